What follows belongs to an exercise in optimizing a design on an open flow for small area; a production flow would make more cautious choices. Where RTL was checked, it was by simulation tests only, not by an equivalence proof against the original. Runs are listed by start time; runs that overlapped did not see each other's results, and the first one shown may already differ from the original design. The series may have gaps, and a smaller design here may also do less where the tests do not look. Only the layout flow was run in runs 1 to 3; the RTL was not checked for function there.

--- flow/run.sh ---
#!/bin/bash
# synth_recipe.tcl (not shown) runs the flow's synth.tcl, then flattens the netlist and writes it again
# the make line also repeats each setting of config.mk as NAME=value (left out here)
make -C /OpenROAD-flow-scripts/flow DESIGN_CONFIG=/design/flow/config.mk WORK_HOME=/design/flow/orfs CLKGATE_MAP_FILE= SYNTH_SCRIPT=/design/flow/synth_recipe.tcl finish
--- flow/config.mk ---
export PLATFORM = sky130hd
export DESIGN_NAME = screen
export DESIGN_NICKNAME = screen
export VERILOG_FILES = /design/flow/design.v
export SDC_FILE = /design/flow/constraint.sdc
export NUM_CORES = 8
export LEC_CHECK = 0
export CAP_MARGIN = 20
export CORE_MARGIN = 2
export CORE_UTILIZATION = 20
export PLACE_DENSITY = 0.3
export SLEW_MARGIN = 20
--- flow/constraint.sdc ---
create_clock -name core_clock -period 16.0 [get_ports {clk}]
set_input_delay 3.2000 -clock core_clock [delete_from_list [all_inputs] [get_ports {clk}]]
set_output_delay 3.2000 -clock core_clock [all_outputs]
set_load 0.01 [all_outputs]
--- flow/design.v ---
module screen(input wire clk,input wire rst,output[3:0]vgaRed,output[3:0]vgaGreen,output [3:0]vgaBlue,output hsync,output vsync,
input [2:0]color,input [3:0]blockcommand,input isenter,input choosing,input[4:0]keyboardcommand,input ischanged,input auto,output[15:0] led,output isdone);
    wire valid;
    wire [9:0] h_cnt;  
    wire [9:0] v_cnt;   
   pixel_gen pixel_gen_inst(
       .h_cnt(h_cnt),
       .v_cnt(v_cnt),
       .clk(clk),
       .rst(rst),
       .valid(valid),
       .vgaRed(vgaRed),
       .vgaGreen(vgaGreen),
       .vgaBlue(vgaBlue),
       .color(color),
       .blockcommand(blockcommand),
       .isenter(isenter),
       .choosing(choosing),
       .keyboardcommand(keyboardcommand),
       .keyboardischanged(ischanged),
       .auto(auto),
       .led(led),
       .isdone(isdone)
    );
    vga_controller   vga_inst(
      .pclk(clk),
      .reset(rst),
      .hsync(hsync),
      .vsync(vsync),
      .valid(valid),
      .h_cnt(h_cnt),
      .v_cnt(v_cnt)
    );
endmodule
module pixel_gen(
   input [9:0] h_cnt,
   input [9:0] v_cnt,
   input clk,
   input rst,
   input valid,
   input [2:0]color,
   input [3:0]blockcommand,
   input isenter,
   input choosing,
   input [4:0]keyboardcommand,
   output reg [3:0] vgaRed,
   output reg [3:0] vgaGreen,
   output reg [3:0] vgaBlue,
   input wire keyboardischanged,
   input wire auto,
   output wire[15:0]led,
   output wire isdone
   );
   wire v_1;
   wire v_2;
   wire v_3;
   wire v_4;
   wire h_1;
   wire h_2;
   wire h_3;
   wire h_4;
   wire h_5;
   wire h_6;
   wire h_7;
   wire h_8;
   wire h_9;
   wire h_10;
   wire h_11;
   wire blackpart1;
   wire blackpart2;
   wire blackpart3;
   wire blackpart4;
   wire blackpart5;
   wire blackpart6;
   wire blackpart7;
   wire blackpart8;
   wire blackpart9;
   wire blackpart10;
   wire block1;
   wire block2;
   wire block3;
   wire block4;
   wire block5;
   wire block6;
   wire block7;
   wire block8;
   wire block9;
   wire block10;
   wire block11;
   wire block12;
   wire bound1;
   wire bound2;
   wire bound3;
   wire bound4;
   wire bound5;
   wire bound6;
   wire frame1;
   wire frame2;
   wire frame3;
   wire frame4;
   wire frame5;
   wire frame6;
   wire frame7;
   wire frame8;
   wire frame9;
   wire frame;
   wire frame10;
   wire frame11;
   wire frame12;
   wire blank;
   reg [2:0]color1,nextcolor1;
   reg [2:0]color2,nextcolor2;
   reg [2:0]color3,nextcolor3;
   reg [2:0]color4,nextcolor4;
   reg [2:0]color5,nextcolor5;
   reg [2:0]color6,nextcolor6;
   reg [2:0]color7,nextcolor7;
   reg [2:0]color8,nextcolor8;
   reg [2:0]color9,nextcolor9;
   reg [2:0]color10,nextcolor10;
   reg [2:0]color11,nextcolor11;
   reg [2:0]color12,nextcolor12; 
   reg [11:0] colors1,colors2,colors3,colors4,colors5,colors6,colors7,colors8,colors9,colors10,colors11,colors12;
   reg [11:0] nextcolors1,nextcolors2,nextcolors3,nextcolors4,nextcolors5,nextcolors6,nextcolors7,nextcolors8,nextcolors9,nextcolors10,nextcolors11,nextcolors12;
   reg [1:0]state;
   reg [1:0]nextstate;
   wire isenter_de;
   wire isenter_pul;
   wire clk13;
   reg [2:0]entercnt;
   reg [2:0]nextentercnt;
   reg entering;
   reg flag;
   reg nextflag;
   wire colorfull;
   wire b_1,b_2,b_3,b_4,b_5,b_6,b_7,b_8;
   wire [11:0] b1;
   wire [11:0] b2;
   wire [11:0] b3;
   wire [11:0] b4;
   wire [11:0] b5;
   wire [11:0] b6;
   wire [11:0] b7;
   wire [11:0] b8;
   wire [11:0] b9;
   wire [11:0] b10;
   wire [11:0] b11;
   wire [11:0] b12;
   wire [11:0] b13, b14, b15, b16, b17, b18, b19, b20, b21, b22, b23, b24;
    wire ischanged;
    wire [4:0]downfacecommand,command,topfacecommand,sidefacecommand;
    wire downfaceischanged,topfaceischanged,sidefaceischanged;
   wire [11:0]f_colors1,f_colors2,f_colors3,f_colors4,f_colors5,f_colors6,f_colors7,f_colors8,f_colors9,f_colors10,f_colors11,f_colors12;
   wire [11:0]b_colors1,b_colors2,b_colors3,b_colors4,b_colors5,b_colors6,b_colors7,b_colors8,b_colors9,b_colors10,b_colors11,b_colors12;
   reg prechoosing;
   cube_cntrl cub1(.clk(clk),.rst(rst),.command(command),.colors1(f_colors1),.colors2(f_colors2),.colors3(f_colors3),.colors4(f_colors4),.colors5(f_colors5),.colors6(f_colors6),
   .colors7(f_colors7),.colors8(f_colors8),.colors9(f_colors9),.colors10(f_colors10),.colors11(f_colors11),.colors12(f_colors12),
   .colors13(b_colors1),.colors14(b_colors2),.colors15(b_colors3),.colors16(b_colors4),.colors17(b_colors5),.colors18(b_colors6),.colors19(b_colors7),
   .colors20(b_colors8),.colors21(b_colors9),.colors22(b_colors10),.colors23(b_colors11),.colors24(b_colors12),
   .b1(b1),.b2(b2),.b3(b3),.b4(b4),.b5(b5),.b6(b6),.b7(b7),.b8(b8),.b9(b9),.b10(b10),.b11(b11),.b12(b12),
   .b13(b13),.b14(b14),.b15(b15),.b16(b16),.b17(b17),.b18(b18),.b19(b19),.b20(b20),.b21(b21),.b22(b22),.b23(b23),.b24(b24),
   .choosing(choosing),.entercnt(entercnt),.ischanged(ischanged));
    wire downfaceready,downfacedone,topfaceready,topfacedone,sidefaceready;
    wire [3:0]testing;
    AIsolving sol0(.clk(clk),.rst(rst),.ischanged(downfaceischanged),.f1(b1),.f2(b2),.f3(b3),.f4(b4),.f5(b5),.f6(b6),.f7(b7),.f8(b8),.f9(b9),.f10(b10),.f11(b11),.f12(b12),
    .b1(b13),.b2(b14),.b3(b15),.b4(b16),.b5(b17),.b6(b18),.b7(b19),.b8(b20),.b9(b21),.b10(b22),.b11(b23),.b12(b24), .AIcmd(downfacecommand),.ready(downfaceready)
    ,.downfacedone(downfacedone));
    solvetop sol1(.clk(clk),.rst(rst),.ischanged(topfaceischanged),.f2(b2),.f4(b4),.f6(b6),.f8(b8),.f9(b9),.f10(b10),.f11(b11),.f12(b12),
    .b1(b13),.b3(b15),.b5(b17),.b7(b19),  .AIcmd(topfacecommand),.ready(topfaceready)
    ,.topfacedone(topfacedone)
    );
    solveside sol2(.clk(clk),.rst(rst),.ischanged(sidefaceischanged),.f1(b1),.f2(b2),.f3(b3),.f4(b4),.f5(b5),.f6(b6),.f7(b7),.f8(b8),
    .b1(b13),.b2(b14),.b3(b15),.b4(b16),.b5(b17),.b6(b18),.b7(b19),.b8(b20),
    .AIcmd(sidefacecommand),.ready(sidefaceready)
    ,.isdone(isdone),.testing(testing)
    );
    assign led=(isdone)?16'b1111_1111_1111_1111:(topfacedone)?16'b0000_0011_1111_1111:(downfacedone)?16'b0000_0000_0001_1111:16'b0000_0000_0000_0000;
    assign downfaceready=(auto==1&&choosing==0&&entercnt>=2)? 1:0;
    assign topfaceready=(downfacedone==1)? 1:0;
    assign sidefaceready=(topfacedone==1)? 1:0;
   assign command=(auto==0)? keyboardcommand:(downfacedone==0)? downfacecommand:(topfacedone==0)? topfacecommand:sidefacecommand;
   assign ischanged=(auto==0)? keyboardischanged:(downfacedone==0)? downfaceischanged:(topfacedone==0)? topfaceischanged:sidefaceischanged;
   assign v_1=(h_cnt>222&&h_cnt<268)?1'b1:1'b0;
   assign v_2=(h_cnt>272&&h_cnt<318)?1'b1:1'b0;
   assign v_3=(h_cnt>322&&h_cnt<368)?1'b1:1'b0;
   assign v_4=(h_cnt>372&&h_cnt<418)?1'b1:1'b0;
   assign h_1=(427*(v_cnt)<105042+h_cnt*234)?1'b1:1'b0;
   assign h_2=(427*(v_cnt+100)<105042+h_cnt*234)?1'b1:1'b0;
   assign h_3=(427*(v_cnt+200)<105042+h_cnt*234)?1'b1:1'b0;
   assign h_4=(1732*v_cnt<1000*h_cnt-37197)?1'b1:1'b0;
   assign h_5=(1732*v_cnt<1000*h_cnt-137209)?1'b1:1'b0;
   assign h_6=(1000*h_cnt+1732*v_cnt<508490)?1'b1:1'b0;
   assign h_7=(1000*h_cnt+1732*v_cnt<606017)?1'b1:1'b0;
   assign h_8=(1000*h_cnt+1732*v_cnt<702783)?1'b1:1'b0;
   assign h_9=(1000*h_cnt+1732*(v_cnt-100)<702783)?1'b1:1'b0;
   assign h_10=(1000*h_cnt+1732*(v_cnt-200)<702783)?1'b1:1'b0;
   assign b_1=(427*(v_cnt-2)<105042+h_cnt*234 && 427*(v_cnt+100+2)>105042+h_cnt*234)? 1:0;
   assign b_2=(427*(v_cnt+100-2)<105042+h_cnt*234 && 427*(v_cnt+200+2)>105042+h_cnt*234)? 1:0;
   assign b_3=(427*(v_cnt+200-2)<105042+h_cnt*234 && 1732*(v_cnt+2)>1000*h_cnt-37197)? 1:0;
   assign b_4=(1732*(v_cnt-2)<1000*h_cnt-37197 && 1732*(v_cnt+2)>1000*h_cnt-137209)? 1:0;
   assign b_5=(1000*h_cnt+1732*(v_cnt-200-2)<702783 && 1000*h_cnt+1732*(v_cnt-100+2)>702783)? 1:0;
   assign b_6=(1000*h_cnt+1732*(v_cnt-100-2)<702783 && 1000*h_cnt+1732*(v_cnt+2)>702783)? 1:0;
   assign b_7=(1000*h_cnt+1732*(v_cnt-2)<702783 && 1000*h_cnt+1732*(v_cnt+2)>606017)? 1:0;
   assign b_8=(1000*h_cnt+1732*(v_cnt-2)<606017 && 1000*h_cnt+1732*(v_cnt+2)>508490)? 1:0;
   assign blackpart1=((427*(v_cnt-2)<105042+h_cnt*234)&&(427*(v_cnt+2)>105042+h_cnt*234))?1'b1:1'b0;
   assign blackpart2=((427*(v_cnt+100-2)<105042+h_cnt*234)&&(427*(v_cnt+100+2)>105042+h_cnt*234))?1'b1:1'b0;
   assign blackpart3=((427*(v_cnt+200-2)<105042+h_cnt*234)&&(427*(v_cnt+200+2)>105042+h_cnt*234))?1'b1:1'b0;
   assign blackpart4=((1000*h_cnt+1732*(v_cnt-200-2)<702783)&&(1000*h_cnt+1732*(v_cnt-200+2)>702783))?1'b1:1'b0;
   assign blackpart5=((1000*h_cnt+1732*(v_cnt-100-2)<702783)&&(1000*h_cnt+1732*(v_cnt-100+2)>702783))?1'b1:1'b0;
   assign blackpart6=((1000*h_cnt+1732*(v_cnt-2)<702783)&&(1000*h_cnt+1732*(v_cnt+2)>702783))?1'b1:1'b0;
   assign blackpart7=((1732*(v_cnt-2)<1000*h_cnt-37197)&&(1732*(v_cnt+2)>1000*h_cnt-37197))?1'b1:1'b0;
   assign blackpart8=((1732*(v_cnt-2)<1000*h_cnt-137209)&&(1732*(v_cnt+2)>1000*h_cnt-137209))?1'b1:1'b0;
   assign blackpart9=((1000*h_cnt+1732*(v_cnt-2)<606017)&&(1000*h_cnt+1732*(v_cnt+2)>606017))?1'b1:1'b0;
   assign blackpart10=((1000*h_cnt+1732*(v_cnt-2)<508490)&&(1000*h_cnt+1732*(v_cnt+2)>508490))?1'b1:1'b0;
    assign block1=(v_1&&b_1&&!blackpart1&&!blackpart2)?1'b1:1'b0;
    assign block2=(v_1&&b_2&&!blackpart2&&!blackpart3)?1'b1:1'b0;
    assign block3=(v_2&&b_1&&!blackpart1&&!blackpart2)?1'b1:1'b0;
    assign block4=(v_2&&b_2&&!blackpart2&&!blackpart3)?1'b1:1'b0;
    assign block5=(v_3&&b_5&&!blackpart4&&!blackpart5)?1'b1:1'b0;
    assign block6=(v_3&&b_6&&!blackpart5&&!blackpart6)?1'b1:1'b0;
    assign block7=(v_4&&b_5&&!blackpart4&&!blackpart5)?1'b1:1'b0;
    assign block8=(v_4&&b_6&&!blackpart5&&!blackpart6)?1'b1:1'b0;
    assign block9=(b_3&&b_8&&!blackpart3&&!blackpart7&&!blackpart9&&!blackpart10)?1'b1:1'b0;
    assign block10=(b_3&&b_7&&!blackpart6&&!blackpart3&&!blackpart7&&!blackpart9)?1'b1:1'b0;
    assign block11=(b_4&&b_7&&!blackpart6&&!blackpart7&&!blackpart8&&!blackpart9)?1'b1:1'b0;
    assign block12=(b_4&&b_8&&!blackpart7&&!blackpart8&&!blackpart9&&!blackpart10)?1'b1:1'b0;
    assign bound1=(h_cnt<220-2)?1'b1:1'b0;
    assign bound2=(h_cnt>420+2)?1'b1:1'b0;
    assign bound3=(1000*h_cnt+1732*(v_cnt+2)<508490)?1'b1:1'b0;
    assign bound4=(427*(v_cnt-2)>105042+h_cnt*234)?1'b1:1'b0;
    assign bound5=(1732*(v_cnt+2)<1000*h_cnt-137209)?1'b1:1'b0;
    assign bound6=(1000*h_cnt+1732*(v_cnt-200-2)>702783)?1'b1:1'b0;
    assign blank=(bound1|bound2|bound3|bound4|bound5|bound6);
    assign frame1=((blackpart2&&h_cnt>218&&h_cnt<272)||(h_cnt>270-2&&h_cnt<270+2&&h_1&&!h_2)||(blackpart1&&h_cnt>218&&h_cnt<272)||(h_cnt<222&&!blank&&!h_2));
    assign frame2=((blackpart3&&h_cnt>218&&h_cnt<272)||(h_cnt>270-2&&h_cnt<270+2&&h_2&&!h_3)||(blackpart2&&h_cnt>218&&h_cnt<272)||(h_cnt<222&&!blank&&!h_3&&h_2));
    assign frame3=((h_cnt>270-2&&h_cnt<270+2&&h_1&&!h_2)||(h_cnt>270-2&&h_cnt<320+2&&blackpart1)||(h_cnt>320-2&&h_cnt<320+2&&h_1&&!h_2)||(h_cnt>270-2&&h_cnt<320+2&&blackpart2));
    assign frame4=((h_cnt>270-2&&h_cnt<270+2&&h_2&&!h_3)||(h_cnt>270-2&&h_cnt<320+2&&blackpart2)||(h_cnt>320-2&&h_cnt<320+2&&h_2&&!h_3)||(h_cnt>270-2&&h_cnt<320+2&&blackpart3));
    assign frame5=((h_cnt>320-2&&h_cnt<320+2&&h_1&&!h_2)||(h_cnt>320-2&&h_cnt<370+2&&blackpart4)||(h_cnt>370-2&&h_cnt<370+2&&h_10&&!h_9)||(h_cnt>320-2&&h_cnt<370+2&&blackpart5));
    assign frame6=((h_cnt>320-2&&h_cnt<320+2&&h_2&&!h_3)||(h_cnt>320-2&&h_cnt<370+2&&blackpart5)||(h_cnt>370-2&&h_cnt<370+2&&h_9&&!h_8)||(h_cnt>320-2&&h_cnt<370+2&&blackpart6));
    assign frame7=((h_cnt>370-2&&h_cnt<370+2&&h_10&&!h_9)||(h_cnt>370-2&&h_cnt<420+2&&blackpart4)||(h_cnt>420-2&&h_cnt<420+2&&h_10&&!h_9)||(h_cnt>370-2&&h_cnt<420+2&&blackpart5));
    assign frame8=((h_cnt>370-2&&h_cnt<370+2&&h_9&&!h_8)||(h_cnt>370-2&&h_cnt<420+2&&blackpart5)||(h_cnt>420-2&&h_cnt<420+2&&h_9&&!h_8)||(h_cnt>370-2&&h_cnt<420+2&&blackpart6));
    assign frame9=((h_cnt>220-2&&h_cnt<270+2&&blackpart3)||(h_3&&!h_4&&blackpart9)||(h_7&&!h_6&&blackpart7)||(h_3&&!h_4&&blackpart10));
    assign frame10=((h_cnt>270-2&&h_cnt<320+2&&blackpart3)||(h_3&&!h_4&&blackpart6)||(h_8&&!h_7&&blackpart7)||(h_3&&!h_4&&blackpart9));
    assign frame11=((h_8&&!h_7&&blackpart7)||(h_4&&!h_5&&blackpart6)||(h_8&&!h_7&&blackpart8)||(h_4&&!h_5&&blackpart9));
    assign frame12=((h_7&&!h_6&&blackpart7)||(h_4&&!h_5&&blackpart9)||(h_7&&!h_6&&blackpart8)||(h_4&&!h_5&&blackpart10));
    assign frame=blockcommand==1?frame1:
                 blockcommand==2?frame2:
                 blockcommand==3?frame3:
                 blockcommand==4?frame4:
                 blockcommand==5?frame5:
                 blockcommand==6?frame6:
                 blockcommand==7?frame7:
                 blockcommand==8?frame8:
                 blockcommand==9?frame9:
                 blockcommand==10?frame10:
                 blockcommand==11?frame11:
                 blockcommand==12?frame12:
                 frame1;
        always@(posedge clk or posedge rst)begin
            if(rst)begin
                color1<=3'b111;
                color2<=3'b111;
                color3<=3'b111;
                color4<=3'b111;
                color5<=3'b111;
                color6<=3'b111;
                color7<=3'b111;
                color8<=3'b111;
                color9<=3'b111;
                color10<=3'b111;
                color11<=3'b111;
                color12<=3'b111;
                colors1<=12'h0;
                colors2<=12'h0;
                colors3<=12'h0;
                colors4<=12'h0;
                colors5<=12'h0;
                colors6<=12'h0;
                colors7<=12'h0;
                colors8<=12'h0;
                colors9<=12'h0;
                colors10<=12'h0;
                colors11<=12'h0;
                colors12<=12'h0;
                state<=2'b00;
                flag<=1'b0;
                prechoosing<=0;
            end
            else begin
                color1<=nextcolor1;
                color2<=nextcolor2;
                color3<=nextcolor3;
                color4<=nextcolor4;
                color5<=nextcolor5;
                color6<=nextcolor6;
                color7<=nextcolor7;
                color8<=nextcolor8;
                color9<=nextcolor9;
                color10<=nextcolor10;
                color11<=nextcolor11;
                color12<=nextcolor12;
                colors1<=nextcolors1;
                colors2<=nextcolors2;
                colors3<=nextcolors3;
                colors4<=nextcolors4;
                colors5<=nextcolors5;
                colors6<=nextcolors6;
                colors7<=nextcolors7;
                colors8<=nextcolors8;
                colors9<=nextcolors9;
                colors10<=nextcolors10;
                colors11<=nextcolors11;
                colors12<=nextcolors12;
                state<=nextstate;
                flag<=nextflag;
                prechoosing<=choosing;
            end
        end
        always@(*)begin
            nextcolor1=(blockcommand==1&&choosing)? color:color1;
            nextcolor2=(blockcommand==2&&choosing)? color:color2;
            nextcolor3=(blockcommand==3&&choosing)? color:color3;
            nextcolor4=(blockcommand==4&&choosing)? color:color4;
            nextcolor5=(blockcommand==5&&choosing)? color:color5;
            nextcolor6=(blockcommand==6&&choosing)? color:color6;
            nextcolor7=(blockcommand==7&&choosing)? color:color7;
            nextcolor8=(blockcommand==8&&choosing)? color:color8;
            nextcolor9=(blockcommand==9&&choosing)? color:color9;
            nextcolor10=(blockcommand==10&&choosing)? color:color10;
            nextcolor11=(blockcommand==11&&choosing)? color:color11;
            nextcolor12=(blockcommand==12&&choosing)? color:color12;
            nextcolors1=colors1;
            nextcolors2=colors2;
            nextcolors3=colors3;
            nextcolors4=colors4;
            nextcolors5=colors5;
            nextcolors6=colors6;
            nextcolors7=colors7;
            nextcolors8=colors8;
            nextcolors9=colors9;
            nextcolors10=colors10;
            nextcolors11=colors11;
            nextcolors12=colors12;
            nextflag=flag;
            nextstate=state;
            if(choosing)
                begin
                    case(state)
                        2'b00:
                            begin
                                nextcolors1=(prechoosing==0&&choosing==1)? 12'h0:(color1==3'b000)?12'hf00:(color1==3'b001)?12'h0f0:(color1==3'b010)?12'h00f:(color1==3'b011)?12'hfff:(color1==3'b100)?12'hf90:(color1==3'b101)?12'hff0:colors1;
                                nextcolors2=(prechoosing==0&&choosing==1)? 12'h0:(color2==3'b000)?12'hf00:(color2==3'b001)?12'h0f0:(color2==3'b010)?12'h00f:(color2==3'b011)?12'hfff:(color2==3'b100)?12'hf90:(color2==3'b101)?12'hff0:colors2;
                                nextcolors3=(prechoosing==0&&choosing==1)? 12'h0:(color3==3'b000)?12'hf00:(color3==3'b001)?12'h0f0:(color3==3'b010)?12'h00f:(color3==3'b011)?12'hfff:(color3==3'b100)?12'hf90:(color3==3'b101)?12'hff0:colors3;
                                nextcolors4=(prechoosing==0&&choosing==1)? 12'h0:(color4==3'b000)?12'hf00:(color4==3'b001)?12'h0f0:(color4==3'b010)?12'h00f:(color4==3'b011)?12'hfff:(color4==3'b100)?12'hf90:(color4==3'b101)?12'hff0:colors4;
                                nextcolors5=(prechoosing==0&&choosing==1)? 12'h0:(color5==3'b000)?12'hf00:(color5==3'b001)?12'h0f0:(color5==3'b010)?12'h00f:(color5==3'b011)?12'hfff:(color5==3'b100)?12'hf90:(color5==3'b101)?12'hff0:colors5;
                                nextcolors6=(prechoosing==0&&choosing==1)? 12'h0:(color6==3'b000)?12'hf00:(color6==3'b001)?12'h0f0:(color6==3'b010)?12'h00f:(color6==3'b011)?12'hfff:(color6==3'b100)?12'hf90:(color6==3'b101)?12'hff0:colors6;
                                nextcolors7=(prechoosing==0&&choosing==1)? 12'h0:(color7==3'b000)?12'hf00:(color7==3'b001)?12'h0f0:(color7==3'b010)?12'h00f:(color7==3'b011)?12'hfff:(color7==3'b100)?12'hf90:(color7==3'b101)?12'hff0:colors7;
                                nextcolors8=(prechoosing==0&&choosing==1)? 12'h0:(color8==3'b000)?12'hf00:(color8==3'b001)?12'h0f0:(color8==3'b010)?12'h00f:(color8==3'b011)?12'hfff:(color8==3'b100)?12'hf90:(color8==3'b101)?12'hff0:colors8;
                                nextcolors9=(prechoosing==0&&choosing==1)? 12'h0:(color9==3'b000)?12'hf00:(color9==3'b001)?12'h0f0:(color9==3'b010)?12'h00f:(color9==3'b011)?12'hfff:(color9==3'b100)?12'hf90:(color9==3'b101)?12'hff0:colors9;
                                nextcolors10=(prechoosing==0&&choosing==1)? 12'h0:(color10==3'b000)?12'hf00:(color10==3'b001)?12'h0f0:(color10==3'b010)?12'h00f:(color10==3'b011)?12'hfff:(color10==3'b100)?12'hf90:(color10==3'b101)?12'hff0:colors10;
                                nextcolors11=(prechoosing==0&&choosing==1)? 12'h0:(color11==3'b000)?12'hf00:(color11==3'b001)?12'h0f0:(color11==3'b010)?12'h00f:(color11==3'b011)?12'hfff:(color11==3'b100)?12'hf90:(color11==3'b101)?12'hff0:colors11;
                                nextcolors12=(prechoosing==0&&choosing==1)? 12'h0:(color12==3'b000)?12'hf00:(color12==3'b001)?12'h0f0:(color12==3'b010)?12'h00f:(color12==3'b011)?12'hfff:(color12==3'b100)?12'hf90:(color12==3'b101)?12'hff0:colors12;
                                nextstate=(entercnt==3'b001&&flag==1'b0)?2'b01:2'b00;
                            end
                        2'b01:
                             begin
                                nextcolor1=3'b111;
                                nextcolor2=3'b111;
                                nextcolor3=3'b111;
                                nextcolor4=3'b111;
                                nextcolor5=3'b111;
                                nextcolor6=3'b111;
                                nextcolor7=3'b111;
                                nextcolor8=3'b111;
                                nextcolor9=3'b111;
                                nextcolor10=3'b111;
                                nextcolor11=3'b111;
                                nextcolor12=3'b111;
                                nextcolors1=0;
                                nextcolors2=0;
                                nextcolors3=0;
                                nextcolors4=0;
                                nextcolors5=0;
                                nextcolors6=0;
                                nextcolors7=0;
                                nextcolors8=0;
                                nextcolors9=0;
                                nextcolors10=0;
                                nextcolors11=0;
                                nextcolors12=0;
                                nextflag=1'b1;
                                nextstate=2'b00;
                            end
                    endcase
                end    
            else 
                begin
                    nextcolors1=b1;
                    nextcolors2=b2;
                    nextcolors3=b3;
                    nextcolors4=b4;
                    nextcolors5=b5;
                    nextcolors6=b6;
                    nextcolors7=b7;
                    nextcolors8=b8;
                    nextcolors9=b9;
                    nextcolors10=b10;
                    nextcolors11=b11;
                    nextcolors12=b12;
                end
        end
        assign colorfull=(colors1!=0&&colors2!=0&&colors3!=0&&colors4!=0&&colors5!=0&&colors6!=0&&colors7!=0
                        &&colors8!=0&&colors9!=0&&colors10!=0&&colors11!=0&&colors12!=0)?1'b1:1'b0;
        always@(*)
            begin
                if(rst)begin nextentercnt=0; end
                else
                    begin
                        if(isenter && entercnt==3'b000 && colorfull) begin nextentercnt=entercnt+3'b001; end
                        else if(isenter && entercnt==3'b001) begin nextentercnt=entercnt+3'b001; end
                        else if(isenter && entercnt==3'b010 && colorfull) begin nextentercnt=entercnt+3'b001; end
                        else begin nextentercnt=entercnt; end
                    end
            end
        always@(posedge clk or posedge rst)
            begin 
                if(rst) begin entercnt<=0; end
                else begin entercnt<=nextentercnt; end
            end
        wire tmpenter;
        wire tmpenter2;
        assign tmpenter=(entercnt==3'b001&&flag==1'b0&&choosing)?1'b1:1'b0;
        assign tmpenter2=(entercnt==3'b010&&choosing)?1'b1:1'b0;
        storecolor str1(.colors1(colors1),.colors2(colors2),.colors3(colors3),.colors4(colors4),.colors5(colors5),
                        .colors6(colors6),.colors7(colors7),.colors8(colors8),.colors9(colors9),.colors10(colors10),.colors11(colors11),.colors12(colors12),
                .f_colors1(f_colors1),.f_colors2(f_colors2),.f_colors3(f_colors3),.f_colors4(f_colors4),.f_colors5(f_colors5),.
                f_colors6(f_colors6),.f_colors7(f_colors7),.f_colors8(f_colors8),.f_colors9(f_colors9),.f_colors10(f_colors10),.f_colors11(f_colors11),.f_colors12(f_colors12),
                .b_colors1(b_colors1),.b_colors2(b_colors2),.b_colors3(b_colors3),.b_colors4(b_colors4),.b_colors5(b_colors5),.b_colors6(b_colors6),
                .b_colors7(b_colors7),.b_colors8(b_colors8),.b_colors9(b_colors9),.b_colors10(b_colors10),.b_colors11(b_colors11),.b_colors12(b_colors12),
                .isenteronce(tmpenter),.isentertwice(tmpenter2),.rst(rst),.clk(clk));
       always @(*) begin
       if(!valid)
             {vgaRed, vgaGreen, vgaBlue} = 12'h0;
        else if(frame)
        begin
            if(choosing&&entercnt==3'b000) begin {vgaRed, vgaGreen, vgaBlue} = 12'h60c; end
            else if(choosing&&entercnt==3'b001) begin {vgaRed, vgaGreen, vgaBlue} = 12'h0; end
            else if(choosing&&entercnt==3'b010) begin {vgaRed, vgaGreen, vgaBlue} = 12'h60c; end
            else if(choosing&&entercnt==3'b011) begin {vgaRed, vgaGreen, vgaBlue} = 12'h0; end
            else if(!choosing) begin {vgaRed, vgaGreen, vgaBlue} = 12'h0; end
            else begin {vgaRed, vgaGreen, vgaBlue} = 12'h0; end
        end
        else if(block1)begin
            if(choosing&&entercnt==3'b000)begin {vgaRed, vgaGreen, vgaBlue} =colors1; end
            else if(choosing&&entercnt==3'b001) begin {vgaRed, vgaGreen, vgaBlue} = f_colors1; end
            else if(choosing&&entercnt==3'b010) begin {vgaRed, vgaGreen, vgaBlue} = colors1; end
            else if(choosing&&entercnt==3'b011) begin {vgaRed, vgaGreen, vgaBlue} = b_colors1; end
            else if(!choosing) begin {vgaRed, vgaGreen, vgaBlue} = b1; end
            else begin {vgaRed, vgaGreen, vgaBlue} = 12'h0; end
        end
        else if(block2)begin
             if(choosing&&entercnt==3'b000)begin {vgaRed, vgaGreen, vgaBlue} = colors2; end
             else if(choosing&&entercnt==3'b001) begin {vgaRed, vgaGreen, vgaBlue} = f_colors2; end
             else if(choosing&&entercnt==3'b010) begin {vgaRed, vgaGreen, vgaBlue} = colors2; end
             else if(choosing&&entercnt==3'b011) begin {vgaRed, vgaGreen, vgaBlue} = b_colors2; end
             else if(!choosing) begin {vgaRed, vgaGreen, vgaBlue} = b2; end
             else begin {vgaRed, vgaGreen, vgaBlue} = 12'h0; end
        end
        else if(block3)begin
            if(choosing&&entercnt==3'b000)begin {vgaRed, vgaGreen, vgaBlue} = colors3; end
            else if(choosing&&entercnt==3'b001) begin {vgaRed, vgaGreen, vgaBlue} = f_colors3; end
            else if(choosing&&entercnt==3'b010) begin {vgaRed, vgaGreen, vgaBlue} = colors3; end
            else if(choosing&&entercnt==3'b011) begin {vgaRed, vgaGreen, vgaBlue} = b_colors3; end
            else if(!choosing) begin {vgaRed, vgaGreen, vgaBlue} = b3; end
            else begin {vgaRed, vgaGreen, vgaBlue} = 12'h0; end
        end
        else if(block4)begin
            if(choosing&&entercnt==3'b000)begin {vgaRed, vgaGreen, vgaBlue} = colors4; end
            else if(choosing&&entercnt==3'b001) begin {vgaRed, vgaGreen, vgaBlue} = f_colors4; end
            else if(choosing&&entercnt==3'b010) begin {vgaRed, vgaGreen, vgaBlue} = colors4; end
            else if(choosing&&entercnt==3'b011) begin {vgaRed, vgaGreen, vgaBlue} = b_colors4; end
            else if(!choosing) begin {vgaRed, vgaGreen, vgaBlue} = b4; end
            else begin {vgaRed, vgaGreen, vgaBlue} = 12'h0; end
        end
        else if(block5)begin
            if(choosing&&entercnt==3'b000)begin {vgaRed, vgaGreen, vgaBlue} = colors5; end
            else if(choosing&&entercnt==3'b001) begin {vgaRed, vgaGreen, vgaBlue} = f_colors5; end
            else if(choosing&&entercnt==3'b010) begin {vgaRed, vgaGreen, vgaBlue} = colors5; end
            else if(choosing&&entercnt==3'b011) begin {vgaRed, vgaGreen, vgaBlue} = b_colors5; end
            else if(!choosing) begin {vgaRed, vgaGreen, vgaBlue} = b5; end
            else begin {vgaRed, vgaGreen, vgaBlue} = 12'h0; end
        end
        else if(block6)begin
            if(choosing&&entercnt==3'b000)begin {vgaRed, vgaGreen, vgaBlue} = colors6; end
            else if(choosing&&entercnt==3'b001) begin {vgaRed, vgaGreen, vgaBlue} = f_colors6; end
            else if(choosing&&entercnt==3'b010) begin {vgaRed, vgaGreen, vgaBlue} = colors6; end
            else if(choosing&&entercnt==3'b011) begin {vgaRed, vgaGreen, vgaBlue} = b_colors6; end
            else if(!choosing) begin {vgaRed, vgaGreen, vgaBlue} = b6; end
            else begin {vgaRed, vgaGreen, vgaBlue} = 12'h0; end
        end
        else if(block7)begin
            if(choosing&&entercnt==3'b000)begin {vgaRed, vgaGreen, vgaBlue} = colors7; end
            else if(choosing&&entercnt==3'b001) begin {vgaRed, vgaGreen, vgaBlue} = f_colors7; end
            else if(choosing&&entercnt==3'b010) begin {vgaRed, vgaGreen, vgaBlue} = colors7; end
            else if(choosing&&entercnt==3'b011) begin {vgaRed, vgaGreen, vgaBlue} = b_colors7; end
            else if(!choosing) begin {vgaRed, vgaGreen, vgaBlue} = b7; end
            else begin {vgaRed, vgaGreen, vgaBlue} = 12'h0; end
        end
        else if(block8)begin
            if(choosing&&entercnt==3'b000)begin {vgaRed, vgaGreen, vgaBlue} = colors8; end
            else if(choosing&&entercnt==3'b001) begin {vgaRed, vgaGreen, vgaBlue} = f_colors8; end
            else if(choosing&&entercnt==3'b010) begin {vgaRed, vgaGreen, vgaBlue} = colors8; end
            else if(choosing&&entercnt==3'b011) begin {vgaRed, vgaGreen, vgaBlue} = b_colors8; end
            else if(!choosing) begin {vgaRed, vgaGreen, vgaBlue} = b8; end
            else begin {vgaRed, vgaGreen, vgaBlue} = 12'h0; end
        end
        else if(block9)begin
            if(choosing&&entercnt==3'b000)begin {vgaRed, vgaGreen, vgaBlue} = colors9; end
            else if(choosing&&entercnt==3'b001) begin {vgaRed, vgaGreen, vgaBlue} = f_colors9; end
            else if(choosing&&entercnt==3'b010) begin {vgaRed, vgaGreen, vgaBlue} = colors9; end
            else if(choosing&&entercnt==3'b011) begin {vgaRed, vgaGreen, vgaBlue} = b_colors9; end
            else if(!choosing) begin {vgaRed, vgaGreen, vgaBlue} = b9; end
            else begin {vgaRed, vgaGreen, vgaBlue} = 12'h0; end
        end
        else if(block10)begin
            if(choosing&&entercnt==3'b000)begin{vgaRed, vgaGreen, vgaBlue} = colors10; end
            else if(choosing&&entercnt==3'b001) begin {vgaRed, vgaGreen, vgaBlue} = f_colors10; end
            else if(choosing&&entercnt==3'b010) begin {vgaRed, vgaGreen, vgaBlue} = colors10; end
            else if(choosing&&entercnt==3'b011) begin {vgaRed, vgaGreen, vgaBlue} = b_colors10; end
            else if(!choosing) begin {vgaRed, vgaGreen, vgaBlue} = b10; end
            else begin {vgaRed, vgaGreen, vgaBlue} = 12'h0; end
        end
        else if(block11)begin
            if(choosing&&entercnt==3'b000)begin {vgaRed, vgaGreen, vgaBlue} = colors11; end
            else if(choosing&&entercnt==3'b001) begin {vgaRed, vgaGreen, vgaBlue} = f_colors11;end
            else if(choosing&&entercnt==3'b010) begin {vgaRed, vgaGreen, vgaBlue} = colors11; end
            else if(choosing&&entercnt==3'b011) begin {vgaRed, vgaGreen, vgaBlue} = b_colors11; end
            else if(!choosing) begin {vgaRed, vgaGreen, vgaBlue} = b11; end
            else begin {vgaRed, vgaGreen, vgaBlue} = 12'h0; end
        end
        else if(block12)begin
            if(choosing&&entercnt==3'b000)begin {vgaRed, vgaGreen, vgaBlue} = colors12; end
            else if(choosing&&entercnt==3'b001) begin {vgaRed, vgaGreen, vgaBlue} = f_colors12; end
            else if(choosing&&entercnt==3'b010) begin {vgaRed, vgaGreen, vgaBlue} = colors12; end
            else if(choosing&&entercnt==3'b011) begin {vgaRed, vgaGreen, vgaBlue} = b_colors12; end
            else if(!choosing) begin {vgaRed, vgaGreen, vgaBlue} = b12; end
            else begin {vgaRed, vgaGreen, vgaBlue} = 12'h0; end
        end
        else if(blank)
            {vgaRed, vgaGreen, vgaBlue} = 12'hffc;
        else
             {vgaRed, vgaGreen, vgaBlue} = 12'h0;
   end
endmodule
module vga_controller (
    input wire pclk, reset,
    output wire hsync, vsync, valid,
    output wire [9:0]h_cnt,
    output wire [9:0]v_cnt
    );
    reg [9:0]pixel_cnt;
    reg [9:0]line_cnt;
    reg hsync_i,vsync_i;
    parameter HD = 640;
    parameter HF = 16;
    parameter HS = 96;
    parameter HB = 48;
    parameter HT = 800; 
    parameter VD = 480;
    parameter VF = 10;
    parameter VS = 2;
    parameter VB = 33;
    parameter VT = 525;
    parameter hsync_default = 1'b1;
    parameter vsync_default = 1'b1;
    always @(posedge pclk)
        if (reset)
            pixel_cnt <= 0;
        else
            if (pixel_cnt < (HT - 1))
                pixel_cnt <= pixel_cnt + 1;
            else
                pixel_cnt <= 0;
    always @(posedge pclk)
        if (reset)
            hsync_i <= hsync_default;
        else
            if ((pixel_cnt >= (HD + HF - 1)) && (pixel_cnt < (HD + HF + HS - 1)))
                hsync_i <= ~hsync_default;
            else
                hsync_i <= hsync_default; 
    always @(posedge pclk)
        if (reset)
            line_cnt <= 0;
        else
            if (pixel_cnt == (HT -1))
                if (line_cnt < (VT - 1))
                    line_cnt <= line_cnt + 1;
                else
                    line_cnt <= 0;
    always @(posedge pclk)
        if (reset)
            vsync_i <= vsync_default; 
        else if ((line_cnt >= (VD + VF - 1)) && (line_cnt < (VD + VF + VS - 1)))
            vsync_i <= ~vsync_default; 
        else
            vsync_i <= vsync_default; 
    assign hsync = hsync_i;
    assign vsync = vsync_i;
    assign valid = ((pixel_cnt < HD) && (line_cnt < VD));
    assign h_cnt = (pixel_cnt < HD) ? pixel_cnt : 10'd0;
    assign v_cnt = (line_cnt < VD) ? line_cnt : 10'd0;
endmodule
module storecolor(colors1,colors2,colors3,colors4,colors5,colors6,colors7,colors8,colors9,colors10,colors11,colors12,
                f_colors1,f_colors2,f_colors3,f_colors4,f_colors5,f_colors6,f_colors7,f_colors8,f_colors9,f_colors10,f_colors11,f_colors12,
                b_colors1,b_colors2,b_colors3,b_colors4,b_colors5,b_colors6,b_colors7,b_colors8,b_colors9,b_colors10,b_colors11,b_colors12,
                isenteronce,isentertwice,rst,clk);
        input wire [11:0]colors1;
        input wire [11:0]colors2;
        input wire [11:0]colors3;
        input wire [11:0]colors4;
        input wire [11:0]colors5;
        input wire [11:0]colors6;
        input wire [11:0]colors7;
        input wire [11:0]colors8;
        input wire [11:0]colors9;
        input wire [11:0]colors10;
        input wire [11:0]colors11;
        input wire [11:0]colors12;
        input wire isenteronce;
        input wire isentertwice;
        input wire rst;
        input wire clk;
        output reg [11:0]f_colors1;
        output reg [11:0]f_colors2;
        output reg [11:0]f_colors3;
        output reg [11:0]f_colors4;
        output reg [11:0]f_colors5;
        output reg [11:0]f_colors6;
        output reg [11:0]f_colors7;
        output reg [11:0]f_colors8;
        output reg [11:0]f_colors9;
        output reg [11:0]f_colors10;
        output reg [11:0]f_colors11;
        output reg [11:0]f_colors12;
        output reg [11:0]b_colors1;
        output reg [11:0]b_colors2;
        output reg [11:0]b_colors3;
        output reg [11:0]b_colors4;
        output reg [11:0]b_colors5;
        output reg [11:0]b_colors6;
        output reg [11:0]b_colors7;
        output reg [11:0]b_colors8;
        output reg [11:0]b_colors9;
        output reg [11:0]b_colors10;
        output reg [11:0]b_colors11;
        output reg [11:0]b_colors12;
        reg [11:0]nextf_colors1;
        reg [11:0]nextf_colors2;
        reg [11:0]nextf_colors3;
        reg [11:0]nextf_colors4;
        reg [11:0]nextf_colors5;
        reg [11:0]nextf_colors6;
        reg [11:0]nextf_colors7;
        reg [11:0]nextf_colors8;
        reg [11:0]nextf_colors9;
        reg [11:0]nextf_colors10;
        reg [11:0]nextf_colors11;
        reg [11:0]nextf_colors12;
        reg [11:0]nextb_colors1;
        reg [11:0]nextb_colors2;
        reg [11:0]nextb_colors3;
        reg [11:0]nextb_colors4;
        reg [11:0]nextb_colors5;
        reg [11:0]nextb_colors6;
        reg [11:0]nextb_colors7;
        reg [11:0]nextb_colors8;
        reg [11:0]nextb_colors9;
        reg [11:0]nextb_colors10;
        reg [11:0]nextb_colors11;
        reg [11:0]nextb_colors12;
       always@(posedge clk or posedge rst)begin
                if(rst)begin
                        f_colors1<=0;
                        f_colors2<=0;
                        f_colors3<=0;
                        f_colors4<=0;
                        f_colors5<=0;
                        f_colors6<=0;
                        f_colors7<=0;
                        f_colors8<=0;
                        f_colors9<=0;
                        f_colors10<=0;
                        f_colors11<=0;
                        f_colors12<=0;
                        b_colors1<=0;
                        b_colors2<=0;
                        b_colors3<=0;
                        b_colors4<=0;
                        b_colors5<=0;
                        b_colors6<=0;
                        b_colors7<=0;
                        b_colors8<=0;
                        b_colors9<=0;
                        b_colors10<=0;
                        b_colors11<=0;
                        b_colors12<=0;
                end
                else begin
                        f_colors1<=nextf_colors1;
                        f_colors2<=nextf_colors2;
                        f_colors3<=nextf_colors3;
                        f_colors4<=nextf_colors4;
                        f_colors5<=nextf_colors5;
                        f_colors6<=nextf_colors6;
                        f_colors7<=nextf_colors7;
                        f_colors8<=nextf_colors8;
                        f_colors9<=nextf_colors9;
                        f_colors10<=nextf_colors10;
                        f_colors11<=nextf_colors11;
                        f_colors12<=nextf_colors12;
                        b_colors1<=nextb_colors1;
                        b_colors2<=nextb_colors2;
                        b_colors3<=nextb_colors3;
                        b_colors4<=nextb_colors4;
                        b_colors5<=nextb_colors5;
                        b_colors6<=nextb_colors6;
                        b_colors7<=nextb_colors7;
                        b_colors8<=nextb_colors8;
                        b_colors9<=nextb_colors9;
                        b_colors10<=nextb_colors10;
                        b_colors11<=nextb_colors11;
                        b_colors12<=nextb_colors12;
                end
       end
       always@(*)
        begin
                nextf_colors1=(isenteronce)?colors1:f_colors1;
                nextf_colors2=(isenteronce)?colors2:f_colors2;
                nextf_colors3=(isenteronce)?colors3:f_colors3;
                nextf_colors4=(isenteronce)?colors4:f_colors4;
                nextf_colors5=(isenteronce)?colors5:f_colors5;
                nextf_colors6=(isenteronce)?colors6:f_colors6;
                nextf_colors7=(isenteronce)?colors7:f_colors7;
                nextf_colors8=(isenteronce)?colors8:f_colors8;
                nextf_colors9=(isenteronce)?colors9:f_colors9;
                nextf_colors10=(isenteronce)?colors10:f_colors10;
                nextf_colors11=(isenteronce)?colors11:f_colors11;
                nextf_colors12=(isenteronce)?colors12:f_colors12;
                nextb_colors1=(isentertwice)?colors1:b_colors1;
                nextb_colors2=(isentertwice)?colors2:b_colors2;
                nextb_colors3=(isentertwice)?colors3:b_colors3;
                nextb_colors4=(isentertwice)?colors4:b_colors4;
                nextb_colors5=(isentertwice)?colors5:b_colors5;
                nextb_colors6=(isentertwice)?colors6:b_colors6;
                nextb_colors7=(isentertwice)?colors7:b_colors7;
                nextb_colors8=(isentertwice)?colors8:b_colors8;
                nextb_colors9=(isentertwice)?colors9:b_colors9;
                nextb_colors10=(isentertwice)?colors10:b_colors10;
                nextb_colors11=(isentertwice)?colors11:b_colors11;
                nextb_colors12=(isentertwice)?colors12:b_colors12;
        end
endmodule
module cube_cntrl(
input wire clk,
input wire rst,
input wire [4:0]command,
input wire [11:0] colors1,
input wire [11:0] colors2,
input wire [11:0] colors3,
input wire [11:0] colors4,
input wire [11:0] colors5,
input wire [11:0] colors6,
input wire [11:0] colors7,
input wire [11:0] colors8,
input wire [11:0] colors9,
input wire [11:0] colors10,
input wire [11:0] colors11,
input wire [11:0] colors12,
input wire [11:0] colors13,
input wire [11:0] colors14,
input wire [11:0] colors15,
input wire [11:0] colors16,
input wire [11:0] colors17,
input wire [11:0] colors18,
input wire [11:0] colors19,
input wire [11:0] colors20,
input wire [11:0] colors21,
input wire [11:0] colors22,
input wire [11:0] colors23,
input wire [11:0] colors24,
output reg [11:0] b1,
output reg [11:0] b2,
output reg [11:0] b3,
output reg [11:0] b4,
output reg [11:0] b5,
output reg [11:0] b6,
output reg [11:0] b7,
output reg [11:0] b8,
output reg [11:0] b9,
output reg [11:0] b10,
output reg [11:0] b11,
output reg [11:0] b12,
output reg [11:0] b13,
output reg [11:0] b14,
output reg [11:0] b15,
output reg [11:0] b16,
output reg [11:0] b17,
output reg [11:0] b18,
output reg [11:0] b19,
output reg [11:0] b20,
output reg [11:0] b21,
output reg [11:0] b22,
output reg [11:0] b23,
output reg [11:0] b24,
input wire choosing,
input wire [2:0]entercnt,
input wire ischanged  
);
reg state,nextstate;
reg [11:0] nextb1,nextb2,nextb3,nextb4,nextb5,nextb6,nextb7,nextb8,nextb9,nextb10,nextb11,nextb12,
            nextb13,nextb14,nextb15,nextb16,nextb17,nextb18,nextb19,nextb20,nextb21,nextb22,nextb23,nextb24;
always@(posedge clk or posedge rst)begin
    if(rst)begin
        state<=0;
        b1<=0;
        b2<=0;
        b3<=0;
        b4<=0;
        b5<=0;
        b6<=0;
        b7<=0;
        b8<=0;
        b9<=0;
        b10<=0;
        b11<=0;
        b12<=0;
        b13<=0;
        b14<=0;
        b15<=0;
        b16<=0;
        b17<=0;
        b18<=0;
        b19<=0;
        b20<=0;
        b21<=0;
        b22<=0;
        b23<=0;
        b24<=0;
    end
    else begin
        state<=nextstate;
        b1<=nextb1;
        b2<=nextb2;
        b3<=nextb3;
        b4<=nextb4;
        b5<=nextb5;
        b6<=nextb6;
        b7<=nextb7;
        b8<=nextb8;
        b9<=nextb9;
        b10<=nextb10;
        b11<=nextb11;
        b12<=nextb12;
        b13<=nextb13;
        b14<=nextb14;
        b15<=nextb15;
        b16<=nextb16;
        b17<=nextb17;
        b18<=nextb18;
        b19<=nextb19;
        b20<=nextb20;
        b21<=nextb21;
        b22<=nextb22;
        b23<=nextb23;
        b24<=nextb24;
    end
end
always@(*)begin
    nextstate=state;
    nextb1=b1; nextb2=b2; nextb3=b3; nextb4=b4; nextb5=b5; nextb6=b6; nextb7=b7; nextb8=b8; nextb9=b9; nextb10=b10; nextb11=b11; nextb12=b12;
    nextb13=b13; nextb14=b14; nextb15=b15; nextb16=b16; nextb17=b17; nextb18=b18; nextb19=b19; nextb20=b20; nextb21=b21; nextb22=b22; nextb23=b23; nextb24=b24;
    case(state)
        1'b0:begin
            nextb1=colors1;
            nextb2=colors2;
            nextb3=colors3;
            nextb4=colors4;
            nextb5=colors5;
            nextb6=colors6;
            nextb7=colors7;
            nextb8=colors8;
            nextb9=colors9;
            nextb10=colors10;
            nextb11=colors11;
            nextb12=colors12;
            nextb13=colors13;
            nextb14=colors14;
            nextb15=colors15;
            nextb16=colors16;
            nextb17=colors17;
            nextb18=colors18;
            nextb19=colors19;
            nextb20=colors20;
            nextb21=colors21;
            nextb22=colors22;
            nextb23=colors23;
            nextb24=colors24;
            nextstate=(choosing==0 && entercnt>=2)? 1:0;
        end
        1'b1:begin
            if(command==5'b00000&&ischanged)begin
                nextb11=b4;
                nextb10=b3;
                nextb4=b24;
                nextb3=b23;
                nextb24=b20;
                nextb23=b19;
                nextb20=b11;
                nextb19=b10;
                nextb6=b5;
                nextb5=b7;
                nextb7=b8;
                nextb8=b6;
            end
            else if(command==5'b00001&&ischanged)begin
                nextb3=b10;
                nextb4=b11;
                nextb10=b19;
                nextb11=b20;
                nextb19=b23;
                nextb20=b24;
                nextb23=b3;
                nextb24=b4;
                nextb7=b5;
                nextb8=b7;
                nextb6=b8;
                nextb5=b6;
            end
            else if(command==5'b00100&&ischanged)begin
                nextb2=b6;
                nextb4=b8;
                nextb6=b19;
                nextb8=b17;
                nextb19=b15;
                nextb17=b13;
                nextb15=b2;
                nextb13=b4;
                nextb10=b11;
                nextb11=b12;
                nextb12=b9;
                nextb9=b10;
            end
            else if(command==5'b00101&&ischanged)begin
                nextb6=b2;
                nextb8=b4;
                nextb2=b15;
                nextb4=b13;
                nextb15=b19;
                nextb13=b17;
                nextb19=b6;
                nextb17=b8;
                nextb10=b9;
                nextb9=b12;
                nextb12=b11;
                nextb11=b10;
            end
            else if(command==5'b00010&&ischanged)begin
                nextb10=b13;
                nextb9=b14;
                nextb13=b21;
                nextb14=b24;
                nextb21=b5;
                nextb24=b6;
                nextb5=b10;
                nextb6=b9;
                nextb3=b4;
                nextb4=b2;
                nextb2=b1;
                nextb1=b3;
            end
            else if(command==5'b00011&&ischanged)begin
                nextb24=b14;
                nextb21=b13;
                nextb14=b9;
                nextb13=b10;
                nextb9=b6;
                nextb10=b5;
                nextb6=b24;
                nextb5=b21;
                nextb1=b2;
                nextb2=b4;
                nextb4=b3;
                nextb3=b1;
            end
            else if(command==5'b00110&&ischanged)begin
                nextb1=b9;
                nextb2=b12;
                nextb9=b17;
                nextb12=b18;
                nextb17=b22;
                nextb18=b21;
                nextb22=b1;
                nextb21=b2;
                nextb15=b16;
                nextb16=b14;
                nextb14=b13;
                nextb13=b15;
            end
            else if(command==5'b00111&&ischanged)begin
                nextb1=b22;
                nextb2=b21;
                nextb22=b17;
                nextb21=b18;
                nextb17=b9;
                nextb18=b12;
                nextb9=b1;
                nextb12=b2;
                nextb13=b14;
                nextb14=b16;
                nextb16=b15;
                nextb15=b13;
            end
            else if(command==5'b01000&&ischanged)begin
                nextb12=b2;
                nextb11=b4;
                nextb9=b1;
                nextb10=b3;
                nextb2=b21;
                nextb4=b24;
                nextb1=b22;
                nextb3=b23;
                nextb21=b18;
                nextb24=b20;
                nextb22=b17;
                nextb23=b19;
                nextb18=b12;
                nextb20=b11;
                nextb17=b9;
                nextb19=b10;
                nextb5=b7;
                nextb7=b8;
                nextb8=b6;
                nextb6=b5;
                nextb13=b14;
                nextb14=b16;
                nextb16=b15;
                nextb15=b13;
            end
            else if(command==5'b01001&&ischanged)begin
                nextb1=b9;
                nextb2=b12;
                nextb3=b10;                
                nextb4=b11;
                nextb9=b17;
                nextb12=b18;
                nextb10=b19;
                nextb11=b20;
                nextb17=b22;
                nextb18=b21;
                nextb19=b23;
                nextb20=b24;
                nextb22=b1;
                nextb21=b2;
                nextb23=b3;
                nextb24=b4;
                nextb5=b6;
                nextb6=b8;
                nextb7=b5;
                nextb8=b7;
                nextb13=b15;
                nextb14=b13;
                nextb15=b16;
                nextb16=b14;
            end
            else if(command==5'b01010&&ischanged)begin
                nextb1=b5;
                nextb2=b6;
                nextb3=b7;
                nextb4=b8;
                nextb5=b20;
                nextb6=b19;
                nextb7=b18;
                nextb8=b17;
                nextb20=b16;
                nextb19=b15;
                nextb18=b14;
                nextb17=b13;
                nextb16=b1;
                nextb15=b2;
                nextb14=b3;
                nextb13=b4;
                nextb9=b10;
                nextb10=b11;
                nextb11=b12;
                nextb12=b9;
                nextb21=b24;
                nextb22=b21;
                nextb23=b22;
                nextb24=b23;
            end
            else if(command==5'b01011&&ischanged)begin
                nextb1=b16;
                nextb2=b15;
                nextb3=b14;
                nextb4=b13;
                nextb5=b1;
                nextb6=b2;
                nextb7=b3;
                nextb8=b4;
                nextb9=b12;
                nextb10=b9;
                nextb11=b10;
                nextb12=b11;
                nextb13=b17;
                nextb14=b18;
                nextb15=b19;
                nextb16=b20;
                nextb17=b8;
                nextb18=b7;
                nextb19=b6;
                nextb20=b5;
                nextb21=b22;
                nextb22=b23;
                nextb23=b24;
                nextb24=b21;
            end
            else if(command==5'b01100&&ischanged)begin
                nextb1=b3;
                nextb2=b1;
                nextb3=b4;
                nextb4=b2;
                nextb5=b10;
                nextb6=b9;
                nextb7=b11;
                nextb8=b12;
                nextb9=b14;
                nextb10=b13;
                nextb11=b15;
                nextb12=b16;
                nextb13=b21;
                nextb14=b24;
                nextb15=b22;
                nextb16=b23;
                nextb17=b18;
                nextb18=b20;
                nextb19=b17;
                nextb20=b19;
                nextb21=b5;
                nextb22=b7;
                nextb23=b8;
                nextb24=b6;
            end
            else if(command==5'b01101&&ischanged)begin
                nextb1=b2;
                nextb2=b4;
                nextb3=b1;
                nextb4=b3;
                nextb5=b21;
                nextb6=b24;
                nextb7=b22;
                nextb8=b23;
                nextb9=b6;
                nextb10=b5;
                nextb11=b7;
                nextb12=b8;
                nextb13=b10;
                nextb14=b9;
                nextb15=b11;
                nextb16=b12;
                nextb17=b19;
                nextb18=b17;
                nextb19=b20;
                nextb20=b18;
                nextb21=b13;
                nextb22=b15;
                nextb23=b16;
                nextb24=b14;
            end
            else if(command==5'b01110&&ischanged)begin
                nextb12=b8;
                nextb11=b7;
                nextb8=b23;
                nextb7=b22;
                nextb23=b16;
                nextb22=b15;
                nextb16=b12;
                nextb15=b11;
                nextb19=b20;
                nextb20=b18;
                nextb18=b17;
                nextb17=b19;
            end
            else if(command==5'b01111&&ischanged)begin
                nextb12=b16;
                nextb11=b15;
                nextb16=b23;
                nextb15=b22;
                nextb23=b8;
                nextb22=b7;
                nextb8=b12;
                nextb7=b11;
                nextb19=b17;
                nextb17=b18;
                nextb18=b20;
                nextb20=b19;
            end
            else if(command==5'b10000&& ischanged)begin
                nextb1=b16;
                nextb3=b14;
                nextb16=b20;
                nextb14=b18;
                nextb20=b5;
                nextb18=b7;
                nextb5=b1;
                nextb7=b3;
                nextb21=b22;
                nextb22=b23;
                nextb23=b24;
                nextb24=b21;
            end
            else if(command==5'b10001&& ischanged)begin
                nextb1=b5;
                nextb3=b7;
                nextb5=b20;
                nextb7=b18;
                nextb20=b16;
                nextb18=b14;
                nextb16=b1;
                nextb14=b3;
                nextb21=b24;
                nextb24=b23;
                nextb23=b22;
                nextb22=b21;
            end
        end
    endcase
end
endmodule
module AIsolving(clk,rst,ischanged,f1,f2,f3,f4,f5,f6,f7,f8,f9,f10,f11,f12, b1,b2,b3,b4,b5,b6,b7,b8,b9,b10,b11,b12, AIcmd,ready,downfacedone);
    input wire clk;
    input wire rst;
    output reg ischanged;
    input wire ready;
    output reg downfacedone;
    input wire [11:0]f1;
    input wire [11:0]f2;
    input wire [11:0]f3;
    input wire [11:0]f4;
    input wire [11:0]f5;
    input wire [11:0]f6;
    input wire [11:0]f7;
    input wire [11:0]f8;
    input wire [11:0]f9;
    input wire [11:0]f10;
    input wire [11:0]f11;
    input wire [11:0]f12;
    input wire [11:0]b1;
    input wire [11:0]b2;
    input wire [11:0]b3;
    input wire [11:0]b4;
    input wire [11:0]b5;
    input wire [11:0]b6;
    input wire [11:0]b7;
    input wire [11:0]b8;
    input wire [11:0]b9;
    input wire [11:0]b10;
    input wire [11:0]b11;
    input wire [11:0]b12;
    output wire[4:0]AIcmd;
    reg [4:0]aicmd;
    reg [6:0]state;
    reg [6:0]nextstate;
    reg [4:0]nowblock;
    reg [4:0]nextnowblock;
    reg [3:0]f_face1_cnt;
    reg [3:0]f_face2_cnt;
    reg [3:0]f_face3_cnt;    
    reg [3:0]b_face1_cnt;
    reg [3:0]b_face2_cnt;
    reg [3:0]b_face3_cnt;
    reg [3:0]next_f_face1_cnt;
    reg [3:0]next_f_face2_cnt;
    reg [3:0]next_f_face3_cnt;    
    reg [3:0]next_b_face1_cnt;
    reg [3:0]next_b_face2_cnt;
    reg [3:0]next_b_face3_cnt;
    reg [2:0]facecnter;
    reg [2:0]nextfacecnter;
    reg [2:0]Dface;
    reg [2:0]nextDface;
    reg [3:0]maxwhite;
    reg [3:0]nextmaxwhite;
    reg [27:0]turncnt;
    reg [27:0]nextturncnt;
    reg [2:0]spaceblock;
    reg [2:0]nextspaceblock;
    reg [4:0]nowwhiteblock;
    reg [4:0]nextnowwhiteblock;
    assign AIcmd=aicmd;
    always@(*)
        begin
            next_f_face1_cnt=f_face1_cnt;
            next_f_face2_cnt=f_face2_cnt;
            next_f_face3_cnt=f_face3_cnt;
            next_b_face1_cnt=b_face1_cnt;
            next_b_face2_cnt=b_face2_cnt;
            next_b_face3_cnt=b_face3_cnt;
            nextstate=state;
            aicmd=5'b11111;
            nextnowblock=nowblock;
            nextfacecnter=facecnter;
            nextDface=Dface;
            nextmaxwhite=maxwhite;
            nextturncnt=turncnt;
            nextspaceblock=spaceblock;
            nextnowwhiteblock=nowwhiteblock;
            ischanged=0;
            downfacedone=0;
            if(rst)
                begin
                    aicmd=5'b11111;
                    nextnowblock=5'b00000;                    
                    next_f_face1_cnt=4'b0000;
                    next_f_face2_cnt=4'b0000;
                    next_f_face3_cnt=4'b0000;
                    next_b_face1_cnt=4'b0000;
                    next_b_face2_cnt=4'b0000;
                    next_b_face3_cnt=4'b0000;    
                    nextfacecnter=3'b000;    
                    nextDface=3'b000;   
                    nextmaxwhite=4'b0000;   
                    nextturncnt=0;      
                    nextspaceblock=3'b100;
                    nextnowwhiteblock=5'd21;
                    nextstate=7'd0;
                end
            else
                begin
                    if(ready)begin
                        case(state)
                            7'd0:
                                begin                                
                                    aicmd=5'b11111;
                                    ischanged=0;
                                    nextnowblock=5'b00000;
                                    nextstate=7'd1;
                                end
                            7'd1:
                                begin
                                    aicmd=5'b11111;
                                    nextnowblock=nowblock+1;
                                    if(nowblock==5'd1)
                                        begin                                        
                                            if(f1==12'hfff)begin next_f_face1_cnt=f_face1_cnt+1; end
                                            else begin next_f_face1_cnt=f_face1_cnt; end
                                        end
                                    else if(nowblock==5'd2)
                                        begin
                                            if(f2==12'hfff)begin next_f_face1_cnt=f_face1_cnt+1; end
                                            else begin next_f_face1_cnt=f_face1_cnt; end
                                        end
                                    else if(nowblock==5'd3)
                                        begin
                                            if(f3==12'hfff)begin next_f_face1_cnt=f_face1_cnt+1; end
                                            else begin next_f_face1_cnt=f_face1_cnt; end
                                        end
                                    else if(nowblock==5'd4)
                                        begin
                                            if(f4==12'hfff)begin next_f_face1_cnt=f_face1_cnt+1; end
                                            else begin next_f_face1_cnt=f_face1_cnt; end
                                        end
                                    else if(nowblock==5'd5)
                                        begin
                                            if(f5==12'hfff)begin next_f_face2_cnt=f_face2_cnt+1; end
                                            else begin next_f_face2_cnt=f_face2_cnt; end
                                        end
                                    else if(nowblock==5'd6)
                                        begin
                                            if(f6==12'hfff)begin next_f_face2_cnt=f_face2_cnt+1; end
                                            else begin next_f_face2_cnt=f_face2_cnt; end
                                        end
                                    else if(nowblock==5'd7)
                                        begin
                                            if(f7==12'hfff)begin next_f_face2_cnt=f_face2_cnt+1; end
                                            else begin next_f_face2_cnt=f_face2_cnt; end
                                        end
                                    else if(nowblock==5'd8)
                                        begin
                                            if(f8==12'hfff)begin next_f_face2_cnt=f_face2_cnt+1; end
                                            else begin next_f_face2_cnt=f_face2_cnt; end
                                        end
                                    else if(nowblock==5'd9)
                                        begin
                                            if(f9==12'hfff)begin next_f_face3_cnt=f_face3_cnt+1; end
                                            else begin next_f_face3_cnt=f_face3_cnt; end
                                        end
                                    else if(nowblock==5'd10)
                                        begin
                                            if(f10==12'hfff)begin next_f_face3_cnt=f_face3_cnt+1; end
                                            else begin next_f_face3_cnt=f_face3_cnt; end
                                        end
                                    else if(nowblock==5'd11)
                                        begin
                                            if(f11==12'hfff)begin next_f_face3_cnt=f_face3_cnt+1; end
                                            else begin next_f_face3_cnt=f_face3_cnt; end
                                        end
                                    else if(nowblock==5'd12)
                                        begin
                                            if(f12==12'hfff)begin next_f_face3_cnt=f_face3_cnt+1; end
                                            else begin next_f_face3_cnt=f_face3_cnt; end
                                        end
                                    else if(nowblock==5'd13)
                                        begin
                                            if(b1==12'hfff)begin next_b_face1_cnt=b_face1_cnt+1; end
                                            else begin next_b_face1_cnt=b_face1_cnt; end
                                        end
                                    else if(nowblock==5'd14)
                                        begin
                                            if(b2==12'hfff)begin next_b_face1_cnt=b_face1_cnt+1; end
                                            else begin next_b_face1_cnt=b_face1_cnt; end
                                        end
                                    else if(nowblock==5'd15)
                                        begin
                                            if(b3==12'hfff)begin next_b_face1_cnt=b_face1_cnt+1; end
                                            else begin next_b_face1_cnt=b_face1_cnt; end
                                        end
                                    else if(nowblock==5'd16)
                                        begin
                                            if(b4==12'hfff)begin next_b_face1_cnt=b_face1_cnt+1; end
                                            else begin next_b_face1_cnt=b_face1_cnt; end
                                        end
                                    else if(nowblock==5'd17)
                                        begin
                                            if(b5==12'hfff)begin next_b_face2_cnt=b_face2_cnt+1; end
                                            else begin next_b_face2_cnt=b_face2_cnt; end
                                        end
                                    else if(nowblock==5'd18)
                                        begin
                                            if(b6==12'hfff)begin next_b_face2_cnt=b_face2_cnt+1; end
                                            else begin next_b_face2_cnt=b_face2_cnt; end
                                        end
                                    else if(nowblock==5'd19)
                                        begin
                                            if(b7==12'hfff)begin next_b_face2_cnt=b_face2_cnt+1; end
                                            else begin next_b_face2_cnt=b_face2_cnt; end
                                        end
                                    else if(nowblock==5'd20)
                                        begin
                                            if(b8==12'hfff)begin next_b_face2_cnt=b_face2_cnt+1; end
                                            else begin next_b_face2_cnt=b_face2_cnt; end
                                        end
                                    else if(nowblock==5'd21)
                                        begin
                                            if(b9==12'hfff)begin next_b_face3_cnt=b_face3_cnt+1; end
                                            else begin next_b_face3_cnt=b_face3_cnt; end
                                        end
                                    else if(nowblock==5'd22)
                                        begin
                                            if(b10==12'hfff)begin next_b_face3_cnt=b_face3_cnt+1; end
                                            else begin next_b_face3_cnt=b_face3_cnt; end
                                        end
                                    else if(nowblock==5'd23)
                                        begin
                                            if(b11==12'hfff)begin next_b_face3_cnt=b_face3_cnt+1; end
                                            else begin next_b_face3_cnt=b_face3_cnt; end
                                        end
                                    else if(nowblock==5'd24)
                                        begin
                                            if(b12==12'hfff)begin next_b_face3_cnt=b_face3_cnt+1; end
                                            else begin next_b_face3_cnt=b_face3_cnt; end
                                        end
                                    if(nowblock==5'd24)begin nextstate=7'd2; nextnowblock=0;end
                                    else begin nextstate=7'd1; end
                                end
                            7'd2:
                                begin
                                    nextfacecnter=facecnter+1;
                                    if(facecnter==3'd1)
                                        begin 
                                            if(f_face1_cnt>maxwhite) begin nextmaxwhite=f_face1_cnt; nextDface=3'b000; end
                                            else begin nextmaxwhite=maxwhite; nextDface=Dface; end
                                        end
                                    else if(facecnter==3'd2)
                                        begin 
                                            if(f_face2_cnt>maxwhite) begin nextmaxwhite=f_face2_cnt; nextDface=3'b001; end
                                            else begin nextmaxwhite=maxwhite; nextDface=Dface; end
                                        end
                                    else if(facecnter==3'd3)
                                        begin 
                                            if(f_face3_cnt>maxwhite) begin nextmaxwhite=f_face3_cnt; nextDface=3'b010; end
                                            else begin nextmaxwhite=maxwhite; nextDface=Dface; end
                                        end
                                    else if(facecnter==3'd4)
                                        begin 
                                            if(b_face1_cnt>maxwhite) begin nextmaxwhite=b_face1_cnt; nextDface=3'b011; end
                                            else begin nextmaxwhite=maxwhite; nextDface=Dface; end
                                        end
                                    else if(facecnter==3'd5)
                                        begin 
                                            if(b_face2_cnt>maxwhite) begin nextmaxwhite=b_face2_cnt; nextDface=3'b100; end
                                            else begin nextmaxwhite=maxwhite; nextDface=Dface; end
                                        end
                                    else if(facecnter==3'd6)
                                        begin 
                                            if(b_face3_cnt>maxwhite) begin nextmaxwhite=b_face3_cnt; nextDface=3'b101; end
                                            else begin nextmaxwhite=maxwhite; nextDface=Dface; end
                                            nextstate=7'd3;
                                            nextfacecnter=0;
                                        end
                                end
                            7'd3:
                                begin
                                    if(turncnt<27'd7)
                                        begin
                                            nextturncnt=turncnt+1;
                                        end
                                    else
                                        begin
                                            nextstate=7'd5;
                                            ischanged=1;
                                            nextturncnt=0;
                                            if(Dface==3'b000) begin aicmd=5'b01001; end
                                            else if(Dface==3'b001) begin aicmd=5'b01100; end
                                            else if(Dface==3'b010) begin aicmd=5'b01100; nextstate=7'd4;end
                                            else if(Dface==3'b011) begin aicmd=5'b01101; end
                                            else if(Dface==3'b100) begin aicmd=5'b01000; end
                                            else if(Dface==3'b101) begin aicmd=5'b11111;end
                                            else begin aicmd=5'b11111; end
                                        end
                                end
                            7'd4:
                                begin
                                    if(turncnt<27'd7)
                                        begin
                                            nextturncnt=turncnt+1;
                                        end
                                    else
                                        begin
                                            nextstate=7'd5;
                                            ischanged=1;
                                            nextturncnt=0;
                                            aicmd=5'b01100;
                                        end
                                end
                            7'd5:
                                begin
                                    nextnowblock=nowblock+1;
                                    if(nowblock==5'd1)
                                        begin
                                            if(b12!=12'hfff) begin nextspaceblock=3'b000; end
                                            else begin nextspaceblock=spaceblock; end
                                        end
                                    else if(nowblock==5'd2)
                                        begin
                                            if(b11!=12'hfff) begin nextspaceblock=3'b001; end
                                            else begin nextspaceblock=spaceblock; end
                                        end
                                    else if(nowblock==5'd3)
                                        begin
                                            if(b10!=12'hfff) begin nextspaceblock=3'b010; end
                                            else begin nextspaceblock=spaceblock; end
                                        end
                                    else if(nowblock==5'd4)
                                        begin
                                            if(b9!=12'hfff) begin nextspaceblock=3'b011; end
                                            else begin nextspaceblock=spaceblock; end
                                            nextnowblock=0;
                                            nextstate=7'd6;
                                        end
                                end
                            7'd6:
                                begin
                                    if(turncnt<27'd7)
                                        begin
                                            nextturncnt=turncnt+1;
                                        end
                                    else
                                        begin
                                            nextstate=7'd28;
                                            ischanged=1;
                                            nextturncnt=0;
                                            if(spaceblock==3'b000) begin aicmd=5'b11111; end
                                            else if(spaceblock==3'b001) begin aicmd=5'b10001; end
                                            else if(spaceblock==3'b010) begin aicmd=5'b10001; nextstate=7'd7;end
                                            else if(spaceblock==3'b011) begin aicmd=5'b10000; end
                                            else if(spaceblock==3'b100) begin aicmd=5'b11111; nextstate=7'd30; end
                                            else begin aicmd=5'b11111; end
                                        end
                                end
                            7'd7:
                                begin
                                     if(turncnt<27'd7)
                                        begin
                                            nextturncnt=turncnt+1;
                                        end
                                    else
                                        begin
                                            nextstate=7'd28;
                                            nextnowblock=0;
                                            ischanged=1;
                                            nextturncnt=0;
                                            aicmd=5'b10001;
                                        end
                                end
                            7'd28:
                                begin
                                    nextnowblock=nowblock+1;
                                    if(nowblock==5'd1)
                                        begin
                                            if(f4==12'hfff) begin nextnowwhiteblock=5'd1; end
                                            else begin nextnowwhiteblock=nowwhiteblock; end
                                        end
                                    else if(nowblock==5'd2)
                                        begin
                                            if(f6==12'hfff) begin nextnowwhiteblock=5'd2; end
                                            else begin nextnowwhiteblock=nowwhiteblock; end
                                        end
                                    else if(nowblock==5'd3)
                                        begin
                                            if(f10==12'hfff) begin nextnowwhiteblock=5'd3; end
                                            else begin nextnowwhiteblock=nowwhiteblock; end
                                        end
                                    else if(nowblock==5'd4)
                                        begin
                                            if(f8==12'hfff) begin nextnowwhiteblock=5'd4; end
                                            else begin nextnowwhiteblock=nowwhiteblock; end
                                        end
                                    else if(nowblock==5'd5)
                                        begin
                                            if(b7==12'hfff) begin nextnowwhiteblock=5'd5; end
                                            else begin nextnowwhiteblock=nowwhiteblock; end 
                                        end
                                    else if(nowblock==5'd6)
                                        begin
                                            if(f11==12'hfff) begin nextnowwhiteblock=5'd6; end
                                            else begin nextnowwhiteblock=nowwhiteblock; end 
                                        end
                                    else if(nowblock==5'd7)
                                        begin
                                            if(b5==12'hfff) begin nextnowwhiteblock=5'd7; end
                                            else begin nextnowwhiteblock=nowwhiteblock; end 
                                        end
                                    else if(nowblock==5'd8)
                                        begin
                                            if(b3==12'hfff) begin nextnowwhiteblock=5'd8; end
                                            else begin nextnowwhiteblock=nowwhiteblock; end 
                                        end
                                    else if(nowblock==5'd9)
                                        begin
                                            if(f12==12'hfff) begin nextnowwhiteblock=5'd9; end
                                            else begin nextnowwhiteblock=nowwhiteblock; end
                                        end
                                    else if(nowblock==5'd10)
                                        begin
                                            if(b1==12'hfff) begin nextnowwhiteblock=5'd10; end
                                            else begin nextnowwhiteblock=nowwhiteblock; end 
                                        end
                                    else if(nowblock==5'd11)
                                        begin
                                            if(f2==12'hfff) begin nextnowwhiteblock=5'd11; end
                                            else begin nextnowwhiteblock=nowwhiteblock; end 
                                        end
                                    else if(nowblock==5'd12)
                                        begin
                                            if(f9==12'hfff) begin nextnowwhiteblock=5'd12; end
                                            else begin nextnowwhiteblock=nowwhiteblock; end 
                                        end
                                    else if(nowblock==5'd13)
                                        begin
                                            if(f3==12'hfff) begin nextnowwhiteblock=5'd13; end
                                            else begin nextnowwhiteblock=nowwhiteblock; end
                                        end
                                    else if(nowblock==5'd14)
                                        begin
                                            if(f5==12'hfff) begin nextnowwhiteblock=5'd14; end
                                            else begin nextnowwhiteblock=nowwhiteblock; end 
                                        end
                                    else if(nowblock==5'd15)
                                        begin
                                            if(f7==12'hfff) begin nextnowwhiteblock=5'd15; end
                                            else begin nextnowwhiteblock=nowwhiteblock; end
                                        end
                                    else if(nowblock==5'd16)
                                        begin
                                            if(b8==12'hfff) begin nextnowwhiteblock=5'd16; end
                                            else begin nextnowwhiteblock=nowwhiteblock; end
                                        end
                                    else if(nowblock==5'd17)
                                        begin
                                            if(b6==12'hfff) begin nextnowwhiteblock=5'd17; end
                                            else begin nextnowwhiteblock=nowwhiteblock; end 
                                        end
                                    else if(nowblock==5'd18)
                                        begin
                                            if(b4==12'hfff) begin nextnowwhiteblock=5'd18; end
                                            else begin nextnowwhiteblock=nowwhiteblock; end 
                                        end
                                    else if(nowblock==5'd19)
                                        begin
                                            if(b2==12'hfff) begin nextnowwhiteblock=5'd19; end
                                            else begin nextnowwhiteblock=nowwhiteblock; end 
                                        end
                                    else if(nowblock==5'd20)
                                        begin
                                            if(f1==12'hfff) begin nextnowwhiteblock=5'd20; end
                                            else begin nextnowwhiteblock=nowwhiteblock; end 
                                            nextnowblock=0;
                                            nextstate=7'd29;
                                        end
                                end
                            7'd29:
                                begin
                                     if(nowwhiteblock==5'd1) begin nextstate=7'd8; end
                                     else if(nowwhiteblock==5'd2) begin nextstate=7'd9; end
                                     else if(nowwhiteblock==5'd3) begin nextstate=7'd10; end
                                     else if(nowwhiteblock==5'd4) begin nextstate=7'd11; end
                                     else if(nowwhiteblock==5'd5) begin nextstate=7'd12; end
                                     else if(nowwhiteblock==5'd6) begin nextstate=7'd13; end
                                     else if(nowwhiteblock==5'd7) begin nextstate=7'd14; end
                                     else if(nowwhiteblock==5'd8) begin nextstate=7'd15; end
                                     else if(nowwhiteblock==5'd9) begin nextstate=7'd16; end
                                     else if(nowwhiteblock==5'd10) begin nextstate=7'd17; end
                                     else if(nowwhiteblock==5'd11) begin nextstate=7'd18; end
                                     else if(nowwhiteblock==5'd12) begin nextstate=7'd19; end
                                     else if(nowwhiteblock==5'd13) begin nextstate=7'd20; end
                                     else if(nowwhiteblock==5'd14) begin nextstate=7'd21; end
                                     else if(nowwhiteblock==5'd15) begin nextstate=7'd22; end
                                     else if(nowwhiteblock==5'd16) begin nextstate=7'd23; end
                                     else if(nowwhiteblock==5'd17) begin nextstate=7'd24; end
                                     else if(nowwhiteblock==5'd18) begin nextstate=7'd25; end
                                     else if(nowwhiteblock==5'd19) begin nextstate=7'd26; end
                                     else if(nowwhiteblock==5'd20) begin nextstate=7'd27; end
                                     else if(nowwhiteblock==5'd21) begin nextstate=7'd30; end
                                end
                            7'd8:
                                begin
                                    if(turncnt<27'd7)
                                        begin
                                            nextturncnt=turncnt+1;
                                        end
                                    else
                                        begin
                                            nextstate=7'd31;
                                            ischanged=1;
                                            nextturncnt=0;
                                            aicmd=5'b00100;
                                        end
                                end
                            7'd31:
                                begin
                                    if(turncnt<27'd7)
                                        begin
                                            nextturncnt=turncnt+1;
                                        end
                                    else
                                        begin
                                            nextstate=7'd32;
                                            ischanged=1;
                                            nextturncnt=0;
                                            aicmd=5'b00000;
                                        end
                                end
                            7'd32:
                                begin
                                    if(turncnt<27'd7)
                                        begin
                                            nextturncnt=turncnt+1;
                                        end
                                    else
                                        begin
                                            nextstate=7'd33;
                                            ischanged=1;
                                            nextturncnt=0;
                                            aicmd=5'b00101;
                                        end
                                end
                            7'd33:
                                begin
                                    if(turncnt<27'd7)
                                        begin
                                            nextturncnt=turncnt+1;
                                        end
                                    else
                                        begin
                                            nextstate=7'd34;
                                            ischanged=1;
                                            nextturncnt=0;
                                            aicmd=5'b00001;
                                        end
                                end
                            7'd9:
                                begin
                                    if(turncnt<27'd7)
                                        begin
                                            nextturncnt=turncnt+1;
                                        end
                                    else
                                        begin
                                            nextstate=7'd35;
                                            ischanged=1;
                                            nextturncnt=0;
                                            aicmd=5'b00101;
                                        end
                                end
                            7'd35:
                                begin
                                    if(turncnt<27'd7)
                                        begin
                                            nextturncnt=turncnt+1;
                                        end
                                    else
                                        begin
                                            nextstate=7'd36;
                                            ischanged=1;
                                            nextturncnt=0;
                                            aicmd=5'b00011;
                                        end
                                end
                            7'd36:
                                begin
                                    if(turncnt<27'd7)
                                        begin
                                            nextturncnt=turncnt+1;
                                        end
                                    else
                                        begin
                                            nextstate=7'd37;
                                            ischanged=1;
                                            nextturncnt=0;
                                            aicmd=5'b00100;
                                        end
                                end
                            7'd37:
                                begin
                                    if(turncnt<27'd7)
                                        begin
                                            nextturncnt=turncnt+1;
                                        end
                                    else
                                        begin
                                            nextstate=7'd34;
                                            ischanged=1;
                                            nextturncnt=0;
                                            aicmd=5'b00010;
                                        end
                                end
                            7'd10:
                                begin
                                    if(turncnt<27'd7)
                                        begin
                                            nextturncnt=turncnt+1;
                                        end
                                    else
                                        begin
                                            nextstate=7'd38;
                                            ischanged=1;
                                            nextturncnt=0;
                                            aicmd=5'b00011;
                                        end
                                end
                            7'd38:
                                begin
                                    if(turncnt<27'd7)
                                        begin
                                            nextturncnt=turncnt+1;
                                        end
                                    else
                                        begin
                                            nextstate=7'd39;
                                            ischanged=1;
                                            nextturncnt=0;
                                            aicmd=5'b00100;
                                        end
                                end
                            7'd39:
                                begin
                                    if(turncnt<27'd7)
                                        begin
                                            nextturncnt=turncnt+1;
                                        end
                                    else
                                        begin
                                            nextstate=7'd40;
                                            ischanged=1;
                                            nextturncnt=0;
                                            aicmd=5'b00100;
                                        end
                                end
                            7'd40:
                                begin
                                    if(turncnt<27'd7)
                                        begin
                                            nextturncnt=turncnt+1;
                                        end
                                    else
                                        begin
                                            nextstate=7'd41;
                                            ischanged=1;
                                            nextturncnt=0;
                                            aicmd=5'b00010;
                                        end
                                end
                            7'd41:
                                begin
                                    if(turncnt<27'd7)
                                        begin
                                            nextturncnt=turncnt+1;
                                        end
                                    else
                                        begin
                                            nextstate=7'd42;
                                            ischanged=1;
                                            nextturncnt=0;
                                            aicmd=5'b00100;
                                        end
                                end
                            7'd42:
                                begin
                                    if(turncnt<27'd7)
                                        begin
                                            nextturncnt=turncnt+1;
                                        end
                                    else
                                        begin
                                            nextstate=7'd8;
                                            ischanged=1;
                                            nextturncnt=0;
                                            aicmd=5'b11111;
                                        end
                                end
                            7'd11:
                                begin
                                    if(turncnt<27'd7)
                                        begin
                                            nextturncnt=turncnt+1;
                                        end
                                    else
                                        begin
                                            nextstate=7'd43;
                                            ischanged=1;
                                            nextturncnt=0;
                                            aicmd=5'b00100;
                                        end
                                end
                            7'd43:
                                begin
                                    if(turncnt<27'd7)
                                        begin
                                            nextturncnt=turncnt+1;
                                        end
                                    else
                                        begin
                                            nextstate=7'd8;
                                            ischanged=1;
                                            nextturncnt=0;
                                            aicmd=5'b11111;
                                        end
                                end
                            7'd12:
                                begin
                                    if(turncnt<27'd7)
                                        begin
                                            nextturncnt=turncnt+1;
                                        end
                                    else
                                        begin
                                            nextstate=7'd44;
                                            ischanged=1;
                                            nextturncnt=0;
                                            aicmd=5'b00100;
                                        end
                                end
                            7'd44:
                                begin
                                    if(turncnt<27'd7)
                                        begin
                                            nextturncnt=turncnt+1;
                                        end
                                    else
                                        begin
                                            nextstate=7'd9;
                                            ischanged=1;
                                            nextturncnt=0;
                                            aicmd=5'b11111;
                                        end
                                end
                            7'd13:
                                begin
                                    if(turncnt<27'd7)
                                        begin
                                            nextturncnt=turncnt+1;
                                        end
                                    else
                                        begin
                                            nextstate=7'd45;
                                            ischanged=1;
                                            nextturncnt=0;
                                            aicmd=5'b00100;
                                        end
                                end
                            7'd45:
                                begin
                                    if(turncnt<27'd7)
                                        begin
                                            nextturncnt=turncnt+1;
                                        end
                                    else
                                        begin
                                            nextstate=7'd10;
                                            ischanged=1;
                                            nextturncnt=0;
                                            aicmd=5'b11111;
                                        end
                                end
                            7'd14:
                                begin
                                    if(turncnt<27'd7)
                                        begin
                                            nextturncnt=turncnt+1;
                                        end
                                    else
                                        begin
                                            nextstate=7'd46;
                                            ischanged=1;
                                            nextturncnt=0;
                                            aicmd=5'b00100;
                                        end
                                end
                            7'd46:
                                begin
                                    if(turncnt<27'd7)
                                        begin
                                            nextturncnt=turncnt+1;
                                        end
                                    else
                                        begin
                                            nextstate=7'd47;
                                            ischanged=1;
                                            nextturncnt=0;
                                            aicmd=5'b00100;
                                        end
                                end
                            7'd47:
                                begin
                                    if(turncnt<27'd7)
                                        begin
                                            nextturncnt=turncnt+1;
                                        end
                                    else
                                        begin
                                            nextstate=7'd8;
                                            ischanged=1;
                                            nextturncnt=0;
                                            aicmd=5'b11111;
                                        end
                                end
                            7'd15:
                                begin
                                    if(turncnt<27'd7)
                                        begin
                                            nextturncnt=turncnt+1;
                                        end
                                    else
                                        begin
                                            nextstate=7'd48;
                                            ischanged=1;
                                            nextturncnt=0;
                                            aicmd=5'b00100;
                                        end
                                end
                            7'd48:
                                begin
                                    if(turncnt<27'd7)
                                        begin
                                            nextturncnt=turncnt+1;
                                        end
                                    else
                                        begin
                                            nextstate=7'd49;
                                            ischanged=1;
                                            nextturncnt=0;
                                            aicmd=5'b00100;
                                        end
                                end
                            7'd49:
                                begin
                                    if(turncnt<27'd7)
                                        begin
                                            nextturncnt=turncnt+1;
                                        end
                                    else
                                        begin
                                            nextstate=7'd9;
                                            ischanged=1;
                                            nextturncnt=0;
                                            aicmd=5'b11111;
                                        end
                                end
                            7'd16:
                                begin
                                    if(turncnt<27'd7)
                                        begin
                                            nextturncnt=turncnt+1;
                                        end
                                    else
                                        begin
                                            nextstate=7'd50;
                                            ischanged=1;
                                            nextturncnt=0;
                                            aicmd=5'b00100;
                                        end
                                end
                            7'd50:
                                begin
                                    if(turncnt<27'd7)
                                        begin
                                            nextturncnt=turncnt+1;
                                        end
                                    else
                                        begin
                                            nextstate=7'd51;
                                            ischanged=1;
                                            nextturncnt=0;
                                            aicmd=5'b00100;
                                        end
                                end
                            7'd51:
                                begin
                                    if(turncnt<27'd7)
                                        begin
                                            nextturncnt=turncnt+1;
                                        end
                                    else
                                        begin
                                            nextstate=7'd10;
                                            ischanged=1;
                                            nextturncnt=0;
                                            aicmd=5'b11111;
                                        end
                                end
                            7'd17:
                                begin
                                     if(turncnt<27'd7)
                                        begin
                                            nextturncnt=turncnt+1;
                                        end
                                    else
                                        begin
                                            nextstate=7'd52;
                                            ischanged=1;
                                            nextturncnt=0;
                                            aicmd=5'b00101;
                                        end
                                end
                            7'd52:
                                begin
                                     if(turncnt<27'd7)
                                        begin
                                            nextturncnt=turncnt+1;
                                        end
                                    else
                                        begin
                                            nextstate=7'd8;
                                            ischanged=1;
                                            nextturncnt=0;
                                            aicmd=5'b11111;
                                        end
                                end
                            7'd18:
                                begin
                                    if(turncnt<27'd7)
                                        begin
                                            nextturncnt=turncnt+1;
                                        end
                                    else
                                        begin
                                            nextstate=7'd53;
                                            ischanged=1;
                                            nextturncnt=0;
                                            aicmd=5'b00101;
                                        end
                                end
                            7'd53:
                                begin
                                    if(turncnt<27'd7)
                                        begin
                                            nextturncnt=turncnt+1;
                                        end
                                    else
                                        begin
                                            nextstate=7'd9;
                                            ischanged=1;
                                            nextturncnt=0;
                                            aicmd=5'b11111;
                                        end
                                end
                            7'd19:
                                begin
                                    if(turncnt<27'd7)
                                        begin
                                            nextturncnt=turncnt+1;
                                        end
                                    else
                                        begin
                                            nextstate=7'd54;
                                            ischanged=1;
                                            nextturncnt=0;
                                            aicmd=5'b00101;
                                        end
                                end
                            7'd54:
                                begin
                                    if(turncnt<27'd7)
                                        begin
                                            nextturncnt=turncnt+1;
                                        end
                                    else
                                        begin
                                            nextstate=7'd10;
                                            ischanged=1;
                                            nextturncnt=0;
                                            aicmd=5'b11111;
                                        end
                                end
                            7'd20:
                                begin
                                     if(turncnt<27'd7)
                                        begin
                                            nextturncnt=turncnt+1;
                                        end
                                    else
                                        begin
                                            nextstate=7'd55;
                                            ischanged=1;
                                            nextturncnt=0;
                                            aicmd=5'b00000;
                                        end
                                end
                            7'd55:
                                begin
                                    if(turncnt<27'd7)
                                        begin
                                            nextturncnt=turncnt+1;
                                        end
                                    else
                                        begin
                                            nextstate=7'd56;
                                            ischanged=1;
                                            nextturncnt=0;
                                            aicmd=5'b00101;
                                        end
                                end
                            7'd56:
                                begin
                                     if(turncnt<27'd7)
                                        begin
                                            nextturncnt=turncnt+1;
                                        end
                                    else
                                        begin
                                            nextstate=7'd57;
                                            ischanged=1;
                                            nextturncnt=0;
                                            aicmd=5'b00001;
                                        end
                                end
                            7'd57:
                                begin
                                    if(turncnt<27'd7)
                                        begin
                                            nextturncnt=turncnt+1;
                                        end
                                    else
                                        begin
                                            nextstate=7'd8;
                                            ischanged=1;
                                            nextturncnt=0;
                                            aicmd=5'b11111;
                                        end
                                end
                            7'd21:
                                begin
                                    if(turncnt<27'd7)
                                        begin
                                            nextturncnt=turncnt+1;
                                        end
                                    else
                                        begin
                                            nextstate=7'd58;
                                            ischanged=1;
                                            nextturncnt=0;
                                            aicmd=5'b00011;
                                        end
                                end
                            7'd58:
                                begin
                                    if(turncnt<27'd7)
                                        begin
                                            nextturncnt=turncnt+1;
                                        end
                                    else
                                        begin
                                            nextstate=7'd59;
                                            ischanged=1;
                                            nextturncnt=0;
                                            aicmd=5'b00100;
                                        end
                                end
                            7'd59:
                                begin
                                    if(turncnt<27'd7)
                                        begin
                                            nextturncnt=turncnt+1;
                                        end
                                    else
                                        begin
                                            nextstate=7'd60;
                                            ischanged=1;
                                            nextturncnt=0;
                                            aicmd=5'b00010;
                                        end
                                end
                            7'd60:
                                begin
                                     if(turncnt<27'd7)
                                        begin
                                            nextturncnt=turncnt+1;
                                        end
                                    else
                                        begin
                                            nextstate=7'd9;
                                            ischanged=1;
                                            nextturncnt=0;
                                            aicmd=5'b11111;
                                        end
                                end
                            7'd22:
                                begin
                                    if(turncnt<27'd7)
                                        begin
                                            nextturncnt=turncnt+1;
                                        end
                                    else
                                        begin
                                            nextstate=7'd61;
                                            ischanged=1;
                                            nextturncnt=0;
                                            aicmd=5'b10001;
                                        end
                                end
                            7'd61:
                                begin
                                    if(turncnt<27'd7)
                                        begin
                                            nextturncnt=turncnt+1;
                                        end
                                    else
                                        begin
                                            nextstate=7'd20;
                                            ischanged=1;
                                            nextturncnt=0;
                                            aicmd=5'b11111;
                                        end
                                end
                            7'd23:
                                begin
                                    if(turncnt<27'd7)
                                        begin
                                            nextturncnt=turncnt+1;
                                        end
                                    else
                                        begin
                                            nextstate=7'd62;
                                            ischanged=1;
                                            nextturncnt=0;
                                            aicmd=5'b10001;
                                        end
                                end
                            7'd62:
                                begin
                                    if(turncnt<27'd7)
                                        begin
                                            nextturncnt=turncnt+1;
                                        end
                                    else
                                        begin
                                            nextstate=7'd21;
                                            ischanged=1;
                                            nextturncnt=0;
                                            aicmd=5'b11111;
                                        end
                                end
                            7'd24:
                                begin
                                    if(turncnt<27'd7)
                                        begin
                                            nextturncnt=turncnt+1;
                                        end
                                    else
                                        begin
                                            nextstate=7'd63;
                                            ischanged=1;
                                            nextturncnt=0;
                                            aicmd=5'b10001;
                                        end
                                end
                            7'd63:
                                begin
                                    if(turncnt<27'd7)
                                        begin
                                            nextturncnt=turncnt+1;
                                        end
                                    else
                                        begin
                                            nextstate=7'd64;
                                            ischanged=1;
                                            nextturncnt=0;
                                            aicmd=5'b10001;
                                        end
                                end
                            7'd64:
                                begin
                                    if(turncnt<27'd7)
                                        begin
                                            nextturncnt=turncnt+1;
                                        end
                                    else
                                        begin
                                            nextstate=7'd20;
                                            ischanged=1;
                                            nextturncnt=0;
                                            aicmd=5'b11111;
                                        end
                                end
                            7'd25:
                                begin
                                    if(turncnt<27'd7)
                                        begin
                                            nextturncnt=turncnt+1;
                                        end
                                    else
                                        begin
                                            nextstate=7'd56;
                                            ischanged=1;
                                            nextturncnt=0;
                                            aicmd=5'b10001;
                                        end
                                end
                            7'd56:
                                begin
                                    if(turncnt<27'd7)
                                        begin
                                            nextturncnt=turncnt+1;
                                        end
                                    else
                                        begin
                                            nextstate=7'd57;
                                            ischanged=1;
                                            nextturncnt=0;
                                            aicmd=5'b10001;
                                        end
                                end
                            7'd57:
                                begin
                                    if(turncnt<27'd7)
                                        begin
                                            nextturncnt=turncnt+1;
                                        end
                                    else
                                        begin
                                            nextstate=7'd21;
                                            ischanged=1;
                                            nextturncnt=0;
                                            aicmd=5'b11111;
                                        end
                                end
                            7'd26:
                                begin
                                     if(turncnt<27'd7)
                                        begin
                                            nextturncnt=turncnt+1;
                                        end
                                    else
                                        begin
                                            nextstate=7'd58;
                                            ischanged=1;
                                            nextturncnt=0;
                                            aicmd=5'b10000;
                                        end
                                end
                            7'd58:
                                begin
                                    if(turncnt<27'd7)
                                        begin
                                            nextturncnt=turncnt+1;
                                        end
                                    else
                                        begin
                                            nextstate=7'd20;
                                            ischanged=1;
                                            nextturncnt=0;
                                            aicmd=5'b11111;
                                        end
                                end
                            7'd27:
                                begin
                                    if(turncnt<27'd7)
                                        begin
                                            nextturncnt=turncnt+1;
                                        end
                                    else
                                        begin
                                            nextstate=7'd59;
                                            ischanged=1;
                                            nextturncnt=0;
                                            aicmd=5'b10000;
                                        end
                                end
                            7'd59:
                                begin
                                    if(turncnt<27'd7)
                                        begin
                                            nextturncnt=turncnt+1;
                                        end
                                    else
                                        begin
                                            nextstate=7'd21;
                                            ischanged=1;
                                            nextturncnt=0;
                                            aicmd=5'b11111;
                                        end
                                end
                            7'd34:
                                begin
                                    if(turncnt<27'd7)
                                        begin
                                            nextturncnt=turncnt+1;
                                        end
                                    else
                                        begin
                                            nextstate=7'd5;
                                            nextspaceblock=3'b100;
                                            nextnowwhiteblock=5'd21;
                                            ischanged=1;
                                            nextturncnt=0;
                                            aicmd=5'b11111;
                                        end
                                end
                            7'd30:
                                begin
                                    nextstate=7'd30;
                                    aicmd=5'b11111;
                                    downfacedone=1;
                                end
                        endcase
                    end
                end
        end
    always@(posedge clk or posedge rst)
        begin 
            if(rst)
                begin 
                    nowblock<=5'b00000;
                    f_face1_cnt<=4'b0000;
                    f_face2_cnt<=4'b0000;
                    f_face3_cnt<=4'b0000;
                    b_face1_cnt<=4'b0000;
                    b_face2_cnt<=4'b0000;
                    b_face3_cnt<=4'b0000; 
                    facecnter<=3'b000;
                    Dface<=3'b000;
                    maxwhite<=4'b0000;
                    turncnt<=0;
                    state<=7'd0;
                    spaceblock<=3'b100;
                    nowwhiteblock<=5'd21;
                end
            else
                begin
                    state<=nextstate;
                    nowblock<=nextnowblock;
                    f_face1_cnt<=next_f_face1_cnt;
                    f_face2_cnt<=next_f_face2_cnt;
                    f_face3_cnt<=next_f_face3_cnt;
                    b_face1_cnt<=next_b_face1_cnt;
                    b_face2_cnt<=next_b_face2_cnt;
                    b_face3_cnt<=next_b_face3_cnt; 
                    facecnter<=nextfacecnter;
                    Dface<=nextDface;
                    maxwhite<=nextmaxwhite;
                    turncnt<=nextturncnt;
                    spaceblock<=nextspaceblock;
                    nowwhiteblock<=nextnowwhiteblock;
                end
        end
endmodule
module solvetop(
    input clk,
    input rst,
    input wire [11:0]f2,
    input wire [11:0]f4,
    input wire [11:0]f6,
    input wire [11:0]f8,
    input wire [11:0]f9,
    input wire [11:0]f10,
    input wire [11:0]f11,
    input wire [11:0]f12,
    input wire [11:0]b1,
    input wire [11:0]b3,
    input wire [11:0]b5,
    input wire [11:0]b7,
    input wire ready,
    output reg topfacedone,
    output reg [4:0]AIcmd,
    output reg ischanged
);
reg [2:0]topfacestate,nexttopfacestate;
reg [24:0]count,nextcount;
reg [3:0]outputstate,nextoutputstate;
reg [2:0]pattern,nextpattern;
always@(posedge clk or posedge rst)begin
    if(rst)begin
        topfacestate<=1;
        pattern<=0;
        count<=0;
        outputstate<=0;
    end
    else begin
        topfacestate<=nexttopfacestate;
        pattern<=nextpattern;
        count<=nextcount;
        outputstate<=nextoutputstate;
    end
end
always@(*)begin
    nexttopfacestate=topfacestate;
    ischanged=0;
    nextpattern=pattern;
    AIcmd=5'b11111;
    nextcount=count;
    nextoutputstate=outputstate;
    topfacedone=0;
    if(ready)begin
        case(topfacestate)
            1:begin  
                if(f12==12'hff0&&f2==12'hff0&&f6==12'hff0&&b7==12'hff0)begin
                    nexttopfacestate=2;
                    nextpattern=1;
                end
                else if(f9==12'hff0&&f4==12'hff0&&f8==12'hff0&&b5==12'hff0)begin
                    nexttopfacestate=2;
                    nextpattern=2;
                end
                else if(f12==12'hff0&&f10==12'hff0&&f2==12'hff0&&f8==12'hff0)begin
                    nexttopfacestate=2;
                    nextpattern=3;
                end
                else if(f2==12'hff0&&f10==12'hff0&&f11==12'hff0&&b5==12'hff0)begin
                    nexttopfacestate=2;
                    nextpattern=4;
                end
                else if(f10==12'hff0&&f11==12'hff0&&b1==12'hff0&&b3==12'hff0)begin
                    nexttopfacestate=2;
                    nextpattern=5;
                end
                else if(f2==12'hff0&&f4==12'hff0&&b5==12'hff0&&b7==12'hff0)begin
                    nexttopfacestate=2;
                    nextpattern=6;
                end
                else if(f4==12'hff0&&b1==12'hff0&&b3==12'hff0&&b7==12'hff0)begin
                    nexttopfacestate=2;
                    nextpattern=7;
                end
                else if(f9==12'hff0&&f10==12'hff0&&f11==12'hff0&&f12==12'hff0)begin
                    nexttopfacestate=3;
                end
                else begin
                    if(count<25'd7)begin
                        nextcount=count+1;
                    end
                    else begin
                        nextcount=0;
                        AIcmd=5'b01010;
                        ischanged=1;
                    end
                end
            end
            2:begin  
                case(pattern)
                    1:begin
                        case(outputstate)
                            0:begin
                                if(count<25'd7)begin
                                    nextcount=count+1;
                                end
                                else begin
                                    nextcount=0;
                                    nextoutputstate=1;
                                    AIcmd=5'b00001;
                                    ischanged=1;
                                end
                            end
                            1:begin
                                if(count<25'd7)begin
                                    nextcount=count+1;
                                end
                                else begin
                                    nextcount=0;
                                    nextoutputstate=2;
                                    AIcmd=5'b00101;
                                    ischanged=1;
                                end
                            end
                            2:begin
                                if(count<25'd7)begin
                                    nextcount=count+1;
                                end
                                else begin
                                    nextcount=0;
                                    nextoutputstate=3;
                                    AIcmd=5'b00000;
                                    ischanged=1;
                                end
                            end
                            3:begin
                                if(count<25'd7)begin
                                    nextcount=count+1;
                                end
                                else begin
                                    nextcount=0;
                                    nextoutputstate=4;
                                    AIcmd=5'b00101;
                                    ischanged=1;
                                end
                            end
                            4:begin
                                if(count<25'd7)begin
                                    nextcount=count+1;
                                end
                                else begin
                                    nextcount=0;
                                    nextoutputstate=5;
                                    AIcmd=5'b00001;
                                    ischanged=1;
                                end
                            end
                            5:begin
                                if(count<25'd7)begin
                                    nextcount=count+1;
                                end
                                else begin
                                    nextcount=0;
                                    nextoutputstate=6;
                                    AIcmd=5'b00100;
                                    ischanged=1;
                                end
                            end
                            6:begin
                                if(count<25'd7)begin
                                    nextcount=count+1;
                                end
                                else begin
                                    nextcount=0;
                                    nextoutputstate=7;
                                    AIcmd=5'b00100;
                                    ischanged=1;
                                end
                            end
                            7:begin
                                if(count<25'd7)begin
                                    nextcount=count+1;
                                end
                                else begin
                                    nexttopfacestate=3;
                                    AIcmd=5'b00000;
                                    ischanged=1;
                                end
                            end
                        endcase
                    end
                    2:begin
                        case(outputstate)
                            0:begin
                                if(count<25'd7)begin
                                    nextcount=count+1;
                                end
                                else begin
                                    nextcount=0;
                                    nextoutputstate=1;
                                    AIcmd=5'b00000;
                                    ischanged=1;
                                end
                            end
                            1:begin
                                if(count<25'd7)begin
                                    nextcount=count+1;
                                end
                                else begin
                                    nextcount=0;
                                    nextoutputstate=2;
                                    AIcmd=5'b00100;
                                    ischanged=1;
                                end
                            end
                            2:begin
                                if(count<25'd7)begin
                                    nextcount=count+1;
                                end
                                else begin
                                    nextcount=0;
                                    nextoutputstate=3;
                                    AIcmd=5'b00001;
                                    ischanged=1;
                                end
                            end
                            3:begin
                                if(count<25'd7)begin
                                    nextcount=count+1;
                                end
                                else begin
                                    nextcount=0;
                                    nextoutputstate=4;
                                    AIcmd=5'b00100;
                                    ischanged=1;
                                end
                            end
                            4:begin
                                if(count<25'd7)begin
                                    nextcount=count+1;
                                end
                                else begin
                                    nextcount=0;
                                    nextoutputstate=5;
                                    AIcmd=5'b00000;
                                    ischanged=1;
                                end
                            end
                            5:begin
                                if(count<25'd7)begin
                                    nextcount=count+1;
                                end
                                else begin
                                    nextcount=0;
                                    nextoutputstate=6;
                                    AIcmd=5'b00101;
                                    ischanged=1;
                                end
                            end
                            6:begin
                                if(count<25'd7)begin
                                    nextcount=count+1;
                                end
                                else begin
                                    nextcount=0;
                                    nextoutputstate=7;
                                    AIcmd=5'b00101;
                                    ischanged=1;
                                end
                            end
                            7:begin
                                if(count<25'd7)begin
                                    nextcount=count+1;
                                end
                                else begin
                                    nexttopfacestate=3;
                                    AIcmd=5'b00001;
                                    ischanged=1;
                                end
                            end
                        endcase
                    end
                    3:begin
                        case(outputstate)
                            0:begin
                                if(count<25'd7)begin
                                    nextcount=count+1;
                                end
                                else begin
                                    nextcount=0;
                                    nextoutputstate=1;
                                    AIcmd=5'b00010;
                                    ischanged=1;
                                end
                            end
                            1:begin
                                if(count<25'd7)begin
                                    nextcount=count+1;
                                end
                                else begin
                                    nextcount=0;
                                    nextoutputstate=2;
                                    AIcmd=5'b00001;
                                    ischanged=1;
                                end
                            end
                            2:begin
                                if(count<25'd7)begin
                                    nextcount=count+1;
                                end
                                else begin
                                    nextcount=0;
                                    nextoutputstate=3;
                                    AIcmd=5'b00011;
                                    ischanged=1;
                                end
                            end
                            3:begin
                                if(count<25'd7)begin
                                    nextcount=count+1;
                                end
                                else begin
                                    nextcount=0;
                                    nextoutputstate=4;
                                    AIcmd=5'b00000;
                                    ischanged=1;
                                end
                            end
                            4:begin
                                if(count<25'd7)begin
                                    nextcount=count+1;
                                end
                                else begin
                                    nextcount=0;
                                    nextoutputstate=5;
                                    AIcmd=5'b00100;
                                    ischanged=1;
                                end
                            end
                            5:begin
                                if(count<25'd7)begin
                                    nextcount=count+1;
                                end
                                else begin
                                    nextcount=0;
                                    nextoutputstate=6;
                                    AIcmd=5'b00000;
                                    ischanged=1;
                                end
                            end
                            6:begin
                                if(count<25'd7)begin
                                    nextcount=count+1;
                                end
                                else begin
                                    nextcount=0;
                                    nextoutputstate=7;
                                    AIcmd=5'b00101;
                                    ischanged=1;
                                end
                            end
                            7:begin
                                if(count<25'd7)begin
                                    nextcount=count+1;
                                end
                                else begin
                                    nexttopfacestate=3;
                                    AIcmd=5'b00001;
                                    ischanged=1;
                                end
                            end
                        endcase
                    end
                    4:begin
                        case(outputstate)
                            0:begin
                                if(count<25'd7)begin
                                    nextcount=count+1;
                                end
                                else begin
                                    nextcount=0;
                                    nextoutputstate=1;
                                    AIcmd=5'b00000;
                                    ischanged=1;
                                end
                            end
                            1:begin
                                if(count<25'd7)begin
                                    nextcount=count+1;
                                end
                                else begin
                                    nextcount=0;
                                    nextoutputstate=2;
                                    AIcmd=5'b00100;
                                    ischanged=1;
                                end
                            end
                            2:begin
                                if(count<25'd7)begin
                                    nextcount=count+1;
                                end
                                else begin
                                    nextcount=0;
                                    nextoutputstate=3;
                                    AIcmd=5'b00001;
                                    ischanged=1;
                                end
                            end
                            3:begin
                                if(count<25'd7)begin
                                    nextcount=count+1;
                                end
                                else begin
                                    nextcount=0;
                                    nextoutputstate=4;
                                    AIcmd=5'b00101;
                                    ischanged=1;
                                end
                            end
                            4:begin
                                if(count<25'd7)begin
                                    nextcount=count+1;
                                end
                                else begin
                                    nextcount=0;
                                    nextoutputstate=5;
                                    AIcmd=5'b00001;
                                    ischanged=1;
                                end
                            end
                            5:begin
                                if(count<25'd7)begin
                                    nextcount=count+1;
                                end
                                else begin
                                    nextcount=0;
                                    nextoutputstate=6;
                                    AIcmd=5'b00010;
                                    ischanged=1;
                                end
                            end
                            6:begin
                                if(count<25'd7)begin
                                    nextcount=count+1;
                                end
                                else begin
                                    nextcount=0;
                                    nextoutputstate=7;
                                    AIcmd=5'b00000;
                                    ischanged=1;
                                end
                            end
                            7:begin
                                if(count<25'd7)begin
                                    nextcount=count+1;
                                end
                                else begin
                                    nexttopfacestate=3;
                                    AIcmd=5'b00011;
                                    ischanged=1;
                                end
                            end
                        endcase
                    end
                    5:begin
                        case(outputstate)
                            0:begin
                                if(count<25'd7)begin
                                    nextcount=count+1;
                                end
                                else begin
                                    nextcount=0;
                                    nextoutputstate=1;
                                    AIcmd=5'b00010;
                                    ischanged=1;
                                end
                            end
                            1:begin
                                if(count<25'd7)begin
                                    nextcount=count+1;
                                end
                                else begin
                                    nextcount=0;
                                    nextoutputstate=2;
                                    AIcmd=5'b00000;
                                    ischanged=1;
                                end
                            end
                            2:begin
                                if(count<25'd7)begin
                                    nextcount=count+1;
                                end
                                else begin
                                    nextcount=0;
                                    nextoutputstate=3;
                                    AIcmd=5'b00100;
                                    ischanged=1;
                                end
                            end
                            3:begin
                                if(count<25'd7)begin
                                    nextcount=count+1;
                                end
                                else begin
                                    nextcount=0;
                                    nextoutputstate=4;
                                    AIcmd=5'b00001;
                                    ischanged=1;
                                end
                            end
                            4:begin
                                if(count<25'd7)begin
                                    nextcount=count+1;
                                end
                                else begin
                                    nextcount=0;
                                    nextoutputstate=5;
                                    AIcmd=5'b00101;
                                    ischanged=1;
                                end
                            end
                            5:begin
                                if(count<25'd7)begin
                                    nextcount=count+1;
                                end
                                else begin
                                    nexttopfacestate=3;
                                    AIcmd=5'b00011;
                                    ischanged=1;
                                end
                            end                            
                        endcase
                    end
                    6:begin
                        case(outputstate)
                            0:begin
                                if(count<25'd7)begin
                                    nextcount=count+1;
                                end
                                else begin
                                    nextcount=0;
                                    nextoutputstate=1;
                                    AIcmd=5'b00000;
                                    ischanged=1;
                                end
                            end
                            1:begin
                                if(count<25'd7)begin
                                    nextcount=count+1;
                                end
                                else begin
                                    nextcount=0;
                                    nextoutputstate=2;
                                    AIcmd=5'b00000;
                                    ischanged=1;
                                end
                            end
                            2:begin
                                if(count<25'd7)begin
                                    nextcount=count+1;
                                end
                                else begin
                                    nextcount=0;
                                    nextoutputstate=3;
                                    AIcmd=5'b00100;
                                    ischanged=1;
                                end
                            end
                            3:begin
                                if(count<25'd7)begin
                                    nextcount=count+1;
                                end
                                else begin
                                    nextcount=0;
                                    nextoutputstate=4;
                                    AIcmd=5'b00100;
                                    ischanged=1;
                                end
                            end
                            4:begin
                                if(count<25'd7)begin
                                    nextcount=count+1;
                                end
                                else begin
                                    nextcount=0;
                                    nextoutputstate=5;
                                    AIcmd=5'b00001;
                                    ischanged=1;
                                end
                            end
                            5:begin
                                if(count<25'd7)begin
                                    nextcount=count+1;
                                end
                                else begin
                                    nextcount=0;
                                    nextoutputstate=6;
                                    AIcmd=5'b00100;
                                    ischanged=1;
                                end
                            end
                            6:begin
                                if(count<25'd7)begin
                                    nextcount=count+1;
                                end
                                else begin
                                    nextcount=0;
                                    nextoutputstate=7;
                                    AIcmd=5'b00100;
                                    ischanged=1;
                                end
                            end
                            7:begin
                                if(count<25'd7)begin
                                    nextcount=count+1;
                                end
                                else begin
                                    nextoutputstate=8;
                                    nextcount=0;
                                    AIcmd=5'b00001;
                                    ischanged=1;
                                end
                            end
                            8:begin
                                if(count<25'd7)begin
                                    nextcount=count+1;
                                end
                                else begin
                                    nexttopfacestate=3;
                                    AIcmd=5'b00001;
                                    ischanged=1;
                                end
                            end
                        endcase
                    end
                    7:begin
                        case(outputstate)
                            0:begin
                                if(count<25'd7)begin
                                    nextcount=count+1;
                                end
                                else begin
                                    nextcount=0;
                                    nextoutputstate=1;
                                    AIcmd=5'b00010;
                                    ischanged=1;
                                end
                            end
                            1:begin
                                if(count<25'd7)begin
                                    nextcount=count+1;
                                end
                                else begin
                                    nextcount=0;
                                    nextoutputstate=2;
                                    AIcmd=5'b00000;
                                    ischanged=1;
                                end
                            end
                            2:begin
                                if(count<25'd7)begin
                                    nextcount=count+1;
                                end
                                else begin
                                    nextcount=0;
                                    nextoutputstate=3;
                                    AIcmd=5'b00100;
                                    ischanged=1;
                                end
                            end
                            3:begin
                                if(count<25'd7)begin
                                    nextcount=count+1;
                                end
                                else begin
                                    nextcount=0;
                                    nextoutputstate=4;
                                    AIcmd=5'b00001;
                                    ischanged=1;
                                end
                            end
                            4:begin
                                if(count<25'd7)begin
                                    nextcount=count+1;
                                end
                                else begin
                                    nextcount=0;
                                    nextoutputstate=5;
                                    AIcmd=5'b00101;
                                    ischanged=1;
                                end
                            end
                            5:begin
                                if(count<25'd7)begin
                                    nextcount=count+1;
                                end
                                else begin
                                    nextcount=0;
                                    nextoutputstate=6;
                                    AIcmd=5'b00000;
                                    ischanged=1;
                                end
                            end
                            6:begin
                                if(count<25'd7)begin
                                    nextcount=count+1;
                                end
                                else begin
                                    nextcount=0;
                                    nextoutputstate=7;
                                    AIcmd=5'b00100;
                                    ischanged=1;
                                end
                            end
                            7:begin
                                if(count<25'd7)begin
                                    nextcount=count+1;
                                end
                                else begin
                                    nextcount=0;
                                    nextoutputstate=8;
                                    AIcmd=5'b00001;
                                    ischanged=1;
                                end
                            end
                            8:begin
                                if(count<25'd7)begin
                                    nextcount=count+1;
                                end
                                else begin
                                    nextcount=0;
                                    nextoutputstate=9;
                                    AIcmd=5'b00101;
                                    ischanged=1;
                                end
                            end
                            9:begin
                                if(count<25'd7)begin
                                    nextcount=count+1;
                                end
                                else begin
                                    nexttopfacestate=3;
                                    AIcmd=5'b00011;
                                    ischanged=1;
                                end
                            end
                        endcase
                    end
                    default:begin
                        nexttopfacestate=3;
                    end
                endcase
            end
            3:begin
                AIcmd=5'b11111;
                ischanged=1;
                topfacedone=1;
            end
        endcase
    end 
end
endmodule
module solveside(
    input clk,
    input rst,
    input wire [11:0]f1,
    input wire [11:0]f2,
    input wire [11:0]f3,
    input wire [11:0]f4,
    input wire [11:0]f5,
    input wire [11:0]f6,
    input wire [11:0]f7,
    input wire [11:0]f8,
    input wire [11:0]b1,
    input wire [11:0]b2,
    input wire [11:0]b3,
    input wire [11:0]b4,
    input wire [11:0]b5,
    input wire [11:0]b6,
    input wire [11:0]b7,
    input wire [11:0]b8,
    input wire ready,
    output reg isdone,
    output reg [4:0]AIcmd,
    output reg ischanged,
    output wire [3:0]testing
);
reg [4:0] sidestate,nextsidestate; 
reg [24:0]count,nextcount;
reg [3:0]countpair,nextcountpair;
reg [4:0]outputstate,nextoutputstate;
wire countface_1,countface_2,countface_3,countface_4,countface_5,countface_6,countface_7,countface_8;
wire [1:0]inface_1,inface_2,inface_3,inface_4;  
assign countface_1=(f1==f3)? 1:0;   
assign countface_2=(f2==f4)? 1:0;
assign countface_3=(f5==f7)? 1:0;
assign countface_4=(f6==f8)? 1:0;
assign countface_5=(b1==b3)? 1:0;
assign countface_6=(b2==b4)? 1:0;
assign countface_7=(b5==b7)? 1:0;
assign countface_8=(b6==b8)? 1:0;
assign testing=countpair;
always@(posedge clk or posedge rst)begin
    if(rst)begin
        sidestate<=6;
        outputstate<=0;
        countpair<=0;
        count<=0;
    end
    else begin
        sidestate<=nextsidestate;
        outputstate<=nextoutputstate;
        countpair<=nextcountpair;
        count<=nextcount;
    end
end
always@(*)begin
    AIcmd=5'b11111;
    ischanged=0;
    isdone=0;
    nextcountpair=countpair;
    nextcount=count;
    nextsidestate=sidestate;
    nextoutputstate=outputstate;
    if(ready)begin
        case(sidestate)
            0:begin  
                nextcountpair=countface_1+countface_2+countface_3+countface_4+countface_5+countface_6+countface_7+countface_8;
                nextsidestate=1;
            end
            1:begin
                case(countpair) 
                    0:begin
                        case(outputstate)
                            0:begin
                                 if(count<25'd7)begin
                                    nextcount=count+1;
                                end
                                else begin
                                    nextcount=0;
                                    nextoutputstate=1;
                                    AIcmd=5'b00001;
                                    ischanged=1;
                                end
                            end
                            1:begin
                                 if(count<25'd7)begin
                                    nextcount=count+1;
                                end
                                else begin
                                    nextcount=0;
                                    nextoutputstate=2;
                                    AIcmd=5'b00001;
                                    ischanged=1;
                                end
                            end
                            2:begin
                                 if(count<25'd7)begin
                                    nextcount=count+1;
                                end
                                else begin
                                    nextcount=0;
                                    nextoutputstate=3;
                                    AIcmd=5'b00010;
                                    ischanged=1;
                                end
                            end
                            3:begin
                                if(count<25'd7)begin
                                    nextcount=count+1;
                                end
                                else begin
                                    nextcount=0;
                                    nextoutputstate=4;
                                    AIcmd=5'b00010;
                                    ischanged=1;
                                end
                            end
                            4:begin
                                if(count<25'd7)begin
                                    nextcount=count+1;
                                end
                                else begin
                                    nextcount=0;
                                    nextoutputstate=5;
                                    AIcmd=5'b00000;
                                    ischanged=1;
                                end
                            end
                            5:begin
                                if(count<25'd7)begin
                                    nextcount=count+1;
                                end
                                else begin
                                    nextsidestate=3;
                                    AIcmd=5'b00000;
                                    ischanged=1;
                                end
                            end
                        endcase
                    end
                    1:begin
                        if(f2==f4)begin
                            nextsidestate=2;
                        end
                        else if(f1==f3)begin                                                            
                            nextsidestate=5;
                        end
                        else begin
                            if(count<25'd7)begin
                                nextcount=count+1;
                            end
                            else begin
                                nextcount=0;
                                AIcmd=5'b01010;                                
                                ischanged=1;
                            end
                        end
                    end
                    2:begin
                        if(f1==f3&&f2==f4)begin
                            nextsidestate=2;
                        end
                        else begin
                            if(f1!=f3&&f2!=f4)begin
                               if(count<25'd7)begin
                                    nextcount=count+1;
                                end
                                else begin
                                    nextcount=0;
                                    AIcmd=5'b01010;                                    
                                    ischanged=1;
                                end 
                            end
                            else begin
                                if(count<25'd7)begin
                                    nextcount=count+1;
                                end
                                else begin
                                    nextcount=0;
                                    AIcmd=5'b10000;                                    
                                    ischanged=1;
                                end
                            end
                        end
                    end
                    4:begin
                        if(f2==f4)begin
                            nextsidestate=5;
                        end
                        else begin
                            nextsidestate=2;
                        end
                    end
                    5:begin
                        if(f2==f4&&f6==f8)begin
                            nextsidestate=5;
                        end
                        else begin
                            nextsidestate=2;
                        end
                    end                    
                    default:begin
                        nextsidestate=3;
                    end
                endcase
            end
            2:begin
                case(countpair)
                    1:begin
                        case(outputstate)
                            0:begin
                                if(f1==f2)begin                                
                                    nextoutputstate=1;
                                end
                                else begin
                                    if(count<25'd7)begin
                                        nextcount=count+1;
                                    end
                                    else begin
                                        nextcount=0;
                                        AIcmd=5'b10000;
                                        ischanged=1;
                                    end
                                end
                            end
                            1:begin                              
                                if(count<25'd7)begin
                                    nextcount=count+1;
                                end
                                else begin
                                    nextcount=0;
                                    nextoutputstate=2;
                                    AIcmd=5'b00001;
                                    ischanged=1;
                                end                                                                 
                            end
                            2:begin
                                if(count<25'd7)begin
                                    nextcount=count+1;
                                end
                                else begin
                                    nextcount=0;
                                    nextoutputstate=3;
                                    AIcmd=5'b00010;
                                    ischanged=1;
                                end                                        
                            end
                            3:begin
                                if(count<25'd7)begin
                                    nextcount=count+1;
                                end
                                else begin
                                    nextcount=0;
                                    nextoutputstate=4;
                                    AIcmd=5'b00001;
                                    ischanged=1;
                                end    
                            end
                            4:begin
                                if(count<25'd7)begin
                                    nextcount=count+1;
                                end
                                else begin
                                    nextcount=0;
                                    nextoutputstate=5;
                                    AIcmd=5'b00010;
                                    ischanged=1;
                                end    
                            end
                            5:begin
                                if(count<25'd7)begin
                                    nextcount=count+1;
                                end
                                else begin
                                    nextcount=0;
                                    nextoutputstate=6;
                                    AIcmd=5'b00010;
                                    ischanged=1;
                                end    
                            end
                            6:begin
                                if(count<25'd7)begin
                                    nextcount=count+1;
                                end
                                else begin
                                    nextcount=0;
                                    nextoutputstate=7;
                                    AIcmd=5'b00110;
                                    ischanged=1;
                                end    
                            end
                            7:begin
                                if(count<25'd7)begin
                                    nextcount=count+1;
                                end
                                else begin
                                    nextcount=0;
                                    nextoutputstate=8;
                                    AIcmd=5'b00011;
                                    ischanged=1;
                                end    
                            end
                            8:begin
                                if(count<25'd7)begin
                                    nextcount=count+1;
                                end
                                else begin
                                    nextsidestate=3;
                                    AIcmd=5'b00110;
                                    ischanged=1;
                                end    
                            end
                        endcase
                    end
                    2:begin
                        case(outputstate)
                            0:begin
                                if(count<25'd7)begin
                                    nextcount=count+1;
                                end
                                else begin
                                    nextcount=0;
                                    nextoutputstate=1;
                                    AIcmd=5'b00001;
                                    ischanged=1;
                                end    
                            end
                            1:begin
                                if(count<25'd7)begin
                                    nextcount=count+1;
                                end
                                else begin
                                    nextcount=0;
                                    nextoutputstate=2;
                                    AIcmd=5'b00001;
                                    ischanged=1;
                                end    
                            end
                            2:begin
                                if(count<25'd7)begin
                                    nextcount=count+1;
                                end
                                else begin
                                    nextcount=0;
                                    nextoutputstate=3;
                                    AIcmd=5'b00100;
                                    ischanged=1;
                                end    
                            end
                            3:begin
                                if(count<25'd7)begin
                                    nextcount=count+1;
                                end
                                else begin
                                    nextcount=0;
                                    nextoutputstate=4;
                                    AIcmd=5'b00001;
                                    ischanged=1;
                                end    
                            end
                            4:begin
                                if(count<25'd7)begin
                                    nextcount=count+1;
                                end
                                else begin
                                    nextcount=0;
                                    nextoutputstate=5;
                                    AIcmd=5'b00001;
                                    ischanged=1;
                                end    
                            end
                            5:begin
                                if(count<25'd7)begin
                                    nextcount=count+1;
                                end
                                else begin
                                    nextcount=0;
                                    nextoutputstate=6;
                                    AIcmd=5'b00100;
                                    ischanged=1;
                                end    
                            end
                            6:begin
                                if(count<25'd7)begin
                                    nextcount=count+1;
                                end
                                else begin
                                    nextcount=0;
                                    nextoutputstate=7;
                                    AIcmd=5'b10000;
                                    ischanged=1;
                                end    
                            end
                            7:begin
                                if(count<25'd7)begin
                                    nextcount=count+1;
                                end
                                else begin
                                    nextcount=0;
                                    nextoutputstate=8;
                                    AIcmd=5'b00001;
                                    ischanged=1;
                                end    
                            end
                            8:begin
                                if(count<25'd7)begin
                                    nextcount=count+1;
                                end
                                else begin
                                    nextcount=0;
                                    nextoutputstate=9;
                                    AIcmd=5'b00001;
                                    ischanged=1;
                                end    
                            end
                            9:begin
                                if(count<25'd7)begin
                                    nextcount=count+1;
                                end
                                else begin
                                    nextcount=0;
                                    nextoutputstate=10;
                                    AIcmd=5'b00100;
                                    ischanged=1;
                                end    
                            end
                            10:begin
                                if(count<25'd7)begin
                                    nextcount=count+1;
                                end
                                else begin
                                    nextcount=0;
                                    nextoutputstate=11;
                                    AIcmd=5'b00001;
                                    ischanged=1;
                                end    
                            end
                            11:begin
                                if(count<25'd7)begin
                                    nextcount=count+1;
                                end
                                else begin
                                    nextsidestate=3;
                                    AIcmd=5'b00001;
                                    ischanged=1;
                                end    
                            end
                        endcase
                    end
                    4:begin
                     case(outputstate)
                            0:begin
                                if(count<25'd7)begin
                                    nextcount=count+1;
                                end
                                else begin
                                    nextcount=0;
                                    nextoutputstate=1;
                                    AIcmd=5'b00010;
                                    ischanged=1;
                                end    
                            end
                            1:begin
                                if(count<25'd7)begin
                                    nextcount=count+1;
                                end
                                else begin
                                    nextcount=0;
                                    nextoutputstate=2;
                                    AIcmd=5'b00000;
                                    ischanged=1;
                                end    
                            end
                            2:begin
                                if(count<25'd7)begin
                                    nextcount=count+1;
                                end
                                else begin
                                    nextcount=0;
                                    nextoutputstate=3;
                                    AIcmd=5'b00101;
                                    ischanged=1;
                                end    
                            end
                            3:begin
                                if(count<25'd7)begin
                                    nextcount=count+1;
                                end
                                else begin
                                    nextcount=0;
                                    nextoutputstate=4;
                                    AIcmd=5'b00001;
                                    ischanged=1;
                                end    
                            end
                            4:begin
                                if(count<25'd7)begin
                                    nextcount=count+1;
                                end
                                else begin
                                    nextcount=0;
                                    nextoutputstate=5;
                                    AIcmd=5'b00101;
                                    ischanged=1;
                                end    
                            end
                            5:begin
                                if(count<25'd7)begin
                                    nextcount=count+1;
                                end
                                else begin
                                    nextcount=0;
                                    nextoutputstate=6;
                                    AIcmd=5'b00000;
                                    ischanged=1;
                                end    
                            end
                            6:begin
                                if(count<25'd7)begin
                                    nextcount=count+1;
                                end
                                else begin
                                    nextcount=0;
                                    nextoutputstate=7;
                                    AIcmd=5'b00100;
                                    ischanged=1;
                                end    
                            end
                            7:begin
                                if(count<25'd7)begin
                                    nextcount=count+1;
                                end
                                else begin
                                    nextcount=0;
                                    nextoutputstate=8;
                                    AIcmd=5'b00001;
                                    ischanged=1;
                                end    
                            end
                            8:begin
                                if(count<25'd7)begin
                                    nextcount=count+1;
                                end
                                else begin
                                    nextcount=0;
                                    nextoutputstate=9;
                                    AIcmd=5'b00011;
                                    ischanged=1;
                                end    
                            end
                            9:begin
                                if(count<25'd7)begin
                                    nextcount=count+1;
                                end
                                else begin
                                    nextcount=0;
                                    nextoutputstate=10;
                                    AIcmd=5'b00000;
                                    ischanged=1;
                                end    
                            end
                            10:begin
                                if(count<25'd7)begin
                                    nextcount=count+1;
                                end
                                else begin
                                    nextcount=0;
                                    nextoutputstate=11;
                                    AIcmd=5'b00100;
                                    ischanged=1;
                                end    
                            end
                            11:begin
                                if(count<25'd7)begin
                                    nextcount=count+1;
                                end
                                else begin
                                    nextcount=0;
                                    nextoutputstate=12;
                                    AIcmd=5'b00001;
                                    ischanged=1;
                                end    
                            end
                            12:begin
                                if(count<25'd7)begin
                                    nextcount=count+1;
                                end
                                else begin
                                    nextcount=0;
                                    nextoutputstate=13;
                                    AIcmd=5'b00101;
                                    ischanged=1;
                                end 
                            end
                            13:begin
                                if(count<25'd7)begin
                                    nextcount=count+1;
                                end
                                else begin
                                    nextcount=0;
                                    nextoutputstate=14;
                                    AIcmd=5'b00001;
                                    ischanged=1;
                                end 
                            end
                            14:begin
                                if(count<25'd7)begin
                                    nextcount=count+1;
                                end
                                else begin
                                    nextcount=0;
                                    nextoutputstate=15;
                                    AIcmd=5'b00010;
                                    ischanged=1;
                                end 
                            end
                            15:begin
                                if(count<25'd7)begin
                                    nextcount=count+1;
                                end
                                else begin
                                    nextcount=0;
                                    nextoutputstate=16;
                                    AIcmd=5'b00000;
                                    ischanged=1;
                                end 
                            end
                            16:begin
                                if(count<25'd7)begin
                                    nextcount=count+1;
                                end
                                else begin
                                    nextcount=0;
                                    nextoutputstate=17;
                                    AIcmd=5'b00011;
                                    ischanged=1;
                                end 
                            end
                            17:begin
                                if(f1==f2)begin
                                    nextsidestate=3;
                                end
                                else begin
                                    if(count<25'd7)begin
                                        nextcount=count+1;
                                    end
                                    else begin
                                        nextcount=0;
                                        AIcmd=5'b00100;
                                        ischanged=1;
                                    end 
                                end
                            end
                        endcase   
                    end
                    5:begin
                        case(outputstate)
                            0:begin
                                if(b1==b3)begin
                                    nextoutputstate=1;
                                end
                                else begin
                                    if(count<25'd7)begin
                                        nextcount=count+1;
                                    end
                                    else begin
                                        nextcount=0;
                                        AIcmd=5'b00100;
                                        ischanged=1;
                                    end
                                end                                
                            end
                            1:begin  
                                if(count<25'd7)begin
                                    nextcount=count+1;
                                end
                                else begin
                                    nextcount=0;
                                    nextoutputstate=2;
                                    AIcmd=5'b00000;
                                    ischanged=1;
                                end
                            end
                            2:begin
                                if(count<25'd7)begin
                                    nextcount=count+1;
                                end
                                else begin
                                    nextcount=0;
                                    nextoutputstate=3;
                                    AIcmd=5'b00100;
                                    ischanged=1;
                                end    
                            end
                            3:begin
                                if(count<25'd7)begin
                                    nextcount=count+1;
                                end
                                else begin
                                    nextcount=0;
                                    nextoutputstate=4;
                                    AIcmd=5'b00001;
                                    ischanged=1;
                                end    
                            end
                            4:begin
                                if(count<25'd7)begin
                                    nextcount=count+1;
                                end
                                else begin
                                    nextcount=0;
                                    nextoutputstate=5;
                                    AIcmd=5'b00101;
                                    ischanged=1;
                                end    
                            end
                            5:begin
                                if(count<25'd7)begin
                                    nextcount=count+1;
                                end
                                else begin
                                    nextcount=0;
                                    nextoutputstate=6;
                                    AIcmd=5'b00001;
                                    ischanged=1;
                                end    
                            end
                            6:begin
                                if(count<25'd7)begin
                                    nextcount=count+1;
                                end
                                else begin
                                    nextcount=0;
                                    nextoutputstate=7;
                                    AIcmd=5'b00010;
                                    ischanged=1;
                                end    
                            end
                            7:begin
                                if(count<25'd7)begin
                                    nextcount=count+1;
                                end
                                else begin
                                    nextcount=0;
                                    nextoutputstate=8;
                                    AIcmd=5'b00000;
                                    ischanged=1;
                                end    
                            end
                            8:begin
                                if(count<25'd7)begin
                                    nextcount=count+1;
                                end
                                else begin
                                    nextcount=0;
                                    nextoutputstate=9;
                                    AIcmd=5'b00000;
                                    ischanged=1;
                                end    
                            end
                            9:begin
                                if(count<25'd7)begin
                                    nextcount=count+1;
                                end
                                else begin
                                    nextcount=0;
                                    nextoutputstate=10;
                                    AIcmd=5'b00101;
                                    ischanged=1;
                                end    
                            end
                            10:begin
                                if(count<25'd7)begin
                                    nextcount=count+1;
                                end
                                else begin
                                    nextcount=0;
                                    nextoutputstate=11;
                                    AIcmd=5'b00001;
                                    ischanged=1;
                                end    
                            end
                            11:begin
                                if(count<25'd7)begin
                                    nextcount=count+1;
                                end
                                else begin
                                    nextcount=0;
                                    nextoutputstate=12;
                                    AIcmd=5'b00101;
                                    ischanged=1;
                                end    
                            end
                            12:begin
                                if(count<25'd7)begin
                                    nextcount=count+1;
                                end
                                else begin
                                    nextcount=0;
                                    nextoutputstate=13;
                                    AIcmd=5'b00000;
                                    ischanged=1;
                                end 
                            end
                            13:begin
                                if(count<25'd7)begin
                                    nextcount=count+1;
                                end
                                else begin
                                    nextcount=0;
                                    nextoutputstate=14;
                                    AIcmd=5'b00100;
                                    ischanged=1;
                                end 
                            end
                            14:begin
                                if(count<25'd7)begin
                                    nextcount=count+1;
                                end
                                else begin
                                    nextcount=0;
                                    nextoutputstate=15;
                                    AIcmd=5'b00001;
                                    ischanged=1;
                                end 
                            end
                            15:begin
                                if(count<25'd7)begin
                                    nextcount=count+1;
                                end
                                else begin
                                    nextsidestate=3;
                                    AIcmd=5'b00011;
                                    ischanged=1;
                                end 
                            end
                        endcase
                    end
                    default:begin
                        nextsidestate=3;
                    end
                endcase
            end
            3:begin   
                if(f1!=f2&&b1!=b2)begin
                    nextsidestate=7;
                end
                else begin
                    AIcmd=5'b11111;
                    ischanged=0;
                    isdone=1;
                end
            end
            5:begin  
                case(outputstate)
                    0:begin
                        if(count<25'd7)begin
                            nextcount=count+1;
                        end
                        else begin
                            nextcount=0;
                            nextoutputstate=1;
                            AIcmd=5'b01100;
                            ischanged=1;
                        end
                    end
                    1:begin
                        if(count<25'd7)begin
                            nextcount=count+1;
                        end
                        else begin
                            nextcount=0;
                            nextoutputstate=0;
                            nextsidestate=1;
                            AIcmd=5'b01100;
                            ischanged=1;
                        end
                    end
                endcase
            end
            6:begin  
                if(count<25'd7)begin
                    nextcount=count+1;
                end
                else begin
                    nextcount=0;
                    nextsidestate=0;
                end
            end
            7:begin  
                if(count<25'd7)begin
                    nextcount=count+1;
                end
                else begin
                    nextcount=0;
                    nextsidestate=3;
                    AIcmd=5'b00100;
                    ischanged=1;
                end
            end
            default:begin
                nextsidestate=3;
            end
        endcase
    end
end
endmodule
==> impl_metrics.json, run 1 <==
{
  "status": "finished clean",
  "ant_nets": 0,
  "maxSlewViolCount": 0,
  "highest_layer": "met5",
  "antenna_found_initial": 118,
  "synth-edff-count": 0,
  "drc_errors": 0,
  "reg.largest.list": "pixel_gen_inst.sol0.turncnt: 28 flops, pixel_gen_inst.sol1.count: 25 flops, pixel_gen_inst.sol2.count: 25 flops",
  "core_region_area_um2": 723000,
  "final.fill_count": 79900,
  "syn_area_um2": 145000,
  "place_inst": 27700,
  "finalWeightedCongestion": 0.974,
  "arrival_ps": 12480,
  "fin_nets": 20900,
  "numCtsBuffers": 145,
  "max_cap_violations": 0,
  "fmax_ghz": 0.0638,
  "dieArea_um2": 733000,
  "syn_to_final_growth_pct": 14.9,
  "dr_wl_met2_mm": 413,
  "ios": 49,
  "met3RoutedLength_mm": 84.1,
  "cts_root_buffer": "clkbuf_16",
  "clk_latency_ps": 950,
  "cts_tree": "yes",
  "fin_skew_ps": 109,
  "yosysUniqueCellTypes": 128,
  "tightest_slew_ps": 1430,
  "hold_violations": 0,
  "setup_viol": 0,
  "grt_pass1_vias": 148000,
  "synthDominantCellAreaShare_pct": 15.1,
  "grt_pass1_wl_mm": 1310,
  "synth_common_cells": "2,006 x nand2_1, 1,681 x ha_1, 1,681 x inv_1",
  "dp.final_hpwl_mm": 724,
  "syn_inst": 18600,
  "vias": 153000,
  "start_kind": "register",
  "wl_met1_mm": 410,
  "die_x_um": 856,
  "cp-end-kind": "output pin",
  "wl_mm": 963,
  "synth-seq-area-share_pct": 16.2,
  "timing.final.crit_share_pct": 98.0,
  "synthMostInstantiatedCell": "nand2_1",
  "stdcell_count": 28100,
  "avgSynthCellArea_um2": 7.82,
  "crit_fanout": 7,
  "grt_overflow": 0,
  "postPlaceCellArea_um2": 160000,
  "drt_pre_antenna_iters": 10,
  "htreeDepth": 4,
  "regMostFlops": "pixel_gen_inst.sol0.turncnt",
  "rsz0062_at_grt": "true",
  "r2r_setup_slack_ps": 6140,
  "synth_flop_cell": "dfrtp_1",
  "relSlewSlack_pct": 4.86,
  "fin_crit_ps": 15680,
  "std_cell_rows": 312,
  "die-height_um": 856,
  "clk_path_buf_depth": 4,
  "initial_utilization_pct": 20.1,
  "wl_per_cell_um": 34.3,
  "synth_async_sr_flop_share_pct": 97.7,
  "clk_pin_slew_ps": 60,
  "ys_ff_latch": 940,
  "viasPerCell": 5.44,
  "crit_type": "register to output pin",
  "worst_path_most_repeated_cell": "ha_1",
  "min-delay-path-class": "register to register",
  "crit_path_max_incr_delay_ps": 760,
  "crit_slowest_cell": "or4b_1",
  "design_area_um2": 167000,
  "synth_area_leaders": "dfrtp_1 15%, ha_1 14%, fa_1 11%",
  "grt_usage_pct": 25.2,
  "yosys_warnings": 7,
  "synth_largest_area_cell": "dfrtp_1",
  "drt_iter0_markers": 17900,
  "cts_sinks": 940,
  "largest_reg_flops": 28,
  "required_ps": 12800,
  "cts_hold_buffers": 0,
  "drive_gt1_share_pct": 10.0,
  "portBuffers": 48,
  "grt_max_degree": 117
}
## critical path, delay by kind of cell (launching register included)
family	cells	cell delay (ps)
flip-flops	1	340
buffers and inverters	10	2080
adder cells (fa/ha/maj)	7	2860
XOR/XNOR	2	560
AO/OA/AOI/OAI	15	4120
AND/OR/NAND/NOR	5	1570
## kinds of logic (layout without fill, tap and decap cells)
kind of cell    count (synthesis)  after routing  synth area share, %
compound gates               5444           5444                 25.1
xor+xnor                      704            704                 4.28
fa+ha+maj                    2508           2508                 25.9
buf+inv                      3014           2883                 7.99
flops                         940            940                 16.2
mux                           406            406                 2.93
other cells                     2             60              0.00517
simple gates                 5545           5545                 17.7
## metal layers
layer / GRT usage, % / vias up
li1: - / 66200
met1: 33.0 / 77100
met2: 38.6 / 7380
met3: 6.66 / 1879
met4: 11.6 / 54
met5: 0.0452 / -
## path summary, 6_finish.rpt
path / start / to / depth (start not counted)
max in group asynchronous: rst / pixel_gen_inst.colors7[1] / 5
worst max register to register: pixel_gen_inst.cub1.b11[8] / pixel_gen_inst.cub1.b23[10] / 19
min in group asynchronous: rst / pixel_gen_inst.sol0.state[1] / 2
worst min register to register: pixel_gen_inst.cub1.b15[4] / pixel_gen_inst.cub1.b15[4] / 2
worst max-delay path: vga_inst.line_cnt[5] / vgaGreen[2] / 39
worst min-delay path: pixel_gen_inst.cub1.b15[4] / pixel_gen_inst.cub1.b15[4] / 2
## final cells by class
| cell class | count | area (um^2) | area share (%) |
|---|---|---|---|
| antenna | 52 | 130 | 0.0780 |
| timing repair buffer | 934 | 7620 | 4.57 |
| tap | 9577 | 12000 | 7.18 |
| clock buffer | 201 | 4200 | 2.52 |
| sequential | 940 | 23500 | 14.1 |
| multi-input combinational | 14600 | 112000 | 67.4 |
| clock inverter | 55 | 592 | 0.355 |
| inverter | 1693 | 6400 | 3.83 |
## through the flow
step / hold WS, ps / utilization [%] / setup TNS (ps) / worst slack (ps)
2_1_floorplan: 435 / - / 0 / 1610
3_3_place_gp: 468 / 22.1 / -5480 / -582
3_5_place_dp: 471 / 22.1 / -5640 / -586
4_1_cts: 484 / 22.9 / 0 / 0.505
5_1_grt: 512 / 23.1 / -80.1 / -40.5
6_report: 481 / 23.1 / 0 / 321
## placed cells by master (no fill, tap or decap), types with 225 or more instances in the layout
| master | n |
|---|---|
| o211ai_1 | 239 |
| nor2_1 | 1374 |
| a21oi_1 | 1310 |
| o22ai_1 | 272 |
| a221oi_1 | 258 |
| inv_1 | 1662 |
| xor2_1 | 239 |
| a211oi_1 | 225 |
| o21ai_0 | 1039 |
| fa_1 | 824 |
| nor3_1 | 314 |
| nand2_1 | 1969 |
| nand4_1 | 226 |
| mux2i_1 | 251 |
| dfrtp_1 | 872 |
| a31oi_1 | 250 |
| ha_1 | 1649 |
| buf_4 | 836 |
| nor2b_1 | 255 |
| nand3_1 | 397 |
| xnor2_1 | 410 |
## timing repair
item,CTS,global route
setup buffers,13,36
endpoints found under the hold margin,0,0
pin swaps,15,32
resized for setup,132,189
endpoints found under the setup margin,12,12
Power of run 1 is not shown: the default activity estimate is doubtful for this run.
==> inputs of run 2 (changes only) <==
==> flow/design.v (replaced) <==
module screen(input wire clk, input wire rst, output [3:0] vgaRed, output [3:0] vgaGreen,
    output [3:0] vgaBlue, output hsync, output vsync,
    input [2:0] color, input [3:0] blockcommand, input isenter, input choosing,
    input [4:0] keyboardcommand, input ischanged, input auto, output [15:0] led, output isdone);
    reg [9:0] pixel_cnt, line_cnt;
    reg hsync_i, vsync_i;
    always @(posedge clk) begin
        if (rst) pixel_cnt <= 10'd0;
        else if (pixel_cnt < 10'd799) pixel_cnt <= pixel_cnt + 10'd1;
        else pixel_cnt <= 10'd0;
    end
    always @(posedge clk) begin
        if (rst) hsync_i <= 1'b1;
        else hsync_i <= !((pixel_cnt >= 10'd655) && (pixel_cnt < 10'd751));
    end
    always @(posedge clk) begin
        if (rst) line_cnt <= 10'd0;
        else if (pixel_cnt == 10'd799) begin
            if (line_cnt < 10'd524) line_cnt <= line_cnt + 10'd1;
            else line_cnt <= 10'd0;
        end
    end
    always @(posedge clk) begin
        if (rst) vsync_i <= 1'b1;
        else vsync_i <= !((line_cnt >= 10'd489) && (line_cnt < 10'd491));
    end
    assign hsync = hsync_i;
    assign vsync = vsync_i;
    wire vis_line = (line_cnt < 10'd480);
    wire valid = (pixel_cnt < 10'd640) && vis_line;
    reg [9:0] ga, gr, ga2;
    reg [7:0] gr2;
    always @(posedge clk) begin
        if (rst || !vis_line) begin ga <= 10'd0; gr <= 10'd0; ga2 <= 10'd0; gr2 <= 8'd0; end
        else if (pixel_cnt == 10'd799) begin
            if (gr >= 10'd268) begin gr <= gr - 10'd268; ga <= ga + 10'd2; end
            else begin gr <= gr + 10'd732; ga <= ga + 10'd1; end
            if (gr2 >= 8'd41) begin gr2 <= gr2 - 8'd41; ga2 <= ga2 + 10'd2; end
            else begin gr2 <= gr2 + 8'd193; ga2 <= ga2 + 10'd1; end
        end
    end
    wire [12:1] blk, fr;
    wire blank;
    geom geom_inst(.h(pixel_cnt), .a(ga), .r(gr), .a2(ga2), .r2(gr2), .blk(blk), .fr(fr), .blank(blank));
    reg [2:0] ccode;
    always @(*) begin
        case (color)
            3'd0: ccode = 3'b100;  3'd1: ccode = 3'b010;  3'd2: ccode = 3'b001;
            3'd3: ccode = 3'b101;  3'd4: ccode = 3'b110;  3'd5: ccode = 3'b111;
            default: ccode = 3'b000;
        endcase
    end
    reg [35:0] cN;       
    reg [35:0] csN;      
    reg st, fl, prech;
    reg [1:0] ec;
    wire [71:0] cube;
    wire [35:0] f_colors, b_colors;
    wire [12:1] csnz;
    genvar gi;
    generate for (gi = 1; gi <= 12; gi = gi + 1) begin : g_entry
        always @(posedge clk or posedge rst) begin
            if (rst) cN[3*gi-1:3*gi-3] <= 3'd0;
            else if (choosing) begin
                if (st) cN[3*gi-1:3*gi-3] <= 3'd0;
                else if (blockcommand == gi) cN[3*gi-1:3*gi-3] <= ccode;
            end
        end
        always @(posedge clk or posedge rst) begin
            if (rst) csN[3*gi-1:3*gi-3] <= 3'd0;
            else if (choosing) begin
                if (st || !prech) csN[3*gi-1:3*gi-3] <= 3'd0;
                else if (cN[3*gi-1:3*gi-3] != 3'd0) csN[3*gi-1:3*gi-3] <= cN[3*gi-1:3*gi-3];
            end
            else csN[3*gi-1:3*gi-3] <= cube[3*gi-1:3*gi-3];
        end
        assign csnz[gi] = (csN[3*gi-1:3*gi-3] != 3'd0);
    end endgenerate
    wire colorfull = &csnz;
    always @(posedge clk or posedge rst) begin
        if (rst) begin st <= 1'b0; fl <= 1'b0; prech <= 1'b0; ec <= 2'd0; end
        else begin
            prech <= choosing;
            if (choosing) begin
                if (st) begin st <= 1'b0; fl <= 1'b1; end
                else if (ec == 2'd1 && !fl) st <= 1'b1;
            end
            if (isenter) begin
                case (ec)
                    2'd0: if (colorfull) ec <= 2'd1;
                    2'd1: ec <= 2'd2;
                    2'd2: if (colorfull) ec <= 2'd3;
                    default: ;
                endcase
            end
        end
    end
    wire tmpenter = (ec == 2'd1) && !fl && choosing;
    wire tmpenter2 = (ec == 2'd2) && choosing;
    storecolor str1(.clk(clk), .rst(rst), .isenteronce(tmpenter), .isentertwice(tmpenter2),
                    .colors(csN), .f_colors(f_colors), .b_colors(b_colors));
    wire [4:0] command;
    wire chg;
    cube_cntrl cub1(.clk(clk), .rst(rst), .command(command), .ischanged(chg),
                    .fcol(f_colors), .bcol(b_colors), .load_done(!choosing && ec[1]), .b(cube));
    wire ready0 = auto && !choosing && ec[1];
    wire dfd, tfd;
    reg [4:0] cnt;
    wire [4:0] cnt0, cnt1, cnt2, cmd0, cmd1, cmd2;
    wire chg0, chg1, chg2;
    AIsolving sol0(.clk(clk), .rst(rst), .ready(ready0), .cube(cube), .cnt(cnt), .cnt_nxt(cnt0),
                   .AIcmd(cmd0), .ischanged(chg0), .downfacedone(dfd));
    solvetop sol1(.clk(clk), .rst(rst), .ready(dfd), .cube(cube), .cnt(cnt), .cnt_nxt(cnt1),
                  .AIcmd(cmd1), .ischanged(chg1), .topfacedone(tfd));
    solveside sol2(.clk(clk), .rst(rst), .ready(tfd), .cube(cube), .cnt(cnt), .cnt_nxt(cnt2),
                   .AIcmd(cmd2), .ischanged(chg2), .isdone(isdone));
    always @(posedge clk or posedge rst) begin
        if (rst) cnt <= 5'd0;
        else if (ready0) cnt <= !dfd ? cnt0 : !tfd ? cnt1 : cnt2;
    end
    assign command = !auto ? keyboardcommand : !dfd ? cmd0 : !tfd ? cmd1 : cmd2;
    assign chg = !auto ? ischanged : !dfd ? chg0 : !tfd ? chg1 : chg2;
    assign led = isdone ? 16'hffff : tfd ? 16'h03ff : dfd ? 16'h001f : 16'h0000;
    reg frame;
    always @(*) begin
        case (blockcommand)
            4'd2: frame = fr[2];   4'd3: frame = fr[3];   4'd4: frame = fr[4];
            4'd5: frame = fr[5];   4'd6: frame = fr[6];   4'd7: frame = fr[7];
            4'd8: frame = fr[8];   4'd9: frame = fr[9];   4'd10: frame = fr[10];
            4'd11: frame = fr[11]; 4'd12: frame = fr[12]; default: frame = fr[1];
        endcase
    end
    wire m_col = choosing && !ec[0];
    reg [2:0] bcode;
    integer k;
    always @(*) begin
        bcode = 3'd0;
        for (k = 1; k <= 12; k = k + 1)
            if (blk[k])
                bcode = bcode | (!choosing ? cube[3*k-1 -: 3] :
                                 !ec[0] ? csN[3*k-1 -: 3] :
                                 ec[1] ? b_colors[3*k-1 -: 3] : f_colors[3*k-1 -: 3]);
    end
    reg [11:0] rgb;
    always @(*) begin
        if (!valid) rgb = 12'h000;
        else if (frame) rgb = m_col ? 12'h60c : 12'h000;
        else if (|blk) rgb = {{4{bcode[2]}}, {bcode[1] | (bcode[2] & bcode[0]), {2{(bcode[1] & !bcode[2]) | (bcode[2] & bcode[0])}},
                              bcode[1] | (bcode[2] & bcode[0])}, {4{bcode[0] & !bcode[1]}}};
        else if (blank) rgb = 12'hffc;
        else rgb = 12'h000;
    end
    assign {vgaRed, vgaGreen, vgaBlue} = rgb;
endmodule
module geom(input [9:0] h, input [9:0] a, input [9:0] r, input [9:0] a2, input [7:0] r2,
  output [12:1] blk, output [12:1] fr, output blank);
  wire [10:0] S = {1'b0,h} + {1'b0,a};
  wire [11:0] Du = {2'b0,h} + 12'd1024 - {2'b0,a};
  wire [11:0] D2u = {2'b0,h} + 12'd1024 - {2'b0,a2};
  wire tA0 = (D2u>=12'd577) | ((D2u==12'd576) & (r2<=8'd209));
  wire h_1 = tA0;
  wire tA1 = (D2u>=12'd759) | ((D2u==12'd758) & (r2<=8'd97));
  wire h_2 = tA1;
  wire tA2 = (D2u>=12'd942) | ((D2u==12'd941) & (r2<=8'd219));
  wire h_3 = tA2;
  wire tB3 = (Du>=12'd1063) | ((Du==12'd1062) & (r<=10'd802));
  wire h_4 = tB3;
  wire tB4 = (Du>=12'd1163) | ((Du==12'd1162) & (r<=10'd790));
  wire h_5 = tB4;
  wire tC5 = (S>11'd508) | ((S==11'd508) & (r>=10'd490));
  wire h_6 = ~tC5;
  wire tC6 = (S>11'd606) | ((S==11'd606) & (r>=10'd17));
  wire h_7 = ~tC6;
  wire tC7 = (S>11'd702) | ((S==11'd702) & (r>=10'd783));
  wire h_8 = ~tC7;
  wire tC8 = (S>11'd875) | ((S==11'd875) & (r>=10'd983));
  wire h_9 = ~tC8;
  wire tC9 = (S>11'd1049) | ((S==11'd1049) & (r>=10'd183));
  wire h_10 = ~tC9;
  wire tA10 = (D2u>=12'd573) | ((D2u==12'd572) & (r2<=8'd127));
  wire tA11 = (D2u>=12'd763) | ((D2u==12'd762) & (r2<=8'd180));
  wire b_1 = tA10 & ~tA11;
  wire tA12 = (D2u>=12'd755) | ((D2u==12'd754) & (r2<=8'd15));
  wire tA13 = (D2u>=12'd945) | ((D2u==12'd944) & (r2<=8'd68));
  wire b_2 = tA12 & ~tA13;
  wire tA14 = (D2u>=12'd938) | ((D2u==12'd937) & (r2<=8'd137));
  wire tB15 = (Du>=12'd1066) | ((Du==12'd1065) & (r<=10'd339));
  wire b_3 = tA14 & ~tB15;
  wire tB16 = (Du>=12'd1059) | ((Du==12'd1058) & (r<=10'd266));
  wire tB17 = (Du>=12'd1166) | ((Du==12'd1165) & (r<=10'd327));
  wire b_4 = tB16 & ~tB17;
  wire tC18 = (S>11'd1052) | ((S==11'd1052) & (r>=10'd647));
  wire tC19 = (S>11'd872) | ((S==11'd872) & (r>=10'd520));
  wire b_5 = ~tC18 & tC19;
  wire tC20 = (S>11'd879) | ((S==11'd879) & (r>=10'd447));
  wire tC21 = (S>11'd699) | ((S==11'd699) & (r>=10'd320));
  wire b_6 = ~tC20 & tC21;
  wire tC22 = (S>11'd706) | ((S==11'd706) & (r>=10'd247));
  wire tC23 = (S>11'd602) | ((S==11'd602) & (r>=10'd554));
  wire b_7 = ~tC22 & tC23;
  wire tC24 = (S>11'd609) | ((S==11'd609) & (r>=10'd481));
  wire tC25 = (S>11'd505) | ((S==11'd505) & (r>=10'd27));
  wire b_8 = ~tC24 & tC25;
  wire tA26 = (D2u>=12'd580) | ((D2u==12'd579) & (r2<=8'd58));
  wire bp1 = tA10 & ~tA26;
  wire bp2 = tA12 & ~tA11;
  wire bp3 = tA14 & ~tA13;
  wire tC27 = (S>11'd1045) | ((S==11'd1045) & (r>=10'd720));
  wire bp4 = ~tC18 & tC27;
  wire bp5 = ~tC20 & tC19;
  wire bp6 = ~tC22 & tC21;
  wire bp7 = tB16 & ~tB15;
  wire tB28 = (Du>=12'd1159) | ((Du==12'd1158) & (r<=10'd254));
  wire bp8 = tB28 & ~tB17;
  wire bp9 = ~tC24 & tC23;
  wire tC29 = (S>11'd511) | ((S==11'd511) & (r>=10'd954));
  wire bp10 = ~tC29 & tC25;
  wire v_1 = (h>10'd222)&(h<10'd268);
  wire v_2 = (h>10'd272)&(h<10'd318);
  wire v_3 = (h>10'd322)&(h<10'd368);
  wire v_4 = (h>10'd372)&(h<10'd418);
  assign blk[1] = v_1&b_1&~bp1&~bp2;
  assign blk[2] = v_1&b_2&~bp2&~bp3;
  assign blk[3] = v_2&b_1&~bp1&~bp2;
  assign blk[4] = v_2&b_2&~bp2&~bp3;
  assign blk[5] = v_3&b_5&~bp4&~bp5;
  assign blk[6] = v_3&b_6&~bp5&~bp6;
  assign blk[7] = v_4&b_5&~bp4&~bp5;
  assign blk[8] = v_4&b_6&~bp5&~bp6;
  assign blk[9] = b_3&b_8&~bp3&~bp7&~bp9&~bp10;
  assign blk[10] = b_3&b_7&~bp6&~bp3&~bp7&~bp9;
  assign blk[11] = b_4&b_7&~bp6&~bp7&~bp8&~bp9;
  assign blk[12] = b_4&b_8&~bp7&~bp8&~bp9&~bp10;
  wire tC30 = (S>11'd505) | ((S==11'd505) & (r>=10'd26));
  wire tA31 = (D2u>=12'd573) | ((D2u==12'd572) & (r2<=8'd128));
  wire tB32 = (Du>=12'd1166) | ((Du==12'd1165) & (r<=10'd326));
  wire tC33 = (S>11'd1052) | ((S==11'd1052) & (r>=10'd648));
  assign blank = (h<10'd218) | (h>10'd422) | ~tC30 | ~tA31 | tB32 | tC33;
  assign fr[1] = (bp2&(h>10'd218)&(h<10'd272))|((h>10'd268)&(h<10'd272)&h_1&~h_2)|(bp1&(h>10'd218)&(h<10'd272))|((h<10'd222)&~blank&~h_2);
  assign fr[2] = (bp3&(h>10'd218)&(h<10'd272))|((h>10'd268)&(h<10'd272)&h_2&~h_3)|(bp2&(h>10'd218)&(h<10'd272))|((h<10'd222)&~blank&~h_3&h_2);
  assign fr[3] = ((h>10'd268)&(h<10'd272)&h_1&~h_2)|((h>10'd268)&(h<10'd322)&bp1)|((h>10'd318)&(h<10'd322)&h_1&~h_2)|((h>10'd268)&(h<10'd322)&bp2);
  assign fr[4] = ((h>10'd268)&(h<10'd272)&h_2&~h_3)|((h>10'd268)&(h<10'd322)&bp2)|((h>10'd318)&(h<10'd322)&h_2&~h_3)|((h>10'd268)&(h<10'd322)&bp3);
  assign fr[5] = ((h>10'd318)&(h<10'd322)&h_1&~h_2)|((h>10'd318)&(h<10'd372)&bp4)|((h>10'd368)&(h<10'd372)&h_10&~h_9)|((h>10'd318)&(h<10'd372)&bp5);
  assign fr[6] = ((h>10'd318)&(h<10'd322)&h_2&~h_3)|((h>10'd318)&(h<10'd372)&bp5)|((h>10'd368)&(h<10'd372)&h_9&~h_8)|((h>10'd318)&(h<10'd372)&bp6);
  assign fr[7] = ((h>10'd368)&(h<10'd372)&h_10&~h_9)|((h>10'd368)&(h<10'd422)&bp4)|((h>10'd418)&(h<10'd422)&h_10&~h_9)|((h>10'd368)&(h<10'd422)&bp5);
  assign fr[8] = ((h>10'd368)&(h<10'd372)&h_9&~h_8)|((h>10'd368)&(h<10'd422)&bp5)|((h>10'd418)&(h<10'd422)&h_9&~h_8)|((h>10'd368)&(h<10'd422)&bp6);
  assign fr[9] = ((h>10'd218)&(h<10'd272)&bp3)|(h_3&~h_4&bp9)|(h_7&~h_6&bp7)|(h_3&~h_4&bp10);
  assign fr[10] = ((h>10'd268)&(h<10'd322)&bp3)|(h_3&~h_4&bp6)|(h_8&~h_7&bp7)|(h_3&~h_4&bp9);
  assign fr[11] = (h_8&~h_7&bp7)|(h_4&~h_5&bp6)|(h_8&~h_7&bp8)|(h_4&~h_5&bp9);
  assign fr[12] = (h_7&~h_6&bp7)|(h_4&~h_5&bp9)|(h_7&~h_6&bp8)|(h_4&~h_5&bp10);
endmodule
module storecolor(input wire clk, input wire rst, input wire isenteronce, input wire isentertwice,
    input wire [35:0] colors, output reg [35:0] f_colors, output reg [35:0] b_colors);
    always @(posedge clk or posedge rst) begin
        if (rst) begin f_colors <= 36'd0; b_colors <= 36'd0; end
        else begin
            if (isenteronce) f_colors <= colors;
            if (isentertwice) b_colors <= colors;
        end
    end
endmodule
module cube_cntrl(input wire clk, input wire rst, input wire [4:0] command, input wire ischanged,
  input wire [35:0] fcol, input wire [35:0] bcol, input wire load_done, output reg [71:0] b);
  reg state;
  always @(posedge clk or posedge rst) begin
    if (rst) begin state <= 1'b0; b <= 72'd0; end
    else if (!state) begin b <= {bcol, fcol}; state <= load_done; end
    else if (ischanged) begin
      case (command)
        5'd0: begin  
          b[8:6] <= b[68:66]; b[11:9] <= b[71:69]; b[14:12] <= b[20:18]; b[17:15] <= b[14:12];
          b[20:18] <= b[23:21]; b[23:21] <= b[17:15]; b[29:27] <= b[8:6]; b[32:30] <= b[11:9];
          b[56:54] <= b[29:27]; b[59:57] <= b[32:30]; b[68:66] <= b[56:54]; b[71:69] <= b[59:57];
        end
        5'd1: begin  
          b[8:6] <= b[29:27]; b[11:9] <= b[32:30]; b[14:12] <= b[17:15]; b[17:15] <= b[23:21];
          b[20:18] <= b[14:12]; b[23:21] <= b[20:18]; b[29:27] <= b[56:54]; b[32:30] <= b[59:57];
          b[56:54] <= b[68:66]; b[59:57] <= b[71:69]; b[68:66] <= b[8:6]; b[71:69] <= b[11:9];
        end
        5'd2: begin  
          b[2:0] <= b[8:6]; b[5:3] <= b[2:0]; b[8:6] <= b[11:9]; b[11:9] <= b[5:3];
          b[14:12] <= b[29:27]; b[17:15] <= b[26:24]; b[26:24] <= b[41:39]; b[29:27] <= b[38:36];
          b[38:36] <= b[62:60]; b[41:39] <= b[71:69]; b[62:60] <= b[14:12]; b[71:69] <= b[17:15];
        end
        5'd3: begin  
          b[2:0] <= b[5:3]; b[5:3] <= b[11:9]; b[8:6] <= b[2:0]; b[11:9] <= b[8:6];
          b[14:12] <= b[62:60]; b[17:15] <= b[71:69]; b[26:24] <= b[17:15]; b[29:27] <= b[14:12];
          b[38:36] <= b[29:27]; b[41:39] <= b[26:24]; b[62:60] <= b[38:36]; b[71:69] <= b[41:39];
        end
        5'd4: begin  
          b[5:3] <= b[17:15]; b[11:9] <= b[23:21]; b[17:15] <= b[56:54]; b[23:21] <= b[50:48];
          b[26:24] <= b[29:27]; b[29:27] <= b[32:30]; b[32:30] <= b[35:33]; b[35:33] <= b[26:24];
          b[38:36] <= b[11:9]; b[44:42] <= b[5:3]; b[50:48] <= b[38:36]; b[56:54] <= b[44:42];
        end
        5'd5: begin  
          b[5:3] <= b[44:42]; b[11:9] <= b[38:36]; b[17:15] <= b[5:3]; b[23:21] <= b[11:9];
          b[26:24] <= b[35:33]; b[29:27] <= b[26:24]; b[32:30] <= b[29:27]; b[35:33] <= b[32:30];
          b[38:36] <= b[50:48]; b[44:42] <= b[56:54]; b[50:48] <= b[23:21]; b[56:54] <= b[17:15];
        end
        5'd6: begin  
          b[2:0] <= b[26:24]; b[5:3] <= b[35:33]; b[26:24] <= b[50:48]; b[35:33] <= b[53:51];
          b[38:36] <= b[44:42]; b[41:39] <= b[38:36]; b[44:42] <= b[47:45]; b[47:45] <= b[41:39];
          b[50:48] <= b[65:63]; b[53:51] <= b[62:60]; b[62:60] <= b[5:3]; b[65:63] <= b[2:0];
        end
        5'd7: begin  
          b[2:0] <= b[65:63]; b[5:3] <= b[62:60]; b[26:24] <= b[2:0]; b[35:33] <= b[5:3];
          b[38:36] <= b[41:39]; b[41:39] <= b[47:45]; b[44:42] <= b[38:36]; b[47:45] <= b[44:42];
          b[50:48] <= b[26:24]; b[53:51] <= b[35:33]; b[62:60] <= b[53:51]; b[65:63] <= b[50:48];
        end
        5'd8: begin  
          b[2:0] <= b[65:63]; b[5:3] <= b[62:60]; b[8:6] <= b[68:66]; b[11:9] <= b[71:69];
          b[14:12] <= b[20:18]; b[17:15] <= b[14:12]; b[20:18] <= b[23:21]; b[23:21] <= b[17:15];
          b[26:24] <= b[2:0]; b[29:27] <= b[8:6]; b[32:30] <= b[11:9]; b[35:33] <= b[5:3];
          b[38:36] <= b[41:39]; b[41:39] <= b[47:45]; b[44:42] <= b[38:36]; b[47:45] <= b[44:42];
          b[50:48] <= b[26:24]; b[53:51] <= b[35:33]; b[56:54] <= b[29:27]; b[59:57] <= b[32:30];
          b[62:60] <= b[53:51]; b[65:63] <= b[50:48]; b[68:66] <= b[56:54]; b[71:69] <= b[59:57];
        end
        5'd9: begin  
          b[2:0] <= b[26:24]; b[5:3] <= b[35:33]; b[8:6] <= b[29:27]; b[11:9] <= b[32:30];
          b[14:12] <= b[17:15]; b[17:15] <= b[23:21]; b[20:18] <= b[14:12]; b[23:21] <= b[20:18];
          b[26:24] <= b[50:48]; b[29:27] <= b[56:54]; b[32:30] <= b[59:57]; b[35:33] <= b[53:51];
          b[38:36] <= b[44:42]; b[41:39] <= b[38:36]; b[44:42] <= b[47:45]; b[47:45] <= b[41:39];
          b[50:48] <= b[65:63]; b[53:51] <= b[62:60]; b[56:54] <= b[68:66]; b[59:57] <= b[71:69];
          b[62:60] <= b[5:3]; b[65:63] <= b[2:0]; b[68:66] <= b[8:6]; b[71:69] <= b[11:9];
        end
        5'd10: begin  
          b[2:0] <= b[14:12]; b[5:3] <= b[17:15]; b[8:6] <= b[20:18]; b[11:9] <= b[23:21];
          b[14:12] <= b[59:57]; b[17:15] <= b[56:54]; b[20:18] <= b[53:51]; b[23:21] <= b[50:48];
          b[26:24] <= b[29:27]; b[29:27] <= b[32:30]; b[32:30] <= b[35:33]; b[35:33] <= b[26:24];
          b[38:36] <= b[11:9]; b[41:39] <= b[8:6]; b[44:42] <= b[5:3]; b[47:45] <= b[2:0];
          b[50:48] <= b[38:36]; b[53:51] <= b[41:39]; b[56:54] <= b[44:42]; b[59:57] <= b[47:45];
          b[62:60] <= b[71:69]; b[65:63] <= b[62:60]; b[68:66] <= b[65:63]; b[71:69] <= b[68:66];
        end
        5'd11: begin  
          b[2:0] <= b[47:45]; b[5:3] <= b[44:42]; b[8:6] <= b[41:39]; b[11:9] <= b[38:36];
          b[14:12] <= b[2:0]; b[17:15] <= b[5:3]; b[20:18] <= b[8:6]; b[23:21] <= b[11:9];
          b[26:24] <= b[35:33]; b[29:27] <= b[26:24]; b[32:30] <= b[29:27]; b[35:33] <= b[32:30];
          b[38:36] <= b[50:48]; b[41:39] <= b[53:51]; b[44:42] <= b[56:54]; b[47:45] <= b[59:57];
          b[50:48] <= b[23:21]; b[53:51] <= b[20:18]; b[56:54] <= b[17:15]; b[59:57] <= b[14:12];
          b[62:60] <= b[65:63]; b[65:63] <= b[68:66]; b[68:66] <= b[71:69]; b[71:69] <= b[62:60];
        end
        5'd12: begin  
          b[2:0] <= b[8:6]; b[5:3] <= b[2:0]; b[8:6] <= b[11:9]; b[11:9] <= b[5:3];
          b[14:12] <= b[29:27]; b[17:15] <= b[26:24]; b[20:18] <= b[32:30]; b[23:21] <= b[35:33];
          b[26:24] <= b[41:39]; b[29:27] <= b[38:36]; b[32:30] <= b[44:42]; b[35:33] <= b[47:45];
          b[38:36] <= b[62:60]; b[41:39] <= b[71:69]; b[44:42] <= b[65:63]; b[47:45] <= b[68:66];
          b[50:48] <= b[53:51]; b[53:51] <= b[59:57]; b[56:54] <= b[50:48]; b[59:57] <= b[56:54];
          b[62:60] <= b[14:12]; b[65:63] <= b[20:18]; b[68:66] <= b[23:21]; b[71:69] <= b[17:15];
        end
        5'd13: begin  
          b[2:0] <= b[5:3]; b[5:3] <= b[11:9]; b[8:6] <= b[2:0]; b[11:9] <= b[8:6];
          b[14:12] <= b[62:60]; b[17:15] <= b[71:69]; b[20:18] <= b[65:63]; b[23:21] <= b[68:66];
          b[26:24] <= b[17:15]; b[29:27] <= b[14:12]; b[32:30] <= b[20:18]; b[35:33] <= b[23:21];
          b[38:36] <= b[29:27]; b[41:39] <= b[26:24]; b[44:42] <= b[32:30]; b[47:45] <= b[35:33];
          b[50:48] <= b[56:54]; b[53:51] <= b[50:48]; b[56:54] <= b[59:57]; b[59:57] <= b[53:51];
          b[62:60] <= b[38:36]; b[65:63] <= b[44:42]; b[68:66] <= b[47:45]; b[71:69] <= b[41:39];
        end
        5'd14: begin  
          b[20:18] <= b[65:63]; b[23:21] <= b[68:66]; b[32:30] <= b[20:18]; b[35:33] <= b[23:21];
          b[44:42] <= b[32:30]; b[47:45] <= b[35:33]; b[50:48] <= b[56:54]; b[53:51] <= b[50:48];
          b[56:54] <= b[59:57]; b[59:57] <= b[53:51]; b[65:63] <= b[44:42]; b[68:66] <= b[47:45];
        end
        5'd15: begin  
          b[20:18] <= b[32:30]; b[23:21] <= b[35:33]; b[32:30] <= b[44:42]; b[35:33] <= b[47:45];
          b[44:42] <= b[65:63]; b[47:45] <= b[68:66]; b[50:48] <= b[53:51]; b[53:51] <= b[59:57];
          b[56:54] <= b[50:48]; b[59:57] <= b[56:54]; b[65:63] <= b[20:18]; b[68:66] <= b[23:21];
        end
        5'd16: begin  
          b[2:0] <= b[47:45]; b[8:6] <= b[41:39]; b[14:12] <= b[2:0]; b[20:18] <= b[8:6];
          b[41:39] <= b[53:51]; b[47:45] <= b[59:57]; b[53:51] <= b[20:18]; b[59:57] <= b[14:12];
          b[62:60] <= b[65:63]; b[65:63] <= b[68:66]; b[68:66] <= b[71:69]; b[71:69] <= b[62:60];
        end
        5'd17: begin  
          b[2:0] <= b[14:12]; b[8:6] <= b[20:18]; b[14:12] <= b[59:57]; b[20:18] <= b[53:51];
          b[41:39] <= b[8:6]; b[47:45] <= b[2:0]; b[53:51] <= b[41:39]; b[59:57] <= b[47:45];
          b[62:60] <= b[71:69]; b[65:63] <= b[62:60]; b[68:66] <= b[65:63]; b[71:69] <= b[68:66];
        end
        default: ;
      endcase
    end
  end
endmodule
module AIsolving(input wire clk, input wire rst, input wire ready, input wire [71:0] cube,
    input wire [4:0] cnt, output reg [4:0] cnt_nxt, output reg [4:0] AIcmd,
    output reg ischanged, output wire downfacedone);
    localparam WHITE = 3'b101;
    localparam C_R = 5'd0, C_RP = 5'd1, C_F = 5'd2, C_FP = 5'd3, C_U = 5'd4, C_UP = 5'd5,
               C_X = 5'd8, C_XP = 5'd9, C_Z = 5'd12, C_ZP = 5'd13, C_D = 5'd16, C_DP = 5'd17,
               C_NO = 5'd31;
    localparam Initial = 7'd0, Scan = 7'd1, FindD = 7'd2, Turning = 7'd3, Turnagain = 7'd4,
               Findspace = 7'd5, TurningDown = 7'd6, DownTurnagain = 7'd7, findWhite = 7'd28,
               readyturnwhite = 7'd29, End = 7'd30, rest = 7'd34;
    reg [6:0] state, nstate;
    reg [8:0] x, nx;
    wire [24:1] wh;
    genvar gi;
    generate for (gi = 1; gi <= 24; gi = gi + 1) begin : g_wh
        assign wh[gi] = (cube[3*gi-1:3*gi-3] == WHITE);
    end endgenerate
    reg scanw, findw, spacew;
    always @(*) begin
        case (cnt)
            5'd1: scanw = wh[1];   5'd2: scanw = wh[2];   5'd3: scanw = wh[3];   5'd4: scanw = wh[4];
            5'd5: scanw = wh[5];   5'd6: scanw = wh[6];   5'd7: scanw = wh[7];   5'd8: scanw = wh[8];
            5'd9: scanw = wh[9];   5'd10: scanw = wh[10]; 5'd11: scanw = wh[11]; 5'd12: scanw = wh[12];
            5'd13: scanw = wh[13]; 5'd14: scanw = wh[14]; 5'd15: scanw = wh[15]; 5'd16: scanw = wh[16];
            5'd17: scanw = wh[17]; 5'd18: scanw = wh[18]; 5'd19: scanw = wh[19]; 5'd20: scanw = wh[20];
            5'd21: scanw = wh[21]; 5'd22: scanw = wh[22]; 5'd23: scanw = wh[23]; 5'd24: scanw = wh[24];
            default: scanw = 1'b0;
        endcase
        case (cnt)
            5'd1: findw = wh[4];   5'd2: findw = wh[6];   5'd3: findw = wh[10];  5'd4: findw = wh[8];
            5'd5: findw = wh[19];  5'd6: findw = wh[11];  5'd7: findw = wh[17];  5'd8: findw = wh[15];
            5'd9: findw = wh[12];  5'd10: findw = wh[13]; 5'd11: findw = wh[2];  5'd12: findw = wh[9];
            5'd13: findw = wh[3];  5'd14: findw = wh[5];  5'd15: findw = wh[7];  5'd16: findw = wh[20];
            5'd17: findw = wh[18]; 5'd18: findw = wh[16]; 5'd19: findw = wh[14]; 5'd20: findw = wh[1];
            default: findw = 1'b0;
        endcase
        case (cnt)
            5'd1: spacew = wh[24]; 5'd2: spacew = wh[23]; 5'd3: spacew = wh[22]; 5'd4: spacew = wh[21];
            default: spacew = 1'b1;
        endcase
    end
    wire act = (cnt[2:0] == 3'd7);
    wire [2:0] cur1 = x[2:0] + {2'b00, scanw};
    wire faceend = (cnt == 5'd4) | (cnt == 5'd8) | (cnt == 5'd12) | (cnt == 5'd16) |
                   (cnt == 5'd20) | (cnt == 5'd24);
    reg [2:0] faceidx;
    always @(*) begin
        case (cnt)
            5'd4: faceidx = 3'd0;  5'd8: faceidx = 3'd1;  5'd12: faceidx = 3'd2;
            5'd16: faceidx = 3'd3; 5'd20: faceidx = 3'd4; default: faceidx = 3'd5;
        endcase
    end
    task step(input [4:0] c, input [6:0] n);
        begin
            if (!act) cnt_nxt = cnt + 5'd1;
            else begin cnt_nxt = 5'd0; ischanged = 1'b1; AIcmd = c; nstate = n; end
        end
    endtask
    always @(*) begin
        nstate = state;
        nx = x;
        cnt_nxt = cnt;
        AIcmd = C_NO;
        ischanged = 1'b0;
        if (ready) begin
            case (state)
                Initial: begin cnt_nxt = 5'd0; nstate = Scan; end
                Scan: begin
                    cnt_nxt = cnt + 5'd1;
                    nx[2:0] = cur1;
                    if (faceend) begin
                        nx[2:0] = 3'd0;
                        if (cur1 > x[5:3]) begin nx[5:3] = cur1; nx[8:6] = faceidx; end
                    end
                    if (cnt == 5'd24) begin nstate = FindD; cnt_nxt = 5'd0; end
                end
                FindD: begin
                    cnt_nxt = cnt + 5'd1;
                    if (cnt == 5'd6) begin nstate = Turning; cnt_nxt = 5'd0; end
                end
                Turning: begin
                    if (!act) cnt_nxt = cnt + 5'd1;
                    else begin
                        cnt_nxt = 5'd0; ischanged = 1'b1; nstate = Findspace; nx[2:0] = 3'd4;
                        case (x[8:6])
                            3'd0: AIcmd = C_XP;
                            3'd1: AIcmd = C_Z;
                            3'd2: begin AIcmd = C_Z; nstate = Turnagain; end
                            3'd3: AIcmd = C_ZP;
                            3'd4: AIcmd = C_X;
                            default: AIcmd = C_NO;
                        endcase
                    end
                end
                Turnagain: begin step(C_Z, Findspace); if (act) nx[2:0] = 3'd4; end
                Findspace: begin
                    cnt_nxt = cnt + 5'd1;
                    if (!spacew) nx[2:0] = cnt[2:0] - 3'd1;
                    if (cnt == 5'd4) begin cnt_nxt = 5'd0; nstate = TurningDown; end
                end
                TurningDown: begin
                    if (!act) cnt_nxt = cnt + 5'd1;
                    else begin
                        cnt_nxt = 5'd0; ischanged = 1'b1; nstate = findWhite; nx[8:4] = 5'd21;
                        case (x[2:0])
                            3'd0: AIcmd = C_NO;
                            3'd1: AIcmd = C_DP;
                            3'd2: begin AIcmd = C_DP; nstate = DownTurnagain; end
                            3'd3: AIcmd = C_D;
                            3'd4: begin AIcmd = C_NO; nstate = End; end
                            default: AIcmd = C_NO;
                        endcase
                    end
                end
                DownTurnagain: begin step(C_DP, findWhite); if (act) nx[8:4] = 5'd21; end
                findWhite: begin
                    cnt_nxt = cnt + 5'd1;
                    if (findw) nx[8:4] = cnt;
                    if (cnt == 5'd20) begin cnt_nxt = 5'd0; nstate = readyturnwhite; end
                end
                readyturnwhite: begin
                    if (x[8:4] == 5'd21) nstate = End;
                    else if (x[8:4] >= 5'd1 && x[8:4] <= 5'd20) nstate = {2'b00, x[8:4]} + 7'd7;
                end
                7'd8:  step(C_U, 7'd31);
                7'd31: step(C_R, 7'd32);
                7'd32: step(C_UP, 7'd33);
                7'd33: step(C_RP, rest);
                7'd9:  step(C_UP, 7'd35);
                7'd35: step(C_FP, 7'd36);
                7'd36: step(C_U, 7'd37);
                7'd37: step(C_F, rest);
                7'd10: step(C_FP, 7'd38);
                7'd38: step(C_U, 7'd39);
                7'd39: step(C_U, 7'd40);
                7'd40: step(C_F, 7'd41);
                7'd41: step(C_U, 7'd42);
                7'd42: step(C_NO, 7'd8);
                7'd11: step(C_U, 7'd43);
                7'd43: step(C_NO, 7'd8);
                7'd12: step(C_U, 7'd44);
                7'd44: step(C_NO, 7'd9);
                7'd13: step(C_U, 7'd45);
                7'd45: step(C_NO, 7'd10);
                7'd14: step(C_U, 7'd46);
                7'd46: step(C_U, 7'd47);
                7'd47: step(C_NO, 7'd8);
                7'd15: step(C_U, 7'd48);
                7'd48: step(C_U, 7'd49);
                7'd49: step(C_NO, 7'd9);
                7'd16: step(C_U, 7'd50);
                7'd50: step(C_U, 7'd51);
                7'd51: step(C_NO, 7'd10);
                7'd17: step(C_UP, 7'd52);
                7'd52: step(C_NO, 7'd8);
                7'd18: step(C_UP, 7'd53);
                7'd53: step(C_NO, 7'd9);
                7'd19: step(C_UP, 7'd54);
                7'd54: step(C_NO, 7'd10);
                7'd20: step(C_R, 7'd55);
                7'd55: step(C_UP, 7'd56);
                7'd56: step(C_RP, 7'd57);
                7'd57: step(C_NO, 7'd8);
                7'd21: step(C_FP, 7'd58);
                7'd58: step(C_U, 7'd59);
                7'd59: step(C_F, 7'd60);
                7'd60: step(C_NO, 7'd9);
                7'd22: step(C_DP, 7'd61);
                7'd61: step(C_NO, 7'd20);
                7'd23: step(C_DP, 7'd62);
                7'd62: step(C_NO, 7'd21);
                7'd24: step(C_DP, 7'd63);
                7'd63: step(C_DP, 7'd64);
                7'd64: step(C_NO, 7'd20);
                7'd25: step(C_DP, 7'd56);
                7'd26: step(C_D, 7'd58);
                7'd27: step(C_D, 7'd59);
                rest: begin step(C_NO, Findspace); if (act) nx[2:0] = 3'd4; end
                default: ;
            endcase
        end
    end
    assign downfacedone = ready & (state == End);
    always @(posedge clk or posedge rst) begin
        if (rst) begin state <= Initial; x <= 9'd0; end
        else begin state <= nstate; x <= nx; end
    end
endmodule
module solvetop(input wire clk, input wire rst, input wire ready, input wire [71:0] cube,
    input wire [4:0] cnt, output reg [4:0] cnt_nxt, output reg [4:0] AIcmd,
    output reg ischanged, output wire topfacedone);
    localparam YELLOW = 3'b111;
    localparam C_R = 5'd0, C_RP = 5'd1, C_F = 5'd2, C_FP = 5'd3, C_U = 5'd4, C_UP = 5'd5,
               C_Y = 5'd10, C_NO = 5'd31;
    reg [1:0] state;           
    reg [2:0] pattern;
    reg [3:0] ostate;
    reg [1:0] nstate;
    reg [2:0] npattern;
    reg [3:0] nostate;
    wire y2  = cube[5:3]   == YELLOW;
    wire y4  = cube[11:9]  == YELLOW;
    wire y6  = cube[17:15] == YELLOW;
    wire y8  = cube[23:21] == YELLOW;
    wire y9  = cube[26:24] == YELLOW;
    wire y10 = cube[29:27] == YELLOW;
    wire y11 = cube[32:30] == YELLOW;
    wire y12 = cube[35:33] == YELLOW;
    wire y13 = cube[38:36] == YELLOW;
    wire y15 = cube[44:42] == YELLOW;
    wire y17 = cube[50:48] == YELLOW;
    wire y19 = cube[56:54] == YELLOW;
    wire act = (cnt[2:0] == 3'd7);
    reg [4:0] pcmd;
    reg plast;
    always @(*) begin
        pcmd = C_NO;
        plast = 1'b0;
        case (pattern)
            3'd1: case (ostate)
                4'd0: pcmd = C_RP; 4'd1: pcmd = C_UP; 4'd2: pcmd = C_R;  4'd3: pcmd = C_UP;
                4'd4: pcmd = C_RP; 4'd5: pcmd = C_U;  4'd6: pcmd = C_U;
                4'd7: begin pcmd = C_R; plast = 1'b1; end
                default: ;
            endcase
            3'd2: case (ostate)
                4'd0: pcmd = C_R;  4'd1: pcmd = C_U;  4'd2: pcmd = C_RP; 4'd3: pcmd = C_U;
                4'd4: pcmd = C_R;  4'd5: pcmd = C_UP; 4'd6: pcmd = C_UP;
                4'd7: begin pcmd = C_RP; plast = 1'b1; end
                default: ;
            endcase
            3'd3: case (ostate)
                4'd0: pcmd = C_F;  4'd1: pcmd = C_RP; 4'd2: pcmd = C_FP; 4'd3: pcmd = C_R;
                4'd4: pcmd = C_U;  4'd5: pcmd = C_R;  4'd6: pcmd = C_UP;
                4'd7: begin pcmd = C_RP; plast = 1'b1; end
                default: ;
            endcase
            3'd4: case (ostate)
                4'd0: pcmd = C_R;  4'd1: pcmd = C_U;  4'd2: pcmd = C_RP; 4'd3: pcmd = C_UP;
                4'd4: pcmd = C_RP; 4'd5: pcmd = C_F;  4'd6: pcmd = C_R;
                4'd7: begin pcmd = C_FP; plast = 1'b1; end
                default: ;
            endcase
            3'd5: case (ostate)
                4'd0: pcmd = C_F;  4'd1: pcmd = C_R;  4'd2: pcmd = C_U;  4'd3: pcmd = C_RP;
                4'd4: pcmd = C_UP;
                4'd5: begin pcmd = C_FP; plast = 1'b1; end
                default: ;
            endcase
            3'd6: case (ostate)
                4'd0: pcmd = C_R;  4'd1: pcmd = C_R;  4'd2: pcmd = C_U;  4'd3: pcmd = C_U;
                4'd4: pcmd = C_RP; 4'd5: pcmd = C_U;  4'd6: pcmd = C_U;  4'd7: pcmd = C_RP;
                4'd8: begin pcmd = C_RP; plast = 1'b1; end
                default: ;
            endcase
            3'd7: case (ostate)
                4'd0: pcmd = C_F;  4'd1: pcmd = C_R;  4'd2: pcmd = C_U;  4'd3: pcmd = C_RP;
                4'd4: pcmd = C_UP; 4'd5: pcmd = C_R;  4'd6: pcmd = C_U;  4'd7: pcmd = C_RP;
                4'd8: pcmd = C_UP;
                4'd9: begin pcmd = C_FP; plast = 1'b1; end
                default: ;
            endcase
            default: ;
        endcase
    end
    wire pvalid = (pattern == 3'd5) ? (ostate <= 4'd5) :
                  (pattern == 3'd6) ? (ostate <= 4'd8) :
                  (pattern == 3'd7) ? (ostate <= 4'd9) : (ostate <= 4'd7);
    always @(*) begin
        nstate = state;
        npattern = pattern;
        nostate = ostate;
        cnt_nxt = cnt;
        AIcmd = C_NO;
        ischanged = 1'b0;
        if (ready) begin
            case (state)
                2'd1: begin
                    if (y12 & y2 & y6 & y19)        begin nstate = 2'd2; npattern = 3'd1; end
                    else if (y9 & y4 & y8 & y17)    begin nstate = 2'd2; npattern = 3'd2; end
                    else if (y12 & y10 & y2 & y8)   begin nstate = 2'd2; npattern = 3'd3; end
                    else if (y2 & y10 & y11 & y17)  begin nstate = 2'd2; npattern = 3'd4; end
                    else if (y10 & y11 & y13 & y15) begin nstate = 2'd2; npattern = 3'd5; end
                    else if (y2 & y4 & y17 & y19)   begin nstate = 2'd2; npattern = 3'd6; end
                    else if (y4 & y13 & y15 & y19)  begin nstate = 2'd2; npattern = 3'd7; end
                    else if (y9 & y10 & y11 & y12)  begin nstate = 2'd3; cnt_nxt = 5'd0; end
                    else if (!act) cnt_nxt = cnt + 5'd1;
                    else begin cnt_nxt = 5'd0; AIcmd = C_Y; ischanged = 1'b1; end
                end
                2'd2: begin
                    if (pattern == 3'd0) begin nstate = 2'd3; cnt_nxt = 5'd0; end
                    else if (pvalid) begin
                        if (!act) cnt_nxt = cnt + 5'd1;
                        else begin
                            cnt_nxt = 5'd0; AIcmd = pcmd; ischanged = 1'b1;
                            if (plast) nstate = 2'd3;
                            else nostate = ostate + 4'd1;
                        end
                    end
                end
                2'd3: begin AIcmd = C_NO; ischanged = 1'b1; end
                default: ;
            endcase
        end
    end
    assign topfacedone = ready & (state == 2'd3);
    always @(posedge clk or posedge rst) begin
        if (rst) begin state <= 2'd1; pattern <= 3'd0; ostate <= 4'd0; end
        else begin state <= nstate; pattern <= npattern; ostate <= nostate; end
    end
endmodule
module solveside(input wire clk, input wire rst, input wire ready, input wire [71:0] cube,
    input wire [4:0] cnt, output reg [4:0] cnt_nxt, output reg [4:0] AIcmd,
    output reg ischanged, output reg isdone);
    localparam C_R = 5'd0, C_RP = 5'd1, C_F = 5'd2, C_FP = 5'd3, C_U = 5'd4, C_UP = 5'd5,
               C_L = 5'd6, C_Y = 5'd10, C_Z = 5'd12, C_D = 5'd16, C_NO = 5'd31;
    wire [2:0] f1 = cube[2:0],   f2 = cube[5:3],   f3 = cube[8:6],   f4 = cube[11:9];
    wire [2:0] f5 = cube[14:12], f6 = cube[17:15], f7 = cube[20:18], f8 = cube[23:21];
    wire [2:0] b1 = cube[38:36], b2 = cube[41:39], b3 = cube[44:42], b4 = cube[47:45];
    wire [2:0] b5 = cube[50:48], b6 = cube[53:51], b7 = cube[56:54], b8 = cube[59:57];
    reg [2:0] state, nstate;
    reg [3:0] countpair, ncountpair;
    reg [4:0] ostate, nostate;
    wire act = (cnt[2:0] == 3'd7);
    wire e13 = (f1 == f3), e24 = (f2 == f4), e12 = (f1 == f2), e68 = (f6 == f8);
    wire [3:0] pairs = {3'd0, e13} + {3'd0, e24} + {3'd0, f5 == f7} + {3'd0, e68} +
                       {3'd0, b1 == b3} + {3'd0, b2 == b4} + {3'd0, b5 == b7} + {3'd0, b6 == b8};
    reg [4:0] scmd;
    reg slast, sknown;
    always @(*) begin
        scmd = C_NO; slast = 1'b0; sknown = 1'b1;
        if (state == 3'd1) begin    
            case (ostate)
                5'd0: scmd = C_RP; 5'd1: scmd = C_RP; 5'd2: scmd = C_F; 5'd3: scmd = C_F;
                5'd4: scmd = C_R;  5'd5: begin scmd = C_R; slast = 1'b1; end
                default: sknown = 1'b0;
            endcase
        end else case (countpair)
            4'd1: case (ostate)
                5'd1: scmd = C_RP; 5'd2: scmd = C_F; 5'd3: scmd = C_RP; 5'd4: scmd = C_F;
                5'd5: scmd = C_F;  5'd6: scmd = C_L; 5'd7: scmd = C_FP;
                5'd8: begin scmd = C_L; slast = 1'b1; end
                default: sknown = 1'b0;
            endcase
            4'd2: case (ostate)
                5'd0: scmd = C_RP; 5'd1: scmd = C_RP; 5'd2: scmd = C_U;  5'd3: scmd = C_RP;
                5'd4: scmd = C_RP; 5'd5: scmd = C_U;  5'd6: scmd = C_D;  5'd7: scmd = C_RP;
                5'd8: scmd = C_RP; 5'd9: scmd = C_U;  5'd10: scmd = C_RP;
                5'd11: begin scmd = C_RP; slast = 1'b1; end
                default: sknown = 1'b0;
            endcase
            4'd4: case (ostate)
                5'd0: scmd = C_F;   5'd1: scmd = C_R;   5'd2: scmd = C_UP;  5'd3: scmd = C_RP;
                5'd4: scmd = C_UP;  5'd5: scmd = C_R;   5'd6: scmd = C_U;   5'd7: scmd = C_RP;
                5'd8: scmd = C_FP;  5'd9: scmd = C_R;   5'd10: scmd = C_U;  5'd11: scmd = C_RP;
                5'd12: scmd = C_UP; 5'd13: scmd = C_RP; 5'd14: scmd = C_F;  5'd15: scmd = C_R;
                5'd16: scmd = C_FP;
                default: sknown = 1'b0;
            endcase
            4'd5: case (ostate)
                5'd1: scmd = C_R;   5'd2: scmd = C_U;   5'd3: scmd = C_RP;  5'd4: scmd = C_UP;
                5'd5: scmd = C_RP;  5'd6: scmd = C_F;   5'd7: scmd = C_R;   5'd8: scmd = C_R;
                5'd9: scmd = C_UP;  5'd10: scmd = C_RP; 5'd11: scmd = C_UP; 5'd12: scmd = C_R;
                5'd13: scmd = C_U;  5'd14: scmd = C_RP;
                5'd15: begin scmd = C_FP; slast = 1'b1; end
                default: sknown = 1'b0;
            endcase
            default: sknown = 1'b0;
        endcase
    end
    task seqstep;
        begin
            if (!act) cnt_nxt = cnt + 5'd1;
            else begin
                AIcmd = scmd; ischanged = 1'b1;
                if (slast) nstate = 3'd3;
                else begin cnt_nxt = 5'd0; nostate = ostate + 5'd1; end
            end
        end
    endtask
    task wait_move(input [4:0] c);
        begin
            if (!act) cnt_nxt = cnt + 5'd1;
            else begin cnt_nxt = 5'd0; AIcmd = c; ischanged = 1'b1; end
        end
    endtask
    always @(*) begin
        nstate = state;
        ncountpair = countpair;
        nostate = ostate;
        cnt_nxt = cnt;
        AIcmd = C_NO;
        ischanged = 1'b0;
        isdone = 1'b0;
        if (ready) begin
            case (state)
                3'd0: begin ncountpair = pairs; nstate = 3'd1; end
                3'd1: case (countpair)
                    4'd0: if (sknown) seqstep;
                    4'd1: if (e24) nstate = 3'd2;
                          else if (e13) nstate = 3'd5;
                          else wait_move(C_Y);
                    4'd2: if (e13 & e24) nstate = 3'd2;
                          else if (!e13 & !e24) wait_move(C_Y);
                          else wait_move(C_D);
                    4'd4: nstate = e24 ? 3'd5 : 3'd2;
                    4'd5: nstate = (e24 & e68) ? 3'd5 : 3'd2;
                    default: nstate = 3'd3;
                endcase
                3'd2: case (countpair)
                    4'd1: if (ostate == 5'd0) begin
                              if (e12) nostate = 5'd1;
                              else wait_move(C_D);
                          end else if (sknown) seqstep;
                    4'd2: if (sknown) seqstep;
                    4'd4: if (ostate == 5'd17) begin
                              if (e12) nstate = 3'd3;
                              else wait_move(C_U);
                          end else if (sknown) seqstep;
                    4'd5: if (ostate == 5'd0) begin
                              if (b1 == b3) nostate = 5'd1;
                              else wait_move(C_U);
                          end else if (sknown) seqstep;
                    default: nstate = 3'd3;
                endcase
                3'd3: if (f1 != f2 && b1 != b2) nstate = 3'd7;
                      else isdone = 1'b1;
                3'd5: case (ostate)
                    5'd0: begin wait_move(C_Z); if (act) nostate = 5'd1; end
                    5'd1: begin wait_move(C_Z); if (act) begin nostate = 5'd0; nstate = 3'd1; end end
                    default: ;
                endcase
                3'd6: if (!act) cnt_nxt = cnt + 5'd1;
                      else begin cnt_nxt = 5'd0; nstate = 3'd0; end
                3'd7: begin wait_move(C_U); if (act) nstate = 3'd3; end
                default: nstate = 3'd3;
            endcase
        end
    end
    always @(posedge clk or posedge rst) begin
        if (rst) begin state <= 3'd6; countpair <= 4'd0; ostate <= 5'd0; end
        else begin state <= nstate; countpair <= ncountpair; ostate <= nostate; end
    end
endmodule
==> impl_metrics.json, run 2 <==
{
  "status": "finished clean",
  "relSlewSlack_pct": 25.5,
  "initial_utilization_pct": 20.2,
  "fin_tns_setup_ps": 0,
  "cts_sinks": 322,
  "hold_path_depth": 1,
  "max_cap_violations": 0,
  "cp-end-kind": "output pin",
  "wl_mm": 158,
  "drt_iter0_markers": 2917,
  "synth_largest_area_cell": "dfrtp_1",
  "layout_commonest_cell": "nor2_1",
  "clk_latency_ps": 660,
  "crit_slowest_cell": "clkdlybuf4s50_1",
  "vias": 31800,
  "avgSynthCellArea_um2": 7.71,
  "ant_nets": 0,
  "die-height_um": 393,
  "timing.final.crit_share_pct": 63.1,
  "path_buf_inv": 3,
  "postPlaceCellArea_um2": 32800,
  "syn_to_final_growth_pct": 14.0,
  "fin_nets": 3925,
  "met1_usage_pct": 26.7,
  "crit_chain": "clkdlybuf4s50_1, nor2_1, inv_1, a31oi_1, o31ai_1, a211oi_1, nand4_1, nor3_1, nand4_1, a21boi_1, nor3b_1, clkdlybuf4s50_1",
  "yosysUniqueCellTypes": 115,
  "largest_reg_flops": 72,
  "hold_violations": 0,
  "synth-seq-area-share_pct": 25.6,
  "ios": 49,
  "synth_common_cells": "349 x nor2_1, 325 x nand2_1, 291 x a21oi_1",
  "synth-edff-count": 0,
  "postCtsSetupRepairBufs": 0,
  "numCtsBuffers": 50,
  "clk_pin_slew_ps": 50,
  "fin_crit_ps": 10090,
  "dp.final_hpwl_mm": 114,
  "drive_gt1_share_pct": 9.68,
  "viasPerCell": 5.41,
  "grt_pass1_vias": 31300,
  "cp_top_family": "buffers and inverters",
  "timing.rr.end": "cub1.b[20]",
  "grt.busiest_layer": "met2",
  "final.fill_count": 16700,
  "synth_async_sr_flop_share_pct": 82.0,
  "dieArea_um2": 155000,
  "grt_overflow": 0,
  "gr-usage-met2_pct": 33.0,
  "grt_max_degree": 91,
  "min-delay-path-class": "register to register",
  "finalWeightedCongestion": 0.863,
  "min_from": "fl",
  "stdcell_count": 5874,
  "synth_area_leaders": "dfrtp_1 22%, a21oi_1 4.8%, o21ai_0 4.5%",
  "holdPathEnd": "fl",
  "htreeDepth": 2,
  "fin_skew_ps": 29.3,
  "antenna_found_initial": 6,
  "rsz0062_at_grt": "false",
  "syn_area_um2": 30300,
  "place_inst": 5777,
  "tightest_slew_ps": 1110,
  "crit_path_max_incr_delay_ps": 700,
  "crit_type": "primary input to output pin",
  "post_cts_resized": 0,
  "fmax_ghz": 0.0991,
  "synthDominantCellAreaShare_pct": 21.6,
  "maxSlewViolCount": 0,
  "yosys_warnings": 6,
  "drc_errors": 0,
  "portBuffers": 48,
  "regMostFlops": "cub1.b",
  "synthMostInstantiatedCell": "nor2_1",
  "wl_per_cell_um": 26.8,
  "grt_usage_pct": 19.9,
  "synth_flop_cell": "dfrtp_1",
  "clk_path_buf_depth": 3,
  "holdWs_ps": 456,
  "drt_pre_antenna_iters": 9,
  "core_region_area_um2": 150000,
  "grt_pass1_wl_mm": 230,
  "crit_fanout": 14,
  "cts_hold_buffers": 0,
  "std_cell_rows": 142,
  "r2r_start": "sol2.ostate[0]",
  "met3_usage_pct": 2.07,
  "setup_viol": 0,
  "cts_root_buffer": "clkbuf_16",
  "start_kind": "primary input",
  "r2r_setup_slack_ps": 9790,
  "cts_tree": "yes",
  "arrival_ps": 6890,
  "required_ps": 12800,
  "final_cell_mix": "349 x nor2_1, 323 x nand2_1, 291 x a21oi_1, 269 x o21ai_0, 259 x dfrtp_1",
  "design_area_um2": 34500,
  "ys_ff_latch": 322,
  "die_x_um": 393,
  "syn_inst": 3932,
  "r2r_cells": 14
}
run 2: cell types whose count changed after synthesis, sizes merged, moves of 225 or more:
cell / change
xor2: -225
nor3: -248
inv: -1579
xnor2: -371
ha: -1594
nand3: -281
nor2: -1071
clkbuf: -779
nand2: -1683
a21oi: -1052
fa: -817
o21ai: -799
dfrtp: -614
run 2: worst max path at each step:
stage                     from          end  cells after the start
6_report       blockcommand[0]   vgaBlue[0]                     12
5_1_grt        blockcommand[0]   vgaBlue[1]                     12
4_1_cts        blockcommand[0]   vgaBlue[0]                     12
3_5_place_dp   blockcommand[0]   vgaBlue[0]                     12
3_3_place_gp   blockcommand[0]   vgaBlue[0]                     12
2_1_floorplan              rst  line_cnt[1]                      3
run 2: cell type report:
cell class	count	area, um^2	share of cell area [%]
diodes	4	10.0	0.0290
clock buffers	69	1410	4.07
clock inverters	24	300	0.869
inverters	116	443	1.28
multi-input cells	3150	20700	59.8
flip-flops and latches	322	7770	22.5
well taps	2016	2520	7.30
repair buffers	173	1420	4.10
run 2: per-stage QoR:
stage,setup WS (ps),util (%)
3_3_place_gp,5730,21.9
4_1_cts,5850,23.0
6_report,5910,23.0
5_1_grt,5630,23.0
2_1_floorplan,5420,-
3_5_place_dp,5860,21.9
run 2: layer usage:
layer  wire length, um  part of all wire (%)
met5                43                 0.027
met4              5600                   3.6
met3              6510                   4.1
met2             73900                    47
met1             71400                    45
run 2: kinds of logic after synthesis:
family / share of synthesized area (%)
AND/OR/NAND/NOR: 23.1
XOR/XNOR: 3.10
multiplexers: 6.99
AO/OA/AOI/OAI: 30.9
flip-flops: 25.6
adder cells (fa/ha/maj): 4.05
buffers and inverters: 6.28
Power of run 2 is not shown: the default activity estimate is doubtful for this run.
==> inputs of run 3 (changes only) <==
--- a/flow/design.v
+++ b/flow/design.v
@@ -29,11 +29,11 @@
     wire vis_line = (line_cnt < 10'd480);
     wire valid = (pixel_cnt < 10'd640) && vis_line;
-    reg [9:0] ga, gr, ga2;
-    reg [7:0] gr2;
+    reg [9:0] ga, ga2;
+    reg [7:0] gr, gr2;
     always @(posedge clk) begin
-        if (rst || !vis_line) begin ga <= 10'd0; gr <= 10'd0; ga2 <= 10'd0; gr2 <= 8'd0; end
+        if (rst || !vis_line) begin ga <= 10'd0; gr <= 8'd0; ga2 <= 10'd0; gr2 <= 8'd0; end
         else if (pixel_cnt == 10'd799) begin
-            if (gr >= 10'd268) begin gr <= gr - 10'd268; ga <= ga + 10'd2; end
-            else begin gr <= gr + 10'd732; ga <= ga + 10'd1; end
+            if (gr >= 8'd67) begin gr <= gr - 8'd67; ga <= ga + 10'd2; end
+            else begin gr <= gr + 8'd183; ga <= ga + 10'd1; end
             if (gr2 >= 8'd41) begin gr2 <= gr2 - 8'd41; ga2 <= ga2 + 10'd2; end
             else begin gr2 <= gr2 + 8'd193; ga2 <= ga2 + 10'd1; end
@@ -60,5 +60,5 @@
     genvar gi;
     generate for (gi = 1; gi <= 12; gi = gi + 1) begin : g_entry
-        always @(posedge clk or posedge rst) begin
+        always @(posedge clk) begin
             if (rst) cN[3*gi-1:3*gi-3] <= 3'd0;
             else if (choosing) begin
@@ -67,5 +67,5 @@
             end
         end
-        always @(posedge clk or posedge rst) begin
+        always @(posedge clk) begin
             if (rst) csN[3*gi-1:3*gi-3] <= 3'd0;
             else if (choosing) begin
@@ -100,25 +100,23 @@
     storecolor str1(.clk(clk), .rst(rst), .isenteronce(tmpenter), .isentertwice(tmpenter2),
                     .colors(csN), .f_colors(f_colors), .b_colors(b_colors));
-    wire [4:0] command;
-    wire chg;
-    cube_cntrl cub1(.clk(clk), .rst(rst), .command(command), .ischanged(chg),
+    wire [17:0] mv, mv0, mv1, mv2;
+    cube_cntrl cub1(.clk(clk), .rst(rst), .mv(mv),
                     .fcol(f_colors), .bcol(b_colors), .load_done(!choosing && ec[1]), .b(cube));
     wire ready0 = auto && !choosing && ec[1];
     wire dfd, tfd;
     reg [4:0] cnt;
-    wire [4:0] cnt0, cnt1, cnt2, cmd0, cmd1, cmd2;
-    wire chg0, chg1, chg2;
+    wire [4:0] cnt0, cnt1, cnt2;
     AIsolving sol0(.clk(clk), .rst(rst), .ready(ready0), .cube(cube), .cnt(cnt), .cnt_nxt(cnt0),
-                   .AIcmd(cmd0), .ischanged(chg0), .downfacedone(dfd));
+                   .mv(mv0), .downfacedone(dfd));
     solvetop sol1(.clk(clk), .rst(rst), .ready(dfd), .cube(cube), .cnt(cnt), .cnt_nxt(cnt1),
-                  .AIcmd(cmd1), .ischanged(chg1), .topfacedone(tfd));
+                  .mv(mv1), .topfacedone(tfd));
     solveside sol2(.clk(clk), .rst(rst), .ready(tfd), .cube(cube), .cnt(cnt), .cnt_nxt(cnt2),
-                   .AIcmd(cmd2), .ischanged(chg2), .isdone(isdone));
+                   .mv(mv2), .isdone(isdone));
     always @(posedge clk or posedge rst) begin
         if (rst) cnt <= 5'd0;
         else if (ready0) cnt <= !dfd ? cnt0 : !tfd ? cnt1 : cnt2;
     end
-    assign command = !auto ? keyboardcommand : !dfd ? cmd0 : !tfd ? cmd1 : cmd2;
-    assign chg = !auto ? ischanged : !dfd ? chg0 : !tfd ? chg1 : chg2;
+    wire [17:0] kmv = (!auto && ischanged && keyboardcommand < 5'd18) ? (18'd1 << keyboardcommand) : 18'd0;
+    assign mv = kmv | mv0 | mv1 | mv2;
     assign led = isdone ? 16'hffff : tfd ? 16'h03ff : dfd ? 16'h001f : 16'h0000;
     reg frame;
@@ -153,5 +151,5 @@
     assign {vgaRed, vgaGreen, vgaBlue} = rgb;
 endmodule
-module geom(input [9:0] h, input [9:0] a, input [9:0] r, input [9:0] a2, input [7:0] r2,
+module geom(input [9:0] h, input [9:0] a, input [7:0] r, input [9:0] a2, input [7:0] r2,
   output [12:1] blk, output [12:1] fr, output blank);
   wire [10:0] S = {1'b0,h} + {1'b0,a};
@@ -164,17 +162,17 @@
   wire tA2 = (D2u>=12'd942) | ((D2u==12'd941) & (r2<=8'd219));
   wire h_3 = tA2;
-  wire tB3 = (Du>=12'd1063) | ((Du==12'd1062) & (r<=10'd802));
+  wire tB3 = (Du>=12'd1063) | ((Du==12'd1062) & (r<=8'd200));
   wire h_4 = tB3;
-  wire tB4 = (Du>=12'd1163) | ((Du==12'd1162) & (r<=10'd790));
+  wire tB4 = (Du>=12'd1163) | ((Du==12'd1162) & (r<=8'd197));
   wire h_5 = tB4;
-  wire tC5 = (S>11'd508) | ((S==11'd508) & (r>=10'd490));
+  wire tC5 = (S>11'd508) | ((S==11'd508) & (r>=8'd123));
   wire h_6 = ~tC5;
-  wire tC6 = (S>11'd606) | ((S==11'd606) & (r>=10'd17));
+  wire tC6 = (S>11'd606) | ((S==11'd606) & (r>=8'd5));
   wire h_7 = ~tC6;
-  wire tC7 = (S>11'd702) | ((S==11'd702) & (r>=10'd783));
+  wire tC7 = (S>11'd702) | ((S==11'd702) & (r>=8'd196));
   wire h_8 = ~tC7;
-  wire tC8 = (S>11'd875) | ((S==11'd875) & (r>=10'd983));
+  wire tC8 = (S>11'd879) | ((S==11'd879) & (r>=8'd112));
   wire h_9 = ~tC8;
-  wire tC9 = (S>11'd1049) | ((S==11'd1049) & (r>=10'd183));
+  wire tC9 = (S>11'd1052) | ((S==11'd1052) & (r>=8'd162));
   wire h_10 = ~tC9;
   wire tA10 = (D2u>=12'd573) | ((D2u==12'd572) & (r2<=8'd127));
@@ -185,35 +183,33 @@
   wire b_2 = tA12 & ~tA13;
   wire tA14 = (D2u>=12'd938) | ((D2u==12'd937) & (r2<=8'd137));
-  wire tB15 = (Du>=12'd1066) | ((Du==12'd1065) & (r<=10'd339));
+  wire tB15 = (Du>=12'd1066) | ((Du==12'd1065) & (r<=8'd84));
   wire b_3 = tA14 & ~tB15;
-  wire tB16 = (Du>=12'd1059) | ((Du==12'd1058) & (r<=10'd266));
-  wire tB17 = (Du>=12'd1166) | ((Du==12'd1165) & (r<=10'd327));
+  wire tB16 = (Du>=12'd1059) | ((Du==12'd1058) & (r<=8'd66));
+  wire tB17 = (Du>=12'd1166) | ((Du==12'd1165) & (r<=8'd81));
   wire b_4 = tB16 & ~tB17;
-  wire tC18 = (S>11'd1052) | ((S==11'd1052) & (r>=10'd647));
-  wire tC19 = (S>11'd872) | ((S==11'd872) & (r>=10'd520));
-  wire b_5 = ~tC18 & tC19;
-  wire tC20 = (S>11'd879) | ((S==11'd879) & (r>=10'd447));
-  wire tC21 = (S>11'd699) | ((S==11'd699) & (r>=10'd320));
-  wire b_6 = ~tC20 & tC21;
-  wire tC22 = (S>11'd706) | ((S==11'd706) & (r>=10'd247));
-  wire tC23 = (S>11'd602) | ((S==11'd602) & (r>=10'd554));
-  wire b_7 = ~tC22 & tC23;
-  wire tC24 = (S>11'd609) | ((S==11'd609) & (r>=10'd481));
-  wire tC25 = (S>11'd505) | ((S==11'd505) & (r>=10'd27));
-  wire b_8 = ~tC24 & tC25;
-  wire tA26 = (D2u>=12'd580) | ((D2u==12'd579) & (r2<=8'd58));
-  wire bp1 = tA10 & ~tA26;
+  wire tC18 = (S>11'd872) | ((S==11'd872) & (r>=8'd130));
+  wire b_5 = ~tC9 & tC18;
+  wire tC19 = (S>11'd699) | ((S==11'd699) & (r>=8'd80));
+  wire b_6 = ~tC8 & tC19;
+  wire tC20 = (S>11'd706) | ((S==11'd706) & (r>=8'd62));
+  wire tC21 = (S>11'd602) | ((S==11'd602) & (r>=8'd139));
+  wire b_7 = ~tC20 & tC21;
+  wire tC22 = (S>11'd609) | ((S==11'd609) & (r>=8'd121));
+  wire tC23 = (S>11'd505) | ((S==11'd505) & (r>=8'd7));
+  wire b_8 = ~tC22 & tC23;
+  wire tA24 = (D2u>=12'd580) | ((D2u==12'd579) & (r2<=8'd58));
+  wire bp1 = tA10 & ~tA24;
   wire bp2 = tA12 & ~tA11;
   wire bp3 = tA14 & ~tA13;
-  wire tC27 = (S>11'd1045) | ((S==11'd1045) & (r>=10'd720));
-  wire bp4 = ~tC18 & tC27;
-  wire bp5 = ~tC20 & tC19;
-  wire bp6 = ~tC22 & tC21;
+  wire tC25 = (S>11'd1045) | ((S==11'd1045) & (r>=8'd180));
+  wire bp4 = ~tC9 & tC25;
+  wire bp5 = ~tC8 & tC18;
+  wire bp6 = ~tC20 & tC19;
   wire bp7 = tB16 & ~tB15;
-  wire tB28 = (Du>=12'd1159) | ((Du==12'd1158) & (r<=10'd254));
-  wire bp8 = tB28 & ~tB17;
-  wire bp9 = ~tC24 & tC23;
-  wire tC29 = (S>11'd511) | ((S==11'd511) & (r>=10'd954));
-  wire bp10 = ~tC29 & tC25;
+  wire tB26 = (Du>=12'd1159) | ((Du==12'd1158) & (r<=8'd63));
+  wire bp8 = tB26 & ~tB17;
+  wire bp9 = ~tC22 & tC21;
+  wire tC27 = (S>11'd511) | ((S==11'd511) & (r>=8'd239));
+  wire bp10 = ~tC27 & tC23;
   wire v_1 = (h>10'd222)&(h<10'd268);
   wire v_2 = (h>10'd272)&(h<10'd318);
@@ -232,9 +228,8 @@
   assign blk[11] = b_4&b_7&~bp6&~bp7&~bp8&~bp9;
   assign blk[12] = b_4&b_8&~bp7&~bp8&~bp9&~bp10;
-  wire tC30 = (S>11'd505) | ((S==11'd505) & (r>=10'd26));
-  wire tA31 = (D2u>=12'd573) | ((D2u==12'd572) & (r2<=8'd128));
-  wire tB32 = (Du>=12'd1166) | ((Du==12'd1165) & (r<=10'd326));
-  wire tC33 = (S>11'd1052) | ((S==11'd1052) & (r>=10'd648));
-  assign blank = (h<10'd218) | (h>10'd422) | ~tC30 | ~tA31 | tB32 | tC33;
+  wire tC28 = (S>11'd505) | ((S==11'd505) & (r>=8'd7));
+  wire tB29 = (Du>=12'd1166) | ((Du==12'd1165) & (r<=8'd81));
+  wire tC30 = (S>11'd1052) | ((S==11'd1052) & (r>=8'd162));
+  assign blank = (h<10'd218) | (h>10'd422) | ~tC28 | ~tA10 | tB29 | tC30;
   assign fr[1] = (bp2&(h>10'd218)&(h<10'd272))|((h>10'd268)&(h<10'd272)&h_1&~h_2)|(bp1&(h>10'd218)&(h<10'd272))|((h<10'd222)&~blank&~h_2);
   assign fr[2] = (bp3&(h>10'd218)&(h<10'd272))|((h>10'd268)&(h<10'd272)&h_2&~h_3)|(bp2&(h>10'd218)&(h<10'd272))|((h<10'd222)&~blank&~h_3&h_2);
@@ -252,5 +247,5 @@
 module storecolor(input wire clk, input wire rst, input wire isenteronce, input wire isentertwice,
     input wire [35:0] colors, output reg [35:0] f_colors, output reg [35:0] b_colors);
-    always @(posedge clk or posedge rst) begin
+    always @(posedge clk) begin
         if (rst) begin f_colors <= 36'd0; b_colors <= 36'd0; end
         else begin
@@ -260,128 +255,214 @@
     end
 endmodule
-module cube_cntrl(input wire clk, input wire rst, input wire [4:0] command, input wire ischanged,
+module cube_cntrl(input wire clk, input wire rst, input wire [17:0] mv,
   input wire [35:0] fcol, input wire [35:0] bcol, input wire load_done, output reg [71:0] b);
   reg state;
   always @(posedge clk or posedge rst) begin
-    if (rst) begin state <= 1'b0; b <= 72'd0; end
-    else if (!state) begin b <= {bcol, fcol}; state <= load_done; end
-    else if (ischanged) begin
-      case (command)
-        5'd0: begin  
-          b[8:6] <= b[68:66]; b[11:9] <= b[71:69]; b[14:12] <= b[20:18]; b[17:15] <= b[14:12];
-          b[20:18] <= b[23:21]; b[23:21] <= b[17:15]; b[29:27] <= b[8:6]; b[32:30] <= b[11:9];
-          b[56:54] <= b[29:27]; b[59:57] <= b[32:30]; b[68:66] <= b[56:54]; b[71:69] <= b[59:57];
-        end
-        5'd1: begin  
-          b[8:6] <= b[29:27]; b[11:9] <= b[32:30]; b[14:12] <= b[17:15]; b[17:15] <= b[23:21];
-          b[20:18] <= b[14:12]; b[23:21] <= b[20:18]; b[29:27] <= b[56:54]; b[32:30] <= b[59:57];
-          b[56:54] <= b[68:66]; b[59:57] <= b[71:69]; b[68:66] <= b[8:6]; b[71:69] <= b[11:9];
-        end
-        5'd2: begin  
-          b[2:0] <= b[8:6]; b[5:3] <= b[2:0]; b[8:6] <= b[11:9]; b[11:9] <= b[5:3];
-          b[14:12] <= b[29:27]; b[17:15] <= b[26:24]; b[26:24] <= b[41:39]; b[29:27] <= b[38:36];
-          b[38:36] <= b[62:60]; b[41:39] <= b[71:69]; b[62:60] <= b[14:12]; b[71:69] <= b[17:15];
-        end
-        5'd3: begin  
-          b[2:0] <= b[5:3]; b[5:3] <= b[11:9]; b[8:6] <= b[2:0]; b[11:9] <= b[8:6];
-          b[14:12] <= b[62:60]; b[17:15] <= b[71:69]; b[26:24] <= b[17:15]; b[29:27] <= b[14:12];
-          b[38:36] <= b[29:27]; b[41:39] <= b[26:24]; b[62:60] <= b[38:36]; b[71:69] <= b[41:39];
-        end
-        5'd4: begin  
-          b[5:3] <= b[17:15]; b[11:9] <= b[23:21]; b[17:15] <= b[56:54]; b[23:21] <= b[50:48];
-          b[26:24] <= b[29:27]; b[29:27] <= b[32:30]; b[32:30] <= b[35:33]; b[35:33] <= b[26:24];
-          b[38:36] <= b[11:9]; b[44:42] <= b[5:3]; b[50:48] <= b[38:36]; b[56:54] <= b[44:42];
-        end
-        5'd5: begin  
-          b[5:3] <= b[44:42]; b[11:9] <= b[38:36]; b[17:15] <= b[5:3]; b[23:21] <= b[11:9];
-          b[26:24] <= b[35:33]; b[29:27] <= b[26:24]; b[32:30] <= b[29:27]; b[35:33] <= b[32:30];
-          b[38:36] <= b[50:48]; b[44:42] <= b[56:54]; b[50:48] <= b[23:21]; b[56:54] <= b[17:15];
-        end
-        5'd6: begin  
-          b[2:0] <= b[26:24]; b[5:3] <= b[35:33]; b[26:24] <= b[50:48]; b[35:33] <= b[53:51];
-          b[38:36] <= b[44:42]; b[41:39] <= b[38:36]; b[44:42] <= b[47:45]; b[47:45] <= b[41:39];
-          b[50:48] <= b[65:63]; b[53:51] <= b[62:60]; b[62:60] <= b[5:3]; b[65:63] <= b[2:0];
-        end
-        5'd7: begin  
-          b[2:0] <= b[65:63]; b[5:3] <= b[62:60]; b[26:24] <= b[2:0]; b[35:33] <= b[5:3];
-          b[38:36] <= b[41:39]; b[41:39] <= b[47:45]; b[44:42] <= b[38:36]; b[47:45] <= b[44:42];
-          b[50:48] <= b[26:24]; b[53:51] <= b[35:33]; b[62:60] <= b[53:51]; b[65:63] <= b[50:48];
-        end
-        5'd8: begin  
-          b[2:0] <= b[65:63]; b[5:3] <= b[62:60]; b[8:6] <= b[68:66]; b[11:9] <= b[71:69];
-          b[14:12] <= b[20:18]; b[17:15] <= b[14:12]; b[20:18] <= b[23:21]; b[23:21] <= b[17:15];
-          b[26:24] <= b[2:0]; b[29:27] <= b[8:6]; b[32:30] <= b[11:9]; b[35:33] <= b[5:3];
-          b[38:36] <= b[41:39]; b[41:39] <= b[47:45]; b[44:42] <= b[38:36]; b[47:45] <= b[44:42];
-          b[50:48] <= b[26:24]; b[53:51] <= b[35:33]; b[56:54] <= b[29:27]; b[59:57] <= b[32:30];
-          b[62:60] <= b[53:51]; b[65:63] <= b[50:48]; b[68:66] <= b[56:54]; b[71:69] <= b[59:57];
-        end
-        5'd9: begin  
-          b[2:0] <= b[26:24]; b[5:3] <= b[35:33]; b[8:6] <= b[29:27]; b[11:9] <= b[32:30];
-          b[14:12] <= b[17:15]; b[17:15] <= b[23:21]; b[20:18] <= b[14:12]; b[23:21] <= b[20:18];
-          b[26:24] <= b[50:48]; b[29:27] <= b[56:54]; b[32:30] <= b[59:57]; b[35:33] <= b[53:51];
-          b[38:36] <= b[44:42]; b[41:39] <= b[38:36]; b[44:42] <= b[47:45]; b[47:45] <= b[41:39];
-          b[50:48] <= b[65:63]; b[53:51] <= b[62:60]; b[56:54] <= b[68:66]; b[59:57] <= b[71:69];
-          b[62:60] <= b[5:3]; b[65:63] <= b[2:0]; b[68:66] <= b[8:6]; b[71:69] <= b[11:9];
-        end
-        5'd10: begin  
-          b[2:0] <= b[14:12]; b[5:3] <= b[17:15]; b[8:6] <= b[20:18]; b[11:9] <= b[23:21];
-          b[14:12] <= b[59:57]; b[17:15] <= b[56:54]; b[20:18] <= b[53:51]; b[23:21] <= b[50:48];
-          b[26:24] <= b[29:27]; b[29:27] <= b[32:30]; b[32:30] <= b[35:33]; b[35:33] <= b[26:24];
-          b[38:36] <= b[11:9]; b[41:39] <= b[8:6]; b[44:42] <= b[5:3]; b[47:45] <= b[2:0];
-          b[50:48] <= b[38:36]; b[53:51] <= b[41:39]; b[56:54] <= b[44:42]; b[59:57] <= b[47:45];
-          b[62:60] <= b[71:69]; b[65:63] <= b[62:60]; b[68:66] <= b[65:63]; b[71:69] <= b[68:66];
-        end
-        5'd11: begin  
-          b[2:0] <= b[47:45]; b[5:3] <= b[44:42]; b[8:6] <= b[41:39]; b[11:9] <= b[38:36];
-          b[14:12] <= b[2:0]; b[17:15] <= b[5:3]; b[20:18] <= b[8:6]; b[23:21] <= b[11:9];
-          b[26:24] <= b[35:33]; b[29:27] <= b[26:24]; b[32:30] <= b[29:27]; b[35:33] <= b[32:30];
-          b[38:36] <= b[50:48]; b[41:39] <= b[53:51]; b[44:42] <= b[56:54]; b[47:45] <= b[59:57];
-          b[50:48] <= b[23:21]; b[53:51] <= b[20:18]; b[56:54] <= b[17:15]; b[59:57] <= b[14:12];
-          b[62:60] <= b[65:63]; b[65:63] <= b[68:66]; b[68:66] <= b[71:69]; b[71:69] <= b[62:60];
-        end
-        5'd12: begin  
-          b[2:0] <= b[8:6]; b[5:3] <= b[2:0]; b[8:6] <= b[11:9]; b[11:9] <= b[5:3];
-          b[14:12] <= b[29:27]; b[17:15] <= b[26:24]; b[20:18] <= b[32:30]; b[23:21] <= b[35:33];
-          b[26:24] <= b[41:39]; b[29:27] <= b[38:36]; b[32:30] <= b[44:42]; b[35:33] <= b[47:45];
-          b[38:36] <= b[62:60]; b[41:39] <= b[71:69]; b[44:42] <= b[65:63]; b[47:45] <= b[68:66];
-          b[50:48] <= b[53:51]; b[53:51] <= b[59:57]; b[56:54] <= b[50:48]; b[59:57] <= b[56:54];
-          b[62:60] <= b[14:12]; b[65:63] <= b[20:18]; b[68:66] <= b[23:21]; b[71:69] <= b[17:15];
-        end
-        5'd13: begin  
-          b[2:0] <= b[5:3]; b[5:3] <= b[11:9]; b[8:6] <= b[2:0]; b[11:9] <= b[8:6];
-          b[14:12] <= b[62:60]; b[17:15] <= b[71:69]; b[20:18] <= b[65:63]; b[23:21] <= b[68:66];
-          b[26:24] <= b[17:15]; b[29:27] <= b[14:12]; b[32:30] <= b[20:18]; b[35:33] <= b[23:21];
-          b[38:36] <= b[29:27]; b[41:39] <= b[26:24]; b[44:42] <= b[32:30]; b[47:45] <= b[35:33];
-          b[50:48] <= b[56:54]; b[53:51] <= b[50:48]; b[56:54] <= b[59:57]; b[59:57] <= b[53:51];
-          b[62:60] <= b[38:36]; b[65:63] <= b[44:42]; b[68:66] <= b[47:45]; b[71:69] <= b[41:39];
-        end
-        5'd14: begin  
-          b[20:18] <= b[65:63]; b[23:21] <= b[68:66]; b[32:30] <= b[20:18]; b[35:33] <= b[23:21];
-          b[44:42] <= b[32:30]; b[47:45] <= b[35:33]; b[50:48] <= b[56:54]; b[53:51] <= b[50:48];
-          b[56:54] <= b[59:57]; b[59:57] <= b[53:51]; b[65:63] <= b[44:42]; b[68:66] <= b[47:45];
-        end
-        5'd15: begin  
-          b[20:18] <= b[32:30]; b[23:21] <= b[35:33]; b[32:30] <= b[44:42]; b[35:33] <= b[47:45];
-          b[44:42] <= b[65:63]; b[47:45] <= b[68:66]; b[50:48] <= b[53:51]; b[53:51] <= b[59:57];
-          b[56:54] <= b[50:48]; b[59:57] <= b[56:54]; b[65:63] <= b[20:18]; b[68:66] <= b[23:21];
-        end
-        5'd16: begin  
-          b[2:0] <= b[47:45]; b[8:6] <= b[41:39]; b[14:12] <= b[2:0]; b[20:18] <= b[8:6];
-          b[41:39] <= b[53:51]; b[47:45] <= b[59:57]; b[53:51] <= b[20:18]; b[59:57] <= b[14:12];
-          b[62:60] <= b[65:63]; b[65:63] <= b[68:66]; b[68:66] <= b[71:69]; b[71:69] <= b[62:60];
-        end
-        5'd17: begin  
-          b[2:0] <= b[14:12]; b[8:6] <= b[20:18]; b[14:12] <= b[59:57]; b[20:18] <= b[53:51];
-          b[41:39] <= b[8:6]; b[47:45] <= b[2:0]; b[53:51] <= b[41:39]; b[59:57] <= b[47:45];
-          b[62:60] <= b[71:69]; b[65:63] <= b[62:60]; b[68:66] <= b[65:63]; b[71:69] <= b[68:66];
-        end
-        default: ;
-      endcase
-    end
+    if (rst) state <= 1'b0;
+    else if (!state) state <= load_done;
   end
+  wire ld = !state && !rst;
+  wire [17:0] m = mv & {18{state}};
+  wire [71:0] src = {bcol, fcol};
+  wire [71:0] nb;
+  assign nb[2:0] = ({3{ld}} & src[2:0])
+      | ({3{state & ~(m[2] | m[3] | m[6] | m[7] | m[8] | m[9] | m[10] | m[11] | m[12] | m[13] | m[16] | m[17])}} & b[2:0])
+      | ({3{m[3] | m[13]}} & b[5:3])
+      | ({3{m[2] | m[12]}} & b[8:6])
+      | ({3{m[10] | m[17]}} & b[14:12])
+      | ({3{m[6] | m[9]}} & b[26:24])
+      | ({3{m[11] | m[16]}} & b[47:45])
+      | ({3{m[7] | m[8]}} & b[65:63]);
+  assign nb[5:3] = ({3{ld}} & src[5:3])
+      | ({3{state & ~(m[2] | m[3] | m[4] | m[5] | m[6] | m[7] | m[8] | m[9] | m[10] | m[11] | m[12] | m[13])}} & b[5:3])
+      | ({3{m[2] | m[12]}} & b[2:0])
+      | ({3{m[3] | m[13]}} & b[11:9])
+      | ({3{m[4] | m[10]}} & b[17:15])
+      | ({3{m[6] | m[9]}} & b[35:33])
+      | ({3{m[5] | m[11]}} & b[44:42])
+      | ({3{m[7] | m[8]}} & b[62:60]);
+  assign nb[8:6] = ({3{ld}} & src[8:6])
+      | ({3{state & ~(m[0] | m[1] | m[2] | m[3] | m[8] | m[9] | m[10] | m[11] | m[12] | m[13] | m[16] | m[17])}} & b[8:6])
+      | ({3{m[3] | m[13]}} & b[2:0])
+      | ({3{m[2] | m[12]}} & b[11:9])
+      | ({3{m[10] | m[17]}} & b[20:18])
+      | ({3{m[1] | m[9]}} & b[29:27])
+      | ({3{m[11] | m[16]}} & b[41:39])
+      | ({3{m[0] | m[8]}} & b[68:66]);
+  assign nb[11:9] = ({3{ld}} & src[11:9])
+      | ({3{state & ~(m[0] | m[1] | m[2] | m[3] | m[4] | m[5] | m[8] | m[9] | m[10] | m[11] | m[12] | m[13])}} & b[11:9])
+      | ({3{m[2] | m[12]}} & b[5:3])
+      | ({3{m[3] | m[13]}} & b[8:6])
+      | ({3{m[4] | m[10]}} & b[23:21])
+      | ({3{m[1] | m[9]}} & b[32:30])
+      | ({3{m[5] | m[11]}} & b[38:36])
+      | ({3{m[0] | m[8]}} & b[71:69]);
+  assign nb[14:12] = ({3{ld}} & src[14:12])
+      | ({3{state & ~(m[0] | m[1] | m[2] | m[3] | m[8] | m[9] | m[10] | m[11] | m[12] | m[13] | m[16] | m[17])}} & b[14:12])
+      | ({3{m[11] | m[16]}} & b[2:0])
+      | ({3{m[1] | m[9]}} & b[17:15])
+      | ({3{m[0] | m[8]}} & b[20:18])
+      | ({3{m[2] | m[12]}} & b[29:27])
+      | ({3{m[10] | m[17]}} & b[59:57])
+      | ({3{m[3] | m[13]}} & b[62:60]);
+  assign nb[17:15] = ({3{ld}} & src[17:15])
+      | ({3{state & ~(m[0] | m[1] | m[2] | m[3] | m[4] | m[5] | m[8] | m[9] | m[10] | m[11] | m[12] | m[13])}} & b[17:15])
+      | ({3{m[5] | m[11]}} & b[5:3])
+      | ({3{m[0] | m[8]}} & b[14:12])
+      | ({3{m[1] | m[9]}} & b[23:21])
+      | ({3{m[2] | m[12]}} & b[26:24])
+      | ({3{m[4] | m[10]}} & b[56:54])
+      | ({3{m[3] | m[13]}} & b[71:69]);
+  assign nb[20:18] = ({3{ld}} & src[20:18])
+      | ({3{state & ~(m[0] | m[1] | m[8] | m[9] | m[10] | m[11] | m[12] | m[13] | m[14] | m[15] | m[16] | m[17])}} & b[20:18])
+      | ({3{m[11] | m[16]}} & b[8:6])
+      | ({3{m[1] | m[9]}} & b[14:12])
+      | ({3{m[0] | m[8]}} & b[23:21])
+      | ({3{m[12] | m[15]}} & b[32:30])
+      | ({3{m[10] | m[17]}} & b[53:51])
+      | ({3{m[13] | m[14]}} & b[65:63]);
+  assign nb[23:21] = ({3{ld}} & src[23:21])
+      | ({3{state & ~(m[0] | m[1] | m[4] | m[5] | m[8] | m[9] | m[10] | m[11] | m[12] | m[13] | m[14] | m[15])}} & b[23:21])
+      | ({3{m[5] | m[11]}} & b[11:9])
+      | ({3{m[0] | m[8]}} & b[17:15])
+      | ({3{m[1] | m[9]}} & b[20:18])
+      | ({3{m[12] | m[15]}} & b[35:33])
+      | ({3{m[4] | m[10]}} & b[50:48])
+      | ({3{m[13] | m[14]}} & b[68:66]);
+  assign nb[26:24] = ({3{ld}} & src[26:24])
+      | ({3{state & ~(m[2] | m[3] | m[4] | m[5] | m[6] | m[7] | m[8] | m[9] | m[10] | m[11] | m[12] | m[13])}} & b[26:24])
+      | ({3{m[7] | m[8]}} & b[2:0])
+      | ({3{m[3] | m[13]}} & b[17:15])
+      | ({3{m[4] | m[10]}} & b[29:27])
+      | ({3{m[5] | m[11]}} & b[35:33])
+      | ({3{m[2] | m[12]}} & b[41:39])
+      | ({3{m[6] | m[9]}} & b[50:48]);
+  assign nb[29:27] = ({3{ld}} & src[29:27])
+      | ({3{state & ~(m[0] | m[1] | m[2] | m[3] | m[4] | m[5] | m[8] | m[9] | m[10] | m[11] | m[12] | m[13])}} & b[29:27])
+      | ({3{m[0] | m[8]}} & b[8:6])
+      | ({3{m[3] | m[13]}} & b[14:12])
+      | ({3{m[5] | m[11]}} & b[26:24])
+      | ({3{m[4] | m[10]}} & b[32:30])
+      | ({3{m[2] | m[12]}} & b[38:36])
+      | ({3{m[1] | m[9]}} & b[56:54]);
+  assign nb[32:30] = ({3{ld}} & src[32:30])
+      | ({3{state & ~(m[0] | m[1] | m[4] | m[5] | m[8] | m[9] | m[10] | m[11] | m[12] | m[13] | m[14] | m[15])}} & b[32:30])
+      | ({3{m[0] | m[8]}} & b[11:9])
+      | ({3{m[13] | m[14]}} & b[20:18])
+      | ({3{m[5] | m[11]}} & b[29:27])
+      | ({3{m[4] | m[10]}} & b[35:33])
+      | ({3{m[12] | m[15]}} & b[44:42])
+      | ({3{m[1] | m[9]}} & b[59:57]);
+  assign nb[35:33] = ({3{ld}} & src[35:33])
+      | ({3{state & ~(m[4] | m[5] | m[6] | m[7] | m[8] | m[9] | m[10] | m[11] | m[12] | m[13] | m[14] | m[15])}} & b[35:33])
+      | ({3{m[7] | m[8]}} & b[5:3])
+      | ({3{m[13] | m[14]}} & b[23:21])
+      | ({3{m[4] | m[10]}} & b[26:24])
+      | ({3{m[5] | m[11]}} & b[32:30])
+      | ({3{m[12] | m[15]}} & b[47:45])
+      | ({3{m[6] | m[9]}} & b[53:51]);
+  assign nb[38:36] = ({3{ld}} & src[38:36])
+      | ({3{state & ~(m[2] | m[3] | m[4] | m[5] | m[6] | m[7] | m[8] | m[9] | m[10] | m[11] | m[12] | m[13])}} & b[38:36])
+      | ({3{m[4] | m[10]}} & b[11:9])
+      | ({3{m[3] | m[13]}} & b[29:27])
+      | ({3{m[7] | m[8]}} & b[41:39])
+      | ({3{m[6] | m[9]}} & b[44:42])
+      | ({3{m[5] | m[11]}} & b[50:48])
+      | ({3{m[2] | m[12]}} & b[62:60]);
+  assign nb[41:39] = ({3{ld}} & src[41:39])
+      | ({3{state & ~(m[2] | m[3] | m[6] | m[7] | m[8] | m[9] | m[10] | m[11] | m[12] | m[13] | m[16] | m[17])}} & b[41:39])
+      | ({3{m[10] | m[17]}} & b[8:6])
+      | ({3{m[3] | m[13]}} & b[26:24])
+      | ({3{m[6] | m[9]}} & b[38:36])
+      | ({3{m[7] | m[8]}} & b[47:45])
+      | ({3{m[11] | m[16]}} & b[53:51])
+      | ({3{m[2] | m[12]}} & b[71:69]);
+  assign nb[44:42] = ({3{ld}} & src[44:42])
+      | ({3{state & ~(m[4] | m[5] | m[6] | m[7] | m[8] | m[9] | m[10] | m[11] | m[12] | m[13] | m[14] | m[15])}} & b[44:42])
+      | ({3{m[4] | m[10]}} & b[5:3])
+      | ({3{m[13] | m[14]}} & b[32:30])
+      | ({3{m[7] | m[8]}} & b[38:36])
+      | ({3{m[6] | m[9]}} & b[47:45])
+      | ({3{m[5] | m[11]}} & b[56:54])
+      | ({3{m[12] | m[15]}} & b[65:63]);
+  assign nb[47:45] = ({3{ld}} & src[47:45])
+      | ({3{state & ~(m[6] | m[7] | m[8] | m[9] | m[10] | m[11] | m[12] | m[13] | m[14] | m[15] | m[16] | m[17])}} & b[47:45])
+      | ({3{m[10] | m[17]}} & b[2:0])
+      | ({3{m[13] | m[14]}} & b[35:33])
+      | ({3{m[6] | m[9]}} & b[41:39])
+      | ({3{m[7] | m[8]}} & b[44:42])
+      | ({3{m[11] | m[16]}} & b[59:57])
+      | ({3{m[12] | m[15]}} & b[68:66]);
+  assign nb[50:48] = ({3{ld}} & src[50:48])
+      | ({3{state & ~(m[4] | m[5] | m[6] | m[7] | m[8] | m[9] | m[10] | m[11] | m[12] | m[13] | m[14] | m[15])}} & b[50:48])
+      | ({3{m[5] | m[11]}} & b[23:21])
+      | ({3{m[7] | m[8]}} & b[26:24])
+      | ({3{m[4] | m[10]}} & b[38:36])
+      | ({3{m[12] | m[15]}} & b[53:51])
+      | ({3{m[13] | m[14]}} & b[56:54])
+      | ({3{m[6] | m[9]}} & b[65:63]);
+  assign nb[53:51] = ({3{ld}} & src[53:51])
+      | ({3{state & ~(m[6] | m[7] | m[8] | m[9] | m[10] | m[11] | m[12] | m[13] | m[14] | m[15] | m[16] | m[17])}} & b[53:51])
+      | ({3{m[11] | m[16]}} & b[20:18])
+      | ({3{m[7] | m[8]}} & b[35:33])
+      | ({3{m[10] | m[17]}} & b[41:39])
+      | ({3{m[13] | m[14]}} & b[50:48])
+      | ({3{m[12] | m[15]}} & b[59:57])
+      | ({3{m[6] | m[9]}} & b[62:60]);
+  assign nb[56:54] = ({3{ld}} & src[56:54])
+      | ({3{state & ~(m[0] | m[1] | m[4] | m[5] | m[8] | m[9] | m[10] | m[11] | m[12] | m[13] | m[14] | m[15])}} & b[56:54])
+      | ({3{m[5] | m[11]}} & b[17:15])
+      | ({3{m[0] | m[8]}} & b[29:27])
+      | ({3{m[4] | m[10]}} & b[44:42])
+      | ({3{m[12] | m[15]}} & b[50:48])
+      | ({3{m[13] | m[14]}} & b[59:57])
+      | ({3{m[1] | m[9]}} & b[68:66]);
+  assign nb[59:57] = ({3{ld}} & src[59:57])
+      | ({3{state & ~(m[0] | m[1] | m[8] | m[9] | m[10] | m[11] | m[12] | m[13] | m[14] | m[15] | m[16] | m[17])}} & b[59:57])
+      | ({3{m[11] | m[16]}} & b[14:12])
+      | ({3{m[0] | m[8]}} & b[32:30])
+      | ({3{m[10] | m[17]}} & b[47:45])
+      | ({3{m[13] | m[14]}} & b[53:51])
+      | ({3{m[12] | m[15]}} & b[56:54])
+      | ({3{m[1] | m[9]}} & b[71:69]);
+  assign nb[62:60] = ({3{ld}} & src[62:60])
+      | ({3{state & ~(m[2] | m[3] | m[6] | m[7] | m[8] | m[9] | m[10] | m[11] | m[12] | m[13] | m[16] | m[17])}} & b[62:60])
+      | ({3{m[6] | m[9]}} & b[5:3])
+      | ({3{m[2] | m[12]}} & b[14:12])
+      | ({3{m[3] | m[13]}} & b[38:36])
+      | ({3{m[7] | m[8]}} & b[53:51])
+      | ({3{m[11] | m[16]}} & b[65:63])
+      | ({3{m[10] | m[17]}} & b[71:69]);
+  assign nb[65:63] = ({3{ld}} & src[65:63])
+      | ({3{state & ~(m[6] | m[7] | m[8] | m[9] | m[10] | m[11] | m[12] | m[13] | m[14] | m[15] | m[16] | m[17])}} & b[65:63])
+      | ({3{m[6] | m[9]}} & b[2:0])
+      | ({3{m[12] | m[15]}} & b[20:18])
+      | ({3{m[13] | m[14]}} & b[44:42])
+      | ({3{m[7] | m[8]}} & b[50:48])
+      | ({3{m[10] | m[17]}} & b[62:60])
+      | ({3{m[11] | m[16]}} & b[68:66]);
+  assign nb[68:66] = ({3{ld}} & src[68:66])
+      | ({3{state & ~(m[0] | m[1] | m[8] | m[9] | m[10] | m[11] | m[12] | m[13] | m[14] | m[15] | m[16] | m[17])}} & b[68:66])
+      | ({3{m[1] | m[9]}} & b[8:6])
+      | ({3{m[12] | m[15]}} & b[23:21])
+      | ({3{m[13] | m[14]}} & b[47:45])
+      | ({3{m[0] | m[8]}} & b[56:54])
+      | ({3{m[10] | m[17]}} & b[65:63])
+      | ({3{m[11] | m[16]}} & b[71:69]);
+  assign nb[71:69] = ({3{ld}} & src[71:69])
+      | ({3{state & ~(m[0] | m[1] | m[2] | m[3] | m[8] | m[9] | m[10] | m[11] | m[12] | m[13] | m[16] | m[17])}} & b[71:69])
+      | ({3{m[1] | m[9]}} & b[11:9])
+      | ({3{m[2] | m[12]}} & b[17:15])
+      | ({3{m[3] | m[13]}} & b[41:39])
+      | ({3{m[0] | m[8]}} & b[59:57])
+      | ({3{m[11] | m[16]}} & b[62:60])
+      | ({3{m[10] | m[17]}} & b[68:66]);
+  always @(posedge clk) b <= nb;
 endmodule
 module AIsolving(input wire clk, input wire rst, input wire ready, input wire [71:0] cube,
-    input wire [4:0] cnt, output reg [4:0] cnt_nxt, output reg [4:0] AIcmd,
-    output reg ischanged, output wire downfacedone);
+    input wire [4:0] cnt, output reg [4:0] cnt_nxt, output wire [17:0] mv, output wire downfacedone);
+    reg [4:0] AIcmd;
+    reg ischanged;
+    assign mv = (ischanged && AIcmd < 5'd18) ? (18'd1 << AIcmd) : 18'd0;
     localparam WHITE = 3'b101;
     localparam C_R = 5'd0, C_RP = 5'd1, C_F = 5'd2, C_FP = 5'd3, C_U = 5'd4, C_UP = 5'd5,
@@ -570,6 +651,8 @@
 endmodule
 module solvetop(input wire clk, input wire rst, input wire ready, input wire [71:0] cube,
-    input wire [4:0] cnt, output reg [4:0] cnt_nxt, output reg [4:0] AIcmd,
-    output reg ischanged, output wire topfacedone);
+    input wire [4:0] cnt, output reg [4:0] cnt_nxt, output wire [17:0] mv, output wire topfacedone);
+    reg [4:0] AIcmd;
+    reg ischanged;
+    assign mv = (ischanged && AIcmd < 5'd18) ? (18'd1 << AIcmd) : 18'd0;
     localparam YELLOW = 3'b111;
     localparam C_R = 5'd0, C_RP = 5'd1, C_F = 5'd2, C_FP = 5'd3, C_U = 5'd4, C_UP = 5'd5,
@@ -693,6 +776,8 @@
 endmodule
 module solveside(input wire clk, input wire rst, input wire ready, input wire [71:0] cube,
-    input wire [4:0] cnt, output reg [4:0] cnt_nxt, output reg [4:0] AIcmd,
-    output reg ischanged, output reg isdone);
+    input wire [4:0] cnt, output reg [4:0] cnt_nxt, output wire [17:0] mv, output reg isdone);
+    reg [4:0] AIcmd;
+    reg ischanged;
+    assign mv = (ischanged && AIcmd < 5'd18) ? (18'd1 << AIcmd) : 18'd0;
     localparam C_R = 5'd0, C_RP = 5'd1, C_F = 5'd2, C_FP = 5'd3, C_U = 5'd4, C_UP = 5'd5,
                C_L = 5'd6, C_Y = 5'd10, C_Z = 5'd12, C_D = 5'd16, C_NO = 5'd31;
--- a/flow/config.mk
+++ b/flow/config.mk
@@ -6,7 +6,8 @@
 export NUM_CORES = 8
 export LEC_CHECK = 0
-export CAP_MARGIN = 20
+export CAP_MARGIN = 0
 export CORE_MARGIN = 2
-export CORE_UTILIZATION = 20
-export PLACE_DENSITY = 0.3
-export SLEW_MARGIN = 20
+export CORE_UTILIZATION = 45
+export CTS_BUF_LIST = sky130_fd_sc_hd__clkbuf_4
+export PLACE_DENSITY = 0.6
+export SLEW_MARGIN = 0
==> impl_metrics.json, run 3 <==
{
  "dieArea_um2": 67500,
  "synth-seq-area-share_pct": 22.7,
  "max_cap_violations": 0,
  "stdcell_count": 4930,
  "cp_top_family": "compound AO/OA/AOI/OAI gates",
  "synth_flop_cell": "dfxtp_1",
  "grt_overflow": 0,
  "grt_pass1_wl_mm": 184,
  "crit_path_max_incr_delay_ps": 840,
  "syn_to_final_growth_pct": 6.40,
  "layout_commonest_cell": "nand2_1",
  "grt_usage_pct": 34.7,
  "yosysUniqueCellTypes": 112,
  "fin_crit_ps": 10470,
  "min_from": "str1.f_colors[32]",
  "fin_ws_ps": 5530,
  "post_cts_resized": 0,
  "core_region_area_um2": 64600,
  "portBuffers": 48,
  "vias": 33300,
  "crit_fanout": 20,
  "rsz0062_at_grt": "false",
  "status": "finished clean",
  "cts_sinks": 322,
  "synth_area_leaders": "dfxtp_1 19%, nand2_1 7.2%, a21oi_1 6.0%",
  "start_kind": "register",
  "antenna_found_initial": 6,
  "hold_path_depth": 2,
  "r2r_cells": 16,
  "place_inst": 4744,
  "min-delay-path-class": "register to register",
  "crit_chain": "ha_1, nor2b_1, a2111oi_0, o211ai_1, a21oi_1, nand4bb_1, nor2_1, nor3_1, o2111ai_1, o21ai_0, a2111oi_0, a21oi_1, o31ai_1, clkdlybuf4s50_1",
  "fin_tns_setup_ps": 0,
  "die_x_um": 260,
  "ant_nets": 0,
  "crit_type": "register to output pin",
  "holdWs_ps": 470,
  "fmax_ghz": 0.0955,
  "synth_common_cells": "568 x nand2_1, 353 x a21oi_1, 312 x nor2_1",
  "holdPathEnd": "str1.f_colors[32]",
  "hold_violations": 0,
  "drt_pre_antenna_iters": 9,
  "synthMostInstantiatedCell": "nand2_1",
  "largest_reg_flops": 72,
  "regMostFlops": "cub1.b",
  "viasPerCell": 6.76,
  "r2r_setup_slack_ps": 9700,
  "syn_area_um2": 29500,
  "timing.final.crit_share_pct": 65.4,
  "drive_gt1_share_pct": 8.41,
  "arrival_ps": 7270,
  "grt_pass1_vias": 30500,
  "cts_root_buffer": "clkbuf_4",
  "required_ps": 12800,
  "postCtsSetupRepairBufs": 0,
  "clk_pin_slew_ps": 70,
  "wl_mm": 121,
  "avgSynthCellArea_um2": 7.10,
  "cts_tree": "yes",
  "die-height_um": 260,
  "fin_skew_ps": 93.4,
  "tightest_slew_ps": 1290,
  "ys_ff_latch": 322,
  "drc_errors": 0,
  "std_cell_rows": 93,
  "numCtsBuffers": 98,
  "wl_per_cell_um": 24.5,
  "synth-edff-count": 0,
  "cts_hold_buffers": 0,
  "relSlewSlack_pct": 13.6,
  "initial_utilization_pct": 45.6,
  "clk_path_buf_depth": 3,
  "cp-end-kind": "output pin",
  "r2r_start": "cub1.b[4]",
  "maxSlewViolCount": 0,
  "synth_async_sr_flop_share_pct": 14.9,
  "drt_iter0_markers": 4712,
  "path_buf_inv": 1,
  "dp.final_hpwl_mm": 84.4,
  "crit_slowest_cell": "dfxtp_1",
  "setup_viol": 0,
  "synthDominantCellAreaShare_pct": 18.6,
  "syn_inst": 4151,
  "finalWeightedCongestion": 0.980,
  "ios": 49,
  "timing.rr.end": "cub1.b[62]",
  "htreeDepth": 3,
  "synth_largest_area_cell": "dfxtp_1",
  "grt_max_degree": 84,
  "final_cell_mix": "567 x nand2_1, 352 x a21oi_1, 309 x nor2_1, 274 x dfxtp_1, 239 x o21ai_0",
  "fin_nets": 4103,
  "place_ws_ps": 5660,
  "clk_latency_ps": 960,
  "yosys_warnings": 6
}
run 3: cell types whose count changed after synthesis, moves of 45 or more:
cell	before	now
clkbuf_1	245	290
mux2i_1	115	52
dfxtp_1	58	274
dfrtp_1	261	45
nand3_1	131	226
a21oi_1	291	353
a32oi_1	16	77
nand2_1	325	568
mux2_2	86	13
run 3: worst max path at each step:
stage / start / to / slack, ps / depth (start not counted)
2_1_floorplan: blockcommand[2] / vgaBlue[3] / 7070 / 11
3_3_place_gp: blockcommand[1] / vgaRed[2] / 5620 / 12
3_5_place_dp: blockcommand[1] / vgaRed[2] / 5660 / 12
4_1_cts: pixel_cnt[4] / vgaRed[2] / 5610 / 14
5_1_grt: pixel_cnt[2] / vgaRed[2] / 5040 / 14
6_report: pixel_cnt[2] / vgaRed[2] / 5530 / 14
run 3: metal layers:
layer  up-vias  routed length (um)  GRT usage, %  part of all wire (%)
met5         -                  26             0                 0.022
met1     15700               49600          46.7                    41
met3       418               13400          7.92                    11
met4         4                6680          17.7                   5.5
li1      15200                   -             -                     -
met2      2043               51200          51.7                    42
run 3: cells by family after synthesis:
family	Yosys count	share of synthesized area [%]
xor gates and xnor gates	104	3.09
buffers and inverters	499	6.83
muxes	65	2.26
and+or+nand+nor	1690	28.5
DFF	322	22.7
adders and majority gates	97	4.29
AOI/OAI and AO/OA	1374	32.3
run 3: stage by stage:
stage	util, %	cell area [um^2]
after global routing	48.5	31300
after global placement	46.5	30100
final	48.5	31300
after detailed placement	46.5	30100
after floorplan	-	29500
after CTS	48.5	31300
run 3: worst reg2reg max path, cell delays in order (launching register included):
cell and delay (ps):
dfxtp_1 830, xnor2_1 230, nand3_1 260, inv_1 230, ha_1 350, nand2b_1 150
a2111oi_0 140, a41oi_1 370, inv_1 90, a31oi_1 500, o31a_1 210, nor4_1 70
nor3_1 770, nand2_1 1030, a32oi_1 600, nand3_1 120, a221o_1 270
run 3: final cells by class:
class	count	area, um^2
tap	855	1070
antenna	7	17.5
clock inverter	39	210
multi-input combinational	3330	20800
timing repair buffer	119	1010
fill	6668	33200
clock buffer	140	1050
sequential	322	6700
inverter	118	443
Power of run 3 is not shown: the default activity estimate is doubtful for this run.
==> inputs of run 4 (changes only) <==
--- a/flow/design.v
+++ b/flow/design.v
@@ -56,5 +56,6 @@
     reg [1:0] ec;
     wire [71:0] cube;
-    wire [35:0] f_colors, b_colors;
+    wire [35:0] store;        
+    wire cstate;              
     wire [12:1] csnz;
     genvar gi;
@@ -98,9 +99,10 @@
     wire tmpenter = (ec == 2'd1) && !fl && choosing;
     wire tmpenter2 = (ec == 2'd2) && choosing;
-    storecolor str1(.clk(clk), .rst(rst), .isenteronce(tmpenter), .isentertwice(tmpenter2),
-                    .colors(csN), .f_colors(f_colors), .b_colors(b_colors));
+    wire load_done = !choosing && ec[1];
+    storecolor str1(.clk(clk), .rst(rst), .cube_on(cstate), .isenteronce(tmpenter), .isentertwice(tmpenter2),
+                    .xfer(!cstate && load_done), .colors(csN), .half2(cube[71:36]), .store(store));
     wire [17:0] mv, mv0, mv1, mv2;
-    cube_cntrl cub1(.clk(clk), .rst(rst), .mv(mv),
-                    .fcol(f_colors), .bcol(b_colors), .load_done(!choosing && ec[1]), .b(cube));
+    cube_cntrl cub1(.clk(clk), .rst(rst), .mv(mv), .fcol(store), .csN(csN), .we2(tmpenter2),
+                    .load_done(load_done), .state(cstate), .b(cube));
     wire ready0 = auto && !choosing && ec[1];
     wire dfd, tfd;
@@ -138,5 +140,5 @@
                 bcode = bcode | (!choosing ? cube[3*k-1 -: 3] :
                                  !ec[0] ? csN[3*k-1 -: 3] :
-                                 ec[1] ? b_colors[3*k-1 -: 3] : f_colors[3*k-1 -: 3]);
+                                 (ec[1] && !cstate) ? cube[3*k+35 -: 3] : store[3*k-1 -: 3]);
     end
     reg [11:0] rgb;
@@ -245,17 +247,17 @@
   assign fr[12] = (h_7&~h_6&bp7)|(h_4&~h_5&bp9)|(h_7&~h_6&bp8)|(h_4&~h_5&bp10);
 endmodule
-module storecolor(input wire clk, input wire rst, input wire isenteronce, input wire isentertwice,
-    input wire [35:0] colors, output reg [35:0] f_colors, output reg [35:0] b_colors);
+module storecolor(input wire clk, input wire rst, input wire cube_on, input wire isenteronce,
+    input wire isentertwice, input wire xfer, input wire [35:0] colors, input wire [35:0] half2,
+    output reg [35:0] store);
+    wire wr = isenteronce || (cube_on && isentertwice);
     always @(posedge clk) begin
-        if (rst) begin f_colors <= 36'd0; b_colors <= 36'd0; end
-        else begin
-            if (isenteronce) f_colors <= colors;
-            if (isentertwice) b_colors <= colors;
-        end
+        if (rst) store <= 36'd0;
+        else if (wr) store <= colors;
+        else if (xfer) store <= half2;
     end
 endmodule
 module cube_cntrl(input wire clk, input wire rst, input wire [17:0] mv,
-  input wire [35:0] fcol, input wire [35:0] bcol, input wire load_done, output reg [71:0] b);
-  reg state;
+  input wire [35:0] fcol, input wire [35:0] csN, input wire we2, input wire load_done,
+  output reg state, output reg [71:0] b);
   always @(posedge clk or posedge rst) begin
     if (rst) state <= 1'b0;
@@ -264,7 +266,8 @@
   wire ld = !state && !rst;
   wire [17:0] m = mv & {18{state}};
-  wire [71:0] src = {bcol, fcol};
+  wire ld2 = ld && we2;
+  wire hold2 = ld && !we2;
   wire [71:0] nb;
-  assign nb[2:0] = ({3{ld}} & src[2:0])
+  assign nb[2:0] = ({3{ld}} & fcol[2:0])
       | ({3{state & ~(m[2] | m[3] | m[6] | m[7] | m[8] | m[9] | m[10] | m[11] | m[12] | m[13] | m[16] | m[17])}} & b[2:0])
       | ({3{m[3] | m[13]}} & b[5:3])
@@ -274,5 +277,5 @@
       | ({3{m[11] | m[16]}} & b[47:45])
       | ({3{m[7] | m[8]}} & b[65:63]);
-  assign nb[5:3] = ({3{ld}} & src[5:3])
+  assign nb[5:3] = ({3{ld}} & fcol[5:3])
       | ({3{state & ~(m[2] | m[3] | m[4] | m[5] | m[6] | m[7] | m[8] | m[9] | m[10] | m[11] | m[12] | m[13])}} & b[5:3])
       | ({3{m[2] | m[12]}} & b[2:0])
@@ -282,5 +285,5 @@
       | ({3{m[5] | m[11]}} & b[44:42])
       | ({3{m[7] | m[8]}} & b[62:60]);
-  assign nb[8:6] = ({3{ld}} & src[8:6])
+  assign nb[8:6] = ({3{ld}} & fcol[8:6])
       | ({3{state & ~(m[0] | m[1] | m[2] | m[3] | m[8] | m[9] | m[10] | m[11] | m[12] | m[13] | m[16] | m[17])}} & b[8:6])
       | ({3{m[3] | m[13]}} & b[2:0])
@@ -290,5 +293,5 @@
       | ({3{m[11] | m[16]}} & b[41:39])
       | ({3{m[0] | m[8]}} & b[68:66]);
-  assign nb[11:9] = ({3{ld}} & src[11:9])
+  assign nb[11:9] = ({3{ld}} & fcol[11:9])
       | ({3{state & ~(m[0] | m[1] | m[2] | m[3] | m[4] | m[5] | m[8] | m[9] | m[10] | m[11] | m[12] | m[13])}} & b[11:9])
       | ({3{m[2] | m[12]}} & b[5:3])
@@ -298,5 +301,5 @@
       | ({3{m[5] | m[11]}} & b[38:36])
       | ({3{m[0] | m[8]}} & b[71:69]);
-  assign nb[14:12] = ({3{ld}} & src[14:12])
+  assign nb[14:12] = ({3{ld}} & fcol[14:12])
       | ({3{state & ~(m[0] | m[1] | m[2] | m[3] | m[8] | m[9] | m[10] | m[11] | m[12] | m[13] | m[16] | m[17])}} & b[14:12])
       | ({3{m[11] | m[16]}} & b[2:0])
@@ -306,5 +309,5 @@
       | ({3{m[10] | m[17]}} & b[59:57])
       | ({3{m[3] | m[13]}} & b[62:60]);
-  assign nb[17:15] = ({3{ld}} & src[17:15])
+  assign nb[17:15] = ({3{ld}} & fcol[17:15])
       | ({3{state & ~(m[0] | m[1] | m[2] | m[3] | m[4] | m[5] | m[8] | m[9] | m[10] | m[11] | m[12] | m[13])}} & b[17:15])
       | ({3{m[5] | m[11]}} & b[5:3])
@@ -314,5 +317,5 @@
       | ({3{m[4] | m[10]}} & b[56:54])
       | ({3{m[3] | m[13]}} & b[71:69]);
-  assign nb[20:18] = ({3{ld}} & src[20:18])
+  assign nb[20:18] = ({3{ld}} & fcol[20:18])
       | ({3{state & ~(m[0] | m[1] | m[8] | m[9] | m[10] | m[11] | m[12] | m[13] | m[14] | m[15] | m[16] | m[17])}} & b[20:18])
       | ({3{m[11] | m[16]}} & b[8:6])
@@ -322,5 +325,5 @@
       | ({3{m[10] | m[17]}} & b[53:51])
       | ({3{m[13] | m[14]}} & b[65:63]);
-  assign nb[23:21] = ({3{ld}} & src[23:21])
+  assign nb[23:21] = ({3{ld}} & fcol[23:21])
       | ({3{state & ~(m[0] | m[1] | m[4] | m[5] | m[8] | m[9] | m[10] | m[11] | m[12] | m[13] | m[14] | m[15])}} & b[23:21])
       | ({3{m[5] | m[11]}} & b[11:9])
@@ -330,5 +333,5 @@
       | ({3{m[4] | m[10]}} & b[50:48])
       | ({3{m[13] | m[14]}} & b[68:66]);
-  assign nb[26:24] = ({3{ld}} & src[26:24])
+  assign nb[26:24] = ({3{ld}} & fcol[26:24])
       | ({3{state & ~(m[2] | m[3] | m[4] | m[5] | m[6] | m[7] | m[8] | m[9] | m[10] | m[11] | m[12] | m[13])}} & b[26:24])
       | ({3{m[7] | m[8]}} & b[2:0])
@@ -338,5 +341,5 @@
       | ({3{m[2] | m[12]}} & b[41:39])
       | ({3{m[6] | m[9]}} & b[50:48]);
-  assign nb[29:27] = ({3{ld}} & src[29:27])
+  assign nb[29:27] = ({3{ld}} & fcol[29:27])
       | ({3{state & ~(m[0] | m[1] | m[2] | m[3] | m[4] | m[5] | m[8] | m[9] | m[10] | m[11] | m[12] | m[13])}} & b[29:27])
       | ({3{m[0] | m[8]}} & b[8:6])
@@ -346,5 +349,5 @@
       | ({3{m[2] | m[12]}} & b[38:36])
       | ({3{m[1] | m[9]}} & b[56:54]);
-  assign nb[32:30] = ({3{ld}} & src[32:30])
+  assign nb[32:30] = ({3{ld}} & fcol[32:30])
       | ({3{state & ~(m[0] | m[1] | m[4] | m[5] | m[8] | m[9] | m[10] | m[11] | m[12] | m[13] | m[14] | m[15])}} & b[32:30])
       | ({3{m[0] | m[8]}} & b[11:9])
@@ -354,5 +357,5 @@
       | ({3{m[12] | m[15]}} & b[44:42])
       | ({3{m[1] | m[9]}} & b[59:57]);
-  assign nb[35:33] = ({3{ld}} & src[35:33])
+  assign nb[35:33] = ({3{ld}} & fcol[35:33])
       | ({3{state & ~(m[4] | m[5] | m[6] | m[7] | m[8] | m[9] | m[10] | m[11] | m[12] | m[13] | m[14] | m[15])}} & b[35:33])
       | ({3{m[7] | m[8]}} & b[5:3])
@@ -362,6 +365,6 @@
       | ({3{m[12] | m[15]}} & b[47:45])
       | ({3{m[6] | m[9]}} & b[53:51]);
-  assign nb[38:36] = ({3{ld}} & src[38:36])
-      | ({3{state & ~(m[2] | m[3] | m[4] | m[5] | m[6] | m[7] | m[8] | m[9] | m[10] | m[11] | m[12] | m[13])}} & b[38:36])
+  assign nb[38:36] = ({3{ld2}} & csN[2:0])
+      | ({3{hold2 | (state & ~(m[2] | m[3] | m[4] | m[5] | m[6] | m[7] | m[8] | m[9] | m[10] | m[11] | m[12] | m[13]))}} & b[38:36])
       | ({3{m[4] | m[10]}} & b[11:9])
       | ({3{m[3] | m[13]}} & b[29:27])
@@ -370,6 +373,6 @@
       | ({3{m[5] | m[11]}} & b[50:48])
       | ({3{m[2] | m[12]}} & b[62:60]);
-  assign nb[41:39] = ({3{ld}} & src[41:39])
-      | ({3{state & ~(m[2] | m[3] | m[6] | m[7] | m[8] | m[9] | m[10] | m[11] | m[12] | m[13] | m[16] | m[17])}} & b[41:39])
+  assign nb[41:39] = ({3{ld2}} & csN[5:3])
+      | ({3{hold2 | (state & ~(m[2] | m[3] | m[6] | m[7] | m[8] | m[9] | m[10] | m[11] | m[12] | m[13] | m[16] | m[17]))}} & b[41:39])
       | ({3{m[10] | m[17]}} & b[8:6])
       | ({3{m[3] | m[13]}} & b[26:24])
@@ -378,6 +381,6 @@
       | ({3{m[11] | m[16]}} & b[53:51])
       | ({3{m[2] | m[12]}} & b[71:69]);
-  assign nb[44:42] = ({3{ld}} & src[44:42])
-      | ({3{state & ~(m[4] | m[5] | m[6] | m[7] | m[8] | m[9] | m[10] | m[11] | m[12] | m[13] | m[14] | m[15])}} & b[44:42])
+  assign nb[44:42] = ({3{ld2}} & csN[8:6])
+      | ({3{hold2 | (state & ~(m[4] | m[5] | m[6] | m[7] | m[8] | m[9] | m[10] | m[11] | m[12] | m[13] | m[14] | m[15]))}} & b[44:42])
       | ({3{m[4] | m[10]}} & b[5:3])
       | ({3{m[13] | m[14]}} & b[32:30])
@@ -386,6 +389,6 @@
       | ({3{m[5] | m[11]}} & b[56:54])
       | ({3{m[12] | m[15]}} & b[65:63]);
-  assign nb[47:45] = ({3{ld}} & src[47:45])
-      | ({3{state & ~(m[6] | m[7] | m[8] | m[9] | m[10] | m[11] | m[12] | m[13] | m[14] | m[15] | m[16] | m[17])}} & b[47:45])
+  assign nb[47:45] = ({3{ld2}} & csN[11:9])
+      | ({3{hold2 | (state & ~(m[6] | m[7] | m[8] | m[9] | m[10] | m[11] | m[12] | m[13] | m[14] | m[15] | m[16] | m[17]))}} & b[47:45])
       | ({3{m[10] | m[17]}} & b[2:0])
       | ({3{m[13] | m[14]}} & b[35:33])
@@ -394,6 +397,6 @@
       | ({3{m[11] | m[16]}} & b[59:57])
       | ({3{m[12] | m[15]}} & b[68:66]);
-  assign nb[50:48] = ({3{ld}} & src[50:48])
-      | ({3{state & ~(m[4] | m[5] | m[6] | m[7] | m[8] | m[9] | m[10] | m[11] | m[12] | m[13] | m[14] | m[15])}} & b[50:48])
+  assign nb[50:48] = ({3{ld2}} & csN[14:12])
+      | ({3{hold2 | (state & ~(m[4] | m[5] | m[6] | m[7] | m[8] | m[9] | m[10] | m[11] | m[12] | m[13] | m[14] | m[15]))}} & b[50:48])
       | ({3{m[5] | m[11]}} & b[23:21])
       | ({3{m[7] | m[8]}} & b[26:24])
@@ -402,6 +405,6 @@
       | ({3{m[13] | m[14]}} & b[56:54])
       | ({3{m[6] | m[9]}} & b[65:63]);
-  assign nb[53:51] = ({3{ld}} & src[53:51])
-      | ({3{state & ~(m[6] | m[7] | m[8] | m[9] | m[10] | m[11] | m[12] | m[13] | m[14] | m[15] | m[16] | m[17])}} & b[53:51])
+  assign nb[53:51] = ({3{ld2}} & csN[17:15])
+      | ({3{hold2 | (state & ~(m[6] | m[7] | m[8] | m[9] | m[10] | m[11] | m[12] | m[13] | m[14] | m[15] | m[16] | m[17]))}} & b[53:51])
       | ({3{m[11] | m[16]}} & b[20:18])
       | ({3{m[7] | m[8]}} & b[35:33])
@@ -410,6 +413,6 @@
       | ({3{m[12] | m[15]}} & b[59:57])
       | ({3{m[6] | m[9]}} & b[62:60]);
-  assign nb[56:54] = ({3{ld}} & src[56:54])
-      | ({3{state & ~(m[0] | m[1] | m[4] | m[5] | m[8] | m[9] | m[10] | m[11] | m[12] | m[13] | m[14] | m[15])}} & b[56:54])
+  assign nb[56:54] = ({3{ld2}} & csN[20:18])
+      | ({3{hold2 | (state & ~(m[0] | m[1] | m[4] | m[5] | m[8] | m[9] | m[10] | m[11] | m[12] | m[13] | m[14] | m[15]))}} & b[56:54])
       | ({3{m[5] | m[11]}} & b[17:15])
       | ({3{m[0] | m[8]}} & b[29:27])
@@ -418,6 +421,6 @@
       | ({3{m[13] | m[14]}} & b[59:57])
       | ({3{m[1] | m[9]}} & b[68:66]);
-  assign nb[59:57] = ({3{ld}} & src[59:57])
-      | ({3{state & ~(m[0] | m[1] | m[8] | m[9] | m[10] | m[11] | m[12] | m[13] | m[14] | m[15] | m[16] | m[17])}} & b[59:57])
+  assign nb[59:57] = ({3{ld2}} & csN[23:21])
+      | ({3{hold2 | (state & ~(m[0] | m[1] | m[8] | m[9] | m[10] | m[11] | m[12] | m[13] | m[14] | m[15] | m[16] | m[17]))}} & b[59:57])
       | ({3{m[11] | m[16]}} & b[14:12])
       | ({3{m[0] | m[8]}} & b[32:30])
@@ -426,6 +429,6 @@
       | ({3{m[12] | m[15]}} & b[56:54])
       | ({3{m[1] | m[9]}} & b[71:69]);
-  assign nb[62:60] = ({3{ld}} & src[62:60])
-      | ({3{state & ~(m[2] | m[3] | m[6] | m[7] | m[8] | m[9] | m[10] | m[11] | m[12] | m[13] | m[16] | m[17])}} & b[62:60])
+  assign nb[62:60] = ({3{ld2}} & csN[26:24])
+      | ({3{hold2 | (state & ~(m[2] | m[3] | m[6] | m[7] | m[8] | m[9] | m[10] | m[11] | m[12] | m[13] | m[16] | m[17]))}} & b[62:60])
       | ({3{m[6] | m[9]}} & b[5:3])
       | ({3{m[2] | m[12]}} & b[14:12])
@@ -434,6 +437,6 @@
       | ({3{m[11] | m[16]}} & b[65:63])
       | ({3{m[10] | m[17]}} & b[71:69]);
-  assign nb[65:63] = ({3{ld}} & src[65:63])
-      | ({3{state & ~(m[6] | m[7] | m[8] | m[9] | m[10] | m[11] | m[12] | m[13] | m[14] | m[15] | m[16] | m[17])}} & b[65:63])
+  assign nb[65:63] = ({3{ld2}} & csN[29:27])
+      | ({3{hold2 | (state & ~(m[6] | m[7] | m[8] | m[9] | m[10] | m[11] | m[12] | m[13] | m[14] | m[15] | m[16] | m[17]))}} & b[65:63])
       | ({3{m[6] | m[9]}} & b[2:0])
       | ({3{m[12] | m[15]}} & b[20:18])
@@ -442,6 +445,6 @@
       | ({3{m[10] | m[17]}} & b[62:60])
       | ({3{m[11] | m[16]}} & b[68:66]);
-  assign nb[68:66] = ({3{ld}} & src[68:66])
-      | ({3{state & ~(m[0] | m[1] | m[8] | m[9] | m[10] | m[11] | m[12] | m[13] | m[14] | m[15] | m[16] | m[17])}} & b[68:66])
+  assign nb[68:66] = ({3{ld2}} & csN[32:30])
+      | ({3{hold2 | (state & ~(m[0] | m[1] | m[8] | m[9] | m[10] | m[11] | m[12] | m[13] | m[14] | m[15] | m[16] | m[17]))}} & b[68:66])
       | ({3{m[1] | m[9]}} & b[8:6])
       | ({3{m[12] | m[15]}} & b[23:21])
@@ -450,6 +453,6 @@
       | ({3{m[10] | m[17]}} & b[65:63])
       | ({3{m[11] | m[16]}} & b[71:69]);
-  assign nb[71:69] = ({3{ld}} & src[71:69])
-      | ({3{state & ~(m[0] | m[1] | m[2] | m[3] | m[8] | m[9] | m[10] | m[11] | m[12] | m[13] | m[16] | m[17])}} & b[71:69])
+  assign nb[71:69] = ({3{ld2}} & csN[35:33])
+      | ({3{hold2 | (state & ~(m[0] | m[1] | m[2] | m[3] | m[8] | m[9] | m[10] | m[11] | m[12] | m[13] | m[16] | m[17]))}} & b[71:69])
       | ({3{m[1] | m[9]}} & b[11:9])
       | ({3{m[2] | m[12]}} & b[17:15])
==> flow/flow/run.sh (new file) <==
#!/bin/bash
# Own layout flow: the standard synthesis, then an area re-mapping of the
# combinational logic (flip-flops untouched), then the standard flow from
# floorplan to finish with a lighter clock tree and port buffers.
set -euo pipefail
W=$(pwd)
F=$W/flow
YOSYS=${FLOW_HOME}/../tools/install/yosys/bin/yosys
[[ -x $YOSYS ]] || YOSYS=yosys
PLAT=${FLOW_PLATFORM:-sky130hd}
LIB=${FLOW_HOME}/platforms/$PLAT/lib/sky130_fd_sc_hd__tt_025C_1v80.lib
R=$W/orfs/results/$PLAT/screen/base

# 1. standard synthesis
bash standard.sh synth > $W/log_1_synth.txt 2>&1

# 2. area re-mapping of the logic between the flip-flops
cp $R/1_2_yosys.v $W/std_1_2_yosys.v
DU=$(sed -n '/DONT_USE_CELLS/,/^$/p' ${FLOW_HOME}/platforms/$PLAT/config.mk | grep -o 'sky130_fd_sc_hd__[A-Za-z0-9_]*' | sed 's/^/-dont_use /' | tr '\n' ' ')
sed -e "s|@LIB@|$LIB|g" -e "s|@IN@|$W/std_1_2_yosys.v|" -e "s|@TOP@|${FLOW_TOP:-screen}|" \
    -e "s|@ABC@|$F/area.abc|" -e "s|@OUT@|$W/reopt_1_2_yosys.v|g" -e "s|@DONTUSE@|$DU|" $F/reopt.ys > $W/reopt.ys
$YOSYS -s $W/reopt.ys > $W/log_2_reopt.txt 2>&1
cp $W/reopt_1_2_yosys.v $R/1_2_yosys.v
touch $R/1_2_yosys.v

# 3. the standard flow from the re-mapped netlist
bash standard.sh \
  "CTS_ARGS=-sink_clustering_enable -repair_clock_nets -buf_list sky130_fd_sc_hd__clkbuf_4 -dont_use_dummy_load" \
  "BUFFER_PORTS_ARGS=-buffer_cell sky130_fd_sc_hd__buf_1" \
  finish > $W/log_3_finish.txt 2>&1
==> flow/flow/area.abc (new file) <==
strash
dch
map -a
mfs2
strash
dch
map -a
mfs2
strash
dch
map -a
mfs2
strash
dch
map -a
mfs2
strash
dch
map -a
mfs2
strash
dch
map -a
mfs2
strash
dch
map -a
mfs2
strash
dch
map -a
mfs2
strash
dch
map -a
topo
==> flow/flow/reopt.ys (new file) <==
# Re-map the standard synthesis's logic for area. The flip-flop cells are kept as
# they are (blackboxes: same instances, names and cell types); only the
# combinational cells between them are rebuilt by ABC.
read_liberty -ignore_miss_func @LIB@
blackbox sky130_fd_sc_hd__df* sky130_fd_sc_hd__edf* sky130_fd_sc_hd__sdf* sky130_fd_sc_hd__sedf* sky130_fd_sc_hd__dl*
read_verilog @IN@
hierarchy -top @TOP@
flatten
opt -purge
abc -liberty @LIB@ @DONTUSE@ -script @ABC@
read_liberty -lib -overwrite -ignore_miss_func @LIB@
opt_clean -purge
setundef -zero
hilomap -singleton -hicell sky130_fd_sc_hd__conb_1 HI -locell sky130_fd_sc_hd__conb_1 LO
splitnets
opt_clean -purge
insbuf -buf sky130_fd_sc_hd__buf_4 A X
check -assert -mapped
tee -o @OUT@.stat stat -liberty @LIB@
write_verilog -noattr -nohex -nodec @OUT@
==> flow/standard.sh (new file) <==
#!/bin/bash
# synth_recipe.tcl (not shown) runs the flow's synth.tcl, then flattens the netlist and writes it again
# the make line also repeats each setting of config.mk as NAME=value (left out here)
make -C /OpenROAD-flow-scripts/flow DESIGN_CONFIG=/design/flow/config.mk WORK_HOME=/design/flow/orfs CLKGATE_MAP_FILE= SYNTH_SCRIPT=/design/flow/synth_recipe.tcl "${@:-finish}"
removed: flow/run.sh
==> impl_metrics.json, run 4 <==
{
  "fin_crit_ps": 10380,
  "grt_pass1_vias": 27200,
  "crit_fanout": 8,
  "syn_to_final_growth_pct": 8.35,
  "cp-end-kind": "output pin",
  "clk_latency_ps": 900,
  "grt_usage_pct": 47.9,
  "grt_overflow": 0,
  "status": "finished clean",
  "maxSlewViolCount": 0,
  "dieArea_um2": 49700,
  "worst_path_most_repeated_cell": "nor2_1",
  "fin_nets": 3636,
  "numCtsBuffers": 85,
  "syn_area_um2": 21600,
  "finalWeightedCongestion": 1.20,
  "tightest_slew_ps": 1270,
  "relSlewSlack_pct": 14.6,
  "fin_tns_setup_ps": 0,
  "initial_utilization_pct": 45.4,
  "cts_sinks": 286,
  "rsz0062_at_grt": "false",
  "yosys_warnings": 6,
  "crit_type": "register to output pin",
  "die-height_um": 223,
  "clk_pin_slew_ps": 60,
  "syn_inst": 3460,
  "place_ws_ps": 6230,
  "clk_path_buf_depth": 3,
  "drt_pre_antenna_iters": 11,
  "antenna_found_initial": 6,
  "met3RoutedLength_mm": 19.9,
  "grt_max_degree": 68,
  "viasPerCell": 7.04,
  "fin_ws_ps": 5620,
  "cts_hold_buffers": 0,
  "fin_util_pct": 49.2,
  "regMostFlops": "cub1.b",
  "required_ps": 12800,
  "wl_per_cell_um": 28.9,
  "min-delay-path-class": "register to register",
  "portBuffers": 48,
  "timing.final.crit_share_pct": 64.8,
  "arrival_ps": 7180,
  "layout_commonest_cell": "nor2_1",
  "setup_viol": 0,
  "cts_root_buffer": "clkbuf_4",
  "drive_gt1_share_pct": 4.87,
  "ant_nets": 0,
  "holdWs_ps": 472,
  "crit_slowest_cell": "dfxtp_1",
  "vias": 29800,
  "highest_layer": "met5",
  "drc_errors": 0,
  "grt_pass1_wl_mm": 178,
  "cts_tree": "yes",
  "dp.final_hpwl_mm": 90.0,
  "post_cts_resized": 0,
  "start_kind": "register",
  "crit_path_max_incr_delay_ps": 540,
  "die_x_um": 223,
  "std_cell_rows": 80,
  "largest_reg_flops": 72,
  "postCtsSetupRepairBufs": 0,
  "final_cell_mix": "593 x nor2_1, 550 x clkinv_1, 424 x nand2_1, 335 x o21ai_0, 297 x a21oi_1",
  "htreeDepth": 3,
  "dr_wl_met2_mm": 47.1,
  "fmax_ghz": 0.0964,
  "core_region_area_um2": 47500,
  "r2r_setup_slack_ps": 8240,
  "avgSynthCellArea_um2": 6.24,
  "fin_skew_ps": 104,
  "max_cap_violations": 0,
  "hold_violations": 0,
  "wl_mm": 122,
  "ios": 49,
  "drt_iter0_markers": 5034,
  "wl_met1_mm": 44.6
}
-- run 4: cell types whose count changed in the layout (fill, tap and decap cells not counted), moves of 56 or more --
| cell | before | now |
|---|---|---|
| o21ai_0 | 239 | 335 |
| ha_1 | 89 | 0 |
| nand2_1 | 567 | 424 |
| o22ai_1 | 33 | 186 |
| xnor2_1 | 66 | 10 |
| clkinv_1 | 32 | 550 |
| a32oi_1 | 77 | 7 |
| inv_1 | 113 | 0 |
| nand3_1 | 226 | 107 |
| nor2_1 | 309 | 593 |
| nand2b_1 | 62 | 0 |
-- run 4: critical path: cells and delay by family, from the launching register on --
kind	cells	cell delay, ps
AO/OA/AOI/OAI	11	2170
buffers and inverters	6	940
flip-flops	1	540
AND/OR/NAND/NOR	18	2690
-- run 4: worst paths after layout --
path / startpoint / endpoint / cells after the start
setup / recovery: pixel_cnt[0] / vgaGreen[1] / 35
hold / removal: gr[0] / gr[0] / 2
setup reg to reg: sol0.state[6] / cub1.b[16] / 22
hold reg to reg: gr[0] / gr[0] / 2
max in group asynchronous: rst / sol0.state[1] / 4
min in group asynchronous: rst / prech / 3
-- run 4: area by class of cell --
cell class              count  area (um^2)
multi-input cells        2595        13400
inverters                 551         2070
well taps                 615          769
fillers                  4919        24200
flip-flops and latches    286         5970
diodes                      1         2.50
clock buffers              85          638
repair buffers             99          564
-- run 4: layer usage --
layer	vias up	global-route usage, %
met1	13700	58.4
met2	2718	65.5
li1	12700	-
met4	4	33.3
met5	-	0.391
met3	731	23.2
-- run 4: metrics by stage --
stage,cells,area (um^2)
CTS,4229,23400
global route,4232,23400
floorplan,3460,21600
detailed placement,4144,22700
finish,4232,23400
global placement,4144,22700
Power of run 4 is not shown: the default activity estimate is doubtful for this run.
==> inputs of run 5 (changes only) <==
==> flow/design.v (replaced) <==
module screen(input wire clk, input wire rst, output [3:0] vgaRed, output [3:0] vgaGreen,
    output [3:0] vgaBlue, output hsync, output vsync,
    input [2:0] color, input [3:0] blockcommand, input isenter, input choosing,
    input [4:0] keyboardcommand, input ischanged, input auto, output [15:0] led, output isdone);
    reg [9:0] pixel_cnt, line_cnt;
    always @(posedge clk) begin
        if (rst) pixel_cnt <= 10'd0;
        else if (pixel_cnt < 10'd799) pixel_cnt <= pixel_cnt + 10'd1;
        else pixel_cnt <= 10'd0;
    end
    always @(posedge clk) begin
        if (rst) line_cnt <= 10'd0;
        else if (pixel_cnt == 10'd799) begin
            if (line_cnt < 10'd524) line_cnt <= line_cnt + 10'd1;
            else line_cnt <= 10'd0;
        end
    end
    assign hsync = !((pixel_cnt >= 10'd656) && (pixel_cnt <= 10'd751));
    assign vsync = (pixel_cnt == 10'd0) ? !((line_cnt == 10'd490) || (line_cnt == 10'd491))
                                        : !((line_cnt == 10'd489) || (line_cnt == 10'd490));
    wire vis_line = (line_cnt < 10'd480);
    wire valid = (pixel_cnt < 10'd640) && vis_line;
    reg [9:0] ga;
    reg [7:0] gr, gr2;
    reg [5:0] gd;
    wire gc = (gr >= 8'd67), gc2 = (gr2 >= 8'd41);
    always @(posedge clk) begin
        if (rst || !vis_line) begin ga <= 10'd0; gr <= 8'd0; gd <= 6'd0; gr2 <= 8'd0; end
        else if (pixel_cnt == 10'd799) begin
            ga <= ga + {8'd0, gc, !gc};
            gr <= gc ? gr - 8'd67 : gr + 8'd183;
            gr2 <= gc2 ? gr2 - 8'd41 : gr2 + 8'd193;
            if (gc2 && !gc) gd <= gd + 6'd1;
            else if (gc && !gc2) gd <= gd - 6'd1;
        end
    end
    wire [12:1] blk, fr;
    wire blank;
    geom geom_inst(.h(pixel_cnt), .a(ga), .r(gr), .d(gd), .r2(gr2), .blk(blk), .fr(fr), .blank(blank));
    reg [2:0] ccode;
    always @(*) begin
        case (color)
            3'd0: ccode = 3'b100;  3'd1: ccode = 3'b010;  3'd2: ccode = 3'b001;
            3'd3: ccode = 3'b101;  3'd4: ccode = 3'b110;  3'd5: ccode = 3'b111;
            default: ccode = 3'b000;
        endcase
    end
    reg [35:0] cN;       
    reg [35:0] csN;      
    reg st, fl, prech;
    reg [1:0] ec;
    wire [71:0] cube;
    wire [35:0] store;        
    wire cstate;              
    wire [12:1] csnz;
    genvar gi;
    generate for (gi = 1; gi <= 12; gi = gi + 1) begin : g_entry
        always @(posedge clk) begin
            if (rst) cN[3*gi-1:3*gi-3] <= 3'd0;
            else if (choosing) begin
                if (st) cN[3*gi-1:3*gi-3] <= 3'd0;
                else if (blockcommand == gi) cN[3*gi-1:3*gi-3] <= ccode;
            end
        end
        always @(posedge clk) begin
            if (rst) csN[3*gi-1:3*gi-3] <= 3'd0;
            else if (choosing) begin
                if (st || !prech) csN[3*gi-1:3*gi-3] <= 3'd0;
                else if (cN[3*gi-1:3*gi-3] != 3'd0) csN[3*gi-1:3*gi-3] <= cN[3*gi-1:3*gi-3];
            end
            else csN[3*gi-1:3*gi-3] <= cube[3*gi-1:3*gi-3];
        end
        assign csnz[gi] = (csN[3*gi-1:3*gi-3] != 3'd0);
    end endgenerate
    wire colorfull = &csnz;
    always @(posedge clk or posedge rst) begin
        if (rst) begin st <= 1'b0; fl <= 1'b0; prech <= 1'b0; ec <= 2'd0; end
        else begin
            prech <= choosing;
            if (choosing) begin
                if (st) begin st <= 1'b0; fl <= 1'b1; end
                else if (ec == 2'd1 && !fl) st <= 1'b1;
            end
            if (isenter) begin
                case (ec)
                    2'd0: if (colorfull) ec <= 2'd1;
                    2'd1: ec <= 2'd2;
                    2'd2: if (colorfull) ec <= 2'd3;
                    default: ;
                endcase
            end
        end
    end
    wire tmpenter = (ec == 2'd1) && !fl && choosing;
    wire tmpenter2 = (ec == 2'd2) && choosing;
    wire load_done = !choosing && ec[1];
    wire bw;                  
    storecolor str1(.clk(clk), .rst(rst), .isenteronce(tmpenter), .isentertwice(tmpenter2),
                    .colors(csN), .store(store), .second(bw));
    wire [17:0] mv;
    cube_cntrl cub1(.clk(clk), .rst(rst), .mv(mv), .store(store), .second(bw),
                    .load_done(load_done), .state(cstate), .b(cube));
    wire ready0 = auto && !choosing && ec[1];
    wire dfd, tfd;
    wire [4:0] scode;
    wire schg;
    AIsolving sol(.clk(clk), .rst(rst), .ready(ready0), .cube(cube), .code(scode), .chg(schg),
                  .downfacedone(dfd), .topfacedone(tfd), .isdone(isdone));
    wire [4:0] cmd = auto ? scode : keyboardcommand;
    wire cmdchg = auto ? schg : ischanged;
    assign mv = (cmdchg && cmd < 5'd18) ? (18'd1 << cmd) : 18'd0;
    assign led = isdone ? 16'hffff : tfd ? 16'h03ff : dfd ? 16'h001f : 16'h0000;
    reg frame;
    always @(*) begin
        case (blockcommand)
            4'd2: frame = fr[2];   4'd3: frame = fr[3];   4'd4: frame = fr[4];
            4'd5: frame = fr[5];   4'd6: frame = fr[6];   4'd7: frame = fr[7];
            4'd8: frame = fr[8];   4'd9: frame = fr[9];   4'd10: frame = fr[10];
            4'd11: frame = fr[11]; 4'd12: frame = fr[12]; default: frame = fr[1];
        endcase
    end
    wire m_col = choosing && !ec[0];
    reg [2:0] bcode;
    integer k;
    always @(*) begin
        bcode = 3'd0;
        for (k = 1; k <= 12; k = k + 1)
            if (blk[k])
                bcode = bcode | (!choosing ? cube[3*k-1 -: 3] :
                                 !ec[0] ? csN[3*k-1 -: 3] :
                                 (!ec[1] || bw) ? store[3*k-1 -: 3] : 3'd0);
    end
    reg [11:0] rgb;
    always @(*) begin
        if (!valid) rgb = 12'h000;
        else if (frame) rgb = m_col ? 12'h60c : 12'h000;
        else if (|blk) rgb = {{4{bcode[2]}}, {bcode[1] | (bcode[2] & bcode[0]), {2{(bcode[1] & !bcode[2]) | (bcode[2] & bcode[0])}},
                              bcode[1] | (bcode[2] & bcode[0])}, {4{bcode[0] & !bcode[1]}}};
        else if (blank) rgb = 12'hffc;
        else rgb = 12'h000;
    end
    assign {vgaRed, vgaGreen, vgaBlue} = rgb;
endmodule
module geom(input [9:0] h, input [9:0] a, input [7:0] r, input [5:0] d, input [7:0] r2,
  output [12:1] blk, output [12:1] fr, output blank);
  wire [10:0] S = {1'b0,h} + {1'b0,a};
  wire [11:0] Du = {2'b0,h} + 12'd1024 - {2'b0,a};
  wire [11:0] D2u = Du - {6'b0,d};
  wire tA0 = (D2u>=12'd577) | ((D2u==12'd576) & (r2<=8'd209));
  wire h_1 = tA0;
  wire tA1 = (D2u>=12'd759) | ((D2u==12'd758) & (r2<=8'd97));
  wire h_2 = tA1;
  wire tA2 = (D2u>=12'd942) | ((D2u==12'd941) & (r2<=8'd219));
  wire h_3 = tA2;
  wire tB3 = (Du>=12'd1063) | ((Du==12'd1062) & (r<=8'd200));
  wire h_4 = tB3;
  wire tB4 = (Du>=12'd1163) | ((Du==12'd1162) & (r<=8'd197));
  wire h_5 = tB4;
  wire tC5 = (S>11'd508) | ((S==11'd508) & (r>=8'd123));
  wire h_6 = ~tC5;
  wire tC6 = (S>11'd606) | ((S==11'd606) & (r>=8'd5));
  wire h_7 = ~tC6;
  wire tC7 = (S>11'd702) | ((S==11'd702) & (r>=8'd196));
  wire h_8 = ~tC7;
  wire tC8 = (S>11'd879) | ((S==11'd879) & (r>=8'd112));
  wire h_9 = ~tC8;
  wire tC9 = (S>11'd1052) | ((S==11'd1052) & (r>=8'd162));
  wire h_10 = ~tC9;
  wire tA10 = (D2u>=12'd573) | ((D2u==12'd572) & (r2<=8'd127));
  wire tA11 = (D2u>=12'd763) | ((D2u==12'd762) & (r2<=8'd180));
  wire b_1 = tA10 & ~tA11;
  wire tA12 = (D2u>=12'd755) | ((D2u==12'd754) & (r2<=8'd15));
  wire tA13 = (D2u>=12'd945) | ((D2u==12'd944) & (r2<=8'd68));
  wire b_2 = tA12 & ~tA13;
  wire tA14 = (D2u>=12'd938) | ((D2u==12'd937) & (r2<=8'd137));
  wire tB15 = (Du>=12'd1066) | ((Du==12'd1065) & (r<=8'd84));
  wire b_3 = tA14 & ~tB15;
  wire tB16 = (Du>=12'd1059) | ((Du==12'd1058) & (r<=8'd66));
  wire tB17 = (Du>=12'd1166) | ((Du==12'd1165) & (r<=8'd81));
  wire b_4 = tB16 & ~tB17;
  wire tC18 = (S>11'd872) | ((S==11'd872) & (r>=8'd130));
  wire b_5 = ~tC9 & tC18;
  wire tC19 = (S>11'd699) | ((S==11'd699) & (r>=8'd80));
  wire b_6 = ~tC8 & tC19;
  wire tC20 = (S>11'd706) | ((S==11'd706) & (r>=8'd62));
  wire tC21 = (S>11'd602) | ((S==11'd602) & (r>=8'd139));
  wire b_7 = ~tC20 & tC21;
  wire tC22 = (S>11'd609) | ((S==11'd609) & (r>=8'd121));
  wire tC23 = (S>11'd505) | ((S==11'd505) & (r>=8'd7));
  wire b_8 = ~tC22 & tC23;
  wire tA24 = (D2u>=12'd580) | ((D2u==12'd579) & (r2<=8'd58));
  wire bp1 = tA10 & ~tA24;
  wire bp2 = tA12 & ~tA11;
  wire bp3 = tA14 & ~tA13;
  wire tC25 = (S>11'd1045) | ((S==11'd1045) & (r>=8'd180));
  wire bp4 = ~tC9 & tC25;
  wire bp5 = ~tC8 & tC18;
  wire bp6 = ~tC20 & tC19;
  wire bp7 = tB16 & ~tB15;
  wire tB26 = (Du>=12'd1159) | ((Du==12'd1158) & (r<=8'd63));
  wire bp8 = tB26 & ~tB17;
  wire bp9 = ~tC22 & tC21;
  wire tC27 = (S>11'd511) | ((S==11'd511) & (r>=8'd239));
  wire bp10 = ~tC27 & tC23;
  wire v_1 = (h>10'd222)&(h<10'd268);
  wire v_2 = (h>10'd272)&(h<10'd318);
  wire v_3 = (h>10'd322)&(h<10'd368);
  wire v_4 = (h>10'd372)&(h<10'd418);
  assign blk[1] = v_1&b_1&~bp1&~bp2;
  assign blk[2] = v_1&b_2&~bp2&~bp3;
  assign blk[3] = v_2&b_1&~bp1&~bp2;
  assign blk[4] = v_2&b_2&~bp2&~bp3;
  assign blk[5] = v_3&b_5&~bp4&~bp5;
  assign blk[6] = v_3&b_6&~bp5&~bp6;
  assign blk[7] = v_4&b_5&~bp4&~bp5;
  assign blk[8] = v_4&b_6&~bp5&~bp6;
  assign blk[9] = b_3&b_8&~bp3&~bp7&~bp9&~bp10;
  assign blk[10] = b_3&b_7&~bp6&~bp3&~bp7&~bp9;
  assign blk[11] = b_4&b_7&~bp6&~bp7&~bp8&~bp9;
  assign blk[12] = b_4&b_8&~bp7&~bp8&~bp9&~bp10;
  wire tC28 = (S>11'd505) | ((S==11'd505) & (r>=8'd7));
  wire tB29 = (Du>=12'd1166) | ((Du==12'd1165) & (r<=8'd81));
  wire tC30 = (S>11'd1052) | ((S==11'd1052) & (r>=8'd162));
  assign blank = (h<10'd218) | (h>10'd422) | ~tC28 | ~tA10 | tB29 | tC30;
  assign fr[1] = (bp2&(h>10'd218)&(h<10'd272))|((h>10'd268)&(h<10'd272)&h_1&~h_2)|(bp1&(h>10'd218)&(h<10'd272))|((h<10'd222)&~blank&~h_2);
  assign fr[2] = (bp3&(h>10'd218)&(h<10'd272))|((h>10'd268)&(h<10'd272)&h_2&~h_3)|(bp2&(h>10'd218)&(h<10'd272))|((h<10'd222)&~blank&~h_3&h_2);
  assign fr[3] = ((h>10'd268)&(h<10'd272)&h_1&~h_2)|((h>10'd268)&(h<10'd322)&bp1)|((h>10'd318)&(h<10'd322)&h_1&~h_2)|((h>10'd268)&(h<10'd322)&bp2);
  assign fr[4] = ((h>10'd268)&(h<10'd272)&h_2&~h_3)|((h>10'd268)&(h<10'd322)&bp2)|((h>10'd318)&(h<10'd322)&h_2&~h_3)|((h>10'd268)&(h<10'd322)&bp3);
  assign fr[5] = ((h>10'd318)&(h<10'd322)&h_1&~h_2)|((h>10'd318)&(h<10'd372)&bp4)|((h>10'd368)&(h<10'd372)&h_10&~h_9)|((h>10'd318)&(h<10'd372)&bp5);
  assign fr[6] = ((h>10'd318)&(h<10'd322)&h_2&~h_3)|((h>10'd318)&(h<10'd372)&bp5)|((h>10'd368)&(h<10'd372)&h_9&~h_8)|((h>10'd318)&(h<10'd372)&bp6);
  assign fr[7] = ((h>10'd368)&(h<10'd372)&h_10&~h_9)|((h>10'd368)&(h<10'd422)&bp4)|((h>10'd418)&(h<10'd422)&h_10&~h_9)|((h>10'd368)&(h<10'd422)&bp5);
  assign fr[8] = ((h>10'd368)&(h<10'd372)&h_9&~h_8)|((h>10'd368)&(h<10'd422)&bp5)|((h>10'd418)&(h<10'd422)&h_9&~h_8)|((h>10'd368)&(h<10'd422)&bp6);
  assign fr[9] = ((h>10'd218)&(h<10'd272)&bp3)|(h_3&~h_4&bp9)|(h_7&~h_6&bp7)|(h_3&~h_4&bp10);
  assign fr[10] = ((h>10'd268)&(h<10'd322)&bp3)|(h_3&~h_4&bp6)|(h_8&~h_7&bp7)|(h_3&~h_4&bp9);
  assign fr[11] = (h_8&~h_7&bp7)|(h_4&~h_5&bp6)|(h_8&~h_7&bp8)|(h_4&~h_5&bp9);
  assign fr[12] = (h_7&~h_6&bp7)|(h_4&~h_5&bp9)|(h_7&~h_6&bp8)|(h_4&~h_5&bp10);
endmodule
module storecolor(input wire clk, input wire rst, input wire isenteronce, input wire isentertwice,
    input wire [35:0] colors, output reg [35:0] store, output reg second);
    always @(posedge clk) begin
        if (rst) begin store <= 36'd0; second <= 1'b0; end
        else begin
            if (isenteronce || isentertwice) store <= colors;
            if (isentertwice) second <= 1'b1;
        end
    end
endmodule
module cube_cntrl(input wire clk, input wire rst, input wire [17:0] mv,
  input wire [35:0] store, input wire second, input wire load_done,
  output reg state, output reg [71:0] b);
  always @(posedge clk or posedge rst) begin
    if (rst) state <= 1'b0;
    else if (!state) state <= load_done;
  end
  wire ld = !state && !rst;
  wire [17:0] m = mv & {18{state}};
  wire ld1 = ld && !second;
  wire ld2 = ld && second;
  wire [71:0] nb;
  assign nb[2:0] = ({3{ld1}} & store[2:0])
      | ({3{ld2 | (state & ~(m[2] | m[3] | m[6] | m[7] | m[8] | m[9] | m[10] | m[11] | m[12] | m[13] | m[16] | m[17]))}} & b[2:0])
      | ({3{m[3] | m[13]}} & b[5:3])
      | ({3{m[2] | m[12]}} & b[8:6])
      | ({3{m[10] | m[17]}} & b[14:12])
      | ({3{m[6] | m[9]}} & b[26:24])
      | ({3{m[11] | m[16]}} & b[47:45])
      | ({3{m[7] | m[8]}} & b[65:63]);
  assign nb[5:3] = ({3{ld1}} & store[5:3])
      | ({3{ld2 | (state & ~(m[2] | m[3] | m[4] | m[5] | m[6] | m[7] | m[8] | m[9] | m[10] | m[11] | m[12] | m[13]))}} & b[5:3])
      | ({3{m[2] | m[12]}} & b[2:0])
      | ({3{m[3] | m[13]}} & b[11:9])
      | ({3{m[4] | m[10]}} & b[17:15])
      | ({3{m[6] | m[9]}} & b[35:33])
      | ({3{m[5] | m[11]}} & b[44:42])
      | ({3{m[7] | m[8]}} & b[62:60]);
  assign nb[8:6] = ({3{ld1}} & store[8:6])
      | ({3{ld2 | (state & ~(m[0] | m[1] | m[2] | m[3] | m[8] | m[9] | m[10] | m[11] | m[12] | m[13] | m[16] | m[17]))}} & b[8:6])
      | ({3{m[3] | m[13]}} & b[2:0])
      | ({3{m[2] | m[12]}} & b[11:9])
      | ({3{m[10] | m[17]}} & b[20:18])
      | ({3{m[1] | m[9]}} & b[29:27])
      | ({3{m[11] | m[16]}} & b[41:39])
      | ({3{m[0] | m[8]}} & b[68:66]);
  assign nb[11:9] = ({3{ld1}} & store[11:9])
      | ({3{ld2 | (state & ~(m[0] | m[1] | m[2] | m[3] | m[4] | m[5] | m[8] | m[9] | m[10] | m[11] | m[12] | m[13]))}} & b[11:9])
      | ({3{m[2] | m[12]}} & b[5:3])
      | ({3{m[3] | m[13]}} & b[8:6])
      | ({3{m[4] | m[10]}} & b[23:21])
      | ({3{m[1] | m[9]}} & b[32:30])
      | ({3{m[5] | m[11]}} & b[38:36])
      | ({3{m[0] | m[8]}} & b[71:69]);
  assign nb[14:12] = ({3{ld1}} & store[14:12])
      | ({3{ld2 | (state & ~(m[0] | m[1] | m[2] | m[3] | m[8] | m[9] | m[10] | m[11] | m[12] | m[13] | m[16] | m[17]))}} & b[14:12])
      | ({3{m[11] | m[16]}} & b[2:0])
      | ({3{m[1] | m[9]}} & b[17:15])
      | ({3{m[0] | m[8]}} & b[20:18])
      | ({3{m[2] | m[12]}} & b[29:27])
      | ({3{m[10] | m[17]}} & b[59:57])
      | ({3{m[3] | m[13]}} & b[62:60]);
  assign nb[17:15] = ({3{ld1}} & store[17:15])
      | ({3{ld2 | (state & ~(m[0] | m[1] | m[2] | m[3] | m[4] | m[5] | m[8] | m[9] | m[10] | m[11] | m[12] | m[13]))}} & b[17:15])
      | ({3{m[5] | m[11]}} & b[5:3])
      | ({3{m[0] | m[8]}} & b[14:12])
      | ({3{m[1] | m[9]}} & b[23:21])
      | ({3{m[2] | m[12]}} & b[26:24])
      | ({3{m[4] | m[10]}} & b[56:54])
      | ({3{m[3] | m[13]}} & b[71:69]);
  assign nb[20:18] = ({3{ld1}} & store[20:18])
      | ({3{ld2 | (state & ~(m[0] | m[1] | m[8] | m[9] | m[10] | m[11] | m[12] | m[13] | m[14] | m[15] | m[16] | m[17]))}} & b[20:18])
      | ({3{m[11] | m[16]}} & b[8:6])
      | ({3{m[1] | m[9]}} & b[14:12])
      | ({3{m[0] | m[8]}} & b[23:21])
      | ({3{m[12] | m[15]}} & b[32:30])
      | ({3{m[10] | m[17]}} & b[53:51])
      | ({3{m[13] | m[14]}} & b[65:63]);
  assign nb[23:21] = ({3{ld1}} & store[23:21])
      | ({3{ld2 | (state & ~(m[0] | m[1] | m[4] | m[5] | m[8] | m[9] | m[10] | m[11] | m[12] | m[13] | m[14] | m[15]))}} & b[23:21])
      | ({3{m[5] | m[11]}} & b[11:9])
      | ({3{m[0] | m[8]}} & b[17:15])
      | ({3{m[1] | m[9]}} & b[20:18])
      | ({3{m[12] | m[15]}} & b[35:33])
      | ({3{m[4] | m[10]}} & b[50:48])
      | ({3{m[13] | m[14]}} & b[68:66]);
  assign nb[26:24] = ({3{ld1}} & store[26:24])
      | ({3{ld2 | (state & ~(m[2] | m[3] | m[4] | m[5] | m[6] | m[7] | m[8] | m[9] | m[10] | m[11] | m[12] | m[13]))}} & b[26:24])
      | ({3{m[7] | m[8]}} & b[2:0])
      | ({3{m[3] | m[13]}} & b[17:15])
      | ({3{m[4] | m[10]}} & b[29:27])
      | ({3{m[5] | m[11]}} & b[35:33])
      | ({3{m[2] | m[12]}} & b[41:39])
      | ({3{m[6] | m[9]}} & b[50:48]);
  assign nb[29:27] = ({3{ld1}} & store[29:27])
      | ({3{ld2 | (state & ~(m[0] | m[1] | m[2] | m[3] | m[4] | m[5] | m[8] | m[9] | m[10] | m[11] | m[12] | m[13]))}} & b[29:27])
      | ({3{m[0] | m[8]}} & b[8:6])
      | ({3{m[3] | m[13]}} & b[14:12])
      | ({3{m[5] | m[11]}} & b[26:24])
      | ({3{m[4] | m[10]}} & b[32:30])
      | ({3{m[2] | m[12]}} & b[38:36])
      | ({3{m[1] | m[9]}} & b[56:54]);
  assign nb[32:30] = ({3{ld1}} & store[32:30])
      | ({3{ld2 | (state & ~(m[0] | m[1] | m[4] | m[5] | m[8] | m[9] | m[10] | m[11] | m[12] | m[13] | m[14] | m[15]))}} & b[32:30])
      | ({3{m[0] | m[8]}} & b[11:9])
      | ({3{m[13] | m[14]}} & b[20:18])
      | ({3{m[5] | m[11]}} & b[29:27])
      | ({3{m[4] | m[10]}} & b[35:33])
      | ({3{m[12] | m[15]}} & b[44:42])
      | ({3{m[1] | m[9]}} & b[59:57]);
  assign nb[35:33] = ({3{ld1}} & store[35:33])
      | ({3{ld2 | (state & ~(m[4] | m[5] | m[6] | m[7] | m[8] | m[9] | m[10] | m[11] | m[12] | m[13] | m[14] | m[15]))}} & b[35:33])
      | ({3{m[7] | m[8]}} & b[5:3])
      | ({3{m[13] | m[14]}} & b[23:21])
      | ({3{m[4] | m[10]}} & b[26:24])
      | ({3{m[5] | m[11]}} & b[32:30])
      | ({3{m[12] | m[15]}} & b[47:45])
      | ({3{m[6] | m[9]}} & b[53:51]);
  assign nb[38:36] = ({3{ld2}} & store[2:0])
      | ({3{state & ~(m[2] | m[3] | m[4] | m[5] | m[6] | m[7] | m[8] | m[9] | m[10] | m[11] | m[12] | m[13])}} & b[38:36])
      | ({3{m[4] | m[10]}} & b[11:9])
      | ({3{m[3] | m[13]}} & b[29:27])
      | ({3{m[7] | m[8]}} & b[41:39])
      | ({3{m[6] | m[9]}} & b[44:42])
      | ({3{m[5] | m[11]}} & b[50:48])
      | ({3{m[2] | m[12]}} & b[62:60]);
  assign nb[41:39] = ({3{ld2}} & store[5:3])
      | ({3{state & ~(m[2] | m[3] | m[6] | m[7] | m[8] | m[9] | m[10] | m[11] | m[12] | m[13] | m[16] | m[17])}} & b[41:39])
      | ({3{m[10] | m[17]}} & b[8:6])
      | ({3{m[3] | m[13]}} & b[26:24])
      | ({3{m[6] | m[9]}} & b[38:36])
      | ({3{m[7] | m[8]}} & b[47:45])
      | ({3{m[11] | m[16]}} & b[53:51])
      | ({3{m[2] | m[12]}} & b[71:69]);
  assign nb[44:42] = ({3{ld2}} & store[8:6])
      | ({3{state & ~(m[4] | m[5] | m[6] | m[7] | m[8] | m[9] | m[10] | m[11] | m[12] | m[13] | m[14] | m[15])}} & b[44:42])
      | ({3{m[4] | m[10]}} & b[5:3])
      | ({3{m[13] | m[14]}} & b[32:30])
      | ({3{m[7] | m[8]}} & b[38:36])
      | ({3{m[6] | m[9]}} & b[47:45])
      | ({3{m[5] | m[11]}} & b[56:54])
      | ({3{m[12] | m[15]}} & b[65:63]);
  assign nb[47:45] = ({3{ld2}} & store[11:9])
      | ({3{state & ~(m[6] | m[7] | m[8] | m[9] | m[10] | m[11] | m[12] | m[13] | m[14] | m[15] | m[16] | m[17])}} & b[47:45])
      | ({3{m[10] | m[17]}} & b[2:0])
      | ({3{m[13] | m[14]}} & b[35:33])
      | ({3{m[6] | m[9]}} & b[41:39])
      | ({3{m[7] | m[8]}} & b[44:42])
      | ({3{m[11] | m[16]}} & b[59:57])
      | ({3{m[12] | m[15]}} & b[68:66]);
  assign nb[50:48] = ({3{ld2}} & store[14:12])
      | ({3{state & ~(m[4] | m[5] | m[6] | m[7] | m[8] | m[9] | m[10] | m[11] | m[12] | m[13] | m[14] | m[15])}} & b[50:48])
      | ({3{m[5] | m[11]}} & b[23:21])
      | ({3{m[7] | m[8]}} & b[26:24])
      | ({3{m[4] | m[10]}} & b[38:36])
      | ({3{m[12] | m[15]}} & b[53:51])
      | ({3{m[13] | m[14]}} & b[56:54])
      | ({3{m[6] | m[9]}} & b[65:63]);
  assign nb[53:51] = ({3{ld2}} & store[17:15])
      | ({3{state & ~(m[6] | m[7] | m[8] | m[9] | m[10] | m[11] | m[12] | m[13] | m[14] | m[15] | m[16] | m[17])}} & b[53:51])
      | ({3{m[11] | m[16]}} & b[20:18])
      | ({3{m[7] | m[8]}} & b[35:33])
      | ({3{m[10] | m[17]}} & b[41:39])
      | ({3{m[13] | m[14]}} & b[50:48])
      | ({3{m[12] | m[15]}} & b[59:57])
      | ({3{m[6] | m[9]}} & b[62:60]);
  assign nb[56:54] = ({3{ld2}} & store[20:18])
      | ({3{state & ~(m[0] | m[1] | m[4] | m[5] | m[8] | m[9] | m[10] | m[11] | m[12] | m[13] | m[14] | m[15])}} & b[56:54])
      | ({3{m[5] | m[11]}} & b[17:15])
      | ({3{m[0] | m[8]}} & b[29:27])
      | ({3{m[4] | m[10]}} & b[44:42])
      | ({3{m[12] | m[15]}} & b[50:48])
      | ({3{m[13] | m[14]}} & b[59:57])
      | ({3{m[1] | m[9]}} & b[68:66]);
  assign nb[59:57] = ({3{ld2}} & store[23:21])
      | ({3{state & ~(m[0] | m[1] | m[8] | m[9] | m[10] | m[11] | m[12] | m[13] | m[14] | m[15] | m[16] | m[17])}} & b[59:57])
      | ({3{m[11] | m[16]}} & b[14:12])
      | ({3{m[0] | m[8]}} & b[32:30])
      | ({3{m[10] | m[17]}} & b[47:45])
      | ({3{m[13] | m[14]}} & b[53:51])
      | ({3{m[12] | m[15]}} & b[56:54])
      | ({3{m[1] | m[9]}} & b[71:69]);
  assign nb[62:60] = ({3{ld2}} & store[26:24])
      | ({3{state & ~(m[2] | m[3] | m[6] | m[7] | m[8] | m[9] | m[10] | m[11] | m[12] | m[13] | m[16] | m[17])}} & b[62:60])
      | ({3{m[6] | m[9]}} & b[5:3])
      | ({3{m[2] | m[12]}} & b[14:12])
      | ({3{m[3] | m[13]}} & b[38:36])
      | ({3{m[7] | m[8]}} & b[53:51])
      | ({3{m[11] | m[16]}} & b[65:63])
      | ({3{m[10] | m[17]}} & b[71:69]);
  assign nb[65:63] = ({3{ld2}} & store[29:27])
      | ({3{state & ~(m[6] | m[7] | m[8] | m[9] | m[10] | m[11] | m[12] | m[13] | m[14] | m[15] | m[16] | m[17])}} & b[65:63])
      | ({3{m[6] | m[9]}} & b[2:0])
      | ({3{m[12] | m[15]}} & b[20:18])
      | ({3{m[13] | m[14]}} & b[44:42])
      | ({3{m[7] | m[8]}} & b[50:48])
      | ({3{m[10] | m[17]}} & b[62:60])
      | ({3{m[11] | m[16]}} & b[68:66]);
  assign nb[68:66] = ({3{ld2}} & store[32:30])
      | ({3{state & ~(m[0] | m[1] | m[8] | m[9] | m[10] | m[11] | m[12] | m[13] | m[14] | m[15] | m[16] | m[17])}} & b[68:66])
      | ({3{m[1] | m[9]}} & b[8:6])
      | ({3{m[12] | m[15]}} & b[23:21])
      | ({3{m[13] | m[14]}} & b[47:45])
      | ({3{m[0] | m[8]}} & b[56:54])
      | ({3{m[10] | m[17]}} & b[65:63])
      | ({3{m[11] | m[16]}} & b[71:69]);
  assign nb[71:69] = ({3{ld2}} & store[35:33])
      | ({3{state & ~(m[0] | m[1] | m[2] | m[3] | m[8] | m[9] | m[10] | m[11] | m[12] | m[13] | m[16] | m[17])}} & b[71:69])
      | ({3{m[1] | m[9]}} & b[11:9])
      | ({3{m[2] | m[12]}} & b[17:15])
      | ({3{m[3] | m[13]}} & b[41:39])
      | ({3{m[0] | m[8]}} & b[59:57])
      | ({3{m[11] | m[16]}} & b[62:60])
      | ({3{m[10] | m[17]}} & b[68:66]);
  always @(posedge clk) b <= nb;
endmodule
module AIsolving(input wire clk, input wire rst, input wire ready, input wire [71:0] cube,
    output reg [4:0] code, output reg chg, output wire downfacedone, output wire topfacedone,
    output reg isdone);
    localparam WHITE = 3'b101, YELLOW = 3'b111;
    reg [7:0] pc, npc;
    reg [4:0] cnt, ncnt;
    reg [8:0] x, nx;
    wire [24:1] wh, ye;
    genvar gi;
    generate for (gi = 1; gi <= 24; gi = gi + 1) begin : g_col
        assign wh[gi] = (cube[3*gi-1:3*gi-3] == WHITE);
        assign ye[gi] = (cube[3*gi-1:3*gi-3] == YELLOW);
    end endgenerate
    wire [2:0] s1 = cube[2:0], s2 = cube[5:3], s3 = cube[8:6], s4 = cube[11:9];
    wire [2:0] s5 = cube[14:12], s6 = cube[17:15], s7 = cube[20:18], s8 = cube[23:21];
    wire [2:0] s13 = cube[38:36], s14 = cube[41:39], s15 = cube[44:42], s16 = cube[47:45];
    wire [2:0] s17 = cube[50:48], s18 = cube[53:51], s19 = cube[56:54], s20 = cube[59:57];
    wire e13 = (s1 == s3), e24 = (s2 == s4), e12 = (s1 == s2), e68 = (s6 == s8);
    wire [3:0] pairs = {3'd0, e13} + {3'd0, e24} + {3'd0, s5 == s7} + {3'd0, e68} +
                       {3'd0, s13 == s15} + {3'd0, s14 == s16} + {3'd0, s17 == s19} + {3'd0, s18 == s20};
    reg scanw, findw, spacew;
    always @(*) begin
        case (cnt)
            5'd1: scanw = wh[1]; 5'd2: scanw = wh[2]; 5'd3: scanw = wh[3]; 5'd4: scanw = wh[4]; 5'd5: scanw = wh[5]; 5'd6: scanw = wh[6]; 5'd7: scanw = wh[7]; 5'd8: scanw = wh[8]; 5'd9: scanw = wh[9]; 5'd10: scanw = wh[10]; 5'd11: scanw = wh[11]; 5'd12: scanw = wh[12]; 5'd13: scanw = wh[13]; 5'd14: scanw = wh[14]; 5'd15: scanw = wh[15]; 5'd16: scanw = wh[16]; 5'd17: scanw = wh[17]; 5'd18: scanw = wh[18]; 5'd19: scanw = wh[19]; 5'd20: scanw = wh[20]; 5'd21: scanw = wh[21]; 5'd22: scanw = wh[22]; 5'd23: scanw = wh[23]; 5'd24: scanw = wh[24];
            default: scanw = 1'b0;
        endcase
        case (cnt)
            5'd1: findw = wh[4]; 5'd2: findw = wh[6]; 5'd3: findw = wh[10]; 5'd4: findw = wh[8]; 5'd5: findw = wh[19]; 5'd6: findw = wh[11]; 5'd7: findw = wh[17]; 5'd8: findw = wh[15]; 5'd9: findw = wh[12]; 5'd10: findw = wh[13]; 5'd11: findw = wh[2]; 5'd12: findw = wh[9]; 5'd13: findw = wh[3]; 5'd14: findw = wh[5]; 5'd15: findw = wh[7]; 5'd16: findw = wh[20]; 5'd17: findw = wh[18]; 5'd18: findw = wh[16]; 5'd19: findw = wh[14]; 5'd20: findw = wh[1];
            default: findw = 1'b0;
        endcase
        case (cnt)
            5'd1: spacew = wh[24]; 5'd2: spacew = wh[23]; 5'd3: spacew = wh[22]; 5'd4: spacew = wh[21];
            default: spacew = 1'b1;
        endcase
    end
    wire act = (cnt[2:0] == 3'd7);
    wire [2:0] cur1 = x[2:0] + {2'b00, scanw};
    wire faceend = (cnt == 5'd4) | (cnt == 5'd8) | (cnt == 5'd12) | (cnt == 5'd16) | (cnt == 5'd20) | (cnt == 5'd24);
    reg [2:0] faceidx;
    always @(*) begin
        case (cnt)
            5'd4: faceidx = 3'd0; 5'd8: faceidx = 3'd1; 5'd12: faceidx = 3'd2;
            5'd16: faceidx = 3'd3; 5'd20: faceidx = 3'd4; default: faceidx = 3'd5;
        endcase
    end
    reg wkeep, wjmp;
    reg [4:0] wmv;
    reg [7:0] wtgt;
    wire isw = !((pc[7:3] == 5'd0) || (pc == 8'd64) || (pc[7:4] == 4'b1000));
    wire [7:0] wnext = wjmp ? wtgt : pc + 8'd1;
    always @(*) begin
        wkeep = 1'b0; wmv = 5'd31; wjmp = 1'b0; wtgt = 8'd0;
        case (pc)
            8'd8: begin wmv = 5'd12; wjmp = 1'b1; wtgt = 8'd3; end  
            8'd9: begin wmv = 5'd17; wjmp = 1'b1; wtgt = 8'd5; end  
            8'd10: begin wmv = 5'd31; wjmp = 1'b1; wtgt = 8'd3; end  
            8'd11: begin wmv = 5'd0; end  
            8'd12: begin wmv = 5'd5; end  
            8'd13: begin wmv = 5'd1; wjmp = 1'b1; wtgt = 8'd10; end  
            8'd14: begin wmv = 5'd3; end  
            8'd15: begin wmv = 5'd4; end  
            8'd16: begin wmv = 5'd2; wjmp = 1'b1; wtgt = 8'd10; end  
            8'd17: begin wmv = 5'd4; end  
            8'd18: begin wmv = 5'd4; end  
            8'd19: begin wmv = 5'd2; end  
            8'd20: begin wmv = 5'd4; end  
            8'd21: begin wmv = 5'd31; wjmp = 1'b1; wtgt = 8'd33; end  
            8'd22: begin wmv = 5'd31; wjmp = 1'b1; wtgt = 8'd33; end  
            8'd23: begin wmv = 5'd31; wjmp = 1'b1; wtgt = 8'd34; end  
            8'd24: begin wmv = 5'd31; wjmp = 1'b1; wtgt = 8'd35; end  
            8'd25: begin wmv = 5'd4; end  
            8'd26: begin wmv = 5'd31; wjmp = 1'b1; wtgt = 8'd33; end  
            8'd27: begin wmv = 5'd4; end  
            8'd28: begin wmv = 5'd31; wjmp = 1'b1; wtgt = 8'd34; end  
            8'd29: begin wmv = 5'd4; end  
            8'd30: begin wmv = 5'd31; wjmp = 1'b1; wtgt = 8'd35; end  
            8'd31: begin wmv = 5'd31; wjmp = 1'b1; wtgt = 8'd33; end  
            8'd32: begin wmv = 5'd31; wjmp = 1'b1; wtgt = 8'd45; end  
            8'd33: begin wmv = 5'd4; wjmp = 1'b1; wtgt = 8'd11; end  
            8'd34: begin wmv = 5'd5; wjmp = 1'b1; wtgt = 8'd14; end  
            8'd35: begin wmv = 5'd3; wjmp = 1'b1; wtgt = 8'd17; end  
            8'd36: begin wmv = 5'd4; wjmp = 1'b1; wtgt = 8'd22; end  
            8'd37: begin wmv = 5'd4; wjmp = 1'b1; wtgt = 8'd23; end  
            8'd38: begin wmv = 5'd4; wjmp = 1'b1; wtgt = 8'd24; end  
            8'd39: begin wmv = 5'd4; wjmp = 1'b1; wtgt = 8'd25; end  
            8'd40: begin wmv = 5'd4; wjmp = 1'b1; wtgt = 8'd27; end  
            8'd41: begin wmv = 5'd4; wjmp = 1'b1; wtgt = 8'd29; end  
            8'd42: begin wmv = 5'd5; wjmp = 1'b1; wtgt = 8'd31; end  
            8'd43: begin wmv = 5'd5; wjmp = 1'b1; wtgt = 8'd53; end  
            8'd44: begin wmv = 5'd5; wjmp = 1'b1; wtgt = 8'd54; end  
            8'd45: begin wmv = 5'd0; wjmp = 1'b1; wtgt = 8'd55; end  
            8'd46: begin wmv = 5'd3; wjmp = 1'b1; wtgt = 8'd58; end  
            8'd47: begin wmv = 5'd17; wjmp = 1'b1; wtgt = 8'd61; end  
            8'd48: begin wmv = 5'd17; wjmp = 1'b1; wtgt = 8'd62; end  
            8'd49: begin wmv = 5'd17; wjmp = 1'b1; wtgt = 8'd63; end  
            8'd50: begin wmv = 5'd17; wjmp = 1'b1; wtgt = 8'd56; end  
            8'd51: begin wmv = 5'd16; wjmp = 1'b1; wtgt = 8'd58; end  
            8'd52: begin wmv = 5'd16; wjmp = 1'b1; wtgt = 8'd59; end  
            8'd53: begin wmv = 5'd31; wjmp = 1'b1; wtgt = 8'd34; end  
            8'd54: begin wmv = 5'd31; wjmp = 1'b1; wtgt = 8'd35; end  
            8'd55: begin wmv = 5'd5; end  
            8'd56: begin wmv = 5'd1; end  
            8'd57: begin wmv = 5'd31; wjmp = 1'b1; wtgt = 8'd33; end  
            8'd58: begin wmv = 5'd4; end  
            8'd59: begin wmv = 5'd2; end  
            8'd60: begin wmv = 5'd31; wjmp = 1'b1; wtgt = 8'd34; end  
            8'd61: begin wmv = 5'd31; wjmp = 1'b1; wtgt = 8'd45; end  
            8'd62: begin wmv = 5'd31; wjmp = 1'b1; wtgt = 8'd46; end  
            8'd63: begin wmv = 5'd17; wjmp = 1'b1; wtgt = 8'd32; end  
            8'd65: begin wmv = 5'd1; end  
            8'd66: begin wmv = 5'd5; end  
            8'd67: begin wmv = 5'd0; end  
            8'd68: begin wmv = 5'd5; end  
            8'd69: begin wmv = 5'd1; end  
            8'd70: begin wmv = 5'd4; end  
            8'd71: begin wmv = 5'd4; end  
            8'd72: begin wmv = 5'd0; wjmp = 1'b1; wtgt = 8'd144; end  
            8'd73: begin wmv = 5'd0; end  
            8'd74: begin wmv = 5'd4; end  
            8'd75: begin wmv = 5'd1; end  
            8'd76: begin wmv = 5'd4; end  
            8'd77: begin wmv = 5'd0; end  
            8'd78: begin wmv = 5'd5; end  
            8'd79: begin wmv = 5'd5; end  
            8'd80: begin wmv = 5'd1; wjmp = 1'b1; wtgt = 8'd144; end  
            8'd81: begin wmv = 5'd2; end  
            8'd82: begin wmv = 5'd1; end  
            8'd83: begin wmv = 5'd3; end  
            8'd84: begin wmv = 5'd0; end  
            8'd85: begin wmv = 5'd4; end  
            8'd86: begin wmv = 5'd0; end  
            8'd87: begin wmv = 5'd5; end  
            8'd88: begin wmv = 5'd1; wjmp = 1'b1; wtgt = 8'd144; end  
            8'd89: begin wmv = 5'd0; end  
            8'd90: begin wmv = 5'd4; end  
            8'd91: begin wmv = 5'd1; end  
            8'd92: begin wmv = 5'd5; end  
            8'd93: begin wmv = 5'd1; end  
            8'd94: begin wmv = 5'd2; end  
            8'd95: begin wmv = 5'd0; end  
            8'd96: begin wmv = 5'd3; wjmp = 1'b1; wtgt = 8'd144; end  
            8'd97: begin wmv = 5'd2; end  
            8'd98: begin wmv = 5'd0; end  
            8'd99: begin wmv = 5'd4; end  
            8'd100: begin wmv = 5'd1; end  
            8'd101: begin wmv = 5'd5; end  
            8'd102: begin wmv = 5'd3; wjmp = 1'b1; wtgt = 8'd144; end  
            8'd103: begin wmv = 5'd0; end  
            8'd104: begin wmv = 5'd0; end  
            8'd105: begin wmv = 5'd4; end  
            8'd106: begin wmv = 5'd4; end  
            8'd107: begin wmv = 5'd1; end  
            8'd108: begin wmv = 5'd4; end  
            8'd109: begin wmv = 5'd4; end  
            8'd110: begin wmv = 5'd1; end  
            8'd111: begin wmv = 5'd1; wjmp = 1'b1; wtgt = 8'd144; end  
            8'd112: begin wmv = 5'd2; end  
            8'd113: begin wmv = 5'd0; end  
            8'd114: begin wmv = 5'd4; end  
            8'd115: begin wmv = 5'd1; end  
            8'd116: begin wmv = 5'd5; end  
            8'd117: begin wmv = 5'd0; end  
            8'd118: begin wmv = 5'd4; end  
            8'd119: begin wmv = 5'd1; end  
            8'd120: begin wmv = 5'd5; end  
            8'd121: begin wmv = 5'd3; wjmp = 1'b1; wtgt = 8'd144; end  
            8'd144: begin wmv = 5'd31; wjmp = 1'b1; wtgt = 8'd128; end  
            8'd145: begin wmv = 5'd4; wjmp = 1'b1; wtgt = 8'd129; end  
            8'd146: begin wmv = 5'd1; end  
            8'd147: begin wmv = 5'd1; end  
            8'd148: begin wmv = 5'd2; end  
            8'd149: begin wmv = 5'd2; end  
            8'd150: begin wmv = 5'd0; end  
            8'd151: begin wmv = 5'd0; wjmp = 1'b1; wtgt = 8'd129; wkeep = 1'b1; end  
            8'd152: begin wmv = 5'd12; end  
            8'd153: begin wmv = 5'd12; wjmp = 1'b1; wtgt = 8'd130; end  
            8'd154: begin wmv = 5'd12; end  
            8'd155: begin wmv = 5'd12; wjmp = 1'b1; wtgt = 8'd132; end  
            8'd156: begin wmv = 5'd12; end  
            8'd157: begin wmv = 5'd12; wjmp = 1'b1; wtgt = 8'd133; end  
            8'd158: begin wmv = 5'd1; end  
            8'd159: begin wmv = 5'd2; end  
            8'd160: begin wmv = 5'd1; end  
            8'd161: begin wmv = 5'd2; end  
            8'd162: begin wmv = 5'd2; end  
            8'd163: begin wmv = 5'd6; end  
            8'd164: begin wmv = 5'd3; end  
            8'd165: begin wmv = 5'd6; wjmp = 1'b1; wtgt = 8'd129; wkeep = 1'b1; end  
            8'd166: begin wmv = 5'd1; end  
            8'd167: begin wmv = 5'd1; end  
            8'd168: begin wmv = 5'd4; end  
            8'd169: begin wmv = 5'd1; end  
            8'd170: begin wmv = 5'd1; end  
            8'd171: begin wmv = 5'd4; end  
            8'd172: begin wmv = 5'd16; end  
            8'd173: begin wmv = 5'd1; end  
            8'd174: begin wmv = 5'd1; end  
            8'd175: begin wmv = 5'd4; end  
            8'd176: begin wmv = 5'd1; end  
            8'd177: begin wmv = 5'd1; wjmp = 1'b1; wtgt = 8'd129; wkeep = 1'b1; end  
            8'd178: begin wmv = 5'd2; end  
            8'd179: begin wmv = 5'd0; end  
            8'd180: begin wmv = 5'd5; end  
            8'd181: begin wmv = 5'd1; end  
            8'd182: begin wmv = 5'd5; end  
            8'd183: begin wmv = 5'd0; end  
            8'd184: begin wmv = 5'd4; end  
            8'd185: begin wmv = 5'd1; end  
            8'd186: begin wmv = 5'd3; end  
            8'd187: begin wmv = 5'd0; end  
            8'd188: begin wmv = 5'd4; end  
            8'd189: begin wmv = 5'd1; end  
            8'd190: begin wmv = 5'd5; end  
            8'd191: begin wmv = 5'd1; end  
            8'd192: begin wmv = 5'd2; end  
            8'd193: begin wmv = 5'd0; end  
            8'd194: begin wmv = 5'd3; wjmp = 1'b1; wtgt = 8'd136; end  
            8'd195: begin wmv = 5'd0; end  
            8'd196: begin wmv = 5'd4; end  
            8'd197: begin wmv = 5'd1; end  
            8'd198: begin wmv = 5'd5; end  
            8'd199: begin wmv = 5'd1; end  
            8'd200: begin wmv = 5'd2; end  
            8'd201: begin wmv = 5'd0; end  
            8'd202: begin wmv = 5'd0; end  
            8'd203: begin wmv = 5'd5; end  
            8'd204: begin wmv = 5'd1; end  
            8'd205: begin wmv = 5'd5; end  
            8'd206: begin wmv = 5'd0; end  
            8'd207: begin wmv = 5'd4; end  
            8'd208: begin wmv = 5'd1; end  
            8'd209: begin wmv = 5'd3; wjmp = 1'b1; wtgt = 8'd129; wkeep = 1'b1; end  
            default: ;
        endcase
    end
    task waitmove(input [4:0] m);
        begin
            if (!act) ncnt = cnt + 5'd1;
            else begin ncnt = 5'd0; code = m; chg = 1'b1; end
        end
    endtask
    always @(*) begin
        npc = pc; ncnt = cnt; nx = x; code = 5'd31; chg = 1'b0; isdone = 1'b0;
        if (ready) begin
            if (isw) begin
                if (!act) ncnt = cnt + 5'd1;
                else begin
                    code = wmv; chg = 1'b1; npc = wnext;
                    if (!wkeep) ncnt = 5'd0;
                end
            end else case (pc)
                8'd0: begin
                    ncnt = cnt + 5'd1;
                    nx[2:0] = cur1;
                    if (faceend) begin
                        nx[2:0] = 3'd0;
                        if (cur1 > x[5:3]) begin nx[5:3] = cur1; nx[8:6] = faceidx; end
                    end
                    if (cnt == 5'd24) begin npc = 8'd1; ncnt = 5'd0; end
                end
                8'd1: begin
                    ncnt = cnt + 5'd1;
                    if (cnt == 5'd6) begin npc = 8'd2; ncnt = 5'd0; end
                end
                8'd2: begin
                    if (!act) ncnt = cnt + 5'd1;
                    else begin
                        ncnt = 5'd0; chg = 1'b1; npc = 8'd3;
                        case (x[8:6])
                            3'd0: code = 5'd9;
                            3'd1: code = 5'd12;
                            3'd2: begin code = 5'd12; npc = 8'd8; end
                            3'd3: code = 5'd13;
                            3'd4: code = 5'd8;
                            default: code = 5'd31;
                        endcase
                    end
                end
                8'd3: begin
                    ncnt = cnt + 5'd1;
                    if (cnt == 5'd0) nx[2:0] = 3'd4;
                    else if (!spacew) nx[2:0] = cnt[2:0] - 3'd1;
                    if (cnt == 5'd4) begin ncnt = 5'd0; npc = 8'd4; end
                end
                8'd4: begin
                    if (!act) ncnt = cnt + 5'd1;
                    else begin
                        ncnt = 5'd0; chg = 1'b1; npc = 8'd5;
                        case (x[2:0])
                            3'd0: code = 5'd31;
                            3'd1: code = 5'd17;
                            3'd2: begin code = 5'd17; npc = 8'd9; end
                            3'd3: code = 5'd16;
                            3'd4: begin code = 5'd31; npc = 8'd64; end
                            default: code = 5'd31;
                        endcase
                    end
                end
                8'd5: begin
                    ncnt = cnt + 5'd1;
                    if (cnt == 5'd0) nx[8:4] = 5'd21;
                    else if (findw) nx[8:4] = cnt;
                    if (cnt == 5'd20) begin ncnt = 5'd0; npc = 8'd6; end
                end
                8'd6: begin
                    if (x[8:4] == 5'd21) npc = 8'd64;
                    else if (x[8:4] >= 5'd1 && x[8:4] <= 5'd20) npc = {3'b001, x[8:4]};
                end
                8'd64: begin
                    if (ye[12] & ye[2] & ye[6] & ye[19]) npc = 8'd65;
                    else if (ye[9] & ye[4] & ye[8] & ye[17]) npc = 8'd73;
                    else if (ye[12] & ye[10] & ye[2] & ye[8]) npc = 8'd81;
                    else if (ye[2] & ye[10] & ye[11] & ye[17]) npc = 8'd89;
                    else if (ye[10] & ye[11] & ye[13] & ye[15]) npc = 8'd97;
                    else if (ye[2] & ye[4] & ye[17] & ye[19]) npc = 8'd103;
                    else if (ye[4] & ye[13] & ye[15] & ye[19]) npc = 8'd112;
                    else if (ye[9] & ye[10] & ye[11] & ye[12]) begin npc = 8'd144; ncnt = 5'd0; end
                    else waitmove(5'd10);
                end
                8'd128: case (pairs)
                    4'd0: npc = 8'd146;
                    4'd1: npc = 8'd130;
                    4'd2: npc = 8'd131;
                    4'd4: npc = 8'd132;
                    4'd5: npc = 8'd133;
                    default: npc = 8'd134;
                endcase
                8'd130: if (e24) npc = 8'd135; else if (e13) npc = 8'd152; else waitmove(5'd10);
                8'd131: if (e13 & e24) npc = 8'd166; else if (!e13 & !e24) waitmove(5'd10); else waitmove(5'd16);
                8'd132: npc = e24 ? 8'd154 : 8'd178;
                8'd133: npc = (e24 & e68) ? 8'd156 : 8'd137;
                8'd134: npc = 8'd129;
                8'd135: if (e12) npc = 8'd158; else waitmove(5'd16);
                8'd136: if (e12) npc = 8'd129; else waitmove(5'd4);
                8'd137: if (s13 == s15) npc = 8'd195; else waitmove(5'd4);
                8'd129: if (s1 != s2 && s13 != s14) npc = 8'd145; else isdone = 1'b1;
                default: ;
            endcase
        end
    end
    assign downfacedone = ready & (pc[7] | pc[6]);
    assign topfacedone = ready & pc[7];
    always @(posedge clk or posedge rst) begin
        if (rst) begin pc <= 8'd0; cnt <= 5'd31; x <= 9'd0; end
        else begin pc <= npc; cnt <= ncnt; x <= nx; end
    end
endmodule
--- a/flow/flow/run.sh
+++ b/flow/flow/run.sh
@@ -26,5 +26,5 @@
 # 3. the standard flow from the re-mapped netlist
 bash standard.sh \
-  "CTS_ARGS=-sink_clustering_enable -repair_clock_nets -buf_list sky130_fd_sc_hd__clkbuf_4 -dont_use_dummy_load" \
+  "CTS_ARGS=-sink_clustering_enable -repair_clock_nets -buf_list sky130_fd_sc_hd__clkbuf_4 -dont_use_dummy_load -sink_clustering_size 6 -sink_clustering_max_diameter 60" \
   "BUFFER_PORTS_ARGS=-buffer_cell sky130_fd_sc_hd__buf_1" \
   finish > $W/log_3_finish.txt 2>&1
==> flow/flow/area.abc (replaced) <==
&get -n
&deepsyn -T 120
&put
strash
dch
map -a
mfs2
strash
&get -n
&deepsyn -T 120
&put
strash
dch
map -a
mfs2
strash
&get -n
&deepsyn -T 120
&put
strash
dch
map -a
mfs2
strash
&get -n
&deepsyn -T 120
&put
strash
dch
map -a
mfs2
strash
dch
map -a
topo
==> impl_metrics.json, run 5 <==
{
  "postCtsSetupRepairBufs": 0,
  "wl_per_cell_um": 27.0,
  "viasPerCell": 6.96,
  "relSlewSlack_pct": 13.4,
  "fmax_ghz": 0.0945,
  "regMostFlops": "cub1.b",
  "grt_usage_pct": 43.6,
  "fin_nets": 2966,
  "ant_nets": 0,
  "cts_sinks": 261,
  "crit_slowest_cell": "or4_2",
  "final_cell_mix": "504 x clkinv_1, 450 x nor2_1, 303 x nand2_1, 264 x o22ai_1, 233 x dfxtp_1",
  "place_ws_ps": 5820,
  "clk_latency_ps": 870,
  "fin_crit_ps": 10580,
  "met1_usage_pct": 56.7,
  "dieArea_um2": 42400,
  "wl_mm": 93.7,
  "syn_area_um2": 18300,
  "die-height_um": 206,
  "ios": 49,
  "portBuffers": 48,
  "clk_path_buf_depth": 3,
  "drt_pre_antenna_iters": 11,
  "fin_tns_setup_ps": 0,
  "post_cts_resized": 0,
  "cp-end-kind": "output pin",
  "hold_violations": 0,
  "worst_path_most_repeated_cell": "nor2_1",
  "grt_overflow": 0,
  "clk_pin_slew_ps": 80,
  "fin_skew_ps": 136,
  "final.fill_count": 4164,
  "crit_type": "register to output pin",
  "cts_tree": "yes",
  "largest_reg_flops": 72,
  "grt_pass1_wl_mm": 139,
  "htreeDepth": 2,
  "tightest_slew_ps": 1290,
  "dp.final_hpwl_mm": 69.0,
  "core_region_area_um2": 40000,
  "syn_to_final_growth_pct": 6.93,
  "timing.final.crit_share_pct": 66.1,
  "std_cell_rows": 73,
  "status": "finished clean",
  "setup_viol": 0,
  "syn_inst": 2843,
  "cts_hold_buffers": 0,
  "start_kind": "register",
  "yosys_warnings": 4,
  "layout_commonest_cell": "clkinv_1",
  "finalWeightedCongestion": 1.09,
  "avgSynthCellArea_um2": 6.45,
  "fin_ws_ps": 5420,
  "met3_usage_pct": 17.7,
  "drt_iter0_markers": 4001,
  "initial_utilization_pct": 45.8,
  "antenna_found_initial": 4,
  "drc_errors": 0,
  "gr-usage-met2_pct": 61.9,
  "min-delay-path-class": "register to register",
  "required_ps": 12800,
  "arrival_ps": 7380,
  "maxSlewViolCount": 0,
  "grt_pass1_vias": 22100,
  "rsz0062_at_grt": "false",
  "vias": 24200,
  "die_x_um": 206,
  "crit_path_max_incr_delay_ps": 710,
  "drive_gt1_share_pct": 3.80,
  "grt.busiest_layer": "met2",
  "max_cap_violations": 0,
  "grt_max_degree": 38,
  "crit_fanout": 5,
  "cts_root_buffer": "clkbuf_4",
  "numCtsBuffers": 50,
  "fin_util_pct": 49.0
}
run 5: per-layer routing:
layer,routed length (um),vias up
met5,122,-
met1,36200,11100
li1,-,10500
met3,14500,484
met2,36800,2063
met4,6040,6
run 5: metrics by stage:
step | hold slack (ps) | instances | area, um^2
2_1_floorplan | 433 | 2843 | 18300
3_3_place_gp | 449 | 3421 | 19200
3_5_place_dp | 454 | 3421 | 19200
4_1_cts | 436 | 3471 | 19600
5_1_grt | 459 | 3472 | 19600
6_report | 413 | 3475 | 19600
run 5: worst max-delay path, delay by kind of cell, from the launching register on:
family / cells / cell delay [ps]
AO/OA/AOI/OAI: 9 / 2080
flip-flops: 1 / 430
AND/OR/NAND/NOR: 19 / 3300
buffers and inverters: 5 / 550
XOR/XNOR: 1 / 250
run 5: path summary, 6_finish.rpt:
check | from | to | slack (ps) | depth (start not counted)
setup / recovery | pixel_cnt[1] | vgaBlue[3] | 5420 | 34
hold / removal | cN[31] | csN[31] | 410 | 2
setup reg to reg | sol.pc[4] | cub1.b[66] | 7360 | 26
hold reg to reg | cN[31] | csN[31] | 410 | 2
max in group asynchronous | rst | sol.cnt[3] | 12890 | 4
min in group asynchronous | rst | ec[1] | 2620 | 4
run 5: final cells by class:
cell class              instances  area, um^2  share of cell area [%]
diodes                          4        10.0                  0.0511
clock buffers                  50         375                    1.91
inverters                     504        1890                    9.65
multi-input cells            2050       10900                    55.4
flip-flops and latches        261        5370                    27.4
well taps                     525         657                    3.35
repair buffers                 81         428                    2.18
Power of run 5 is not shown: the default activity estimate is doubtful for this run.
==> inputs of run 6 (changes only) <==
==> flow/flow/area.abc (replaced) <==
&get -n
&deepsyn -T 120
&put
&get -n
&st
&dch
&nf -R 1000 -a -p
&put
mfs2
&get -n
&deepsyn -T 120
&put
&get -n
&st
&dch
&nf -R 1000 -a -p
&put
mfs2
&get -n
&deepsyn -T 120
&put
&get -n
&st
&dch
&nf -R 1000 -a -p
&put
mfs2
&get -n
&deepsyn -T 120
&put
&get -n
&st
&dch
&nf -R 1000 -a -p
&put
mfs2
&get -n
&st
&dch
&nf -R 1000 -a -p
&put
mfs2
&get -n
&st
&dch
&nf -R 1000 -a -p
&put
mfs2
&get -n
&st
&dch
&nf -R 1000 -a -p
&put
topo
--- a/flow/flow/reopt.ys
+++ b/flow/flow/reopt.ys
@@ -15,5 +15,5 @@
 splitnets
 opt_clean -purge
-insbuf -buf sky130_fd_sc_hd__buf_4 A X
+insbuf -buf sky130_fd_sc_hd__buf_1 A X
 check -assert -mapped
 tee -o @OUT@.stat stat -liberty @LIB@
==> impl_metrics.json, run 6 <==
{
  "status": "finished clean",
  "fmax_ghz": 0.0821,
  "final.fill_count": 3950,
  "core_region_area_um2": 38600,
  "worst_path_most_repeated_cell": "o21ai_0",
  "start_kind": "register",
  "relSlewSlack_pct": 18.5,
  "grt_max_degree": 43,
  "rsz0062_at_grt": "false",
  "cp_top_family": "compound AO/OA/AOI/OAI gates",
  "r2r_setup_slack_ps": 8250,
  "hold_path_depth": 1,
  "fin_nets": 2521,
  "postCtsSetupRepairBufs": 0,
  "post_cts_resized": 0,
  "fin_crit_ps": 12180,
  "seq_area_um2": 5370,
  "syn_inst": 2361,
  "cts_sinks": 261,
  "regMostFlops": "cub1.b",
  "viasPerCell": 7.19,
  "r2r_start": "sol.pc[3]",
  "min_from": "fl",
  "drt_pre_antenna_iters": 15,
  "clk_path_buf_depth": 3,
  "min-delay-path-class": "register to register",
  "crit_fanout": 11,
  "yosys_warnings": 4,
  "setup_viol": 0,
  "cts_hold_buffers": 0,
  "vias": 21700,
  "dieArea_um2": 40700,
  "holdWs_ps": 458,
  "fin_tns_setup_ps": 0,
  "arrival_ps": 8980,
  "syn_area_um2": 17600,
  "wl_per_cell_um": 26.7,
  "crit_type": "register to output pin",
  "final_cell_mix": "298 x nand2_1, 297 x nor2_1, 233 x dfxtp_1, 189 x a21oi_1, 171 x o21ai_0",
  "holdPathEnd": "fl",
  "cts_tree": "yes",
  "grt_pass1_wl_mm": 123,
  "drive_gt1_share_pct": 5.60,
  "hold_violations": 0,
  "htreeDepth": 2,
  "clk_latency_ps": 840,
  "initial_utilization_pct": 45.5,
  "maxSlewViolCount": 0,
  "std_cell_rows": 72,
  "die-height_um": 202,
  "finalWeightedCongestion": 1.04,
  "fin_skew_ps": 138,
  "avgSynthCellArea_um2": 7.45,
  "path_buf_inv": 4,
  "drt_iter0_markers": 4225,
  "antenna_found_initial": 2,
  "timing.final.crit_share_pct": 76.1,
  "numCtsBuffers": 51,
  "grt_pass1_vias": 20200,
  "crit_slowest_cell": "or4_1",
  "crit_path_max_incr_delay_ps": 570,
  "die_x_um": 202,
  "layout_commonest_cell": "nand2_1",
  "drc_errors": 0,
  "max_cap_violations": 0,
  "timing.rr.end": "cub1.b[13]",
  "cts_root_buffer": "clkbuf_4",
  "dp.final_hpwl_mm": 55.9,
  "portBuffers": 48,
  "cp-end-kind": "output pin",
  "largest_reg_flops": 72,
  "ant_nets": 0,
  "wl_mm": 80.8,
  "ios": 49,
  "multiInputGateArea_um2": 12100,
  "syn_to_final_growth_pct": 9.64,
  "grt_usage_pct": 38.6,
  "clk_pin_slew_ps": 70,
  "required_ps": 12800,
  "tightest_slew_ps": 1220,
  "r2r_cells": 26,
  "grt_overflow": 0
}
## run 6: worst max-delay path by stage
stage / from / endpoint / slack [ps] / cells past startpoint
4_1_cts: pixel_cnt[0] / vgaGreen[2] / 3900 / 30
3_3_place_gp: pixel_cnt[0] / vgaGreen[2] / 5110 / 30
2_1_floorplan: pixel_cnt[0] / vgaGreen[1] / 6360 / 30
5_1_grt: pixel_cnt[0] / vgaGreen[1] / 3160 / 30
6_report: pixel_cnt[1] / vgaGreen[2] / 3820 / 30
3_5_place_dp: pixel_cnt[0] / vgaGreen[2] / 4800 / 30
## run 6: area by class of cell
cell class / instances / share of cell area [%]
well taps: 518 / 3.36
repair buffers: 117 / 3.62
multi-input cells: 2038 / 62.5
clock buffers: 51 / 1.98
inverters: 34 / 0.661
diodes: 4 / 0.0519
flip-flops and latches: 261 / 27.8
## run 6: per-stage QoR
stage | util (%) | worst slack [ps] | cell area [um^2] | std cells
6_report | 49.9 | 3820 | 19300 | 3023
5_1_grt | 49.9 | 3160 | 19300 | 3020
2_1_floorplan | - | 6360 | 17600 | 2361
3_5_place_dp | 48.9 | 4800 | 18900 | 2968
3_3_place_gp | 48.9 | 5110 | 18900 | 2968
4_1_cts | 49.9 | 3900 | 19300 | 3019
## run 6: worst register-to-register path, stage by stage (launching register included)
cell	delay (ps)
dfrtp_1	360
buf_4	260
nor2_1	520
nand2_1	340
nor3_1	720
o31ai_1	210
nor2_1	180
and2_0	230
nand2_1	100
a21o_1	200
nand2b_1	180
nand2_1	90
o211ai_1	120
a211oi_1	270
nor3_1	140
or2_0	570
a21o_1	340
nand2b_1	180
and2_0	210
a21oi_1	210
nor2b_1	70
nor2_1	710
clkinv_1	210
a21oi_1	540
nand2b_1	560
a22oi_1	130
nand3_1	130
## run 6: per-layer routing
layer | wire length [um] | global-route usage, % | vias to the layer above
met1 | 32100 | 51.4 | 10100
met2 | 33600 | 56.1 | 1648
met5 | 9 | 0.119 | -
met3 | 10600 | 12.2 | 408
li1 | - | - | 9535
met4 | 4490 | 19.0 | 2
Power of run 6 is not shown: the default activity estimate is doubtful for this run.
==> inputs of run 7 (changes only) <==
--- a/flow/config.mk
+++ b/flow/config.mk
@@ -10,4 +10,5 @@
 export CORE_UTILIZATION = 45
 export CTS_BUF_LIST = sky130_fd_sc_hd__clkbuf_4
+export GPL_TIMING_DRIVEN = 0
 export PLACE_DENSITY = 0.6
 export SLEW_MARGIN = 0
==> impl_metrics.json, run 7 <==
{
  "crit_slowest_cell": "dfxtp_1",
  "portBuffers": 48,
  "yosys_warnings": 4,
  "cts_root_buffer": "clkbuf_4",
  "rsz0062_at_grt": "false",
  "crit_path_max_incr_delay_ps": 580,
  "die-height_um": 202,
  "dieArea_um2": 40900,
  "crit_fanout": 10,
  "wl_per_cell_um": 26.1,
  "drt_pre_antenna_iters": 17,
  "relSlewSlack_pct": 6.61,
  "core_region_area_um2": 38700,
  "setup_viol": 0,
  "fin_tns_setup_ps": 0,
  "cts_hold_buffers": 0,
  "std_cell_rows": 72,
  "hold_violations": 0,
  "drive_gt1_share_pct": 3.78,
  "largest_reg_flops": 72,
  "seq_area_um2": 5370,
  "drt_iter0_markers": 3846,
  "required_ps": 12800,
  "ant_nets": 0,
  "grt_max_degree": 40,
  "path_buf_inv": 3,
  "vias": 21500,
  "clk_path_buf_depth": 3,
  "crit_type": "register to output pin",
  "numCtsBuffers": 51,
  "fin_crit_ps": 11440,
  "cts_sinks": 261,
  "htreeDepth": 2,
  "wl_mm": 78.7,
  "cp_top_family": "compound AO/OA/AOI/OAI gates",
  "fin_nets": 2510,
  "initial_utilization_pct": 45.6,
  "tightest_slew_ps": 1400,
  "avgSynthCellArea_um2": 7.47,
  "multiInputGateArea_um2": 12100,
  "min-delay-path-class": "register to register",
  "clk_latency_ps": 820,
  "antenna_found_initial": 2,
  "postCtsSetupRepairBufs": 0,
  "cp-end-kind": "output pin",
  "start_kind": "register",
  "grt_pass1_vias": 19800,
  "arrival_ps": 8240,
  "fin_skew_ps": 153,
  "viasPerCell": 7.15,
  "post_cts_resized": 0,
  "die_x_um": 202,
  "syn_inst": 2368,
  "final.fill_count": 3963,
  "final_cell_mix": "288 x nand2_1, 267 x nor2_1, 233 x dfxtp_1, 205 x a21oi_1, 175 x o21ai_0",
  "max_cap_violations": 0,
  "drc_errors": 0,
  "ios": 49,
  "grt_usage_pct": 37.4,
  "fmax_ghz": 0.0874,
  "syn_area_um2": 17700,
  "finalWeightedCongestion": 0.995,
  "syn_to_final_growth_pct": 9.09,
  "regMostFlops": "cub1.b",
  "dp.final_hpwl_mm": 55.9,
  "clk_pin_slew_ps": 80,
  "maxSlewViolCount": 0,
  "grt_pass1_wl_mm": 120,
  "grt_overflow": 0,
  "layout_commonest_cell": "nand2_1",
  "timing.final.crit_share_pct": 71.5,
  "status": "finished clean",
  "cts_tree": "yes"
}
[run 7: final timing paths]
kind	slack [ps]	from	to	cells past startpoint
min	480	fl	fl	1
max in group asynchronous	12480	rst	sol.x[6]	2
min in group asynchronous	2820	rst	fl	2
max reg2reg	6970	sol.pc[2]	cub1.b[60]	23
min reg2reg	480	fl	fl	1
max	4560	pixel_cnt[1]	vgaGreen[1]	27
[run 7: final cells by class]
class | count | area share [%]
tap | 518 | 3.36
timing repair buffer | 71 | 2.53
sequential | 261 | 27.8
clock buffer | 51 | 1.98
inverter | 40 | 0.778
multi-input combinational | 2039 | 62.9
antenna | 2 | 0.0259
buffer | 28 | 0.545
[run 7: routing by layer]
layer | global-route usage (%) | share of wire (%) | up-vias
met2 | 54.6 | 41 | 1643
met1 | 51.5 | 41 | 10000
met3 | 11.2 | 14 | 305
met4 | 14.6 | 4.5 | 2
met5 | 0 | 0.038 | -
li1 | - | - | 9553
[run 7: per-stage QoR]
step | instances | hold WS [ps] | area (um^2) | setup WS [ps] | utilization, %
after global routing | 3010 | 487 | 19300 | 3920 | 49.8
final | 3010 | 477 | 19300 | 4560 | 49.8
after global placement | 2934 | 446 | 18500 | 1510 | 47.8
after CTS | 3007 | 473 | 19300 | 4590 | 49.8
after floorplan | 2368 | 429 | 17700 | 6870 | -
after detailed placement | 2956 | 457 | 18900 | 4820 | 48.8
Power of run 7 is not shown: the default activity estimate is doubtful for this run.
==> inputs of run 8 (changes only) <==
--- a/flow/config.mk
+++ b/flow/config.mk
@@ -8,7 +8,7 @@
 export CAP_MARGIN = 0
 export CORE_MARGIN = 2
-export CORE_UTILIZATION = 45
+export CORE_UTILIZATION = 60
 export CTS_BUF_LIST = sky130_fd_sc_hd__clkbuf_4
 export GPL_TIMING_DRIVEN = 0
-export PLACE_DENSITY = 0.6
+export PLACE_DENSITY = 0.75
 export SLEW_MARGIN = 0
==> impl_metrics.json, run 8 <==
{
  "tightest_slew_ps": 1540,
  "hold_violations": 0,
  "r2r_start": "sol.pc[2]",
  "r2r_cells": 24,
  "r2r_setup_slack_ps": 7460,
  "place_ws_ps": 4870,
  "clk_path_buf_depth": 3,
  "drt_pre_antenna_iters": 23,
  "fin_nets": 2502,
  "violatedChecks": "max-capacitance violations, max-slew violations",
  "grt_overflow": 0,
  "std_cell_rows": 62,
  "seq_area_um2": 5370,
  "crit_fanout": 10,
  "cts_tree": "yes",
  "crit_path_max_incr_delay_ps": 570,
  "largest_reg_flops": 72,
  "syn_to_final_growth_pct": 8.41,
  "cts_hold_buffers": 0,
  "fin_skew_ps": 126,
  "htreeDepth": 2,
  "clk_pin_slew_ps": 80,
  "worst_path_most_repeated_cell": "o21ai_0",
  "timing.final.crit_share_pct": 75.4,
  "post_cts_resized": 0,
  "postCtsSetupRepairBufs": 0,
  "avgSynthCellArea_um2": 7.45,
  "max_cap_violations": 1,
  "regMostFlops": "cub1.b",
  "portBuffers": 48,
  "hold_path_depth": 1,
  "start_kind": "register",
  "die-height_um": 175,
  "cp-end-kind": "output pin",
  "wl_per_cell_um": 25.8,
  "cts_root_buffer": "clkbuf_4",
  "crit_type": "register to output pin",
  "numCtsBuffers": 50,
  "setup_viol": 0,
  "min_from": "csN[4]",
  "core_region_area_um2": 28800,
  "grt_usage_pct": 47.1,
  "multiInputGateArea_um2": 12100,
  "relSlewSlack_pct": -2.57,
  "status": "failed layout checks",
  "drt_iter0_markers": 5585,
  "die_x_um": 175,
  "final.fill_count": 2548,
  "maxSlewViolCount": 11,
  "grt_pass1_wl_mm": 115,
  "fin_tns_setup_ps": 0,
  "timing.rr.end": "cub1.b[13]",
  "drc_errors": 0,
  "layout_commonest_cell": "nand2_1",
  "grt_pass1_vias": 20600,
  "drive_gt1_share_pct": 3.95,
  "finalWeightedCongestion": 1.02,
  "antenna_found_initial": 3,
  "initial_utilization_pct": 61.2,
  "ios": 49,
  "clk_latency_ps": 760,
  "ant_nets": 0,
  "vias": 22000,
  "fin_ws_ps": 3940,
  "fin_crit_ps": 12060,
  "dieArea_um2": 30700,
  "required_ps": 12800,
  "syn_area_um2": 17600,
  "cts_sinks": 261,
  "syn_inst": 2361,
  "grt_max_degree": 43,
  "fmax_ghz": 0.0829,
  "fin_util_pct": 66.3,
  "viasPerCell": 7.65,
  "dp.final_hpwl_mm": 51.4,
  "wl_mm": 74.0,
  "arrival_ps": 8860,
  "holdPathEnd": "str1.store[4]",
  "rsz0062_at_grt": "false",
  "final_cell_mix": "298 x nand2_1, 297 x nor2_1, 233 x dfxtp_1, 189 x a21oi_1, 171 x o21ai_0",
  "crit_slowest_cell": "dfxtp_1",
  "min-delay-path-class": "register to register",
  "yosys_warnings": 4
}
## run 8: worst max-delay path, delay by kind of cell, from the launching register on
family / cells / cell delay (ps)
compound gates: 14 / 3550
xor+xnor: 3 / 1180
fa+ha+maj: 3 / 1130
buf+inv: 4 / 400
flops: 1 / 570
simple gates: 11 / 1330
## run 8: area by class of cell
type / count / area share, %
repair buffers: 71 / 2.73
plain buffers: 28 / 0.551
clock buffers: 50 / 1.97
well taps: 384 / 2.52
diodes: 3 / 0.0393
flip-flops and latches: 261 / 28.2
inverters: 34 / 0.669
multi-input cells: 2038 / 63.4
## run 8: stage by stage
step	std cells	cell area, um^2	hold slack (ps)
floorplan	2361	17600	429
global placement	2793	18300	443
detailed placement	2815	18700	456
CTS	2865	19100	473
global route	2867	19100	491
finish	2869	19100	465
## run 8: metal layers
metal / part of all wire, % / up-vias / wire length, um / global-route usage (%)
met5: 0.058 / - / 43 / 0
met2: 41 / 1863 / 30000 / 68.2
li1: - / 9501 / - / -
met4: 6.6 / 4 / 4870 / 23.8
met1: 36 / 10100 / 27000 / 59.0
met3: 16 / 515 / 12100 / 21.1
## run 8: worst max-delay path by stage
stage | depth (start not counted) | startpoint | to
3_5_place_dp | 31 | pixel_cnt[0] | vgaGreen[1]
6_report | 35 | pixel_cnt[0] | vgaGreen[2]
5_1_grt | 35 | pixel_cnt[0] | vgaGreen[1]
4_1_cts | 31 | pixel_cnt[1] | vgaGreen[2]
2_1_floorplan | 30 | pixel_cnt[0] | vgaGreen[1]
3_3_place_gp | 15 | choosing | cub1.b[19]
Power of run 8 is not shown: the default activity estimate is doubtful for this run.

[afterwards: timing with drivers on the ports]
The results above use ideal ports. As a check the final layouts listed here were re-extracted and re-timed, cells and wires unchanged.
Step 1 assumes that a clkbuf_16 drives the clock port and a buf_2 every other input.
Step 2 times the ports against the registers' clock, not the clock port: input delays grow and output delays shrink by t, the midpoint of the rising clock arrivals with the driver on.
Slacks: ideal / step 1 / step 2; pairs: ideal / step 1.
run | shift t [ns] | slack for setup (ns) | worst hold slack (ns) | worst setup path at the end | pins driven straight from the clock port
run 1 | 1.012 | 0.321 / 0.206 / 1.219 | 0.481 / 0.481 / 0.481 | register to output | 1
run 2 | 0.712 | 5.911 / 5.851 / 5.851 | 0.456 / 0.456 / 0.456 | input to output | 1
run 3 | 0.978 | 5.531 / 5.470 / 5.548 | 0.470 / 0.470 / 0.470 | input to output | 1
run 4 | 0.912 | 5.624 / 5.563 / 5.798 | 0.472 / 0.472 / 0.472 | input to output | 1
run 5 | 0.855 | 5.420 / 5.368 / 5.620 | 0.413 / 0.413 / 0.413 | input to output | 1
run 6 | 0.831 | 3.817 / 3.763 / 4.594 | 0.458 / 0.458 / 0.458 | register to output | 1
run 7 | 0.790 | 4.564 / 4.517 / 4.612 | 0.477 / 0.477 / 0.477 | input to output | 1
run 8 | 0.739 | 3.939 / 3.892 / 4.631 | 0.465 / 0.465 / 0.465 | register to output | 1
The setup slack of run 2, which loses most, moves by -0.060 ns with the drivers and by -0.060 ns with both steps.
